From an optimization exercise on the open Yosys and OpenROAD flow, aimed at small area and a short achievable clock period; shortcuts taken in it are not production practice.
Where RTL was checked, it was by simulation tests only, not by an equivalence proof against the original.
Order is by start time. A run may have started before the one above it ended, and the first run may already hold edits.
Some runs may be left out. An edit can pass the tests and still lose a function that they never use.
Function not checked in runs 10 and 13 to 18: the RTL went through the layout flow alone.
Power figures rest on the tool's default switching activity, not on a simulated workload.

<file path="config.mk">
export PLATFORM = sky130hd
export DESIGN_NAME = yaklasik_carpma
export DESIGN_NICKNAME = yaklasik_carpma
export VERILOG_FILES = /design/flow/design.v
export SDC_FILE = /design/flow/constraint.sdc
export NUM_CORES = 4
export LEC_CHECK = 0
export CAP_MARGIN = 20
export CORE_MARGIN = 2
export CORE_UTILIZATION = 30
export SLEW_MARGIN = 20
</file>
<file path="constraint.sdc">
create_clock -name core_clock -period 11.0 [get_ports {clk}]
set_input_delay 2.2000 -clock core_clock [delete_from_list [all_inputs] [get_ports {clk}]]
set_output_delay 2.2000 -clock core_clock [all_outputs]
set_load 0.01 [all_outputs]
</file>
<file path="design.v">
`timescale 1ns / 1ps
module yaklasik_carpma(
    input clk,
    input rst,
    input [31:0]sayi1,
    input [31:0]sayi2,
    output reg [63:0] tahmini_sonuc
    );
    reg [1:0] sayac;
    reg [2:0] sira_sayma;
    reg bellek_kontrol;
    reg [2:0] bellek_bulundu_kontrol_index;
    reg [7:0] gecerli;
    reg [71:0] bellek [7:0];
    reg bellek_kontrol_next;
    reg [2:0] bellek_bulundu_next;
    integer tarama;
    always@(*)begin
        bellek_kontrol_next=0;
        bellek_bulundu_next=0;
        for(tarama=0;tarama<8;tarama=tarama+1)begin
            if(gecerli[tarama]&&bellek[tarama][71:68]==sayi1[31:28]&&bellek[tarama][67:64]==sayi2[31:28])begin
                bellek_kontrol_next=1; 
                bellek_bulundu_next=tarama;
            end
        end
    end
    wire [63:0] carpim = sayi1*sayi2;
    always@(posedge clk) begin
        if(rst)begin
            sayac<=2'd0;
            sira_sayma<=3'd0;
            bellek_kontrol<=1'b0;
            bellek_bulundu_kontrol_index<=3'd0;
            gecerli<=8'd0;
            tahmini_sonuc<=64'd0;
        end
        else begin
            sayac<=sayac+2'd1;
            if(sayac==2'd0)begin
                bellek_kontrol<=bellek_kontrol_next;
                bellek_bulundu_kontrol_index<=bellek_bulundu_next;
            end
            if(sayac==2'd3)begin
                if(bellek_kontrol)begin
                    tahmini_sonuc<=bellek[bellek_bulundu_kontrol_index][63:0];
                end
                else begin
                    tahmini_sonuc<=carpim; 
                    bellek[sira_sayma]<={sayi1[31:28],sayi2[31:28],carpim};
                    gecerli[sira_sayma]<=1'b1;
                    sira_sayma<=sira_sayma+3'd1;
                end
            end
        end
    end
endmodule
</file>
<file path="run.sh">
#!/bin/bash
# synth_recipe.tcl (not shown) runs the flow's synth.tcl, then flattens the netlist and writes it again
# the make line also repeats each setting of config.mk as NAME=value (left out here)
make -C /OpenROAD-flow-scripts/flow DESIGN_CONFIG=/design/flow/config.mk WORK_HOME=/design/flow/orfs CLKGATE_MAP_FILE= SYNTH_SCRIPT=/design/flow/synth_recipe.tcl finish
</file>
==> run_results.csv, run 1 <==
group,metric,value,unit
cts,cts_buffer_depth,3,
sta,final_hold_viol_count,0,
placement,dp_hpwl,119000,um
grt,grt_max_degree,82,
grt,overflow,0,
cts,ctsRootBufferMaster,"clkbuf_16",
floorplan,rows,162,
setup_path,arrival,10.50,ns
sta,max_freq,97.9,MHz
logic_synthesis,synth_top_area_share,30.6,%
floorplan,coreArea,0.194,sq mm
placement,numPortBuffers,129,
placement,place_area,0.0636,sq mm
detailed_routing,vias,36900,
floorplan,dieWidth,446,um
logic_synthesis,synth_top_area_cell,"fa_1",
cts,cts_setup_buffers,0,
cts,htreeDepth,2,
hold_path,hp-class,"reg -> reg",
floorplan,start_util,30.1,%
detailed_routing,drtIter0Drc,2816,
finish,fillers,19200,
floorplan,ios,130,
finish,syn2layout_area_growth,11.7,%
logic_synthesis,seq_area_frac_synth,32.4,%
cts,cts_resized,0,
sta,setup_ws,0.785,ns
setup_path,startpoint_type,"primary input",
logic_synthesis,syn_area_per_cell,11.6,sq um
placement,dpl_worst_slack,0.167,ns
sta,fin_crit_sh,92.9,%
detailed_routing,vias_per_cell,4.79,
detailed_routing,dr.pass1.iters,5,
logic_synthesis,synthFlopType,"edfxtp_1",
logic_synthesis,synth_fp_nets,6264,
logic_synthesis,yosys.cell_count.top_type,"fa_1",
floorplan,die_area,0.199,sq mm
cts,clk_pin_slew_worst_paths,0.07,ns
flow_run,drv_cap,0,
setup_path,crit_top_cell,"fa_1",
setup_path,crit_slowest_cell,"xnor2_1",
logic_synthesis,synth_cells,5032,
cts,cts.hold.buffers_added,0,
sta,tightest_slew,1.08,ns
detailed_routing,routed_wl,157000,um
detailed_routing,ant_nets,0,
finish,drive_above_1_share,8.37,%
cts,cts_tree,"yes",
finish,utilization,33.6,%
detailed_routing,drcViolationCount,0,
finish,design_area,0.0654,sq mm
sta,rsz0062_at_grt,"no",
logic_synthesis,ys_types,61,
finish,seq_area,0.0190,sq mm
cts,numCtsBuffers,57,
sta,skew,0.0352,ns
finish,nNetsFinal,6346,
setup_path,critPathTopFamily,"adder cells",
grt,globalRouteTotalUtil,15.9,%
logic_synthesis,synth_seq_cells,660,
grt,grt_pass1_vias,39600,
logic_synthesis,synth_edf_count,576,
grt,grt_antenna_before_repair,23,
setup_path,path_buf_inv,7,
run_status,status,"timing/DRC/antenna clean",
grt,grt_pass1_wl,245000,um
floorplan,die_h,446,um
finish,multiInputGateArea,0.0353,sq mm
logic_synthesis,synthesis.area,0.0586,sq mm
cts,clkSinkCount,660,
sta,drv_slew,0,
setup_path,end_kind,"register",
detailed_routing,post_drt_wl_per_cell,20.4,um
setup_path,path_max_fanout,12,
sta,final.setup.tns,0,ns
sta,maxSlewHeadroom,27.3,%
logic_synthesis,synth.area.top_cells,"fa_1 31%, edfxtp_1 30%, and2_1 6.0%",
sta,period_minus_slack,10.21,ns
placement,gp_congestion,0.882,
setup_path,critical_path_required,11.29,ns
setup_path,critPathMaxStageDelay,0.86,ns
sta,setup_violations,0,
logic_synthesis,async_flop_share,0,%
setup_path,critical_path_class,"in -> reg",
cts,insertion_delay,0.63,ns
logic_synthesis,synth_commonest_cells,"896 x fa_1, 877 x inv_1, 576 x edfxtp_1",
logic_synthesis,ys_warn_count,1,
[worst min-delay path, cell delays in order, from the launching register on]
cell	delay, ns
dfxtp_1	0.31
nand2_1	0.05
nand2_1	0.04
[sequential cells by signal (all words and copies together), names as in the netlist, named ones only]
signal	flops
bellek_kontrol	1
sira_sayma	3
sayac	2
bellek	576
tahmini_sonuc	64
gecerli	8
bellek_bulundu_kontrol_index	3
[cell families after synthesis]
logic type | synth area share (%)
AND/OR/NAND/NOR | 11.7
buffers and inverters | 7.50
adder cells (fa/ha/maj) | 36.4
flip-flops | 32.4
AO/OA/AOI/OAI | 3.57
multiplexers | 6.45
XOR/XNOR | 1.94
[cell usage in the layout, fill, tap and decap left out, drive strengths merged, types with 48 or more instances in the layout]
master and count:
edfxtp 576, and2 563, o21ai 48, ha 270, buf 195, mux2i 85
fa 896, nor2 127, xnor2 68, nand2 551, clkdlybuf4s50 120, dfxtp 84
inv 879, clkbuf 73, mux4 128, xor2 62, a21oi 110
[metal layers]
layer  part of all wire (%)  track usage, %
met2                     47            26.4
met4                    2.6            3.99
met3                    5.7            1.93
met5                   0.10               0
met1                     44            22.1
[cell type report]
type / count / area share (%)
Sequential cell: 660 / 29.0
Tap cell: 2542 / 4.86
Timing Repair Buffer: 315 / 4.39
Clock inverter: 33 / 0.438
Inverter: 877 / 5.03
Antenna cell: 2 / 0.00765
Multi-Input combinational cell: 3203 / 53.9
Clock buffer: 73 / 2.30
[worst paths after layout]
| check | startpoint | to | slack [ns] | depth (start not counted) |
|---|---|---|---|---|
| max | sayi1[11] | bellek[0][57] | 0.79 | 26 |
| min | tahmini_sonuc[39] | tahmini_sonuc[39] | 0.45 | 2 |
| max reg2reg | bellek_kontrol | bellek[5][10] | 7.28 | 6 |
| min reg2reg | tahmini_sonuc[39] | tahmini_sonuc[39] | 0.45 | 2 |
[through the flow]
| stage | std cells | hold slack (ns) |
|---|---|---|
| 3_5_place_dp | 7597 | 0.440 |
| 4_1_cts | 7703 | 0.448 |
| 6_report | 7705 | 0.446 |
| 3_3_place_gp | 7597 | 0.429 |
| 5_1_grt | 7704 | 0.453 |
| 2_1_floorplan | 5032 | 0.417 |
Power of run 1 is left out: the tool's default activity adds up to more than one toggle a clock period on the data nets, which glitch-free logic cannot reach.
==> run 2: changes to the inputs <==
==> design.v (replaced) <==
`timescale 1ns / 1ps
module yaklasik_carpma(
    input clk,
    input rst,
    input [31:0] sayi1,
    input [31:0] sayi2,
    output [63:0] tahmini_sonuc
    );
    reg [1:0]  ph;           
    reg [7:0]  ptr;          
    reg [7:0]  gecerli;      
    reg [7:0]  etiket [0:7];
    reg [63:0] veri [0:7];
    reg [7:0]  isabet;       
    reg [7:0]  osec;         
    reg [31:0] ra, rb;       
    reg [31:0] acc;          
    reg [21:0] alt;          
    wire [7:0] tag = {ra[31:28], rb[31:28]};
    reg  [7:0] esles;
    integer i;
    always @(*) begin
        for (i = 0; i < 8; i = i + 1)
            esles[i] = gecerli[i] && (etiket[i] == tag);
    end
    reg [10:0] bsel;
    always @(*) begin
        case (ph)
            2'd1: bsel = rb[10:0];
            2'd2: bsel = rb[21:11];
            default: bsel = {1'b0, rb[31:22]};
        endcase
    end
    wire [31:0] eklenen = (ph == 2'd1) ? 32'd0 : acc;
    wire [42:0] s = {11'd0, eklenen} + ra * bsel;
    wire [63:0] carpim = {s[41:0], alt};
    wire miss = ~|isabet;
    always @(posedge clk) begin
        ra <= sayi1;
        rb <= sayi2;
        acc <= s[42:11];
        alt <= {s[10:0], alt[21:11]};
        isabet <= esles;
        if (rst) begin
            ph <= 2'd0;
            ptr <= 8'd1;
            gecerli <= 8'd0;
            osec <= 8'd0;
        end else begin
            ph <= ph + 2'd1;
            if (ph == 2'd3) begin
                osec <= miss ? ptr : isabet;
                if (miss) begin
                    gecerli <= gecerli | ptr;
                    ptr <= {ptr[6:0], ptr[7]};
                end
            end
        end
    end
    always @(posedge clk) begin
        for (i = 0; i < 8; i = i + 1)
            if (ph == 2'd3 && miss && ptr[i]) begin
                veri[i] <= carpim;
                etiket[i] <= tag;
            end
    end
    reg [63:0] cikis;
    always @(*) begin
        cikis = 64'd0;
        for (i = 0; i < 8; i = i + 1)
            cikis = cikis | ({64{osec[i]}} & veri[i]);
    end
    assign tahmini_sonuc = cikis;
endmodule
==> run 2 against run 1 <==
Routed wire length decreased by 42%. Worst setup slack improved by 2.5 ns. Largest cell class is now sequential cells. Sequential share of layout area grew 20 points. Critical path type is now reg -> reg. Die area is 38% lower. Still clean on timing, DRC and antenna.
==> run_results.csv, run 2 <==
group,metric,value,unit
setup_path,critical_path_class,"reg -> reg",
finish,regMostFlops,"veri",
cts,cts_tree,"yes",
logic_synthesis,synthFlopType,"edfxtp_1",
detailed_routing,ant_nets,0,
floorplan,die_h,352,um
setup_path,r2r_setup_slack,3.24,ns
logic_synthesis,synth_cells,2749,
finish,nNetsFinal,3284,
sta,max_freq,129,MHz
finish,diodes,0,
finish,syn2layout_area_growth,15.6,%
finish,layout_commonest_cell,"edfxtp_1",
setup_path,critical_path_required,11.29,ns
sta,setup_violations,0,
floorplan,ios,130,
grt,grtUsageMet3,2.28,%
floorplan,die_area,0.124,sq mm
logic_synthesis,syn_area_per_cell,13.2,sq um
cts,htreeDepth,3,
placement,numPortBuffers,129,
detailed_routing,routed_wl,91200,um
sta,maxSlewHeadroom,25.4,%
logic_synthesis,synthesis.area,0.0363,sq mm
detailed_routing,drcViolationCount,0,
setup_path,r2r-start,"ph[0]",
cts,cts_resized,0,
cts,cts.hold.buffers_added,0,
logic_synthesis,synth_edf_count,576,
sta,skew,0.0599,ns
logic_synthesis,ys_types,53,
hold_path,holdPathEnd,"alt[6]",
detailed_routing,drtIter0Drc,1747,
grt,grt_pass1_wl,141000,um
logic_synthesis,ys_warn_count,3,
finish,largest_reg_flops,512,
cts,clk_pin_slew_worst_paths,0.06,ns
setup_path,path_max_fanout,32,
cts,cts_setup_buffers,0,
hold_path,holdCritStartpoint,"alt[17]",
sta,fin_crit_sh,70.5,%
grt,grt_max_degree,65,
grt,grt_util_met2,24.1,%
logic_synthesis,seq_area_frac_synth,56.1,%
logic_synthesis,synth_top_area_share,47.7,%
sta,period_minus_slack,7.76,ns
detailed_routing,post_drt_wl_per_cell,20.2,um
finish,fillers,11700,
grt,grt_pass1_vias,22700,
sta,rsz0062_at_grt,"no",
logic_synthesis,synth_fp_nets,3201,
placement,gp_congestion,0.821,
finish,drive_above_1_share,6.66,%
setup_path,end_kind,"register",
floorplan,coreArea,0.120,sq mm
logic_synthesis,synth_commonest_cells,"576 x edfxtp_1, 316 x inv_1, 301 x fa_1",
sta,final_hold_viol_count,0,
grt,grt_busiest_layer,"met2",
cts,ctsRootBufferMaster,"clkbuf_16",
flow_run,drv_cap,0,
grt,use_met1,21.2,%
floorplan,dieWidth,352,um
logic_synthesis,synth.area.top_cells,"edfxtp_1 48%, fa_1 17%, dfxtp_1 8.4%",
detailed_routing,dr.pass1.iters,8,
cts,insertion_delay,0.64,ns
floorplan,start_util,30.2,%
sta,drv_slew,0,
detailed_routing,vias_per_cell,4.80,
detailed_routing,vias,21600,
placement,dp_hpwl,57900,um
setup_path,path_cells,"inv_1 -> ha_1 -> nand2_1 -> o21ai_2 -> buf_4 -> nand2_1 -> fa_1 -> inv_1 -> fa_1 -> inv_1 -> fa_1 -> inv_1 -> fa_1 -> inv_1 -> fa_1 -> inv_1 -> ha_1 -> o211ai_1 -> a31oi_1 -> a21oi_1 -> o31a_1 -> o21a_1 -> o211a_1 -> a211oi_1",
setup_path,reg2reg_to,"veri[6][57]",
finish,mostFrequentLayoutCells,"576 x edfxtp_1, 316 x inv_1, 301 x fa_1",
setup_path,critPathMaxStageDelay,0.82,ns
logic_synthesis,async_flop_share,0,%
grt,globalRouteTotalUtil,14.9,%
setup_path,crit_top_cell,"inv_1",
logic_synthesis,synth_top_area_cell,"edfxtp_1",
grt,overflow,0,
setup_path,reg2reg_depth,24,
floorplan,rows,127,
hold_path,hold_depth,0,
hold_path,hp-class,"reg -> reg",
sta,final.setup.tns,0,ns
cts,cts_buffer_depth,3,
setup_path,startpoint_type,"register",
grt,grt_antenna_before_repair,0,
logic_synthesis,synth_seq_cells,728,
setup_path,arrival,8.05,ns
cts,clkSinkCount,728,
setup_path,crit_slowest_cell,"ha_1",
sta,tightest_slew,1.11,ns
run_status,status,"timing/DRC/antenna clean",
cts,numCtsBuffers,77,
logic_synthesis,yosys.cell_count.top_type,"edfxtp_1",
finish,largest_registers,"veri: 512 flops, etiket: 64 flops",
-- run 2: cell types whose count changed in the layout (fill, tap and decap cells not counted), moves of 184 or more --
cell,change
fa_1,-595
and2_1,-442
inv_1,-561
nand2_1,-260
a22oi_1,+265
ha_1,-184
-- run 2: worst max path at each step --
stage,from,end,slack (ns),cells past startpoint
2_1_floorplan,ph[0],veri[0][60],3.86,27
3_3_place_gp,ph[0],veri[2][62],3.26,24
3_5_place_dp,ph[0],veri[1][62],3.11,24
4_1_cts,ph[0],veri[1][62],3.13,24
5_1_grt,ph[0],veri[1][57],2.61,24
6_report,ph[0],veri[6][57],3.24,24
-- run 2: final cells by class --
| type | instances | area, sq um | area share, % |
|---|---|---|---|
| multi-input combinational | 1538 | 14200 | 33.8 |
| clock inverter | 31 | 365 | 0.871 |
| sequential | 728 | 20400 | 48.6 |
| inverter | 324 | 1240 | 2.95 |
| clock buffer | 112 | 2220 | 5.29 |
| tap | 1612 | 2020 | 4.81 |
| timing repair buffer | 163 | 1540 | 3.68 |
-- run 2: cell families (layout without fill, tap and decap cells) --
group	count (synthesis)	count (layout)	share of synthesized area (%)
adder cells (fa/ha/maj)	386	386	19.5
multiplexers	7	7	0.193
buffers and inverters	483	630	5.00
flip-flops	728	728	56.1
AND/OR/NAND/NOR	612	612	8.24
XOR/XNOR	101	101	2.44
AO/OA/AOI/OAI	432	432	8.51
-- run 2: critical path: cells and delay by family (launching register included) --
| kind | cells | cell delay, ns |
|---|---|---|
| adder cells (fa/ha/maj) | 7 | 3.69 |
| AO/OA/AOI/OAI | 8 | 2.36 |
| buffers and inverters | 7 | 0.68 |
| flip-flops | 1 | 0.40 |
| AND/OR/NAND/NOR | 2 | 0.28 |
-- run 2: routing by layer --
layer  routed length, um  share of wire (%)
met1               42500                 47
met2               42700                 47
met3                4850                5.3
met4                1160                1.3
met5                   0                  0
-- run 2: through the flow --
stage / instances / setup slack, ns / utilization (%) / hold slack, ns / area, sq um
6_report: 4508 / 3.24 / 34.9 / 0.425 / 41900
5_1_grt: 4508 / 2.61 / 34.9 / 0.462 / 41900
4_1_cts: 4508 / 3.13 / 34.9 / 0.438 / 41900
3_5_place_dp: 4365 / 3.11 / 32.8 / 0.445 / 39300
3_3_place_gp: 4365 / 3.26 / 32.8 / 0.440 / 39300
2_1_floorplan: 2749 / 3.86 / - / 0.401 / 36300
Power of run 2 is left out for the same reason.
==> run 3: changes to the inputs <==
==> design.v (replaced) <==
`timescale 1ns / 1ps
module yaklasik_carpma(
    input clk,
    input rst,
    input [31:0] sayi1,
    input [31:0] sayi2,
    output [63:0] tahmini_sonuc
    );
    reg [1:0]  ph;           
    reg        ilk;          
    reg        son;          
    reg [7:0]  ptr;          
    reg [7:0]  gecerli;      
    reg [7:0]  etiket [0:7];
    reg [63:0] veri [0:7];
    reg [7:0]  yaz;          
    reg [7:0]  isabet;       
    reg [7:0]  osec;         
    reg [31:0] ra;           
    reg [3:0]  rbt;          
    reg [10:0] rbs;          
    reg [31:0] acc;          
    reg [21:0] alt;          
    wire [7:0] tag = {ra[31:28], rbt};
    reg  [7:0] esles;
    integer i;
    always @(*) begin
        for (i = 0; i < 8; i = i + 1)
            esles[i] = gecerli[i] && (etiket[i] == tag);
    end
    wire [31:0] eklenen = ilk ? 32'd0 : acc;
    wire [42:0] s = {11'd0, eklenen} + ra * rbs;
    wire [63:0] carpim = {s[41:0], alt};
    always @(posedge clk) begin
        ra <= sayi1;
        rbt <= sayi2[31:28];
        case (ph)
            2'd0: rbs <= sayi2[10:0];
            2'd1: rbs <= sayi2[21:11];
            default: rbs <= {1'b0, sayi2[31:22]};
        endcase
        acc <= s[42:11];
        alt <= {s[10:0], alt[21:11]};
        isabet <= esles;
        yaz <= (ph == 2'd2 && esles == 8'd0) ? ptr : 8'd0;
        if (rst) begin
            ph <= 2'd0;
            ilk <= 1'b0;
            son <= 1'b0;
            ptr <= 8'd1;
            gecerli <= 8'd0;
            osec <= 8'd0;
        end else begin
            ph <= ph + 2'd1;
            ilk <= (ph == 2'd0);
            son <= (ph == 2'd2);
            if (son) begin
                osec <= (isabet == 8'd0) ? ptr : isabet;
                if (isabet == 8'd0) begin
                    gecerli <= gecerli | ptr;
                    ptr <= {ptr[6:0], ptr[7]};
                end
            end
        end
    end
    always @(posedge clk) begin
        for (i = 0; i < 8; i = i + 1)
            if (yaz[i]) begin
                veri[i] <= carpim;
                etiket[i] <= tag;
            end
    end
    reg [63:0] cikis;
    always @(*) begin
        cikis = 64'd0;
        for (i = 0; i < 8; i = i + 1)
            cikis = cikis | ({64{osec[i]}} & veri[i]);
    end
    assign tahmini_sonuc = cikis;
endmodule
==> run 3 against run 2 <==
Die area is 0.84% lower. Cell count shrank 0.78%. Global-route usage shrank 0.076 points. Highest routed layer unchanged. Routed wire length shrank 1.6%. Maximum frequency up 18%. Sequential share of layout area up 0.19 points. Critical path depth is 5 lower. Design area shrank 0.89%. Clock-buffer cell count is 11 lower. Worst setup slack gained 1.2 ns. Clock skew decreased by 0.0097 ns.
==> run_results.csv, run 3 <==
group,metric,value,unit
cts,clkSinkCount,721,
finish,layout_commonest_cell,"edfxtp_1",
hold_path,hp-class,"reg -> reg",
sta,setup_violations,0,
logic_synthesis,synthFlopType,"edfxtp_1",
detailed_routing,ant_nets,0,
detailed_routing,drtIter0Drc,1534,
setup_path,crit_slowest_cell,"dfxtp_2",
finish,drive_above_1_share,6.33,%
setup_path,end_kind,"register",
sta,setup_ws,4.44,ns
cts,ctsRootBufferMaster,"clkbuf_16",
logic_synthesis,syn_area_per_cell,13.3,sq um
finish,largest_registers,"veri: 512 flops, etiket: 64 flops",
logic_synthesis,synth_top_area_share,48.1,%
cts,cts_buffer_depth,3,
logic_synthesis,synthesis.area,0.0360,sq mm
hold_path,holdPathEnd,"alt[4]",
cts,cts_setup_buffers,0,
grt,grt_antenna_before_repair,0,
finish,mostFrequentLayoutCells,"576 x edfxtp_1, 315 x inv_1, 304 x nand2_1",
floorplan,die_area,0.123,sq mm
setup_path,arrival,6.91,ns
cts,cts_tree,"yes",
sta,max_freq,152,MHz
detailed_routing,dr.pass1.iters,7,
setup_path,critPathMaxStageDelay,0.77,ns
detailed_routing,vias,21300,
placement,dp_hpwl,57100,um
placement,gp_congestion,0.802,
floorplan,die_h,350,um
flow_run,drv_cap,0,
detailed_routing,post_drt_wl_per_cell,20.1,um
detailed_routing,routed_wl,89700,um
cts,cts_resized,0,
setup_path,r2r-start,"rbs[2]",
placement,dpl_worst_slack,4.48,ns
logic_synthesis,synth_top_area_cell,"edfxtp_1",
cts,numCtsBuffers,77,
grt,overflow,0,
setup_path,critical_path_class,"reg -> reg",
sta,rsz0062_at_grt,"no",
detailed_routing,drcViolationCount,0,
setup_path,reg2reg_to,"veri[0][61]",
setup_path,crit_top_cell,"fa_1",
floorplan,rows,127,
sta,final_hold_viol_count,0,
logic_synthesis,yosys.cell_count.top_type,"edfxtp_1",
sta,fin_crit_sh,59.7,%
hold_path,hold_depth,0,
logic_synthesis,ys_warn_count,3,
floorplan,dieWidth,350,um
logic_synthesis,synth_cells,2708,
placement,numPortBuffers,129,
grt,grt_pass1_wl,139000,um
run_status,status,"timing/DRC/antenna clean",
cts,clk_pin_slew_worst_paths,0.06,ns
logic_synthesis,synth_fp_nets,3159,
floorplan,coreArea,0.119,sq mm
setup_path,path_cells,"nand2_1 -> fa_1 -> fa_1 -> inv_1 -> fa_1 -> fa_1 -> inv_1 -> fa_1 -> inv_1 -> ha_1 -> o21a_1 -> o21ai_0 -> a31oi_2 -> a31oi_1 -> o21ai_2 -> a21oi_1 -> or3_1 -> o2bb2ai_1 -> xnor2_1",
sta,maxSlewHeadroom,24.7,%
floorplan,ios,130,
finish,syn2layout_area_growth,15.5,%
grt,grt_pass1_vias,22700,
cts,insertion_delay,0.66,ns
cts,htreeDepth,3,
cts,cts.hold.buffers_added,0,
setup_path,critical_path_required,11.34,ns
setup_path,r2r_setup_slack,4.44,ns
floorplan,start_util,30.1,%
sta,drv_slew,0,
hold_path,holdCritStartpoint,"alt[15]",
logic_synthesis,async_flop_share,0,%
finish,regMostFlops,"veri",
sta,skew,0.0501,ns
logic_synthesis,synth.area.top_cells,"edfxtp_1 48%, fa_1 17%, dfxtp_1 8.1%",
finish,nNetsFinal,3246,
setup_path,reg2reg_depth,19,
setup_path,startpoint_type,"register",
sta,final.setup.tns,0,ns
setup_path,path_max_fanout,32,
sta,period_minus_slack,6.56,ns
grt,globalRouteTotalUtil,14.8,%
logic_synthesis,synth_seq_cells,721,
grt,grt_max_degree,66,
detailed_routing,vias_per_cell,4.77,
logic_synthesis,synth_commonest_cells,"576 x edfxtp_1, 315 x inv_1, 304 x nand2_1",
logic_synthesis,seq_area_frac_synth,56.2,%
logic_synthesis,synth_edf_count,576,
finish,largest_reg_flops,512,
logic_synthesis,ys_types,58,
sta,tightest_slew,1.12,ns
run 3: cell count changes after synthesis, moves of 7 or more:
cell	change
a21o_1	-11
and3_1	-7
clkbuf_1	-7
dfxtp_1	-7
inv_2	-8
nand2_1	+14
nor2_1	-7
o21ai_0	+8
o21ai_1	-20
run 3: metrics by stage:
step / std cells / hold WS [ns] / area (sq um) / util (%)
final: 4473 / 0.453 / 41600 / 34.8
after global routing: 4471 / 0.479 / 41500 / 34.8
after CTS: 4471 / 0.453 / 41600 / 34.8
after detailed placement: 4328 / 0.444 / 39000 / 32.6
after global placement: 4328 / 0.428 / 39000 / 32.6
after floorplan: 2708 / 0.401 / 36000 / -
run 3: cells by family after synthesis:
kind of cell               after synthesis  synth area share [%]
AOI/OAI and AO/OA                      407                  8.13
muxes                                    7                 0.195
buffers and inverters                  465                  4.86
adders and majority gates              385                  19.7
DFF                                    721                  56.2
xor gates and xnor gates               102                  2.48
and+or+nand+nor                        621                  8.49
run 3: critical path: cells and delay by family, from the launching register on:
kind | cells | cell delay (ns)
and+or+nand+nor | 2 | 0.58
DFF | 1 | 0.77
AOI/OAI and AO/OA | 7 | 1.33
xor gates and xnor gates | 1 | 0.53
adders and majority gates | 6 | 2.87
buffers and inverters | 3 | 0.15
run 3: per-layer routing:
metal	share of wire, %	global-route usage [%]
met1	45	20.4
met2	47	24.3
met3	5.9	2.53
met4	1.9	3.61
met5	0	0
run 3: worst max-delay path by stage:
| stage | start | cells after the start | to |
|---|---|---|---|
| after floorplan | ra[28] | 20 | veri[0][61] |
| after global placement | rbs[2] | 19 | veri[2][61] |
| after detailed placement | rbs[2] | 19 | veri[4][61] |
| after CTS | rbs[2] | 19 | veri[0][61] |
| after global routing | rbs[2] | 19 | veri[0][61] |
| final | rbs[2] | 19 | veri[0][61] |
run 3: final cells by class:
type	count	area [sq um]
Clock inverter	42	442
Fill cell	11600	77900
Multi-Input combinational cell	1522	14000
Antenna cell	2	5.00
Timing Repair Buffer	158	1500
Clock buffer	101	2120
Inverter	315	1180
Sequential cell	721	20300
Tap cell	1612	2020
Power of run 3 is left out for the same reason.
==> run 4: changes to the inputs <==
==> design.v (replaced) <==
`timescale 1ns / 1ps
module yaklasik_carpma(
    input clk,
    input rst,
    input [31:0] sayi1,
    input [31:0] sayi2,
    output [63:0] tahmini_sonuc
    );
    reg [1:0]  ph;           
    reg        ilk;          
    reg [7:0]  ptr;          
    reg [7:0]  gecerli;      
    reg [7:0]  etiket [0:7];
    reg [63:0] veri [0:7];
    reg [7:0]  yaz;          
    reg [7:0]  isabet;       
    reg [7:0]  osec;         
    reg [31:0] ra;           
    reg [3:0]  rbt;          
    reg [7:0]  bir, iki, eks;   
    reg        ust;          
    reg [48:0] ts, tc;       
    reg [15:0] ls, lc;       
    wire [7:0] tag = {ra[31:28], rbt};
    reg  [7:0] esles;
    integer i;
    always @(*) begin
        for (i = 0; i < 8; i = i + 1)
            esles[i] = gecerli[i] && (etiket[i] == tag);
    end
    wire [15:0] yb = (ph == 2'd0) ? sayi2[15:0] : sayi2[31:16];
    wire [16:0] ybx = {yb, 1'b0};
    reg [7:0] bir_n, iki_n, eks_n;
    always @(*) begin
        for (i = 0; i < 8; i = i + 1) begin
            bir_n[i] = ybx[2*i+1] ^ ybx[2*i];
            iki_n[i] = (ybx[2*i+2] & ~ybx[2*i+1] & ~ybx[2*i]) |
                       (~ybx[2*i+2] & ybx[2*i+1] & ybx[2*i]);
            eks_n[i] = ybx[2*i+2];
        end
    end
    wire [32:0] pp0 = (({33{bir[0]}} & {1'b0, ra}) | ({33{iki[0]}} & {ra, 1'b0})) ^ {33{eks[0]}};
    wire [32:0] pp1 = (({33{bir[1]}} & {1'b0, ra}) | ({33{iki[1]}} & {ra, 1'b0})) ^ {33{eks[1]}};
    wire [32:0] pp2 = (({33{bir[2]}} & {1'b0, ra}) | ({33{iki[2]}} & {ra, 1'b0})) ^ {33{eks[2]}};
    wire [32:0] pp3 = (({33{bir[3]}} & {1'b0, ra}) | ({33{iki[3]}} & {ra, 1'b0})) ^ {33{eks[3]}};
    wire [32:0] pp4 = (({33{bir[4]}} & {1'b0, ra}) | ({33{iki[4]}} & {ra, 1'b0})) ^ {33{eks[4]}};
    wire [32:0] pp5 = (({33{bir[5]}} & {1'b0, ra}) | ({33{iki[5]}} & {ra, 1'b0})) ^ {33{eks[5]}};
    wire [32:0] pp6 = (({33{bir[6]}} & {1'b0, ra}) | ({33{iki[6]}} & {ra, 1'b0})) ^ {33{eks[6]}};
    wire [32:0] pp7 = (({33{bir[7]}} & {1'b0, ra}) | ({33{iki[7]}} & {ra, 1'b0})) ^ {33{eks[7]}};
    wire [31:0] pp8 = {32{ust}} & ra;
    wire [32:0] tsa = ts[48:16] & {33{~ilk}};
    wire [32:0] tca = tc[48:16] & {33{~ilk}};
    wire s1, k2;
    wire s3, k4;
    wire s5, k6;
    wire s7, k8;
    wire s9, k10;
    wire s11, k12;
    wire s13, k14;
    wire s15, k16;
    wire s17, k18;
    wire s19, k20;
    wire s21, k22;
    wire s23, k24;
    wire s25, k26;
    wire s27, k28;
    wire s29, k30;
    wire s31, k32;
    wire s33, k34;
    wire s35, k36;
    wire s37, k38;
    wire s39, k40;
    wire s41, k42;
    wire s43, k44;
    wire s45, k46;
    wire s47, k48;
    wire s49, k50;
    wire s51, k52;
    wire s53, k54;
    wire s55, k56;
    wire s57, k58;
    wire s59, k60;
    wire s61, k62;
    wire s63, k64;
    wire s65, k66;
    wire s67, k68;
    wire s69, k70;
    wire s71, k72;
    wire s73, k74;
    wire s75, k76;
    wire s77, k78;
    wire s79, k80;
    wire s81, k82;
    wire s83, k84;
    wire s85, k86;
    wire s87, k88;
    wire s89, k90;
    wire s91, k92;
    wire s93, k94;
    wire s95, k96;
    wire s97, k98;
    wire s99, k100;
    wire s101, k102;
    wire s103, k104;
    wire s105, k106;
    wire s107, k108;
    wire s109, k110;
    wire s111, k112;
    wire s113, k114;
    wire s115, k116;
    wire s117, k118;
    wire s119, k120;
    wire s121, k122;
    wire s123, k124;
    wire s125, k126;
    wire s127, k128;
    wire s129, k130;
    wire s131, k132;
    wire s133, k134;
    wire s135, k136;
    wire s137, k138;
    wire s139, k140;
    wire s141, k142;
    wire s143, k144;
    wire s145, k146;
    wire s147, k148;
    wire s149, k150;
    wire s151, k152;
    wire s153, k154;
    wire s155, k156;
    wire s157, k158;
    wire s159, k160;
    wire s161, k162;
    wire s163, k164;
    wire s165, k166;
    wire s167, k168;
    wire s169, k170;
    wire s171, k172;
    wire s173, k174;
    wire s175, k176;
    wire s177, k178;
    wire s179, k180;
    wire s181, k182;
    wire s183, k184;
    wire s185, k186;
    wire s187, k188;
    wire s189, k190;
    wire s191, k192;
    wire s193, k194;
    wire s195, k196;
    wire s197, k198;
    wire s199, k200;
    wire s201, k202;
    wire s203, k204;
    wire s205, k206;
    wire s207, k208;
    wire s209, k210;
    wire s211, k212;
    wire s213, k214;
    wire s215, k216;
    wire s217, k218;
    wire s219, k220;
    wire s221, k222;
    wire s223, k224;
    wire s225, k226;
    wire s227, k228;
    wire s229, k230;
    wire s231, k232;
    wire s233, k234;
    wire s235, k236;
    wire s237, k238;
    wire s239, k240;
    wire s241, k242;
    wire s243, k244;
    wire s245, k246;
    wire s247, k248;
    wire s249, k250;
    wire s251, k252;
    wire s253, k254;
    wire s255, k256;
    wire s257, k258;
    wire s259, k260;
    wire s261, k262;
    wire s263, k264;
    wire s265, k266;
    wire s267, k268;
    wire s269, k270;
    wire s271, k272;
    wire s273, k274;
    wire s275, k276;
    wire s277, k278;
    wire s279, k280;
    wire s281, k282;
    wire s283, k284;
    wire s285, k286;
    wire s287, k288;
    wire s289, k290;
    wire s291, k292;
    wire s293, k294;
    wire s295, k296;
    wire s297, k298;
    wire s299, k300;
    wire s301, k302;
    wire s303, k304;
    wire s305, k306;
    wire s307, k308;
    wire s309, k310;
    wire s311, k312;
    wire s313, k314;
    wire s315, k316;
    wire s317, k318;
    wire s319, k320;
    wire s321, k322;
    wire s323, k324;
    wire s325, k326;
    wire s327, k328;
    wire s329, k330;
    wire s331, k332;
    wire s333, k334;
    wire s335, k336;
    wire s337, k338;
    wire s339, k340;
    wire s341, k342;
    wire s343, k344;
    wire s345, k346;
    wire s347, k348;
    wire s349, k350;
    wire s351, k352;
    wire s353, k354;
    wire s355, k356;
    wire s357, k358;
    wire s359, k360;
    wire s361, k362;
    wire s363, k364;
    wire s365, k366;
    wire s367, k368;
    wire s369, k370;
    wire s371, k372;
    wire s373, k374;
    wire s375, k376;
    wire s377, k378;
    wire s379, k380;
    wire s381, k382;
    wire s383, k384;
    wire s385, k386;
    wire s387, k388;
    wire s389, k390;
    wire s391, k392;
    wire s393, k394;
    wire s395, k396;
    wire s397, k398;
    wire s399, k400;
    wire s401, k402;
    wire s403, k404;
    wire s405, k406;
    wire s407, k408;
    wire s409, k410;
    wire s411, k412;
    wire s413, k414;
    wire s415, k416;
    wire s417, k418;
    wire s419, k420;
    wire s421, k422;
    wire s423, k424;
    wire s425, k426;
    wire s427, k428;
    wire s429, k430;
    wire s431, k432;
    wire s433, k434;
    wire s435, k436;
    wire s437, k438;
    wire s439, k440;
    wire s441, k442;
    wire s443, k444;
    wire s445, k446;
    wire s447, k448;
    wire s449, k450;
    wire s451, k452;
    wire s453, k454;
    wire s455, k456;
    wire s457, k458;
    wire s459, k460;
    wire s461, k462;
    wire s463, k464;
    wire s465, k466;
    wire s467, k468;
    wire s469, k470;
    wire s471, k472;
    wire s473, k474;
    wire s475, k476;
    wire s477, k478;
    wire s479, k480;
    wire s481, k482;
    wire s483, k484;
    wire s485, k486;
    wire s487, k488;
    wire s489, k490;
    wire s491, k492;
    wire s493, k494;
    wire s495, k496;
    wire s497, k498;
    wire s499, k500;
    wire s501, k502;
    wire s503, k504;
    wire s505, k506;
    wire s507, k508;
    wire s509, k510;
    wire s511, k512;
    wire s513, k514;
    wire s515, k516;
    wire s517, k518;
    wire s519, k520;
    wire s521, k522;
    wire s523, k524;
    wire s525, k526;
    wire s527, k528;
    wire s529, k530;
    wire s531, k532;
    wire s533, k534;
    wire s535, k536;
    wire s537, k538;
    wire s539, k540;
    wire s541, k542;
    wire s543, k544;
    wire s545, k546;
    wire s547, k548;
    wire s549, k550;
    wire s551, k552;
    wire s553, k554;
    wire s555, k556;
    wire s557, k558;
    wire s559, k560;
    wire s561, k562;
    wire s563, k564;
    wire s565, k566;
    wire s567, k568;
    wire s569, k570;
    wire s571, k572;
    wire s573, k574;
    wire s575, k576;
    wire s577, k578;
    wire s579, k580;
    wire s581, k582;
    wire s583, k584;
    wire s585, k586;
    wire s587, k588;
    wire s589, k590;
    wire s591, k592;
    wire s593, k594;
    wire s595, k596;
    wire s597, k598;
    wire s599, k600;
    wire s601, k602;
    wire s603, k604;
    wire s605, k606;
    wire s607, k608;
    wire s609, k610;
    yarim_toplayici us1 (eks[6], tsa[12], s1, k2);
    yarim_toplayici us3 (tsa[13], tca[13], s3, k4);
    tam_toplayici us5 (eks[7], tsa[14], tca[14], s5, k6);
    yarim_toplayici us7 (pp0[14], pp1[12], s7, k8);
    tam_toplayici us9 (tsa[15], tca[15], pp0[15], s9, k10);
    yarim_toplayici us11 (pp1[13], pp2[11], s11, k12);
    tam_toplayici us13 (tsa[16], tca[16], pp8[0], s13, k14);
    tam_toplayici us15 (pp0[16], pp1[14], pp2[12], s15, k16);
    tam_toplayici us17 (tsa[17], tca[17], pp8[1], s17, k18);
    tam_toplayici us19 (pp0[17], pp1[15], pp2[13], s19, k20);
    tam_toplayici us21 (tsa[18], tca[18], pp8[2], s21, k22);
    tam_toplayici us23 (pp0[18], pp1[16], pp2[14], s23, k24);
    tam_toplayici us25 (tsa[19], tca[19], pp8[3], s25, k26);
    tam_toplayici us27 (pp0[19], pp1[17], pp2[15], s27, k28);
    tam_toplayici us29 (tsa[20], tca[20], pp8[4], s29, k30);
    tam_toplayici us31 (pp0[20], pp1[18], pp2[16], s31, k32);
    tam_toplayici us33 (tsa[21], tca[21], pp8[5], s33, k34);
    tam_toplayici us35 (pp0[21], pp1[19], pp2[17], s35, k36);
    tam_toplayici us37 (tsa[22], tca[22], pp8[6], s37, k38);
    tam_toplayici us39 (pp0[22], pp1[20], pp2[18], s39, k40);
    tam_toplayici us41 (tsa[23], tca[23], pp8[7], s41, k42);
    tam_toplayici us43 (pp0[23], pp1[21], pp2[19], s43, k44);
    tam_toplayici us45 (tsa[24], tca[24], pp8[8], s45, k46);
    tam_toplayici us47 (pp0[24], pp1[22], pp2[20], s47, k48);
    tam_toplayici us49 (tsa[25], tca[25], pp8[9], s49, k50);
    tam_toplayici us51 (pp0[25], pp1[23], pp2[21], s51, k52);
    tam_toplayici us53 (tsa[26], tca[26], pp8[10], s53, k54);
    tam_toplayici us55 (pp0[26], pp1[24], pp2[22], s55, k56);
    tam_toplayici us57 (tsa[27], tca[27], pp8[11], s57, k58);
    tam_toplayici us59 (pp0[27], pp1[25], pp2[23], s59, k60);
    tam_toplayici us61 (tsa[28], tca[28], pp8[12], s61, k62);
    tam_toplayici us63 (pp0[28], pp1[26], pp2[24], s63, k64);
    tam_toplayici us65 (tsa[29], tca[29], pp8[13], s65, k66);
    tam_toplayici us67 (pp0[29], pp1[27], pp2[25], s67, k68);
    tam_toplayici us69 (tsa[30], tca[30], pp8[14], s69, k70);
    tam_toplayici us71 (pp0[30], pp1[28], pp2[26], s71, k72);
    tam_toplayici us73 (tsa[31], tca[31], pp8[15], s73, k74);
    tam_toplayici us75 (pp0[31], pp1[29], pp2[27], s75, k76);
    tam_toplayici us77 (tsa[32], tca[32], pp8[16], s77, k78);
    tam_toplayici us79 (pp0[32], pp1[30], pp2[28], s79, k80);
    tam_toplayici us81 (~eks[0], pp8[17], pp1[31], s81, k82);
    yarim_toplayici us83 (eks[3], tsa[6], s83, k84);
    yarim_toplayici us85 (tsa[7], tca[7], s85, k86);
    tam_toplayici us87 (eks[4], tsa[8], tca[8], s87, k88);
    yarim_toplayici us89 (pp0[8], pp1[6], s89, k90);
    tam_toplayici us91 (tsa[9], tca[9], pp0[9], s91, k92);
    yarim_toplayici us93 (pp1[7], pp2[5], s93, k94);
    tam_toplayici us95 (eks[5], tsa[10], tca[10], s95, k96);
    tam_toplayici us97 (pp0[10], pp1[8], pp2[6], s97, k98);
    yarim_toplayici us99 (pp3[4], pp4[2], s99, k100);
    tam_toplayici us101 (tsa[11], tca[11], pp0[11], s101, k102);
    tam_toplayici us103 (pp1[9], pp2[7], pp3[5], s103, k104);
    yarim_toplayici us105 (pp4[3], pp5[1], s105, k106);
    tam_toplayici us107 (tca[12], pp0[12], pp1[10], s107, k108);
    tam_toplayici us109 (pp2[8], pp3[6], pp4[4], s109, k110);
    tam_toplayici us111 (pp5[2], pp6[0], s1, s111, k112);
    tam_toplayici us113 (pp0[13], pp1[11], pp2[9], s113, k114);
    tam_toplayici us115 (pp3[7], pp4[5], pp5[3], s115, k116);
    tam_toplayici us117 (pp6[1], k2, s3, s117, k118);
    tam_toplayici us119 (pp2[10], pp3[8], pp4[6], s119, k120);
    tam_toplayici us121 (pp5[4], pp6[2], pp7[0], s121, k122);
    tam_toplayici us123 (k4, s5, s7, s123, k124);
    tam_toplayici us125 (pp3[9], pp4[7], pp5[5], s125, k126);
    tam_toplayici us127 (pp6[3], pp7[1], k6, s127, k128);
    tam_toplayici us129 (k8, s11, s9, s129, k130);
    tam_toplayici us131 (pp3[10], pp4[8], pp5[6], s131, k132);
    tam_toplayici us133 (pp6[4], pp7[2], k12, s133, k134);
    tam_toplayici us135 (s13, k10, s15, s135, k136);
    tam_toplayici us137 (pp3[11], pp4[9], pp5[7], s137, k138);
    tam_toplayici us139 (pp6[5], pp7[3], k14, s139, k140);
    tam_toplayici us141 (s17, k16, s19, s141, k142);
    tam_toplayici us143 (pp3[12], pp4[10], pp5[8], s143, k144);
    tam_toplayici us145 (pp6[6], pp7[4], k18, s145, k146);
    tam_toplayici us147 (s21, k20, s23, s147, k148);
    tam_toplayici us149 (pp3[13], pp4[11], pp5[9], s149, k150);
    tam_toplayici us151 (pp6[7], pp7[5], k22, s151, k152);
    tam_toplayici us153 (s25, k24, s27, s153, k154);
    tam_toplayici us155 (pp3[14], pp4[12], pp5[10], s155, k156);
    tam_toplayici us157 (pp6[8], pp7[6], k26, s157, k158);
    tam_toplayici us159 (s29, k28, s31, s159, k160);
    tam_toplayici us161 (pp3[15], pp4[13], pp5[11], s161, k162);
    tam_toplayici us163 (pp6[9], pp7[7], k30, s163, k164);
    tam_toplayici us165 (s33, k32, s35, s165, k166);
    tam_toplayici us167 (pp3[16], pp4[14], pp5[12], s167, k168);
    tam_toplayici us169 (pp6[10], pp7[8], k34, s169, k170);
    tam_toplayici us171 (s37, k36, s39, s171, k172);
    tam_toplayici us173 (pp3[17], pp4[15], pp5[13], s173, k174);
    tam_toplayici us175 (pp6[11], pp7[9], k38, s175, k176);
    tam_toplayici us177 (s41, k40, s43, s177, k178);
    tam_toplayici us179 (pp3[18], pp4[16], pp5[14], s179, k180);
    tam_toplayici us181 (pp6[12], pp7[10], k42, s181, k182);
    tam_toplayici us183 (s45, k44, s47, s183, k184);
    tam_toplayici us185 (pp3[19], pp4[17], pp5[15], s185, k186);
    tam_toplayici us187 (pp6[13], pp7[11], k46, s187, k188);
    tam_toplayici us189 (s49, k48, s51, s189, k190);
    tam_toplayici us191 (pp3[20], pp4[18], pp5[16], s191, k192);
    tam_toplayici us193 (pp6[14], pp7[12], k50, s193, k194);
    tam_toplayici us195 (s53, k52, s55, s195, k196);
    tam_toplayici us197 (pp3[21], pp4[19], pp5[17], s197, k198);
    tam_toplayici us199 (pp6[15], pp7[13], k54, s199, k200);
    tam_toplayici us201 (s57, k56, s59, s201, k202);
    tam_toplayici us203 (pp3[22], pp4[20], pp5[18], s203, k204);
    tam_toplayici us205 (pp6[16], pp7[14], k58, s205, k206);
    tam_toplayici us207 (s61, k60, s63, s207, k208);
    tam_toplayici us209 (pp3[23], pp4[21], pp5[19], s209, k210);
    tam_toplayici us211 (pp6[17], pp7[15], k62, s211, k212);
    tam_toplayici us213 (s65, k64, s67, s213, k214);
    tam_toplayici us215 (pp3[24], pp4[22], pp5[20], s215, k216);
    tam_toplayici us217 (pp6[18], pp7[16], k66, s217, k218);
    tam_toplayici us219 (s69, k68, s71, s219, k220);
    tam_toplayici us221 (pp3[25], pp4[23], pp5[21], s221, k222);
    tam_toplayici us223 (pp6[19], pp7[17], k70, s223, k224);
    tam_toplayici us225 (s73, k72, s75, s225, k226);
    tam_toplayici us227 (pp3[26], pp4[24], pp5[22], s227, k228);
    tam_toplayici us229 (pp6[20], pp7[18], k74, s229, k230);
    tam_toplayici us231 (s77, k76, s79, s231, k232);
    tam_toplayici us233 (pp2[29], pp3[27], pp4[25], s233, k234);
    tam_toplayici us235 (pp5[23], pp6[21], pp7[19], s235, k236);
    tam_toplayici us237 (k78, k80, s81, s237, k238);
    tam_toplayici us239 (pp8[18], pp1[32], pp2[30], s239, k240);
    tam_toplayici us241 (pp3[28], pp4[26], pp5[24], s241, k242);
    tam_toplayici us243 (pp6[22], pp7[20], k82, s243, k244);
    tam_toplayici us245 (~eks[1], pp8[19], pp2[31], s245, k246);
    tam_toplayici us247 (pp3[29], pp4[27], pp5[25], s247, k248);
    yarim_toplayici us249 (pp6[23], pp7[21], s249, k250);
    tam_toplayici us251 (pp8[20], pp2[32], pp3[30], s251, k252);
    tam_toplayici us253 (pp4[28], pp5[26], pp6[24], s253, k254);
    tam_toplayici us255 (~eks[2], pp8[21], pp3[31], s255, k256);
    yarim_toplayici us257 (pp4[29], pp5[27], s257, k258);
    tam_toplayici us259 (pp8[22], pp3[32], pp4[30], s259, k260);
    yarim_toplayici us261 (~eks[3], pp8[23], s261, k262);
    yarim_toplayici us263 (eks[1], tsa[2], s263, k264);
    yarim_toplayici us265 (tsa[3], tca[3], s265, k266);
    tam_toplayici us267 (eks[2], tsa[4], tca[4], s267, k268);
    yarim_toplayici us269 (pp0[4], pp1[2], s269, k270);
    tam_toplayici us271 (tsa[5], tca[5], pp0[5], s271, k272);
    yarim_toplayici us273 (pp1[3], pp2[1], s273, k274);
    tam_toplayici us275 (tca[6], pp0[6], pp1[4], s275, k276);
    tam_toplayici us277 (pp2[2], pp3[0], s83, s277, k278);
    tam_toplayici us279 (pp0[7], pp1[5], pp2[3], s279, k280);
    tam_toplayici us281 (pp3[1], k84, s85, s281, k282);
    tam_toplayici us283 (pp2[4], pp3[2], pp4[0], s283, k284);
    tam_toplayici us285 (k86, s87, s89, s285, k286);
    tam_toplayici us287 (pp3[3], pp4[1], k88, s287, k288);
    tam_toplayici us289 (k90, s93, s91, s289, k290);
    tam_toplayici us291 (pp5[0], k94, s95, s291, k292);
    tam_toplayici us293 (s99, k92, s97, s293, k294);
    tam_toplayici us295 (k96, k100, s105, s295, k296);
    tam_toplayici us297 (k98, s101, s103, s297, k298);
    tam_toplayici us299 (k106, k102, k104, s299, k300);
    tam_toplayici us301 (s107, s109, s111, s301, k302);
    tam_toplayici us303 (k108, k110, k112, s303, k304);
    tam_toplayici us305 (s113, s115, s117, s305, k306);
    tam_toplayici us307 (k114, k116, k118, s307, k308);
    tam_toplayici us309 (s119, s121, s123, s309, k310);
    tam_toplayici us311 (k120, k122, s125, s311, k312);
    tam_toplayici us313 (s127, k124, s129, s313, k314);
    tam_toplayici us315 (k126, s131, k128, s315, k316);
    tam_toplayici us317 (s133, k130, s135, s317, k318);
    tam_toplayici us319 (k132, s137, k134, s319, k320);
    tam_toplayici us321 (s139, k136, s141, s321, k322);
    tam_toplayici us323 (k138, s143, k140, s323, k324);
    tam_toplayici us325 (s145, k142, s147, s325, k326);
    tam_toplayici us327 (k144, s149, k146, s327, k328);
    tam_toplayici us329 (s151, k148, s153, s329, k330);
    tam_toplayici us331 (k150, s155, k152, s331, k332);
    tam_toplayici us333 (s157, k154, s159, s333, k334);
    tam_toplayici us335 (k156, s161, k158, s335, k336);
    tam_toplayici us337 (s163, k160, s165, s337, k338);
    tam_toplayici us339 (k162, s167, k164, s339, k340);
    tam_toplayici us341 (s169, k166, s171, s341, k342);
    tam_toplayici us343 (k168, s173, k170, s343, k344);
    tam_toplayici us345 (s175, k172, s177, s345, k346);
    tam_toplayici us347 (k174, s179, k176, s347, k348);
    tam_toplayici us349 (s181, k178, s183, s349, k350);
    tam_toplayici us351 (k180, s185, k182, s351, k352);
    tam_toplayici us353 (s187, k184, s189, s353, k354);
    tam_toplayici us355 (k186, s191, k188, s355, k356);
    tam_toplayici us357 (s193, k190, s195, s357, k358);
    tam_toplayici us359 (k192, s197, k194, s359, k360);
    tam_toplayici us361 (s199, k196, s201, s361, k362);
    tam_toplayici us363 (k198, s203, k200, s363, k364);
    tam_toplayici us365 (s205, k202, s207, s365, k366);
    tam_toplayici us367 (k204, s209, k206, s367, k368);
    tam_toplayici us369 (s211, k208, s213, s369, k370);
    tam_toplayici us371 (k210, s215, k212, s371, k372);
    tam_toplayici us373 (s217, k214, s219, s373, k374);
    tam_toplayici us375 (k216, s221, k218, s375, k376);
    tam_toplayici us377 (s223, k220, s225, s377, k378);
    tam_toplayici us379 (k222, s227, k224, s379, k380);
    tam_toplayici us381 (s229, k226, s231, s381, k382);
    tam_toplayici us383 (k228, s233, s235, s383, k384);
    tam_toplayici us385 (k230, k232, s237, s385, k386);
    tam_toplayici us387 (k234, k236, s239, s387, k388);
    tam_toplayici us389 (s241, k238, s243, s389, k390);
    tam_toplayici us391 (s249, k240, k242, s391, k392);
    tam_toplayici us393 (s245, s247, k244, s393, k394);
    tam_toplayici us395 (pp7[22], k250, k246, s395, k396);
    tam_toplayici us397 (k248, s251, s253, s397, k398);
    tam_toplayici us399 (pp6[25], pp7[23], s257, s399, k400);
    tam_toplayici us401 (k252, k254, s255, s401, k402);
    tam_toplayici us403 (pp5[28], pp6[26], pp7[24], s403, k404);
    tam_toplayici us405 (k258, k256, s259, s405, k406);
    tam_toplayici us407 (pp4[31], pp5[29], pp6[27], s407, k408);
    tam_toplayici us409 (pp7[25], s261, k260, s409, k410);
    tam_toplayici us411 (pp8[24], pp4[32], pp5[30], s411, k412);
    tam_toplayici us413 (pp6[28], pp7[26], k262, s413, k414);
    tam_toplayici us415 (~eks[4], pp8[25], pp5[31], s415, k416);
    yarim_toplayici us417 (pp6[29], pp7[27], s417, k418);
    tam_toplayici us419 (pp8[26], pp5[32], pp6[30], s419, k420);
    yarim_toplayici us421 (~eks[5], pp8[27], s421, k422);
    yarim_toplayici us423 (eks[0], tsa[0], s423, k424);
    yarim_toplayici us425 (tsa[1], tca[1], s425, k426);
    tam_toplayici us427 (tca[2], pp0[2], pp1[0], s427, k428);
    tam_toplayici us429 (pp0[3], pp1[1], k264, s429, k430);
    tam_toplayici us431 (pp2[0], k266, s267, s431, k432);
    tam_toplayici us433 (k268, k270, s273, s433, k434);
    tam_toplayici us435 (k274, k272, s275, s435, k436);
    tam_toplayici us437 (k276, k278, s279, s437, k438);
    tam_toplayici us439 (k280, k282, s283, s439, k440);
    tam_toplayici us441 (k284, s287, k286, s441, k442);
    tam_toplayici us443 (k288, s291, k290, s443, k444);
    tam_toplayici us445 (k292, s295, k294, s445, k446);
    tam_toplayici us447 (k296, k298, s299, s447, k448);
    tam_toplayici us449 (k300, s303, k302, s449, k450);
    tam_toplayici us451 (k304, s307, k306, s451, k452);
    tam_toplayici us453 (k308, s311, k310, s453, k454);
    tam_toplayici us455 (k312, s315, k314, s455, k456);
    tam_toplayici us457 (k316, s319, k318, s457, k458);
    tam_toplayici us459 (k320, s323, k322, s459, k460);
    tam_toplayici us461 (k324, s327, k326, s461, k462);
    tam_toplayici us463 (k328, s331, k330, s463, k464);
    tam_toplayici us465 (k332, s335, k334, s465, k466);
    tam_toplayici us467 (k336, s339, k338, s467, k468);
    tam_toplayici us469 (k340, s343, k342, s469, k470);
    tam_toplayici us471 (k344, s347, k346, s471, k472);
    tam_toplayici us473 (k348, s351, k350, s473, k474);
    tam_toplayici us475 (k352, s355, k354, s475, k476);
    tam_toplayici us477 (k356, s359, k358, s477, k478);
    tam_toplayici us479 (k360, s363, k362, s479, k480);
    tam_toplayici us481 (k364, s367, k366, s481, k482);
    tam_toplayici us483 (k368, s371, k370, s483, k484);
    tam_toplayici us485 (k372, s375, k374, s485, k486);
    tam_toplayici us487 (k376, s379, k378, s487, k488);
    tam_toplayici us489 (s383, k380, k382, s489, k490);
    tam_toplayici us491 (k384, s387, k386, s491, k492);
    tam_toplayici us493 (k388, s391, k390, s493, k494);
    tam_toplayici us495 (k392, s395, s397, s495, k496);
    tam_toplayici us497 (s399, k396, k398, s497, k498);
    tam_toplayici us499 (s403, k400, k402, s499, k500);
    tam_toplayici us501 (k404, s407, k406, s501, k502);
    tam_toplayici us503 (k408, s411, s413, s503, k504);
    tam_toplayici us505 (s417, k412, s415, s505, k506);
    tam_toplayici us507 (pp7[28], k418, k416, s507, k508);
    tam_toplayici us509 (pp6[31], pp7[29], s421, s509, k510);
    tam_toplayici us511 (pp8[28], pp6[32], pp7[30], s511, k512);
    yarim_toplayici us513 (~eks[6], pp8[29], s513, k514);
    yarim_toplayici us515 (tca[0], pp0[0], s515, k516);
    tam_toplayici us517 (pp0[1], k424, s425, s517, k518);
    tam_toplayici us519 (k426, s263, s427, s519, k520);
    tam_toplayici us521 (s265, k428, s429, s521, k522);
    tam_toplayici us523 (s269, k430, s431, s523, k524);
    tam_toplayici us525 (s271, k432, s433, s525, k526);
    tam_toplayici us527 (s277, k434, s435, s527, k528);
    tam_toplayici us529 (s281, k436, s437, s529, k530);
    tam_toplayici us531 (s285, k438, s439, s531, k532);
    tam_toplayici us533 (k440, s289, s441, s533, k534);
    tam_toplayici us535 (s293, k442, s443, s535, k536);
    tam_toplayici us537 (s297, k444, s445, s537, k538);
    tam_toplayici us539 (s301, k446, s447, s539, k540);
    tam_toplayici us541 (s305, k448, s449, s541, k542);
    tam_toplayici us543 (s309, k450, s451, s543, k544);
    tam_toplayici us545 (k452, s313, s453, s545, k546);
    tam_toplayici us547 (s317, k454, s455, s547, k548);
    tam_toplayici us549 (s321, k456, s457, s549, k550);
    tam_toplayici us551 (s325, k458, s459, s551, k552);
    tam_toplayici us553 (s329, k460, s461, s553, k554);
    tam_toplayici us555 (s333, k462, s463, s555, k556);
    tam_toplayici us557 (s337, k464, s465, s557, k558);
    tam_toplayici us559 (s341, k466, s467, s559, k560);
    tam_toplayici us561 (s345, k468, s469, s561, k562);
    tam_toplayici us563 (s349, k470, s471, s563, k564);
    tam_toplayici us565 (s353, k472, s473, s565, k566);
    tam_toplayici us567 (s357, k474, s475, s567, k568);
    tam_toplayici us569 (s361, k476, s477, s569, k570);
    tam_toplayici us571 (s365, k478, s479, s571, k572);
    tam_toplayici us573 (s369, k480, s481, s573, k574);
    tam_toplayici us575 (s373, k482, s483, s575, k576);
    tam_toplayici us577 (s377, k484, s485, s577, k578);
    tam_toplayici us579 (s381, k486, s487, s579, k580);
    tam_toplayici us581 (s385, k488, s489, s581, k582);
    tam_toplayici us583 (s389, k490, s491, s583, k584);
    tam_toplayici us585 (s393, k492, s493, s585, k586);
    tam_toplayici us587 (k394, s495, k494, s587, k588);
    tam_toplayici us589 (s401, k496, s497, s589, k590);
    tam_toplayici us591 (s405, k498, s499, s591, k592);
    tam_toplayici us593 (s409, k500, s501, s593, k594);
    tam_toplayici us595 (k410, s503, k502, s595, k596);
    tam_toplayici us597 (k414, s505, k504, s597, k598);
    tam_toplayici us599 (s419, k506, s507, s599, k600);
    tam_toplayici us601 (k420, s509, k508, s601, k602);
    tam_toplayici us603 (k422, s511, k510, s603, k604);
    tam_toplayici us605 (pp7[31], s513, k512, s605, k606);
    tam_toplayici us607 (pp8[30], pp7[32], k514, s607, k608);
    yarim_toplayici us609 (~eks[7], pp8[31], s609, k610);
    wire [48:0] ns, nc;
    assign ns[0] = s515;
    assign nc[0] = s423;
    assign ns[1] = k516;
    assign nc[1] = s517;
    assign ns[2] = k518;
    assign nc[2] = s519;
    assign ns[3] = k520;
    assign nc[3] = s521;
    assign ns[4] = k522;
    assign nc[4] = s523;
    assign ns[5] = k524;
    assign nc[5] = s525;
    assign ns[6] = k526;
    assign nc[6] = s527;
    assign ns[7] = k528;
    assign nc[7] = s529;
    assign ns[8] = k530;
    assign nc[8] = s531;
    assign ns[9] = k532;
    assign nc[9] = s533;
    assign ns[10] = k534;
    assign nc[10] = s535;
    assign ns[11] = k536;
    assign nc[11] = s537;
    assign ns[12] = k538;
    assign nc[12] = s539;
    assign ns[13] = k540;
    assign nc[13] = s541;
    assign ns[14] = k542;
    assign nc[14] = s543;
    assign ns[15] = k544;
    assign nc[15] = s545;
    assign ns[16] = k546;
    assign nc[16] = s547;
    assign ns[17] = k548;
    assign nc[17] = s549;
    assign ns[18] = k550;
    assign nc[18] = s551;
    assign ns[19] = k552;
    assign nc[19] = s553;
    assign ns[20] = k554;
    assign nc[20] = s555;
    assign ns[21] = k556;
    assign nc[21] = s557;
    assign ns[22] = k558;
    assign nc[22] = s559;
    assign ns[23] = k560;
    assign nc[23] = s561;
    assign ns[24] = k562;
    assign nc[24] = s563;
    assign ns[25] = k564;
    assign nc[25] = s565;
    assign ns[26] = k566;
    assign nc[26] = s567;
    assign ns[27] = k568;
    assign nc[27] = s569;
    assign ns[28] = k570;
    assign nc[28] = s571;
    assign ns[29] = k572;
    assign nc[29] = s573;
    assign ns[30] = k574;
    assign nc[30] = s575;
    assign ns[31] = k576;
    assign nc[31] = s577;
    assign ns[32] = k578;
    assign nc[32] = s579;
    assign ns[33] = k580;
    assign nc[33] = s581;
    assign ns[34] = k582;
    assign nc[34] = s583;
    assign ns[35] = k584;
    assign nc[35] = s585;
    assign ns[36] = k586;
    assign nc[36] = s587;
    assign ns[37] = k588;
    assign nc[37] = s589;
    assign ns[38] = k590;
    assign nc[38] = s591;
    assign ns[39] = k592;
    assign nc[39] = s593;
    assign ns[40] = k594;
    assign nc[40] = s595;
    assign ns[41] = k596;
    assign nc[41] = s597;
    assign ns[42] = k598;
    assign nc[42] = s599;
    assign ns[43] = k600;
    assign nc[43] = s601;
    assign ns[44] = k602;
    assign nc[44] = s603;
    assign ns[45] = k604;
    assign nc[45] = s605;
    assign ns[46] = k606;
    assign nc[46] = s607;
    assign ns[47] = k608;
    assign nc[47] = s609;
    assign ns[48] = k610;
    assign nc[48] = 1'b0;
    wire [63:0] carpim = {ts[47:0], ls} + {tc[47:0], lc} + 64'h5555555600000000;
    always @(posedge clk) begin
        ra <= sayi1;
        rbt <= sayi2[31:28];
        bir <= bir_n;
        iki <= iki_n;
        eks <= eks_n;
        ust <= yb[15];
        ts <= ns;
        tc <= nc;
        ls <= ts[15:0];
        lc <= tc[15:0];
        isabet <= esles;
        yaz <= (ph == 2'd2 && esles == 8'd0) ? ptr : 8'd0;
        if (rst) begin
            ph <= 2'd0;
            ilk <= 1'b0;
            ptr <= 8'd1;
            gecerli <= 8'd0;
            osec <= 8'd0;
        end else begin
            ph <= ph + 2'd1;
            ilk <= (ph == 2'd0);
            if (ph == 2'd3) begin
                osec <= (isabet == 8'd0) ? ptr : isabet;
                if (isabet == 8'd0) begin
                    gecerli <= gecerli | ptr;
                    ptr <= {ptr[6:0], ptr[7]};
                end
            end
        end
    end
    always @(posedge clk) begin
        for (i = 0; i < 8; i = i + 1)
            if (yaz[i]) begin
                veri[i] <= carpim;
                etiket[i] <= tag;
            end
    end
    reg [63:0] cikis;
    always @(*) begin
        cikis = 64'd0;
        for (i = 0; i < 8; i = i + 1)
            cikis = cikis | ({64{osec[i]}} & veri[i]);
    end
    assign tahmini_sonuc = cikis;
endmodule
module tam_toplayici(input a, input b, input c, output s, output co);
    assign s = a ^ b ^ c;
    assign co = (a & b) | (a & c) | (b & c);
endmodule
module yarim_toplayici(input a, input b, output s, output co);
    assign s = a ^ b;
    assign co = a & b;
endmodule
--- a/config.mk
+++ b/config.mk
@@ -9,3 +9,5 @@
 export CORE_MARGIN = 2
 export CORE_UTILIZATION = 30
 export SLEW_MARGIN = 20
+export SYNTH_HIERARCHICAL = 1
+export SYNTH_MINIMUM_KEEP_SIZE = 0
==> run 4 against run 3 <==
Via count increased by 24%. Hold slack got worse by 0.11 ns. Maximum frequency increased by 28%. Highest routed layer is now met5. Critical path depth down 15. Worst setup slack improved by 1.4 ns.
==> run_results.csv, run 4 <==
group,metric,value,unit
finish,nNetsFinal,3687,
finish,largest_registers,"veri: 512 flops, etiket: 64 flops, ts: 49 flops",
detailed_routing,dr.pass1.iters,6,
cts,cts_tree,"yes",
grt,grt_pass1_vias,27400,
logic_synthesis,synth_cells,3177,
setup_path,critical_path_required,8.80,ns
logic_synthesis,ys_warn_count,9,
logic_synthesis,synth_mux_area_share,0.554,%
grt,grt_max_degree,68,
cts,numCtsBuffers,87,
logic_synthesis,synth-simple-area-share,5.16,%
finish,design_area,0.0477,sq mm
sta,maxSlewHeadroom,21.7,%
finish,regMostFlops,"veri",
cts,cts_buffer_depth,3,
setup_path,arrival,2.93,ns
setup_path,path_cells,"buf_4 -> a22oi_1 -> nand4_1 -> clkdlybuf4s50_1",
sta,skew,0.0302,ns
logic_synthesis,synth_xor_area_share,8.28,%
placement,gp_congestion,0.861,
logic_synthesis,synth_compound_area_share,12.6,%
setup_path,end_kind,"output pin",
placement,dpl_worst_slack,6.56,ns
detailed_routing,ant_nets,0,
finish,largest_reg_flops,512,
sta,tightest_slew,1.17,ns
finish,layout_commonest_cell,"edfxtp_1",
logic_synthesis,synthFlopType,"edfxtp_1",
sta,setup_ws,5.87,ns
floorplan,ios,130,
sta,fin_crit_sh,46.6,%
setup_path,path_max_fanout,62,
cts,insertion_delay,0.68,ns
logic_synthesis,syn_area_per_cell,13.2,sq um
logic_synthesis,synth.area.top_cells,"edfxtp_1 41%, fa_1 13%, dfxtp_1 11%",
grt,grt_antenna_before_repair,3,
sta,period_minus_slack,5.13,ns
floorplan,die_area,0.143,sq mm
finish,syn2layout_area_growth,13.7,%
finish,mostFrequentLayoutCells,"576 x edfxtp_1, 504 x a22oi_1, 356 x xnor2_1",
detailed_routing,vias_per_cell,5.17,
placement,dp_hpwl,73800,um
grt,globalRouteTotalUtil,16.3,%
cts,clk_pin_slew_worst_paths,0.06,ns
floorplan,coreArea,0.139,sq mm
logic_synthesis,async_flop_share,0,%
logic_synthesis,synth_fp_nets,3677,
placement,place_inst,4974,
floorplan,dieWidth,378,um
flow_run,drv_cap,0,
setup_path,crit_slowest_cell,"buf_4",
cts,htreeDepth,3,
floorplan,rows,137,
setup_path,startpoint_type,"register",
placement,numPortBuffers,129,
finish,stdcell_count,5132,
cts,cts_resized,0,
floorplan,start_util,30.2,%
sta,drv_slew,0,
cts,ctsRootBufferMaster,"clkbuf_16",
setup_path,critical_path_class,"reg -> out",
logic_synthesis,synthesis.area,0.0420,sq mm
detailed_routing,post_drt_wl_per_cell,22.9,um
logic_synthesis,synth_top_area_cell,"edfxtp_1",
sta,max_freq,195,MHz
sta,setup_violations,0,
logic_synthesis,ys_types,63,
cts,cts_setup_buffers,0,
sta,final.setup.tns,0,ns
floorplan,die_h,378,um
placement,place_area,0.0450,sq mm
grt,grt_pass1_wl,176000,um
logic_synthesis,synth_edf_count,576,
logic_synthesis,seq_area_frac_synth,52.3,%
setup_path,critPathMaxStageDelay,0.73,ns
detailed_routing,drcViolationCount,0,
sta,final_hold_viol_count,0,
finish,drive_above_1_share,6.88,%
logic_synthesis,synthAdderAreaFrac,18.0,%
cts,clkSinkCount,808,
detailed_routing,drtIter0Drc,2603,
detailed_routing,vias,26500,
logic_synthesis,synth_seq_cells,808,
cts,cts.hold.buffers_added,0,
logic_synthesis,synth_commonest_cells,"576 x edfxtp_1, 504 x a22oi_1, 356 x xnor2_1",
detailed_routing,routed_wl,118000,um
run_status,status,"timing/DRC/antenna clean",
sta,rsz0062_at_grt,"no",
logic_synthesis,synth_top_area_share,41.2,%
grt,overflow,0,
hold_path,hp-class,"reg -> reg",
logic_synthesis,yosys.cell_count.top_type,"edfxtp_1",
logic_synthesis,synth_top_family_by_area,"adder cells",
==> run 4: cell types whose count changed after synthesis, sizes merged, moves of 31 or more <==
cell | previous run | this run
inv | 315 | 97
buf | 24 | 59
nand2 | 306 | 99
a22oi | 267 | 504
o21ai | 23 | 54
xnor2 | 53 | 356
ha | 84 | 152
dfxtp | 145 | 232
a21oi | 56 | 106
clkbuf | 126 | 190
and2 | 118 | 44
nor2 | 30 | 74
==> run 4: routing by layer <==
layer	global-route usage (%)	vias to the layer above	share of wire, %
met1	23.2	13500	45
met2	25.2	1111	45
met5	0	-	0.027
li1	-	11700	-
met4	4.63	6	2.3
met3	3.20	194	7.9
==> run 4: final timing paths <==
check	slack, ns	end	cells past startpoint	start
worst min-delay path	0.34	lc[2]	0	tc[2]
worst max-delay path	5.87	tahmini_sonuc[6]	4	osec[0]
worst max register to register	6.70	veri[7][63]	12	ls[1]
worst min register to register	0.34	lc[2]	0	tc[2]
==> run 4: layout make-up <==
class,count,area (sq um)
tap,1876,2350
antenna,2,5.00
clock buffer,107,2290
timing repair buffer,170,1600
multi-input combinational,2023,18700
clock inverter,49,372
fill,13700,91500
sequential,808,22000
inverter,97,364
==> run 4: stage by stage <==
step	hold WS (ns)	util, %
floorplan	0.334	-
global placement	0.343	32.4
detailed placement	0.344	32.4
CTS	0.347	34.3
global route	0.353	34.3
finish	0.345	34.3
==> run 4: cells by family after synthesis <==
group                    count (synthesis)
flip-flops                             808
multiplexers                            23
AND/OR/NAND/NOR                        416
AO/OA/AOI/OAI                          752
adder cells (fa/ha/maj)                434
other                                    1
XOR/XNOR                               397
buffers and inverters                  346
==> run 4: worst max-delay path: cells and delay by family (launching register included) <==
family | cells | cell delay, ns
compound gates | 1 | 0.24
buf+inv | 2 | 1.31
flops | 1 | 0.35
simple gates | 1 | 0.25
==> run 4: modules after synthesis, one instance, submodules excluded <==
module / cells / cell area [sq um]
yarim_toplayici: 1 / 12.5
yaklasik_carpma: 2872 / 36100
tam_toplayici: 1 / 20.0
Power of run 4 is not shown: the default activity estimate is doubtful for this run.
==> run 5: changes to the inputs <==
==> design.v (replaced) <==
`timescale 1ns / 1ps
module yaklasik_carpma(
    input clk,
    input rst,
    input [31:0] sayi1,
    input [31:0] sayi2,
    output [63:0] tahmini_sonuc
    );
    reg [1:0]  ph;           
    reg        ilk;          
    reg [7:0]  ptr;          
    reg [7:0]  gecerli;      
    reg [7:0]  etiket [0:7];
    reg [63:0] veri [0:7];
    reg [7:0]  yaz;          
    reg [7:0]  isabet;       
    reg        son;          
    reg [63:0] cikis;        
    reg [31:0] ra;           
    reg [3:0]  rbt;          
    reg [7:0]  bir, iki, eks;   
    reg        ust;          
    reg [48:0] ts, tc;       
    reg [15:0] ls, lc;       
    wire [7:0] tag = {ra[31:28], rbt};
    reg  [7:0] esles;
    integer i;
    always @(*) begin
        for (i = 0; i < 8; i = i + 1)
            esles[i] = gecerli[i] && (etiket[i] == tag);
    end
    wire [15:0] yb = (ph == 2'd0) ? sayi2[15:0] : sayi2[31:16];
    wire [16:0] ybx = {yb, 1'b0};
    reg [7:0] bir_n, iki_n, eks_n;
    always @(*) begin
        for (i = 0; i < 8; i = i + 1) begin
            bir_n[i] = ybx[2*i+1] ^ ybx[2*i];
            iki_n[i] = (ybx[2*i+2] & ~ybx[2*i+1] & ~ybx[2*i]) |
                       (~ybx[2*i+2] & ybx[2*i+1] & ybx[2*i]);
            eks_n[i] = ybx[2*i+2];
        end
    end
    wire [32:0] pp0 = (({33{bir[0]}} & {1'b0, ra}) | ({33{iki[0]}} & {ra, 1'b0})) ^ {33{eks[0]}};
    wire [32:0] pp1 = (({33{bir[1]}} & {1'b0, ra}) | ({33{iki[1]}} & {ra, 1'b0})) ^ {33{eks[1]}};
    wire [32:0] pp2 = (({33{bir[2]}} & {1'b0, ra}) | ({33{iki[2]}} & {ra, 1'b0})) ^ {33{eks[2]}};
    wire [32:0] pp3 = (({33{bir[3]}} & {1'b0, ra}) | ({33{iki[3]}} & {ra, 1'b0})) ^ {33{eks[3]}};
    wire [32:0] pp4 = (({33{bir[4]}} & {1'b0, ra}) | ({33{iki[4]}} & {ra, 1'b0})) ^ {33{eks[4]}};
    wire [32:0] pp5 = (({33{bir[5]}} & {1'b0, ra}) | ({33{iki[5]}} & {ra, 1'b0})) ^ {33{eks[5]}};
    wire [32:0] pp6 = (({33{bir[6]}} & {1'b0, ra}) | ({33{iki[6]}} & {ra, 1'b0})) ^ {33{eks[6]}};
    wire [32:0] pp7 = (({33{bir[7]}} & {1'b0, ra}) | ({33{iki[7]}} & {ra, 1'b0})) ^ {33{eks[7]}};
    wire [31:0] pp8 = {32{ust}} & ra;
    wire [32:0] tsa = ts[48:16] & {33{~ilk}};
    wire [32:0] tca = tc[48:16] & {33{~ilk}};
    wire s1, k2;
    wire s3, k4;
    wire s5, k6;
    wire s7, k8;
    wire s9, k10;
    wire s11, k12;
    wire s13, k14;
    wire s15, k16;
    wire s17, k18;
    wire s19, k20;
    wire s21, k22;
    wire s23, k24;
    wire s25, k26;
    wire s27, k28;
    wire s29, k30;
    wire s31, k32;
    wire s33, k34;
    wire s35, k36;
    wire s37, k38;
    wire s39, k40;
    wire s41, k42;
    wire s43, k44;
    wire s45, k46;
    wire s47, k48;
    wire s49, k50;
    wire s51, k52;
    wire s53, k54;
    wire s55, k56;
    wire s57, k58;
    wire s59, k60;
    wire s61, k62;
    wire s63, k64;
    wire s65, k66;
    wire s67, k68;
    wire s69, k70;
    wire s71, k72;
    wire s73, k74;
    wire s75, k76;
    wire s77, k78;
    wire s79, k80;
    wire s81, k82;
    wire s83, k84;
    wire s85, k86;
    wire s87, k88;
    wire s89, k90;
    wire s91, k92;
    wire s93, k94;
    wire s95, k96;
    wire s97, k98;
    wire s99, k100;
    wire s101, k102;
    wire s103, k104;
    wire s105, k106;
    wire s107, k108;
    wire s109, k110;
    wire s111, k112;
    wire s113, k114;
    wire s115, k116;
    wire s117, k118;
    wire s119, k120;
    wire s121, k122;
    wire s123, k124;
    wire s125, k126;
    wire s127, k128;
    wire s129, k130;
    wire s131, k132;
    wire s133, k134;
    wire s135, k136;
    wire s137, k138;
    wire s139, k140;
    wire s141, k142;
    wire s143, k144;
    wire s145, k146;
    wire s147, k148;
    wire s149, k150;
    wire s151, k152;
    wire s153, k154;
    wire s155, k156;
    wire s157, k158;
    wire s159, k160;
    wire s161, k162;
    wire s163, k164;
    wire s165, k166;
    wire s167, k168;
    wire s169, k170;
    wire s171, k172;
    wire s173, k174;
    wire s175, k176;
    wire s177, k178;
    wire s179, k180;
    wire s181, k182;
    wire s183, k184;
    wire s185, k186;
    wire s187, k188;
    wire s189, k190;
    wire s191, k192;
    wire s193, k194;
    wire s195, k196;
    wire s197, k198;
    wire s199, k200;
    wire s201, k202;
    wire s203, k204;
    wire s205, k206;
    wire s207, k208;
    wire s209, k210;
    wire s211, k212;
    wire s213, k214;
    wire s215, k216;
    wire s217, k218;
    wire s219, k220;
    wire s221, k222;
    wire s223, k224;
    wire s225, k226;
    wire s227, k228;
    wire s229, k230;
    wire s231, k232;
    wire s233, k234;
    wire s235, k236;
    wire s237, k238;
    wire s239, k240;
    wire s241, k242;
    wire s243, k244;
    wire s245, k246;
    wire s247, k248;
    wire s249, k250;
    wire s251, k252;
    wire s253, k254;
    wire s255, k256;
    wire s257, k258;
    wire s259, k260;
    wire s261, k262;
    wire s263, k264;
    wire s265, k266;
    wire s267, k268;
    wire s269, k270;
    wire s271, k272;
    wire s273, k274;
    wire s275, k276;
    wire s277, k278;
    wire s279, k280;
    wire s281, k282;
    wire s283, k284;
    wire s285, k286;
    wire s287, k288;
    wire s289, k290;
    wire s291, k292;
    wire s293, k294;
    wire s295, k296;
    wire s297, k298;
    wire s299, k300;
    wire s301, k302;
    wire s303, k304;
    wire s305, k306;
    wire s307, k308;
    wire s309, k310;
    wire s311, k312;
    wire s313, k314;
    wire s315, k316;
    wire s317, k318;
    wire s319, k320;
    wire s321, k322;
    wire s323, k324;
    wire s325, k326;
    wire s327, k328;
    wire s329, k330;
    wire s331, k332;
    wire s333, k334;
    wire s335, k336;
    wire s337, k338;
    wire s339, k340;
    wire s341, k342;
    wire s343, k344;
    wire s345, k346;
    wire s347, k348;
    wire s349, k350;
    wire s351, k352;
    wire s353, k354;
    wire s355, k356;
    wire s357, k358;
    wire s359, k360;
    wire s361, k362;
    wire s363, k364;
    wire s365, k366;
    wire s367, k368;
    wire s369, k370;
    wire s371, k372;
    wire s373, k374;
    wire s375, k376;
    wire s377, k378;
    wire s379, k380;
    wire s381, k382;
    wire s383, k384;
    wire s385, k386;
    wire s387, k388;
    wire s389, k390;
    wire s391, k392;
    wire s393, k394;
    wire s395, k396;
    wire s397, k398;
    wire s399, k400;
    wire s401, k402;
    wire s403, k404;
    wire s405, k406;
    wire s407, k408;
    wire s409, k410;
    wire s411, k412;
    wire s413, k414;
    wire s415, k416;
    wire s417, k418;
    wire s419, k420;
    wire s421, k422;
    wire s423, k424;
    wire s425, k426;
    wire s427, k428;
    wire s429, k430;
    wire s431, k432;
    wire s433, k434;
    wire s435, k436;
    wire s437, k438;
    wire s439, k440;
    wire s441, k442;
    wire s443, k444;
    wire s445, k446;
    wire s447, k448;
    wire s449, k450;
    wire s451, k452;
    wire s453, k454;
    wire s455, k456;
    wire s457, k458;
    wire s459, k460;
    wire s461, k462;
    wire s463, k464;
    wire s465, k466;
    wire s467, k468;
    wire s469, k470;
    wire s471, k472;
    wire s473, k474;
    wire s475, k476;
    wire s477, k478;
    wire s479, k480;
    wire s481, k482;
    wire s483, k484;
    wire s485, k486;
    wire s487, k488;
    wire s489, k490;
    wire s491, k492;
    wire s493, k494;
    wire s495, k496;
    wire s497, k498;
    wire s499, k500;
    wire s501, k502;
    wire s503, k504;
    wire s505, k506;
    wire s507, k508;
    wire s509, k510;
    wire s511, k512;
    wire s513, k514;
    wire s515, k516;
    wire s517, k518;
    wire s519, k520;
    wire s521, k522;
    wire s523, k524;
    wire s525, k526;
    wire s527, k528;
    wire s529, k530;
    wire s531, k532;
    wire s533, k534;
    wire s535, k536;
    wire s537, k538;
    wire s539, k540;
    wire s541, k542;
    wire s543, k544;
    wire s545, k546;
    wire s547, k548;
    wire s549, k550;
    wire s551, k552;
    wire s553, k554;
    wire s555, k556;
    wire s557, k558;
    wire s559, k560;
    wire s561, k562;
    wire s563, k564;
    wire s565, k566;
    wire s567, k568;
    wire s569, k570;
    wire s571, k572;
    wire s573, k574;
    wire s575, k576;
    wire s577, k578;
    wire s579, k580;
    wire s581, k582;
    wire s583, k584;
    wire s585, k586;
    wire s587, k588;
    wire s589, k590;
    wire s591, k592;
    wire s593, k594;
    wire s595, k596;
    wire s597, k598;
    wire s599, k600;
    wire s601, k602;
    wire s603, k604;
    wire s605, k606;
    wire s607, k608;
    wire s609, k610;
    wire s611, k612;
    wire s613, k614;
    wire s615, k616;
    wire s617, k618;
    wire s619, k620;
    wire s621, k622;
    wire s623, k624;
    wire s625, k626;
    wire s627, k628;
    wire s629, k630;
    wire s631, k632;
    wire s633, k634;
    wire s635, k636;
    wire s637, k638;
    wire s639, k640;
    wire s641, k642;
    wire s643, k644;
    wire s645, k646;
    wire s647, k648;
    wire s649, k650;
    wire s651, k652;
    wire s653, k654;
    wire s655, k656;
    wire s657, k658;
    yarim_toplayici us1 (eks[6], tsa[12], s1, k2);
    yarim_toplayici us3 (tsa[13], tca[13], s3, k4);
    tam_toplayici us5 (eks[7], tsa[14], tca[14], s5, k6);
    yarim_toplayici us7 (pp0[14], pp1[12], s7, k8);
    tam_toplayici us9 (tsa[15], tca[15], pp0[15], s9, k10);
    yarim_toplayici us11 (pp1[13], pp2[11], s11, k12);
    tam_toplayici us13 (tsa[16], tca[16], pp8[0], s13, k14);
    tam_toplayici us15 (pp0[16], pp1[14], pp2[12], s15, k16);
    tam_toplayici us17 (~ilk, tsa[17], tca[17], s17, k18);
    tam_toplayici us19 (pp8[1], pp0[17], pp1[15], s19, k20);
    yarim_toplayici us21 (pp2[13], pp3[11], s21, k22);
    tam_toplayici us23 (~ilk, tsa[18], tca[18], s23, k24);
    tam_toplayici us25 (pp8[2], pp0[18], pp1[16], s25, k26);
    tam_toplayici us27 (pp2[14], pp3[12], pp4[10], s27, k28);
    tam_toplayici us29 (tsa[19], tca[19], pp8[3], s29, k30);
    tam_toplayici us31 (pp0[19], pp1[17], pp2[15], s31, k32);
    yarim_toplayici us33 (pp3[13], pp4[11], s33, k34);
    tam_toplayici us35 (~ilk, tsa[20], tca[20], s35, k36);
    tam_toplayici us37 (pp8[4], pp0[20], pp1[18], s37, k38);
    tam_toplayici us39 (pp2[16], pp3[14], pp4[12], s39, k40);
    tam_toplayici us41 (tsa[21], tca[21], pp8[5], s41, k42);
    tam_toplayici us43 (pp0[21], pp1[19], pp2[17], s43, k44);
    yarim_toplayici us45 (pp3[15], pp4[13], s45, k46);
    tam_toplayici us47 (~ilk, tsa[22], tca[22], s47, k48);
    tam_toplayici us49 (pp8[6], pp0[22], pp1[20], s49, k50);
    tam_toplayici us51 (pp2[18], pp3[16], pp4[14], s51, k52);
    tam_toplayici us53 (tsa[23], tca[23], pp8[7], s53, k54);
    tam_toplayici us55 (pp0[23], pp1[21], pp2[19], s55, k56);
    yarim_toplayici us57 (pp3[17], pp4[15], s57, k58);
    tam_toplayici us59 (~ilk, tsa[24], tca[24], s59, k60);
    tam_toplayici us61 (pp8[8], pp0[24], pp1[22], s61, k62);
    tam_toplayici us63 (pp2[20], pp3[18], pp4[16], s63, k64);
    tam_toplayici us65 (tsa[25], tca[25], pp8[9], s65, k66);
    tam_toplayici us67 (pp0[25], pp1[23], pp2[21], s67, k68);
    yarim_toplayici us69 (pp3[19], pp4[17], s69, k70);
    tam_toplayici us71 (~ilk, tsa[26], tca[26], s71, k72);
    tam_toplayici us73 (pp8[10], pp0[26], pp1[24], s73, k74);
    tam_toplayici us75 (pp2[22], pp3[20], pp4[18], s75, k76);
    tam_toplayici us77 (tsa[27], tca[27], pp8[11], s77, k78);
    tam_toplayici us79 (pp0[27], pp1[25], pp2[23], s79, k80);
    yarim_toplayici us81 (pp3[21], pp4[19], s81, k82);
    tam_toplayici us83 (~ilk, tsa[28], tca[28], s83, k84);
    tam_toplayici us85 (pp8[12], pp0[28], pp1[26], s85, k86);
    tam_toplayici us87 (pp2[24], pp3[22], pp4[20], s87, k88);
    tam_toplayici us89 (tsa[29], tca[29], pp8[13], s89, k90);
    tam_toplayici us91 (pp0[29], pp1[27], pp2[25], s91, k92);
    yarim_toplayici us93 (pp3[23], pp4[21], s93, k94);
    tam_toplayici us95 (~ilk, tsa[30], tca[30], s95, k96);
    tam_toplayici us97 (pp8[14], pp0[30], pp1[28], s97, k98);
    tam_toplayici us99 (pp2[26], pp3[24], pp4[22], s99, k100);
    tam_toplayici us101 (tsa[31], tca[31], pp8[15], s101, k102);
    tam_toplayici us103 (pp0[31], pp1[29], pp2[27], s103, k104);
    yarim_toplayici us105 (pp3[25], pp4[23], s105, k106);
    tam_toplayici us107 (~ilk, tsa[32], tca[32], s107, k108);
    tam_toplayici us109 (pp8[16], pp0[32], pp1[30], s109, k110);
    tam_toplayici us111 (pp2[28], pp3[26], pp4[24], s111, k112);
    tam_toplayici us113 (~eks[0], pp8[17], pp1[31], s113, k114);
    yarim_toplayici us115 (pp2[29], pp3[27], s115, k116);
    tam_toplayici us117 (~ilk, pp8[18], pp1[32], s117, k118);
    yarim_toplayici us119 (eks[3], tsa[6], s119, k120);
    yarim_toplayici us121 (tsa[7], tca[7], s121, k122);
    tam_toplayici us123 (eks[4], tsa[8], tca[8], s123, k124);
    yarim_toplayici us125 (pp0[8], pp1[6], s125, k126);
    tam_toplayici us127 (tsa[9], tca[9], pp0[9], s127, k128);
    yarim_toplayici us129 (pp1[7], pp2[5], s129, k130);
    tam_toplayici us131 (eks[5], tsa[10], tca[10], s131, k132);
    tam_toplayici us133 (pp0[10], pp1[8], pp2[6], s133, k134);
    yarim_toplayici us135 (pp3[4], pp4[2], s135, k136);
    tam_toplayici us137 (tsa[11], tca[11], pp0[11], s137, k138);
    tam_toplayici us139 (pp1[9], pp2[7], pp3[5], s139, k140);
    yarim_toplayici us141 (pp4[3], pp5[1], s141, k142);
    tam_toplayici us143 (tca[12], pp0[12], pp1[10], s143, k144);
    tam_toplayici us145 (pp2[8], pp3[6], pp4[4], s145, k146);
    tam_toplayici us147 (pp5[2], pp6[0], s1, s147, k148);
    tam_toplayici us149 (pp0[13], pp1[11], pp2[9], s149, k150);
    tam_toplayici us151 (pp3[7], pp4[5], pp5[3], s151, k152);
    tam_toplayici us153 (pp6[1], k2, s3, s153, k154);
    tam_toplayici us155 (pp2[10], pp3[8], pp4[6], s155, k156);
    tam_toplayici us157 (pp5[4], pp6[2], pp7[0], s157, k158);
    tam_toplayici us159 (k4, s5, s7, s159, k160);
    tam_toplayici us161 (pp3[9], pp4[7], pp5[5], s161, k162);
    tam_toplayici us163 (pp6[3], pp7[1], k6, s163, k164);
    tam_toplayici us165 (k8, s11, s9, s165, k166);
    tam_toplayici us167 (pp3[10], pp4[8], pp5[6], s167, k168);
    tam_toplayici us169 (pp6[4], pp7[2], k12, s169, k170);
    tam_toplayici us171 (s13, k10, s15, s171, k172);
    tam_toplayici us173 (pp4[9], pp5[7], pp6[5], s173, k174);
    tam_toplayici us175 (pp7[3], s17, s21, s175, k176);
    tam_toplayici us177 (k14, k16, s19, s177, k178);
    tam_toplayici us179 (pp5[8], pp6[6], pp7[4], s179, k180);
    tam_toplayici us181 (k18, k22, s23, s181, k182);
    tam_toplayici us183 (k20, s25, s27, s183, k184);
    tam_toplayici us185 (pp5[9], pp6[7], pp7[5], s185, k186);
    tam_toplayici us187 (k24, s33, s29, s187, k188);
    tam_toplayici us189 (k26, k28, s31, s189, k190);
    tam_toplayici us191 (pp5[10], pp6[8], pp7[6], s191, k192);
    tam_toplayici us193 (k34, s35, k30, s193, k194);
    tam_toplayici us195 (k32, s37, s39, s195, k196);
    tam_toplayici us197 (pp5[11], pp6[9], pp7[7], s197, k198);
    tam_toplayici us199 (k36, s45, s41, s199, k200);
    tam_toplayici us201 (k38, k40, s43, s201, k202);
    tam_toplayici us203 (pp5[12], pp6[10], pp7[8], s203, k204);
    tam_toplayici us205 (k46, s47, k42, s205, k206);
    tam_toplayici us207 (k44, s49, s51, s207, k208);
    tam_toplayici us209 (pp5[13], pp6[11], pp7[9], s209, k210);
    tam_toplayici us211 (k48, s57, s53, s211, k212);
    tam_toplayici us213 (k50, k52, s55, s213, k214);
    tam_toplayici us215 (pp5[14], pp6[12], pp7[10], s215, k216);
    tam_toplayici us217 (k58, s59, k54, s217, k218);
    tam_toplayici us219 (k56, s61, s63, s219, k220);
    tam_toplayici us221 (pp5[15], pp6[13], pp7[11], s221, k222);
    tam_toplayici us223 (k60, s69, s65, s223, k224);
    tam_toplayici us225 (k62, k64, s67, s225, k226);
    tam_toplayici us227 (pp5[16], pp6[14], pp7[12], s227, k228);
    tam_toplayici us229 (k70, s71, k66, s229, k230);
    tam_toplayici us231 (k68, s73, s75, s231, k232);
    tam_toplayici us233 (pp5[17], pp6[15], pp7[13], s233, k234);
    tam_toplayici us235 (k72, s81, s77, s235, k236);
    tam_toplayici us237 (k74, k76, s79, s237, k238);
    tam_toplayici us239 (pp5[18], pp6[16], pp7[14], s239, k240);
    tam_toplayici us241 (k82, s83, k78, s241, k242);
    tam_toplayici us243 (k80, s85, s87, s243, k244);
    tam_toplayici us245 (pp5[19], pp6[17], pp7[15], s245, k246);
    tam_toplayici us247 (k84, s93, s89, s247, k248);
    tam_toplayici us249 (k86, k88, s91, s249, k250);
    tam_toplayici us251 (pp5[20], pp6[18], pp7[16], s251, k252);
    tam_toplayici us253 (k94, s95, k90, s253, k254);
    tam_toplayici us255 (k92, s97, s99, s255, k256);
    tam_toplayici us257 (pp5[21], pp6[19], pp7[17], s257, k258);
    tam_toplayici us259 (k96, s105, s101, s259, k260);
    tam_toplayici us261 (k98, k100, s103, s261, k262);
    tam_toplayici us263 (pp5[22], pp6[20], pp7[18], s263, k264);
    tam_toplayici us265 (k106, s107, k102, s265, k266);
    tam_toplayici us267 (k104, s109, s111, s267, k268);
    tam_toplayici us269 (pp4[25], pp5[23], pp6[21], s269, k270);
    tam_toplayici us271 (pp7[19], k108, s115, s271, k272);
    tam_toplayici us273 (k110, k112, s113, s273, k274);
    tam_toplayici us275 (pp2[30], pp3[28], pp4[26], s275, k276);
    tam_toplayici us277 (pp5[24], pp6[22], pp7[20], s277, k278);
    tam_toplayici us279 (k116, k114, s117, s279, k280);
    tam_toplayici us281 (~eks[1], pp8[19], pp2[31], s281, k282);
    tam_toplayici us283 (pp3[29], pp4[27], pp5[25], s283, k284);
    tam_toplayici us285 (pp6[23], pp7[21], k118, s285, k286);
    tam_toplayici us287 (~ilk, pp8[20], pp2[32], s287, k288);
    tam_toplayici us289 (pp3[30], pp4[28], pp5[26], s289, k290);
    yarim_toplayici us291 (pp6[24], pp7[22], s291, k292);
    tam_toplayici us293 (~eks[2], pp8[21], pp3[31], s293, k294);
    tam_toplayici us295 (pp4[29], pp5[27], pp6[25], s295, k296);
    tam_toplayici us297 (~ilk, pp8[22], pp3[32], s297, k298);
    yarim_toplayici us299 (pp4[30], pp5[28], s299, k300);
    tam_toplayici us301 (~eks[3], pp8[23], pp4[31], s301, k302);
    yarim_toplayici us303 (~ilk, pp8[24], s303, k304);
    yarim_toplayici us305 (eks[1], tsa[2], s305, k306);
    yarim_toplayici us307 (tsa[3], tca[3], s307, k308);
    tam_toplayici us309 (eks[2], tsa[4], tca[4], s309, k310);
    yarim_toplayici us311 (pp0[4], pp1[2], s311, k312);
    tam_toplayici us313 (tsa[5], tca[5], pp0[5], s313, k314);
    yarim_toplayici us315 (pp1[3], pp2[1], s315, k316);
    tam_toplayici us317 (tca[6], pp0[6], pp1[4], s317, k318);
    tam_toplayici us319 (pp2[2], pp3[0], s119, s319, k320);
    tam_toplayici us321 (pp0[7], pp1[5], pp2[3], s321, k322);
    tam_toplayici us323 (pp3[1], k120, s121, s323, k324);
    tam_toplayici us325 (pp2[4], pp3[2], pp4[0], s325, k326);
    tam_toplayici us327 (k122, s123, s125, s327, k328);
    tam_toplayici us329 (pp3[3], pp4[1], k124, s329, k330);
    tam_toplayici us331 (k126, s129, s127, s331, k332);
    tam_toplayici us333 (pp5[0], k130, s131, s333, k334);
    tam_toplayici us335 (s135, k128, s133, s335, k336);
    tam_toplayici us337 (k132, k136, s141, s337, k338);
    tam_toplayici us339 (k134, s137, s139, s339, k340);
    tam_toplayici us341 (k142, k138, k140, s341, k342);
    tam_toplayici us343 (s143, s145, s147, s343, k344);
    tam_toplayici us345 (k144, k146, k148, s345, k346);
    tam_toplayici us347 (s149, s151, s153, s347, k348);
    tam_toplayici us349 (k150, k152, k154, s349, k350);
    tam_toplayici us351 (s155, s157, s159, s351, k352);
    tam_toplayici us353 (k156, k158, s161, s353, k354);
    tam_toplayici us355 (s163, k160, s165, s355, k356);
    tam_toplayici us357 (k162, s167, k164, s357, k358);
    tam_toplayici us359 (s169, k166, s171, s359, k360);
    tam_toplayici us361 (k168, s173, k170, s361, k362);
    tam_toplayici us363 (s175, k172, s177, s363, k364);
    tam_toplayici us365 (k174, s179, k176, s365, k366);
    tam_toplayici us367 (s181, k178, s183, s367, k368);
    tam_toplayici us369 (k180, s185, k182, s369, k370);
    tam_toplayici us371 (s187, k184, s189, s371, k372);
    tam_toplayici us373 (k186, s191, k188, s373, k374);
    tam_toplayici us375 (s193, k190, s195, s375, k376);
    tam_toplayici us377 (k192, s197, k194, s377, k378);
    tam_toplayici us379 (s199, k196, s201, s379, k380);
    tam_toplayici us381 (k198, s203, k200, s381, k382);
    tam_toplayici us383 (s205, k202, s207, s383, k384);
    tam_toplayici us385 (k204, s209, k206, s385, k386);
    tam_toplayici us387 (s211, k208, s213, s387, k388);
    tam_toplayici us389 (k210, s215, k212, s389, k390);
    tam_toplayici us391 (s217, k214, s219, s391, k392);
    tam_toplayici us393 (k216, s221, k218, s393, k394);
    tam_toplayici us395 (s223, k220, s225, s395, k396);
    tam_toplayici us397 (k222, s227, k224, s397, k398);
    tam_toplayici us399 (s229, k226, s231, s399, k400);
    tam_toplayici us401 (k228, s233, k230, s401, k402);
    tam_toplayici us403 (s235, k232, s237, s403, k404);
    tam_toplayici us405 (k234, s239, k236, s405, k406);
    tam_toplayici us407 (s241, k238, s243, s407, k408);
    tam_toplayici us409 (k240, s245, k242, s409, k410);
    tam_toplayici us411 (s247, k244, s249, s411, k412);
    tam_toplayici us413 (k246, s251, k248, s413, k414);
    tam_toplayici us415 (s253, k250, s255, s415, k416);
    tam_toplayici us417 (k252, s257, k254, s417, k418);
    tam_toplayici us419 (s259, k256, s261, s419, k420);
    tam_toplayici us421 (k258, s263, k260, s421, k422);
    tam_toplayici us423 (s265, k262, s267, s423, k424);
    tam_toplayici us425 (k264, s269, k266, s425, k426);
    tam_toplayici us427 (s271, k268, s273, s427, k428);
    tam_toplayici us429 (k270, s275, s277, s429, k430);
    tam_toplayici us431 (k272, k274, s279, s431, k432);
    tam_toplayici us433 (k276, k278, s281, s433, k434);
    tam_toplayici us435 (s283, k280, s285, s435, k436);
    tam_toplayici us437 (s291, k282, k284, s437, k438);
    tam_toplayici us439 (s287, s289, k286, s439, k440);
    tam_toplayici us441 (pp7[23], k292, k288, s441, k442);
    tam_toplayici us443 (k290, s293, s295, s443, k444);
    tam_toplayici us445 (pp6[26], pp7[24], s299, s445, k446);
    tam_toplayici us447 (k294, k296, s297, s447, k448);
    tam_toplayici us449 (pp5[29], pp6[27], pp7[25], s449, k450);
    tam_toplayici us451 (k300, k298, s301, s451, k452);
    tam_toplayici us453 (pp4[32], pp5[30], pp6[28], s453, k454);
    tam_toplayici us455 (pp7[26], s303, k302, s455, k456);
    tam_toplayici us457 (~eks[4], pp8[25], pp5[31], s457, k458);
    tam_toplayici us459 (pp6[29], pp7[27], k304, s459, k460);
    tam_toplayici us461 (~ilk, pp8[26], pp5[32], s461, k462);
    yarim_toplayici us463 (pp6[30], pp7[28], s463, k464);
    tam_toplayici us465 (~eks[5], pp8[27], pp6[31], s465, k466);
    yarim_toplayici us467 (~ilk, pp8[28], s467, k468);
    yarim_toplayici us469 (eks[0], tsa[0], s469, k470);
    yarim_toplayici us471 (tsa[1], tca[1], s471, k472);
    tam_toplayici us473 (tca[2], pp0[2], pp1[0], s473, k474);
    tam_toplayici us475 (pp0[3], pp1[1], k306, s475, k476);
    tam_toplayici us477 (pp2[0], k308, s309, s477, k478);
    tam_toplayici us479 (k310, k312, s315, s479, k480);
    tam_toplayici us481 (k316, k314, s317, s481, k482);
    tam_toplayici us483 (k318, k320, s321, s483, k484);
    tam_toplayici us485 (k322, k324, s325, s485, k486);
    tam_toplayici us487 (k326, s329, k328, s487, k488);
    tam_toplayici us489 (k330, s333, k332, s489, k490);
    tam_toplayici us491 (k334, s337, k336, s491, k492);
    tam_toplayici us493 (k338, k340, s341, s493, k494);
    tam_toplayici us495 (k342, s345, k344, s495, k496);
    tam_toplayici us497 (k346, s349, k348, s497, k498);
    tam_toplayici us499 (k350, s353, k352, s499, k500);
    tam_toplayici us501 (k354, s357, k356, s501, k502);
    tam_toplayici us503 (k358, s361, k360, s503, k504);
    tam_toplayici us505 (k362, s365, k364, s505, k506);
    tam_toplayici us507 (k366, s369, k368, s507, k508);
    tam_toplayici us509 (k370, s373, k372, s509, k510);
    tam_toplayici us511 (k374, s377, k376, s511, k512);
    tam_toplayici us513 (k378, s381, k380, s513, k514);
    tam_toplayici us515 (k382, s385, k384, s515, k516);
    tam_toplayici us517 (k386, s389, k388, s517, k518);
    tam_toplayici us519 (k390, s393, k392, s519, k520);
    tam_toplayici us521 (k394, s397, k396, s521, k522);
    tam_toplayici us523 (k398, s401, k400, s523, k524);
    tam_toplayici us525 (k402, s405, k404, s525, k526);
    tam_toplayici us527 (k406, s409, k408, s527, k528);
    tam_toplayici us529 (k410, s413, k412, s529, k530);
    tam_toplayici us531 (k414, s417, k416, s531, k532);
    tam_toplayici us533 (k418, s421, k420, s533, k534);
    tam_toplayici us535 (k422, s425, k424, s535, k536);
    tam_toplayici us537 (s429, k426, k428, s537, k538);
    tam_toplayici us539 (k430, s433, k432, s539, k540);
    tam_toplayici us541 (k434, s437, k436, s541, k542);
    tam_toplayici us543 (k438, s441, s443, s543, k544);
    tam_toplayici us545 (s445, k442, k444, s545, k546);
    tam_toplayici us547 (s449, k446, k448, s547, k548);
    tam_toplayici us549 (k450, s453, k452, s549, k550);
    tam_toplayici us551 (k454, s457, s459, s551, k552);
    tam_toplayici us553 (s463, k458, s461, s553, k554);
    tam_toplayici us555 (pp7[29], k464, k462, s555, k556);
    tam_toplayici us557 (pp6[32], pp7[30], s467, s557, k558);
    tam_toplayici us559 (~eks[6], pp8[29], pp7[31], s559, k560);
    yarim_toplayici us561 (~ilk, pp8[30], s561, k562);
    yarim_toplayici us563 (tca[0], pp0[0], s563, k564);
    tam_toplayici us565 (pp0[1], k470, s471, s565, k566);
    tam_toplayici us567 (k472, s305, s473, s567, k568);
    tam_toplayici us569 (s307, k474, s475, s569, k570);
    tam_toplayici us571 (s311, k476, s477, s571, k572);
    tam_toplayici us573 (s313, k478, s479, s573, k574);
    tam_toplayici us575 (s319, k480, s481, s575, k576);
    tam_toplayici us577 (s323, k482, s483, s577, k578);
    tam_toplayici us579 (s327, k484, s485, s579, k580);
    tam_toplayici us581 (k486, s331, s487, s581, k582);
    tam_toplayici us583 (s335, k488, s489, s583, k584);
    tam_toplayici us585 (s339, k490, s491, s585, k586);
    tam_toplayici us587 (s343, k492, s493, s587, k588);
    tam_toplayici us589 (s347, k494, s495, s589, k590);
    tam_toplayici us591 (s351, k496, s497, s591, k592);
    tam_toplayici us593 (k498, s355, s499, s593, k594);
    tam_toplayici us595 (s359, k500, s501, s595, k596);
    tam_toplayici us597 (s363, k502, s503, s597, k598);
    tam_toplayici us599 (s367, k504, s505, s599, k600);
    tam_toplayici us601 (s371, k506, s507, s601, k602);
    tam_toplayici us603 (s375, k508, s509, s603, k604);
    tam_toplayici us605 (s379, k510, s511, s605, k606);
    tam_toplayici us607 (s383, k512, s513, s607, k608);
    tam_toplayici us609 (s387, k514, s515, s609, k610);
    tam_toplayici us611 (s391, k516, s517, s611, k612);
    tam_toplayici us613 (s395, k518, s519, s613, k614);
    tam_toplayici us615 (s399, k520, s521, s615, k616);
    tam_toplayici us617 (s403, k522, s523, s617, k618);
    tam_toplayici us619 (s407, k524, s525, s619, k620);
    tam_toplayici us621 (s411, k526, s527, s621, k622);
    tam_toplayici us623 (s415, k528, s529, s623, k624);
    tam_toplayici us625 (s419, k530, s531, s625, k626);
    tam_toplayici us627 (s423, k532, s533, s627, k628);
    tam_toplayici us629 (s427, k534, s535, s629, k630);
    tam_toplayici us631 (s431, k536, s537, s631, k632);
    tam_toplayici us633 (s435, k538, s539, s633, k634);
    tam_toplayici us635 (s439, k540, s541, s635, k636);
    tam_toplayici us637 (k440, s543, k542, s637, k638);
    tam_toplayici us639 (s447, k544, s545, s639, k640);
    tam_toplayici us641 (s451, k546, s547, s641, k642);
    tam_toplayici us643 (s455, k548, s549, s643, k644);
    tam_toplayici us645 (k456, s551, k550, s645, k646);
    tam_toplayici us647 (k460, s553, k552, s647, k648);
    tam_toplayici us649 (s465, k554, s555, s649, k650);
    tam_toplayici us651 (k466, s557, k556, s651, k652);
    tam_toplayici us653 (k468, s559, k558, s653, k654);
    tam_toplayici us655 (pp7[32], s561, k560, s655, k656);
    tam_toplayici us657 (~eks[7], pp8[31], k562, s657, k658);
    wire [48:0] ns, nc;
    assign ns[0] = s563;
    assign nc[0] = s469;
    assign ns[1] = k564;
    assign nc[1] = s565;
    assign ns[2] = k566;
    assign nc[2] = s567;
    assign ns[3] = k568;
    assign nc[3] = s569;
    assign ns[4] = k570;
    assign nc[4] = s571;
    assign ns[5] = k572;
    assign nc[5] = s573;
    assign ns[6] = k574;
    assign nc[6] = s575;
    assign ns[7] = k576;
    assign nc[7] = s577;
    assign ns[8] = k578;
    assign nc[8] = s579;
    assign ns[9] = k580;
    assign nc[9] = s581;
    assign ns[10] = k582;
    assign nc[10] = s583;
    assign ns[11] = k584;
    assign nc[11] = s585;
    assign ns[12] = k586;
    assign nc[12] = s587;
    assign ns[13] = k588;
    assign nc[13] = s589;
    assign ns[14] = k590;
    assign nc[14] = s591;
    assign ns[15] = k592;
    assign nc[15] = s593;
    assign ns[16] = k594;
    assign nc[16] = s595;
    assign ns[17] = k596;
    assign nc[17] = s597;
    assign ns[18] = k598;
    assign nc[18] = s599;
    assign ns[19] = k600;
    assign nc[19] = s601;
    assign ns[20] = k602;
    assign nc[20] = s603;
    assign ns[21] = k604;
    assign nc[21] = s605;
    assign ns[22] = k606;
    assign nc[22] = s607;
    assign ns[23] = k608;
    assign nc[23] = s609;
    assign ns[24] = k610;
    assign nc[24] = s611;
    assign ns[25] = k612;
    assign nc[25] = s613;
    assign ns[26] = k614;
    assign nc[26] = s615;
    assign ns[27] = k616;
    assign nc[27] = s617;
    assign ns[28] = k618;
    assign nc[28] = s619;
    assign ns[29] = k620;
    assign nc[29] = s621;
    assign ns[30] = k622;
    assign nc[30] = s623;
    assign ns[31] = k624;
    assign nc[31] = s625;
    assign ns[32] = k626;
    assign nc[32] = s627;
    assign ns[33] = k628;
    assign nc[33] = s629;
    assign ns[34] = k630;
    assign nc[34] = s631;
    assign ns[35] = k632;
    assign nc[35] = s633;
    assign ns[36] = k634;
    assign nc[36] = s635;
    assign ns[37] = k636;
    assign nc[37] = s637;
    assign ns[38] = k638;
    assign nc[38] = s639;
    assign ns[39] = k640;
    assign nc[39] = s641;
    assign ns[40] = k642;
    assign nc[40] = s643;
    assign ns[41] = k644;
    assign nc[41] = s645;
    assign ns[42] = k646;
    assign nc[42] = s647;
    assign ns[43] = k648;
    assign nc[43] = s649;
    assign ns[44] = k650;
    assign nc[44] = s651;
    assign ns[45] = k652;
    assign nc[45] = s653;
    assign ns[46] = k654;
    assign nc[46] = s655;
    assign ns[47] = k656;
    assign nc[47] = s657;
    assign ns[48] = k658;
    assign nc[48] = 1'b0;
    reg [63:0] okunan;
    always @(*) begin
        okunan = 64'd0;
        for (i = 0; i < 8; i = i + 1)
            okunan = okunan | ({64{isabet[i]}} & veri[i]);
    end
    wire [63:0] carpim = {ts[47:0], ls} + {tc[47:0], lc};
    always @(posedge clk) begin
        ra <= sayi1;
        rbt <= sayi2[31:28];
        bir <= bir_n;
        iki <= iki_n;
        eks <= eks_n;
        ust <= yb[15];
        ts <= ns;
        tc <= nc;
        ls <= ts[15:0];
        lc <= tc[15:0];
        isabet <= esles;
        yaz <= (son && !rst && isabet == 8'd0) ? ptr : 8'd0;
        if (rst) begin
            ph <= 2'd0;
            ilk <= 1'b0;
            son <= 1'b0;
            cikis <= 64'd0;
            ptr <= 8'd1;
            gecerli <= 8'd0;
        end else begin
            ph <= ph + 2'd1;
            ilk <= (ph == 2'd0);
            son <= (ph == 2'd2);
            if (son) begin
                cikis <= okunan | ({64{isabet == 8'd0}} & carpim);
                if (isabet == 8'd0) begin
                    gecerli <= gecerli | ptr;
                    ptr <= {ptr[6:0], ptr[7]};
                end
            end
        end
    end
    always @(posedge clk) begin
        for (i = 0; i < 8; i = i + 1)
            if (yaz[i]) begin
                veri[i] <= cikis;
                etiket[i] <= tag;
            end
    end
    assign tahmini_sonuc = cikis;
endmodule
module tam_toplayici(input a, input b, input c, output s, output co);
    assign s = a ^ b ^ c;
    assign co = (a & b) | (a & c) | (b & c);
endmodule
module yarim_toplayici(input a, input b, output s, output co);
    assign s = a ^ b;
    assign co = a & b;
endmodule
==> run 5 against run 4 <==
Critical path depth grew 3. Critical endpoint is now cikis[61]. Core utilization barely moved. Still clean. Worst setup slack better by 0.92 ns. Via count grew 7.6%. Non-clock buffer count grew 2. Hold slack worse by 0.033 ns.
==> run_results.csv, run 5 <==
group,metric,value,unit
logic_synthesis,syn_area_per_cell,13.2,sq um
power_and_ir_drop,power.leakage,16.8,nW
cts,clk_pin_slew_worst_paths,0.07,ns
cts,cts_buffer_depth,3,
floorplan,die_h,386,um
hold_path,hp-class,"reg -> reg",
logic_synthesis,synth_commonest_cells,"576 x edfxtp_1, 328 x a22oi_1, 324 x xnor2_1",
logic_synthesis,ys_types,73,
finish,mostFrequentLayoutCells,"576 x edfxtp_1, 328 x a22oi_1, 324 x xnor2_1",
finish,nNetsFinal,3770,
floorplan,ios,130,
logic_synthesis,synth_edf_count,576,
setup_path,critical_path_class,"in -> reg",
floorplan,rows,140,
logic_synthesis,synth.area.top_cells,"edfxtp_1 40%, fa_1 14%, dfxtp_1 13%",
run_status,status,"timing/DRC/antenna clean",
grt,overflow,0,
placement,gp_congestion,0.919,
logic_synthesis,async_flop_share,0,%
sta,fin_crit_sh,38.2,%
cts,cts.hold.buffers_added,0,
sta,final_hold_viol_count,0,
sta,rsz0062_at_grt,"no",
setup_path,crit_top_cell,"buf_4",
logic_synthesis,seq_area_frac_synth,52.8,%
cts,htreeDepth,3,
detailed_routing,routed_wl,131000,um
finish,largest_registers,"veri: 512 flops, cikis: 64 flops, etiket: 64 flops",
finish,largest_reg_flops,512,
floorplan,dieWidth,386,um
sta,setup_ws,6.80,ns
setup_path,startpoint_type,"primary input",
cts,insertion_delay,0.67,ns
finish,layout_commonest_cell,"edfxtp_1",
sta,skew,0.0528,ns
detailed_routing,drcViolationCount,0,
logic_synthesis,ys_warn_count,9,
cts,cts_tree,"yes",
sta,drv_slew,0,
finish,fillers,14000,
cts,numCtsBuffers,88,
logic_synthesis,synth_top_area_share,39.6,%
detailed_routing,vias,28500,
logic_synthesis,synthFlopType,"edfxtp_1",
grt,grt_antenna_before_repair,1,
sta,tightest_slew,1.12,ns
logic_synthesis,synth_fp_nets,3779,
setup_path,end_kind,"register",
grt,grt_pass1_vias,29000,
cts,cts_resized,0,
setup_path,arrival,4.70,ns
grt,globalRouteTotalUtil,17.4,%
setup_path,path_cells,"buf_4 -> inv_1 -> nand2_1 -> buf_4 -> nor3_1 -> mux2i_1 -> nand3_1",
sta,maxSlewHeadroom,25.6,%
logic_synthesis,yosys.cell_count.top_type,"edfxtp_1",
grt,grt_pass1_wl,195000,um
setup_path,critical_path_required,11.50,ns
setup_path,path_max_fanout,72,
setup_path,crit_slowest_cell,"buf_4",
sta,max_freq,238,MHz
detailed_routing,post_drt_wl_per_cell,24.8,um
floorplan,start_util,30.1,%
setup_path,critPathMaxStageDelay,0.75,ns
detailed_routing,dr.pass1.iters,6,
cts,clkSinkCount,865,
finish,diodes,0,
finish,regMostFlops,"veri",
detailed_routing,ant_nets,0,
detailed_routing,drtIter0Drc,2869,
sta,setup_violations,0,
placement,dp_hpwl,83800,um
cts,ctsRootBufferMaster,"clkbuf_16",
placement,dpl_worst_slack,6.15,ns
power_and_ir_drop,powerDensity,322,mW/mm^2
logic_synthesis,synth_seq_cells,865,
finish,multiInputGateArea,0.0194,sq mm
flow_run,drv_cap,0,
sta,final.setup.tns,0,ns
cts,cts_setup_buffers,0,
floorplan,coreArea,0.145,sq mm
sta,period_minus_slack,4.20,ns
finish,drive_above_1_share,7.27,%
detailed_routing,vias_per_cell,5.38,
logic_synthesis,synth_top_area_cell,"edfxtp_1",
floorplan,die_area,0.149,sq mm
grt,grt_max_degree,73,
logic_synthesis,synthesis.area,0.0437,sq mm
finish,syn2layout_area_growth,13.8,%
logic_synthesis,synth_cells,3318,
placement,numPortBuffers,129,
power_and_ir_drop,max-vdd-ir-drop,0.266,mV
finish,seq_area,0.0232,sq mm
run 5: cell type report:
type	instances	share of cell area [%]
multi-input combinational	2138	39.1
timing repair buffer	172	3.24
tap	1917	4.82
inverter	44	0.332
sequential	865	46.5
clock buffer	118	5.08
clock inverter	45	0.933
run 5: routing by layer:
metal,up-vias,track usage [%],routed length (um)
met5,-,0,13
met4,2,5.43,4010
met3,247,2.79,8930
met2,1296,29.0,62900
met1,14700,23.3,55300
li1,12300,-,-
run 5: cells by family after synthesis:
logic type                 share of synthesized area [%]
AOI/OAI and AO/OA                                   13.1
xor gates and xnor gates                            7.81
adders and majority gates                           16.4
buffers and inverters                               2.76
DFF                                                 52.8
muxes                                              0.944
other                                            0.00858
and+or+nand+nor                                     6.18
run 5: final timing paths:
path,startpoint,end,slack (ns),cells after the start
worst max-delay path,rst,cikis[61],6.80,7
worst min-delay path,ts[8],ls[8],0.31,0
worst max register to register,ilk,tc[31],6.89,8
worst min register to register,ts[8],ls[8],0.31,0
run 5: per-module statistics from Yosys, one instance, submodules excluded:
module	cells inside	flops+latches
yarim_toplayici	1	0
yaklasik_carpma	2989	865
tam_toplayici	1	0
run 5: critical path: cells and delay by family:
family	cells	cell delay, ns
mux	1	0.15
buf+inv	3	1.91
simple gates	3	0.37
run 5: power breakdown:
group	internal (mW)	switching, mW
sequential	4.03	0.497
clock	1.77	1.29
combinational	3.58	4.85
run 5: metrics by stage:
| stage | hold slack (ns) | std cells | cell area [sq um] | total power, mW | utilization, % |
|---|---|---|---|---|---|
| after floorplan | 0.334 | 3318 | 43700 | 9.93 | - |
| after global placement | 0.344 | 5136 | 46800 | 12.8 | 32.2 |
| after detailed placement | 0.345 | 5136 | 46800 | 13.0 | 32.2 |
| after CTS | 0.300 | 5299 | 49800 | 16.1 | 34.3 |
| after global routing | 0.316 | 5299 | 49800 | 17.2 | 34.3 |
| final | 0.312 | 5299 | 49800 | 16.0 | 34.3 |
==> run 6: changes to the inputs <==
--- a/config.mk
+++ b/config.mk
@@ -5,9 +5,9 @@
 export SDC_FILE = /design/flow/constraint.sdc
 export NUM_CORES = 4
 export LEC_CHECK = 0
-export CAP_MARGIN = 20
+export CAP_MARGIN = 50
 export CORE_MARGIN = 2
 export CORE_UTILIZATION = 30
-export SLEW_MARGIN = 20
+export SLEW_MARGIN = 70
 export SYNTH_HIERARCHICAL = 1
 export SYNTH_MINIMUM_KEEP_SIZE = 0
==> run 6 against run 5 <==
Critical path type is now reg -> out. Critical endpoint is now tahmini_sonuc[35]. Largest cell class unchanged. Clock skew fell by 0.018 ns. Sequential share of layout area fell by 1.5 points. Maximum frequency rose by 0.87%. Sequential power fell by 1%. Routed wire length rose by 1.0%. Largest power group unchanged. Non-clock buffer count rose by 55. Design area rose by 4.0%. Still clean. Global-route usage rose by 0.19 points.
==> run_results.csv, run 6 <==
group,metric,value,unit
sta,max_freq,240,MHz
finish,syn2layout_area_growth,18.4,%
logic_synthesis,synth_seq_cells,865,
logic_synthesis,yosys.cell_count.top_type,"edfxtp_1",
setup_path,path_cells,"clkdlybuf4s50_1",
grt,globalRouteTotalUtil,17.6,%
hold_path,holdCritStartpoint,"tc[8]",
logic_synthesis,synthesis.area,0.0437,sq mm
setup_path,arrival,1.97,ns
grt,grtUsageMet3,3.14,%
finish,mostFrequentLayoutCells,"576 x edfxtp_1, 328 x a22oi_1, 316 x xnor2_1",
logic_synthesis,synth.area.top_cells,"edfxtp_1 40%, fa_1 14%, dfxtp_1 13%",
sta,setup_violations,0,
cts,clk_pin_slew_worst_paths,0.06,ns
finish,largest_reg_flops,512,
setup_path,crit_slowest_cell,"clkdlybuf4s50_1",
cts,clkSinkCount,865,
logic_synthesis,ys_types,73,
hold_path,holdPathEnd,"lc[8]",
sta,skew,0.0351,ns
logic_synthesis,async_flop_share,0,%
cts,insertion_delay,0.71,ns
finish,nNetsFinal,3824,
sta,timing.hold.ws,0.355,ns
grt,use_met1,23.3,%
power_and_ir_drop,power.leakage,17.5,nW
detailed_routing,drtIter0Drc,2971,
grt,overflow,0,
floorplan,die_h,386,um
sta,drv_slew,0,
placement,dp_hpwl,91300,um
cts,cts_resized,0,
run_status,status,"timing/DRC/antenna clean",
cts,numCtsBuffers,87,
floorplan,coreArea,0.145,sq mm
finish,drive_above_1_share,11.1,%
setup_path,reg2reg_to,"tc[33]",
setup_path,end_kind,"output pin",
grt,grt_pass1_vias,29000,
setup_path,reg2reg_depth,8,
finish,regMostFlops,"veri",
hold_path,hold_depth,0,
logic_synthesis,synth_cells,3318,
floorplan,ios,130,
logic_synthesis,syn_area_per_cell,13.2,sq um
sta,rsz0062_at_grt,"no",
placement,dpl_worst_slack,7.14,ns
setup_path,critical_path_class,"reg -> out",
cts,cts_buffer_depth,3,
logic_synthesis,synth_edf_count,576,
sta,final_hold_viol_count,0,
cts,ctsRootBufferMaster,"clkbuf_16",
grt,grt_antenna_before_repair,1,
detailed_routing,vias_per_cell,5.34,
floorplan,die_area,0.149,sq mm
sta,period_minus_slack,4.17,ns
power_and_ir_drop,max-vdd-ir-drop,0.255,mV
grt,grt_busiest_layer,"met2",
logic_synthesis,synth_fp_nets,3779,
logic_synthesis,synthFlopType,"edfxtp_1",
logic_synthesis,ys_warn_count,9,
cts,htreeDepth,3,
floorplan,dieWidth,386,um
floorplan,rows,140,
finish,diodes,0,
setup_path,path_buf_inv,1,
sta,final.setup.tns,0,ns
setup_path,path_max_fanout,10,
detailed_routing,post_drt_wl_per_cell,24.7,um
flow_run,drv_cap,0,
setup_path,r2r_setup_slack,7.10,ns
cts,cts_tree,"yes",
setup_path,critPathTopFamily,"buffers and inverters",
logic_synthesis,synth_commonest_cells,"576 x edfxtp_1, 328 x a22oi_1, 324 x xnor2_1",
cts,cts.hold.buffers_added,0,
setup_path,r2r-start,"ilk",
setup_path,critical_path_required,8.80,ns
power_and_ir_drop,powerDensity,317,mW/mm^2
placement,gp_congestion,0.919,
sta,fin_crit_sh,37.9,%
setup_path,critPathMaxStageDelay,0.72,ns
detailed_routing,vias,28600,
finish,largest_registers,"veri: 512 flops, cikis: 64 flops, etiket: 64 flops",
grt,grt_max_degree,67,
logic_synthesis,synth_top_area_cell,"edfxtp_1",
grt,grt_util_met2,29.4,%
detailed_routing,ant_nets,0,
detailed_routing,drcViolationCount,0,
logic_synthesis,synth_top_area_share,39.6,%
logic_synthesis,seq_area_frac_synth,52.8,%
detailed_routing,routed_wl,133000,um
finish,fillers,13800,
cts,cts_setup_buffers,0,
hold_path,hp-class,"reg -> reg",
setup_path,startpoint_type,"register",
floorplan,start_util,30.1,%
detailed_routing,dr.pass1.iters,6,
placement,numPortBuffers,129,
grt,grt_pass1_wl,196000,um
setup_path,setup.worst_path.start,"cikis[35]",
sta,setup_ws,6.83,ns
finish,layout_commonest_cell,"edfxtp_1",
==> run 6: routing by layer <==
layer,vias to the layer above,part of all wire (%)
met5,-,0
met4,0,2.7
met3,250,7.2
met2,1255,48
met1,14700,42
li1,12400,-
==> run 6: per-stage QoR <==
stage               instance area (sq um)  power (mW)  util [%]  cells
floorplan                           43700        9.93         -   3318
global placement                    46800        12.8      32.2   5136
detailed placement                  48500        13.2      33.4   5185
CTS                                 51600        16.4      35.5   5349
global route                        51800        17.5      35.6   5355
finish                              51800        16.4      35.6   5355
==> run 6: per-module statistics from Yosys, one instance, submodules excluded <==
module           cells  times used
yarim_toplayici      1          32
yaklasik_carpma   2989           1
tam_toplayici        1         297
==> run 6: cell type report <==
type,count,area (sq um),area share [%]
clock inverter,45,591,1.14
sequential,865,23300,45.0
multi-input combinational,2138,19700,38.1
timing repair buffer,227,3120,6.02
clock buffer,119,2460,4.76
inverter,44,168,0.324
tap,1917,2400,4.63
==> run 6: worst max path at each step <==
stage	to	slack (ns)	cells past startpoint
2_1_floorplan	tc[30]	6.99	10
3_3_place_gp	cikis[59]	6.12	7
3_5_place_dp	tc[33]	7.14	8
4_1_cts	tahmini_sonuc[30]	6.73	1
5_1_grt	tahmini_sonuc[35]	6.74	1
6_report	tahmini_sonuc[35]	6.83	1
==> run 6: power breakdown <==
part	internal, mW	switching (mW)	leakage [nW]
registers	4.03	0.442	7.74
clock network	1.82	1.32	1.48
logic	3.75	5.03	8.27
total	9.60	6.79	17.5
==> run 6: logic make-up (layout without fill, tap and decap cells) <==
| kind of cell | Yosys count | in the layout | share of synthesized area (%) |
|---|---|---|---|
| and+or+nand+nor | 529 | 529 | 6.18 |
| muxes | 41 | 41 | 0.944 |
| adders and majority gates | 395 | 395 | 16.4 |
| DFF | 865 | 865 | 52.8 |
| AOI/OAI and AO/OA | 782 | 782 | 13.1 |
| buffers and inverters | 315 | 435 | 2.76 |
| other | 1 | 1 | 0.00858 |
| xor gates and xnor gates | 390 | 390 | 7.81 |
==> run 6: worst reg2reg max path, cell delays in order (launching register included) <==
cell and delay [ns]:
dfxtp_2 0.33, buf_8 0.33, inv_1 0.34, buf_4 0.30
fa_1 0.60, fa_1 0.46, fa_1 0.46, fa_1 0.52
fa_1 0.42
==> run 7: changes to the inputs <==
--- a/design.v
+++ b/design.v
@@ -8,6 +8,7 @@
     );
     reg [1:0]  ph;           
     reg        ilk;          
+    reg        ilkn;         
     reg [7:0]  ptr;          
     reg [7:0]  gecerli;      
     reg [7:0]  etiket [0:7];
@@ -16,6 +17,7 @@
     reg [7:0]  isabet;       
     reg        son;          
     reg [63:0] cikis;        
+    reg [7:0]  osec;         
     reg [31:0] ra;           
     reg [3:0]  rbt;          
     reg [7:0]  bir, iki, eks;   
@@ -50,7 +52,7 @@
     wire [32:0] pp7 = (({33{bir[7]}} & {1'b0, ra}) | ({33{iki[7]}} & {ra, 1'b0})) ^ {33{eks[7]}};
     wire [31:0] pp8 = {32{ust}} & ra;
     wire [32:0] tsa = ts[48:16] & {33{~ilk}};
-    wire [32:0] tca = tc[48:16] & {33{~ilk}};
+    wire [32:0] tca = tc[48:16] & {33{ilkn}};
     wire s1, k2;
     wire s3, k4;
     wire s5, k6;
@@ -388,57 +390,57 @@
     yarim_toplayici us11 (pp1[13], pp2[11], s11, k12);
     tam_toplayici us13 (tsa[16], tca[16], pp8[0], s13, k14);
     tam_toplayici us15 (pp0[16], pp1[14], pp2[12], s15, k16);
-    tam_toplayici us17 (~ilk, tsa[17], tca[17], s17, k18);
-    tam_toplayici us19 (pp8[1], pp0[17], pp1[15], s19, k20);
-    yarim_toplayici us21 (pp2[13], pp3[11], s21, k22);
-    tam_toplayici us23 (~ilk, tsa[18], tca[18], s23, k24);
-    tam_toplayici us25 (pp8[2], pp0[18], pp1[16], s25, k26);
-    tam_toplayici us27 (pp2[14], pp3[12], pp4[10], s27, k28);
+    tam_toplayici us17 (tsa[17], tca[17], pp8[1], s17, k18);
+    tam_toplayici us19 (pp0[17], pp1[15], pp2[13], s19, k20);
+    yarim_toplayici us21 (pp3[11], pp4[9], s21, k22);
+    tam_toplayici us23 (tsa[18], tca[18], pp8[2], s23, k24);
+    tam_toplayici us25 (pp0[18], pp1[16], pp2[14], s25, k26);
+    tam_toplayici us27 (pp3[12], pp4[10], pp5[8], s27, k28);
     tam_toplayici us29 (tsa[19], tca[19], pp8[3], s29, k30);
     tam_toplayici us31 (pp0[19], pp1[17], pp2[15], s31, k32);
     yarim_toplayici us33 (pp3[13], pp4[11], s33, k34);
-    tam_toplayici us35 (~ilk, tsa[20], tca[20], s35, k36);
-    tam_toplayici us37 (pp8[4], pp0[20], pp1[18], s37, k38);
-    tam_toplayici us39 (pp2[16], pp3[14], pp4[12], s39, k40);
+    tam_toplayici us35 (tsa[20], tca[20], pp8[4], s35, k36);
+    tam_toplayici us37 (pp0[20], pp1[18], pp2[16], s37, k38);
+    tam_toplayici us39 (pp3[14], pp4[12], pp5[10], s39, k40);
     tam_toplayici us41 (tsa[21], tca[21], pp8[5], s41, k42);
     tam_toplayici us43 (pp0[21], pp1[19], pp2[17], s43, k44);
     yarim_toplayici us45 (pp3[15], pp4[13], s45, k46);
-    tam_toplayici us47 (~ilk, tsa[22], tca[22], s47, k48);
-    tam_toplayici us49 (pp8[6], pp0[22], pp1[20], s49, k50);
-    tam_toplayici us51 (pp2[18], pp3[16], pp4[14], s51, k52);
+    tam_toplayici us47 (tsa[22], tca[22], pp8[6], s47, k48);
+    tam_toplayici us49 (pp0[22], pp1[20], pp2[18], s49, k50);
+    tam_toplayici us51 (pp3[16], pp4[14], pp5[12], s51, k52);
     tam_toplayici us53 (tsa[23], tca[23], pp8[7], s53, k54);
     tam_toplayici us55 (pp0[23], pp1[21], pp2[19], s55, k56);
     yarim_toplayici us57 (pp3[17], pp4[15], s57, k58);
-    tam_toplayici us59 (~ilk, tsa[24], tca[24], s59, k60);
-    tam_toplayici us61 (pp8[8], pp0[24], pp1[22], s61, k62);
-    tam_toplayici us63 (pp2[20], pp3[18], pp4[16], s63, k64);
+    tam_toplayici us59 (tsa[24], tca[24], pp8[8], s59, k60);
+    tam_toplayici us61 (pp0[24], pp1[22], pp2[20], s61, k62);
+    tam_toplayici us63 (pp3[18], pp4[16], pp5[14], s63, k64);
     tam_toplayici us65 (tsa[25], tca[25], pp8[9], s65, k66);
     tam_toplayici us67 (pp0[25], pp1[23], pp2[21], s67, k68);
     yarim_toplayici us69 (pp3[19], pp4[17], s69, k70);
-    tam_toplayici us71 (~ilk, tsa[26], tca[26], s71, k72);
-    tam_toplayici us73 (pp8[10], pp0[26], pp1[24], s73, k74);
-    tam_toplayici us75 (pp2[22], pp3[20], pp4[18], s75, k76);
+    tam_toplayici us71 (tsa[26], tca[26], pp8[10], s71, k72);
+    tam_toplayici us73 (pp0[26], pp1[24], pp2[22], s73, k74);
+    tam_toplayici us75 (pp3[20], pp4[18], pp5[16], s75, k76);
     tam_toplayici us77 (tsa[27], tca[27], pp8[11], s77, k78);
     tam_toplayici us79 (pp0[27], pp1[25], pp2[23], s79, k80);
     yarim_toplayici us81 (pp3[21], pp4[19], s81, k82);
-    tam_toplayici us83 (~ilk, tsa[28], tca[28], s83, k84);
-    tam_toplayici us85 (pp8[12], pp0[28], pp1[26], s85, k86);
-    tam_toplayici us87 (pp2[24], pp3[22], pp4[20], s87, k88);
+    tam_toplayici us83 (tsa[28], tca[28], pp8[12], s83, k84);
+    tam_toplayici us85 (pp0[28], pp1[26], pp2[24], s85, k86);
+    tam_toplayici us87 (pp3[22], pp4[20], pp5[18], s87, k88);
     tam_toplayici us89 (tsa[29], tca[29], pp8[13], s89, k90);
     tam_toplayici us91 (pp0[29], pp1[27], pp2[25], s91, k92);
     yarim_toplayici us93 (pp3[23], pp4[21], s93, k94);
-    tam_toplayici us95 (~ilk, tsa[30], tca[30], s95, k96);
-    tam_toplayici us97 (pp8[14], pp0[30], pp1[28], s97, k98);
-    tam_toplayici us99 (pp2[26], pp3[24], pp4[22], s99, k100);
+    tam_toplayici us95 (tsa[30], tca[30], pp8[14], s95, k96);
+    tam_toplayici us97 (pp0[30], pp1[28], pp2[26], s97, k98);
+    tam_toplayici us99 (pp3[24], pp4[22], pp5[20], s99, k100);
     tam_toplayici us101 (tsa[31], tca[31], pp8[15], s101, k102);
     tam_toplayici us103 (pp0[31], pp1[29], pp2[27], s103, k104);
     yarim_toplayici us105 (pp3[25], pp4[23], s105, k106);
-    tam_toplayici us107 (~ilk, tsa[32], tca[32], s107, k108);
-    tam_toplayici us109 (pp8[16], pp0[32], pp1[30], s109, k110);
-    tam_toplayici us111 (pp2[28], pp3[26], pp4[24], s111, k112);
+    tam_toplayici us107 (tsa[32], tca[32], pp8[16], s107, k108);
+    tam_toplayici us109 (pp0[32], pp1[30], pp2[28], s109, k110);
+    tam_toplayici us111 (pp3[26], pp4[24], pp5[22], s111, k112);
     tam_toplayici us113 (~eks[0], pp8[17], pp1[31], s113, k114);
     yarim_toplayici us115 (pp2[29], pp3[27], s115, k116);
-    tam_toplayici us117 (~ilk, pp8[18], pp1[32], s117, k118);
+    tam_toplayici us117 (pp8[18], pp1[32], pp2[30], s117, k118);
     yarim_toplayici us119 (eks[3], tsa[6], s119, k120);
     yarim_toplayici us121 (tsa[7], tca[7], s121, k122);
     tam_toplayici us123 (eks[4], tsa[8], tca[8], s123, k124);
@@ -466,72 +468,72 @@
     tam_toplayici us167 (pp3[10], pp4[8], pp5[6], s167, k168);
     tam_toplayici us169 (pp6[4], pp7[2], k12, s169, k170);
     tam_toplayici us171 (s13, k10, s15, s171, k172);
-    tam_toplayici us173 (pp4[9], pp5[7], pp6[5], s173, k174);
-    tam_toplayici us175 (pp7[3], s17, s21, s175, k176);
-    tam_toplayici us177 (k14, k16, s19, s177, k178);
-    tam_toplayici us179 (pp5[8], pp6[6], pp7[4], s179, k180);
-    tam_toplayici us181 (k18, k22, s23, s181, k182);
+    tam_toplayici us173 (pp5[7], pp6[5], pp7[3], s173, k174);
+    tam_toplayici us175 (ilkn, s21, k14, s175, k176);
+    tam_toplayici us177 (s17, k16, s19, s177, k178);
+    tam_toplayici us179 (pp6[6], pp7[4], ilkn, s179, k180);
+    tam_toplayici us181 (k22, k18, s23, s181, k182);
     tam_toplayici us183 (k20, s25, s27, s183, k184);
     tam_toplayici us185 (pp5[9], pp6[7], pp7[5], s185, k186);
-    tam_toplayici us187 (k24, s33, s29, s187, k188);
+    tam_toplayici us187 (s33, k24, s29, s187, k188);
     tam_toplayici us189 (k26, k28, s31, s189, k190);
-    tam_toplayici us191 (pp5[10], pp6[8], pp7[6], s191, k192);
-    tam_toplayici us193 (k34, s35, k30, s193, k194);
+    tam_toplayici us191 (pp6[8], pp7[6], ilkn, s191, k192);
+    tam_toplayici us193 (k34, k30, s35, s193, k194);
     tam_toplayici us195 (k32, s37, s39, s195, k196);
     tam_toplayici us197 (pp5[11], pp6[9], pp7[7], s197, k198);
-    tam_toplayici us199 (k36, s45, s41, s199, k200);
+    tam_toplayici us199 (s45, k36, s41, s199, k200);
     tam_toplayici us201 (k38, k40, s43, s201, k202);
-    tam_toplayici us203 (pp5[12], pp6[10], pp7[8], s203, k204);
-    tam_toplayici us205 (k46, s47, k42, s205, k206);
+    tam_toplayici us203 (pp6[10], pp7[8], ilkn, s203, k204);
+    tam_toplayici us205 (k46, k42, s47, s205, k206);
     tam_toplayici us207 (k44, s49, s51, s207, k208);
     tam_toplayici us209 (pp5[13], pp6[11], pp7[9], s209, k210);
-    tam_toplayici us211 (k48, s57, s53, s211, k212);
+    tam_toplayici us211 (s57, k48, s53, s211, k212);
     tam_toplayici us213 (k50, k52, s55, s213, k214);
-    tam_toplayici us215 (pp5[14], pp6[12], pp7[10], s215, k216);
-    tam_toplayici us217 (k58, s59, k54, s217, k218);
+    tam_toplayici us215 (pp6[12], pp7[10], ilkn, s215, k216);
+    tam_toplayici us217 (k58, k54, s59, s217, k218);
     tam_toplayici us219 (k56, s61, s63, s219, k220);
     tam_toplayici us221 (pp5[15], pp6[13], pp7[11], s221, k222);
-    tam_toplayici us223 (k60, s69, s65, s223, k224);
+    tam_toplayici us223 (s69, k60, s65, s223, k224);
     tam_toplayici us225 (k62, k64, s67, s225, k226);
-    tam_toplayici us227 (pp5[16], pp6[14], pp7[12], s227, k228);
-    tam_toplayici us229 (k70, s71, k66, s229, k230);
+    tam_toplayici us227 (pp6[14], pp7[12], ilkn, s227, k228);
+    tam_toplayici us229 (k70, k66, s71, s229, k230);
     tam_toplayici us231 (k68, s73, s75, s231, k232);
     tam_toplayici us233 (pp5[17], pp6[15], pp7[13], s233, k234);
-    tam_toplayici us235 (k72, s81, s77, s235, k236);
+    tam_toplayici us235 (s81, k72, s77, s235, k236);
     tam_toplayici us237 (k74, k76, s79, s237, k238);
-    tam_toplayici us239 (pp5[18], pp6[16], pp7[14], s239, k240);
-    tam_toplayici us241 (k82, s83, k78, s241, k242);
+    tam_toplayici us239 (pp6[16], pp7[14], ilkn, s239, k240);
+    tam_toplayici us241 (k82, k78, s83, s241, k242);
     tam_toplayici us243 (k80, s85, s87, s243, k244);
     tam_toplayici us245 (pp5[19], pp6[17], pp7[15], s245, k246);
-    tam_toplayici us247 (k84, s93, s89, s247, k248);
+    tam_toplayici us247 (s93, k84, s89, s247, k248);
     tam_toplayici us249 (k86, k88, s91, s249, k250);
-    tam_toplayici us251 (pp5[20], pp6[18], pp7[16], s251, k252);
-    tam_toplayici us253 (k94, s95, k90, s253, k254);
+    tam_toplayici us251 (pp6[18], pp7[16], ilkn, s251, k252);
+    tam_toplayici us253 (k94, k90, s95, s253, k254);
     tam_toplayici us255 (k92, s97, s99, s255, k256);
     tam_toplayici us257 (pp5[21], pp6[19], pp7[17], s257, k258);
-    tam_toplayici us259 (k96, s105, s101, s259, k260);
+    tam_toplayici us259 (s105, k96, s101, s259, k260);
     tam_toplayici us261 (k98, k100, s103, s261, k262);
-    tam_toplayici us263 (pp5[22], pp6[20], pp7[18], s263, k264);
-    tam_toplayici us265 (k106, s107, k102, s265, k266);
+    tam_toplayici us263 (pp6[20], pp7[18], ilkn, s263, k264);
+    tam_toplayici us265 (k106, k102, s107, s265, k266);
     tam_toplayici us267 (k104, s109, s111, s267, k268);
     tam_toplayici us269 (pp4[25], pp5[23], pp6[21], s269, k270);
-    tam_toplayici us271 (pp7[19], k108, s115, s271, k272);
+    tam_toplayici us271 (pp7[19], s115, k108, s271, k272);
     tam_toplayici us273 (k110, k112, s113, s273, k274);
-    tam_toplayici us275 (pp2[30], pp3[28], pp4[26], s275, k276);
-    tam_toplayici us277 (pp5[24], pp6[22], pp7[20], s277, k278);
+    tam_toplayici us275 (pp3[28], pp4[26], pp5[24], s275, k276);
+    tam_toplayici us277 (pp6[22], pp7[20], ilkn, s277, k278);
     tam_toplayici us279 (k116, k114, s117, s279, k280);
     tam_toplayici us281 (~eks[1], pp8[19], pp2[31], s281, k282);
     tam_toplayici us283 (pp3[29], pp4[27], pp5[25], s283, k284);
     tam_toplayici us285 (pp6[23], pp7[21], k118, s285, k286);
-    tam_toplayici us287 (~ilk, pp8[20], pp2[32], s287, k288);
-    tam_toplayici us289 (pp3[30], pp4[28], pp5[26], s289, k290);
-    yarim_toplayici us291 (pp6[24], pp7[22], s291, k292);
+    tam_toplayici us287 (pp8[20], pp2[32], pp3[30], s287, k288);
+    tam_toplayici us289 (pp4[28], pp5[26], pp6[24], s289, k290);
+    yarim_toplayici us291 (pp7[22], ilkn, s291, k292);
     tam_toplayici us293 (~eks[2], pp8[21], pp3[31], s293, k294);
     tam_toplayici us295 (pp4[29], pp5[27], pp6[25], s295, k296);
-    tam_toplayici us297 (~ilk, pp8[22], pp3[32], s297, k298);
-    yarim_toplayici us299 (pp4[30], pp5[28], s299, k300);
+    tam_toplayici us297 (pp8[22], pp3[32], pp4[30], s297, k298);
+    yarim_toplayici us299 (pp5[28], pp6[26], s299, k300);
     tam_toplayici us301 (~eks[3], pp8[23], pp4[31], s301, k302);
-    yarim_toplayici us303 (~ilk, pp8[24], s303, k304);
+    yarim_toplayici us303 (pp8[24], pp4[32], s303, k304);
     yarim_toplayici us305 (eks[1], tsa[2], s305, k306);
     yarim_toplayici us307 (tsa[3], tca[3], s307, k308);
     tam_toplayici us309 (eks[2], tsa[4], tca[4], s309, k310);
@@ -564,56 +566,56 @@
     tam_toplayici us363 (s175, k172, s177, s363, k364);
     tam_toplayici us365 (k174, s179, k176, s365, k366);
     tam_toplayici us367 (s181, k178, s183, s367, k368);
-    tam_toplayici us369 (k180, s185, k182, s369, k370);
+    tam_toplayici us369 (s185, k180, k182, s369, k370);
     tam_toplayici us371 (s187, k184, s189, s371, k372);
     tam_toplayici us373 (k186, s191, k188, s373, k374);
     tam_toplayici us375 (s193, k190, s195, s375, k376);
-    tam_toplayici us377 (k192, s197, k194, s377, k378);
+    tam_toplayici us377 (s197, k192, k194, s377, k378);
     tam_toplayici us379 (s199, k196, s201, s379, k380);
     tam_toplayici us381 (k198, s203, k200, s381, k382);
     tam_toplayici us383 (s205, k202, s207, s383, k384);
-    tam_toplayici us385 (k204, s209, k206, s385, k386);
+    tam_toplayici us385 (s209, k204, k206, s385, k386);
     tam_toplayici us387 (s211, k208, s213, s387, k388);
     tam_toplayici us389 (k210, s215, k212, s389, k390);
     tam_toplayici us391 (s217, k214, s219, s391, k392);
-    tam_toplayici us393 (k216, s221, k218, s393, k394);
+    tam_toplayici us393 (s221, k216, k218, s393, k394);
     tam_toplayici us395 (s223, k220, s225, s395, k396);
     tam_toplayici us397 (k222, s227, k224, s397, k398);
     tam_toplayici us399 (s229, k226, s231, s399, k400);
-    tam_toplayici us401 (k228, s233, k230, s401, k402);
+    tam_toplayici us401 (s233, k228, k230, s401, k402);
     tam_toplayici us403 (s235, k232, s237, s403, k404);
     tam_toplayici us405 (k234, s239, k236, s405, k406);
     tam_toplayici us407 (s241, k238, s243, s407, k408);
-    tam_toplayici us409 (k240, s245, k242, s409, k410);
+    tam_toplayici us409 (s245, k240, k242, s409, k410);
     tam_toplayici us411 (s247, k244, s249, s411, k412);
     tam_toplayici us413 (k246, s251, k248, s413, k414);
     tam_toplayici us415 (s253, k250, s255, s415, k416);
-    tam_toplayici us417 (k252, s257, k254, s417, k418);
+    tam_toplayici us417 (s257, k252, k254, s417, k418);
     tam_toplayici us419 (s259, k256, s261, s419, k420);
     tam_toplayici us421 (k258, s263, k260, s421, k422);
     tam_toplayici us423 (s265, k262, s267, s423, k424);
-    tam_toplayici us425 (k264, s269, k266, s425, k426);
+    tam_toplayici us425 (s269, k264, k266, s425, k426);
     tam_toplayici us427 (s271, k268, s273, s427, k428);
     tam_toplayici us429 (k270, s275, s277, s429, k430);
     tam_toplayici us431 (k272, k274, s279, s431, k432);
-    tam_toplayici us433 (k276, k278, s281, s433, k434);
-    tam_toplayici us435 (s283, k280, s285, s435, k436);
-    tam_toplayici us437 (s291, k282, k284, s437, k438);
-    tam_toplayici us439 (s287, s289, k286, s439, k440);
-    tam_toplayici us441 (pp7[23], k292, k288, s441, k442);
-    tam_toplayici us443 (k290, s293, s295, s443, k444);
-    tam_toplayici us445 (pp6[26], pp7[24], s299, s445, k446);
+    tam_toplayici us433 (k276, s281, s283, s433, k434);
+    tam_toplayici us435 (k278, k280, s285, s435, k436);
+    tam_toplayici us437 (k282, k284, s287, s437, k438);
+    tam_toplayici us439 (s289, s291, k286, s439, k440);
+    tam_toplayici us441 (pp7[23], k288, k290, s441, k442);
+    tam_toplayici us443 (k292, s293, s295, s443, k444);
+    tam_toplayici us445 (pp7[24], ilkn, s299, s445, k446);
     tam_toplayici us447 (k294, k296, s297, s447, k448);
     tam_toplayici us449 (pp5[29], pp6[27], pp7[25], s449, k450);
     tam_toplayici us451 (k300, k298, s301, s451, k452);
-    tam_toplayici us453 (pp4[32], pp5[30], pp6[28], s453, k454);
-    tam_toplayici us455 (pp7[26], s303, k302, s455, k456);
+    tam_toplayici us453 (pp5[30], pp6[28], pp7[26], s453, k454);
+    tam_toplayici us455 (ilkn, s303, k302, s455, k456);
     tam_toplayici us457 (~eks[4], pp8[25], pp5[31], s457, k458);
     tam_toplayici us459 (pp6[29], pp7[27], k304, s459, k460);
-    tam_toplayici us461 (~ilk, pp8[26], pp5[32], s461, k462);
-    yarim_toplayici us463 (pp6[30], pp7[28], s463, k464);
+    tam_toplayici us461 (pp8[26], pp5[32], pp6[30], s461, k462);
+    yarim_toplayici us463 (pp7[28], ilkn, s463, k464);
     tam_toplayici us465 (~eks[5], pp8[27], pp6[31], s465, k466);
-    yarim_toplayici us467 (~ilk, pp8[28], s467, k468);
+    yarim_toplayici us467 (pp8[28], pp6[32], s467, k468);
     yarim_toplayici us469 (eks[0], tsa[0], s469, k470);
     yarim_toplayici us471 (tsa[1], tca[1], s471, k472);
     tam_toplayici us473 (tca[2], pp0[2], pp1[0], s473, k474);
@@ -649,18 +651,18 @@
     tam_toplayici us533 (k418, s421, k420, s533, k534);
     tam_toplayici us535 (k422, s425, k424, s535, k536);
     tam_toplayici us537 (s429, k426, k428, s537, k538);
-    tam_toplayici us539 (k430, s433, k432, s539, k540);
+    tam_toplayici us539 (s433, k430, k432, s539, k540);
     tam_toplayici us541 (k434, s437, k436, s541, k542);
     tam_toplayici us543 (k438, s441, s443, s543, k544);
     tam_toplayici us545 (s445, k442, k444, s545, k546);
     tam_toplayici us547 (s449, k446, k448, s547, k548);
     tam_toplayici us549 (k450, s453, k452, s549, k550);
     tam_toplayici us551 (k454, s457, s459, s551, k552);
-    tam_toplayici us553 (s463, k458, s461, s553, k554);
-    tam_toplayici us555 (pp7[29], k464, k462, s555, k556);
-    tam_toplayici us557 (pp6[32], pp7[30], s467, s557, k558);
+    tam_toplayici us553 (k458, s461, s463, s553, k554);
+    tam_toplayici us555 (pp7[29], k462, k464, s555, k556);
+    tam_toplayici us557 (pp7[30], ilkn, s467, s557, k558);
     tam_toplayici us559 (~eks[6], pp8[29], pp7[31], s559, k560);
-    yarim_toplayici us561 (~ilk, pp8[30], s561, k562);
+    yarim_toplayici us561 (pp8[30], pp7[32], s561, k562);
     yarim_toplayici us563 (tca[0], pp0[0], s563, k564);
     tam_toplayici us565 (pp0[1], k470, s471, s565, k566);
     tam_toplayici us567 (k472, s305, s473, s567, k568);
@@ -707,7 +709,7 @@
     tam_toplayici us649 (s465, k554, s555, s649, k650);
     tam_toplayici us651 (k466, s557, k556, s651, k652);
     tam_toplayici us653 (k468, s559, k558, s653, k654);
-    tam_toplayici us655 (pp7[32], s561, k560, s655, k656);
+    tam_toplayici us655 (ilkn, s561, k560, s655, k656);
     tam_toplayici us657 (~eks[7], pp8[31], k562, s657, k658);
     wire [48:0] ns, nc;
     assign ns[0] = s563;
@@ -808,13 +810,17 @@
     assign nc[47] = s657;
     assign ns[48] = k658;
     assign nc[48] = 1'b0;
+    wire [7:0] okusec = son ? isabet : osec;
     reg [63:0] okunan;
     always @(*) begin
         okunan = 64'd0;
         for (i = 0; i < 8; i = i + 1)
-            okunan = okunan | ({64{isabet[i]}} & veri[i]);
+            okunan = okunan | ({64{okusec[i]}} & veri[i]);
     end
     wire [63:0] carpim = {ts[47:0], ls} + {tc[47:0], lc};
+    wire [63:0] cikis_y = okunan | ({64{son && isabet == 8'd0}} & carpim);
+    wire [63:0] cikis_n;
+    sifirla usif[63:0] (.d(cikis_y), .r(rst), .q(cikis_n));
     always @(posedge clk) begin
         ra <= sayi1;
         rbt <= sayi2[31:28];
@@ -827,20 +833,23 @@
         ls <= ts[15:0];
         lc <= tc[15:0];
         isabet <= esles;
-        yaz <= (son && !rst && isabet == 8'd0) ? ptr : 8'd0;
+        yaz <= (ph == 2'd2 && esles == 8'd0) ? ptr : 8'd0;
+        cikis <= cikis_n;
         if (rst) begin
             ph <= 2'd0;
             ilk <= 1'b0;
+            ilkn <= 1'b1;
             son <= 1'b0;
-            cikis <= 64'd0;
+            osec <= 8'd0;
             ptr <= 8'd1;
             gecerli <= 8'd0;
         end else begin
             ph <= ph + 2'd1;
             ilk <= (ph == 2'd0);
+            ilkn <= (ph != 2'd0);
             son <= (ph == 2'd2);
             if (son) begin
-                cikis <= okunan | ({64{isabet == 8'd0}} & carpim);
+                osec <= (isabet == 8'd0) ? ptr : isabet;
                 if (isabet == 8'd0) begin
                     gecerli <= gecerli | ptr;
                     ptr <= {ptr[6:0], ptr[7]};
@@ -851,7 +860,7 @@
     always @(posedge clk) begin
         for (i = 0; i < 8; i = i + 1)
             if (yaz[i]) begin
-                veri[i] <= cikis;
+                veri[i] <= carpim;
                 etiket[i] <= tag;
             end
     end
@@ -861,6 +870,9 @@
     assign s = a ^ b ^ c;
     assign co = (a & b) | (a & c) | (b & c);
 endmodule
+module sifirla(input d, input r, output q);
+    assign q = d & ~r;
+endmodule
 module yarim_toplayici(input a, input b, output s, output co);
     assign s = a ^ b;
     assign co = a & b;
--- a/config.mk
+++ b/config.mk
@@ -5,9 +5,9 @@
 export SDC_FILE = /design/flow/constraint.sdc
 export NUM_CORES = 4
 export LEC_CHECK = 0
-export CAP_MARGIN = 50
+export CAP_MARGIN = 20
 export CORE_MARGIN = 2
 export CORE_UTILIZATION = 30
-export SLEW_MARGIN = 70
+export SLEW_MARGIN = 20
 export SYNTH_HIERARCHICAL = 1
 export SYNTH_MINIMUM_KEEP_SIZE = 0
==> run 7 against run 6 <==
Still clean on timing, DRC and antenna. Die area is 2.4% higher. Sequential cell count is 9 higher. Maximum frequency is 5.6% higher. Hold slack better by 0.00061 ns. Global-route usage is 1.3 points lower. Clock skew is 0.0094 ns higher. Critical endpoint is now tahmini_sonuc[46]. Highest routed layer is now met5.
==> run_results.csv, run 7 <==
group,metric,value,unit
run_status,status,"timing/DRC/antenna clean",
sta,final_hold_viol_count,0,
setup_path,path_buf_inv,1,
setup_path,startpoint_type,"register",
detailed_routing,vias_per_cell,5.26,
setup_path,crit_slowest_cell,"clkdlybuf4s50_1",
logic_synthesis,syn_area_per_cell,13.4,sq um
cts,htreeDepth,3,
finish,regMostFlops,"veri",
setup_path,path_cells,"clkdlybuf4s50_1",
setup_path,end_kind,"output pin",
cts,numCtsBuffers,94,
logic_synthesis,synth_top_area_share,38.6,%
cts,ctsRootBufferMaster,"clkbuf_16",
logic_synthesis,synth_seq_cells,874,
detailed_routing,dr.pass1.iters,6,
floorplan,rows,141,
cts,cts_setup_buffers,0,
sta,max_freq,253,MHz
sta,rsz0062_at_grt,"no",
placement,dp_hpwl,78600,um
sta,fin_crit_sh,35.9,%
placement,place_area,0.0478,sq mm
placement,gp_congestion,0.868,
floorplan,die_h,390,um
finish,design_area,0.0509,sq mm
grt,grt_antenna_before_repair,6,
logic_synthesis,synth_top_area_cell,"edfxtp_1",
sta,tightest_slew,1.10,ns
logic_synthesis,ys_warn_count,9,
logic_synthesis,synthesis.area,0.0448,sq mm
finish,largest_reg_flops,512,
setup_path,path_max_fanout,1,
finish,syn2layout_area_growth,13.7,%
detailed_routing,ant_nets,0,
cts,cts.hold.buffers_added,0,
logic_synthesis,synth.area.top_cells,"edfxtp_1 39%, dfxtp_1 13%, fa_1 13%",
detailed_routing,vias,28200,
setup_path,arrival,1.75,ns
setup_path,critPathTopFamily,"buffers and inverters",
grt,globalRouteTotalUtil,16.3,%
logic_synthesis,yosys.cell_count.top_type,"edfxtp_1",
floorplan,coreArea,0.148,sq mm
sta,drv_slew,0,
setup_path,critical_path_required,8.80,ns
logic_synthesis,synth_commonest_cells,"576 x edfxtp_1, 377 x a22oi_1, 340 x xnor2_1",
sta,period_minus_slack,3.95,ns
finish,layout_commonest_cell,"edfxtp_1",
finish,drive_above_1_share,9.33,%
floorplan,die_area,0.152,sq mm
floorplan,start_util,30.2,%
grt,grt_pass1_vias,29000,
detailed_routing,routed_wl,126000,um
grt,grt_max_degree,68,
cts,cts_buffer_depth,3,
cts,clkSinkCount,874,
grt,grt_pass1_wl,190000,um
logic_synthesis,synthFlopType,"edfxtp_1",
hold_path,hp-class,"reg -> reg",
logic_synthesis,synth_cells,3349,
flow_run,drv_cap,0,
sta,setup_violations,0,
cts,cts_tree,"yes",
logic_synthesis,synth_edf_count,576,
logic_synthesis,ys_types,83,
setup_path,critPathMaxStageDelay,0.58,ns
sta,maxSlewHeadroom,26.3,%
logic_synthesis,async_flop_share,0,%
sta,final.setup.tns,0,ns
cts,insertion_delay,0.72,ns
floorplan,ios,130,
detailed_routing,drcViolationCount,0,
detailed_routing,drtIter0Drc,2989,
detailed_routing,post_drt_wl_per_cell,23.5,um
logic_synthesis,seq_area_frac_synth,52.0,%
cts,cts_resized,0,
sta,skew,0.0445,ns
grt,overflow,0,
finish,nNetsFinal,3822,
logic_synthesis,synth_fp_nets,3810,
placement,numPortBuffers,129,
floorplan,dieWidth,390,um
finish,largest_registers,"veri: 512 flops, cikis: 64 flops, etiket: 64 flops",
cts,clk_pin_slew_worst_paths,0.06,ns
setup_path,critical_path_class,"reg -> out",
finish,mostFrequentLayoutCells,"576 x edfxtp_1, 377 x a22oi_1, 339 x xnor2_1",
[run 7: changes by cell type in the layout (fill, tap and decap cells not counted), sizes merged, moves of 16 or more]
cell and delta:
buf -51, and2 +45, a222oi -49, a22oi +49, inv -23, nor3 -22, xnor2 +16, mux2i -22
nor2b +29, a22o +25, clkinv +18, o22ai -23, a221oi +28
[run 7: metal layers]
metal	wire (um)	vias to the layer above	global-route usage, %
met5	35	-	0
met4	3360	6	4.83
met3	10400	231	3.69
met2	57200	1244	25.9
met1	55100	14400	22.3
li1	-	12300	-
[run 7: Yosys stat by module, one instance, submodules excluded]
module | copies in the design | cells | flip-flops and latches | area [sq um]
yaklasik_carpma | 1 | 2956 | 874 | 37500
tam_toplayici | 297 | 1 | 0 | 20.0
sifirla | 64 | 1 | 0 | 13.8
yarim_toplayici | 32 | 1 | 0 | 12.5
[run 7: final timing paths]
| kind | startpoint | end | slack (ns) | cells past startpoint |
|---|---|---|---|---|
| max | cikis[46] | tahmini_sonuc[46] | 7.05 | 1 |
| min reg2reg | tc[10] | lc[10] | 0.36 | 0 |
| min | tc[10] | lc[10] | 0.36 | 0 |
| max reg2reg | bir[1] | tc[33] | 7.09 | 7 |
[run 7: metrics by stage]
step           hold slack (ns)  utilization [%]  worst slack (ns)  std cells
4_1_cts                  0.357             34.4              7.01       5369
2_1_floorplan            0.334                -              6.97       3349
6_report                 0.355             34.4              7.05       5371
3_5_place_dp             0.346             32.3              6.99       5195
5_1_grt                  0.371             34.4              6.89       5369
3_3_place_gp             0.345             32.3              7.03       5195
[run 7: cell type report]
cell class / instances / area [sq um]
diodes: 2 / 5.00
clock buffers: 115 / 2480
clock inverters: 59 / 609
fillers: 14300 / 97100
inverters: 24 / 90.1
multi-input cells: 2191 / 20400
flip-flops and latches: 874 / 23300
well taps: 1930 / 2410
repair buffers: 176 / 1650
[run 7: cells by family after synthesis]
kind of cell,synth area share [%]
flip-flops,52.0
AO/OA/AOI/OAI,13.2
AND/OR/NAND/NOR,7.81
adder cells (fa/ha/maj),16.0
XOR/XNOR,7.71
buffers and inverters,2.60
multiplexers,0.632
other,0.00838
Power of run 7 is not shown: the default activity estimate is doubtful for this run.
==> run 8: changes to the inputs <==
==> flow/run.sh (new file) <==
#!/bin/bash
# The standard layout, with timing repair aimed at a tighter slack target
# (repair_timing -setup_margin) so that it also works on paths that already
# meet the clock period.  Everything else is the standard flow.
set -euo pipefail
export SETUP_SLACK_MARGIN=7.5
bash standard.sh > standard_run.log 2>&1
==> standard.sh (new file) <==
#!/bin/bash
# synth_recipe.tcl (not shown) runs the flow's synth.tcl, then flattens the netlist and writes it again
# the make line also repeats each setting of config.mk as NAME=value (left out here)
make -C /OpenROAD-flow-scripts/flow DESIGN_CONFIG=/design/flow/config.mk WORK_HOME=/design/flow/orfs CLKGATE_MAP_FILE= SYNTH_SCRIPT=/design/flow/synth_recipe.tcl "${@:-finish}"
removed: run.sh
==> run 8 against run 7 <==
Still clean on timing, DRC and antenna. Clock skew decreased by 0.0036 ns. Clock-buffer cell count increased by 7. Worst setup slack improved by 0.47 ns. First-iteration DRC count decreased by 9.2%. Global-route usage increased by 0.20 points. Critical path type is now reg -> reg. Highest routed layer unchanged.
==> run_results.csv, run 8 <==
group,metric,value,unit
grt,grt_pass1_vias,28800,
setup_path,path_max_fanout,17,
finish,nNetsFinal,3842,
finish,largest_registers,"veri: 512 flops, cikis: 64 flops, etiket: 64 flops",
finish,stdcell_count,5390,
setup_path,critical_path_class,"reg -> reg",
logic_synthesis,syn_area_per_cell,13.4,sq um
setup_path,end_kind,"register",
detailed_routing,vias_per_cell,5.27,
cts,numCtsBuffers,92,
logic_synthesis,async_flop_share,0,%
cts,insertion_delay,0.72,ns
logic_synthesis,synth_seq_cells,874,
sta,tightest_slew,1.08,ns
finish,layout_commonest_cell,"edfxtp_1",
placement,place_inst,5190,
floorplan,rows,141,
sta,maxSlewHeadroom,28.0,%
finish,seq_area,0.0235,sq mm
cts,cts_tree,"yes",
cts,clkSinkCount,874,
setup_path,arrival,4.06,ns
cts,clk_pin_slew_worst_paths,0.06,ns
detailed_routing,routed_wl,129000,um
grt,grt_max_degree,65,
floorplan,die_h,390,um
cts,cts_buffer_depth,3,
detailed_routing,ant_nets,0,
grt,overflow,0,
grt,grt_pass1_wl,191000,um
placement,dp_hpwl,79600,um
cts,htreeDepth,3,
logic_synthesis,synth_top_area_share,38.6,%
placement,gp_congestion,0.885,
detailed_routing,drtIter0Drc,2715,
floorplan,die_area,0.152,sq mm
sta,rsz0062_at_grt,"yes",
sta,period_minus_slack,3.48,ns
logic_synthesis,synth_top_area_cell,"edfxtp_1",
sta,skew,0.0409,ns
sta,setup_violations,0,
floorplan,coreArea,0.148,sq mm
sta,drv_slew,0,
setup_path,startpoint_type,"register",
finish,utilization,35.1,%
cts,ctsRootBufferMaster,"clkbuf_16",
logic_synthesis,synth_cells,3349,
detailed_routing,drcViolationCount,0,
floorplan,ios,130,
cts,cts.hold.buffers_added,0,
logic_synthesis,synthesis.area,0.0448,sq mm
finish,regMostFlops,"veri",
logic_synthesis,synth_fp_nets,3810,
detailed_routing,post_drt_wl_per_cell,24.0,um
placement,numPortBuffers,129,
logic_synthesis,synth_commonest_cells,"576 x edfxtp_1, 377 x a22oi_1, 340 x xnor2_1",
logic_synthesis,synth.area.top_cells,"edfxtp_1 39%, dfxtp_1 13%, fa_1 13%",
logic_synthesis,synth_edf_count,576,
setup_path,critical_path_required,11.58,ns
hold_path,hp-class,"reg -> reg",
grt,grt_antenna_before_repair,6,
logic_synthesis,yosys.cell_count.top_type,"edfxtp_1",
grt,globalRouteTotalUtil,16.5,%
sta,max_freq,287,MHz
logic_synthesis,seq_area_frac_synth,52.0,%
finish,multiInputGateArea,0.0207,sq mm
detailed_routing,dr.pass1.iters,6,
logic_synthesis,ys_types,83,
run_status,status,"timing/DRC/antenna clean",
sta,final_hold_viol_count,0,
finish,syn2layout_area_growth,15.9,%
finish,drive_above_1_share,13.0,%
finish,mostFrequentLayoutCells,"576 x edfxtp_1, 375 x a22oi_1, 325 x xnor2_1",
sta,fin_crit_sh,31.6,%
logic_synthesis,ys_warn_count,9,
floorplan,dieWidth,390,um
finish,largest_reg_flops,512,
sta,final.setup.tns,0,ns
detailed_routing,vias,28400,
finish,fillers,14200,
floorplan,start_util,30.2,%
flow_run,drv_cap,0,
logic_synthesis,synthFlopType,"edfxtp_1",
run 8: cell types whose count changed in the layout (fill, tap and decap cells not counted), moves of 12 or more:
cell,before,now
clkdlybuf4s15_1,0,35
xnor2_1,339,325
clkdlybuf4s50_1,128,64
clkdlybuf4s15_2,0,12
dfxtp_1,275,234
dfxtp_4,8,43
run 8: per-layer routing:
layer	part of all wire, %	GRT usage [%]
met1	44	23.1
met2	45	25.8
met3	8.1	3.55
met4	2.7	4.56
met5	0.046	0
run 8: Yosys stat by module, one instance, submodules excluded:
module	area, sq um	times used	cells
yaklasik_carpma	37500	1	2956
tam_toplayici	20.0	297	1
sifirla	13.8	64	1
yarim_toplayici	12.5	32	1
run 8: stage by stage:
stage,cell area [sq um],hold slack (ns),setup slack [ns]
finish,51900,0.343,7.52
floorplan,44900,0.334,7.47
global placement,47800,0.343,6.90
global route,51900,0.357,7.38
detailed placement,47800,0.351,6.94
CTS,51300,0.342,7.47
run 8: final cells by class:
class / count / area share [%]
inverters: 24 / 0.174
clock buffers: 122 / 4.91
clock inverters: 49 / 1.18
diodes: 2 / 0.00964
flip-flops and latches: 874 / 45.2
repair buffers: 198 / 4.09
multi-input cells: 2191 / 39.8
well taps: 1930 / 4.65
run 8: worst paths after layout:
kind	slack [ns]	end	cells past startpoint	from
max	7.52	tc[32]	8	iki[2]
min	0.34	ls[5]	0	ts[5]
max reg2reg	7.52	tc[32]	8	iki[2]
min reg2reg	0.34	ls[5]	0	ts[5]
run 8: kinds of logic after synthesis:
logic type	after synthesis	synth area share, %
other	1	0.00838
XOR/XNOR	393	7.71
multiplexers	27	0.632
flip-flops	874	52.0
buffers and inverters	284	2.60
AO/OA/AOI/OAI	807	13.2
adder cells (fa/ha/maj)	395	16.0
AND/OR/NAND/NOR	568	7.81
run 8: worst max-delay path, cell delays in order (launching register included):
cell	delay, ns
dfxtp_4	0.54
buf_16	0.22
a22oi_1	0.10
xnor2_1	0.20
fa_1	0.48
fa_1	0.47
fa_1	0.40
fa_1	0.51
fa_1	0.42
run 8: repair_timing:
| item | CTS | global route |
|---|---|---|
| setup buffers | 7 | 18 |
| resized for setup | 234 | 92 |
| cloned | 0 | 2 |
| pin swaps | 1 | 6 |
| setup endpoints to repair | 197 | 136 |
Power of run 8 is not shown: the default activity estimate is doubtful for this run.
==> run 9: changes to the inputs <==
==> run.sh (new file) <==
#!/bin/bash
# synth_recipe.tcl (not shown) runs the flow's synth.tcl, then flattens the netlist and writes it again
# the make line also repeats each setting of config.mk as NAME=value (left out here)
make -C /OpenROAD-flow-scripts/flow DESIGN_CONFIG=/design/flow/config.mk WORK_HOME=/design/flow/orfs CLKGATE_MAP_FILE= SYNTH_SCRIPT=/design/flow/synth_recipe.tcl finish
--- a/config.mk
+++ b/config.mk
@@ -7,7 +7,8 @@
 export LEC_CHECK = 0
 export CAP_MARGIN = 20
 export CORE_MARGIN = 2
-export CORE_UTILIZATION = 30
+export CORE_UTILIZATION = 65
+export CTS_BUF_LIST = sky130_fd_sc_hd__clkbuf_4 sky130_fd_sc_hd__clkbuf_8
 export SLEW_MARGIN = 20
 export SYNTH_HIERARCHICAL = 1
 export SYNTH_MINIMUM_KEEP_SIZE = 0
removed: flow/run.sh
removed: standard.sh
==> run 9 against run 8 <==
Still clean. Die area fell by 53%. Cell count fell by 18%. Clock-buffer cell count rose by 94. Non-clock buffer count fell by 23. Critical path depth fell by 1. Core utilization rose by 37 points. Design area fell by 4.5%. Sequential cell count did not move. Global-route usage rose by 19 points. Critical endpoint is now tc[16]. Highest routed layer is now met4.
==> run_results.csv, run 9 <==
group,metric,value,unit
sta,drv_slew,0,
setup_path,reg2reg_to,"tc[16]",
finish,mostFrequentLayoutCells,"576 x edfxtp_1, 377 x a22oi_1, 340 x xnor2_1",
setup_path,end_kind,"register",
logic_synthesis,ys_types,83,
floorplan,coreArea,0.0683,sq mm
floorplan,die_h,266,um
setup_path,reg2reg_depth,7,
grt,grt_antenna_before_repair,1,
placement,dp_hpwl,77000,um
hold_path,hold_depth,0,
cts,numCtsBuffers,143,
hold_path,holdCritStartpoint,"ts[15]",
sta,final_hold_viol_count,0,
finish,nNetsFinal,3870,
setup_path,r2r_setup_slack,7.03,ns
sta,maxSlewHeadroom,21.7,%
logic_synthesis,synth_edf_count,576,
sta,skew,0.0482,ns
setup_path,startpoint_type,"register",
finish,drive_above_1_share,12.1,%
grt,globalRouteTotalUtil,35.1,%
cts,clk_pin_slew_worst_paths,0.06,ns
floorplan,dieWidth,266,um
detailed_routing,vias_per_cell,6.68,
detailed_routing,drcViolationCount,0,
run_status,status,"timing/DRC/antenna clean",
logic_synthesis,synth.area.top_cells,"edfxtp_1 39%, dfxtp_1 13%, fa_1 13%",
cts,cts_setup_buffers,0,
finish,syn2layout_area_growth,10.8,%
grt,grt_pass1_wl,185000,um
grt,grt_max_degree,68,
detailed_routing,vias,29400,
detailed_routing,post_drt_wl_per_cell,27.9,um
logic_synthesis,seq_area_frac_synth,52.0,%
sta,timing.hold.ws,0.322,ns
finish,largest_registers,"veri: 512 flops, cikis: 64 flops, etiket: 64 flops",
detailed_routing,ant_nets,0,
cts,cts_buffer_depth,3,
hold_path,hp-class,"reg -> reg",
placement,gp_congestion,0.937,
logic_synthesis,synth_cells,3349,
hold_path,holdPathEnd,"ls[15]",
sta,period_minus_slack,3.97,ns
floorplan,start_util,65.5,%
cts,insertion_delay,0.80,ns
detailed_routing,dr.pass1.iters,6,
detailed_routing,routed_wl,123000,um
logic_synthesis,synth_commonest_cells,"576 x edfxtp_1, 377 x a22oi_1, 340 x xnor2_1",
cts,clkSinkCount,874,
sta,final.setup.tns,0,ns
cts,cts.hold.buffers_added,0,
floorplan,ios,130,
setup_path,arrival,4.61,ns
sta,tightest_slew,1.17,ns
finish,largest_reg_flops,512,
grt,overflow,0,
cts,cts_resized,0,
setup_path,path_max_fanout,17,
logic_synthesis,synthFlopType,"edfxtp_1",
logic_synthesis,synth_seq_cells,874,
sta,setup_violations,0,
logic_synthesis,synth_top_area_share,38.6,%
finish,fillers,4524,
setup_path,r2r-start,"ra[15]",
floorplan,die_area,0.0710,sq mm
placement,numPortBuffers,129,
logic_synthesis,synthesis.area,0.0448,sq mm
finish,layout_commonest_cell,"edfxtp_1",
setup_path,critical_path_required,11.64,ns
finish,regMostFlops,"veri",
logic_synthesis,syn_area_per_cell,13.4,sq um
sta,max_freq,252,MHz
logic_synthesis,yosys.cell_count.top_type,"edfxtp_1",
logic_synthesis,synth_top_area_cell,"edfxtp_1",
sta,rsz0062_at_grt,"no",
cts,ctsRootBufferMaster,"clkbuf_8",
setup_path,setup.worst_path.start,"ra[15]",
grt,grt_pass1_vias,30500,
flow_run,drv_cap,0,
logic_synthesis,async_flop_share,0,%
logic_synthesis,synth_fp_nets,3810,
sta,fin_crit_sh,36.1,%
floorplan,rows,96,
setup_path,critical_path_class,"reg -> reg",
logic_synthesis,ys_warn_count,9,
cts,htreeDepth,4,
cts,cts_tree,"yes",
detailed_routing,drtIter0Drc,3165,
-- run 9: cell count changes in the layout (fill, tap and decap cells not counted), moves of 10 or more --
cell,before,now
buf_2,10,0
clkbuf_1,17,0
clkbuf_16,96,0
clkbuf_4,0,55
clkbuf_8,14,162
clkdlybuf4s15_1,35,0
clkdlybuf4s15_2,12,0
clkdlybuf4s50_1,64,128
dfxtp_1,234,273
dfxtp_4,43,8
xnor2_1,325,340
xnor2_2,11,0
-- run 9: kinds of logic (layout without fill, tap and decap cells) --
kind of cell,Yosys count,after routing,synth area share [%]
DFF,874,874,52.0
AOI/OAI and AO/OA,807,807,13.2
and+or+nand+nor,568,568,7.81
adders and majority gates,395,395,16.0
xor gates and xnor gates,393,393,7.71
buffers and inverters,284,459,2.60
muxes,27,27,0.632
other,1,2,0.00838
-- run 9: per-layer routing --
metal	global-route usage [%]	share of wire, %	vias up
met5	0	0	-
met4	15.8	4.2	0
li1	-	-	12500
met3	7.05	9.2	314
met1	48.2	40	14900
met2	54.6	47	1804
-- run 9: cell type report --
class | instances | area, sq um | share of cell area, %
clock inverter | 44 | 454 | 0.916
antenna | 1 | 2.50 | 0.00505
clock buffer | 216 | 2630 | 5.30
sequential | 874 | 23300 | 47.0
timing repair buffer | 175 | 1640 | 3.31
inverter | 24 | 90.1 | 0.182
multi-input combinational | 2191 | 20400 | 41.0
tap | 882 | 1100 | 2.23
-- run 9: per-module statistics from Yosys (local to each module, per instance) --
module | times used | flops+latches | cell area, sq um | cells inside
sifirla | 64 | 0 | 13.8 | 1
tam_toplayici | 297 | 0 | 20.0 | 1
yaklasik_carpma | 1 | 874 | 37500 | 2956
yarim_toplayici | 32 | 0 | 12.5 | 1
-- run 9: worst max path at each step --
stage                        endpoint  slack, ns  cells after the start
CTS                 tahmini_sonuc[35]       7.03                      1
detailed placement            osec[1]       6.64                      4
global placement               ptr[0]       6.68                      5
global route                cikis[46]       6.90                     12
finish                         tc[16]       7.03                      7
floorplan                      tc[31]       6.97                     10
-- run 9: critical path, cell delays in order, from the launching register on --
cell	delay, ns
dfxtp_1	0.96
a22oi_1	0.24
xnor2_1	0.20
fa_1	0.59
fa_1	0.47
fa_1	0.41
fa_1	0.51
fa_1	0.41
-- run 9: per-stage QoR --
step	instance area, sq um	worst slack [ns]	instances	utilization (%)
after global placement	46500	6.68	4146	68.0
final	49600	7.03	4407	72.5
after floorplan	44800	6.97	3349	-
after global routing	49600	6.90	4407	72.5
after detailed placement	46500	6.64	4146	68.0
after CTS	49600	7.03	4406	72.5
Power of run 9 is not shown: the default activity estimate is doubtful for this run.
==> run 10: changes to the inputs <==
--- a/design.v
+++ b/design.v
@@ -21,6 +21,7 @@
     reg [31:0] ra;           
     reg [3:0]  rbt;          
     reg [7:0]  bir, iki, eks;   
+    reg [7:0]  birt, ikit, ekst;   
     reg        ust;          
     reg [48:0] ts, tc;       
     reg [15:0] ls, lc;       
@@ -42,14 +43,38 @@
             eks_n[i] = ybx[2*i+2];
         end
     end
-    wire [32:0] pp0 = (({33{bir[0]}} & {1'b0, ra}) | ({33{iki[0]}} & {ra, 1'b0})) ^ {33{eks[0]}};
-    wire [32:0] pp1 = (({33{bir[1]}} & {1'b0, ra}) | ({33{iki[1]}} & {ra, 1'b0})) ^ {33{eks[1]}};
-    wire [32:0] pp2 = (({33{bir[2]}} & {1'b0, ra}) | ({33{iki[2]}} & {ra, 1'b0})) ^ {33{eks[2]}};
-    wire [32:0] pp3 = (({33{bir[3]}} & {1'b0, ra}) | ({33{iki[3]}} & {ra, 1'b0})) ^ {33{eks[3]}};
-    wire [32:0] pp4 = (({33{bir[4]}} & {1'b0, ra}) | ({33{iki[4]}} & {ra, 1'b0})) ^ {33{eks[4]}};
-    wire [32:0] pp5 = (({33{bir[5]}} & {1'b0, ra}) | ({33{iki[5]}} & {ra, 1'b0})) ^ {33{eks[5]}};
-    wire [32:0] pp6 = (({33{bir[6]}} & {1'b0, ra}) | ({33{iki[6]}} & {ra, 1'b0})) ^ {33{eks[6]}};
-    wire [32:0] pp7 = (({33{bir[7]}} & {1'b0, ra}) | ({33{iki[7]}} & {ra, 1'b0})) ^ {33{eks[7]}};
+    wire [32:0] bir0 = {{16{~birt[0]}}, {17{bir[0]}}};
+    wire [32:0] iki0 = {{16{~ikit[0]}}, {17{iki[0]}}};
+    wire [32:0] eks0 = {{16{~ekst[0]}}, {17{eks[0]}}};
+    wire [32:0] pp0 = (bir0 & {1'b0, ra} | iki0 & {ra, 1'b0}) ^ eks0;
+    wire [32:0] bir1 = {{16{~birt[1]}}, {17{bir[1]}}};
+    wire [32:0] iki1 = {{16{~ikit[1]}}, {17{iki[1]}}};
+    wire [32:0] eks1 = {{16{~ekst[1]}}, {17{eks[1]}}};
+    wire [32:0] pp1 = (bir1 & {1'b0, ra} | iki1 & {ra, 1'b0}) ^ eks1;
+    wire [32:0] bir2 = {{16{~birt[2]}}, {17{bir[2]}}};
+    wire [32:0] iki2 = {{16{~ikit[2]}}, {17{iki[2]}}};
+    wire [32:0] eks2 = {{16{~ekst[2]}}, {17{eks[2]}}};
+    wire [32:0] pp2 = (bir2 & {1'b0, ra} | iki2 & {ra, 1'b0}) ^ eks2;
+    wire [32:0] bir3 = {{16{~birt[3]}}, {17{bir[3]}}};
+    wire [32:0] iki3 = {{16{~ikit[3]}}, {17{iki[3]}}};
+    wire [32:0] eks3 = {{16{~ekst[3]}}, {17{eks[3]}}};
+    wire [32:0] pp3 = (bir3 & {1'b0, ra} | iki3 & {ra, 1'b0}) ^ eks3;
+    wire [32:0] bir4 = {{16{~birt[4]}}, {17{bir[4]}}};
+    wire [32:0] iki4 = {{16{~ikit[4]}}, {17{iki[4]}}};
+    wire [32:0] eks4 = {{16{~ekst[4]}}, {17{eks[4]}}};
+    wire [32:0] pp4 = (bir4 & {1'b0, ra} | iki4 & {ra, 1'b0}) ^ eks4;
+    wire [32:0] bir5 = {{16{~birt[5]}}, {17{bir[5]}}};
+    wire [32:0] iki5 = {{16{~ikit[5]}}, {17{iki[5]}}};
+    wire [32:0] eks5 = {{16{~ekst[5]}}, {17{eks[5]}}};
+    wire [32:0] pp5 = (bir5 & {1'b0, ra} | iki5 & {ra, 1'b0}) ^ eks5;
+    wire [32:0] bir6 = {{16{~birt[6]}}, {17{bir[6]}}};
+    wire [32:0] iki6 = {{16{~ikit[6]}}, {17{iki[6]}}};
+    wire [32:0] eks6 = {{16{~ekst[6]}}, {17{eks[6]}}};
+    wire [32:0] pp6 = (bir6 & {1'b0, ra} | iki6 & {ra, 1'b0}) ^ eks6;
+    wire [32:0] bir7 = {{16{~birt[7]}}, {17{bir[7]}}};
+    wire [32:0] iki7 = {{16{~ikit[7]}}, {17{iki[7]}}};
+    wire [32:0] eks7 = {{16{~ekst[7]}}, {17{eks[7]}}};
+    wire [32:0] pp7 = (bir7 & {1'b0, ra} | iki7 & {ra, 1'b0}) ^ eks7;
     wire [31:0] pp8 = {32{ust}} & ra;
     wire [32:0] tsa = ts[48:16] & {33{~ilk}};
     wire [32:0] tca = tc[48:16] & {33{ilkn}};
@@ -827,6 +852,9 @@
         bir <= bir_n;
         iki <= iki_n;
         eks <= eks_n;
+        birt <= ~bir_n;
+        ikit <= ~iki_n;
+        ekst <= ~eks_n;
         ust <= yb[15];
         ts <= ns;
         tc <= nc;
==> flow/run.sh (new file) <==
#!/bin/bash
# The standard layout, with timing repair aimed at a tighter slack target
# (repair_timing -setup_margin) so that it also works on paths that already
# meet the clock period.  Everything else is the standard flow.
set -euo pipefail
export SETUP_SLACK_MARGIN=7.5
bash standard.sh > standard_run.log 2>&1
==> standard.sh (new file) <==
#!/bin/bash
# synth_recipe.tcl (not shown) runs the flow's synth.tcl, then flattens the netlist and writes it again
# the make line also repeats each setting of config.mk as NAME=value (left out here)
make -C /OpenROAD-flow-scripts/flow DESIGN_CONFIG=/design/flow/config.mk WORK_HOME=/design/flow/orfs CLKGATE_MAP_FILE= SYNTH_SCRIPT=/design/flow/synth_recipe.tcl "${@:-finish}"
--- a/config.mk
+++ b/config.mk
@@ -7,8 +7,7 @@
 export LEC_CHECK = 0
 export CAP_MARGIN = 20
 export CORE_MARGIN = 2
-export CORE_UTILIZATION = 65
-export CTS_BUF_LIST = sky130_fd_sc_hd__clkbuf_4 sky130_fd_sc_hd__clkbuf_8
+export CORE_UTILIZATION = 30
 export SLEW_MARGIN = 20
 export SYNTH_HIERARCHICAL = 1
 export SYNTH_MINIMUM_KEEP_SIZE = 0
removed: run.sh
==> run 10 against run 9 <==
Area after synthesis is 0.17% higher. Worst setup slack gained 0.50 ns. Global-route usage fell by 18 points. Cell count up 24%. Sequential share of layout area down 1.3 points. Core utilization decreased by 37 points. Register-to-register slack gained 0.50 ns. Sequential cell count rose by 24. Clock-buffer cell count is 92 lower. Critical path type unchanged. Highest routed layer unchanged.
==> run_results.csv, run 10 <==
group,metric,value,unit
logic_synthesis,synth.area.top_cells,"edfxtp_1 39%, dfxtp_1 14%, fa_1 13%",
setup_path,startpoint_type,"register",
logic_synthesis,synth_compound_area_share,12.5,%
logic_synthesis,syn_area_per_cell,13.3,sq um
grt,globalRouteTotalUtil,16.8,%
run_status,status,"timing/DRC/antenna clean",
finish,mostFrequentLayoutCells,"576 x edfxtp_1, 323 x xnor2_1, 293 x fa_1",
cts,cts_buffer_depth,3,
floorplan,coreArea,0.148,sq mm
cts,numCtsBuffers,92,
logic_synthesis,synthFlopType,"edfxtp_1",
floorplan,start_util,30.3,%
sta,rsz0062_at_grt,"no",
logic_synthesis,ys_types,64,
finish,nNetsFinal,3904,
logic_synthesis,synth_top_area_share,38.6,%
cts,clkSinkCount,898,
finish,largest_registers,"veri: 512 flops, cikis: 64 flops, etiket: 64 flops",
setup_path,path_cells,"a22oi_2 -> xnor2_1 -> fa_1 -> fa_1 -> fa_1 -> fa_1 -> fa_1",
flow_run,drv_cap,0,
setup_path,path_buf_inv,0,
sta,tightest_slew,1.11,ns
floorplan,rows,141,
floorplan,dieWidth,391,um
logic_synthesis,synth_mux_area_share,0.580,%
sta,period_minus_slack,3.47,ns
logic_synthesis,synthAdderAreaFrac,16.0,%
setup_path,path_max_fanout,17,
logic_synthesis,seq_area_frac_synth,52.9,%
logic_synthesis,synth_seq_cells,898,
setup_path,critPathMaxStageDelay,0.64,ns
placement,gp_congestion,0.910,
finish,utilization,35.4,%
logic_synthesis,async_flop_share,0,%
detailed_routing,vias_per_cell,5.21,
placement,dp_hpwl,83100,um
logic_synthesis,synth_xor_area_share,7.73,%
grt,grt_antenna_before_repair,1,
sta,skew,0.0469,ns
grt,grt_pass1_vias,28600,
grt,grt_max_degree,56,
setup_path,critPathTopFamily,"adder cells",
setup_path,crit_top_cell,"fa_1",
placement,numPortBuffers,129,
detailed_routing,post_drt_wl_per_cell,24.2,um
floorplan,ios,130,
logic_synthesis,synth_top_family_by_area,"adder cells",
sta,final.setup.tns,0,ns
logic_synthesis,synthesis.area,0.0448,sq mm
detailed_routing,drcViolationCount,0,
finish,design_area,0.0525,sq mm
cts,htreeDepth,3,
sta,setup_violations,0,
sta,final_hold_viol_count,0,
grt,overflow,0,
floorplan,die_area,0.153,sq mm
setup_path,critical_path_required,11.57,ns
logic_synthesis,ys_warn_count,9,
finish,multiInputGateArea,0.0206,sq mm
cts,ctsRootBufferMaster,"clkbuf_16",
logic_synthesis,synth_commonest_cells,"576 x edfxtp_1, 343 x xnor2_1, 322 x dfxtp_1",
cts,cts_tree,"yes",
finish,drive_above_1_share,16.5,%
logic_synthesis,yosys.cell_count.top_type,"edfxtp_1",
placement,place_area,0.0480,sq mm
logic_synthesis,synth_edf_count,576,
detailed_routing,ant_nets,0,
cts,clk_pin_slew_worst_paths,0.07,ns
detailed_routing,vias,28400,
detailed_routing,drtIter0Drc,2911,
setup_path,arrival,4.04,ns
detailed_routing,dr.pass1.iters,8,
sta,timing.hold.ws,0.346,ns
sta,maxSlewHeadroom,25.4,%
detailed_routing,routed_wl,132000,um
logic_synthesis,synth-simple-area-share,7.50,%
sta,drv_slew,0,
finish,fillers,14200,
floorplan,die_h,391,um
logic_synthesis,synth_fp_nets,3830,
logic_synthesis,synth_top_area_cell,"edfxtp_1",
setup_path,crit_slowest_cell,"fa_1",
hold_path,hp-class,"reg -> reg",
finish,syn2layout_area_growth,17.0,%
setup_path,end_kind,"register",
finish,layout_commonest_cell,"edfxtp_1",
finish,seq_area,0.0240,sq mm
finish,regMostFlops,"veri",
setup_path,critical_path_class,"reg -> reg",
finish,largest_reg_flops,512,
logic_synthesis,synth_cells,3369,
sta,fin_crit_sh,31.6,%
sta,max_freq,288,MHz
cts,insertion_delay,0.72,ns
grt,grt_pass1_wl,192000,um
## run 10: cell types whose count changed after synthesis, moves of 11 or more
cell | before | now
o21ai_0 | 50 | 35
o21a_1 | 10 | 21
a21o_1 | 40 | 56
nand2_1 | 150 | 131
a22oi_1 | 377 | 256
and2_1 | 81 | 64
a21oi_1 | 105 | 93
dfxtp_1 | 298 | 322
clkinv_1 | 0 | 17
o22ai_1 | 2 | 121
inv_1 | 24 | 46
clkbuf_1 | 203 | 220
nor2_1 | 60 | 80
## run 10: metal layers
layer	vias to the layer above	track usage [%]	wire, um
met5	-	0	0
met4	0	6.24	4970
met3	232	3.02	8680
met2	1127	26.9	61100
met1	14500	22.8	57000
li1	12500	-	-
## run 10: through the flow
| step | std cells | worst slack (ns) |
|---|---|---|
| final | 5452 | 7.53 |
| after global routing | 5451 | 7.43 |
| after CTS | 5403 | 7.47 |
| after detailed placement | 5215 | 6.60 |
| after global placement | 5215 | 6.64 |
| after floorplan | 3369 | 7.50 |
## run 10: cell families (layout without fill, tap and decap cells)
family	Yosys count	in the layout
XOR/XNOR	396	396
multiplexers	25	25
adder cells (fa/ha/maj)	395	395
AND/OR/NAND/NOR	553	553
flip-flops	898	898
other	1	2
AO/OA/AOI/OAI	782	782
buffers and inverters	319	471
## run 10: layout make-up
cell class | instances | area share, %
tap | 1930 | 4.60
inverter | 63 | 0.642
timing repair inverter | 3 | 0.0286
sequential | 898 | 45.7
antenna | 1 | 0.00477
multi-input combinational | 2152 | 39.3
clock buffer | 124 | 4.87
clock inverter | 48 | 1.07
timing repair buffer | 233 | 3.78
## run 10: what timing repair did
| action | 4_1_cts | 5_1_grt |
|---|---|---|
| setup buffers | 16 | 44 |
| pin swaps | 9 | 28 |
| resized for setup | 386 | 130 |
| hold buffers | 0 | 0 |
| gates cloned | 0 | 4 |
| setup endpoints to repair | 421 | 230 |
## run 10: per-module statistics from Yosys, one instance, submodules excluded
| module | copies in the design | cells inside |
|---|---|---|
| yaklasik_carpma | 1 | 2976 |
| tam_toplayici | 297 | 1 |
| sifirla | 64 | 1 |
| yarim_toplayici | 32 | 1 |
## run 10: path summary, 6_finish.rpt
| path | start | end | slack [ns] | cells past startpoint |
|---|---|---|---|---|
| worst max-delay path | bir[0] | tc[17] | 7.53 | 7 |
| worst min-delay path | ts[12] | ls[12] | 0.35 | 0 |
| worst max register to register | bir[0] | tc[17] | 7.53 | 7 |
| worst min register to register | ts[12] | ls[12] | 0.35 | 0 |
## run 10: worst register-to-register path: cells and delay by family, from the launching register on
kind / cells / cell delay [ns]
flip-flops: 1 / 0.53
XOR/XNOR: 1 / 0.18
adder cells (fa/ha/maj): 5 / 2.47
AO/OA/AOI/OAI: 1 / 0.17
Power of run 10 is not shown: the default activity estimate is doubtful for this run.
==> run 11: changes to the inputs <==
==> design.v: back to that of run 7 <==
==> flow/run.sh (replaced) <==
#!/bin/bash
# The standard layout, with two changes to how it is made:
# - timing repair aims at a tighter slack target (repair_timing -setup_margin),
#   so that it also works on paths that already meet the clock period;
# - the port buffers are plain buf_1 cells (repair resizes them as needed).
set -euo pipefail
export SETUP_SLACK_MARGIN=7.5
export BUFFER_PORTS_ARGS="-buffer_cell sky130_fd_sc_hd__buf_1"
bash standard.sh > standard_run.log 2>&1
--- a/config.mk
+++ b/config.mk
@@ -8,6 +8,8 @@
 export CAP_MARGIN = 20
 export CORE_MARGIN = 2
 export CORE_UTILIZATION = 30
+export CTS_CLUSTER_DIAMETER = 120
+export CTS_CLUSTER_SIZE = 18
 export SLEW_MARGIN = 20
 export SYNTH_HIERARCHICAL = 1
 export SYNTH_MINIMUM_KEEP_SIZE = 0
==> run 11 against run 10 <==
Global-route usage down 0.65 points. Design area is 4.9% lower. Critical path depth did not move. Routed wire length shrank 4.0%. Critical endpoint is now tc[21]. Die area fell by 0.17%. First-iteration DRC count barely moved. Synthesized cell count down 0.59%. Sequential cell count shrank 24. Non-clock buffer count is 20 lower. Core utilization down 1.7 points. Still clean on timing, DRC and antenna.
==> run_results.csv, run 11 <==
group,metric,value,unit
finish,nNetsFinal,3821,
finish,stdcell_count,5336,
sta,rsz0062_at_grt,"yes",
hold_path,hp-class,"reg -> reg",
finish,utilization,33.7,%
finish,layout_commonest_cell,"edfxtp_1",
floorplan,dieWidth,390,um
grt,grt_pass1_vias,28600,
cts,htreeDepth,2,
floorplan,coreArea,0.148,sq mm
finish,regMostFlops,"veri",
detailed_routing,met3_length,10700,um
setup_path,r2r_setup_slack,7.54,ns
logic_synthesis,syn_area_per_cell,13.4,sq um
sta,skew,0.0639,ns
grt,grt_max_degree,66,
sta,final_hold_viol_count,0,
setup_path,startpoint_type,"register",
sta,drv_slew,0,
cts,ctsRootBufferMaster,"clkbuf_16",
floorplan,start_util,30.2,%
finish,syn2layout_area_growth,11.5,%
setup_path,r2r-start,"eks[4]",
setup_path,reg2reg_depth,7,
floorplan,die_area,0.152,sq mm
placement,gp_congestion,0.869,
sta,fin_crit_sh,31.5,%
placement,dpl_worst_slack,6.50,ns
setup_path,reg2reg_to,"tc[21]",
setup_path,end_kind,"register",
cts,numCtsBuffers,56,
floorplan,rows,141,
logic_synthesis,ys_types,83,
cts,insertion_delay,0.71,ns
logic_synthesis,synth.area.top_cells,"edfxtp_1 39%, dfxtp_1 13%, fa_1 13%",
cts,cts_tree,"yes",
placement,place_inst,5192,
logic_synthesis,synth_edf_count,576,
finish,mostFrequentLayoutCells,"576 x edfxtp_1, 374 x a22oi_1, 319 x xnor2_1",
sta,period_minus_slack,3.46,ns
detailed_routing,drtIter0Drc,2912,
detailed_routing,ant_nets,0,
logic_synthesis,synth_fp_nets,3810,
sta,tightest_slew,1.07,ns
logic_synthesis,synth_top_area_cell,"edfxtp_1",
logic_synthesis,synth_cells,3349,
placement,dp_hpwl,78300,um
detailed_routing,highest_layer,"met5",
hold_path,holdPathEnd,"lc[15]",
detailed_routing,vias,28400,
cts,clk_pin_slew_worst_paths,0.08,ns
run_status,status,"timing/DRC/antenna clean",
finish,largest_reg_flops,512,
logic_synthesis,synth_commonest_cells,"576 x edfxtp_1, 377 x a22oi_1, 340 x xnor2_1",
detailed_routing,dr.pass1.iters,5,
finish,drive_above_1_share,10.7,%
grt,overflow,0,
grt,grt_pass1_wl,188000,um
logic_synthesis,synth_seq_cells,874,
detailed_routing,post_drt_wl_per_cell,23.7,um
logic_synthesis,synthFlopType,"edfxtp_1",
detailed_routing,routed_wl,127000,um
detailed_routing,drcViolationCount,0,
floorplan,die_h,390,um
cts,clkSinkCount,874,
sta,setup_ws,7.54,ns
logic_synthesis,async_flop_share,0,%
hold_path,hold_depth,0,
detailed_routing,vias_per_cell,5.32,
logic_synthesis,yosys.cell_count.top_type,"edfxtp_1",
detailed_routing,wl_met1,55500,um
placement,numPortBuffers,129,
setup_path,arrival,4.03,ns
setup_path,critical_path_class,"reg -> reg",
logic_synthesis,synthesis.area,0.0448,sq mm
logic_synthesis,ys_warn_count,9,
sta,setup_violations,0,
setup_path,critical_path_required,11.57,ns
sta,maxSlewHeadroom,28.6,%
grt,grt_antenna_before_repair,5,
floorplan,ios,130,
logic_synthesis,synth_top_area_share,38.6,%
cts,cts_buffer_depth,3,
setup_path,path_max_fanout,35,
grt,globalRouteTotalUtil,16.2,%
sta,max_freq,289,MHz
flow_run,drv_cap,0,
logic_synthesis,seq_area_frac_synth,52.0,%
setup_path,setup.worst_path.start,"eks[4]",
hold_path,holdCritStartpoint,"tc[15]",
sta,final.setup.tns,0,ns
finish,fillers,14400,
detailed_routing,routed-wl-met2,57500,um
finish,largest_registers,"veri: 512 flops, cikis: 64 flops, etiket: 64 flops",
run 11: worst max-delay path: stages (launching register included):
cell and delay, ns:
dfxtp_2 0.33, clkbuf_8 0.40, xnor2_1 0.17, fa_1 0.55, fa_1 0.48, fa_1 0.41, fa_1 0.51, fa_1 0.43
run 11: timing repair:
action,in CTS,in global routing
setup endpoints to repair,146,205
hold endpoints to repair,0,0
hold buffers,0,0
cloned,0,4
resized for setup,76,107
buffers inserted,9,27
pin swaps,0,11
run 11: worst max-delay path by stage:
stage	end	slack, ns	cells after the start
floorplan	tc[31]	7.47	10
global placement	cikis[2]	6.56	4
detailed placement	cikis[0]	6.50	4
CTS	cikis[20]	7.43	12
global route	cikis[34]	7.47	11
finish	tc[21]	7.54	7
run 11: logic make-up after synthesis:
| logic type | Yosys count | share of synthesized area (%) |
|---|---|---|
| adder cells (fa/ha/maj) | 395 | 16.0 |
| multiplexers | 27 | 0.632 |
| buffers and inverters | 284 | 2.60 |
| AND/OR/NAND/NOR | 568 | 7.81 |
| XOR/XNOR | 393 | 7.71 |
| AO/OA/AOI/OAI | 807 | 13.2 |
| flip-flops | 874 | 52.0 |
| other | 1 | 0.00838 |
run 11: layout make-up:
cell class              instances  area, sq um  share of cell area (%)
clock buffers                  95         1570                    3.14
repair buffers                213         1560                    3.12
diodes                          1         2.50                 0.00502
multi-input cells            2191        20700                    41.5
clock inverters                 8          119                   0.238
inverters                      24         90.1                   0.181
flip-flops and latches        874        23400                    47.0
well taps                    1930         2410                    4.84
run 11: Yosys stat by module, one instance, submodules excluded:
| module | flops+latches | times used | area, sq um |
|---|---|---|---|
| yarim_toplayici | 0 | 32 | 12.5 |
| sifirla | 0 | 64 | 13.8 |
| yaklasik_carpma | 874 | 1 | 37500 |
| tam_toplayici | 0 | 297 | 20.0 |
run 11: per-stage QoR:
step	area, sq um	hold slack (ns)
final	49900	0.364
after CTS	49100	0.365
after floorplan	44900	0.334
after detailed placement	47000	0.353
after global routing	49900	0.370
after global placement	47000	0.344
run 11: per-layer routing:
layer / track usage, % / vias to the layer above
met5: 0 / -
met4: 3.42 / 8
met3: 3.61 / 195
met2: 25.4 / 1288
met1: 22.9 / 14600
li1: - / 12300
Power of run 11 is not shown: the default activity estimate is doubtful for this run.
==> run 12: changes to the inputs <==
--- a/config.mk
+++ b/config.mk
@@ -9,7 +9,7 @@
 export CORE_MARGIN = 2
 export CORE_UTILIZATION = 30
 export CTS_CLUSTER_DIAMETER = 120
-export CTS_CLUSTER_SIZE = 18
+export CTS_CLUSTER_SIZE = 22
 export SLEW_MARGIN = 20
 export SYNTH_HIERARCHICAL = 1
 export SYNTH_MINIMUM_KEEP_SIZE = 0
==> run 12 against run 11 <==
Area after synthesis unchanged. Core utilization shrank 0.20 points. Critical path depth increased by 1. Die area stayed put. Still clean on timing, DRC and antenna. Sequential share of layout area increased by 0.27 points. Critical path type unchanged. Hold slack got worse by 0.0030 ns. Register-to-register slack about the same. Synthesized cell count did not move. Global-route usage fell by 0.062 points. Cell count shrank 0.34%.
==> run_results.csv, run 12 <==
group,metric,value,unit
floorplan,coreArea,0.148,sq mm
placement,dp_hpwl,78300,um
cts,cts_tree,"yes",
finish,largest_registers,"veri: 512 flops, cikis: 64 flops, etiket: 64 flops",
sta,period_minus_slack,3.45,ns
cts,clk_pin_slew_worst_paths,0.10,ns
finish,mostFrequentLayoutCells,"576 x edfxtp_1, 373 x a22oi_1, 320 x xnor2_1",
sta,max_freq,289,MHz
sta,fin_crit_sh,31.4,%
setup_path,critPathTopFamily,"adder cells",
logic_synthesis,synth_fp_nets,3810,
cts,cts_buffer_depth,3,
logic_synthesis,synth_top_area_share,38.6,%
setup_path,end_kind,"register",
detailed_routing,routed-wl-met2,57400,um
sta,skew,0.0602,ns
floorplan,die_h,390,um
run_status,status,"timing/DRC/antenna clean",
finish,nNetsFinal,3809,
setup_path,critical_path_class,"reg -> reg",
grt,overflow,0,
finish,largest_reg_flops,512,
setup_path,path_max_fanout,8,
detailed_routing,wl_met1,55800,um
sta,final.setup.tns,0,ns
detailed_routing,ant_nets,0,
logic_synthesis,synth_edf_count,576,
cts,clkSinkCount,874,
hold_path,hp-class,"reg -> reg",
flow_run,drv_cap,0,
logic_synthesis,synth_commonest_cells,"576 x edfxtp_1, 377 x a22oi_1, 340 x xnor2_1",
setup_path,path_cells,"buf_4 -> a22oi_1 -> xnor2_1 -> fa_2 -> fa_2 -> fa_2 -> fa_1 -> fa_1",
sta,maxSlewHeadroom,28.7,%
logic_synthesis,synthFlopType,"edfxtp_1",
floorplan,dieWidth,390,um
floorplan,ios,130,
cts,insertion_delay,0.69,ns
logic_synthesis,seq_area_frac_synth,52.0,%
sta,final_hold_viol_count,0,
floorplan,rows,141,
sta,drv_slew,0,
grt,grt_pass1_vias,28500,
setup_path,crit_slowest_cell,"fa_2",
detailed_routing,highest_layer,"met5",
finish,drive_above_1_share,10.5,%
setup_path,path_buf_inv,1,
grt,globalRouteTotalUtil,16.1,%
logic_synthesis,synthesis.area,0.0448,sq mm
setup_path,startpoint_type,"register",
floorplan,die_area,0.152,sq mm
setup_path,crit_top_cell,"fa_2",
cts,cts.hold.buffers_added,0,
finish,regMostFlops,"veri",
setup_path,critical_path_required,11.57,ns
logic_synthesis,ys_types,83,
sta,setup_violations,0,
finish,layout_commonest_cell,"edfxtp_1",
logic_synthesis,synth_seq_cells,874,
logic_synthesis,yosys.cell_count.top_type,"edfxtp_1",
setup_path,arrival,4.03,ns
floorplan,start_util,30.2,%
grt,grt_max_degree,66,
logic_synthesis,ys_warn_count,9,
grt,grt_pass1_wl,187000,um
grt,grt_antenna_before_repair,6,
sta,rsz0062_at_grt,"yes",
finish,syn2layout_area_growth,10.8,%
detailed_routing,routed_wl,126000,um
placement,gp_congestion,0.869,
cts,htreeDepth,2,
detailed_routing,drtIter0Drc,2628,
cts,numCtsBuffers,48,
detailed_routing,drcViolationCount,0,
setup_path,critPathMaxStageDelay,0.60,ns
logic_synthesis,synth_top_area_cell,"edfxtp_1",
cts,ctsRootBufferMaster,"clkbuf_16",
detailed_routing,vias_per_cell,5.31,
finish,fillers,14500,
logic_synthesis,syn_area_per_cell,13.4,sq um
logic_synthesis,synth_cells,3349,
detailed_routing,vias,28300,
detailed_routing,met3_length,10200,um
finish,utilization,33.5,%
sta,tightest_slew,1.07,ns
placement,numPortBuffers,129,
logic_synthesis,async_flop_share,0,%
logic_synthesis,synth.area.top_cells,"edfxtp_1 39%, dfxtp_1 13%, fa_1 13%",
detailed_routing,post_drt_wl_per_cell,23.7,um
detailed_routing,dr.pass1.iters,6,
-- run 12: cell counts after synthesis --
Identical to the previous run, type by type.
-- run 12: per-layer routing --
| metal | vias to the layer above | global-route usage, % |
|---|---|---|
| li1 | 12300 | - |
| met1 | 14500 | 22.8 |
| met2 | 1245 | 25.3 |
| met3 | 179 | 3.44 |
| met4 | 12 | 3.48 |
| met5 | - | 0 |
-- run 12: per-stage QoR --
step | setup WS (ns) | cells | cell area (sq um) | hold slack, ns
final | 7.55 | 5318 | 49600 | 0.361
after global routing | 7.41 | 5315 | 49600 | 0.369
after CTS | 7.47 | 5288 | 48800 | 0.363
after detailed placement | 6.50 | 5192 | 47000 | 0.353
after global placement | 6.56 | 5192 | 47000 | 0.344
after floorplan | 7.47 | 3349 | 44900 | 0.334
-- run 12: area by class of cell --
class,count,area (sq um),area share (%)
repair buffers,209,1470,2.96
diodes,3,7.51,0.0151
well taps,1930,2410,4.87
inverters,24,90.1,0.182
multi-input cells,2191,20700,41.8
clock inverters,10,130,0.262
flip-flops and latches,874,23400,47.3
clock buffers,77,1310,2.64
-- run 12: modules after synthesis (local to each module, per instance) --
module | flip-flops and latches | cells
sifirla | 0 | 1
yarim_toplayici | 0 | 1
tam_toplayici | 0 | 1
yaklasik_carpma | 874 | 2956
-- run 12: path summary, 6_finish.rpt --
path                from  endpoint  slack, ns  cells after the start
hold reg to reg   ts[15]    ls[15]       0.36                      0
hold / removal    ts[15]    ls[15]       0.36                      0
setup / recovery  bir[0]    tc[28]       7.55                      8
setup reg to reg  bir[0]    tc[28]       7.55                      8
-- run 12: kinds of logic after synthesis --
| group | count (synthesis) | share of synthesized area [%] |
|---|---|---|
| other | 1 | 0.00838 |
| xor gates and xnor gates | 393 | 7.71 |
| DFF | 874 | 52.0 |
| AOI/OAI and AO/OA | 807 | 13.2 |
| adders and majority gates | 395 | 16.0 |
| muxes | 27 | 0.632 |
| and+or+nand+nor | 568 | 7.81 |
| buffers and inverters | 284 | 2.60 |
-- run 12: what timing repair did --
| action | in CTS | in global routing |
|---|---|---|
| endpoints found under the setup margin | 147 | 197 |
| gates cloned | 0 | 2 |
| pin swaps | 0 | 10 |
| setup buffers | 9 | 25 |
| resized for setup | 77 | 111 |
-- run 12: worst register-to-register path, stage by stage (launching register included) --
cell	delay (ns)
dfxtp_4	0.41
buf_4	0.20
a22oi_1	0.24
xnor2_1	0.14
fa_2	0.60
fa_2	0.44
fa_2	0.41
fa_1	0.53
fa_1	0.42
Power of run 12 is not shown: the default activity estimate is doubtful for this run.
==> run 13: changes to the inputs <==
--- a/design.v
+++ b/design.v
@@ -23,7 +23,7 @@
     reg [7:0]  bir, iki, eks;   
     reg        ust;          
     reg [48:0] ts, tc;       
-    reg [15:0] ls, lc;       
+    reg [16:0] lt;           
     wire [7:0] tag = {ra[31:28], rbt};
     reg  [7:0] esles;
     integer i;
@@ -810,17 +810,16 @@
     assign nc[47] = s657;
     assign ns[48] = k658;
     assign nc[48] = 1'b0;
-    wire [7:0] okusec = son ? isabet : osec;
+    wire [7:0] okusec = (son ? isabet : osec) & {8{~rst}};
     reg [63:0] okunan;
     always @(*) begin
         okunan = 64'd0;
         for (i = 0; i < 8; i = i + 1)
             okunan = okunan | ({64{okusec[i]}} & veri[i]);
     end
-    wire [63:0] carpim = {ts[47:0], ls} + {tc[47:0], lc};
-    wire [63:0] cikis_y = okunan | ({64{son && isabet == 8'd0}} & carpim);
-    wire [63:0] cikis_n;
-    sifirla usif[63:0] (.d(cikis_y), .r(rst), .q(cikis_n));
+    wire [47:0] ust48 = ts[47:0] + tc[47:0] + {47'd0, lt[16]};
+    wire [63:0] carpim = {ust48, lt[15:0]};
+    wire [63:0] cikis_n = okunan | ({64{son && !rst && isabet == 8'd0}} & carpim);
     always @(posedge clk) begin
         ra <= sayi1;
         rbt <= sayi2[31:28];
@@ -830,8 +829,7 @@
         ust <= yb[15];
         ts <= ns;
         tc <= nc;
-        ls <= ts[15:0];
-        lc <= tc[15:0];
+        lt <= {1'b0, ts[15:0]} + {1'b0, tc[15:0]};
         isabet <= esles;
         yaz <= (ph == 2'd2 && esles == 8'd0) ? ptr : 8'd0;
         cikis <= cikis_n;
@@ -870,9 +868,6 @@
     assign s = a ^ b ^ c;
     assign co = (a & b) | (a & c) | (b & c);
 endmodule
-module sifirla(input d, input r, output q);
-    assign q = d & ~r;
-endmodule
 module yarim_toplayici(input a, input b, output s, output co);
     assign s = a ^ b;
     assign co = a & b;
==> run 13 against run 12 <==
Largest cell class unchanged. Hold slack improved by 0.083 ns. Critical path depth unchanged. Clock skew increased by 0.0060 ns. Design area decreased by 2.8%. Worst setup slack got worse by 0.083 ns. Sequential share of layout area increased by 0.80 points. Core utilization increased by 0.62 points. Clock-buffer cell count increased by 2. Still clean on timing, DRC and antenna. Die area decreased by 4.8%. Cell count decreased by 3.9%. Synthesized cell count decreased by 6.0%. First-iteration DRC count decreased by 0.27%.
==> run_results.csv, run 13 <==
group,metric,value,unit
run_status,status,"timing/DRC/antenna clean",
placement,gp_congestion,0.905,
floorplan,rows,138,
sta,setup_violations,0,
setup_path,startpoint_type,"register",
floorplan,dieWidth,381,um
logic_synthesis,ys_warn_count,9,
logic_synthesis,synth_top_area_cell,"edfxtp_1",
sta,rsz0062_at_grt,"yes",
detailed_routing,vias_per_cell,5.25,
logic_synthesis,synth_edf_count,576,
sta,max_freq,283,MHz
logic_synthesis,synthFlopType,"edfxtp_1",
grt,globalRouteTotalUtil,17.0,%
detailed_routing,routed_wl,127000,um
sta,fin_crit_sh,32.2,%
cts,htreeDepth,2,
finish,regMostFlops,"veri",
setup_path,path_max_fanout,16,
cts,cts_tree,"yes",
finish,layout_commonest_cell,"edfxtp_1",
logic_synthesis,syn_area_per_cell,13.5,sq um
logic_synthesis,async_flop_share,0,%
cts,cts.hold.buffers_added,0,
logic_synthesis,synthesis.area,0.0426,sq mm
logic_synthesis,yosys.cell_count.top_type,"edfxtp_1",
grt,grt_max_degree,66,
grt,use_met1,23.4,%
setup_path,critPathMaxStageDelay,0.54,ns
setup_path,path_cells,"buf_12 -> a22oi_2 -> xnor2_1 -> fa_1 -> fa_1 -> fa_2 -> fa_1 -> fa_1",
logic_synthesis,synth_seq_cells,859,
finish,diodes,0,
sta,final.setup.tns,0,ns
logic_synthesis,synth_cells,3148,
detailed_routing,vias,26900,
hold_path,hp-class,"reg -> reg",
setup_path,end_kind,"register",
sta,drv_slew,0,
setup_path,crit_top_cell,"fa_1",
finish,syn2layout_area_growth,13.1,%
grt,grt_util_met2,27.8,%
sta,skew,0.0662,ns
logic_synthesis,seq_area_frac_synth,53.9,%
grt,grt_pass1_vias,27200,
setup_path,path_buf_inv,1,
grt,grt_antenna_before_repair,1,
logic_synthesis,ys_types,58,
floorplan,die_h,381,um
grt,overflow,0,
grt,grt_pass1_wl,186000,um
detailed_routing,drcViolationCount,0,
grt,grt_busiest_layer,"met2",
sta,final_hold_viol_count,0,
cts,cts_buffer_depth,3,
placement,numPortBuffers,129,
placement,dp_hpwl,76100,um
cts,numCtsBuffers,47,
detailed_routing,post_drt_wl_per_cell,24.9,um
logic_synthesis,synth.area.top_cells,"edfxtp_1 41%, fa_1 14%, dfxtp_1 13%",
grt,grtUsageMet3,2.49,%
logic_synthesis,synth_fp_nets,3595,
sta,period_minus_slack,3.54,ns
flow_run,drv_cap,0,
setup_path,critical_path_required,11.48,ns
detailed_routing,dr.pass1.iters,6,
finish,drive_above_1_share,10.9,%
setup_path,critPathTopFamily,"adder cells",
setup_path,crit_slowest_cell,"fa_1",
floorplan,die_area,0.145,sq mm
sta,tightest_slew,1.12,ns
logic_synthesis,synth_commonest_cells,"576 x edfxtp_1, 376 x a22oi_1, 328 x xnor2_1",
cts,clkSinkCount,859,
cts,insertion_delay,0.67,ns
finish,mostFrequentLayoutCells,"576 x edfxtp_1, 340 x a22oi_1, 313 x xnor2_1",
floorplan,coreArea,0.141,sq mm
setup_path,critical_path_class,"reg -> reg",
detailed_routing,ant_nets,0,
finish,largest_registers,"veri: 512 flops, cikis: 64 flops, etiket: 64 flops",
cts,ctsRootBufferMaster,"clkbuf_16",
setup_path,arrival,4.01,ns
logic_synthesis,synth_top_area_share,40.6,%
finish,largest_reg_flops,512,
cts,clk_pin_slew_worst_paths,0.10,ns
detailed_routing,drtIter0Drc,2621,
floorplan,ios,130,
floorplan,start_util,30.2,%
sta,maxSlewHeadroom,25.0,%
finish,nNetsFinal,3631,
## run 13: path summary, 6_finish.rpt
kind,start,to,slack (ns),cells past startpoint
worst max-delay path,bir[0],tc[21],7.46,8
worst min-delay path,ph[0],ph[0],0.44,1
worst max register to register,bir[0],tc[21],7.46,8
worst min register to register,ph[0],ph[0],0.44,1
## run 13: modules after synthesis, one instance, submodules excluded
module           cells inside  area, sq um  times used
tam_toplayici               1         20.0         297
yaklasik_carpma          2819        36300           1
yarim_toplayici             1         12.5          32
## run 13: through the flow
step	utilization (%)	area (sq um)	worst slack (ns)	hold slack, ns	cells
floorplan	-	42700	7.42	0.393	3148
detailed placement	31.8	44900	6.01	0.404	4963
CTS	33.6	47500	7.50	0.418	5088
global route	34.1	48200	7.40	0.453	5113
finish	34.1	48200	7.46	0.444	5113
global placement	31.8	44900	6.02	0.404	4963
## run 13: logic make-up after synthesis
logic type               synth area share, %
AO/OA/AOI/OAI                           12.6
other                                0.00880
flip-flops                              53.9
XOR/XNOR                                8.08
adder cells (fa/ha/maj)                 16.5
multiplexers                           0.781
buffers and inverters                   2.68
AND/OR/NAND/NOR                         5.50
## run 13: layout make-up
class | count | area [sq um]
clock buffer | 79 | 1300
inverter | 43 | 161
tap | 1890 | 2360
timing repair buffer | 234 | 1970
fill | 13700 | 93000
sequential | 859 | 23200
clock inverter | 9 | 180
multi-input combinational | 1999 | 19100
## run 13: routing by layer
metal | vias to the layer above | wire length [um]
li1 | 11600 | -
met1 | 13900 | 55300
met4 | 2 | 3660
met2 | 1160 | 59300
met3 | 207 | 8960
met5 | - | 10
## run 13: repair_timing
action                     in CTS  in global routing
gates cloned                    6                  4
setup endpoints to repair     215                157
setup buffers                  31                 21
pin swaps                       9                 50
gates resized for setup       157                 82
hold endpoints to repair        0                  0
Power of run 13 is not shown: the default activity estimate is doubtful for this run.
==> run 14: changes to the inputs <==
--- a/config.mk
+++ b/config.mk
@@ -9,7 +9,7 @@
 export CORE_MARGIN = 2
 export CORE_UTILIZATION = 30
 export CTS_CLUSTER_DIAMETER = 120
-export CTS_CLUSTER_SIZE = 22
+export CTS_CLUSTER_SIZE = 26
 export SLEW_MARGIN = 20
 export SYNTH_HIERARCHICAL = 1
 export SYNTH_MINIMUM_KEEP_SIZE = 0
==> run 14 against run 13 <==
Via count barely moved. Still clean. Area after synthesis stayed put. Clock-buffer cell count fell by 12. Global-route usage decreased by 0.071 points. Synthesized cell count is the same. Maximum frequency fell by 0.20%. Non-clock buffer count is 5 higher. Sequential share of layout area increased by 0.17 points. Cell count about the same. Core utilization is 0.13 points lower. Clock skew decreased by 0.019 ns. Register-to-register slack is essentially flat.
==> run_results.csv, run 14 <==
group,metric,value,unit
cts,cts_tree,"yes",
cts,cts_buffer_depth,3,
cts,ctsRootBufferMaster,"clkbuf_16",
detailed_routing,post_drt_wl_per_cell,25.1,um
finish,drive_above_1_share,9.92,%
sta,tightest_slew,1.14,ns
detailed_routing,drtIter0Drc,2761,
floorplan,coreArea,0.141,sq mm
logic_synthesis,ys_types,58,
sta,maxSlewHeadroom,23.4,%
run_status,status,"timing/DRC/antenna clean",
grt,grt_antenna_before_repair,2,
floorplan,die_h,381,um
logic_synthesis,synth_seq_cells,859,
logic_synthesis,ys_warn_count,9,
logic_synthesis,synthesis.area,0.0426,sq mm
setup_path,reg2reg_depth,8,
detailed_routing,vias,26900,
setup_path,critical_path_class,"reg -> reg",
logic_synthesis,seq_area_frac_synth,53.9,%
sta,drv_slew,0,
placement,gp_congestion,0.905,
floorplan,die_area,0.145,sq mm
logic_synthesis,synth_top_area_cell,"edfxtp_1",
logic_synthesis,synth_edf_count,576,
setup_path,r2r_setup_slack,7.46,ns
placement,numPortBuffers,129,
grt,grt_pass1_vias,27100,
cts,clkSinkCount,859,
sta,final.setup.tns,0,ns
logic_synthesis,synth_fp_nets,3595,
finish,syn2layout_area_growth,12.7,%
sta,final_hold_viol_count,0,
finish,mostFrequentLayoutCells,"576 x edfxtp_1, 354 x a22oi_1, 319 x xnor2_1",
hold_path,hold_depth,1,
cts,insertion_delay,0.66,ns
sta,period_minus_slack,3.54,ns
grt,globalRouteTotalUtil,16.9,%
hold_path,hp-class,"reg -> reg",
sta,skew,0.0475,ns
sta,rsz0062_at_grt,"yes",
cts,clk_pin_slew_worst_paths,0.10,ns
logic_synthesis,syn_area_per_cell,13.5,sq um
setup_path,startpoint_type,"register",
detailed_routing,vias_per_cell,5.26,
finish,regMostFlops,"veri",
floorplan,ios,130,
floorplan,rows,138,
logic_synthesis,synthFlopType,"edfxtp_1",
sta,setup_violations,0,
finish,layout_commonest_cell,"edfxtp_1",
setup_path,r2r-start,"bir[0]",
logic_synthesis,synth_top_area_share,40.6,%
setup_path,end_kind,"register",
setup_path,arrival,4.05,ns
detailed_routing,drcViolationCount,0,
detailed_routing,routed_wl,128000,um
setup_path,path_max_fanout,16,
placement,dp_hpwl,76100,um
detailed_routing,dr.pass1.iters,6,
cts,numCtsBuffers,42,
setup_path,critical_path_required,11.51,ns
grt,grt_max_degree,66,
logic_synthesis,synth.area.top_cells,"edfxtp_1 41%, fa_1 14%, dfxtp_1 13%",
hold_path,holdPathEnd,"ph[0]",
logic_synthesis,synth_commonest_cells,"576 x edfxtp_1, 376 x a22oi_1, 328 x xnor2_1",
grt,grt_pass1_wl,184000,um
sta,fin_crit_sh,32.2,%
grt,overflow,0,
setup_path,reg2reg_to,"tc[21]",
flow_run,drv_cap,0,
detailed_routing,ant_nets,0,
floorplan,start_util,30.2,%
finish,largest_reg_flops,512,
cts,cts.hold.buffers_added,0,
finish,largest_registers,"veri: 512 flops, cikis: 64 flops, etiket: 64 flops",
logic_synthesis,synth_cells,3148,
logic_synthesis,yosys.cell_count.top_type,"edfxtp_1",
sta,max_freq,282,MHz
finish,nNetsFinal,3631,
floorplan,dieWidth,381,um
hold_path,holdCritStartpoint,"ph[0]",
logic_synthesis,async_flop_share,0,%
cts,htreeDepth,2,
-- run 14: stage by stage --
stage	util [%]	instance area, sq um	hold WS, ns	worst slack [ns]	cells
finish	34.0	48000	0.437	7.46	5108
floorplan	-	42700	0.393	7.42	3148
detailed placement	31.8	44900	0.404	6.01	4963
CTS	33.4	47200	0.418	7.47	5069
global placement	31.8	44900	0.404	6.02	4963
global route	34.0	48000	0.442	7.41	5107
-- run 14: cell type report --
type	count	area [sq um]
fillers	13700	93200
well taps	1890	2360
multi-input cells	1999	18900
repair buffers	239	2080
clock buffers	67	1150
inverters	43	161
flip-flops and latches	859	23200
clock inverters	10	175
diodes	1	2.50
-- run 14: logic make-up (layout without fill, tap and decap cells) --
logic type / count (synthesis) / after routing / synth area share [%]
DFF: 859 / 859 / 53.9
AOI/OAI and AO/OA: 732 / 732 / 12.6
and+or+nand+nor: 457 / 459 / 5.50
xor gates and xnor gates: 393 / 393 / 8.08
adders and majority gates: 381 / 381 / 16.5
buffers and inverters: 292 / 359 / 2.68
muxes: 33 / 33 / 0.781
other: 1 / 2 / 0.00880
-- run 14: how the worst max path moves through the flow --
stage,startpoint,to
finish,bir[0],tc[21]
global route,bir[0],tc[21]
CTS,eks[7],tc[24]
detailed placement,rst,cikis[51]
global placement,rst,cikis[51]
floorplan,ra[30],tc[32]
-- run 14: what timing repair did --
action,in CTS,in global routing
endpoints found under the setup margin,215,165
cloned,4,7
pin swaps,3,31
resized for setup,127,81
buffers inserted,25,31
-- run 14: layer usage --
layer	wire length, um	part of all wire, %	global-route usage, %	vias up
met1	54000	42	22.8	13800
met3	10400	8.1	3.54	208
met2	59500	47	27.2	1251
met4	4040	3.2	5.34	2
li1	-	-	-	11600
met5	35	0.027	0	-
-- run 14: worst max-delay path, stage by stage (launching register included) --
cell	delay, ns
dfxtp_4	0.37
buf_12	0.15
a22oi_1	0.22
xnor2_1	0.14
fa_2	0.62
fa_2	0.48
fa_1	0.41
fa_1	0.52
fa_1	0.47
-- run 14: per-module statistics from Yosys, one instance, submodules excluded --
| module | cells | cell area, sq um | flops+latches | times used |
|---|---|---|---|---|
| tam_toplayici | 1 | 20.0 | 0 | 297 |
| yaklasik_carpma | 2819 | 36300 | 859 | 1 |
| yarim_toplayici | 1 | 12.5 | 0 | 32 |
Power of run 14 is not shown: the default activity estimate is doubtful for this run.
==> run 15: changes to the inputs <==
--- a/config.mk
+++ b/config.mk
@@ -7,9 +7,9 @@
 export LEC_CHECK = 0
 export CAP_MARGIN = 20
 export CORE_MARGIN = 2
-export CORE_UTILIZATION = 30
+export CORE_UTILIZATION = 50
 export CTS_CLUSTER_DIAMETER = 120
-export CTS_CLUSTER_SIZE = 26
+export CTS_CLUSTER_SIZE = 22
 export SLEW_MARGIN = 20
 export SYNTH_HIERARCHICAL = 1
 export SYNTH_MINIMUM_KEEP_SIZE = 0
==> run 15 against run 14 <==
Global-route usage is 11 points higher. Critical path depth stayed put. Die area is 40% lower. Routed wire length is 2.2% lower. First-iteration DRC count is 4.3% lower. Highest routed layer is now met4.
==> run_results.csv, run 15 <==
group,metric,value,unit
run_status,status,"timing/DRC/antenna clean",
sta,rsz0062_at_grt,"yes",
detailed_routing,routed_wl,125000,um
setup_path,path_cells,"buf_12 -> a22oi_1 -> xnor2_1 -> fa_1 -> fa_1 -> fa_2 -> fa_1 -> fa_1",
logic_synthesis,synth_edf_count,576,
sta,skew,0.0299,ns
floorplan,die_h,296,um
detailed_routing,drtIter0Drc,2642,
detailed_routing,dr.pass1.iters,6,
cts,ctsRootBufferMaster,"clkbuf_16",
setup_path,cp.depth,8,
finish,regMostFlops,"veri",
grt,grt_pass1_wl,182000,um
grt,grt_antenna_before_repair,0,
sta,tightest_slew,1.18,ns
logic_synthesis,synth_top_area_share,40.6,%
logic_synthesis,synth_top_area_cell,"edfxtp_1",
cts,htreeDepth,2,
logic_synthesis,syn_area_per_cell,13.5,sq um
setup_path,path_buf_inv,1,
setup_path,end_kind,"register",
logic_synthesis,synth_fp_nets,3595,
logic_synthesis,seq_area_frac_synth,53.9,%
logic_synthesis,synthFlopType,"edfxtp_1",
hold_path,hp-class,"reg -> reg",
grt,grtUsageMet3,3.39,%
placement,numPortBuffers,129,
finish,seq_area,0.0232,sq mm
sta,final_hold_viol_count,0,
grt,grt_busiest_layer,"met2",
setup_path,crit_slowest_cell,"fa_1",
floorplan,dieWidth,296,um
setup_path,critical_path_class,"reg -> reg",
setup_path,reg2reg_depth,8,
cts,insertion_delay,0.64,ns
cts,numCtsBuffers,46,
setup_path,arrival,4.01,ns
logic_synthesis,synth_cells,3148,
setup_path,startpoint_type,"register",
sta,drv_slew,0,
detailed_routing,post_drt_wl_per_cell,28.7,um
logic_synthesis,synth_seq_cells,859,
finish,syn2layout_area_growth,10.8,%
logic_synthesis,ys_types,58,
sta,setup_violations,0,
logic_synthesis,yosys.cell_count.top_type,"edfxtp_1",
placement,gp_congestion,0.888,
detailed_routing,ant_nets,0,
grt,overflow,0,
floorplan,ios,130,
finish,diodes,0,
cts,cts_buffer_depth,3,
logic_synthesis,synth_commonest_cells,"576 x edfxtp_1, 376 x a22oi_1, 328 x xnor2_1",
logic_synthesis,async_flop_share,0,%
grt,grt_pass1_vias,27900,
sta,max_freq,285,MHz
floorplan,rows,107,
finish,nNetsFinal,3633,
cts,clk_pin_slew_worst_paths,0.10,ns
grt,use_met1,37.5,%
logic_synthesis,synthesis.area,0.0426,sq mm
grt,globalRouteTotalUtil,28.0,%
floorplan,coreArea,0.0847,sq mm
setup_path,critPathTopFamily,"adder cells",
detailed_routing,vias,27100,
finish,drive_above_1_share,9.77,%
flow_run,drv_cap,0,
setup_path,path_max_fanout,8,
grt,grt_util_met2,47.8,%
placement,dp_hpwl,77000,um
floorplan,start_util,50.3,%
sta,period_minus_slack,3.51,ns
finish,largest_registers,"veri: 512 flops, cikis: 64 flops, etiket: 64 flops",
finish,multiInputGateArea,0.0190,sq mm
finish,fillers,6932,
cts,cts_tree,"yes",
grt,grt_max_degree,68,
sta,final.setup.tns,0,ns
logic_synthesis,ys_warn_count,9,
finish,mostFrequentLayoutCells,"576 x edfxtp_1, 355 x a22oi_1, 317 x xnor2_1",
setup_path,crit_top_cell,"fa_1",
cts,clkSinkCount,859,
setup_path,critical_path_required,11.50,ns
detailed_routing,drcViolationCount,0,
floorplan,die_area,0.0876,sq mm
detailed_routing,vias_per_cell,6.20,
sta,maxSlewHeadroom,20.9,%
cts,cts.hold.buffers_added,0,
setup_path,critPathMaxStageDelay,0.55,ns
finish,layout_commonest_cell,"edfxtp_1",
finish,largest_reg_flops,512,
sta,fin_crit_sh,31.9,%
logic_synthesis,synth.area.top_cells,"edfxtp_1 41%, fa_1 14%, dfxtp_1 13%",
hold_path,hold_depth,1,
==> run 15: cell count changes in the layout (fill, tap and decap cells not counted), sizes merged <==
cell    delta
clkinv     -2
bufbuf     -1
buf        -2
clkbuf    +13
inv        -1
diode      -1
==> run 15: logic make-up after synthesis <==
| family | after synthesis | share of synthesized area (%) |
|---|---|---|
| compound gates | 732 | 12.6 |
| xor+xnor | 393 | 8.08 |
| mux | 33 | 0.781 |
| fa+ha+maj | 381 | 16.5 |
| buf+inv | 292 | 2.68 |
| simple gates | 457 | 5.50 |
| other cells | 1 | 0.00880 |
| flops | 859 | 53.9 |
==> run 15: final cells by class <==
type	instances	share of cell area, %
Clock buffer	79	2.75
Clock inverter	7	0.255
Inverter	43	0.342
Multi-Input combinational cell	1999	40.2
Sequential cell	859	49.1
Tap cell	1144	3.03
Timing Repair Buffer	237	4.39
==> run 15: path summary, 6_finish.rpt <==
path	start	slack [ns]	end
min	ph[0]	0.43	ph[0]
min reg2reg	ph[0]	0.43	ph[0]
max reg2reg	bir[1]	7.49	tc[25]
max	bir[1]	7.49	tc[25]
==> run 15: metrics by stage <==
stage,cell area [sq um],instances,setup slack (ns),hold WS [ns],utilization [%]
after floorplan,42700,3148,7.42,0.393,-
after global placement,44000,4222,6.12,0.403,52.0
after detailed placement,44100,4222,6.06,0.404,52.0
after CTS,46200,4325,7.48,0.424,54.5
after global routing,47200,4368,7.44,0.438,55.7
final,47200,4368,7.49,0.428,55.7
==> run 15: metal layers <==
metal,up-vias,share of wire (%)
li1,11600,-
met1,14000,41
met2,1226,49
met3,259,6.6
met4,0,3.7
met5,-,0
==> run 15: per-module statistics from Yosys (local to each module, per instance) <==
module,cell area [sq um],copies in the design
yaklasik_carpma,36300,1
tam_toplayici,20.0,297
yarim_toplayici,12.5,32
==> run 15: timing repair <==
action | 4_1_cts | 5_1_grt
setup endpoints to repair | 204 | 162
resized for setup | 113 | 94
gates cloned | 4 | 10
setup buffers | 13 | 33
pin swaps | 4 | 50
Power of run 15 is not shown: the default activity estimate is doubtful for this run.
==> run 16: changes to the inputs <==
--- a/flow/run.sh
+++ b/flow/run.sh
@@ -4,6 +4,6 @@
 #   so that it also works on paths that already meet the clock period;
 # - the port buffers are plain buf_1 cells (repair resizes them as needed).
 set -euo pipefail
-export SETUP_SLACK_MARGIN=7.5
+export SETUP_SLACK_MARGIN=8.0
 export BUFFER_PORTS_ARGS="-buffer_cell sky130_fd_sc_hd__buf_1"
 bash standard.sh > standard_run.log 2>&1
--- a/config.mk
+++ b/config.mk
@@ -7,7 +7,7 @@
 export LEC_CHECK = 0
 export CAP_MARGIN = 20
 export CORE_MARGIN = 2
-export CORE_UTILIZATION = 50
+export CORE_UTILIZATION = 30
 export CTS_CLUSTER_DIAMETER = 120
 export CTS_CLUSTER_SIZE = 22
 export SLEW_MARGIN = 20
==> run 16 against run 15 <==
Sequential cell count did not move. Sequential share of layout area fell by 4.4 points. Cell count rose by 20%. Global-route usage fell by 10 points. Hold slack got worse by 0.0087 ns. Register-to-register slack improved by 0.03 ns. Worst setup slack improved by 0.030 ns. Core utilization fell by 19 points. Clock-buffer cell count rose by 1. Design area rose by 11%. Critical path type unchanged. Largest cell class unchanged.
==> run_results.csv, run 16 <==
group,metric,value,unit
logic_synthesis,synth_xor_area_share,8.08,%
placement,numPortBuffers,129,
logic_synthesis,synth_compound_area_share,12.6,%
sta,fin_crit_sh,31.7,%
finish,regMostFlops,"veri",
grt,grt_pass1_vias,27800,
placement,gp_congestion,0.885,
finish,largest_registers,"veri: 512 flops, cikis: 64 flops, etiket: 64 flops",
grt,overflow,0,
cts,cts_tree,"yes",
floorplan,start_util,30.2,%
sta,max_freq,287,MHz
hold_path,hp-class,"reg -> reg",
logic_synthesis,synth_edf_count,576,
sta,maxSlewHeadroom,31.0,%
logic_synthesis,async_flop_share,0,%
finish,utilization,37.0,%
run_status,status,"timing/DRC/antenna clean",
cts,insertion_delay,0.71,ns
logic_synthesis,synth_top_area_share,40.6,%
detailed_routing,dr.pass1.iters,5,
setup_path,critical_path_class,"reg -> reg",
logic_synthesis,synth_top_family_by_area,"adder cells",
sta,final.setup.tns,0,ns
logic_synthesis,yosys.cell_count.top_type,"edfxtp_1",
flow_run,drv_cap,0,
finish,largest_reg_flops,512,
finish,nNetsFinal,3760,
floorplan,dieWidth,381,um
finish,fillers,13400,
setup_path,startpoint_type,"register",
setup_path,path_max_fanout,8,
grt,grt_pass1_wl,194000,um
cts,clkSinkCount,859,
logic_synthesis,synthFlopType,"edfxtp_1",
finish,design_area,0.0522,sq mm
logic_synthesis,synth_commonest_cells,"576 x edfxtp_1, 376 x a22oi_1, 328 x xnor2_1",
grt,grtUsageMet3,2.76,%
sta,rsz0062_at_grt,"yes",
logic_synthesis,synth-simple-area-share,5.50,%
cts,numCtsBuffers,47,
finish,seq_area,0.0233,sq mm
sta,tightest_slew,1.04,ns
logic_synthesis,seq_area_frac_synth,53.9,%
grt,globalRouteTotalUtil,17.8,%
sta,final_hold_viol_count,0,
logic_synthesis,syn_area_per_cell,13.5,sq um
logic_synthesis,synthesis.area,0.0426,sq mm
cts,htreeDepth,2,
setup_path,crit_top_cell,"fa_2",
finish,mostFrequentLayoutCells,"576 x edfxtp_1, 273 x xnor2_1, 238 x a22oi_1",
setup_path,arrival,4.02,ns
cts,ctsRootBufferMaster,"clkbuf_16",
placement,dp_hpwl,77600,um
logic_synthesis,synth_top_area_cell,"edfxtp_1",
setup_path,critical_path_required,11.54,ns
detailed_routing,post_drt_wl_per_cell,25.7,um
setup_path,critPathMaxStageDelay,0.54,ns
grt,grt_util_met2,28.9,%
grt,grt_antenna_before_repair,2,
setup_path,crit_slowest_cell,"fa_2",
cts,cts_buffer_depth,3,
detailed_routing,routed_wl,134000,um
cts,clk_pin_slew_worst_paths,0.10,ns
logic_synthesis,synth_fp_nets,3595,
detailed_routing,ant_nets,0,
sta,period_minus_slack,3.48,ns
sta,setup_violations,0,
logic_synthesis,ys_warn_count,9,
floorplan,rows,138,
floorplan,ios,130,
floorplan,die_area,0.145,sq mm
detailed_routing,vias_per_cell,5.24,
finish,multiInputGateArea,0.0209,sq mm
detailed_routing,drtIter0Drc,2788,
placement,place_area,0.0459,sq mm
floorplan,die_h,381,um
grt,grt_max_degree,59,
grt,use_met1,24.6,%
floorplan,coreArea,0.141,sq mm
finish,layout_commonest_cell,"edfxtp_1",
logic_synthesis,synth_cells,3148,
detailed_routing,vias,27500,
sta,drv_slew,0,
grt,grt_busiest_layer,"met2",
logic_synthesis,synth_seq_cells,859,
logic_synthesis,synth_mux_area_share,0.781,%
logic_synthesis,synth.area.top_cells,"edfxtp_1 41%, fa_1 14%, dfxtp_1 13%",
sta,skew,0.0786,ns
logic_synthesis,synthAdderAreaFrac,16.5,%
setup_path,path_cells,"clkbuf_16 -> a22oi_1 -> xnor2_1 -> fa_2 -> fa_1 -> fa_2 -> fa_2 -> fa_1",
finish,drive_above_1_share,27.3,%
setup_path,end_kind,"register",
logic_synthesis,ys_types,58,
finish,syn2layout_area_growth,22.5,%
detailed_routing,drcViolationCount,0,
-- run 16: final timing paths --
check                             from     end  slack (ns)  cells past startpoint
worst max register to register  bir[2]  tc[28]        7.52                      8
worst min register to register   ph[0]   ph[0]        0.42                      1
worst max-delay path            bir[2]  tc[28]        7.52                      8
worst min-delay path             ph[0]   ph[0]        0.42                      1
-- run 16: kinds of logic (layout without fill, tap and decap cells) --
family                     after synthesis  in the layout
other                                    1              2
buffers and inverters                  292            492
DFF                                    859            859
and+or+nand+nor                        457            460
xor gates and xnor gates               393            394
AOI/OAI and AO/OA                      732            732
adders and majority gates              381            381
muxes                                   33             33
-- run 16: per-module statistics from Yosys (local to each module, per instance) --
| module | area (sq um) | cells | flip-flops and latches |
|---|---|---|---|
| yaklasik_carpma | 36300 | 2819 | 859 |
| tam_toplayici | 20.0 | 1 | 0 |
| yarim_toplayici | 12.5 | 1 | 0 |
-- run 16: cell type report --
cell class | instances | area share [%]
sequential | 859 | 44.6
antenna | 1 | 0.00479
multi-input combinational | 2001 | 40.0
inverter | 43 | 0.309
clock buffer | 80 | 2.53
tap | 1890 | 4.53
timing repair buffer | 361 | 7.83
clock inverter | 8 | 0.232
-- run 16: metrics by stage --
step	hold WS, ns	worst slack [ns]	cells
after global routing	0.448	7.47	5242
after floorplan	0.393	7.61	3148
final	0.419	7.52	5243
after global placement	0.400	5.86	4972
after CTS	0.420	7.51	5166
after detailed placement	0.407	5.85	4973
-- run 16: critical path: cells and delay by family (launching register included) --
kind / cells / cell delay, ns
buffers and inverters: 1 / 0.23
XOR/XNOR: 1 / 0.21
AO/OA/AOI/OAI: 1 / 0.11
flip-flops: 1 / 0.48
adder cells (fa/ha/maj): 5 / 2.35
-- run 16: what timing repair did --
action,CTS,global route
setup buffers,87,65
pin swaps,86,103
endpoints found under the setup margin,452,321
gates resized for setup,548,160
gates cloned,18,11
hold buffers,0,0
-- run 16: routing by layer --
metal | vias to the layer above | routed length [um]
met5 | - | 13
met4 | 2 | 4650
met3 | 203 | 9450
met2 | 1165 | 63100
met1 | 14200 | 57300
li1 | 11900 | -
Power of run 16 is not shown: the default activity estimate is doubtful for this run.
==> run 17: changes to the inputs <==
==> design.v (replaced) <==
`timescale 1ns / 1ps
module yaklasik_carpma(
    input clk,
    input rst,
    input [31:0] sayi1,
    input [31:0] sayi2,
    output [63:0] tahmini_sonuc
    );
    reg [1:0]  ph;           
    reg        ilk;          
    reg        ilkn;         
    reg [7:0]  ptr;          
    reg [7:0]  gecerli;      
    reg [7:0]  etiket [0:7];
    reg [63:0] veri [0:7];
    reg [7:0]  yaz;          
    reg [7:0]  isabet;       
    reg        son;          
    reg [63:0] cikis;        
    reg [7:0]  osec;         
    reg [31:0] ra;           
    reg [3:0]  rbt;          
    reg [4:0]  bir, iki, uc, dort, eks;   
    reg [1:0]  ust;          
    reg [33:0] ra3;          
    reg [48:0] ts, tc;       
    reg [16:0] lt;           
    wire [7:0] tag = {ra[31:28], rbt};
    reg  [7:0] esles;
    integer i;
    always @(*) begin
        for (i = 0; i < 8; i = i + 1)
            esles[i] = gecerli[i] && (etiket[i] == tag);
    end
    wire [15:0] yb = (ph == 2'd0) ? sayi2[15:0] : sayi2[31:16];
    wire [18:0] ybx = {2'b00, yb, 1'b0};
    reg [4:0] bir_n, iki_n, uc_n, dort_n, eks_n;
    reg [2:0] v, m;
    always @(*) begin
        for (i = 0; i < 5; i = i + 1) begin
            v = {2'b00, ybx[3*i]} + {2'b00, ybx[3*i+1]} + {1'b0, ybx[3*i+2], 1'b0};
            m = ybx[3*i+3] ? 3'd4 - v : v;
            bir_n[i] = (m == 3'd1);
            iki_n[i] = (m == 3'd2);
            uc_n[i] = (m == 3'd3);
            dort_n[i] = (m == 3'd4);
            eks_n[i] = ybx[3*i+3];
        end
    end
    wire [1:0] ust_n = {yb[15] & yb[14], yb[15] ^ yb[14]};
    wire [33:0] a1 = {2'b00, ra};
    wire [33:0] a2 = {1'b0, ra, 1'b0};
    wire [33:0] a4 = {ra, 2'b00};
    wire [33:0] pp0 = ({34{bir[0]}} & a1 | {34{iki[0]}} & a2 | {34{uc[0]}} & ra3 | {34{dort[0]}} & a4) ^ {34{eks[0]}};
    wire [33:0] pp1 = ({34{bir[1]}} & a1 | {34{iki[1]}} & a2 | {34{uc[1]}} & ra3 | {34{dort[1]}} & a4) ^ {34{eks[1]}};
    wire [33:0] pp2 = ({34{bir[2]}} & a1 | {34{iki[2]}} & a2 | {34{uc[2]}} & ra3 | {34{dort[2]}} & a4) ^ {34{eks[2]}};
    wire [33:0] pp3 = ({34{bir[3]}} & a1 | {34{iki[3]}} & a2 | {34{uc[3]}} & ra3 | {34{dort[3]}} & a4) ^ {34{eks[3]}};
    wire [33:0] pp4 = ({34{bir[4]}} & a1 | {34{iki[4]}} & a2 | {34{uc[4]}} & ra3 | {34{dort[4]}} & a4) ^ {34{eks[4]}};
    wire [32:0] pp5 = {33{ust[0]}} & a1[32:0] | {33{ust[1]}} & a2[32:0];
    wire [32:0] tsa = ts[48:16] & {33{~ilk}};
    wire [32:0] tca = tc[48:16] & {33{ilkn}};
    wire s1, k2;
    wire s3, k4;
    wire s5, k6;
    wire s7, k8;
    wire s9, k10;
    wire s11, k12;
    wire s13, k14;
    wire s15, k16;
    wire s17, k18;
    wire s19, k20;
    wire s21, k22;
    wire s23, k24;
    wire s25, k26;
    wire s27, k28;
    wire s29, k30;
    wire s31, k32;
    wire s33, k34;
    wire s35, k36;
    wire s37, k38;
    wire s39, k40;
    wire s41, k42;
    wire s43, k44;
    wire s45, k46;
    wire s47, k48;
    wire s49, k50;
    wire s51, k52;
    wire s53, k54;
    wire s55, k56;
    wire s57, k58;
    wire s59, k60;
    wire s61, k62;
    wire s63, k64;
    wire s65, k66;
    wire s67, k68;
    wire s69, k70;
    wire s71, k72;
    wire s73, k74;
    wire s75, k76;
    wire s77, k78;
    wire s79, k80;
    wire s81, k82;
    wire s83, k84;
    wire s85, k86;
    wire s87, k88;
    wire s89, k90;
    wire s91, k92;
    wire s93, k94;
    wire s95, k96;
    wire s97, k98;
    wire s99, k100;
    wire s101, k102;
    wire s103, k104;
    wire s105, k106;
    wire s107, k108;
    wire s109, k110;
    wire s111, k112;
    wire s113, k114;
    wire s115, k116;
    wire s117, k118;
    wire s119, k120;
    wire s121, k122;
    wire s123, k124;
    wire s125, k126;
    wire s127, k128;
    wire s129, k130;
    wire s131, k132;
    wire s133, k134;
    wire s135, k136;
    wire s137, k138;
    wire s139, k140;
    wire s141, k142;
    wire s143, k144;
    wire s145, k146;
    wire s147, k148;
    wire s149, k150;
    wire s151, k152;
    wire s153, k154;
    wire s155, k156;
    wire s157, k158;
    wire s159, k160;
    wire s161, k162;
    wire s163, k164;
    wire s165, k166;
    wire s167, k168;
    wire s169, k170;
    wire s171, k172;
    wire s173, k174;
    wire s175, k176;
    wire s177, k178;
    wire s179, k180;
    wire s181, k182;
    wire s183, k184;
    wire s185, k186;
    wire s187, k188;
    wire s189, k190;
    wire s191, k192;
    wire s193, k194;
    wire s195, k196;
    wire s197, k198;
    wire s199, k200;
    wire s201, k202;
    wire s203, k204;
    wire s205, k206;
    wire s207, k208;
    wire s209, k210;
    wire s211, k212;
    wire s213, k214;
    wire s215, k216;
    wire s217, k218;
    wire s219, k220;
    wire s221, k222;
    wire s223, k224;
    wire s225, k226;
    wire s227, k228;
    wire s229, k230;
    wire s231, k232;
    wire s233, k234;
    wire s235, k236;
    wire s237, k238;
    wire s239, k240;
    wire s241, k242;
    wire s243, k244;
    wire s245, k246;
    wire s247, k248;
    wire s249, k250;
    wire s251, k252;
    wire s253, k254;
    wire s255, k256;
    wire s257, k258;
    wire s259, k260;
    wire s261, k262;
    wire s263, k264;
    wire s265, k266;
    wire s267, k268;
    wire s269, k270;
    wire s271, k272;
    wire s273, k274;
    wire s275, k276;
    wire s277, k278;
    wire s279, k280;
    wire s281, k282;
    wire s283, k284;
    wire s285, k286;
    wire s287, k288;
    wire s289, k290;
    wire s291, k292;
    wire s293, k294;
    wire s295, k296;
    wire s297, k298;
    wire s299, k300;
    wire s301, k302;
    wire s303, k304;
    wire s305, k306;
    wire s307, k308;
    wire s309, k310;
    wire s311, k312;
    wire s313, k314;
    wire s315, k316;
    wire s317, k318;
    wire s319, k320;
    wire s321, k322;
    wire s323, k324;
    wire s325, k326;
    wire s327, k328;
    wire s329, k330;
    wire s331, k332;
    wire s333, k334;
    wire s335, k336;
    wire s337, k338;
    wire s339, k340;
    wire s341, k342;
    wire s343, k344;
    wire s345, k346;
    wire s347, k348;
    wire s349, k350;
    wire s351, k352;
    wire s353, k354;
    wire s355, k356;
    wire s357, k358;
    wire s359, k360;
    wire s361, k362;
    wire s363, k364;
    wire s365, k366;
    wire s367, k368;
    wire s369, k370;
    wire s371, k372;
    wire s373, k374;
    wire s375, k376;
    wire s377, k378;
    wire s379, k380;
    wire s381, k382;
    wire s383, k384;
    wire s385, k386;
    wire s387, k388;
    wire s389, k390;
    wire s391, k392;
    wire s393, k394;
    wire s395, k396;
    wire s397, k398;
    wire s399, k400;
    wire s401, k402;
    wire s403, k404;
    wire s405, k406;
    wire s407, k408;
    wire s409, k410;
    wire s411, k412;
    wire s413, k414;
    wire s415, k416;
    wire s417, k418;
    wire s419, k420;
    wire s421, k422;
    wire s423, k424;
    wire s425, k426;
    wire s427, k428;
    wire s429, k430;
    wire s431, k432;
    wire s433, k434;
    wire s435, k436;
    wire s437, k438;
    wire s439, k440;
    wire s441, k442;
    wire s443, k444;
    wire s445, k446;
    wire s447, k448;
    wire s449, k450;
    wire s451, k452;
    wire s453, k454;
    wire s455, k456;
    wire s457, k458;
    wire s459, k460;
    wire s461, k462;
    wire s463, k464;
    wire s465, k466;
    yarim_toplayici us1 (eks[3], tsa[9], s1, k2);
    yarim_toplayici us3 (tsa[10], tca[10], s3, k4);
    yarim_toplayici us5 (tsa[11], tca[11], s5, k6);
    tam_toplayici us7 (eks[4], tsa[12], tca[12], s7, k8);
    yarim_toplayici us9 (pp0[12], pp1[9], s9, k10);
    tam_toplayici us11 (tsa[13], tca[13], pp0[13], s11, k12);
    yarim_toplayici us13 (pp1[10], pp2[7], s13, k14);
    tam_toplayici us15 (tsa[14], tca[14], pp0[14], s15, k16);
    yarim_toplayici us17 (pp1[11], pp2[8], s17, k18);
    tam_toplayici us19 (tsa[15], tca[15], pp5[0], s19, k20);
    tam_toplayici us21 (pp0[15], pp1[12], pp2[9], s21, k22);
    tam_toplayici us23 (tsa[16], tca[16], pp5[1], s23, k24);
    tam_toplayici us25 (pp0[16], pp1[13], pp2[10], s25, k26);
    tam_toplayici us27 (tsa[17], tca[17], pp5[2], s27, k28);
    tam_toplayici us29 (pp0[17], pp1[14], pp2[11], s29, k30);
    tam_toplayici us31 (tsa[18], tca[18], pp5[3], s31, k32);
    tam_toplayici us33 (pp0[18], pp1[15], pp2[12], s33, k34);
    yarim_toplayici us35 (pp3[9], pp4[6], s35, k36);
    tam_toplayici us37 (tsa[19], tca[19], pp5[4], s37, k38);
    tam_toplayici us39 (pp0[19], pp1[16], pp2[13], s39, k40);
    tam_toplayici us41 (pp3[10], pp4[7], ilkn, s41, k42);
    tam_toplayici us43 (tsa[20], tca[20], pp5[5], s43, k44);
    tam_toplayici us45 (pp0[20], pp1[17], pp2[14], s45, k46);
    tam_toplayici us47 (pp3[11], pp4[8], ilkn, s47, k48);
    tam_toplayici us49 (tsa[21], tca[21], pp5[6], s49, k50);
    tam_toplayici us51 (pp0[21], pp1[18], pp2[15], s51, k52);
    yarim_toplayici us53 (pp3[12], pp4[9], s53, k54);
    tam_toplayici us55 (tsa[22], tca[22], pp5[7], s55, k56);
    tam_toplayici us57 (pp0[22], pp1[19], pp2[16], s57, k58);
    tam_toplayici us59 (pp3[13], pp4[10], ilkn, s59, k60);
    tam_toplayici us61 (tsa[23], tca[23], pp5[8], s61, k62);
    tam_toplayici us63 (pp0[23], pp1[20], pp2[17], s63, k64);
    tam_toplayici us65 (pp3[14], pp4[11], ilkn, s65, k66);
    tam_toplayici us67 (tsa[24], tca[24], pp5[9], s67, k68);
    tam_toplayici us69 (pp0[24], pp1[21], pp2[18], s69, k70);
    yarim_toplayici us71 (pp3[15], pp4[12], s71, k72);
    tam_toplayici us73 (tsa[25], tca[25], pp5[10], s73, k74);
    tam_toplayici us75 (pp0[25], pp1[22], pp2[19], s75, k76);
    tam_toplayici us77 (pp3[16], pp4[13], ilkn, s77, k78);
    tam_toplayici us79 (tsa[26], tca[26], pp5[11], s79, k80);
    tam_toplayici us81 (pp0[26], pp1[23], pp2[20], s81, k82);
    tam_toplayici us83 (pp3[17], pp4[14], ilkn, s83, k84);
    tam_toplayici us85 (tsa[27], tca[27], pp5[12], s85, k86);
    tam_toplayici us87 (pp0[27], pp1[24], pp2[21], s87, k88);
    yarim_toplayici us89 (pp3[18], pp4[15], s89, k90);
    tam_toplayici us91 (tsa[28], tca[28], pp5[13], s91, k92);
    tam_toplayici us93 (pp0[28], pp1[25], pp2[22], s93, k94);
    tam_toplayici us95 (pp3[19], pp4[16], ilkn, s95, k96);
    tam_toplayici us97 (tsa[29], tca[29], pp5[14], s97, k98);
    tam_toplayici us99 (pp0[29], pp1[26], pp2[23], s99, k100);
    tam_toplayici us101 (pp3[20], pp4[17], ilkn, s101, k102);
    tam_toplayici us103 (tsa[30], tca[30], pp5[15], s103, k104);
    tam_toplayici us105 (pp0[30], pp1[27], pp2[24], s105, k106);
    yarim_toplayici us107 (pp3[21], pp4[18], s107, k108);
    tam_toplayici us109 (tsa[31], tca[31], pp5[16], s109, k110);
    tam_toplayici us111 (pp0[31], pp1[28], pp2[25], s111, k112);
    tam_toplayici us113 (pp3[22], pp4[19], ilkn, s113, k114);
    tam_toplayici us115 (tsa[32], tca[32], pp5[17], s115, k116);
    tam_toplayici us117 (pp0[32], pp1[29], pp2[26], s117, k118);
    tam_toplayici us119 (pp3[23], pp4[20], ilkn, s119, k120);
    tam_toplayici us121 (pp5[18], pp0[33], pp1[30], s121, k122);
    tam_toplayici us123 (pp2[27], pp3[24], pp4[21], s123, k124);
    tam_toplayici us125 (~eks[0], pp5[19], pp1[31], s125, k126);
    yarim_toplayici us127 (pp5[20], pp1[32], s127, k128);
    yarim_toplayici us129 (pp5[21], pp1[33], s129, k130);
    yarim_toplayici us131 (eks[1], tsa[3], s131, k132);
    yarim_toplayici us133 (tsa[4], tca[4], s133, k134);
    yarim_toplayici us135 (tsa[5], tca[5], s135, k136);
    tam_toplayici us137 (eks[2], tsa[6], tca[6], s137, k138);
    yarim_toplayici us139 (pp0[6], pp1[3], s139, k140);
    tam_toplayici us141 (tsa[7], tca[7], pp0[7], s141, k142);
    yarim_toplayici us143 (pp1[4], pp2[1], s143, k144);
    tam_toplayici us145 (tsa[8], tca[8], pp0[8], s145, k146);
    yarim_toplayici us147 (pp1[5], pp2[2], s147, k148);
    tam_toplayici us149 (tca[9], s1, pp0[9], s149, k150);
    tam_toplayici us151 (pp1[6], pp2[3], pp3[0], s151, k152);
    tam_toplayici us153 (k2, s3, pp0[10], s153, k154);
    tam_toplayici us155 (pp1[7], pp2[4], pp3[1], s155, k156);
    tam_toplayici us157 (k4, s5, pp0[11], s157, k158);
    tam_toplayici us159 (pp1[8], pp2[5], pp3[2], s159, k160);
    tam_toplayici us161 (k6, pp2[6], pp3[3], s161, k162);
    tam_toplayici us163 (pp4[0], s7, s9, s163, k164);
    tam_toplayici us165 (pp3[4], pp4[1], k8, s165, k166);
    tam_toplayici us167 (k10, s13, s11, s167, k168);
    tam_toplayici us169 (pp3[5], pp4[2], k14, s169, k170);
    tam_toplayici us171 (s17, k12, s15, s171, k172);
    tam_toplayici us173 (pp3[6], pp4[3], k18, s173, k174);
    tam_toplayici us175 (s19, k16, s21, s175, k176);
    tam_toplayici us177 (pp3[7], pp4[4], k20, s177, k178);
    tam_toplayici us179 (s23, k22, s25, s179, k180);
    tam_toplayici us181 (pp3[8], pp4[5], k24, s181, k182);
    tam_toplayici us183 (s27, k26, s29, s183, k184);
    tam_toplayici us185 (ilkn, s35, k28, s185, k186);
    tam_toplayici us187 (s31, k30, s33, s187, k188);
    tam_toplayici us189 (k36, k32, s37, s189, k190);
    tam_toplayici us191 (k34, s39, s41, s191, k192);
    tam_toplayici us193 (k38, s43, k40, s193, k194);
    tam_toplayici us195 (s45, k42, s47, s195, k196);
    tam_toplayici us197 (s53, k44, s49, s197, k198);
    tam_toplayici us199 (k46, s51, k48, s199, k200);
    tam_toplayici us201 (k54, k50, s55, s201, k202);
    tam_toplayici us203 (k52, s57, s59, s203, k204);
    tam_toplayici us205 (k56, s61, k58, s205, k206);
    tam_toplayici us207 (s63, k60, s65, s207, k208);
    tam_toplayici us209 (s71, k62, s67, s209, k210);
    tam_toplayici us211 (k64, s69, k66, s211, k212);
    tam_toplayici us213 (k72, k68, s73, s213, k214);
    tam_toplayici us215 (k70, s75, s77, s215, k216);
    tam_toplayici us217 (k74, s79, k76, s217, k218);
    tam_toplayici us219 (s81, k78, s83, s219, k220);
    tam_toplayici us221 (s89, k80, s85, s221, k222);
    tam_toplayici us223 (k82, s87, k84, s223, k224);
    tam_toplayici us225 (k90, k86, s91, s225, k226);
    tam_toplayici us227 (k88, s93, s95, s227, k228);
    tam_toplayici us229 (k92, s97, k94, s229, k230);
    tam_toplayici us231 (s99, k96, s101, s231, k232);
    tam_toplayici us233 (s107, k98, s103, s233, k234);
    tam_toplayici us235 (k100, s105, k102, s235, k236);
    tam_toplayici us237 (k108, k104, s109, s237, k238);
    tam_toplayici us239 (k106, s111, s113, s239, k240);
    tam_toplayici us241 (k110, s115, k112, s241, k242);
    tam_toplayici us243 (s117, k114, s119, s243, k244);
    tam_toplayici us245 (ilkn, k116, k118, s245, k246);
    tam_toplayici us247 (s121, s123, k120, s247, k248);
    tam_toplayici us249 (pp2[28], pp3[25], pp4[22], s249, k250);
    tam_toplayici us251 (k122, k124, s125, s251, k252);
    tam_toplayici us253 (pp2[29], pp3[26], pp4[23], s253, k254);
    tam_toplayici us255 (ilkn, s127, k126, s255, k256);
    tam_toplayici us257 (pp2[30], pp3[27], pp4[24], s257, k258);
    tam_toplayici us259 (ilkn, k128, s129, s259, k260);
    tam_toplayici us261 (~eks[1], pp5[22], pp2[31], s261, k262);
    tam_toplayici us263 (pp3[28], pp4[25], k130, s263, k264);
    tam_toplayici us265 (pp5[23], pp2[32], pp3[29], s265, k266);
    yarim_toplayici us267 (pp4[26], ilkn, s267, k268);
    tam_toplayici us269 (pp5[24], pp2[33], pp3[30], s269, k270);
    yarim_toplayici us271 (pp4[27], ilkn, s271, k272);
    tam_toplayici us273 (~eks[2], pp5[25], pp3[31], s273, k274);
    yarim_toplayici us275 (pp5[26], pp3[32], s275, k276);
    yarim_toplayici us277 (pp5[27], pp3[33], s277, k278);
    yarim_toplayici us279 (eks[0], tsa[0], s279, k280);
    yarim_toplayici us281 (tsa[1], tca[1], s281, k282);
    yarim_toplayici us283 (tsa[2], tca[2], s283, k284);
    tam_toplayici us285 (tca[3], s131, pp0[3], s285, k286);
    tam_toplayici us287 (k132, s133, pp0[4], s287, k288);
    tam_toplayici us289 (k134, s135, pp0[5], s289, k290);
    tam_toplayici us291 (k136, pp2[0], s137, s291, k292);
    tam_toplayici us293 (k138, k140, s143, s293, k294);
    tam_toplayici us295 (k144, s147, k142, s295, k296);
    tam_toplayici us297 (k148, k146, s149, s297, k298);
    tam_toplayici us299 (k150, k152, s153, s299, k300);
    tam_toplayici us301 (k154, k156, s157, s301, k302);
    tam_toplayici us303 (k158, k160, s161, s303, k304);
    tam_toplayici us305 (k162, s165, k164, s305, k306);
    tam_toplayici us307 (k166, s169, k168, s307, k308);
    tam_toplayici us309 (k170, s173, k172, s309, k310);
    tam_toplayici us311 (k174, s177, k176, s311, k312);
    tam_toplayici us313 (k178, s181, k180, s313, k314);
    tam_toplayici us315 (k182, s185, k184, s315, k316);
    tam_toplayici us317 (k186, s189, k188, s317, k318);
    tam_toplayici us319 (k190, s193, k192, s319, k320);
    tam_toplayici us321 (s197, k194, s199, s321, k322);
    tam_toplayici us323 (k198, s201, k200, s323, k324);
    tam_toplayici us325 (k202, s205, k204, s325, k326);
    tam_toplayici us327 (s209, k206, s211, s327, k328);
    tam_toplayici us329 (k210, s213, k212, s329, k330);
    tam_toplayici us331 (k214, s217, k216, s331, k332);
    tam_toplayici us333 (s221, k218, s223, s333, k334);
    tam_toplayici us335 (k222, s225, k224, s335, k336);
    tam_toplayici us337 (k226, s229, k228, s337, k338);
    tam_toplayici us339 (s233, k230, s235, s339, k340);
    tam_toplayici us341 (k234, s237, k236, s341, k342);
    tam_toplayici us343 (k238, s241, k240, s343, k344);
    tam_toplayici us345 (k242, s245, s247, s345, k346);
    tam_toplayici us347 (s249, k246, k248, s347, k348);
    tam_toplayici us349 (k250, s253, k252, s349, k350);
    tam_toplayici us351 (k254, s257, s259, s351, k352);
    tam_toplayici us353 (k258, s261, k260, s353, k354);
    tam_toplayici us355 (s267, k262, s265, s355, k356);
    tam_toplayici us357 (k268, s271, k266, s357, k358);
    tam_toplayici us359 (pp4[28], k272, k270, s359, k360);
    tam_toplayici us361 (pp4[29], ilkn, s275, s361, k362);
    tam_toplayici us363 (pp4[30], ilkn, k276, s363, k364);
    tam_toplayici us365 (~eks[3], pp5[28], pp4[31], s365, k366);
    yarim_toplayici us367 (pp5[29], pp4[32], s367, k368);
    yarim_toplayici us369 (pp5[30], pp4[33], s369, k370);
    yarim_toplayici us371 (tca[0], s279, s371, k372);
    tam_toplayici us373 (k280, s281, pp0[1], s373, k374);
    tam_toplayici us375 (k282, s283, pp0[2], s375, k376);
    tam_toplayici us377 (k284, pp1[0], s285, s377, k378);
    tam_toplayici us379 (pp1[1], k286, s287, s379, k380);
    tam_toplayici us381 (pp1[2], k288, s289, s381, k382);
    tam_toplayici us383 (s139, k290, s291, s383, k384);
    tam_toplayici us385 (s141, k292, s293, s385, k386);
    tam_toplayici us387 (s145, k294, s295, s387, k388);
    tam_toplayici us389 (s151, k296, s297, s389, k390);
    tam_toplayici us391 (s155, k298, s299, s391, k392);
    tam_toplayici us393 (s159, k300, s301, s393, k394);
    tam_toplayici us395 (s163, k302, s303, s395, k396);
    tam_toplayici us397 (k304, s167, s305, s397, k398);
    tam_toplayici us399 (s171, k306, s307, s399, k400);
    tam_toplayici us401 (s175, k308, s309, s401, k402);
    tam_toplayici us403 (s179, k310, s311, s403, k404);
    tam_toplayici us405 (s183, k312, s313, s405, k406);
    tam_toplayici us407 (s187, k314, s315, s407, k408);
    tam_toplayici us409 (s191, k316, s317, s409, k410);
    tam_toplayici us411 (s195, k318, s319, s411, k412);
    tam_toplayici us413 (k196, k320, s321, s413, k414);
    tam_toplayici us415 (s203, k322, s323, s415, k416);
    tam_toplayici us417 (s207, k324, s325, s417, k418);
    tam_toplayici us419 (k208, k326, s327, s419, k420);
    tam_toplayici us421 (s215, k328, s329, s421, k422);
    tam_toplayici us423 (s219, k330, s331, s423, k424);
    tam_toplayici us425 (k220, k332, s333, s425, k426);
    tam_toplayici us427 (s227, k334, s335, s427, k428);
    tam_toplayici us429 (s231, k336, s337, s429, k430);
    tam_toplayici us431 (k232, k338, s339, s431, k432);
    tam_toplayici us433 (s239, k340, s341, s433, k434);
    tam_toplayici us435 (s243, k342, s343, s435, k436);
    tam_toplayici us437 (k244, k344, s345, s437, k438);
    tam_toplayici us439 (s251, k346, s347, s439, k440);
    tam_toplayici us441 (s255, k348, s349, s441, k442);
    tam_toplayici us443 (k256, s351, k350, s443, k444);
    tam_toplayici us445 (s263, s353, k352, s445, k446);
    tam_toplayici us447 (k264, s355, k354, s447, k448);
    tam_toplayici us449 (s269, k356, s357, s449, k450);
    tam_toplayici us451 (s273, k358, s359, s451, k452);
    tam_toplayici us453 (k274, s361, k360, s453, k454);
    tam_toplayici us455 (s277, k362, s363, s455, k456);
    tam_toplayici us457 (k278, s365, k364, s457, k458);
    tam_toplayici us459 (ilkn, s367, k366, s459, k460);
    tam_toplayici us461 (ilkn, k368, s369, s461, k462);
    tam_toplayici us463 (~eks[4], pp5[31], k370, s463, k464);
    yarim_toplayici us465 (pp5[32], ilkn, s465, k466);
    wire [48:0] ns, nc;
    assign ns[0] = s371;
    assign nc[0] = pp0[0];
    assign ns[1] = k372;
    assign nc[1] = s373;
    assign ns[2] = k374;
    assign nc[2] = s375;
    assign ns[3] = k376;
    assign nc[3] = s377;
    assign ns[4] = k378;
    assign nc[4] = s379;
    assign ns[5] = k380;
    assign nc[5] = s381;
    assign ns[6] = k382;
    assign nc[6] = s383;
    assign ns[7] = k384;
    assign nc[7] = s385;
    assign ns[8] = k386;
    assign nc[8] = s387;
    assign ns[9] = k388;
    assign nc[9] = s389;
    assign ns[10] = k390;
    assign nc[10] = s391;
    assign ns[11] = k392;
    assign nc[11] = s393;
    assign ns[12] = k394;
    assign nc[12] = s395;
    assign ns[13] = k396;
    assign nc[13] = s397;
    assign ns[14] = k398;
    assign nc[14] = s399;
    assign ns[15] = k400;
    assign nc[15] = s401;
    assign ns[16] = k402;
    assign nc[16] = s403;
    assign ns[17] = k404;
    assign nc[17] = s405;
    assign ns[18] = k406;
    assign nc[18] = s407;
    assign ns[19] = k408;
    assign nc[19] = s409;
    assign ns[20] = k410;
    assign nc[20] = s411;
    assign ns[21] = k412;
    assign nc[21] = s413;
    assign ns[22] = k414;
    assign nc[22] = s415;
    assign ns[23] = k416;
    assign nc[23] = s417;
    assign ns[24] = k418;
    assign nc[24] = s419;
    assign ns[25] = k420;
    assign nc[25] = s421;
    assign ns[26] = k422;
    assign nc[26] = s423;
    assign ns[27] = k424;
    assign nc[27] = s425;
    assign ns[28] = k426;
    assign nc[28] = s427;
    assign ns[29] = k428;
    assign nc[29] = s429;
    assign ns[30] = k430;
    assign nc[30] = s431;
    assign ns[31] = k432;
    assign nc[31] = s433;
    assign ns[32] = k434;
    assign nc[32] = s435;
    assign ns[33] = k436;
    assign nc[33] = s437;
    assign ns[34] = k438;
    assign nc[34] = s439;
    assign ns[35] = k440;
    assign nc[35] = s441;
    assign ns[36] = k442;
    assign nc[36] = s443;
    assign ns[37] = k444;
    assign nc[37] = s445;
    assign ns[38] = k446;
    assign nc[38] = s447;
    assign ns[39] = k448;
    assign nc[39] = s449;
    assign ns[40] = k450;
    assign nc[40] = s451;
    assign ns[41] = k452;
    assign nc[41] = s453;
    assign ns[42] = k454;
    assign nc[42] = s455;
    assign ns[43] = k456;
    assign nc[43] = s457;
    assign ns[44] = k458;
    assign nc[44] = s459;
    assign ns[45] = k460;
    assign nc[45] = s461;
    assign ns[46] = k462;
    assign nc[46] = s463;
    assign ns[47] = k464;
    assign nc[47] = s465;
    assign ns[48] = k466;
    assign nc[48] = 1'b0;
    wire [7:0] okusec = (son ? isabet : osec) & {8{~rst}};
    reg [63:0] okunan;
    always @(*) begin
        okunan = 64'd0;
        for (i = 0; i < 8; i = i + 1)
            okunan = okunan | ({64{okusec[i]}} & veri[i]);
    end
    wire [47:0] ust48 = ts[47:0] + tc[47:0] + {47'd0, lt[16]};
    wire [63:0] carpim = {ust48, lt[15:0]};
    wire [63:0] cikis_n = okunan | ({64{son && !rst && isabet == 8'd0}} & carpim);
    always @(posedge clk) begin
        ra <= sayi1;
        rbt <= sayi2[31:28];
        ra3 <= {2'b00, sayi1} + {1'b0, sayi1, 1'b0};
        bir <= bir_n;
        iki <= iki_n;
        uc <= uc_n;
        dort <= dort_n;
        eks <= eks_n;
        ust <= ust_n;
        ts <= ns;
        tc <= nc;
        lt <= {1'b0, ts[15:0]} + {1'b0, tc[15:0]};
        isabet <= esles;
        yaz <= (ph == 2'd2 && esles == 8'd0) ? ptr : 8'd0;
        cikis <= cikis_n;
        if (rst) begin
            ph <= 2'd0;
            ilk <= 1'b0;
            ilkn <= 1'b1;
            son <= 1'b0;
            osec <= 8'd0;
            ptr <= 8'd1;
            gecerli <= 8'd0;
        end else begin
            ph <= ph + 2'd1;
            ilk <= (ph == 2'd0);
            ilkn <= (ph != 2'd0);
            son <= (ph == 2'd2);
            if (son) begin
                osec <= (isabet == 8'd0) ? ptr : isabet;
                if (isabet == 8'd0) begin
                    gecerli <= gecerli | ptr;
                    ptr <= {ptr[6:0], ptr[7]};
                end
            end
        end
    end
    always @(posedge clk) begin
        for (i = 0; i < 8; i = i + 1)
            if (yaz[i]) begin
                veri[i] <= carpim;
                etiket[i] <= tag;
            end
    end
    assign tahmini_sonuc = cikis;
endmodule
module tam_toplayici(input a, input b, input c, output s, output co);
    assign s = a ^ b ^ c;
    assign co = (a & b) | (a & c) | (b & c);
endmodule
module yarim_toplayici(input a, input b, output s, output co);
    assign s = a ^ b;
    assign co = a & b;
endmodule
--- a/flow/run.sh
+++ b/flow/run.sh
@@ -4,6 +4,6 @@
 #   so that it also works on paths that already meet the clock period;
 # - the port buffers are plain buf_1 cells (repair resizes them as needed).
 set -euo pipefail
-export SETUP_SLACK_MARGIN=8.0
+export SETUP_SLACK_MARGIN=7.5
 export BUFFER_PORTS_ARGS="-buffer_cell sky130_fd_sc_hd__buf_1"
 bash standard.sh > standard_run.log 2>&1
--- a/config.mk
+++ b/config.mk
@@ -7,7 +7,7 @@
 export LEC_CHECK = 0
 export CAP_MARGIN = 20
 export CORE_MARGIN = 2
-export CORE_UTILIZATION = 30
+export CORE_UTILIZATION = 50
 export CTS_CLUSTER_DIAMETER = 120
 export CTS_CLUSTER_SIZE = 22
 export SLEW_MARGIN = 20
==> run 17 against run 16 <==
Via count is 3.1% higher. Sequential share of layout area grew 5.2 points. Highest routed layer unchanged. Non-clock buffer count decreased by 152. Critical path depth increased by 6. Still clean on timing, DRC and antenna. Area after synthesis up 1.9%. Worst setup slack got worse by 0.43 ns. Clock-buffer cell count decreased by 2. Routed wire length shrank 7.6%. Die area decreased by 38%. Hold slack got worse by 0.0090 ns. Core utilization increased by 18 points. First-iteration DRC count increased by 5.0%.
==> run_results.csv, run 17 <==
group,metric,value,unit
run_status,status,"timing/DRC/antenna clean",
placement,dp_hpwl,81100,um
finish,drive_above_1_share,10.4,%
logic_synthesis,ys_warn_count,9,
finish,syn2layout_area_growth,9.78,%
detailed_routing,drcViolationCount,0,
sta,skew,0.0281,ns
detailed_routing,drtIter0Drc,2927,
cts,numCtsBuffers,47,
finish,layout_commonest_cell,"edfxtp_1",
hold_path,hp-class,"reg -> reg",
floorplan,ios,130,
cts,clk_pin_slew_worst_paths,0.09,ns
setup_path,critPathTopFamily,"compound AO/OA/AOI/OAI gates",
logic_synthesis,ys_types,77,
detailed_routing,vias_per_cell,6.34,
finish,mostFrequentLayoutCells,"576 x edfxtp_1, 286 x dfxtp_1, 247 x a22o_1",
grt,grt_pass1_wl,184000,um
cts,cts_tree,"yes",
logic_synthesis,synth_commonest_cells,"576 x edfxtp_1, 319 x dfxtp_1, 258 x xnor2_1",
logic_synthesis,synthFlopType,"edfxtp_1",
sta,setup_violations,0,
detailed_routing,routed_wl,124000,um
setup_path,end_kind,"register",
grt,globalRouteTotalUtil,27.2,%
floorplan,dieWidth,299,um
cts,insertion_delay,0.65,ns
logic_synthesis,synth.area.top_cells,"edfxtp_1 40%, dfxtp_1 15%, fa_1 9.5%",
setup_path,r2r_setup_slack,7.54,ns
cts,ctsRootBufferMaster,"clkbuf_16",
sta,tightest_slew,1.08,ns
setup_path,path_buf_inv,3,
sta,final_hold_viol_count,0,
sta,fin_crit_sh,35.6,%
grt,grt_antenna_before_repair,5,
logic_synthesis,synth_top_area_share,39.8,%
placement,numPortBuffers,129,
setup_path,path_max_fanout,4,
setup_path,arrival,4.46,ns
sta,period_minus_slack,3.91,ns
logic_synthesis,synth_seq_cells,895,
sta,max_freq,256,MHz
flow_run,drv_cap,0,
sta,maxSlewHeadroom,27.5,%
logic_synthesis,syn_area_per_cell,13.2,sq um
logic_synthesis,yosys.cell_count.top_type,"edfxtp_1",
grt,grt_pass1_vias,28700,
cts,clkSinkCount,895,
setup_path,startpoint_type,"primary input",
logic_synthesis,seq_area_frac_synth,54.5,%
setup_path,critical_path_class,"in -> reg",
logic_synthesis,async_flop_share,0,%
detailed_routing,ant_nets,0,
floorplan,start_util,50.2,%
setup_path,path_cells,"buf_8 -> ha_4 -> inv_2 -> fa_2 -> nor2b_4 -> o2111ai_2 -> a21boi_2 -> a2111oi_4 -> buf_4 -> o31ai_4 -> nand2_2 -> o211ai_1 -> a21oi_2 -> xnor2_1",
finish,largest_reg_flops,512,
sta,drv_slew,0,
logic_synthesis,synth_top_area_cell,"edfxtp_1",
logic_synthesis,synth_fp_nets,3685,
logic_synthesis,synth_edf_count,576,
setup_path,critPathMaxStageDelay,0.37,ns
grt,overflow,0,
floorplan,die_area,0.0892,sq mm
setup_path,crit_slowest_cell,"fa_2",
cts,cts_buffer_depth,3,
finish,largest_registers,"veri: 512 flops, cikis: 64 flops, etiket: 64 flops",
detailed_routing,dr.pass1.iters,7,
finish,nNetsFinal,3676,
grt,grt_max_degree,65,
placement,gp_congestion,0.973,
detailed_routing,post_drt_wl_per_cell,27.8,um
floorplan,coreArea,0.0865,sq mm
floorplan,die_h,299,um
setup_path,critical_path_required,11.55,ns
logic_synthesis,synthesis.area,0.0434,sq mm
floorplan,rows,108,
finish,utilization,55.1,%
sta,rsz0062_at_grt,"yes",
detailed_routing,vias,28300,
cts,htreeDepth,2,
logic_synthesis,synth_cells,3286,
sta,final.setup.tns,0,ns
finish,regMostFlops,"veri",
==> run 17: cell types whose count changed in the layout (fill, tap and decap cells not counted), sizes merged, moves of 20 or more <==
cell	change
ha	+45
fa	-93
and2	-25
a22oi	-245
buf	-141
a22o	+183
a21oi	+20
xnor2	-70
a221oi	+150
a21o	+20
dfxtp	+36
==> run 17: final cells by class <==
cell class                 instances  area (sq um)
sequential                       895         23700
multi-input combinational       2065         19500
clock buffer                      78          1290
fill                            7122         38800
antenna                            2          5.00
tap                             1155          1450
clock inverter                     7           134
timing repair buffer             209          1280
inverter                          59           226
==> run 17: worst register-to-register path: cells and delay by family, from the launching register on <==
family,cells,cell delay (ns)
fa+ha+maj,4,2.16
flops,1,0.33
buf+inv,1,0.31
xor+xnor,1,0.30
compound gates,2,0.29
==> run 17: path summary, 6_finish.rpt <==
check / start / endpoint / cells past startpoint
max: sayi1[1] / ra3[31] / 14
min: ph[0] / ph[0] / 1
max reg2reg: uc[1] / tc[27] / 8
min reg2reg: ph[0] / ph[0] / 1
==> run 17: metrics by stage <==
step / setup WS (ns) / area [sq um] / std cells / hold WS (ns)
6_report: 7.09 / 47700 / 4470 / 0.410
5_1_grt: 6.97 / 47700 / 4469 / 0.425
4_1_cts: 7.07 / 47200 / 4458 / 0.410
3_5_place_dp: 5.88 / 45300 / 4355 / 0.397
3_3_place_gp: 6.01 / 45300 / 4355 / 0.393
2_1_floorplan: 6.81 / 43900 / 3286 / 0.386
==> run 17: timing repair <==
action,4_1_cts,5_1_grt
setup buffers,17,10
gates cloned,1,0
hold buffers,0,0
gates resized for setup,84,84
pin swaps,28,30
setup endpoints to repair,264,187
==> run 17: per-layer routing <==
| layer | share of wire, % | global-route usage [%] | up-vias |
|---|---|---|---|
| li1 | - | - | 12500 |
| met1 | 41 | 35.9 | 14500 |
| met2 | 49 | 46.7 | 1169 |
| met3 | 6.1 | 3.32 | 219 |
| met4 | 3.7 | 9.40 | 4 |
| met5 | 0.020 | 0 | - |
==> run 17: per-module statistics from Yosys (local to each module, per instance) <==
module	flops+latches	cells inside	cell area, sq um
yaklasik_carpma	895	3053	39000
yarim_toplayici	0	1	12.5
tam_toplayici	0	1	20.0
==> run 17: cells by family (layout without fill, tap and decap cells) <==
| family | count (synthesis) | in the layout | synth area share (%) |
|---|---|---|---|
| AO/OA/AOI/OAI | 921 | 921 | 16.6 |
| XOR/XNOR | 325 | 325 | 6.57 |
| adder cells (fa/ha/maj) | 333 | 333 | 13.2 |
| buffers and inverters | 327 | 353 | 2.95 |
| flip-flops | 895 | 895 | 54.5 |
| multiplexers | 32 | 32 | 0.781 |
| other | 1 | 3 | 0.00864 |
| AND/OR/NAND/NOR | 452 | 453 | 5.35 |
Power of run 17 is not shown: the default activity estimate is doubtful for this run.
==> run 18: changes to the inputs <==
==> design.v: back to that of run 13 <==
--- a/flow/run.sh
+++ b/flow/run.sh
@@ -4,6 +4,6 @@
 #   so that it also works on paths that already meet the clock period;
 # - the port buffers are plain buf_1 cells (repair resizes them as needed).
 set -euo pipefail
-export SETUP_SLACK_MARGIN=7.5
+export SETUP_SLACK_MARGIN=7.4
 export BUFFER_PORTS_ARGS="-buffer_cell sky130_fd_sc_hd__buf_1"
 bash standard.sh > standard_run.log 2>&1
==> run 18 against run 17 <==
Still clean on timing, DRC and antenna. Sequential share of layout area rose by 0.19 points. Non-clock buffer count down 11. Cell count down 3.3%. Global-route usage grew 0.43 points. Routed wire length is 1.7% lower. Design area fell by 3.0%. Hold slack improved by 0.022 ns. Clock-buffer cell count fell by 3. First-iteration DRC count shrank 8.8%. Via count shrank 5.5%. Sequential cell count fell by 36. Synthesized cell count down 4.2%.
==> run_results.csv, run 18 <==
group,metric,value,unit
run_status,status,"timing/DRC/antenna clean",
sta,setup_violations,0,
logic_synthesis,synthesis.area,0.0426,sq mm
detailed_routing,vias,26800,
logic_synthesis,ys_types,58,
sta,drv_slew,0,
setup_path,reg2reg_depth,6,
hold_path,hold_depth,1,
sta,final_hold_viol_count,0,
cts,numCtsBuffers,46,
setup_path,path_max_fanout,38,
logic_synthesis,synth_commonest_cells,"576 x edfxtp_1, 376 x a22oi_1, 328 x xnor2_1",
cts,htreeDepth,2,
floorplan,die_area,0.0876,sq mm
grt,grt_pass1_wl,180000,um
detailed_routing,vias_per_cell,6.19,
setup_path,startpoint_type,"primary input",
sta,setup_ws,7.42,ns
sta,max_freq,279,MHz
placement,dp_hpwl,77500,um
placement,gp_congestion,0.903,
logic_synthesis,synth_seq_cells,859,
logic_synthesis,synth_top_area_cell,"edfxtp_1",
cts,cts_tree,"yes",
cts,cts_buffer_depth,3,
detailed_routing,drtIter0Drc,2670,
sta,maxSlewHeadroom,24.7,%
finish,syn2layout_area_growth,8.50,%
floorplan,coreArea,0.0847,sq mm
cts,insertion_delay,0.63,ns
sta,skew,0.0181,ns
sta,tightest_slew,1.12,ns
finish,largest_reg_flops,512,
floorplan,ios,130,
setup_path,cp.depth,8,
logic_synthesis,seq_area_frac_synth,53.9,%
setup_path,path_cells,"clkbuf_2 -> buf_12 -> nor2_4 -> buf_4 -> buf_4 -> nand3_1 -> mux2i_1 -> or3_1",
placement,numPortBuffers,129,
logic_synthesis,async_flop_share,0,%
flow_run,drv_cap,0,
floorplan,rows,107,
cts,clk_pin_slew_worst_paths,0.09,ns
finish,regMostFlops,"veri",
placement,place_inst,4223,
finish,diodes,0,
detailed_routing,dr.pass1.iters,8,
finish,layout_commonest_cell,"edfxtp_1",
logic_synthesis,synth_edf_count,576,
grt,grt_antenna_before_repair,1,
floorplan,die_h,296,um
logic_synthesis,synth_fp_nets,3595,
hold_path,hp-class,"reg -> reg",
setup_path,critical_path_required,11.57,ns
grt,overflow,0,
setup_path,end_kind,"register",
detailed_routing,drcViolationCount,0,
logic_synthesis,yosys.cell_count.top_type,"edfxtp_1",
setup_path,arrival,4.15,ns
grt,globalRouteTotalUtil,27.7,%
logic_synthesis,synth_top_area_share,40.6,%
logic_synthesis,ys_warn_count,9,
finish,nNetsFinal,3593,
setup_path,crit_slowest_cell,"buf_4",
detailed_routing,routed_wl,122000,um
setup_path,crit_top_cell,"buf_4",
finish,drive_above_1_share,6.73,%
setup_path,critical_path_class,"in -> reg",
sta,rsz0062_at_grt,"no",
grt,grt_max_degree,62,
logic_synthesis,syn_area_per_cell,13.5,sq um
finish,utilization,54.6,%
sta,final.setup.tns,0,ns
setup_path,critPathTopFamily,"buffers and inverters",
logic_synthesis,synth_cells,3148,
cts,cts.hold.buffers_added,0,
floorplan,dieWidth,296,um
logic_synthesis,synth.area.top_cells,"edfxtp_1 41%, fa_1 14%, dfxtp_1 13%",
detailed_routing,ant_nets,0,
floorplan,start_util,50.3,%
sta,fin_crit_sh,32.6,%
cts,clkSinkCount,859,
finish,mostFrequentLayoutCells,"576 x edfxtp_1, 376 x a22oi_1, 323 x xnor2_1",
cts,ctsRootBufferMaster,"clkbuf_16",
finish,stdcell_count,4324,
placement,dpl_worst_slack,6.37,ns
setup_path,critPathMaxStageDelay,0.59,ns
setup_path,path_buf_inv,4,
sta,period_minus_slack,3.58,ns
grt,grt_pass1_vias,27700,
logic_synthesis,synthFlopType,"edfxtp_1",
detailed_routing,post_drt_wl_per_cell,28.2,um
finish,largest_registers,"veri: 512 flops, cikis: 64 flops, etiket: 64 flops",
run 18: final timing paths:
kind / slack [ns] / to / from
setup reg to reg: 7.42 / tc[19] / ra[1]
setup / recovery: 7.42 / cikis[52] / rst
hold reg to reg: 0.43 / ph[0] / ph[0]
hold / removal: 0.43 / ph[0] / ph[0]
run 18: logic make-up after synthesis:
kind of cell / count (synthesis) / share of synthesized area [%]
xor+xnor: 393 / 8.08
mux: 33 / 0.781
other cells: 1 / 0.00880
buf+inv: 292 / 2.68
simple gates: 457 / 5.50
fa+ha+maj: 381 / 16.5
compound gates: 732 / 12.6
flops: 859 / 53.9
run 18: layout make-up:
class | count | area (sq um)
Fill cell | 6996 | 38500
Clock inverter | 7 | 85.1
Tap cell | 1144 | 1430
Inverter | 43 | 161
Clock buffer | 75 | 1300
Sequential cell | 859 | 23100
Multi-Input combinational cell | 1998 | 18700
Timing Repair Buffer | 198 | 1400
run 18: stage by stage:
stage               area [sq um]  hold WS, ns
finish                     46200        0.432
floorplan                  42700        0.393
global placement           44000        0.401
global route               46200        0.452
detailed placement         44100        0.419
CTS                        45700        0.433
run 18: worst register-to-register path, cell delays in order (launching register included):
cell,delay (ns)
dfxtp_1,0.92
and2_1,0.26
fa_1,0.46
fa_1,0.46
fa_1,0.43
fa_1,0.52
fa_1,0.41
run 18: layer usage:
metal,part of all wire (%),track usage [%],up-vias
li1,-,-,11500
met1,40,36.5,13900
met2,49,47.8,1148
met3,6.4,3.40,228
met4,3.8,8.81,2
met5,0.012,0,-
run 18: modules after synthesis, one instance, submodules excluded:
module           flops+latches  area (sq um)  cells inside  copies in the design
yaklasik_carpma            859         36300          2819                     1
tam_toplayici                0          20.0             1                   297
yarim_toplayici              0          12.5             1                    32
run 18: what timing repair did:
action | in CTS | in global routing
setup buffers | 2 | 16
pin swaps | 1 | 3
resized for setup | 65 | 65
cloned | 1 | 0
setup endpoints to repair | 172 | 137
Power of run 18 is not shown: the default activity estimate is doubtful for this run.
==> run 19: changes to the inputs <==
--- a/design.v
+++ b/design.v
@@ -25,23 +25,43 @@
     reg [48:0] ts, tc;       
     reg [16:0] lt;           
     wire [7:0] tag = {ra[31:28], rbt};
-    reg  [7:0] esles;
+    wire [7:0] esles;
     integer i;
-    always @(*) begin
-        for (i = 0; i < 8; i = i + 1)
-            esles[i] = gecerli[i] && (etiket[i] == tag);
-    end
+    assign esles[0] = gecerli[0] && (etiket[0] == tag);
+    assign esles[1] = gecerli[1] && (etiket[1] == tag);
+    assign esles[2] = gecerli[2] && (etiket[2] == tag);
+    assign esles[3] = gecerli[3] && (etiket[3] == tag);
+    assign esles[4] = gecerli[4] && (etiket[4] == tag);
+    assign esles[5] = gecerli[5] && (etiket[5] == tag);
+    assign esles[6] = gecerli[6] && (etiket[6] == tag);
+    assign esles[7] = gecerli[7] && (etiket[7] == tag);
     wire [15:0] yb = (ph == 2'd0) ? sayi2[15:0] : sayi2[31:16];
     wire [16:0] ybx = {yb, 1'b0};
-    reg [7:0] bir_n, iki_n, eks_n;
-    always @(*) begin
-        for (i = 0; i < 8; i = i + 1) begin
-            bir_n[i] = ybx[2*i+1] ^ ybx[2*i];
-            iki_n[i] = (ybx[2*i+2] & ~ybx[2*i+1] & ~ybx[2*i]) |
-                       (~ybx[2*i+2] & ybx[2*i+1] & ybx[2*i]);
-            eks_n[i] = ybx[2*i+2];
-        end
-    end
+    wire [7:0] bir_n, iki_n, eks_n;
+    assign bir_n[0] = ybx[1] ^ ybx[0];
+    assign iki_n[0] = (ybx[2] & ~ybx[1] & ~ybx[0]) | (~ybx[2] & ybx[1] & ybx[0]);
+    assign eks_n[0] = ybx[2];
+    assign bir_n[1] = ybx[3] ^ ybx[2];
+    assign iki_n[1] = (ybx[4] & ~ybx[3] & ~ybx[2]) | (~ybx[4] & ybx[3] & ybx[2]);
+    assign eks_n[1] = ybx[4];
+    assign bir_n[2] = ybx[5] ^ ybx[4];
+    assign iki_n[2] = (ybx[6] & ~ybx[5] & ~ybx[4]) | (~ybx[6] & ybx[5] & ybx[4]);
+    assign eks_n[2] = ybx[6];
+    assign bir_n[3] = ybx[7] ^ ybx[6];
+    assign iki_n[3] = (ybx[8] & ~ybx[7] & ~ybx[6]) | (~ybx[8] & ybx[7] & ybx[6]);
+    assign eks_n[3] = ybx[8];
+    assign bir_n[4] = ybx[9] ^ ybx[8];
+    assign iki_n[4] = (ybx[10] & ~ybx[9] & ~ybx[8]) | (~ybx[10] & ybx[9] & ybx[8]);
+    assign eks_n[4] = ybx[10];
+    assign bir_n[5] = ybx[11] ^ ybx[10];
+    assign iki_n[5] = (ybx[12] & ~ybx[11] & ~ybx[10]) | (~ybx[12] & ybx[11] & ybx[10]);
+    assign eks_n[5] = ybx[12];
+    assign bir_n[6] = ybx[13] ^ ybx[12];
+    assign iki_n[6] = (ybx[14] & ~ybx[13] & ~ybx[12]) | (~ybx[14] & ybx[13] & ybx[12]);
+    assign eks_n[6] = ybx[14];
+    assign bir_n[7] = ybx[15] ^ ybx[14];
+    assign iki_n[7] = (ybx[16] & ~ybx[15] & ~ybx[14]) | (~ybx[16] & ybx[15] & ybx[14]);
+    assign eks_n[7] = ybx[16];
     wire [32:0] pp0 = (({33{bir[0]}} & {1'b0, ra}) | ({33{iki[0]}} & {ra, 1'b0})) ^ {33{eks[0]}};
     wire [32:0] pp1 = (({33{bir[1]}} & {1'b0, ra}) | ({33{iki[1]}} & {ra, 1'b0})) ^ {33{eks[1]}};
     wire [32:0] pp2 = (({33{bir[2]}} & {1'b0, ra}) | ({33{iki[2]}} & {ra, 1'b0})) ^ {33{eks[2]}};
@@ -811,12 +831,15 @@
     assign ns[48] = k658;
     assign nc[48] = 1'b0;
     wire [7:0] okusec = (son ? isabet : osec) & {8{~rst}};
-    reg [63:0] okunan;
-    always @(*) begin
-        okunan = 64'd0;
-        for (i = 0; i < 8; i = i + 1)
-            okunan = okunan | ({64{okusec[i]}} & veri[i]);
-    end
+    wire [63:0] okunan =
+        ({64{okusec[0]}} & veri[0]) |
+        ({64{okusec[1]}} & veri[1]) |
+        ({64{okusec[2]}} & veri[2]) |
+        ({64{okusec[3]}} & veri[3]) |
+        ({64{okusec[4]}} & veri[4]) |
+        ({64{okusec[5]}} & veri[5]) |
+        ({64{okusec[6]}} & veri[6]) |
+        ({64{okusec[7]}} & veri[7]);
     wire [47:0] ust48 = ts[47:0] + tc[47:0] + {47'd0, lt[16]};
     wire [63:0] carpim = {ust48, lt[15:0]};
     wire [63:0] cikis_n = okunan | ({64{son && !rst && isabet == 8'd0}} & carpim);
--- a/flow/run.sh
+++ b/flow/run.sh
@@ -4,6 +4,6 @@
 #   so that it also works on paths that already meet the clock period;
 # - the port buffers are plain buf_1 cells (repair resizes them as needed).
 set -euo pipefail
-export SETUP_SLACK_MARGIN=7.4
+export SETUP_SLACK_MARGIN=7.5
 export BUFFER_PORTS_ARGS="-buffer_cell sky130_fd_sc_hd__buf_1"
 bash standard.sh > standard_run.log 2>&1
==> run 19 against run 18 <==
Global-route usage shrank 0.52 points. Critical path type is now reg -> reg. Area after synthesis grew 0.33%. First-iteration DRC count shrank 2.3%. Sequential cell count is the same. Maximum frequency grew 0.30%. Largest cell class unchanged.
==> run_results.csv, run 19 <==
group,metric,value,unit
run_status,status,"timing/DRC/antenna clean",
logic_synthesis,synth_top_area_share,40.5,%
floorplan,die_h,296,um
placement,dpl_worst_slack,6.29,ns
grt,grt_max_degree,68,
sta,fin_crit_sh,32.5,%
sta,maxSlewHeadroom,21.7,%
hold_path,hold_depth,1,
detailed_routing,drtIter0Drc,2609,
finish,layout_commonest_cell,"edfxtp_1",
detailed_routing,post_drt_wl_per_cell,27.8,um
cts,cts_buffer_depth,3,
cts,htreeDepth,2,
cts,clk_pin_slew_worst_paths,0.10,ns
cts,numCtsBuffers,46,
setup_path,crit_top_cell,"fa_1",
setup_path,r2r-start,"ra[15]",
logic_synthesis,synth_fp_nets,3599,
grt,grt_pass1_wl,178000,um
finish,utilization,55.8,%
grt,grt_pass1_vias,27600,
detailed_routing,vias,27200,
setup_path,startpoint_type,"register",
setup_path,end_kind,"register",
grt,overflow,0,
finish,drive_above_1_share,10.3,%
logic_synthesis,synthesis.area,0.0428,sq mm
finish,syn2layout_area_growth,10.9,%
sta,drv_slew,0,
logic_synthesis,ys_types,67,
finish,design_area,0.0474,sq mm
logic_synthesis,synth_seq_cells,859,
detailed_routing,vias_per_cell,6.20,
hold_path,hp-class,"reg -> reg",
flow_run,drv_cap,0,
logic_synthesis,syn_area_per_cell,13.6,sq um
cts,ctsRootBufferMaster,"clkbuf_16",
logic_synthesis,yosys.cell_count.top_type,"edfxtp_1",
sta,tightest_slew,1.14,ns
setup_path,critPathMaxStageDelay,0.52,ns
detailed_routing,dr.pass1.iters,6,
sta,max_freq,280,MHz
cts,cts.hold.buffers_added,0,
cts,cts_tree,"yes",
placement,place_area,0.0441,sq mm
cts,insertion_delay,0.65,ns
finish,nNetsFinal,3646,
logic_synthesis,synth.area.top_cells,"edfxtp_1 40%, fa_1 14%, dfxtp_1 13%",
setup_path,r2r_setup_slack,7.43,ns
finish,diodes,0,
sta,final.setup.tns,0,ns
logic_synthesis,async_flop_share,0,%
setup_path,setup.worst_path.start,"ra[15]",
cts,clkSinkCount,859,
detailed_routing,ant_nets,0,
sta,final_hold_viol_count,0,
setup_path,path_max_fanout,9,
logic_synthesis,synth_cells,3152,
logic_synthesis,synthFlopType,"edfxtp_1",
sta,setup_ws,7.43,ns
setup_path,path_buf_inv,1,
hold_path,holdCritStartpoint,"ph[0]",
hold_path,holdPathEnd,"ph[0]",
floorplan,ios,130,
detailed_routing,routed_wl,122000,um
placement,gp_congestion,0.877,
grt,globalRouteTotalUtil,27.1,%
sta,setup_violations,0,
sta,skew,0.0310,ns
floorplan,coreArea,0.0850,sq mm
finish,largest_registers,"veri: 512 flops, cikis: 64 flops, etiket: 64 flops",
logic_synthesis,synth_commonest_cells,"576 x edfxtp_1, 378 x a22oi_1, 334 x xnor2_1",
setup_path,critPathTopFamily,"adder cells",
floorplan,die_area,0.0879,sq mm
floorplan,start_util,50.3,%
logic_synthesis,seq_area_frac_synth,53.7,%
sta,period_minus_slack,3.57,ns
setup_path,path_cells,"buf_4 -> a22oi_1 -> xnor2_1 -> fa_1 -> fa_1 -> fa_1 -> fa_1 -> fa_1",
finish,regMostFlops,"veri",
placement,numPortBuffers,129,
detailed_routing,drcViolationCount,0,
setup_path,reg2reg_to,"tc[27]",
floorplan,rows,107,
setup_path,reg2reg_depth,8,
logic_synthesis,ys_warn_count,9,
placement,dp_hpwl,72300,um
logic_synthesis,synth_edf_count,576,
sta,rsz0062_at_grt,"yes",
setup_path,critical_path_required,11.52,ns
logic_synthesis,synth_top_area_cell,"edfxtp_1",
setup_path,arrival,4.09,ns
grt,grt_antenna_before_repair,0,
setup_path,crit_slowest_cell,"fa_1",
finish,mostFrequentLayoutCells,"576 x edfxtp_1, 367 x a22oi_1, 321 x xnor2_1",
finish,largest_reg_flops,512,
setup_path,critical_path_class,"reg -> reg",
floorplan,dieWidth,296,um
==> run 19: cell count changes in the layout (fill, tap and decap cells not counted), moves of 7 or more <==
cell	change
fa_1	-10
nor2_1	-14
a22oi_2	+11
fa_2	+10
a22oi_1	-9
and4_1	+7
buf_4	+33
buf_12	+20
a21o_1	+12
a21oi_1	-12
dfxtp_1	-11
==> run 19: Yosys stat by module, one instance, submodules excluded <==
module / cells inside / copies in the design
tam_toplayici: 1 / 297
yaklasik_carpma: 2823 / 1
yarim_toplayici: 1 / 32
==> run 19: metal layers <==
metal / vias up / track usage [%] / wire length [um]
met3: 236 / 3.58 / 7950
li1: 11600 / - / -
met4: 0 / 7.70 / 3710
met5: - / 0 / 0
met2: 1203 / 45.6 / 59300
met1: 14100 / 37.1 / 50900
==> run 19: cell families after synthesis <==
logic type / Yosys count / share of synthesized area [%]
buffers and inverters: 297 / 2.68
XOR/XNOR: 393 / 8.05
other: 1 / 0.00877
AND/OR/NAND/NOR: 453 / 5.59
multiplexers: 32 / 0.758
AO/OA/AOI/OAI: 736 / 12.8
flip-flops: 859 / 53.7
adder cells (fa/ha/maj): 381 / 16.4
==> run 19: layout make-up <==
cell class | count | area [sq um]
clock buffer | 78 | 1270
fill | 6842 | 37600
tap | 1144 | 1430
inverter | 40 | 150
sequential | 859 | 23100
multi-input combinational | 1999 | 19200
clock inverter | 8 | 134
timing repair buffer | 253 | 2130
==> run 19: how the worst max path moves through the flow <==
| stage | slack, ns | cells after the start | end |
|---|---|---|---|
| floorplan | 7.49 | 10 | tc[33] |
| CTS | 7.50 | 7 | tc[19] |
| detailed placement | 6.29 | 8 | cikis[55] |
| global placement | 6.27 | 8 | cikis[52] |
| global route | 7.39 | 8 | tc[27] |
| finish | 7.43 | 8 | tc[27] |
==> run 19: timing repair <==
item	4_1_cts	5_1_grt
resized for setup	114	90
endpoints found under the hold margin	0	0
buffers inserted	14	63
pin swaps	5	37
endpoints found under the setup margin	262	230
gates cloned	2	6
==> run 19: metrics by stage <==
stage | hold WS [ns] | instances
after floorplan | 0.393 | 3152
after global placement | 0.400 | 4210
after detailed placement | 0.405 | 4210
after CTS | 0.418 | 4312
after global routing | 0.456 | 4381
final | 0.416 | 4381
Power of run 19 is not shown: the default activity estimate is doubtful for this run.
==> run 20: changes to the inputs <==
==> run.sh (new file) <==
#!/bin/bash
# synth_recipe.tcl (not shown) runs the flow's synth.tcl, then flattens the netlist and writes it again
# the make line also repeats each setting of config.mk as NAME=value (left out here)
make -C /OpenROAD-flow-scripts/flow DESIGN_CONFIG=/design/flow/config.mk WORK_HOME=/design/flow/orfs CLKGATE_MAP_FILE= SYNTH_SCRIPT=/design/flow/synth_recipe.tcl finish
removed: flow/run.sh
removed: standard.sh
==> run 20 against run 19 <==
Clock skew fell by 0.011 ns. Global-route usage barely moved. First-iteration DRC count fell by 6.8%. Sequential cell count did not move.
==> run_results.csv, run 20 <==
group,metric,value,unit
run_status,status,"timing/DRC/antenna clean",
cts,cts_tree,"yes",
finish,syn2layout_area_growth,8.40,%
placement,numPortBuffers,129,
detailed_routing,ant_nets,0,
cts,cts_buffer_depth,3,
placement,dp_hpwl,75000,um
logic_synthesis,synth_cells,3152,
detailed_routing,drcViolationCount,0,
grt,grt_max_degree,71,
logic_synthesis,yosys.cell_count.top_type,"edfxtp_1",
cts,clk_pin_slew_worst_paths,0.09,ns
grt,overflow,0,
logic_synthesis,ys_types,67,
floorplan,coreArea,0.0850,sq mm
finish,multiInputGateArea,0.0188,sq mm
setup_path,critPathMaxStageDelay,1.03,ns
finish,seq_area,0.0230,sq mm
setup_path,crit_slowest_cell,"dfxtp_1",
placement,gp_congestion,0.882,
detailed_routing,vias,26500,
setup_path,path_max_fanout,17,
logic_synthesis,synthesis.area,0.0428,sq mm
sta,final.setup.tns,0,ns
setup_path,path_cells,"a22oi_1 -> xnor2_1 -> fa_1 -> fa_1 -> fa_1 -> fa_1 -> fa_1",
logic_synthesis,synth_top_area_cell,"edfxtp_1",
cts,ctsRootBufferMaster,"clkbuf_16",
floorplan,die_area,0.0879,sq mm
detailed_routing,highest_layer,"met4",
setup_path,startpoint_type,"register",
cts,cts_setup_buffers,0,
sta,setup_violations,0,
logic_synthesis,synth_top_area_share,40.5,%
grt,grt_antenna_before_repair,0,
finish,mostFrequentLayoutCells,"576 x edfxtp_1, 378 x a22oi_1, 328 x xnor2_1",
floorplan,rows,107,
finish,fillers,7027,
sta,final_hold_viol_count,0,
sta,drv_slew,0,
sta,maxSlewHeadroom,25.2,%
sta,skew,0.0199,ns
logic_synthesis,synthFlopType,"edfxtp_1",
finish,largest_reg_flops,512,
logic_synthesis,ys_warn_count,9,
cts,cts_resized,0,
detailed_routing,drtIter0Drc,2432,
setup_path,critical_path_required,11.49,ns
logic_synthesis,synth_seq_cells,859,
detailed_routing,routed-wl-met2,58200,um
finish,regMostFlops,"veri",
placement,place_area,0.0449,sq mm
cts,numCtsBuffers,45,
cts,insertion_delay,0.63,ns
detailed_routing,post_drt_wl_per_cell,27.6,um
grt,grt_pass1_wl,178000,um
cts,htreeDepth,2,
finish,drive_above_1_share,5.07,%
floorplan,start_util,50.3,%
flow_run,drv_cap,0,
detailed_routing,wl_met1,49100,um
setup_path,critical_path_class,"reg -> reg",
finish,largest_registers,"veri: 512 flops, cikis: 64 flops, etiket: 64 flops",
sta,max_freq,245,MHz
cts,clkSinkCount,859,
sta,fin_crit_sh,37.2,%
floorplan,die_h,296,um
sta,rsz0062_at_grt,"no",
finish,nNetsFinal,3565,
logic_synthesis,synth_commonest_cells,"576 x edfxtp_1, 378 x a22oi_1, 334 x xnor2_1",
logic_synthesis,synth_fp_nets,3599,
floorplan,dieWidth,296,um
logic_synthesis,syn_area_per_cell,13.6,sq um
hold_path,hp-class,"reg -> reg",
logic_synthesis,synth_edf_count,576,
setup_path,crit_top_cell,"fa_1",
setup_path,end_kind,"register",
logic_synthesis,async_flop_share,0,%
floorplan,ios,130,
logic_synthesis,synth.area.top_cells,"edfxtp_1 40%, fa_1 14%, dfxtp_1 13%",
logic_synthesis,seq_area_frac_synth,53.7,%
finish,design_area,0.0463,sq mm
sta,tightest_slew,1.12,ns
grt,globalRouteTotalUtil,27.1,%
detailed_routing,dr.pass1.iters,5,
detailed_routing,routed_wl,119000,um
cts,cts.hold.buffers_added,0,
finish,layout_commonest_cell,"edfxtp_1",
grt,grt_pass1_vias,27600,
sta,period_minus_slack,4.09,ns
setup_path,arrival,4.58,ns
detailed_routing,vias_per_cell,6.16,
detailed_routing,met3_length,7450,um
run 20: cell types whose count changed in the layout (fill, tap and decap cells not counted), sizes merged, moves of 2 or more:
cell           previous run  this run
buf                     246        48
clkbuf                   85        78
nor2                     57        55
diode                     0         3
clkdlybuf4s50             0       128
inv                      44        42
run 20: worst max-delay path, delay by kind of cell (launching register included):
kind / cells / cell delay [ns]
compound gates: 1 / 0.24
xor+xnor: 1 / 0.21
fa+ha+maj: 5 / 2.46
flops: 1 / 1.03
run 20: cell families after synthesis:
family / after synthesis / share of synthesized area [%]
xor+xnor: 393 / 8.05
other cells: 1 / 0.00877
mux: 32 / 0.758
simple gates: 453 / 5.59
compound gates: 736 / 12.8
fa+ha+maj: 381 / 16.4
buf+inv: 297 / 2.68
flops: 859 / 53.7
run 20: path summary, 6_finish.rpt:
path	slack (ns)	endpoint	cells past startpoint	from
max	6.91	tc[19]	7	ra[18]
min	0.42	ph[0]	1	ph[0]
max reg2reg	6.91	tc[19]	7	ra[18]
min reg2reg	0.42	ph[0]	1	ph[0]
run 20: area by class of cell:
| class | instances | share of cell area, % |
|---|---|---|
| Clock buffer | 78 | 2.70 |
| Clock inverter | 6 | 0.189 |
| Sequential cell | 859 | 49.7 |
| Antenna cell | 3 | 0.0162 |
| Multi-Input combinational cell | 1996 | 40.5 |
| Inverter | 40 | 0.324 |
| Timing Repair Buffer | 176 | 3.54 |
| Tap cell | 1144 | 3.09 |
run 20: per-module statistics from Yosys (local to each module, per instance):
module           times used  cells  flip-flops and latches
yaklasik_carpma           1   2823                     859
yarim_toplayici          32      1                       0
tam_toplayici           297      1                       0
run 20: per-layer routing:
layer,up-vias,global-route usage (%)
met4,0,9.16
met5,-,0
met3,224,3.18
met1,13700,36.8
li1,11500,-
met2,1143,45.7
run 20: through the flow:
stage / setup WS (ns) / cells / hold WS (ns) / util, %
after global placement: 6.25 / 4215 / 0.399 / 52.9
final: 6.91 / 4302 / 0.421 / 54.5
after CTS: 6.95 / 4299 / 0.423 / 54.4
after global routing: 6.82 / 4299 / 0.448 / 54.5
after detailed placement: 6.27 / 4215 / 0.407 / 52.9
after floorplan: 7.02 / 3152 / 0.393 / -
Power of run 20 is not shown: the default activity estimate is doubtful for this run.

==> port drivers added, routing unchanged <==
How much do the figures lean on ideal ports? The routed layouts below were timed once more, with nothing changed but the port constraints. Step 1, drivers: a clkbuf_16 drives clk and a buf_2 each remaining input, both assumed. Step 2 moves the port delays by t, midway between the first and last clock arrival at a register: inputs arrive t later, outputs are due t later. That takes back most of the time a late clock gives input paths. Three values: ideal ports, drivers, drivers and shift; two values: the first two.
| run | t (ns) | setup slack, ns | worst setup path at the end |
|---|---|---|---|
| run 1 | 0.684 | 0.785 / 0.724 / 0.040 | input to register |
| run 2 | 0.678 | 3.244 / 3.244 / 3.244 | register to register |
| run 3 | 0.708 | 4.436 / 4.436 / 4.436 | register to register |
| run 4 | 0.732 | 5.873 / 5.802 / 6.534 | register to output |
| run 5 | 0.714 | 6.796 / 6.809 / 6.119 | input to register |
| run 6 | 0.771 | 6.832 / 6.759 / 7.102 | register to register |
| run 7 | 0.766 | 7.052 / 6.980 / 7.015 | input to register |
| run 8 | 0.771 | 7.521 / 7.484 / 6.981 | input to register |
| run 9 | 0.847 | 7.029 / 7.025 / 6.583 | input to register |
| run 10 | 0.765 | 7.529 / 7.494 / 6.800 | input to register |
| run 11 | 0.755 | 7.540 / 7.538 / 6.938 | input to register |
| run 12 | 0.729 | 7.546 / 7.546 / 6.943 | input to register |
| run 13 | 0.709 | 7.463 / 7.461 / 6.828 | input to register |
| run 14 | 0.706 | 7.456 / 7.450 / 6.817 | input to register |
| run 15 | 0.691 | 7.486 / 7.486 / 6.853 | input to register |
| run 16 | 0.741 | 7.517 / 7.498 / 7.083 | input to register |
| run 17 | 0.708 | 7.089 / 7.108 / 6.401 | input to register |
| run 18 | 0.691 | 7.419 / 7.423 / 6.775 | input to register |
| run 19 | 0.699 | 7.429 / 7.429 / 6.864 | input to register |
| run 20 | 0.695 | 6.912 / 6.912 / 6.287 | input to register |
After both steps setup and hold are still met in every run listed. For run 1, which loses most, drivers alone change the setup slack by -0.061 ns; drivers and shift together by -0.745 ns.
